Background: an optimization exercise with open tools, aiming at small area, a short achievable clock period and few clock cycles per item. Do not read the settings as production practice. RTL that was checked went through simulation tests only; none was proved equivalent to the original. Order is by start time. A run may have started before the one above it ended, and the first run may already hold edits. Not every run is shown, and edits may drop behaviour that the tests do not exercise. The RTL of runs 2 to 9, 12 to 14, 18, 22, 29, 33, 38 to 42, 44 to 46 and 52 was laid out without a check of its function. The clock port is modelled as an ideal driver; clocking choices that lean on that would not hold on a real chip.

`design/flow/config.mk`:
```
export PLATFORM = sky130hd
export DESIGN_NAME = atan
export DESIGN_NICKNAME = atan
export VERILOG_FILES = /design/flow/design.v
export SDC_FILE = /design/flow/constraint.sdc
export NUM_CORES = 4
export LEC_CHECK = 0
export CAP_MARGIN = 20
export CORE_MARGIN = 2
export CORE_UTILIZATION = 40
export SLEW_MARGIN = 20
```
`design/flow/constraint.sdc`:
```
create_clock -name core_clock -period 6.0 [get_ports {clk}]
set_input_delay 1.2000 -clock core_clock [delete_from_list [all_inputs] [get_ports {clk}]]
set_output_delay 1.2000 -clock core_clock [all_outputs]
set_load 0.01 [all_outputs]
```
`design/flow/design.v`:
```
module atan
(
    input                       clk         ,
    input                       rst_n       ,
    input                       trig        ,
    output                      vld         ,
    input       signed  [16:0]  para_in     ,
    output  reg signed  [11:0]  atany            
);
reg                     run_latch   ;
reg             [3:0]   cnt         ;
reg     signed  [18:0]  tmp1        ;
reg     signed  [18:0]  tmp2        ;
wire    signed  [19:0]  y0          ;
reg     signed  [19:0]  xr          ;
reg     signed  [19:0]  yr          ;
reg     signed  [19:0]  x2          ;
reg     signed  [19:0]  y2          ;
always @(posedge clk or negedge rst_n)
begin
    if (!rst_n)
        run_latch <= 1'b0;
    else
    begin
        if (trig)
            run_latch <= 1'b1;
        else if (cnt == 4'd9)
            run_latch <= 1'b0;
    end
end
always @(posedge clk or negedge rst_n)
begin
    if (!rst_n)
        cnt <= 4'd0;
    else
    begin
        if (run_latch)
            cnt <= cnt + 4'd1;
        else
            cnt <= 4'd0;
    end
end
assign vld = (cnt == 4'd10);
assign y0 = para_in<<2;
always @(*)
begin
    if (run_latch)
    begin
        case(cnt)
            4'd0:
            begin
                tmp1 = y2>>>1;
                tmp2 = x2>>>1;
            end
            4'd1:
            begin
                tmp1 = y2>>>2;
                tmp2 = x2>>>2;
            end
            4'd2:
            begin
                tmp1 = y2>>>3;
                tmp2 = x2>>>3;
            end
            4'd3:
            begin
                tmp1 = y2>>>4;
                tmp2 = x2>>>4;
            end
            4'd4:
            begin
                tmp1 = y2>>>5;
                tmp2 = x2>>>5;
            end
            4'd5:
            begin
                tmp1 = y2>>>6;
                tmp2 = x2>>>6;
            end
            4'd6:
            begin
                tmp1 = y2>>>7;
                tmp2 = x2>>>7;
            end
            4'd7:
            begin
                tmp1 = y2>>>8;
                tmp2 = x2>>>8;
            end
            4'd8:
            begin
                tmp1 = y2>>>9;
                tmp2 = x2>>>9;
            end
            4'd9:
            begin
                tmp1 = y2>>>10;
                tmp2 = x2>>>10;
            end
            default:     
            begin
                tmp1 = 19'd0;
                tmp2 = 19'd0;
            end
        endcase
    end
    else
    begin
        tmp1 = 19'd0;
        tmp2 = 19'd0;
    end
end
always @(*)
begin
    if (run_latch)
    begin
        if ((x2[19] == y2[19]) | (x2 == 20'd0) | (y2 == 20'd0))
        begin
            xr = x2 + tmp1;
            yr = y2 - tmp2;
        end
        else
        begin
            xr = x2 - tmp1;
            yr = y2 + tmp2;
        end
    end
    else
    begin
        xr = 20'd0;
        yr = 20'd0;
    end
end
always @(posedge clk or negedge rst_n)
begin
    if (!rst_n)
    begin
        x2 <= 20'd0;
        y2 <= 20'd0;
    end
    else
    begin
        if (trig)
        begin
            if (~para_in[16]) 
            begin
                x2 <= 20'd1024 + y0;
                y2 <= y0 - 20'd1024;
            end
            else  
            begin
                x2 <= 20'd1024 - y0;
                y2 <= y0 + 20'd1024;
            end
        end
        else if (run_latch)
        begin
            x2 <= xr;
            y2 <= yr;
        end
    end
end
always @(posedge clk or negedge rst_n)
begin
    if (!rst_n)
        atany <= 12'd0;
    else 
    begin
        if (trig)
        begin
            if (~para_in[16]) 
                atany <= 12'd804;
            else 
                atany <= 12'd3292;
        end
        else if (run_latch)
        begin
            case (cnt)
                4'd0: 
                begin
                    if ((x2[19] == y2[19]) | (x2 == 20'd0) | (y2 == 20'd0))
                        atany <= atany + 12'd475;
                    else
                        atany <= atany - 12'd475;
                end
                4'd1: 
                begin
                    if ((x2[19] == y2[19]) | (x2 == 20'd0) | (y2 == 20'd0)) 
                        atany <= atany + 12'd251;
                    else
                        atany <= atany - 12'd251;
                end
                4'd2: 
                begin
                    if ((x2[19] == y2[19]) | (x2 == 20'd0) | (y2 == 20'd0)) 
                        atany <= atany + 12'd127;
                    else
                        atany <= atany - 12'd127;
                end
                4'd3: 
                begin
                    if ((x2[19] == y2[19]) | (x2 == 20'd0) | (y2 == 20'd0))
                        atany <= atany + 12'd64;
                    else
                        atany <= atany - 12'd64;
                end
                4'd4: 
                begin
                    if ((x2[19] == y2[19]) | (x2 == 20'd0) | (y2 == 20'd0))
                        atany <= atany + 12'd32;
                    else
                        atany <= atany - 12'd32;
                end
                4'd5: 
                begin
                    if ((x2[19] == y2[19]) | (x2 == 20'd0) | (y2 == 20'd0))
                        atany <= atany + 12'd16;
                    else
                        atany <= atany - 12'd16;
                end
                4'd6: 
                begin
                    if ((x2[19] == y2[19]) | (x2 == 20'd0) | (y2 == 20'd0))
                        atany <= atany + 12'd8;
                    else
                        atany <= atany - 12'd8;
                end
                4'd7: 
                begin
                    if ((x2[19] == y2[19]) | (x2 == 20'd0) | (y2 == 20'd0))
                        atany <= atany + 12'd4;
                    else
                        atany <= atany - 12'd4;
                end
                4'd8: 
                begin
                    if ((x2[19] == y2[19]) | (x2 == 20'd0) | (y2 == 20'd0))
                        atany <= atany + 12'd2;
                    else
                        atany <= atany - 12'd2;
                end
                4'd9: 
                begin
                    if ((x2[19] == y2[19]) | (x2 == 20'd0) | (y2 == 20'd0))
                        atany <= atany + 12'd1;
                    else
                        atany <= atany - 12'd1;
                end
            endcase
        end
    end
end
endmodule
```
`design/flow/run.sh`:
```
#!/bin/bash
# synth_recipe.tcl (not shown) runs the flow's synth.tcl, then flattens the netlist and writes it again
# the make line also repeats each setting of config.mk as NAME=value (left out here)
make -C /OpenROAD-flow-scripts/flow DESIGN_CONFIG=/design/flow/config.mk WORK_HOME=/design/flow/orfs CLKGATE_MAP_FILE= SYNTH_SCRIPT=/design/flow/synth_recipe.tcl finish
```
==> impl_metrics.json, run 1 <==
{
  "status": "timing/DRC/antenna clean",
  "htreeDepth": 3,
  "design.core.area_um2": 25000,
  "hold_violations": 0,
  "die_h_um": 163,
  "drtIter0Drc": 1753,
  "cts_buffers": 9,
  "grt_remaining_overflow": 0,
  "antenna_found_initial": 0,
  "ys_seq_elements": 57,
  "synthDominantCellAreaShare_pct": 14.1,
  "async_reset_ff_share_pct": 100,
  "finClkSkew_ns": 0.0129,
  "path_cells": "inv_1 -> ha_2 -> buf_4 -> buf_4 -> a22oi_1 -> nand2_1 -> a221oi_2 -> nand4_1 -> o31a_1 -> o21ai_0 -> xor2_1 -> ha_1 -> nand2_1 -> a2111oi_1 -> o32a_1 -> a221o_1 -> a41oi_1 -> xor2_1 -> o21ai_0",
  "critPathKind": "reg -> reg",
  "yosys.area.top_type": "dfrtp_1",
  "post-route-period-util_pct": 92.8,
  "cts_sinks": 57,
  "max_stage_delay_ns": 0.70,
  "post-route-drc-count": 0,
  "nNetsFinal": 1457,
  "worst_pin_slew_ns": 0.921,
  "arrival_ns": 5.83,
  "dieArea_um2": 26600,
  "syn_avg_cell_area_um2": 7.28,
  "viasPerCell": 6.65,
  "root_buffer": "clkbuf_16",
  "n_fill_cell": 2617,
  "grt_usage_pct": 29.5,
  "cp.required_ns": 6.26,
  "grt_pass1_wl_um": 61300,
  "initial_core_util_pct": 40.5,
  "synthesis.area_um2": 10100,
  "drive_gt1_share_pct": 6.30,
  "cts_tree": "built",
  "cp-end-kind": "flip-flop",
  "synth_edf_count": 0,
  "port_buffers": 32,
  "yosysUniqueCellTypes": 86,
  "tns_ns": 0,
  "min_from": "cnt[0]$_DFF_PN0_",
  "cts_buffer_depth": 2,
  "report.final.slew_viol_count": 0,
  "vias": 11300,
  "grt_max_degree": 58,
  "crit_start": "cnt[1]$_DFF_PN0_",
  "drt_pass1_iterations": 6,
  "cp_slowest_cell": "a2111oi_1",
  "ys_warn_count": 1,
  "slew-limit-headroom_pct": 38.2,
  "synth_area_leaders": "dfrtp_1 (14%), ha_1 (8.5%), xnor2_1 (5.9%), a21oi_1 (5.8%), o21ai_0 (5.0%)",
  "cap_violations": 0,
  "syn_inst": 1393,
  "hpwl_um": 28700,
  "path_clk_slew_ns": 0.06,
  "post-cts-setup-buffers": 0,
  "wl_per_cell_um": 23.2,
  "r2r_start": "cnt[1]$_DFF_PN0_",
  "grt_pass1_vias": 10400,
  "die_x_um": 163,
  "syn-num-nets": 1491,
  "startpoint_type": "flip-flop",
  "fmax_mhz": 180,
  "postRouteAntennaNets": 0,
  "ys_seq_area_share_pct": 14.1,
  "rows": 58,
  "hp-class": "reg -> reg",
  "finalCriticalPeriod_ns": 5.57,
  "insertion_delay_ns": 0.36,
  "place_congestion": 0.998,
  "crit_fanout": 23,
  "synthToLayoutAreaGrowth_pct": 8.11,
  "route.final.wire_length_um": 39300,
  "ios": 33,
  "synth_flop_cell": "dfrtp_1",
  "finalSetupViolations": 0,
  "antenna_cells": 0,
  "grt_setup_unrepaired": "no"
}
[repair_timing]
item / in CTS / in global routing
resized for setup: 0 / 1
hold buffers: 0 / 0
endpoints found under the setup margin: 0 / 1
[path summary, 6_finish.rpt]
path                                 endpoint  slack [ns]  depth (start not counted)
hold / removal               cnt[0]$_DFF_PN0_        0.53                          1
max in group asynchronous    cnt[2]$_DFF_PN0_        4.38                          2
min in group asynchronous  y2[16]$_DFFE_PN0N_        1.02                          2
hold reg to reg              cnt[0]$_DFF_PN0_        0.53                          1
setup reg to reg           x2[18]$_DFFE_PN0N_        0.43                         19
setup / recovery           x2[18]$_DFFE_PN0N_        0.43                         19
[cell type report]
type                       instances  area (um^2)  area share [%]
sequential                        57         1430            13.0
timing repair buffer              70          621            5.66
clock buffer                      11          243            2.21
tap                              330          413            3.77
inverter                          50          188            1.71
multi-input combinational       1171         7990            72.9
clock inverter                     5         78.8           0.719
[cell families (layout without fill, tap and decap cells)]
family / count (synthesis) / in the layout / synth area share, %
xor gates and xnor gates: 103 / 103 / 8.90
adders and majority gates: 78 / 78 / 10.3
muxes: 35 / 35 / 3.53
buffers and inverters: 165 / 136 / 7.31
AOI/OAI and AO/OA: 528 / 528 / 35.2
and+or+nand+nor: 427 / 427 / 20.7
DFF: 57 / 57 / 14.1
[synth_stat cells, types with 7 or more instances]
cell type    n
nand2_1    132
a21oi_1    117
o21ai_0    102
nor2_1      99
ha_1        69
xnor2_1     68
clkbuf_1    67
dfrtp_1     57
inv_1       49
a22oi_1     45
nand3_1     41
xor2_1      35
a21o_1      32
mux2i_1     29
nor3_1      23
a211oi_1    20
nor2b_1     19
o22ai_1     19
a31oi_1     18
buf_2       18
nand2b_1    17
a221oi_1    16
a22o_1      16
o31ai_1     15
a222oi_1    14
buf_1       14
nor4_1      14
and3_1      11
buf_6       11
nand3b_1    11
or3_1       11
and2_1      10
fa_1         9
nand4_1      9
o211ai_1     9
o21a_1       9
a221o_1      8
o2bb2ai_1    8
o221ai_1     7
o41ai_1      7
or4_1        7
[worst max-delay path: cells and delay by family (launching register included)]
| family | cells | cell delay [ns] |
|---|---|---|
| xor gates and xnor gates | 2 | 0.29 |
| AOI/OAI and AO/OA | 9 | 3.08 |
| buffers and inverters | 3 | 0.61 |
| DFF | 1 | 0.39 |
| adders and majority gates | 2 | 0.71 |
| and+or+nand+nor | 3 | 0.42 |
[stage by stage]
step	utilization, %	std cells	hold slack (ns)	worst slack, ns	instance area, um^2
floorplan	-	1393	0.480	0.633	10100
global placement	42.5	1678	0.510	0.325	10600
detailed placement	42.5	1678	0.523	0.346	10600
CTS	43.8	1694	0.533	0.326	11000
global route	43.8	1694	0.559	0.149	11000
finish	43.8	1694	0.531	0.430	11000
[flip-flops by register name, indices dropped and copies added, names as in the netlist]
name / count
run_latch: 1
x2: 20
cnt: 4
atany: 12
y2: 20
[per-layer routing]
layer  part of all wire, %  track usage, %  wire, um
met1                    44            41.5     17200
met2                    44            44.9     17100
met3                   8.5            3.83      3330
met4                   4.2            13.1      1640
met5                     0               0         0
[cells in the final DEF (no fill, tap or decap), types with 30 or more instances in the layout]
cell type	Yosys	routed
nand3_1	41	41
xor2_1	35	35
nor2_1	99	98
inv_1	49	49
a21o_1	32	32
clkdlybuf4s50_1	0	30
xnor2_1	68	68
a21oi_1	117	117
nand2_1	132	132
dfrtp_1	57	54
ha_1	69	66
a22oi_1	45	45
buf_4	4	36
o21ai_0	102	102
Testbench counts, summed over its fixed seeds: cycles 26,408, items 2,400.
Power of run 1 is left out: the tool's default activity adds up to more than one toggle a clock period on the data nets, which glitch-free logic cannot reach.
==> run 2: changes to the inputs <==
==> design/flow/design.v (replaced) <==
module atan
(
    input                       clk         ,
    input                       rst_n       ,
    input                       trig        ,
    output                      vld         ,
    input       signed  [16:0]  para_in     ,
    output      signed  [11:0]  atany
);
reg vld_r;
always @(posedge clk or negedge rst_n)
    if (!rst_n) vld_r <= 1'b0;
    else        vld_r <= trig;
assign vld = vld_r;
wire s = para_in[16];
wire [18:0] p4 = {para_in, 2'b00};
wire [18:0] y0 = s ? p4 + 19'd1024 : p4 - 19'd1024;
wire [18:0] x0 = s ? 19'd1024 - p4 : 19'd1024 + p4;
wire d0 = ~y0[18];
wire [18:0] tx0 = x0 >> 1;
wire [17:0] y1 = d0 ? y0[17:0] - tx0[17:0] : y0[17:0] + tx0[17:0];
wire signed [18:0] ys0 = y0;
wire [18:0] ty0 = ys0 >>> 1;
wire [18:0] x1 = d0 ? x0 + ty0 : x0 - ty0;
wire d1 = ~y1[17];
wire [18:0] tx1 = x1 >> 2;
wire [15:0] y2 = d1 ? y1[15:0] - tx1[15:0] : y1[15:0] + tx1[15:0];
wire signed [17:0] ys1 = y1;
wire [18:0] ty1 = {{1{y1[17]}}, ys1 >>> 2};
wire [18:0] x2 = d1 ? x1 + ty1 : x1 - ty1;
wire d2 = ~y2[15];
wire [18:0] tx2 = x2 >> 3;
wire [15:0] y3 = d2 ? y2[15:0] - tx2[15:0] : y2[15:0] + tx2[15:0];
wire signed [15:0] ys2 = y2;
wire [18:0] ty2 = {{3{y2[15]}}, ys2 >>> 3};
wire [18:0] x3 = d2 ? x2 + ty2 : x2 - ty2;
wire d3 = ~y3[15];
wire [18:0] tx3 = x3 >> 4;
wire [13:0] y4 = d3 ? y3[13:0] - tx3[13:0] : y3[13:0] + tx3[13:0];
wire signed [15:0] ys3 = y3;
wire [18:0] ty3 = {{3{y3[15]}}, ys3 >>> 4};
wire [18:0] x4 = d3 ? x3 + ty3 : x3 - ty3;
wire d4 = ~y4[13];
wire [18:0] tx4 = x4 >> 5;
wire [14:0] y5 = d4 ? {{1{y4[13]}}, y4} - tx4[14:0] : {{1{y4[13]}}, y4} + tx4[14:0];
wire signed [13:0] ys4 = y4;
wire [18:0] ty4 = {{5{y4[13]}}, ys4 >>> 5};
wire [18:0] x5 = d4 ? x4 + ty4 : x4 - ty4;
reg [18:0] xr;
reg [14:0] yr;
reg [5:0] dr;
always @(posedge clk) begin
    xr <= x5;
    yr <= y5;
    dr <= {s, d0, d1, d2, d3, d4};
end
wire sr = dr[5];
wire dq0 = dr[4];
wire dq1 = dr[3];
wire dq2 = dr[2];
wire dq3 = dr[1];
wire dq4 = dr[0];
wire [18:0] x5_b = xr;
wire [14:0] y5_b = yr;
wire d5 = ~y5_b[14];
wire [18:0] tx5 = x5_b >> 6;
wire [11:0] y6 = d5 ? y5_b[11:0] - tx5[11:0] : y5_b[11:0] + tx5[11:0];
wire signed [14:0] ys5 = y5_b;
wire [18:0] ty5 = {{4{y5_b[14]}}, ys5 >>> 6};
wire [18:0] x6 = d5 ? x5_b + ty5 : x5_b - ty5;
wire d6 = ~y6[11];
wire [18:0] tx6 = x6 >> 7;
wire [11:0] y7 = d6 ? y6[11:0] - tx6[11:0] : y6[11:0] + tx6[11:0];
wire signed [11:0] ys6 = y6;
wire [18:0] ty6 = {{7{y6[11]}}, ys6 >>> 7};
wire [18:0] x7 = d6 ? x6 + ty6 : x6 - ty6;
wire d7 = ~y7[11];
wire [18:0] tx7 = x7 >> 8;
wire [10:0] y8 = d7 ? y7[10:0] - tx7[10:0] : y7[10:0] + tx7[10:0];
wire signed [11:0] ys7 = y7;
wire [18:0] ty7 = {{7{y7[11]}}, ys7 >>> 8};
wire [18:0] x8 = d7 ? x7 + ty7 : x7 - ty7;
wire d8 = ~y8[10];
wire [18:0] tx8 = x8 >> 9;
wire [9:0] y9 = d8 ? y8[9:0] - tx8[9:0] : y8[9:0] + tx8[9:0];
wire d9 = ~y9[9];
assign atany = (sr ? 12'd2312 : 12'd3920) + (dq0 ? 12'd950 : 12'd0) + (dq1 ? 12'd502 : 12'd0) + (dq2 ? 12'd254 : 12'd0) + {4'd0, dq3, dq4, d5, d6, d7, d8, d9, 1'b0};
endmodule
==> run 2 against run 1 <==
The layout now fails its checks (setup timing). Synthesized area is 68% higher. Die area increased by 66%. Worst setup slack worse by 9.9 ns. Synthesized cell count up 66%. Final cell count rose by 130%. Sequential share of layout area decreased by 10 points.
==> impl_metrics.json, run 2 <==
{
  "ios": 33,
  "so.violations": "setup timing",
  "crit_fanout": 6,
  "wl_per_cell_um": 15.8,
  "use_met3_pct": 1.10,
  "grt_max_degree": 21,
  "critPathKind": "in -> reg",
  "post-route-period-util_pct": 258,
  "cts_sinks": 41,
  "final_common_cell": "buf_4",
  "tns_ns": -365.92,
  "regMostFlops": "xr",
  "hpwl_um": 47800,
  "post_dp_cell_area_um2": 25000,
  "cts_tree": "built",
  "finalSetupViolations": 48,
  "final_cells": 3871,
  "cts_buffers": 5,
  "grtUsageMet1_pct": 31.4,
  "yosysUniqueCellTypes": 98,
  "nNetsFinal": 3671,
  "syn_avg_cell_area_um2": 7.34,
  "report.final.slew_viol_count": 0,
  "crit_top_cell": "o21ai_2",
  "synth_flop_cell": "dfxtp_1",
  "cp_slowest_cell": "or4b_4",
  "cp.required_ns": 6.17,
  "syn_inst": 2319,
  "grt_pass1_vias": 20700,
  "hold_violations": 0,
  "antenna_cells": 0,
  "max_stage_delay_ns": 0.50,
  "largest_reg_flops": 19,
  "fin_area_um2": 27200,
  "cap_violations": 0,
  "drt_pass1_iterations": 6,
  "viasPerCell": 5.29,
  "worst_slack_ns": -9.50,
  "grt.busiest_layer": "met2",
  "cp-end-kind": "flip-flop",
  "startpoint_type": "input port",
  "port_buffers": 31,
  "vias": 20500,
  "post-place-cells": 3736,
  "fmax_mhz": 64.5,
  "place_congestion": 0.916,
  "initial_core_util_pct": 40.6,
  "grt_setup_unrepaired": "yes",
  "route.final.wire_length_um": 61300,
  "synthesis.area_um2": 17000,
  "post-route-drc-count": 0,
  "design.core.area_um2": 41900,
  "crit_cells": 87,
  "grt_pass1_wl_um": 96900,
  "synthToLayoutAreaGrowth_pct": 59.9,
  "hold_buffers": 0,
  "slew-limit-headroom_pct": 55.9,
  "die_h_um": 210,
  "ys_seq_elements": 41,
  "critPathBufInv": 10,
  "antenna_found_initial": 0,
  "root_buffer": "clkbuf_16",
  "die_x_um": 210,
  "worst_pin_slew_ns": 0.657,
  "yosys.area.top_type": "ha_1",
  "cts_buffer_depth": 2,
  "syn-num-nets": 2659,
  "dieArea_um2": 44200,
  "status": "finished with violations",
  "grt_remaining_overflow": 0,
  "use_met2_pct": 50.4,
  "synth_area_leaders": "ha_1 (22%), xnor2_1 (13%), xor2_1 (6.3%), a21oi_1 (6.0%), nor2_1 (4.9%)",
  "drive_gt1_share_pct": 40.4,
  "synth_edf_count": 0,
  "critPathTopFamily": "compound AO/OA/AOI/OAI gates",
  "postRouteAntennaNets": 0,
  "synthDominantCellAreaShare_pct": 21.7,
  "ys_seq_area_share_pct": 4.85,
  "htreeDepth": 2,
  "final_cell_mix": "buf_4 (973), ha_1 (281), xnor2_1 (234)",
  "netlist_top_cells_count": "ha_1 (295), xnor2_1 (259), nor2_1 (223)",
  "rows": 75,
  "path_clk_slew_ns": 0.07,
  "drtIter0Drc": 1147,
  "synth.most_common_cell": "ha_1",
  "ys_warn_count": 1,
  "hp-class": "in -> async",
  "async_reset_ff_share_pct": 2.44,
  "arrival_ns": 15.67,
  "finalCriticalPeriod_ns": 15.50,
  "grt_usage_pct": 26.2,
  "crit_start": "para_in[1]"
}
## run 2: cell types whose count changed after synthesis, sizes merged, moves of 50 or more
cell    before  now
xnor2       68  261
dfrtp       57    1
ha          69  295
nor3        23   87
a21oi      117  204
inv         49  198
o21bai       6   56
nor2       100  224
xor2        35  124
## run 2: area by class of cell
cell class	instances	area [um^2]
Clock inverter	2	13.8
Inverter	200	777
Fill cell	3425	14700
Sequential cell	41	832
Timing Repair Buffer	1052	8170
Clock buffer	6	139
Multi-Input combinational cell	2031	16600
Tap cell	539	674
## run 2: repair_timing
action,CTS,global route
pin swaps,140,160
resized for setup,227,115
endpoints found under the hold margin,0,0
endpoints found under the setup margin,48,48
setup buffers,125,54
## run 2: worst paths after layout
kind                       slack [ns]         endpoint
worst min-delay path             1.04  vld_r$_DFF_PN0_
worst max-delay path            -9.50   xr[17]$_DFF_P_
min in group core_clock          1.35    dr[5]$_DFF_P_
max in group asynchronous        4.86  vld_r$_DFF_PN0_
## run 2: through the flow
step	setup slack, ns	hold WS (ns)	util [%]
2_1_floorplan	-9.71	0.904	-
3_3_place_gp	-9.58	1.35	59.7
3_5_place_dp	-10.04	1.35	59.7
4_1_cts	-9.13	1.03	63.5
5_1_grt	-10.30	1.04	64.9
6_report	-9.50	1.04	64.9
## run 2: per-layer routing
layer  part of all wire, %  vias to the layer above
met3                   3.0                      152
met1                    43                     9674
li1                      -                    10200
met5                     0                        -
met4                   3.3                        0
met2                    51                      435
## run 2: logic make-up (layout without fill, tap and decap cells)
kind of cell	after synthesis	after routing	share of synthesized area, %
and+or+nand+nor	690	690	20.3
AOI/OAI and AO/OA	619	619	23.5
xor gates and xnor gates	386	386	20.1
adders and majority gates	323	323	24.8
buffers and inverters	247	1260	5.70
DFF	41	41	4.85
muxes	12	12	0.765
other	1	1	0.0220
Power of run 2 is left out for the same reason.
==> run 3: changes to the inputs <==
==> design/flow/design.v (replaced) <==
module atan
(
    input                       clk         ,
    input                       rst_n       ,
    input                       trig        ,
    output                      vld         ,
    input       signed  [16:0]  para_in     ,
    output      signed  [11:0]  atany
);
reg         busy;
reg         vld_r;
reg  [2:0]  cnt;
reg  [18:0] x;
reg  [18:0] y;
reg  [8:0]  dsr;     
wire last = (cnt == 3'd7);
always @(posedge clk or negedge rst_n)
    if (!rst_n) begin
        busy  <= 1'b0;
        vld_r <= 1'b0;
    end else begin
        busy  <= trig | (busy & ~last);
        vld_r <= busy & last;
    end
assign vld = vld_r;
wire        s   = para_in[16];
wire [18:0] p4  = {para_in, 2'b00};
wire [18:0] y0  = s ? p4 + 19'd1024 : p4 - 19'd1024;
wire [18:0] x0  = s ? 19'd1024 - p4 : 19'd1024 + p4;
wire        d   = ~y[18];
wire [18:0] tx  = x >> (cnt + 4'd1);
wire signed [18:0] ys = y;
wire [18:0] ty  = ys >>> (cnt + 4'd1);
wire [17:0] yn  = y[17:0] + (tx[17:0] ^ {18{d}}) + d;
wire [18:0] xn  = x + (ty ^ {19{~d}}) + !d;
always @(posedge clk) begin
    cnt <= trig ? 3'd0 : cnt + 3'd1;
    x   <= trig ? x0 : xn;
    y   <= trig ? y0 : {yn[17], yn};
    dsr <= {dsr[7:0], trig ? s : d};
end
wire       d8 = ~y[18];
wire [9:0] y9 = y[9:0] + (x[18:9] ^ {10{d8}}) + d8;
wire       d9 = ~y9[9];
wire       sr = dsr[8];
wire [11:0] e0 = (sr ? 12'd2312 : 12'd3920) + (dsr[7] ? 12'd950 : 12'd0) + (dsr[6] ? 12'd502 : 12'd0)
               + (dsr[5] ? 12'd254 : 12'd0) + {4'd0, dsr[4:0], d8, 2'b00};
wire [11:0] e1 = e0 + 12'd2;
assign atany = d9 ? e1 : e0;
endmodule
==> run 3 against run 2 <==
The run now finishes clean. Synthesized area decreased by 62%. Non-clock buffer count decreased by 1011. Wire length decreased by 74%. Hold slack got worse by 0.69 ns. Sequential share of layout area increased by 12 points. Worst setup slack improved by 9.8 ns. Final area decreased by 74%. Final cell count decreased by 74%. Utilization decreased by 20 points. Synthesized cell count decreased by 66%. Critical path type is now reg -> out.
==> impl_metrics.json, run 3 <==
{
  "r2r_start": "cnt[2]$_SDFF_PP0_",
  "vias": 5283,
  "nNetsFinal": 891,
  "worst_pin_slew_ns": 0.735,
  "post-route-drc-count": 0,
  "reg2reg_depth": 17,
  "synth_edf_count": 0,
  "design.core.area_um2": 15800,
  "hpwl_um": 12600,
  "place_congestion": 0.908,
  "synth_top_family_by_area": "compound AO/OA/AOI/OAI gates",
  "final_cells": 1005,
  "worstHoldEndpoint": "dsr[1]$_DFF_P_",
  "route.final.wire_length_um": 15700,
  "grt_pass1_vias": 5080,
  "synth.area.mux_share_pct": 12.5,
  "ys_seq_area_share_pct": 16.4,
  "r2r_slack_ns": 0.96,
  "routed.top_layer": "met4",
  "insertion_delay_ns": 0.30,
  "syn_avg_cell_area_um2": 8.23,
  "ys_warn_count": 1,
  "cts_sinks": 52,
  "yosysUniqueCellTypes": 62,
  "finClkSkew_ns": 0.00650,
  "post_dp_cell_area_um2": 6900,
  "grt_remaining_overflow": 0,
  "rr_endpoint": "x[18]$_DFF_P_",
  "cp.required_ns": 4.80,
  "synth_area_leaders": "dfxtp_1 (16%), ha_1 (13%), xnor2_1 (12%), mux2i_1 (7.2%), fa_1 (4.7%)",
  "report.final.slew_viol_count": 0,
  "finalCriticalPeriod_ns": 5.68,
  "multi_input_area_um2": 5020,
  "finalSetupViolations": 0,
  "initial_core_util_pct": 40.6,
  "dieArea_um2": 17000,
  "netlist_top_cells_count": "xnor2_1 (90), nand2_1 (69), ha_1 (68)",
  "critPathKind": "reg -> out",
  "async_reset_ff_share_pct": 3.85,
  "final_common_cell": "xnor2_1",
  "path_clk_slew_ns": 0.07,
  "cap_violations": 0,
  "syn_inst": 779,
  "synth_compound_area_share_pct": 18.4,
  "grt_setup_unrepaired": "no",
  "status": "timing/DRC/antenna clean",
  "synthesis.area_um2": 6410,
  "antenna_cells": 0,
  "hp-class": "reg -> reg",
  "cts_buffers": 5,
  "tns_ns": 0,
  "wl_per_cell_um": 15.6,
  "hold_buffers": 0,
  "min_from": "dsr[0]$_DFF_P_",
  "drtIter0Drc": 259,
  "yosys.area.top_type": "dfxtp_1",
  "startpoint_type": "flip-flop",
  "route.met3.wl_um": 565,
  "root_buffer": "clkbuf_16",
  "port_buffers": 31,
  "slew-limit-headroom_pct": 51.0,
  "ios": 33,
  "postRouteAntennaNets": 0,
  "fin_area_um2": 7050,
  "n_fill_cell": 1596,
  "rows": 46,
  "arrival_ns": 4.48,
  "hold_violations": 0,
  "viasPerCell": 5.26,
  "die_x_um": 131,
  "cp-end-kind": "output port",
  "synth_flop_cell": "dfxtp_1",
  "wl_met2_um": 7200,
  "synthDominantCellAreaShare_pct": 15.6,
  "synth_adder_area_share_pct": 18.0,
  "htreeDepth": 2,
  "fmax_mhz": 176,
  "min_path_cells": 0,
  "final_cell_mix": "xnor2_1 (90), nand2_1 (69), ha_1 (68)",
  "wl_met1_um": 7750,
  "synthXorXnorAreaFrac_pct": 15.7,
  "synthToLayoutAreaGrowth_pct": 10.0,
  "antenna_found_initial": 0,
  "drt_pass1_iterations": 5,
  "grt_usage_pct": 19.5,
  "ys_seq_elements": 52,
  "die_h_um": 131,
  "synthSimpleGateAreaFrac_pct": 13.6,
  "grt_pass1_wl_um": 26100,
  "syn-num-nets": 882,
  "post-route-period-util_pct": 94.6,
  "synth.most_common_cell": "xnor2_1",
  "drive_gt1_share_pct": 6.08,
  "crit_fanout": 5,
  "grt_max_degree": 79,
  "post-place-cells": 997,
  "cts_tree": "built",
  "register_area_um2": 1050,
  "cts_buffer_depth": 2
}
==> run 3: critical path, stage by stage (launching register included) <==
cell and delay (ns):
dfxtp_1 0.31, inv_1 0.11, fa_1 0.51, inv_1 0.05, fa_1 0.51, inv_1 0.05
fa_1 0.46, ha_1 0.24, fa_1 0.40, a21oi_1 0.17, nor2_1 0.07, nor2_2 0.11
xnor2_1 0.10, nor3_1 0.14, and4_4 0.26, xor2_1 0.14, clkdlybuf4s50_1 0.54
==> run 3: metrics by stage <==
step                      hold slack, ns  utilization, %  worst slack, ns
after global routing               0.346            44.7           0.0388
after CTS                          0.349            44.6          0.00752
after global placement             0.336            43.7            0.408
after detailed placement           0.340            43.7            0.340
final                              0.352            44.7            0.324
after floorplan                    0.331               -             1.03
==> run 3: how the worst max path moves through the flow <==
stage                         startpoint  slack [ns]   endpoint  cells past startpoint
after floorplan            y[18]$_DFF_P_        1.03  atany[11]                     14
after global placement    dsr[5]$_DFF_P_        0.41  atany[11]                     16
after detailed placement  dsr[5]$_DFF_P_        0.34  atany[11]                     16
after CTS                 dsr[5]$_DFF_P_       0.008  atany[11]                     16
after global routing      dsr[8]$_DFF_P_        0.04   atany[9]                     16
final                     dsr[8]$_DFF_P_        0.32   atany[9]                     16
==> run 3: metal layers <==
metal  GRT usage (%)  up-vias
met5               0        -
met4            4.38        0
met3            2.81        9
met2            31.7       97
met1            27.5     2434
li1                -     2743
==> run 3: layout make-up <==
cell class	count	area share, %
sequential	52	14.9
clock inverter	1	0.124
multi-input combinational	640	71.2
tap	216	3.83
clock buffer	7	1.88
timing repair buffer	41	5.47
inverter	48	2.56
==> run 3: logic make-up (layout without fill, tap and decap cells) <==
family / count (synthesis) / after routing
AO/OA/AOI/OAI: 191 / 191
XOR/XNOR: 115 / 115
adder cells (fa/ha/maj): 83 / 83
buffers and inverters: 87 / 97
flip-flops: 52 / 52
multiplexers: 65 / 65
other: 1 / 1
AND/OR/NAND/NOR: 185 / 185
==> run 3: timing repair <==
| action | in CTS | in global routing |
|---|---|---|
| setup endpoints to repair | 0 | 3 |
| buffers inserted | 0 | 0 |
| gates resized for setup | 0 | 6 |
Power of run 3 is left out for the same reason.
==> run 4: changes to the inputs <==
--- a/design/flow/config.mk
+++ b/design/flow/config.mk
@@ -9,3 +9,4 @@
 export CORE_MARGIN = 2
 export CORE_UTILIZATION = 40
+export SETUP_SLACK_MARGIN = 3.5
 export SLEW_MARGIN = 20
==> run 4 against run 3 <==
Critical endpoint is now atany[11]. First-iteration DRC count is 22% higher. Synthesized cell count stayed put. Wire length is 26% higher. Clock skew is 0.0075 ns higher.
==> impl_metrics.json, run 4 <==
{
  "netlist_top_cells_count": "xnor2_1 (90), nand2_1 (69), ha_1 (68)",
  "finalSetupViolations": 0,
  "dieArea_um2": 17000,
  "htreeDepth": 2,
  "crit_fanout": 4,
  "grt_pass1_wl_um": 30400,
  "port_buffers": 31,
  "cts_sinks": 52,
  "crit_top_cell": "fa_1",
  "status": "timing/DRC/antenna clean",
  "synth_top_family_by_area": "compound AO/OA/AOI/OAI gates",
  "synth.area.mux_share_pct": 12.5,
  "hpwl_um": 13300,
  "finClkSkew_ns": 0.0140,
  "yosys.area.top_type": "dfxtp_1",
  "arrival_ns": 4.05,
  "insertion_delay_ns": 0.31,
  "cap_violations": 0,
  "rows": 46,
  "syn_inst": 779,
  "final_common_cell": "xnor2_1",
  "slew-limit-headroom_pct": 41.3,
  "cts_tree": "built",
  "route.final.wire_length_um": 19700,
  "finalCriticalPeriod_ns": 5.25,
  "root_buffer": "clkbuf_16",
  "wl_met1_um": 8550,
  "synth_edf_count": 0,
  "grt_pass1_vias": 6017,
  "final_cell_mix": "xnor2_1 (73), buf_4 (65), nand2_1 (63)",
  "fin_area_um2": 8900,
  "worst_pin_slew_ns": 0.881,
  "path_cells": "inv_4 -> fa_1 -> inv_1 -> fa_1 -> inv_1 -> fa_1 -> ha_2 -> fa_2 -> xor2_1 -> nand2_1 -> nor3_1 -> and4_4 -> nand3_4 -> xnor2_2 -> buf_2",
  "drtIter0Drc": 316,
  "register_area_um2": 1070,
  "syn_avg_cell_area_um2": 8.23,
  "hp-class": "reg -> reg",
  "cts_buffer_depth": 2,
  "place_congestion": 0.882,
  "async_reset_ff_share_pct": 3.85,
  "syn-num-nets": 882,
  "synthXorXnorAreaFrac_pct": 15.7,
  "drt_pass1_iterations": 5,
  "postRouteAntennaNets": 0,
  "hold_buffers": 0,
  "grt_setup_unrepaired": "yes",
  "min_path_cells": 0,
  "antenna_found_initial": 0,
  "ys_seq_area_share_pct": 16.4,
  "drive_gt1_share_pct": 34.0,
  "grt_max_degree": 48,
  "n_fill_cell": 1368,
  "max_stage_delay_ns": 0.50,
  "tns_ns": 0,
  "fmax_mhz": 190,
  "cp.required_ns": 4.80,
  "synth_adder_area_share_pct": 18.0,
  "multi_input_area_um2": 5910,
  "path_clk_slew_ns": 0.06,
  "synth_compound_area_share_pct": 18.4,
  "r2r_slack_ns": 1.95,
  "reg2reg_depth": 22,
  "initial_core_util_pct": 40.6,
  "synthToLayoutAreaGrowth_pct": 38.9,
  "vias": 6095,
  "synthDominantCellAreaShare_pct": 15.6,
  "nNetsFinal": 981,
  "ys_warn_count": 1,
  "yosysUniqueCellTypes": 62,
  "cp-end-kind": "output port",
  "synthesis.area_um2": 6410,
  "cp_slowest_cell": "fa_1",
  "design.core.area_um2": 15800,
  "route.met3.wl_um": 885,
  "viasPerCell": 5.57,
  "wl_per_cell_um": 18.0,
  "wl_met2_um": 9700,
  "ios": 33,
  "synthSimpleGateAreaFrac_pct": 13.6,
  "post-route-period-util_pct": 87.6,
  "post_dp_cell_area_um2": 7100,
  "ys_seq_elements": 52,
  "routed.top_layer": "met4",
  "synth_flop_cell": "dfxtp_1",
  "startpoint_type": "flip-flop",
  "die_x_um": 131,
  "synth.most_common_cell": "xnor2_1",
  "report.final.slew_viol_count": 0,
  "cts_buffers": 5,
  "post-route-drc-count": 0,
  "grt_remaining_overflow": 0,
  "die_h_um": 131,
  "critPathKind": "reg -> out",
  "synth_area_leaders": "dfxtp_1 (16%), ha_1 (13%), xnor2_1 (12%), mux2i_1 (7.2%), fa_1 (4.7%)",
  "antenna_cells": 0,
  "hold_violations": 0,
  "grt_usage_pct": 22.7
}
-- run 4: layout make-up --
type	instances	area share (%)
multi-input cells	640	66.4
repair buffers	131	14.3
flip-flops and latches	52	12.1
well taps	216	3.04
inverters	48	2.29
clock buffers	7	1.84
clock inverters	1	0.0984
-- run 4: logic make-up (layout without fill, tap and decap cells) --
kind of cell,count (synthesis),after routing
simple gates,185,185
fa+ha+maj,83,83
compound gates,191,191
mux,65,65
xor+xnor,115,115
flops,52,52
other cells,1,1
buf+inv,87,187
-- run 4: layer usage --
metal	GRT usage [%]	up-vias
li1	-	2936
met1	30.0	2941
met2	38.8	169
met3	2.69	49
met4	6.82	0
met5	0	-
-- run 4: per-stage QoR --
stage	std cells	hold slack [ns]	utilization [%]	setup slack, ns
floorplan	779	0.328	-	1.31
global placement	994	0.339	45.0	0.687
detailed placement	994	0.336	45.0	0.597
CTS	1062	0.350	52.4	0.726
global route	1095	0.362	56.5	0.590
finish	1095	0.351	56.5	0.747
-- run 4: final timing paths --
path | from | to
worst max-delay path | dsr[8]$_DFF_P_ | atany[11]
worst min-delay path | dsr[0]$_DFF_P_ | dsr[1]$_DFF_P_
worst max register to register | cnt[1]$_SDFF_PP0_ | x[18]$_DFF_P_
worst min register to register | dsr[0]$_DFF_P_ | dsr[1]$_DFF_P_
max in group asynchronous | rst_n | busy$_DFF_PN0_
min in group asynchronous | rst_n | vld_r$_DFF_PN0_
-- run 4: worst max-delay path: cells and delay by family, from the launching register on --
family | cells | cell delay [ns]
adders and majority gates | 5 | 1.99
and+or+nand+nor | 4 | 0.71
xor gates and xnor gates | 2 | 0.44
DFF | 1 | 0.34
buffers and inverters | 4 | 0.28
-- run 4: what timing repair did --
item,in CTS,in global routing
buffers inserted,57,33
pin swaps,59,77
setup endpoints to repair,47,47
gates cloned,3,0
endpoints found under the hold margin,0,0
gates resized for setup,164,81
Power of run 4 is left out for the same reason.
==> run 5: changes to the inputs <==
--- a/design/flow/config.mk
+++ b/design/flow/config.mk
@@ -9,4 +9,4 @@
 export CORE_MARGIN = 2
 export CORE_UTILIZATION = 40
-export SETUP_SLACK_MARGIN = 3.5
+export SETUP_SLACK_MARGIN = 2
 export SLEW_MARGIN = 20
==> run 5 against run 4 <==
Still clean. Critical path depth increased by 2. Clock-buffer cell count did not move. Sequential share of layout area rose by 1.8 points. Critical endpoint unchanged.
==> impl_metrics.json, run 5 <==
{
  "async_reset_ff_share_pct": 3.85,
  "startpoint_type": "flip-flop",
  "final_common_cell": "xnor2_1",
  "die_h_um": 131,
  "yosys.area.top_type": "dfxtp_1",
  "ys_seq_elements": 52,
  "netlist_top_cells_count": "xnor2_1 (90), nand2_1 (69), ha_1 (68)",
  "synth.most_common_cell": "xnor2_1",
  "synth_edf_count": 0,
  "htreeDepth": 2,
  "cap_violations": 0,
  "ys_warn_count": 1,
  "hp-class": "reg -> reg",
  "grt_remaining_overflow": 0,
  "cp-end-kind": "output port",
  "cts_buffers": 5,
  "place_congestion": 0.913,
  "finClkSkew_ns": 0.00339,
  "nNetsFinal": 928,
  "finalSetupViolations": 0,
  "ios": 33,
  "fmax_mhz": 193,
  "vias": 5666,
  "yosysUniqueCellTypes": 62,
  "grt_usage_pct": 20.6,
  "arrival_ns": 3.97,
  "initial_core_util_pct": 40.6,
  "critPathKind": "reg -> out",
  "post-route-drc-count": 0,
  "rows": 46,
  "dieArea_um2": 17000,
  "slew-limit-headroom_pct": 49.6,
  "hold_violations": 0,
  "cp.required_ns": 4.80,
  "design.core.area_um2": 15800,
  "ys_seq_area_share_pct": 16.4,
  "final_cell_mix": "xnor2_1 (82), nand2_1 (68), ha_1 (65)",
  "drtIter0Drc": 277,
  "postRouteAntennaNets": 0,
  "syn_inst": 779,
  "cts_buffer_depth": 2,
  "drt_pass1_iterations": 5,
  "worst_pin_slew_ns": 0.755,
  "hold_buffers": 0,
  "grt_pass1_wl_um": 27400,
  "cts_tree": "built",
  "syn-num-nets": 882,
  "viasPerCell": 5.44,
  "synthDominantCellAreaShare_pct": 15.6,
  "insertion_delay_ns": 0.31,
  "port_buffers": 31,
  "wl_per_cell_um": 16.6,
  "antenna_cells": 0,
  "hpwl_um": 12700,
  "grt_pass1_vias": 5288,
  "root_buffer": "clkbuf_16",
  "report.final.slew_viol_count": 0,
  "post-route-period-util_pct": 86.2,
  "grt_max_degree": 79,
  "synth_area_leaders": "dfxtp_1 (16%), ha_1 (13%), xnor2_1 (12%), mux2i_1 (7.2%), fa_1 (4.7%)",
  "die_x_um": 131,
  "tns_ns": 0,
  "path_clk_slew_ns": 0.07,
  "grt_setup_unrepaired": "yes",
  "antenna_found_initial": 0,
  "drive_gt1_share_pct": 18.5,
  "route.final.wire_length_um": 17300,
  "synth_flop_cell": "dfxtp_1",
  "status": "timing/DRC/antenna clean",
  "crit_fanout": 3,
  "cts_sinks": 52,
  "syn_avg_cell_area_um2": 8.23,
  "synthesis.area_um2": 6410,
  "synthToLayoutAreaGrowth_pct": 20.0,
  "finalCriticalPeriod_ns": 5.17
}
==> run 5: path summary, 6_finish.rpt <==
path	startpoint	end	slack [ns]	depth (start not counted)
setup / recovery	dsr[8]$_DFF_P_	atany[11]	0.83	17
hold / removal	dsr[2]$_DFF_P_	dsr[3]$_DFF_P_	0.35	0
setup reg to reg	cnt[0]$_SDFF_PP0_	x[18]$_DFF_P_	2.00	16
hold reg to reg	dsr[2]$_DFF_P_	dsr[3]$_DFF_P_	0.35	0
max in group asynchronous	rst_n	vld_r$_DFF_PN0_	4.84	1
min in group asynchronous	rst_n	busy$_DFF_PN0_	1.05	1
==> run 5: cell families (layout without fill, tap and decap cells) <==
family	Yosys count	in the layout	share of synthesized area, %
AOI/OAI and AO/OA	191	191	18.4
and+or+nand+nor	185	185	13.6
xor gates and xnor gates	115	115	15.7
buffers and inverters	87	134	5.33
adders and majority gates	83	83	18.0
muxes	65	65	12.5
DFF	52	52	16.4
other	1	1	0.0585
==> run 5: timing repair <==
action                                  CTS  global route
endpoints found under the setup margin   28            24
resized for setup                        78            45
gates cloned                              2             0
pin swaps                                13            26
setup buffers                            16            18
==> run 5: cell type report <==
| cell class | count | area (um^2) |
|---|---|---|
| clock buffer | 7 | 143 |
| multi-input combinational | 640 | 5290 |
| sequential | 52 | 1070 |
| inverter | 48 | 195 |
| clock inverter | 1 | 7.51 |
| fill | 1577 | 8080 |
| timing repair buffer | 78 | 721 |
| tap | 216 | 270 |
==> run 5: metrics by stage <==
stage                     hold WS, ns  std cells  utilization (%)  setup WS [ns]  cell area (um^2)
after global placement          0.336        998             44.2          0.670              6970
after floorplan                 0.328        779                -           1.31              6500
final                           0.352       1042             48.8          0.829              7690
after global routing            0.360       1042             48.8          0.599              7690
after CTS                       0.354       1024             46.9          0.755              7400
after detailed placement        0.339        998             44.2          0.630              6970
==> run 5: routing by layer <==
metal | wire, um | vias to the layer above | track usage [%]
met3 | 879 | 30 | 2.97
met5 | 0 | - | 0
met2 | 8080 | 145 | 32.9
met1 | 7890 | 2662 | 28.7
met4 | 471 | 0 | 6.63
li1 | - | 2829 | -
==> run 5: critical path, cell delays in order, from the launching register on <==
cell and delay, ns:
dfxtp_2 0.34, inv_4 0.04, fa_1 0.49, inv_1 0.05, fa_1 0.47, inv_1 0.05, fa_1 0.44, ha_2 0.20
fa_2 0.39, a21oi_2 0.13, nor2_1 0.06, nor2_2 0.16, o21bai_1 0.10, a21oi_2 0.17, xnor2_2 0.18, nand3_4 0.11
xnor2_2 0.14, buf_2 0.14
Power of run 5 is left out for the same reason.
==> run 6: changes to the inputs <==
==> design/flow/design.v (replaced) <==
module atan
(
    input                       clk         ,
    input                       rst_n       ,
    input                       trig        ,
    output                      vld         ,
    input       signed  [16:0]  para_in     ,
    output      signed  [11:0]  atany
);
reg         busy;
reg         vld_r;
reg  [7:0]  h;       
reg  [7:0]  clr;     
reg  [18:0] x;
reg  [19:0] z;
reg  [8:0]  dsr;     
always @(posedge clk or negedge rst_n)
    if (!rst_n) begin
        busy  <= 1'b0;
        vld_r <= 1'b0;
    end else begin
        busy  <= trig | (busy & ~h[7]);
        vld_r <= busy & h[7];
    end
assign vld = vld_r;
wire        s   = para_in[16];
wire [18:0] p4  = {para_in, 2'b00};
wire [18:0] y0  = s ? p4 + 19'd1024 : p4 - 19'd1024;
wire [18:0] x0  = s ? 19'd1024 - p4 : 19'd1024 + p4;
wire        d   = ~z[19];
wire [18:0] xm  = {x[18:8], x[7:0] & ~clr};
wire [19:0] zn  = {z[18:0], 1'b0} + ({1'b0, xm} ^ {20{d}}) + d;
wire [34:0] ze  = {{15{z[19]}}, z};
reg  [18:0] ty;
integer i, j;
always @(*) begin
    ty = 19'd0;
    for (i = 0; i < 8; i = i + 1)
        for (j = 0; j < 19; j = j + 1)
            ty[j] = ty[j] | (h[i] & ze[j + 2*i + 1]);
end
wire [18:0] xn  = x + (ty ^ {19{~d}}) + !d;
always @(posedge clk) begin
    h   <= trig ? 8'd1 : {h[6:0], 1'b0};
    clr <= trig ? 8'd1 : {clr[6:0], 1'b1};
    x   <= trig ? x0 : xn;
    z   <= trig ? {y0[18], y0} : zn;
    dsr <= {dsr[7:0], trig ? s : d};
end
wire       d8 = ~z[19];
wire [9:0] y9 = z[17:8] + (x[18:9] ^ {10{d8}}) + d8;
wire       d9 = ~y9[9];
reg  [11:0] e;
always @(*)
    case (dsr[8:5])
        4'b0000: e = 12'd3920;
        4'b0001: e = 12'd78;
        4'b0010: e = 12'd326;
        4'b0011: e = 12'd580;
        4'b0100: e = 12'd774;
        4'b0101: e = 12'd1028;
        4'b0110: e = 12'd1276;
        4'b0111: e = 12'd1530;
        4'b1000: e = 12'd2312;
        4'b1001: e = 12'd2566;
        4'b1010: e = 12'd2814;
        4'b1011: e = 12'd3068;
        4'b1100: e = 12'd3262;
        4'b1101: e = 12'd3516;
        4'b1110: e = 12'd3764;
        default: e = 12'd4018;
    endcase
wire [11:0] e0 = e + {4'd0, dsr[4:0], d8, 2'b00};
wire [11:0] e1 = e0 + 12'd2;
assign atany = d9 ? e1 : e0;
endmodule
==> run 6 against run 5 <==
Still clean. Clock-buffer cell count increased by 3. Die area decreased by 7.7%. Final area decreased by 8.7%. Worst setup slack improved by 0.87 ns. Clock skew increased by 0.0047 ns. Register-to-register slack improved by 0.27 ns. Largest cell class unchanged.
==> impl_metrics.json, run 6 <==
{
  "yosys.area.top_type": "dfxtp_1",
  "cap_violations": 0,
  "cts_tree": "built",
  "postRouteAntennaNets": 0,
  "critPathKind": "reg -> out",
  "post_dp_cell_area_um2": 6330,
  "root_buffer": "clkbuf_16",
  "final_common_cell": "dfxtp_1",
  "finalCriticalPeriod_ns": 4.30,
  "viasPerCell": 5.67,
  "fin_area_um2": 7020,
  "worst_pin_slew_ns": 0.845,
  "synth.most_common_cell": "dfxtp_1",
  "drt_pass1_iterations": 5,
  "crit_fanout": 5,
  "initial_core_util_pct": 40.7,
  "path_cells": "buf_12 -> xnor2_2 -> ha_1 -> a21o_1 -> or3_1 -> a31oi_2 -> o21a_4 -> mux2i_4 -> buf_6 -> a31oi_4 -> xnor2_1 -> buf_2",
  "ys_warn_count": 1,
  "fmax_mhz": 233,
  "synth_edf_count": 0,
  "cts_buffers": 9,
  "max_stage_delay_ns": 0.37,
  "min_from": "dsr[1]$_DFF_P_",
  "cp.required_ns": 4.80,
  "grt_max_degree": 76,
  "post-route-period-util_pct": 71.7,
  "worstHoldEndpoint": "dsr[2]$_DFF_P_",
  "finalSetupViolations": 0,
  "rows": 44,
  "grt_setup_unrepaired": "yes",
  "port_buffers": 31,
  "finClkSkew_ns": 0.00809,
  "cp-end-kind": "output port",
  "cp_slowest_cell": "dfxtp_4",
  "synthDominantCellAreaShare_pct": 24.1,
  "slew-limit-headroom_pct": 43.6,
  "min_path_cells": 0,
  "ys_seq_area_share_pct": 25.0,
  "syn_inst": 725,
  "synthToLayoutAreaGrowth_pct": 19.1,
  "synth_area_leaders": "dfxtp_1 (24%), ha_1 (11%), xnor2_1 (8.5%), a21oi_1 (4.8%), xor2_1 (4.8%)",
  "die_x_um": 125,
  "wl_per_cell_um": 16.4,
  "tns_ns": 0,
  "place_congestion": 0.922,
  "critPathBufInv": 3,
  "grt_pass1_wl_um": 25700,
  "async_reset_ff_share_pct": 2.74,
  "ios": 33,
  "status": "timing/DRC/antenna clean",
  "netlist_top_cells_count": "dfxtp_1 (71), a21oi_1 (57), xnor2_1 (57)",
  "critPathTopFamily": "compound AO/OA/AOI/OAI gates",
  "route.final.wire_length_um": 15500,
  "antenna_found_initial": 0,
  "synth_flop_cell": "dfxtp_1",
  "drive_gt1_share_pct": 12.6,
  "cts_buffer_depth": 2,
  "design.core.area_um2": 14500,
  "report.final.slew_viol_count": 0,
  "path_clk_slew_ns": 0.06,
  "r2r_slack_ns": 2.27,
  "grt_remaining_overflow": 0,
  "antenna_cells": 0,
  "grt_usage_pct": 19.8,
  "startpoint_type": "flip-flop",
  "n_fill_cell": 1387,
  "hold_violations": 0,
  "syn_avg_cell_area_um2": 8.13,
  "hp-class": "reg -> reg",
  "hpwl_um": 11200,
  "dieArea_um2": 15700,
  "vias": 5365,
  "final_cell_mix": "dfxtp_1 (70), xnor2_1 (54), a21oi_1 (54)",
  "yosysUniqueCellTypes": 63,
  "syn-num-nets": 799,
  "cts_sinks": 73,
  "ys_seq_elements": 73,
  "synthesis.area_um2": 5900,
  "drtIter0Drc": 395,
  "grt_pass1_vias": 5202,
  "arrival_ns": 3.10,
  "nNetsFinal": 831,
  "post-route-drc-count": 0,
  "reg2reg_depth": 12,
  "r2r_start": "h[0]$_DFF_P_",
  "insertion_delay_ns": 0.34,
  "htreeDepth": 3,
  "rr_endpoint": "x[18]$_DFF_P_",
  "hold_slack_ns": 0.357,
  "die_h_um": 125
}
run 6: final cells by class:
cell class | instances | area (um^2) | share of cell area (%)
clock inverters | 6 | 115 | 1.64
inverters | 26 | 101 | 1.44
multi-input cells | 587 | 4330 | 61.7
repair buffers | 60 | 529 | 7.54
well taps | 184 | 230 | 3.28
clock buffers | 10 | 239 | 3.40
flip-flops and latches | 73 | 1480 | 21.0
run 6: kinds of logic (layout without fill, tap and decap cells):
kind of cell               Yosys count  after routing  share of synthesized area, %
and+or+nand+nor                    199            199                          17.0
buffers and inverters               65            102                          4.48
DFF                                 73             73                          25.0
adders and majority gates           54             54                          11.7
xor gates and xnor gates            89             89                          13.2
other                                1              1                        0.0636
muxes                               16             16                          2.74
AOI/OAI and AO/OA                  228            228                          25.9
run 6: worst max path at each step:
| stage | start | endpoint | slack (ns) | cells after the start |
|---|---|---|---|---|
| global placement | z[19]$_DFF_P_ | atany[7] | 1.44 | 11 |
| global route | z[19]$_DFF_P_ | atany[10] | 1.62 | 12 |
| finish | z[19]$_DFF_P_ | atany[10] | 1.70 | 12 |
| floorplan | z[19]$_DFF_P_ | atany[10] | 2.02 | 13 |
| detailed placement | z[19]$_DFF_P_ | atany[10] | 1.39 | 11 |
| CTS | z[19]$_DFF_P_ | atany[10] | 1.66 | 13 |
run 6: through the flow:
stage	util [%]	setup WS [ns]	cells
floorplan	-	2.02	725
global placement	43.7	1.44	905
detailed placement	43.7	1.39	905
CTS	47.7	1.66	938
global route	48.5	1.62	946
finish	48.5	1.70	946
run 6: layer usage:
metal,GRT usage [%],routed length [um]
met5,0,0
met3,3.21,845
met4,6.73,349
met1,27.0,7410
met2,31.9,6920
run 6: worst reg2reg max path: cells and delay by family, from the launching register on:
kind	cells	cell delay, ns
adders and majority gates	1	0.44
AOI/OAI and AO/OA	10	2.21
and+or+nand+nor	1	0.19
DFF	1	0.79
run 6: what timing repair did:
action                                  CTS  global route
endpoints found under the hold margin     0             0
gates resized for setup                  67            10
hold buffers                              0             0
pin swaps                                14            14
gates cloned                              1             0
setup buffers                            16             8
endpoints found under the setup margin   11            13
Power of run 6 is left out for the same reason.
==> run 7: changes to the inputs <==
--- a/design/flow/config.mk
+++ b/design/flow/config.mk
@@ -9,4 +9,4 @@
 export CORE_MARGIN = 2
 export CORE_UTILIZATION = 40
-export SETUP_SLACK_MARGIN = 2
+export SETUP_SLACK_MARGIN = 3
 export SLEW_MARGIN = 20
==> run 7 against run 6 <==
Global-route usage is essentially flat. Register-to-register slack gained 0.54 ns. Die area is the same. Critical path depth grew 2. Synthesized area is the same. Final cell count grew 3.2%. Synthesized cell count is the same. Critical endpoint is now atany[7].
==> impl_metrics.json, run 7 <==
{
  "status": "timing/DRC/antenna clean",
  "wl_met1_um": 7520,
  "critPathBufInv": 4,
  "fin_area_um2": 7530,
  "hold_violations": 0,
  "hold_buffers": 0,
  "cts_buffer_depth": 2,
  "post-place-ws_ns": 1.40,
  "place_congestion": 0.882,
  "ys_warn_count": 1,
  "syn_inst": 725,
  "critPathKind": "reg -> out",
  "synthDominantCellAreaShare_pct": 24.1,
  "viasPerCell": 5.74,
  "fmax_mhz": 234,
  "cp.required_ns": 4.80,
  "design.core.area_um2": 14500,
  "ys_seq_elements": 73,
  "initial_core_util_pct": 40.7,
  "cts_buffers": 9,
  "grt_setup_unrepaired": "yes",
  "port_buffers": 31,
  "grt_pass1_vias": 5257,
  "rows": 44,
  "arrival_ns": 3.08,
  "routed.top_layer": "met4",
  "async_reset_ff_share_pct": 2.74,
  "startpoint_type": "flip-flop",
  "min_from": "dsr[3]$_DFF_P_",
  "synth.most_common_cell": "dfxtp_1",
  "cts_sinks": 73,
  "syn-num-nets": 799,
  "drtIter0Drc": 467,
  "syn_avg_cell_area_um2": 8.13,
  "ys_seq_area_share_pct": 25.0,
  "antenna_found_initial": 0,
  "worst_slack_ns": 1.72,
  "post-route-period-util_pct": 71.3,
  "yosys.area.top_type": "dfxtp_1",
  "antenna_cells": 0,
  "path_cells": "buf_12 -> buf_8 -> xnor2_4 -> ha_4 -> a21o_1 -> a21o_1 -> a21o_1 -> a31oi_4 -> o21a_4 -> mux2i_4 -> buf_6 -> nor2b_4 -> xor2_2 -> buf_2",
  "critPathTopFamily": "compound AO/OA/AOI/OAI gates",
  "yosysUniqueCellTypes": 63,
  "hpwl_um": 11100,
  "drive_gt1_share_pct": 23.1,
  "synth_area_leaders": "dfxtp_1 (24%), ha_1 (11%), xnor2_1 (8.5%), a21oi_1 (4.8%), xor2_1 (4.8%)",
  "report.final.slew_viol_count": 0,
  "grt_usage_pct": 19.9,
  "synth_edf_count": 0,
  "r2r_start": "z[19]$_DFF_P_",
  "crit_fanout": 5,
  "worst_pin_slew_ns": 0.732,
  "hp-class": "reg -> reg",
  "cts_tree": "built",
  "postRouteAntennaNets": 0,
  "wl_met2_um": 7740,
  "nNetsFinal": 861,
  "cp-end-kind": "output port",
  "cap_violations": 0,
  "finalSetupViolations": 0,
  "synth_flop_cell": "dfxtp_1",
  "insertion_delay_ns": 0.34,
  "post-route-drc-count": 0,
  "crit_start": "z[19]$_DFF_P_",
  "grt_max_degree": 76,
  "path_clk_slew_ns": 0.06,
  "finClkSkew_ns": 0.00965,
  "root_buffer": "clkbuf_16",
  "die_x_um": 125,
  "drt_pass1_iterations": 6,
  "route.final.wire_length_um": 16200,
  "tns_ns": 0,
  "die_h_um": 125,
  "synthesis.area_um2": 5900,
  "cp_slowest_cell": "dfxtp_4",
  "final_common_cell": "dfxtp_1",
  "htreeDepth": 3,
  "wl_per_cell_um": 16.6,
  "ios": 33,
  "netlist_top_cells_count": "dfxtp_1 (71), a21oi_1 (57), xnor2_1 (57)",
  "grt_remaining_overflow": 0,
  "route.met3.wl_um": 719,
  "vias": 5607,
  "slew-limit-headroom_pct": 51.2,
  "synthToLayoutAreaGrowth_pct": 27.8,
  "finalCriticalPeriod_ns": 4.28,
  "final_cell_mix": "dfxtp_1 (54), nand2_1 (49), a21oi_1 (49)",
  "grt_pass1_wl_um": 25800,
  "post_dp_cell_area_um2": 6380,
  "max_stage_delay_ns": 0.36,
  "dieArea_um2": 15700,
  "crit_top_cell": "a21o_1"
}
-- run 7: path summary, 6_finish.rpt --
check / slack (ns) / depth (start not counted) / end
setup reg to reg: 2.81 / 11 / x[18]$_DFF_P_
hold reg to reg: 0.36 / 0 / dsr[4]$_DFF_P_
min in group asynchronous: 1.03 / 1 / vld_r$_DFF_PN0_
setup / recovery: 1.72 / 14 / atany[7]
max in group asynchronous: 4.85 / 1 / busy$_DFF_PN0_
hold / removal: 0.36 / 0 / dsr[4]$_DFF_P_
-- run 7: timing repair --
action                                  CTS  global route
pin swaps                                19            46
buffers inserted                         26            29
endpoints found under the setup margin   25            29
resized for setup                        92            66
hold endpoints to repair                  0             0
cloned                                    0             0
-- run 7: layout make-up --
cell class / count / area, um^2
Fill cell: 1314 / 6950
Multi-Input combinational cell: 587 / 4650
Sequential cell: 73 / 1510
Timing Repair Buffer: 90 / 748
Clock buffer: 11 / 233
Tap cell: 184 / 230
Inverter: 26 / 101
Clock inverter: 5 / 56.3
-- run 7: metal layers --
layer | global-route usage [%] | up-vias
met5 | 0 | -
met4 | 5.69 | 0
met3 | 3.64 | 20
met2 | 33.2 | 154
met1 | 26.2 | 2682
li1 | - | 2751
-- run 7: worst reg2reg max path, delay by kind of cell (launching register included) --
family	cells	cell delay, ns
compound gates	5	1.30
fa+ha+maj	1	0.27
buf+inv	1	0.30
flops	1	0.38
simple gates	4	0.83
-- run 7: through the flow --
stage	cells	util (%)	hold WS, ns
2_1_floorplan	725	-	0.337
3_3_place_gp	905	44.0	0.347
3_5_place_dp	905	44.0	0.351
4_1_cts	947	48.5	0.362
5_1_grt	976	52.0	0.367
6_report	976	52.0	0.357
-- run 7: kinds of logic after synthesis --
kind of cell	count (synthesis)	synth area share, %
flops	73	25.0
fa+ha+maj	54	11.7
xor+xnor	89	13.2
buf+inv	65	4.48
mux	16	2.74
simple gates	199	17.0
other cells	1	0.0636
compound gates	228	25.9
Power of run 7 is left out for the same reason.
==> run 8: changes to the inputs <==
--- a/design/flow/design.v
+++ b/design/flow/design.v
@@ -10,6 +10,6 @@
 reg         busy;
 reg         vld_r;
-reg  [7:0]  h;       
 reg  [7:0]  clr;     
+wire [7:0]  h = clr & ~{1'b0, clr[7:1]};    
 reg  [18:0] x;
 reg  [19:0] z;
@@ -20,6 +20,6 @@
         vld_r <= 1'b0;
     end else begin
-        busy  <= trig | (busy & ~h[7]);
-        vld_r <= busy & h[7];
+        busy  <= trig | (busy & ~clr[7]);
+        vld_r <= busy & clr[7];
     end
 assign vld = vld_r;
@@ -42,5 +42,4 @@
 wire [18:0] xn  = x + (ty ^ {19{~d}}) + !d;
 always @(posedge clk) begin
-    h   <= trig ? 8'd1 : {h[6:0], 1'b0};
     clr <= trig ? 8'd1 : {clr[6:0], 1'b1};
     x   <= trig ? x0 : xn;
@@ -48,7 +47,8 @@
     dsr <= {dsr[7:0], trig ? s : d};
 end
-wire       d8 = ~z[19];
-wire [9:0] y9 = z[17:8] + (x[18:9] ^ {10{d8}}) + d8;
-wire       d9 = ~y9[9];
+wire       d8  = ~z[19];
+wire [9:0] y9a = z[17:8] - x[18:9];
+wire [9:0] y9b = z[17:8] + x[18:9];
+wire       d9  = d8 ? ~y9a[9] : ~y9b[9];
 reg  [11:0] e;
 always @(*)
==> run 8 against run 7 <==
Still clean on timing, DRC and antenna. Clock skew is 0.0012 ns lower. Sequential share of layout area fell by 3.3 points. Hold slack lost 0.0037 ns. Fmax is 1.3% higher. Final area up 6.8%. Non-clock buffer count is 11 higher. Flip-flop and latch count decreased by 8. First-iteration DRC count is 12% lower. Wire length up 6.9%. Register-to-register slack got worse by 0.39 ns. Die area grew 2.8%. Critical endpoint is now atany[9].
==> impl_metrics.json, run 8 <==
{
  "yosys.area.top_type": "dfxtp_1",
  "tns_ns": 0,
  "synth.area.mux_share_pct": 1.67,
  "final_cell_mix": "nand2_1 (66), xnor2_1 (66), ha_1 (59)",
  "final_cells": 1028,
  "finalCriticalPeriod_ns": 4.22,
  "critPathBufInv": 4,
  "worst_pin_slew_ns": 0.655,
  "cp_slowest_cell": "dfxtp_4",
  "antenna_cells": 0,
  "finalSetupViolations": 0,
  "root_buffer": "clkbuf_16",
  "post-place-cells": 948,
  "synth_area_leaders": "dfxtp_1 (21%), ha_1 (14%), xnor2_1 (11%), o21ai_0 (4.8%), nand2_1 (4.3%)",
  "grt_max_degree": 70,
  "syn-num-nets": 850,
  "critPathKind": "reg -> out",
  "status": "timing/DRC/antenna clean",
  "critPathTopFamily": "simple AND/OR/NAND/NOR gates",
  "min_from": "dsr[3]$_DFF_P_",
  "cap_violations": 0,
  "hold_buffers": 0,
  "grt_remaining_overflow": 0,
  "route.final.wire_length_um": 17300,
  "arrival_ns": 3.02,
  "max_stage_delay_ns": 0.40,
  "ys_seq_elements": 65,
  "cts_sinks": 65,
  "drt_pass1_iterations": 5,
  "cp-end-kind": "output port",
  "synthXorXnorAreaFrac_pct": 13.9,
  "r2r_start": "clr[3]$_SDFF_PP0_",
  "hpwl_um": 12100,
  "dieArea_um2": 16200,
  "rows": 45,
  "synth_flop_cell": "dfxtp_1",
  "htreeDepth": 3,
  "synthesis.area_um2": 6070,
  "ios": 33,
  "hp-class": "reg -> reg",
  "cp.required_ns": 4.80,
  "grt_pass1_vias": 5409,
  "design.core.area_um2": 15000,
  "synth_compound_area_share_pct": 26.2,
  "async_reset_ff_share_pct": 3.08,
  "report.final.slew_viol_count": 0,
  "nNetsFinal": 925,
  "path_clk_slew_ns": 0.06,
  "crit_start": "z[19]$_DFF_P_",
  "ys_warn_count": 1,
  "wl_per_cell_um": 16.9,
  "synth.most_common_cell": "xnor2_1",
  "cts_buffer_depth": 2,
  "cts_buffers": 9,
  "synth_top_family_by_area": "compound AO/OA/AOI/OAI gates",
  "synthDominantCellAreaShare_pct": 20.8,
  "die_x_um": 127,
  "cts_tree": "built",
  "startpoint_type": "flip-flop",
  "grt_setup_unrepaired": "yes",
  "port_buffers": 31,
  "synthSimpleGateAreaFrac_pct": 17.1,
  "grt_pass1_wl_um": 27600,
  "n_fill_cell": 1345,
  "drive_gt1_share_pct": 25.7,
  "die_h_um": 127,
  "crit_fanout": 3,
  "path_cells": "clkinv_8 -> ha_4 -> fa_2 -> a21oi_2 -> nor2_1 -> nor2_2 -> o21bai_1 -> a21oi_2 -> xor2_2 -> buf_4 -> buf_4 -> nor3_1 -> nor4b_4 -> xnor2_1 -> buf_2",
  "place_congestion": 0.930,
  "yosysUniqueCellTypes": 73,
  "vias": 5825,
  "synthToLayoutAreaGrowth_pct": 32.7,
  "drtIter0Drc": 409,
  "post-route-period-util_pct": 70.4,
  "synth_edf_count": 0,
  "synth_adder_area_share_pct": 14.7,
  "netlist_top_cells_count": "xnor2_1 (75), nand2_1 (69), ha_1 (68)",
  "insertion_delay_ns": 0.34,
  "finClkSkew_ns": 0.00842,
  "antenna_found_initial": 0,
  "syn_inst": 760,
  "viasPerCell": 5.67,
  "syn_avg_cell_area_um2": 7.98,
  "ys_seq_area_share_pct": 21.6,
  "postRouteAntennaNets": 0,
  "fmax_mhz": 237,
  "post-route-drc-count": 0,
  "grt_usage_pct": 21.1,
  "initial_core_util_pct": 40.3,
  "hold_violations": 0,
  "slew-limit-headroom_pct": 56.0
}
==> run 8: changes by cell type in the layout (fill, tap and decap cells not counted), moves of 8 or more <==
cell / delta
xnor2_1: +19
a22oi_1: -17
nand2_1: +17
ha_1: +13
o21ai_0: +13
a21oi_1: -11
buf_6: +10
xor2_1: -10
nor2b_1: -9
a21o_1: +8
dfxtp_1: -8
inv_1: +8
==> run 8: worst paths after layout <==
path	end	slack (ns)	depth (start not counted)
max reg2reg	x[18]$_DFF_P_	2.42	16
max	atany[9]	1.78	15
min	dsr[4]$_DFF_P_	0.35	0
max in group asynchronous	busy$_DFF_PN0_	4.86	1
min reg2reg	dsr[4]$_DFF_P_	0.35	0
min in group asynchronous	vld_r$_DFF_PN0_	1.02	1
==> run 8: cell families (layout without fill, tap and decap cells) <==
family                   count (synthesis)  after routing
multiplexers                            10             10
other                                    1              1
AND/OR/NAND/NOR                        207            207
buffers and inverters                   74            154
flip-flops                              65             65
AO/OA/AOI/OAI                          237            237
XOR/XNOR                                96             96
adder cells (fa/ha/maj)                 70             70
==> run 8: area by class of cell <==
type,count,area [um^2],share of cell area (%)
clock inverters,6,45.0,0.560
inverters,37,154,1.91
well taps,188,235,2.92
clock buffers,10,229,2.84
flip-flops and latches,65,1350,16.8
multi-input cells,621,5130,63.7
repair buffers,101,905,11.2
==> run 8: metrics by stage <==
stage	util, %	area, um^2	hold slack [ns]	setup WS (ns)
global route	53.5	8050	0.364	1.63
detailed placement	44.5	6690	0.346	1.58
floorplan	-	6280	0.337	2.24
global placement	44.5	6690	0.346	1.65
CTS	50.2	7540	0.352	1.68
finish	53.5	8050	0.354	1.78
==> run 8: routing by layer <==
metal,vias up,part of all wire (%),track usage (%)
met4,0,1.6,6.33
met1,2761,45,27.6
met3,23,3.8,2.93
met2,150,49,36.3
met5,-,0,0
li1,2891,-,-
==> run 8: worst reg2reg max path, delay by kind of cell, from the launching register on <==
kind,cells,cell delay (ns)
adders and majority gates,1,0.21
AOI/OAI and AO/OA,8,1.52
buffers and inverters,1,0.13
xor gates and xnor gates,1,0.15
and+or+nand+nor,5,1.05
DFF,1,0.36
==> run 8: what timing repair did <==
item	CTS	global route
cloned	3	1
pin swaps	30	54
gates resized for setup	129	67
setup endpoints to repair	34	28
setup buffers	34	26
Power of run 8 is left out for the same reason.
==> run 9: changes to the inputs <==
--- a/design/flow/config.mk
+++ b/design/flow/config.mk
@@ -9,4 +9,4 @@
 export CORE_MARGIN = 2
 export CORE_UTILIZATION = 40
-export SETUP_SLACK_MARGIN = 3
+export SETUP_SLACK_MARGIN = 2.5
 export SLEW_MARGIN = 20
==> run 9 against run 8 <==
Still clean. Non-clock buffer count is 10 lower. Fmax is essentially flat. Die area stayed put. Utilization decreased by 2.6 points. Clock skew decreased by 0.0027 ns. Clock-buffer cell count is 1 lower. Critical endpoint is now atany[10]. Highest routed layer unchanged.
==> impl_metrics.json, run 9 <==
{
  "status": "timing/DRC/antenna clean",
  "htreeDepth": 3,
  "async_reset_ff_share_pct": 3.08,
  "yosysUniqueCellTypes": 73,
  "synth.most_common_cell": "xnor2_1",
  "hold_buffers": 0,
  "finalSetupViolations": 0,
  "tns_ns": 0,
  "crit_top_cell": "a21oi_2",
  "cp_slowest_cell": "or3_4",
  "cp-end-kind": "output port",
  "max_stage_delay_ns": 0.42,
  "synthesis.area_um2": 6070,
  "r2r_slack_ns": 2.39,
  "register_area_um2": 1350,
  "grt_max_degree": 70,
  "post-route-drc-count": 0,
  "path_cells": "clkinv_8 -> ha_4 -> fa_2 -> a21oi_2 -> nor2_1 -> nor2_2 -> o21bai_1 -> a21oi_2 -> xor2_2 -> or3_4 -> nor4_4 -> xnor2_1 -> buf_2",
  "drtIter0Drc": 534,
  "grt_setup_unrepaired": "yes",
  "final_cell_mix": "xnor2_1 (69), nand2_1 (67), ha_1 (63)",
  "synth_edf_count": 0,
  "die_x_um": 127,
  "reg2reg_depth": 15,
  "yosys.area.top_type": "dfxtp_1",
  "finClkSkew_ns": 0.00569,
  "design.core.area_um2": 15000,
  "dieArea_um2": 16200,
  "nNetsFinal": 915,
  "root_buffer": "clkbuf_16",
  "vias": 5843,
  "route.final.wire_length_um": 17200,
  "drive_gt1_share_pct": 21.0,
  "die_h_um": 127,
  "insertion_delay_ns": 0.34,
  "ys_seq_area_share_pct": 21.6,
  "synthToLayoutAreaGrowth_pct": 26.3,
  "worst_pin_slew_ns": 0.631,
  "grt_pass1_wl_um": 27100,
  "grt_usage_pct": 20.7,
  "final_common_cell": "xnor2_1",
  "startpoint_type": "flip-flop",
  "report.final.slew_viol_count": 0,
  "crit_fanout": 2,
  "antenna_found_initial": 0,
  "cap_violations": 0,
  "place_congestion": 0.882,
  "r2r_start": "clr[4]$_SDFF_PP0_",
  "syn_avg_cell_area_um2": 7.98,
  "critPathTopFamily": "simple AND/OR/NAND/NOR gates",
  "hold_violations": 0,
  "critPathKind": "reg -> out",
  "grt_pass1_vias": 5447,
  "viasPerCell": 5.74,
  "port_buffers": 31,
  "hp-class": "reg -> reg",
  "drt_pass1_iterations": 8,
  "fmax_mhz": 237,
  "cts_tree": "built",
  "cts_sinks": 65,
  "syn_inst": 760,
  "wl_per_cell_um": 16.9,
  "crit_start": "z[19]$_DFF_P_",
  "postRouteAntennaNets": 0,
  "critPathBufInv": 2,
  "ys_warn_count": 1,
  "arrival_ns": 3.03,
  "post-route-period-util_pct": 70.4,
  "crit_cells": 13,
  "synthDominantCellAreaShare_pct": 20.8,
  "hpwl_um": 12100,
  "cp.required_ns": 4.80,
  "rr_endpoint": "x[18]$_DFF_P_",
  "grt_remaining_overflow": 0,
  "ys_seq_elements": 65,
  "syn-num-nets": 850,
  "cts_buffers": 9,
  "path_clk_slew_ns": 0.06,
  "multi_input_area_um2": 4850,
  "antenna_cells": 0,
  "slew-limit-headroom_pct": 57.9,
  "crit_end": "atany[10]",
  "n_fill_cell": 1403,
  "cts_buffer_depth": 2,
  "initial_core_util_pct": 40.3,
  "rows": 45,
  "synth_flop_cell": "dfxtp_1",
  "ios": 33,
  "netlist_top_cells_count": "xnor2_1 (75), nand2_1 (69), ha_1 (68)",
  "finalCriticalPeriod_ns": 4.23,
  "synth_area_leaders": "dfxtp_1 (21%), ha_1 (14%), xnor2_1 (11%), o21ai_0 (4.8%), nand2_1 (4.3%)"
}
==> run 9: timing repair <==
action	4_1_cts	5_1_grt
pin swaps	37	35
setup buffers	40	16
resized for setup	113	22
endpoints found under the setup margin	24	18
==> run 9: logic make-up after synthesis <==
group                    after synthesis  share of synthesized area, %
multiplexers                          10                          1.67
AO/OA/AOI/OAI                        237                          26.2
XOR/XNOR                              96                          13.9
other                                  1                        0.0618
buffers and inverters                 74                          4.74
flip-flops                            65                          21.6
adder cells (fa/ha/maj)               70                          14.7
AND/OR/NAND/NOR                      207                          17.1
==> run 9: worst min path at each step <==
stage | start | endpoint | slack (ns) | cells after the start
after floorplan | dsr[1]$_DFF_P_ | dsr[2]$_DFF_P_ | 0.34 | 0
after global placement | dsr[3]$_DFF_P_ | dsr[4]$_DFF_P_ | 0.35 | 0
after detailed placement | dsr[2]$_DFF_P_ | dsr[3]$_DFF_P_ | 0.35 | 0
after CTS | dsr[2]$_DFF_P_ | dsr[3]$_DFF_P_ | 0.36 | 0
after global routing | dsr[2]$_DFF_P_ | dsr[3]$_DFF_P_ | 0.37 | 0
final | dsr[2]$_DFF_P_ | dsr[3]$_DFF_P_ | 0.36 | 0
==> run 9: layout make-up <==
class	count	share of cell area, %
well taps	188	3.07
repair buffers	91	10.0
clock inverters	7	1.01
clock buffers	9	2.94
multi-input cells	621	63.3
flip-flops and latches	65	17.6
inverters	37	2.01
==> run 9: through the flow <==
step                util (%)  setup WS (ns)  instance area [um^2]  hold WS, ns  instances
finish                  50.9           1.77                  7660        0.360       1018
global route            50.9           1.63                  7660        0.371       1018
CTS                     49.4           1.76                  7430        0.364       1002
detailed placement      43.9           1.59                  6610        0.351        946
global placement        43.9           1.61                  6610        0.353        946
floorplan                  -           2.24                  6210        0.337        760
==> run 9: layer usage <==
layer / share of wire, % / up-vias / wire length, um / track usage [%]
met3: 4.7 / 26 / 808 / 3.52
li1: - / 2875 / - / -
met1: 44 / 2755 / 7600 / 26.0
met2: 49 / 187 / 8450 / 36.4
met5: 0 / - / 0 / 0
met4: 2.1 / 0 / 359 / 6.14
==> run 9: worst register-to-register path: stages, from the launching register on <==
cell and delay (ns):
dfxtp_4 0.36, nor2b_4 0.16, buf_6 0.13, a222oi_1 0.43, nand3_1 0.20, xnor2_2 0.21, fa_2 0.36, a21o_1 0.19
a31oi_2 0.16, o221ai_2 0.17, nand2b_1 0.14, a31oi_2 0.10, or4_1 0.43, a31oi_1 0.22, xor2_1 0.17, o21ai_1 0.07
Power of run 9 is left out for the same reason.
==> run 10: changes to the inputs <==
==> design/flow/design.v (replaced) <==
module atan
(
    input                       clk         ,
    input                       rst_n       ,
    input                       trig        ,
    output                      vld         ,
    input       signed  [16:0]  para_in     ,
    output      signed  [11:0]  atany
);
reg         busy;
reg         vld_r;
reg  [7:1]  clr;     
reg  [18:0] x;
reg  [19:2] z;
reg  [11:0] acc;     
wire [7:0]  ct  = {clr, 1'b1};
wire [7:0]  h   = ct & ~{1'b0, ct[7:1]};      
always @(posedge clk or negedge rst_n)
    if (!rst_n) begin
        busy  <= 1'b0;
        vld_r <= 1'b0;
    end else begin
        busy  <= trig | (busy & ~clr[7]);
        vld_r <= busy & clr[7];
    end
assign vld = vld_r;
wire        s   = para_in[16];
wire [18:0] p4  = {para_in, 2'b00};
wire [18:0] y0  = s ? p4 + 19'd1024 : p4 - 19'd1024;
wire [18:0] x0  = s ? 19'd1024 - p4 : 19'd1024 + p4;
wire        d   = ~z[19];
wire [19:0] zf  = {z, 2'b00};
wire [18:0] xm  = {x[18:1] & {11'h7FF, ~clr}, 1'b0};
wire [19:0] zn  = {zf[18:0], 1'b0} + ({1'b0, xm} ^ {20{d}}) + d;
wire [34:0] ze  = {{15{zf[19]}}, zf};
reg  [18:0] ty;
integer i, j;
always @(*) begin
    ty = 19'd0;
    for (i = 0; i < 8; i = i + 1)
        for (j = 0; j < 19; j = j + 1)
            ty[j] = ty[j] | (h[i] & ze[j + 2*i + 1]);
end
wire [18:0] xn  = x + (ty ^ {19{~d}}) + !d;
wire [11:0] k2  = ({12{h[0]}} & 12'd950) | ({12{h[1]}} & 12'd502) | ({12{h[2]}} & 12'd254)
                | {4'd0, h[3], h[4], h[5], h[6], h[7], 3'd0};
wire [11:0] accn = acc + (k2 & {12{d}});
always @(posedge clk) begin
    clr <= trig ? 7'd0 : {clr[6:1], 1'b1};
    x   <= trig ? x0 : xn;
    z   <= trig ? {y0[18], y0[18:2]} : zn[19:2];
    acc <= trig ? (s ? 12'd2312 : 12'd3920) : accn;
end
wire       d8  = ~z[19];
wire [9:0] y9a = zf[17:8] - x[18:9];
wire [9:0] y9b = zf[17:8] + x[18:9];
wire       d9  = d8 ? ~y9a[9] : ~y9b[9];
wire [11:0] a0 = acc + {9'd0, d8, 2'b00};
wire [11:0] a1 = acc + {9'd0, d8, 2'b10};
assign atany = d9 ? a1 : a0;
endmodule
--- a/design/flow/config.mk
+++ b/design/flow/config.mk
@@ -9,4 +9,3 @@
 export CORE_MARGIN = 2
 export CORE_UTILIZATION = 40
-export SETUP_SLACK_MARGIN = 2.5
 export SLEW_MARGIN = 20
==> run 10 against run 9 <==
Synthesized area down 2.2%. Worst setup slack worse by 0.61 ns. Clock skew about the same. Clock-buffer cell count up 5. Utilization down 5.1 points. Hold slack better by 0.13 ns. Sequential share of layout area down 0.35 points.
==> impl_metrics.json, run 10 <==
{
  "arrival_ns": 3.64,
  "synthToLayoutAreaGrowth_pct": 12.3,
  "synth_area_leaders": "dfxtp_1 (19%), ha_1 (14%), xnor2_1 (9.7%), a21oi_1 (5.2%), nand2_1 (4.9%)",
  "final_cell_mix": "nand2_1 (77), xnor2_1 (66), ha_1 (66)",
  "ys_seq_area_share_pct": 19.4,
  "cp.required_ns": 4.80,
  "ios": 33,
  "startpoint_type": "flip-flop",
  "final_common_cell": "nand2_1",
  "synth_edf_count": 0,
  "post-route-period-util_pct": 80.7,
  "hold_buffers": 0,
  "grt_pass1_vias": 5379,
  "root_buffer": "clkbuf_16",
  "cp-end-kind": "output port",
  "synthDominantCellAreaShare_pct": 18.6,
  "design.core.area_um2": 14500,
  "hpwl_um": 12300,
  "hold_violations": 0,
  "yosys.area.top_type": "dfxtp_1",
  "antenna_cells": 0,
  "status": "timing/DRC/antenna clean",
  "critPathKind": "reg -> out",
  "syn-num-nets": 868,
  "drive_gt1_share_pct": 3.91,
  "cap_violations": 0,
  "post-route-drc-count": 0,
  "async_reset_ff_share_pct": 3.51,
  "regMostFlops": "x",
  "finClkSkew_ns": 0.00571,
  "grt_setup_unrepaired": "no",
  "die_h_um": 126,
  "ys_seq_elements": 57,
  "ys_warn_count": 1,
  "insertion_delay_ns": 0.34,
  "grt_pass1_wl_um": 26800,
  "port_buffers": 31,
  "route.final.wire_length_um": 16400,
  "wl_per_cell_um": 16.8,
  "place_congestion": 0.913,
  "largest_reg_flops": 19,
  "drt_pass1_iterations": 5,
  "finalSetupViolations": 0,
  "grt_usage_pct": 20.9,
  "grt_remaining_overflow": 0,
  "cts_buffers": 9,
  "cts_resized": 0,
  "post-cts-setup-buffers": 0,
  "cp_slowest_cell": "dfxtp_1",
  "syn_avg_cell_area_um2": 7.61,
  "reg2reg_depth": 16,
  "tns_ns": 0,
  "antenna_found_initial": 0,
  "synthesis.area_um2": 5930,
  "path_cells": "ha_1 -> or4_1 -> a21oi_1 -> o31ai_1 -> o2111ai_1 -> and3_1 -> mux2_1 -> xnor2_1 -> clkdlybuf4s50_1",
  "cts_buffer_depth": 2,
  "postRouteAntennaNets": 0,
  "yosysUniqueCellTypes": 68,
  "nNetsFinal": 876,
  "cts_sinks": 57,
  "max_stage_delay_ns": 0.56,
  "finalCriticalPeriod_ns": 4.84,
  "htreeDepth": 3,
  "path_clk_slew_ns": 0.05,
  "synth_flop_cell": "dfxtp_1",
  "drtIter0Drc": 400,
  "grt_max_degree": 68,
  "hp-class": "reg -> reg",
  "fmax_mhz": 207,
  "cts_tree": "built",
  "min_path_cells": 1,
  "viasPerCell": 5.80,
  "slew-limit-headroom_pct": 31.5,
  "syn_inst": 779,
  "vias": 5660,
  "dieArea_um2": 15800,
  "netlist_top_cells_count": "nand2_1 (77), ha_1 (66), xnor2_1 (66)",
  "worst_pin_slew_ns": 1.01,
  "synth.most_common_cell": "nand2_1",
  "die_x_um": 126,
  "initial_core_util_pct": 40.8,
  "rows": 44,
  "report.final.slew_viol_count": 0,
  "crit_fanout": 11
}
==> run 10: critical path: cells and delay by family (launching register included) <==
| kind | cells | cell delay (ns) |
|---|---|---|
| adders and majority gates | 1 | 0.34 |
| AOI/OAI and AO/OA | 3 | 0.37 |
| and+or+nand+nor | 2 | 0.96 |
| xor gates and xnor gates | 1 | 0.14 |
| DFF | 1 | 0.56 |
| buffers and inverters | 1 | 0.55 |
| muxes | 1 | 0.38 |
==> run 10: cell families after synthesis <==
kind of cell | count (synthesis) | share of synthesized area [%]
simple gates | 240 | 19.5
flops | 57 | 19.4
buf+inv | 80 | 5.40
other cells | 1 | 0.0632
mux | 14 | 2.40
compound gates | 222 | 24.1
xor+xnor | 96 | 14.2
fa+ha+maj | 69 | 14.9
==> run 10: layout make-up <==
cell class	instances	area (um^2)
well taps	184	230
repair buffers	36	343
inverters	41	154
multi-input cells	642	4460
clock inverters	2	60.1
clock buffers	14	264
fillers	1495	7870
flip-flops and latches	57	1150
==> run 10: metrics by stage <==
stage | instances | instance area (um^2) | setup WS, ns | util, % | hold WS (ns)
floorplan | 779 | 5930 | 2.31 | - | 0.458
global placement | 960 | 6340 | 1.31 | 43.6 | 0.472
detailed placement | 960 | 6340 | 1.34 | 43.6 | 0.481
CTS | 976 | 6660 | 1.15 | 45.9 | 0.493
global route | 976 | 6660 | 0.923 | 45.9 | 0.516
finish | 976 | 6660 | 1.16 | 45.9 | 0.488
==> run 10: per-layer routing <==
layer,up-vias,GRT usage [%],wire [um]
li1,2807,-,-
met4,0,9.50,464
met1,2623,28.3,7690
met2,195,33.6,7360
met3,35,2.42,904
met5,-,0,0
==> run 10: final timing paths <==
kind	slack, ns	to	from
setup reg to reg	1.28	x[16]$_DFF_P_	clr[1]$_DFF_P_
hold reg to reg	0.49	vld_r$_DFF_PN0_	busy$_DFF_PN0_
min in group asynchronous	1.02	vld_r$_DFF_PN0_	rst_n
max in group asynchronous	4.87	busy$_DFF_PN0_	rst_n
setup / recovery	1.16	atany[9]	z[15]$_DFF_P_
hold / removal	0.49	vld_r$_DFF_PN0_	busy$_DFF_PN0_
Testbench counts for the RTL of run 10, summed over its fixed seeds: cycles 21,608, items 2,400.
Power of run 10 is not shown: the default activity estimate is doubtful for this run.
==> run 11: changes to the inputs <==
--- a/design/flow/config.mk
+++ b/design/flow/config.mk
@@ -9,3 +9,4 @@
 export CORE_MARGIN = 2
 export CORE_UTILIZATION = 40
+export SETUP_SLACK_MARGIN = 3
 export SLEW_MARGIN = 20
==> run 11 against run 10 <==
Synthesized cell count unchanged. Via count is 6.3% higher. Global-route usage up 1.2 points. Non-clock buffer count up 71. Critical path type unchanged.
==> impl_metrics.json, run 11 <==
{
  "status": "timing/DRC/antenna clean",
  "synth.most_common_cell": "nand2_1",
  "rows": 44,
  "critPathKind": "reg -> out",
  "register_area_um2": 1230,
  "crit_top_cell": "buf_4",
  "n_all_buffers": 107,
  "yosysUniqueCellTypes": 68,
  "seq_area_share_pct": 15.6,
  "syn_avg_cell_area_um2": 7.61,
  "cap_violations": 0,
  "cts_tree": "built",
  "path_clk_slew_ns": 0.05,
  "grt_pass1_wl_um": 28600,
  "grt_max_degree": 68,
  "arrival_ns": 2.75,
  "grt_setup_unrepaired": "yes",
  "synthToLayoutAreaGrowth_pct": 33.1,
  "critPathTopFamily": "compound AO/OA/AOI/OAI gates",
  "post-route-drc-count": 0,
  "place_congestion": 0.957,
  "drive_gt1_share_pct": 26.2,
  "n_fill_cell": 1335,
  "startpoint_type": "flip-flop",
  "yosys.area.top_type": "dfxtp_1",
  "insertion_delay_ns": 0.34,
  "multi_input_cells": 642,
  "buf_share_pct": 12.1,
  "finClkSkew_ns": 0.00656,
  "grt_pass1_vias": 5672,
  "ys_warn_count": 1,
  "finalCriticalPeriod_ns": 3.95,
  "initial_core_util_pct": 40.8,
  "syn_inst": 779,
  "async_reset_ff_share_pct": 3.51,
  "root_buffer": "clkbuf_16",
  "slew-limit-headroom_pct": 52.0,
  "grt_remaining_overflow": 0,
  "dieArea_um2": 15800,
  "post-route-period-util_pct": 65.9,
  "tns_ns": 0,
  "ys_seq_elements": 57,
  "drt_pass1_iterations": 5,
  "synth_flop_cell": "dfxtp_1",
  "syn-num-nets": 868,
  "worst_pin_slew_ns": 0.713,
  "taps": 184,
  "antenna_found_initial": 0,
  "vias": 6019,
  "multi_input_area_um2": 5020,
  "finalSetupViolations": 0,
  "fmax_mhz": 253,
  "dominant_cells": "multi-input gates",
  "postRouteAntennaNets": 0,
  "die_x_um": 126,
  "synthesis.area_um2": 5930,
  "grt_usage_pct": 22.1,
  "drtIter0Drc": 474,
  "final_cell_mix": "nand2_1 (74), xnor2_1 (59), buf_4 (58)",
  "max_stage_delay_ns": 0.52,
  "cp_slowest_cell": "or4_4",
  "clkbuf_count": 11,
  "final_common_cell": "nand2_1",
  "synth_area_leaders": "dfxtp_1 (19%), ha_1 (14%), xnor2_1 (9.7%), a21oi_1 (5.2%), nand2_1 (4.9%)",
  "design.core.area_um2": 14500,
  "clk_share_pct": 3.77,
  "cts_buffers": 9,
  "nNetsFinal": 947,
  "critPathBufInv": 4,
  "hpwl_um": 12400,
  "cp.required_ns": 4.80,
  "seq_cells": 57,
  "route.final.wire_length_um": 18600,
  "cp-end-kind": "output port",
  "ys_seq_area_share_pct": 19.4,
  "inv_count": 41,
  "path_cells": "inv_2 -> ha_4 -> or4_4 -> a21oi_2 -> o31ai_2 -> o21a_1 -> buf_4 -> a41oi_4 -> buf_4 -> nor2_2 -> xor2_1 -> buf_2",
  "port_buffers": 31,
  "hp-class": "reg -> reg",
  "regMostFlops": "x",
  "antenna_cells": 0,
  "synthDominantCellAreaShare_pct": 18.6,
  "netlist_top_cells_count": "nand2_1 (77), ha_1 (66), xnor2_1 (66)",
  "htreeDepth": 3,
  "viasPerCell": 5.75,
  "wl_per_cell_um": 17.7,
  "synth_edf_count": 0,
  "report.final.slew_viol_count": 0,
  "ios": 33,
  "cts_sinks": 57,
  "largest_reg_flops": 19,
  "crit_fanout": 4,
  "multi_input_area_share_pct": 63.6,
  "hold_violations": 0,
  "cts_buffer_depth": 2,
  "die_h_um": 126
}
[run 11: cell count changes in the layout (fill, tap and decap cells not counted), sizes merged]
cell           delta
buf              +81
bufbuf            +1
bufinv            -1
clkbuf            -3
clkdlybuf4s50    -11
clkinv            +2
clkinvlp          +2
[run 11: cell families (layout without fill, tap and decap cells)]
kind of cell | count (synthesis) | in the layout | synth area share [%]
AND/OR/NAND/NOR | 240 | 240 | 19.5
AO/OA/AOI/OAI | 222 | 222 | 24.1
XOR/XNOR | 96 | 96 | 14.2
buffers and inverters | 80 | 164 | 5.40
adder cells (fa/ha/maj) | 69 | 69 | 14.9
flip-flops | 57 | 57 | 19.4
multiplexers | 14 | 14 | 2.40
other | 1 | 1 | 0.0632
[run 11: final timing paths]
path | startpoint | end | slack, ns | cells past startpoint
setup / recovery | x[15]$_DFF_P_ | atany[10] | 2.05 | 12
hold reg to reg | busy$_DFF_PN0_ | vld_r$_DFF_PN0_ | 0.50 | 1
min in group asynchronous | rst_n | vld_r$_DFF_PN0_ | 1.02 | 1
setup reg to reg | z[19]$_DFF_P_ | x[16]$_DFF_P_ | 2.43 | 15
hold / removal | busy$_DFF_PN0_ | vld_r$_DFF_PN0_ | 0.50 | 1
max in group asynchronous | rst_n | busy$_DFF_PN0_ | 4.86 | 1
[run 11: metrics by stage]
stage               cell area (um^2)  hold WS [ns]  util [%]  cells  setup slack, ns
detailed placement              6440         0.483      44.3    960             1.34
global route                    7890         0.525      54.3   1047             1.92
CTS                             7300         0.495      50.3   1011             2.02
global placement                6440         0.472      44.3    960             1.39
finish                          7890         0.496      54.3   1047             2.05
floorplan                       6060         0.458         -    779             2.49
[run 11: routing by layer]
metal  vias to the layer above  track usage, %  wire length (um)
li1                       2949               -                 -
met1                      2811            29.2              8310
met2                       211            37.0              8770
met3                        48            3.06              1010
met4                         0            7.95               466
met5                         -               0                 0
[run 11: worst reg2reg max path, delay by kind of cell, from the launching register on]
| family | cells | cell delay [ns] |
|---|---|---|
| DFF | 1 | 0.37 |
| xor gates and xnor gates | 2 | 0.39 |
| and+or+nand+nor | 1 | 0.23 |
| buffers and inverters | 4 | 0.51 |
| muxes | 1 | 0.08 |
| adders and majority gates | 1 | 0.32 |
| AOI/OAI and AO/OA | 6 | 1.54 |
[run 11: timing repair]
| item | in CTS | in global routing |
|---|---|---|
| gates resized for setup | 123 | 82 |
| buffers inserted | 34 | 36 |
| hold buffers | 0 | 0 |
| pin swaps | 25 | 45 |
| endpoints found under the setup margin | 39 | 29 |
| cloned | 1 | 0 |
Power of run 11 is not shown: default switching activity piles up to over one toggle a cycle in this logic, so the estimate is an artifact.
==> run 12: changes to the inputs <==
==> design/flow/design.v (replaced) <==
module atan
(
    input                       clk         ,
    input                       rst_n       ,
    input                       trig        ,
    output                      vld         ,
    input       signed  [16:0]  para_in     ,
    output      signed  [11:0]  atany
);
reg [2:0] v;
always @(posedge clk or negedge rst_n)
    if (!rst_n) v <= 3'd0;
    else        v <= {v[1:0], trig};
assign vld = v[2];
wire s0 = para_in[16];
wire [18:0] p4 = {para_in, 2'b00};
wire [18:0] y0 = s0 ? p4 + 19'd1024 : p4 - 19'd1024;
wire [18:0] x0 = s0 ? 19'd1024 - p4 : 19'd1024 + p4;
wire d0 = ~y0[18];
wire [18:0] tx0 = x0 >> 1;
wire [17:0] y1 = y0[17:0] + (tx0[17:0] ^ {18{d0}}) + d0;
wire signed [18:0] ys0 = y0;
wire [18:0] ty0 = ys0 >>> 1;
wire [18:0] x1 = x0 + (ty0 ^ {19{~d0}}) + !d0;
wire d1 = ~y1[17];
wire [18:0] tx1 = x1 >> 2;
wire [15:0] y2 = y1[15:0] + (tx1[15:0] ^ {16{d1}}) + d1;
wire signed [17:0] ys1 = y1;
wire [18:0] ty1 = {{1{y1[17]}}, ys1 >>> 2};
wire [18:0] x2 = x1 + (ty1 ^ {19{~d1}}) + !d1;
reg [18:0] xr1;
reg [15:0] yr1;
reg [2:0] dr1;
always @(posedge clk) begin
    xr1 <= x2;
    yr1 <= y2;
    dr1 <= {s0, d0, d1};
end
wire d2 = ~yr1[15];
wire [18:0] tx2 = xr1 >> 3;
wire [15:0] y3 = yr1[15:0] + (tx2[15:0] ^ {16{d2}}) + d2;
wire signed [15:0] ys2 = yr1;
wire [18:0] ty2 = {{3{yr1[15]}}, ys2 >>> 3};
wire [18:0] x3 = xr1 + (ty2 ^ {19{~d2}}) + !d2;
wire d3 = ~y3[15];
wire [18:0] tx3 = x3 >> 4;
wire [13:0] y4 = y3[13:0] + (tx3[13:0] ^ {14{d3}}) + d3;
wire signed [15:0] ys3 = y3;
wire [18:0] ty3 = {{3{y3[15]}}, ys3 >>> 4};
wire [18:0] x4 = x3 + (ty3 ^ {19{~d3}}) + !d3;
wire d4 = ~y4[13];
wire [18:0] tx4 = x4 >> 5;
wire [14:0] y5 = {{1{y4[13]}}, y4} + (tx4[14:0] ^ {15{d4}}) + d4;
wire signed [13:0] ys4 = y4;
wire [18:0] ty4 = {{5{y4[13]}}, ys4 >>> 5};
wire [18:0] x5 = x4 + (ty4 ^ {19{~d4}}) + !d4;
reg [18:0] xr2;
reg [14:0] yr2;
reg [5:0] dr2;
always @(posedge clk) begin
    xr2 <= x5;
    yr2 <= y5;
    dr2 <= {dr1[2], dr1[1], dr1[0], d2, d3, d4};
end
wire d5 = ~yr2[14];
wire [18:0] tx5 = xr2 >> 6;
wire [11:0] y6 = yr2[11:0] + (tx5[11:0] ^ {12{d5}}) + d5;
wire signed [14:0] ys5 = yr2;
wire [18:0] ty5 = {{4{yr2[14]}}, ys5 >>> 6};
wire [18:0] x6 = xr2 + (ty5 ^ {19{~d5}}) + !d5;
wire d6 = ~y6[11];
wire [18:0] tx6 = x6 >> 7;
wire [11:0] y7 = y6[11:0] + (tx6[11:0] ^ {12{d6}}) + d6;
wire signed [11:0] ys6 = y6;
wire [18:0] ty6 = {{7{y6[11]}}, ys6 >>> 7};
wire [18:0] x7 = x6 + (ty6 ^ {19{~d6}}) + !d6;
reg [18:0] xr3;
reg [11:0] yr3;
reg [7:0] dr3;
always @(posedge clk) begin
    xr3 <= x7;
    yr3 <= y7;
    dr3 <= {dr2[5], dr2[4], dr2[3], dr2[2], dr2[1], dr2[0], d5, d6};
end
wire d7 = ~yr3[11];
wire [18:0] tx7 = xr3 >> 8;
wire [10:0] y8 = yr3[10:0] + (tx7[10:0] ^ {11{d7}}) + d7;
wire signed [11:0] ys7 = yr3;
wire [18:0] ty7 = {{7{yr3[11]}}, ys7 >>> 8};
wire [18:0] x8 = xr3 + (ty7 ^ {19{~d7}}) + !d7;
wire d8 = ~y8[10];
wire [18:0] tx8 = x8 >> 9;
wire [9:0] y9 = y8[9:0] + (tx8[9:0] ^ {10{d8}}) + d8;
wire d9 = ~y9[9];
wire [11:0] e0 = (dr3[7] ? 12'd2312 : 12'd3920) + (dr3[6] ? 12'd950 : 12'd0) + (dr3[5] ? 12'd502 : 12'd0) + (dr3[4] ? 12'd254 : 12'd0)
               + {4'd0, dr3[3], dr3[2], dr3[1], dr3[0], d7, d8, 2'b00};
wire [11:0] e1 = e0 + 12'd2;
assign atany = d9 ? e1 : e0;
endmodule
--- a/design/flow/config.mk
+++ b/design/flow/config.mk
@@ -9,4 +9,4 @@
 export CORE_MARGIN = 2
 export CORE_UTILIZATION = 40
-export SETUP_SLACK_MARGIN = 3
+export SETUP_SLACK_MARGIN = 1
 export SLEW_MARGIN = 20
==> run 12 against run 11 <==
The layout now fails its checks (setup timing). Global-route usage up 0.47 points. Utilization up 12 points. Synthesized cell count up 120%. Die area up 140%. Non-clock buffer count up 630. Register-to-register slack worse by 3.0 ns. First-iteration DRC count up 27%. Flip-flop and latch count up 63. Critical path depth up 26. Sequential share of layout area down 5.3 points. Clock-buffer cell count up 7. Clock skew up 0.0016 ns.
==> impl_metrics.json, run 12 <==
{
  "grtUsageMet1_pct": 25.5,
  "critPathKind": "reg -> reg",
  "drive_gt1_share_pct": 44.6,
  "report.final.slew_viol_count": 0,
  "wl_per_cell_um": 15.9,
  "hold_slack_ns": 0.321,
  "post-route-drc-count": 0,
  "hpwl_um": 33800,
  "yosysUniqueCellTypes": 75,
  "reg2reg_depth": 38,
  "grt_setup_unrepaired": "yes",
  "hp-class": "reg -> reg",
  "ys_warn_count": 1,
  "crit_top_cell": "o21ai_2",
  "use_met3_pct": 2.85,
  "rows": 69,
  "antenna_cells": 0,
  "design.core.area_um2": 35700,
  "dieArea_um2": 38100,
  "initial_core_util_pct": 40.9,
  "ys_seq_elements": 120,
  "path_clk_slew_ns": 0.06,
  "viasPerCell": 5.11,
  "async_reset_ff_share_pct": 2.50,
  "cp.required_ns": 6.37,
  "netlist_top_cells_count": "xnor2_1 (295), ha_1 (204), xor2_1 (127)",
  "ios": 33,
  "max_stage_delay_ns": 0.39,
  "crit_fanout": 5,
  "antenna_found_initial": 1,
  "grt_usage_pct": 22.6,
  "post-route-period-util_pct": 110,
  "root_buffer": "clkbuf_16",
  "drt_pass1_iterations": 5,
  "multi_input_area_um2": 13800,
  "synthDominantCellAreaShare_pct": 17.7,
  "final_common_cell": "buf_4",
  "postRouteAntennaNets": 0,
  "cts_sinks": 120,
  "synth_area_leaders": "xnor2_1 (18%), ha_1 (17%), dfxtp_1 (16%), xor2_1 (7.6%), a21oi_1 (4.0%)",
  "finalSetupViolations": 46,
  "r2r_slack_ns": -0.57,
  "cp_slowest_cell": "dfxtp_4",
  "hold_buffers": 0,
  "syn-num-nets": 2000,
  "syn_avg_cell_area_um2": 8.35,
  "drtIter0Drc": 603,
  "fmax_mhz": 152,
  "nNetsFinal": 2722,
  "grt.busiest_layer": "met2",
  "grt_remaining_overflow": 0,
  "final_cells": 2946,
  "register_area_um2": 2430,
  "grt_pass1_wl_um": 70400,
  "synth_flop_cell": "dfxtp_1",
  "cap_violations": 0,
  "cts_buffer_depth": 2,
  "synthToLayoutAreaGrowth_pct": 62.9,
  "htreeDepth": 4,
  "yosys.area.top_type": "xnor2_1",
  "synth.most_common_cell": "xnor2_1",
  "die_h_um": 195,
  "post-place-ws_ns": -1.29,
  "final_core_util_pct": 66.6,
  "crit_end": "yr2[14]$_DFF_P_",
  "startpoint_type": "flip-flop",
  "worst_pin_slew_ns": 0.666,
  "cts_buffers": 17,
  "grt_max_degree": 20,
  "place_congestion": 0.863,
  "arrival_ns": 6.94,
  "worst_slack_ns": -0.571,
  "cp-end-kind": "flip-flop",
  "slew-limit-headroom_pct": 55.3,
  "n_fill_cell": 2685,
  "synth_edf_count": 0,
  "r2r_start": "yr1[15]$_DFF_P_",
  "ys_seq_area_share_pct": 16.5,
  "so.violations": "setup timing",
  "rr_endpoint": "yr2[14]$_DFF_P_",
  "syn_inst": 1750,
  "crit_start": "yr1[15]$_DFF_P_",
  "finalCriticalPeriod_ns": 6.57,
  "die_x_um": 195,
  "status": "finished with violations",
  "port_buffers": 31,
  "vias": 15100,
  "use_met2_pct": 43.1,
  "finClkSkew_ns": 0.00819,
  "cts_tree": "built",
  "final_cell_mix": "buf_4 (612), xnor2_1 (209), ha_1 (188)",
  "synthesis.area_um2": 14600,
  "route.final.wire_length_um": 46800,
  "hold_violations": 0,
  "insertion_delay_ns": 0.44,
  "post-place-cells": 2741,
  "grt_pass1_vias": 15000
}
-- run 12: cell types whose count changed after synthesis, sizes merged, moves of 23 or more --
cell   change
a21o      +49
a21oi     +54
nor2      +57
dfxtp     +62
ha       +138
o21ai     +26
inv       +75
xor2      +99
xnor2    +231
fa        +23
-- run 12: what timing repair did --
action                     CTS  global route
pin swaps                  152           174
setup buffers              105            67
resized for setup          283           218
setup endpoints to repair   86            87
cloned                       0             1
-- run 12: cell type report --
class | instances | share of cell area [%]
Clock buffer | 18 | 1.80
Clock inverter | 14 | 0.699
Inverter | 116 | 1.90
Multi-Input combinational cell | 1480 | 57.9
Sequential cell | 120 | 10.2
Tap cell | 461 | 2.42
Timing Repair Buffer | 737 | 25.1
-- run 12: through the flow --
step,setup TNS [ns],instance area (um^2)
floorplan,-4.23,15400
global placement,-31.35,20000
detailed placement,-36.70,20000
CTS,-13.23,22200
global route,-29.37,23800
finish,-15.65,23800
-- run 12: cell families (layout without fill, tap and decap cells) --
family	Yosys count	after routing	share of synthesized area, %
xor+xnor	427	427	25.9
compound gates	409	409	18.3
simple gates	404	404	13.6
fa+ha+maj	230	230	21.0
buf+inv	150	885	3.95
flops	120	120	16.5
mux	9	9	0.651
other cells	1	1	0.0257
-- run 12: worst min path at each step --
stage,from,endpoint,slack [ns],cells after the start
after floorplan,dr1[0]$_DFF_P_,dr2[3]$_DFF_P_,0.31,0
after global placement,dr2[4]$_DFF_P_,dr3[6]$_DFF_P_,0.31,0
after detailed placement,dr1[0]$_DFF_P_,dr2[3]$_DFF_P_,0.31,0
after CTS,dr2[2]$_DFF_P_,dr3[4]$_DFF_P_,0.32,0
after global routing,dr1[1]$_DFF_P_,dr2[4]$_DFF_P_,0.32,0
final,dr2[2]$_DFF_P_,dr3[4]$_DFF_P_,0.32,0
-- run 12: worst max-delay path: cells and delay by family, from the launching register on --
family / cells / cell delay, ns
AOI/OAI and AO/OA: 21 / 3.21
xor gates and xnor gates: 5 / 0.79
adders and majority gates: 3 / 0.81
buffers and inverters: 4 / 0.56
DFF: 1 / 0.39
and+or+nand+nor: 5 / 0.70
-- run 12: per-layer routing --
layer / routed length (um) / vias to the layer above
met1: 19000 / 7200
met4: 1600 / 2
met5: 12 / -
met2: 25100 / 231
met3: 1170 / 105
li1: - / 7515
Power of run 12 is left out for the same reason.
==> run 13: changes to the inputs <==
==> design/flow/design.v (replaced) <==
module atan
(
    input                       clk         ,
    input                       rst_n       ,
    input                       trig        ,
    output                      vld         ,
    input       signed  [16:0]  para_in     ,
    output      signed  [11:0]  atany
);
reg         busy;
reg         vld_r;
reg  [7:1]  clr;     
reg  [18:0] x;
reg  [19:2] z;
reg  [11:0] acc;     
wire [7:0]  ct  = {clr, 1'b1};
wire [7:0]  h   = ct & ~{1'b0, ct[7:1]};      
always @(posedge clk or negedge rst_n)
    if (!rst_n) begin
        busy  <= 1'b0;
        vld_r <= 1'b0;
    end else begin
        busy  <= trig | (busy & ~clr[7]);
        vld_r <= busy & clr[7];
    end
assign vld = vld_r;
wire        s   = para_in[16];
wire [18:0] p4  = {para_in, 2'b00};
wire [18:0] y0  = s ? p4 + 19'd1024 : p4 - 19'd1024;
wire [18:0] x0  = s ? 19'd1024 - p4 : 19'd1024 + p4;
wire        d   = ~z[19];
wire [19:0] zf  = {z, 2'b00};
wire [18:0] xm  = {x[18:1] & {11'h7FF, ~clr}, 1'b0};
wire [19:0] zn  = {zf[18:0], 1'b0} + ({1'b0, xm} ^ {20{d}}) + d;
wire [18:0] za  = zf[18:0] ^ {19{zf[19]}};
wire [33:0] ze  = {15'd0, za};
reg  [18:0] ty;
integer i, j;
always @(*) begin
    ty = 19'd0;
    for (i = 0; i < 8; i = i + 1)
        for (j = 0; j < 19; j = j + 1)
            ty[j] = ty[j] | (h[i] & ze[j + 2*i + 1]);
end
wire [18:0] xn  = x + ty + !d;
wire [11:0] k2  = ({12{h[0]}} & 12'd950) | ({12{h[1]}} & 12'd502) | ({12{h[2]}} & 12'd254)
                | {4'd0, h[3], h[4], h[5], h[6], h[7], 3'd0};
wire [11:0] accn = acc + (k2 & {12{d}});
always @(posedge clk) begin
    clr <= trig ? 7'd0 : {clr[6:1], 1'b1};
    x   <= trig ? x0 : xn;
    z   <= trig ? {y0[18], y0[18:2]} : zn[19:2];
    acc <= trig ? (s ? 12'd2312 : 12'd3920) : accn;
end
wire       d8  = ~z[19];
wire [9:0] y9a = zf[17:8] - x[18:9];
wire [9:0] y9b = zf[17:8] + x[18:9];
wire       d9  = d8 ? ~y9a[9] : ~y9b[9];
wire [11:0] a0 = acc + {9'd0, d8, 2'b00};
wire [11:0] a1 = acc + {9'd0, d8, 2'b10};
assign atany = d9 ? a1 : a0;
endmodule
--- a/design/flow/config.mk
+++ b/design/flow/config.mk
@@ -9,4 +9,4 @@
 export CORE_MARGIN = 2
 export CORE_UTILIZATION = 40
-export SETUP_SLACK_MARGIN = 1
+export SETUP_SLACK_MARGIN = 3
 export SLEW_MARGIN = 20
==> run 13 against run 12 <==
The run now finishes clean. Critical path depth down 26. Final cell count is 61% lower. Critical path type is now reg -> out. Hold slack better by 0.15 ns. Flip-flop and latch count fell by 63. Synthesized cell count decreased by 51%. Via count down 56%. Global-route usage increased by 0.89 points. Clock-buffer cell count fell by 7.
==> impl_metrics.json, run 13 <==
{
  "drive_gt1_share_pct": 28.7,
  "netlist_top_cells_count": "xnor2_1 (69), ha_1 (66), nor2_1 (65)",
  "antenna_cells": 0,
  "largest_reg_flops": 19,
  "antenna_found_initial": 0,
  "grt.busiest_layer": "met2",
  "cts_tree": "built",
  "synth_edf_count": 0,
  "finalSetupViolations": 0,
  "grtUsageMet1_pct": 32.1,
  "wl_met2_um": 9520,
  "cts_buffers": 9,
  "grt_pass1_wl_um": 32800,
  "syn-num-nets": 943,
  "arrival_ns": 2.89,
  "grt_setup_unrepaired": "yes",
  "ys_seq_elements": 57,
  "hold_violations": 0,
  "syn_avg_cell_area_um2": 7.68,
  "finalCriticalPeriod_ns": 4.09,
  "place_congestion": 0.888,
  "n_fill_cell": 1509,
  "route.final.wire_length_um": 20900,
  "ys_warn_count": 1,
  "wl_per_cell_um": 18.1,
  "startpoint_type": "flip-flop",
  "yosysUniqueCellTypes": 77,
  "insertion_delay_ns": 0.35,
  "root_buffer": "clkbuf_16",
  "path_clk_slew_ns": 0.06,
  "initial_core_util_pct": 41.1,
  "postRouteAntennaNets": 0,
  "yosys.area.top_type": "dfxtp_1",
  "post-route-drc-count": 0,
  "grt_usage_pct": 23.5,
  "drtIter0Drc": 588,
  "hp-class": "reg -> reg",
  "grt_pass1_vias": 6265,
  "synthDominantCellAreaShare_pct": 16.8,
  "final_cell_mix": "buf_4 (70), xnor2_1 (62), nor2_1 (60)",
  "tns_ns": 0,
  "route.met3.wl_um": 1300,
  "synthesis.area_um2": 6550,
  "use_met2_pct": 37.0,
  "synth_flop_cell": "dfxtp_1",
  "drt_pass1_iterations": 8,
  "r2r_slack_ns": 2.51,
  "cp.required_ns": 4.80,
  "ios": 33,
  "use_met3_pct": 4.27,
  "vias": 6696,
  "design.core.area_um2": 15900,
  "cts_sinks": 57,
  "synth_area_leaders": "dfxtp_1 (17%), ha_1 (13%), xnor2_1 (9.2%), nor2_1 (3.7%), o21ai_0 (3.7%)",
  "nNetsFinal": 1025,
  "cap_violations": 0,
  "hpwl_um": 13700,
  "async_reset_ff_share_pct": 3.51,
  "status": "timing/DRC/antenna clean",
  "dieArea_um2": 17400,
  "grt_remaining_overflow": 0,
  "die_x_um": 132,
  "slew-limit-headroom_pct": 38.7,
  "htreeDepth": 3,
  "port_buffers": 31,
  "worst_pin_slew_ns": 0.918,
  "rows": 46,
  "cts_buffer_depth": 2,
  "critPathKind": "reg -> out",
  "report.final.slew_viol_count": 0,
  "fmax_mhz": 244,
  "synthToLayoutAreaGrowth_pct": 36.6,
  "ys_seq_area_share_pct": 17.6,
  "crit_fanout": 4,
  "synth.most_common_cell": "xnor2_1",
  "regMostFlops": "x",
  "hold_buffers": 0,
  "post-route-period-util_pct": 68.2,
  "syn_inst": 853,
  "routed.top_layer": "met4",
  "grt_max_degree": 59,
  "viasPerCell": 5.79,
  "die_h_um": 132,
  "wl_met1_um": 9540,
  "final_common_cell": "buf_4",
  "finClkSkew_ns": 0.00695,
  "cp-end-kind": "output port"
}
==> run 13: cell types whose count changed in the layout (fill, tap and decap cells not counted), moves of 70 or more <==
| cell | change |
|---|---|
| buf_4 | -542 |
| dfxtp_1 | -85 |
| ha_1 | -135 |
| inv_1 | -70 |
| xnor2_1 | -147 |
| xnor2_2 | -74 |
| xor2_1 | -92 |
==> run 13: worst paths after layout <==
path | start | end | cells after the start
max | x[11]$_DFF_P_ | atany[9] | 12
min | busy$_DFF_PN0_ | busy$_DFF_PN0_ | 1
max reg2reg | clr[3]$_SDFF_PP0_ | x[14]$_DFF_P_ | 15
min reg2reg | busy$_DFF_PN0_ | busy$_DFF_PN0_ | 1
max in group asynchronous | rst_n | vld_r$_DFF_PN0_ | 1
min in group asynchronous | rst_n | busy$_DFF_PN0_ | 1
==> run 13: layout make-up <==
class / count / area [um^2] / area share [%]
Clock inverter: 5 / 78.8 / 0.881
Timing Repair Buffer: 125 / 1160 / 12.9
Multi-Input combinational cell: 700 / 5790 / 64.7
Inverter: 41 / 163 / 1.82
Timing Repair inverter: 1 / 7.51 / 0.0839
Sequential cell: 57 / 1240 / 13.9
Clock buffer: 11 / 243 / 2.71
Tap cell: 216 / 270 / 3.02
==> run 13: logic make-up after synthesis <==
group / Yosys count / share of synthesized area [%]
compound gates: 279 / 29.4
flops: 57 / 17.6
fa+ha+maj: 70 / 13.8
mux: 13 / 2.01
simple gates: 245 / 19.0
other cells: 1 / 0.0573
xor+xnor: 92 / 12.3
buf+inv: 96 / 5.73
==> run 13: critical path: stages, from the launching register on <==
cell	delay, ns
dfxtp_4	0.36
inv_4	0.04
ha_4	0.25
and4bb_4	0.22
o31ai_4	0.25
a211oi_2	0.10
a311o_1	0.34
a21oi_4	0.21
buf_6	0.14
buf_6	0.09
mux2i_2	0.21
xor2_1	0.17
buf_2	0.15
==> run 13: metrics by stage <==
stage | cells | hold WS (ns) | setup slack (ns) | utilization (%) | cell area (um^2)
after floorplan | 853 | 0.446 | 2.57 | - | 6730
after global placement | 1048 | 0.457 | 1.73 | 44.3 | 7070
after detailed placement | 1048 | 0.470 | 1.62 | 44.3 | 7070
after CTS | 1128 | 0.482 | 1.84 | 52.7 | 8410
after global routing | 1156 | 0.517 | 1.81 | 56.1 | 8940
final | 1156 | 0.475 | 1.91 | 56.1 | 8940
==> run 13: timing repair <==
action                                 4_1_cts  5_1_grt
setup buffers                               60       28
pin swaps                                   31       42
gates cloned                                 4        0
gates resized for setup                    169       71
setup endpoints to repair                   37       34
endpoints found under the hold margin        0        0
Power of run 13 is not shown: the default activity estimate is doubtful for this run.
==> run 14: changes to the inputs <==
==> design/flow/design.v (replaced) <==
module atan
(
    input                       clk         ,
    input                       rst_n       ,
    input                       trig        ,
    output                      vld         ,
    input       signed  [16:0]  para_in     ,
    output      signed  [11:0]  atany
);
reg         busy;
reg         vld_r;
reg  [8:1]  clr;     
reg  [18:0] x;
reg  [19:2] z;
reg  [11:0] acc;     
wire [8:0]  ct  = {clr, 1'b1};
wire [8:0]  h   = ct & ~{1'b0, ct[8:1]};      
always @(posedge clk or negedge rst_n)
    if (!rst_n) begin
        busy  <= 1'b0;
        vld_r <= 1'b0;
    end else begin
        busy  <= trig | (busy & ~clr[8]);
        vld_r <= busy & clr[8];
    end
assign vld = vld_r;
wire        s   = para_in[16];
wire [18:0] p4  = {para_in, 2'b00};
wire [18:0] y0  = s ? p4 + 19'd1024 : p4 - 19'd1024;
wire [18:0] x0  = s ? 19'd1024 - p4 : 19'd1024 + p4;
wire        d   = ~z[19];
wire [19:0] zf  = {z, 2'b00};
wire [18:0] xm  = {x[18:1] & {10'h3FF, ~clr}, 1'b0};
wire [19:0] zn  = {zf[18:0], 1'b0} + ({1'b0, xm} ^ {20{d}}) + d;
wire [18:0] za  = zf[18:0] ^ {19{zf[19]}};
wire [33:0] ze  = {15'd0, za};
reg  [18:0] ty;
integer i, j;
always @(*) begin
    ty = 19'd0;
    for (i = 0; i < 8; i = i + 1)
        for (j = 0; j < 19; j = j + 1)
            ty[j] = ty[j] | (h[i] & ze[j + 2*i + 1]);
end
wire [18:0] xn  = x + ty + !d;
wire [11:0] k2  = ({12{h[0]}} & 12'd950) | ({12{h[1]}} & 12'd502) | ({12{h[2]}} & 12'd254)
                | {4'd0, h[3], h[4], h[5], h[6], h[7], h[8], 2'd0};
wire [11:0] accn = acc + (k2 & {12{d}});
always @(posedge clk) begin
    clr <= trig ? 8'd0 : {clr[7:1], 1'b1};
    x   <= trig ? x0 : xn;
    z   <= trig ? {y0[18], y0[18:2]} : zn[19:2];
    acc <= trig ? (s ? 12'd2312 : 12'd3920) : accn;
end
wire        d9 = ~z[19];
wire [11:0] a1 = acc + 12'd2;
assign atany = d9 ? a1 : acc;
endmodule
==> run 14 against run 13 <==
Worst setup slack improved by 0.98 ns. Still clean. Largest cell class unchanged. Synthesized cell count is 9.8% lower. Register-to-register slack gained 0.38 ns. Final cell count is 12% lower. Via count shrank 5.0%. Wire length up 1.0%. Hold slack better by 0.010 ns. Fmax is 32% higher. Sequential share of layout area grew 1.7 points.
==> impl_metrics.json, run 14 <==
{
  "ys_warn_count": 1,
  "largest_reg_flops": 19,
  "async_reset_ff_share_pct": 3.45,
  "grt_pass1_wl_um": 32000,
  "die_x_um": 126,
  "synth.most_common_cell": "xnor2_1",
  "drt_pass1_iterations": 12,
  "syn-num-nets": 841,
  "report.final.slew_viol_count": 0,
  "synth_edf_count": 0,
  "final_common_cell": "xnor2_1",
  "nNetsFinal": 900,
  "antenna_found_initial": 0,
  "synthToLayoutAreaGrowth_pct": 31.6,
  "synth_area_leaders": "dfxtp_1 (19%), xnor2_1 (11%), ha_1 (10%), a21oi_1 (4.8%), o21ai_0 (4.2%)",
  "status": "timing/DRC/antenna clean",
  "initial_core_util_pct": 40.9,
  "ys_seq_elements": 58,
  "syn_avg_cell_area_um2": 7.73,
  "design.core.area_um2": 14500,
  "post-route-period-util_pct": 51.8,
  "fmax_mhz": 321,
  "cap_violations": 0,
  "dieArea_um2": 15900,
  "port_buffers": 31,
  "cts_sinks": 58,
  "yosysUniqueCellTypes": 68,
  "hold_violations": 0,
  "antenna_cells": 0,
  "arrival_ns": 3.38,
  "grt_remaining_overflow": 0,
  "place_congestion": 0.938,
  "die_h_um": 126,
  "root_buffer": "clkbuf_16",
  "finalCriticalPeriod_ns": 3.11,
  "wl_per_cell_um": 20.8,
  "slew-limit-headroom_pct": 50.0,
  "yosys.area.top_type": "dfxtp_1",
  "vias": 6360,
  "cp.required_ns": 6.26,
  "finClkSkew_ns": 0.00612,
  "post-route-drc-count": 0,
  "synth_flop_cell": "dfxtp_1",
  "synthDominantCellAreaShare_pct": 18.8,
  "regMostFlops": "x",
  "grt_setup_unrepaired": "yes",
  "grt_max_degree": 72,
  "worst_pin_slew_ns": 0.746,
  "synthesis.area_um2": 5950,
  "crit_fanout": 10,
  "ios": 33,
  "path_clk_slew_ns": 0.05,
  "rows": 44,
  "htreeDepth": 3,
  "cts_buffer_depth": 2,
  "drtIter0Drc": 686,
  "route.final.wire_length_um": 21100,
  "crit_start": "z[17]$_DFF_P_",
  "ys_seq_area_share_pct": 19.7,
  "critPathKind": "reg -> reg",
  "hpwl_um": 13200,
  "grt_pass1_vias": 6086,
  "finalSetupViolations": 0,
  "cts_tree": "built",
  "viasPerCell": 6.25,
  "insertion_delay_ns": 0.35,
  "tns_ns": 0,
  "hold_buffers": 0,
  "grt_usage_pct": 25.0,
  "netlist_top_cells_count": "xnor2_1 (76), a21oi_1 (57), dfxtp_1 (56)",
  "final_cell_mix": "xnor2_1 (75), buf_4 (58), a21oi_1 (48)",
  "cp-end-kind": "flip-flop",
  "r2r_start": "z[17]$_DFF_P_",
  "syn_inst": 769,
  "startpoint_type": "flip-flop",
  "cts_buffers": 9,
  "hp-class": "reg -> reg",
  "min_from": "busy$_DFF_PN0_",
  "drive_gt1_share_pct": 25.2,
  "postRouteAntennaNets": 0
}
-- run 14: through the flow --
step	setup WS [ns]	hold WS, ns	cell area [um^2]	util [%]	std cells
3_3_place_gp	2.30	0.461	6300	43.4	931
6_report	2.89	0.485	7830	53.8	1017
3_5_place_dp	2.16	0.486	6300	43.4	931
2_1_floorplan	3.01	0.446	5960	-	769
5_1_grt	2.76	0.511	7830	53.8	1017
4_1_cts	2.85	0.497	7250	49.9	985
-- run 14: final timing paths --
kind                              endpoint  slack [ns]  cells after the start
hold / removal              busy$_DFF_PN0_        0.49                      1
max in group asynchronous   busy$_DFF_PN0_        4.86                      1
setup / recovery             x[16]$_DFF_P_        2.89                     10
hold reg to reg             busy$_DFF_PN0_        0.49                      1
min in group asynchronous  vld_r$_DFF_PN0_        1.02                      1
setup reg to reg             x[16]$_DFF_P_        2.89                     10
-- run 14: final cells by class --
cell class,instances,area [um^2]
inverters,25,101
well taps,184,230
repair buffers,102,956
clock inverters,2,10.0
multi-input cells,630,5020
clock buffers,14,274
flip-flops and latches,58,1220
repair inverters,2,12.5
fillers,1298,6710
-- run 14: layer usage --
layer	vias up	part of all wire, %	track usage (%)	routed length, um
li1	2961	-	-	-
met1	3024	42	32.1	8800
met2	297	48	41.8	10200
met3	78	6.3	3.95	1330
met4	0	3.9	10.3	818
met5	-	0	0	0
-- run 14: timing repair --
item                       in CTS  in global routing
setup endpoints to repair      40                 25
buffers inserted               33                 31
pin swaps                      19                 43
gates cloned                    5                  1
gates resized for setup       104                 89
-- run 14: critical path: stages, from the launching register on --
cell	delay, ns
dfxtp_1	0.72
o22ai_1	0.21
o31ai_2	0.25
o221ai_1	0.19
ha_1	0.46
o21a_1	0.19
o21ai_2	0.08
a22oi_2	0.34
a21oi_2	0.11
or3_1	0.32
a31oi_1	0.15
-- run 14: cells by family after synthesis --
kind of cell	after synthesis	synth area share [%]
flops	58	19.7
other cells	1	0.0630
compound gates	271	30.3
xor+xnor	102	15.0
buf+inv	82	5.34
mux	8	1.41
simple gates	195	16.8
fa+ha+maj	52	11.3
Power of run 14 is not shown: the default activity estimate is doubtful for this run.
==> run 15: changes to the inputs <==
--- a/design/flow/design.v
+++ b/design/flow/design.v
@@ -33,6 +33,5 @@
 wire [18:0] xm  = {x[18:1] & {10'h3FF, ~clr}, 1'b0};
 wire [19:0] zn  = {zf[18:0], 1'b0} + ({1'b0, xm} ^ {20{d}}) + d;
-wire [18:0] za  = zf[18:0] ^ {19{zf[19]}};
-wire [33:0] ze  = {15'd0, za};
+wire [34:0] ze  = {{15{zf[19]}}, zf};
 reg  [18:0] ty;
 integer i, j;
@@ -43,5 +42,5 @@
             ty[j] = ty[j] | (h[i] & ze[j + 2*i + 1]);
 end
-wire [18:0] xn  = x + ty + !d;
+wire [18:0] xn  = x + (ty ^ {19{~d}}) + !d;
 wire [11:0] k2  = ({12{h[0]}} & 12'd950) | ({12{h[1]}} & 12'd502) | ({12{h[2]}} & 12'd254)
                 | {4'd0, h[3], h[4], h[5], h[6], h[7], h[8], 2'd0};
==> run 15 against run 14 <==
Clock-buffer cell count unchanged. Worst setup slack got worse by 0.13 ns. Global-route usage decreased by 0.74 points. Via count decreased by 7.5%. Utilization increased by 1.4 points. Fmax decreased by 3.9%. First-iteration DRC count decreased by 38%. Synthesized area decreased by 5.6%.
==> impl_metrics.json, run 15 <==
{
  "syn-num-nets": 801,
  "finClkSkew_ns": 0.00990,
  "drt_pass1_iterations": 7,
  "viasPerCell": 5.90,
  "postRouteAntennaNets": 0,
  "vias": 5885,
  "ys_seq_area_share_pct": 20.9,
  "post-route-period-util_pct": 53.9,
  "synthDominantCellAreaShare_pct": 20.0,
  "insertion_delay_ns": 0.34,
  "hold_buffers": 0,
  "cts_buffer_depth": 2,
  "tns_ns": 0,
  "finalCriticalPeriod_ns": 3.24,
  "path_clk_slew_ns": 0.06,
  "syn_avg_cell_area_um2": 7.69,
  "max_stage_delay_ns": 0.40,
  "critPathBufInv": 1,
  "synth.most_common_cell": "nand2_1",
  "rows": 43,
  "final_cell_mix": "buf_4 (72), nand2_1 (66), xnor2_1 (61)",
  "n_fill_cell": 1244,
  "route.final.wire_length_um": 18600,
  "report.final.slew_viol_count": 0,
  "netlist_top_cells_count": "nand2_1 (70), xnor2_1 (64), dfxtp_1 (56)",
  "post-route-drc-count": 0,
  "yosysUniqueCellTypes": 69,
  "port_buffers": 31,
  "htreeDepth": 3,
  "cp_slowest_cell": "a221o_1",
  "ys_warn_count": 1,
  "cp-end-kind": "flip-flop",
  "syn_inst": 730,
  "antenna_cells": 0,
  "synth_area_leaders": "dfxtp_1 (20%), ha_1 (11%), xnor2_1 (10%), nand2_1 (4.7%), o21ai_0 (4.4%)",
  "crit_fanout": 5,
  "initial_core_util_pct": 40.8,
  "ios": 33,
  "cts_sinks": 58,
  "grt_remaining_overflow": 0,
  "fmax_mhz": 309,
  "critPathTopFamily": "compound AO/OA/AOI/OAI gates",
  "ys_seq_elements": 58,
  "status": "timing/DRC/antenna clean",
  "antenna_found_initial": 0,
  "die_x_um": 122,
  "drive_gt1_share_pct": 24.4,
  "grt_setup_unrepaired": "yes",
  "finalSetupViolations": 0,
  "die_h_um": 122,
  "grt_usage_pct": 24.3,
  "cts_buffers": 9,
  "synth_flop_cell": "dfxtp_1",
  "startpoint_type": "flip-flop",
  "critPathKind": "reg -> reg",
  "hpwl_um": 12100,
  "synthesis.area_um2": 5620,
  "cts_tree": "built",
  "grt_pass1_wl_um": 28500,
  "cap_violations": 0,
  "synth_edf_count": 0,
  "root_buffer": "clkbuf_16",
  "nNetsFinal": 884,
  "worst_pin_slew_ns": 0.767,
  "grt_max_degree": 72,
  "slew-limit-headroom_pct": 48.4,
  "cp.required_ns": 6.21,
  "hp-class": "reg -> reg",
  "dieArea_um2": 15000,
  "wl_per_cell_um": 18.6,
  "place_congestion": 0.943,
  "final_common_cell": "buf_4",
  "largest_reg_flops": 19,
  "yosys.area.top_type": "dfxtp_1",
  "regMostFlops": "x",
  "hold_violations": 0,
  "drtIter0Drc": 425,
  "path_cells": "buf_4 -> nor2b_4 -> a222oi_1 -> nand4_1 -> mux2i_1 -> ha_1 -> a21oi_2 -> o21ai_2 -> a21oi_2 -> o31ai_4 -> a221o_1 -> a31o_2 -> nand4_1 -> o211ai_1",
  "arrival_ns": 3.45,
  "design.core.area_um2": 13800,
  "grt_pass1_vias": 5638,
  "synthToLayoutAreaGrowth_pct": 35.4,
  "async_reset_ff_share_pct": 3.45
}
-- run 15: cell count changes in the layout (fill, tap and decap cells not counted), moves of 5 or more --
cell,change
xnor2_1,-14
nand3_1,+8
o21a_1,-5
dfxtp_1,+8
o22ai_1,-27
dfxtp_2,-7
nand2_1,+23
buf_4,+14
o221ai_1,-7
mux2i_1,+13
nor2_1,+12
a21oi_1,-15
o221ai_2,-5
-- run 15: metal layers --
metal | vias up | share of wire (%) | global-route usage, %
li1 | 2807 | - | -
met1 | 2802 | 42 | 30.8
met2 | 209 | 48 | 40.5
met3 | 67 | 6.3 | 4.18
met4 | 0 | 3.8 | 10.3
met5 | - | 0 | 0
-- run 15: cell type report --
class                      count  area [um^2]  area share, %
sequential                    58         1210           15.9
multi-input combinational    606         4750           62.4
clock buffer                  14          274           3.60
clock inverter                 2         35.0          0.461
timing repair buffer         113         1010           13.2
timing repair inverter         1         7.51         0.0987
tap                          180          225           2.96
inverter                      24         97.6           1.28
-- run 15: timing repair --
action,4_1_cts,5_1_grt
setup buffers,54,22
cloned,4,1
gates resized for setup,100,47
setup endpoints to repair,42,26
pin swaps,53,42
-- run 15: cell families after synthesis --
family / synth area share [%]
XOR/XNOR: 14.2
buffers and inverters: 4.63
adder cells (fa/ha/maj): 11.6
other: 0.0668
multiplexers: 3.41
flip-flops: 20.9
AND/OR/NAND/NOR: 20.6
AO/OA/AOI/OAI: 24.6
-- run 15: stage by stage --
stage               worst slack, ns  hold WS [ns]  instance area, um^2  util, %  instances
floorplan                      2.87         0.458                 5740        -        730
global placement               2.03         0.470                 6100     44.3        901
detailed placement             1.95         0.476                 6100     44.3        901
CTS                            2.77         0.479                 7250     52.6        975
global route                   2.64         0.486                 7600     55.2        998
finish                         2.76         0.474                 7600     55.2        998
-- run 15: path summary, 6_finish.rpt --
check                                  startpoint         endpoint  slack [ns]  depth (start not counted)
max in group asynchronous                   rst_n   busy$_DFF_PN0_        4.86                          1
worst min register to register     busy$_DFF_PN0_  vld_r$_DFF_PN0_        0.47                          1
min in group asynchronous                   rst_n  vld_r$_DFF_PN0_        1.01                          1
worst min-delay path               busy$_DFF_PN0_  vld_r$_DFF_PN0_        0.47                          1
worst max register to register  clr[2]$_SDFF_PP0_    x[16]$_DFF_P_        2.76                         14
worst max-delay path            clr[2]$_SDFF_PP0_    x[16]$_DFF_P_        2.76                         14
Testbench counts for the RTL of run 15, summed over its fixed seeds: cycles 24,008, items 2,400.
Power of run 15 is not shown: the default activity estimate is doubtful for this run.
==> run 16: changes to the inputs <==
--- a/design/flow/config.mk
+++ b/design/flow/config.mk
@@ -8,5 +8,5 @@
 export CAP_MARGIN = 20
 export CORE_MARGIN = 2
-export CORE_UTILIZATION = 40
+export CORE_UTILIZATION = 60
 export SETUP_SLACK_MARGIN = 3
 export SLEW_MARGIN = 20
==> run 16 against run 15 <==
Non-clock buffer count shrank 22. Fmax fell by 5.9%. Die area is 32% lower. Utilization up 23 points. Via count grew 3.1%. Sequential share of layout area up 0.88 points. Final area is 5.5% lower.
==> impl_metrics.json, run 16 <==
{
  "worst_slack_ns": 2.56,
  "insertion_delay_ns": 0.36,
  "grt_usage_pct": 36.3,
  "ys_seq_area_share_pct": 20.9,
  "grt_pass1_vias": 5538,
  "synth_flop_cell": "dfxtp_1",
  "startpoint_type": "flip-flop",
  "postRouteAntennaNets": 0,
  "finalCriticalPeriod_ns": 3.44,
  "post-route-period-util_pct": 57.3,
  "drive_gt1_share_pct": 22.3,
  "antenna_found_initial": 0,
  "ys_seq_elements": 58,
  "grt_pass1_wl_um": 28600,
  "syn_inst": 730,
  "drtIter0Drc": 631,
  "synth_top_family_by_area": "compound AO/OA/AOI/OAI gates",
  "tns_ns": 0,
  "synthSimpleGateAreaFrac_pct": 20.6,
  "final_core_util_pct": 78.5,
  "ys_warn_count": 1,
  "synth_edf_count": 0,
  "syn_avg_cell_area_um2": 7.69,
  "cap_violations": 0,
  "cp.required_ns": 6.24,
  "initial_core_util_pct": 61.4,
  "largest_reg_flops": 19,
  "die_h_um": 101,
  "rows": 35,
  "synthDominantCellAreaShare_pct": 20.0,
  "yosys.area.top_type": "dfxtp_1",
  "die_x_um": 101,
  "synthesis.area_um2": 5620,
  "register_area_um2": 1210,
  "drt_pass1_iterations": 7,
  "synthXorXnorAreaFrac_pct": 14.2,
  "design.core.area_um2": 9150,
  "place_congestion": 0.941,
  "hold_violations": 0,
  "synth.most_common_cell": "nand2_1",
  "port_buffers": 31,
  "syn-num-nets": 801,
  "root_buffer": "clkbuf_8",
  "final_common_cell": "nand2_1",
  "critPathKind": "reg -> reg",
  "nNetsFinal": 861,
  "fin_area_um2": 7190,
  "post-place-cells": 831,
  "path_clk_slew_ns": 0.08,
  "viasPerCell": 6.70,
  "arrival_ns": 3.68,
  "synth_compound_area_share_pct": 24.6,
  "ios": 33,
  "final_cell_mix": "nand2_1 (67), xnor2_1 (61), nor2_1 (50)",
  "antenna_cells": 0,
  "post-route-drc-count": 0,
  "cts_sinks": 58,
  "hold_slack_ns": 0.490,
  "crit_fanout": 7,
  "synth_area_leaders": "dfxtp_1 (20%), ha_1 (11%), xnor2_1 (10%), nand2_1 (4.7%), o21ai_0 (4.4%)",
  "grt_remaining_overflow": 0,
  "wl_per_cell_um": 21.3,
  "final_cells": 906,
  "grt_max_degree": 73,
  "cts_tree": "built",
  "fmax_mhz": 291,
  "multi_input_area_um2": 4670,
  "hp-class": "reg -> reg",
  "netlist_top_cells_count": "nand2_1 (70), xnor2_1 (64), dfxtp_1 (56)",
  "cts_buffer_depth": 2,
  "status": "timing/DRC/antenna clean",
  "n_fill_cell": 617,
  "report.final.slew_viol_count": 0,
  "worst_pin_slew_ns": 0.795,
  "synthToLayoutAreaGrowth_pct": 28.0,
  "vias": 6070,
  "synth_adder_area_share_pct": 11.6,
  "cp-end-kind": "flip-flop",
  "route.final.wire_length_um": 19300,
  "cts_buffers": 9,
  "post_dp_cell_area_um2": 6000,
  "htreeDepth": 3,
  "post-place-ws_ns": 2.04,
  "grt_setup_unrepaired": "yes",
  "yosysUniqueCellTypes": 69,
  "slew-limit-headroom_pct": 46.5,
  "regMostFlops": "x",
  "finalSetupViolations": 0,
  "hpwl_um": 11900,
  "dieArea_um2": 10200,
  "synth.area.mux_share_pct": 3.41,
  "finClkSkew_ns": 0.0142,
  "async_reset_ff_share_pct": 3.45
}
==> run 16: cell types whose count changed in the layout (fill, tap and decap cells not counted), sizes merged <==
cell | previous run | this run
buf | 81 | 64
clkbuf | 19 | 13
nor2b | 27 | 25
bufinv | 1 | 2
clkdlybuf4s50 | 20 | 19
clkinv | 1 | 2
clkinvlp | 3 | 4
dlymetal6s2s | 2 | 1
nor2 | 53 | 54
==> run 16: cells by family (layout without fill, tap and decap cells) <==
group | count (synthesis) | count (layout)
xor gates and xnor gates | 91 | 91
DFF | 58 | 58
and+or+nand+nor | 235 | 236
AOI/OAI and AO/OA | 207 | 207
adders and majority gates | 51 | 51
muxes | 19 | 19
buffers and inverters | 68 | 132
other | 1 | 1
==> run 16: worst max-delay path, cell delays in order (launching register included) <==
cell and delay, ns:
dfxtp_4 0.42, buf_6 0.13, nor2b_4 0.05, a22o_1 0.29
a221oi_2 0.33, nand3_1 0.17, xnor2_1 0.28, ha_4 0.28
a21oi_4 0.17, o21ai_2 0.07, a21oi_2 0.22, o31ai_4 0.09
a221o_1 0.38, nand3_1 0.11, o211ai_1 0.10, a32o_1 0.22
==> run 16: routing by layer <==
| layer | global-route usage, % | vias to the layer above | part of all wire, % |
|---|---|---|---|
| met5 | 0 | - | 0 |
| li1 | - | 2757 | - |
| met3 | 10.4 | 106 | 11 |
| met2 | 54.4 | 364 | 43 |
| met1 | 49.7 | 2843 | 42 |
| met4 | 12.9 | 0 | 5.0 |
==> run 16: timing repair <==
action | in CTS | in global routing
pin swaps | 44 | 47
resized for setup | 95 | 51
setup endpoints to repair | 38 | 29
cloned | 3 | 0
hold buffers | 0 | 0
setup buffers | 38 | 17
==> run 16: final cells by class <==
type	count	share of cell area, %
repair inverters	1	0.104
multi-input cells	605	65.0
clock buffers	11	1.97
repair buffers	91	11.8
clock inverters	5	1.08
flip-flops and latches	58	16.8
well taps	111	1.93
inverters	24	1.36
==> run 16: final timing paths <==
path | slack, ns | start | cells past startpoint | endpoint
setup / recovery | 2.56 | clr[7]$_SDFF_PP0_ | 15 | x[18]$_DFF_P_
hold / removal | 0.49 | busy$_DFF_PN0_ | 1 | vld_r$_DFF_PN0_
setup reg to reg | 2.56 | clr[7]$_SDFF_PP0_ | 15 | x[18]$_DFF_P_
hold reg to reg | 0.49 | busy$_DFF_PN0_ | 1 | vld_r$_DFF_PN0_
max in group asynchronous | 4.88 | rst_n | 1 | busy$_DFF_PN0_
min in group asynchronous | 0.99 | rst_n | 1 | vld_r$_DFF_PN0_
Power of run 16 is not shown: the default activity estimate is doubtful for this run.
==> run 17: changes to the inputs <==
--- a/design/flow/design.v
+++ b/design/flow/design.v
@@ -13,5 +13,5 @@
 reg  [18:0] x;
 reg  [19:2] z;
-reg  [11:0] acc;     
+reg  [11:1] acc;     
 wire [8:0]  ct  = {clr, 1'b1};
 wire [8:0]  h   = ct & ~{1'b0, ct[8:1]};      
@@ -33,5 +33,6 @@
 wire [18:0] xm  = {x[18:1] & {10'h3FF, ~clr}, 1'b0};
 wire [19:0] zn  = {zf[18:0], 1'b0} + ({1'b0, xm} ^ {20{d}}) + d;
-wire [34:0] ze  = {{15{zf[19]}}, zf};
+wire [18:0] za  = zf[18:0] ^ {19{zf[19]}};
+wire [33:0] ze  = {15'd0, za};
 reg  [18:0] ty;
 integer i, j;
@@ -42,16 +43,16 @@
             ty[j] = ty[j] | (h[i] & ze[j + 2*i + 1]);
 end
-wire [18:0] xn  = x + (ty ^ {19{~d}}) + !d;
+wire [18:0] xn  = x + ty + !d;
 wire [11:0] k2  = ({12{h[0]}} & 12'd950) | ({12{h[1]}} & 12'd502) | ({12{h[2]}} & 12'd254)
                 | {4'd0, h[3], h[4], h[5], h[6], h[7], h[8], 2'd0};
-wire [11:0] accn = acc + (k2 & {12{d}});
+wire [11:1] accn = acc + (k2[11:1] & {11{d}});
 always @(posedge clk) begin
     clr <= trig ? 8'd0 : {clr[7:1], 1'b1};
     x   <= trig ? x0 : xn;
     z   <= trig ? {y0[18], y0[18:2]} : zn[19:2];
-    acc <= trig ? (s ? 12'd2312 : 12'd3920) : accn;
+    acc <= trig ? (s ? 11'd1156 : 11'd1960) : accn;
 end
 wire        d9 = ~z[19];
-wire [11:0] a1 = acc + 12'd2;
-assign atany = d9 ? a1 : acc;
+wire [11:1] a1 = acc + 11'd1;
+assign atany = {d9 ? a1 : acc, 1'b0};
 endmodule
--- a/design/flow/config.mk
+++ b/design/flow/config.mk
@@ -8,5 +8,5 @@
 export CAP_MARGIN = 20
 export CORE_MARGIN = 2
-export CORE_UTILIZATION = 60
+export CORE_UTILIZATION = 40
 export SETUP_SLACK_MARGIN = 3
 export SLEW_MARGIN = 20
==> run 17 against run 16 <==
Still clean. Flip-flop and latch count is the same. First-iteration DRC count decreased by 10%. Final area grew 6.8%. Die area increased by 56%. Synthesized cell count is 5.3% higher. Critical path depth decreased by 2. Clock skew decreased by 0.0086 ns. Clock-buffer cell count up 1. Non-clock buffer count is 5 higher. Via count up 4.0%. Highest routed layer unchanged.
==> impl_metrics.json, run 17 <==
{
  "n_fill_cell": 1382,
  "min_path_cells": 1,
  "cp.required_ns": 6.27,
  "worstHoldEndpoint": "busy$_DFF_PN0_",
  "cts_tree": "built",
  "die_h_um": 126,
  "drtIter0Drc": 565,
  "htreeDepth": 3,
  "grt_pass1_vias": 6003,
  "tns_ns": 0,
  "status": "timing/DRC/antenna clean",
  "grt_pass1_wl_um": 31500,
  "design.core.area_um2": 14500,
  "cp_slowest_cell": "dfxtp_4",
  "hp-class": "reg -> reg",
  "antenna_cells": 0,
  "ys_warn_count": 1,
  "rr_endpoint": "x[16]$_DFF_P_",
  "regMostFlops": "x",
  "route.final.wire_length_um": 20000,
  "finalSetupViolations": 0,
  "post-route-period-util_pct": 51.5,
  "cp-end-kind": "flip-flop",
  "report.final.slew_viol_count": 0,
  "place_congestion": 0.884,
  "viasPerCell": 6.25,
  "synthToLayoutAreaGrowth_pct": 29.0,
  "startpoint_type": "flip-flop",
  "post-route-drc-count": 0,
  "min_from": "busy$_DFF_PN0_",
  "critPathKind": "reg -> reg",
  "nNetsFinal": 893,
  "hold_buffers": 0,
  "synth.most_common_cell": "xnor2_1",
  "root_buffer": "clkbuf_16",
  "hold_violations": 0,
  "grt_max_degree": 72,
  "arrival_ns": 3.37,
  "dieArea_um2": 15900,
  "r2r_slack_ns": 2.91,
  "r2r_start": "clr[2]$_SDFF_PP0_",
  "crit_top_cell": "fa_2",
  "insertion_delay_ns": 0.35,
  "ys_seq_area_share_pct": 19.7,
  "ys_seq_elements": 58,
  "grt_remaining_overflow": 0,
  "hpwl_um": 13000,
  "synthDominantCellAreaShare_pct": 18.8,
  "grt_usage_pct": 24.7,
  "ios": 33,
  "async_reset_ff_share_pct": 3.45,
  "max_stage_delay_ns": 0.37,
  "initial_core_util_pct": 40.9,
  "grt_setup_unrepaired": "yes",
  "synth_area_leaders": "dfxtp_1 (19%), xnor2_1 (11%), ha_1 (10%), a21oi_1 (4.8%), o21ai_0 (4.2%)",
  "fmax_mhz": 323,
  "antenna_found_initial": 0,
  "die_x_um": 126,
  "syn_avg_cell_area_um2": 7.73,
  "cts_buffer_depth": 2,
  "finClkSkew_ns": 0.00555,
  "final_cell_mix": "xnor2_1 (74), buf_4 (56), a21oi_1 (51)",
  "path_cells": "or2b_4 -> o22a_1 -> o2111ai_2 -> o31ai_2 -> fa_2 -> fa_2 -> nor2b_1 -> o21a_1 -> o21ai_4 -> a22oi_2 -> a21oi_2 -> or3_1 -> a31oi_1",
  "yosysUniqueCellTypes": 68,
  "crit_fanout": 5,
  "postRouteAntennaNets": 0,
  "rows": 44,
  "final_common_cell": "xnor2_1",
  "syn_inst": 769,
  "reg2reg_depth": 13,
  "finalCriticalPeriod_ns": 3.09,
  "synthesis.area_um2": 5950,
  "port_buffers": 31,
  "drive_gt1_share_pct": 22.6,
  "worst_pin_slew_ns": 0.937,
  "syn-num-nets": 841,
  "wl_per_cell_um": 19.8,
  "drt_pass1_iterations": 12,
  "synth_flop_cell": "dfxtp_1",
  "largest_reg_flops": 19,
  "path_clk_slew_ns": 0.05,
  "vias": 6310,
  "cts_buffers": 9,
  "cap_violations": 0,
  "yosys.area.top_type": "dfxtp_1",
  "synth_edf_count": 0,
  "slew-limit-headroom_pct": 37.5,
  "netlist_top_cells_count": "xnor2_1 (76), a21oi_1 (57), dfxtp_1 (56)",
  "cts_sinks": 58
}
## run 17: final cells by class
cell class	instances	area [um^2]	share of cell area, %
multi-input cells	630	4890	63.7
flip-flops and latches	58	1210	15.8
repair buffers	96	897	11.7
clock buffers	12	267	3.47
well taps	184	230	3.00
inverters	25	97.6	1.27
clock inverters	4	72.6	0.946
repair inverters	1	7.51	0.0978
## run 17: worst max-delay path by stage
stage	start	endpoint	slack, ns	depth (start not counted)
global route	clr[2]$_SDFF_PP0_	x[15]$_DFF_P_	2.77	15
finish	clr[2]$_SDFF_PP0_	x[16]$_DFF_P_	2.91	13
detailed placement	clr[2]$_SDFF_PP0_	x[17]$_DFF_P_	2.12	13
global placement	clr[2]$_SDFF_PP0_	x[17]$_DFF_P_	2.34	13
CTS	clr[2]$_SDFF_PP0_	x[15]$_DFF_P_	2.95	13
floorplan	clr[2]$_SDFF_PP0_	x[17]$_DFF_P_	3.01	14
## run 17: what timing repair did
item                       4_1_cts  5_1_grt
gates cloned                     5        0
pin swaps                       24       17
gates resized for setup        109       39
buffers inserted                35       23
setup endpoints to repair       39       25
## run 17: through the flow
stage / hold slack, ns / cell area [um^2] / setup slack (ns) / util, % / std cells
after CTS: 0.489 / 7380 / 2.95 / 50.7 / 987
after global routing: 0.507 / 7670 / 2.77 / 52.8 / 1010
after global placement: 0.460 / 6300 / 2.34 / 43.4 / 931
after floorplan: 0.446 / 5960 / 3.01 / - / 769
final: 0.482 / 7670 / 2.91 / 52.8 / 1010
after detailed placement: 0.478 / 6300 / 2.12 / 43.4 / 931
## run 17: logic make-up after synthesis
family | count (synthesis) | share of synthesized area, %
compound gates | 271 | 30.3
simple gates | 195 | 16.8
xor+xnor | 102 | 15.0
buf+inv | 82 | 5.34
flops | 58 | 19.7
fa+ha+maj | 52 | 11.3
mux | 8 | 1.41
other cells | 1 | 0.0630
## run 17: layer usage
metal | vias up | GRT usage (%) | part of all wire (%)
met3 | 87 | 4.12 | 7.1
li1 | 2948 | - | -
met2 | 316 | 40.1 | 46
met1 | 2959 | 31.5 | 42
met4 | 0 | 12.9 | 4.1
met5 | - | 0 | 0
## run 17: critical path: cells and delay by family (launching register included)
kind | cells | cell delay (ns)
AO/OA/AOI/OAI | 8 | 1.14
adder cells (fa/ha/maj) | 2 | 0.72
flip-flops | 1 | 0.37
AND/OR/NAND/NOR | 3 | 0.77
Testbench counts for the RTL of run 17, summed over its fixed seeds: cycles 24,008, items 2,400.
Power of run 17 is not shown: the default activity estimate is doubtful for this run.
==> run 18: changes to the inputs <==
--- a/design/flow/design.v
+++ b/design/flow/design.v
@@ -10,10 +10,9 @@
 reg         busy;
 reg         vld_r;
-reg  [8:1]  clr;     
+reg  [8:0]  h;       
 reg  [18:0] x;
 reg  [19:2] z;
 reg  [11:1] acc;     
-wire [8:0]  ct  = {clr, 1'b1};
-wire [8:0]  h   = ct & ~{1'b0, ct[8:1]};      
+wire [8:1]  clr = {h[8], h[8] | h[7], |h[8:6], |h[8:5], |h[8:4], |h[8:3], |h[8:2], |h[8:1]};
 always @(posedge clk or negedge rst_n)
     if (!rst_n) begin
@@ -21,6 +20,6 @@
         vld_r <= 1'b0;
     end else begin
-        busy  <= trig | (busy & ~clr[8]);
-        vld_r <= busy & clr[8];
+        busy  <= trig | (busy & ~h[8]);
+        vld_r <= busy & h[8];
     end
 assign vld = vld_r;
@@ -48,5 +47,5 @@
 wire [11:1] accn = acc + (k2[11:1] & {11{d}});
 always @(posedge clk) begin
-    clr <= trig ? 8'd0 : {clr[7:1], 1'b1};
+    h   <= trig ? 9'd1 : {h[7:0], 1'b0};
     x   <= trig ? x0 : xn;
     z   <= trig ? {y0[18], y0[18:2]} : zn[19:2];
==> run 18 against run 17 <==
Largest cell class unchanged. Synthesized area decreased by 6.8%. Global-route usage decreased by 2.5 points. Critical endpoint is now z[19]$_DFF_P_. Still clean. Highest routed layer unchanged. Hold slack got worse by 0.0056 ns. Flip-flop and latch count increased by 1. Clock skew increased by 0.00097 ns.
==> impl_metrics.json, run 18 <==
{
  "yosysUniqueCellTypes": 78,
  "critPathBufInv": 2,
  "startpoint_type": "flip-flop",
  "place_congestion": 0.888,
  "ys_seq_elements": 59,
  "hold_buffers": 0,
  "cts_buffers": 9,
  "arrival_ns": 3.58,
  "max_stage_delay_ns": 0.58,
  "regMostFlops": "x",
  "final_cells": 948,
  "path_cells": "or4_4 -> nor2_2 -> nand2_1 -> xnor2_1 -> ha_1 -> a21o_2 -> a211oi_4 -> buf_4 -> buf_6 -> a311oi_4 -> a21boi_2 -> o221ai_4 -> a31oi_2 -> xnor2_1 -> o21ai_1",
  "cp.required_ns": 6.19,
  "grt_usage_pct": 22.2,
  "tns_ns": 0,
  "synth.most_common_cell": "xnor2_1",
  "path_clk_slew_ns": 0.05,
  "syn-num-nets": 765,
  "finClkSkew_ns": 0.00653,
  "report.final.slew_viol_count": 0,
  "antenna_found_initial": 1,
  "ys_warn_count": 1,
  "route.final.wire_length_um": 16200,
  "cap_violations": 0,
  "cp-end-kind": "flip-flop",
  "netlist_top_cells_count": "xnor2_1 (60), dfxtp_1 (57), nand2_1 (57)",
  "grt_max_degree": 51,
  "async_reset_ff_share_pct": 3.39,
  "cp_slowest_cell": "or4_4",
  "final_common_cell": "nand2_1",
  "grt_pass1_vias": 5186,
  "cts_buffer_depth": 2,
  "synth.area.mux_share_pct": 1.29,
  "synthToLayoutAreaGrowth_pct": 33.6,
  "postRouteAntennaNets": 0,
  "syn_avg_cell_area_um2": 8.00,
  "post-route-drc-count": 0,
  "critPathTopFamily": "compound AO/OA/AOI/OAI gates",
  "grt_setup_unrepaired": "yes",
  "cts_sinks": 59,
  "synthSimpleGateAreaFrac_pct": 17.7,
  "die_h_um": 122,
  "synth_edf_count": 0,
  "synth_adder_area_share_pct": 12.1,
  "syn_inst": 693,
  "synthesis.area_um2": 5550,
  "rows": 43,
  "initial_core_util_pct": 40.4,
  "hold_violations": 0,
  "htreeDepth": 3,
  "root_buffer": "clkbuf_16",
  "slew-limit-headroom_pct": 47.3,
  "synthDominantCellAreaShare_pct": 20.6,
  "synth_area_leaders": "dfxtp_1 (21%), ha_1 (11%), xnor2_1 (9.5%), xor2_1 (5.5%), o21ai_0 (4.4%)",
  "port_buffers": 31,
  "viasPerCell": 5.67,
  "drtIter0Drc": 369,
  "ios": 33,
  "grt_pass1_wl_um": 26100,
  "wl_per_cell_um": 17.1,
  "fmax_mhz": 295,
  "finalSetupViolations": 0,
  "post-place-cells": 873,
  "die_x_um": 122,
  "insertion_delay_ns": 0.34,
  "crit_top_cell": "xnor2_1",
  "crit_fanout": 4,
  "synth_flop_cell": "dfxtp_1",
  "synth_top_family_by_area": "compound AO/OA/AOI/OAI gates",
  "n_fill_cell": 1245,
  "synthXorXnorAreaFrac_pct": 15.0,
  "design.core.area_um2": 13700,
  "post-route-period-util_pct": 56.4,
  "status": "timing/DRC/antenna clean",
  "antenna_cells": 0,
  "synth_compound_area_share_pct": 26.6,
  "final_cell_mix": "nand2_1 (57), xnor2_1 (56), dfxtp_1 (49), buf_4 (49), ha_1 (44)",
  "largest_reg_flops": 19,
  "drt_pass1_iterations": 5,
  "vias": 5377,
  "drive_gt1_share_pct": 25.8,
  "cts_tree": "built",
  "hp-class": "reg -> reg",
  "finalCriticalPeriod_ns": 3.39,
  "hpwl_um": 10800,
  "nNetsFinal": 836,
  "worst_pin_slew_ns": 0.791,
  "grt_remaining_overflow": 0,
  "dieArea_um2": 14800,
  "ys_seq_area_share_pct": 21.5,
  "yosys.area.top_type": "dfxtp_1",
  "critPathKind": "reg -> reg"
}
## run 18: changes by cell type in the layout (fill, tap and decap cells not counted), sizes merged, moves of 8 or more
cell,delta
nand2,+13
o22ai,-29
nor2,-9
a22oi,+8
nand4,-12
xor2,+9
inv,+13
xnor2,-16
nor2b,-13
o221ai,-11
a21oi,-14
## run 18: cell families after synthesis
family,count (synthesis)
xor+xnor,95
simple gates,192
other cells,1
flops,59
compound gates,216
mux,7
buf+inv,71
fa+ha+maj,52
## run 18: area by class of cell
cell class              instances  area [um^2]  area share, %
clock buffers                  13          260           3.51
clock inverters                 2         35.0          0.473
inverters                      37          155           2.09
multi-input cells             563         4640           62.6
flip-flops and latches         59         1220           16.4
well taps                     180          225           3.04
repair buffers                 94          880           11.9
## run 18: what timing repair did
action | 4_1_cts | 5_1_grt
gates resized for setup | 110 | 60
pin swaps | 29 | 43
setup endpoints to repair | 50 | 37
setup buffers | 38 | 21
cloned | 1 | 0
## run 18: per-stage QoR
step,hold WS (ns),instance area [um^2],setup WS [ns],util (%)
after global routing,0.507,7410,2.50,54.0
after detailed placement,0.465,5990,1.90,43.7
after global placement,0.455,5990,1.97,43.7
final,0.477,7410,2.61,54.0
after CTS,0.476,7030,2.65,51.2
after floorplan,0.446,5650,2.83,-
## run 18: per-layer routing
metal  vias to the layer above  global-route usage [%]  routed length, um
met5                         -                       0                  0
met4                         0                    8.84                439
met3                        32                    3.23                740
met2                       151                    36.8               7870
met1                      2559                    29.1               7180
li1                       2635                       -                  -
## run 18: final timing paths
check                      depth (start not counted)         endpoint       startpoint  slack, ns
setup / recovery                                  15    z[19]$_DFF_P_  h[5]$_SDFF_PP0_       2.61
hold / removal                                     1   busy$_DFF_PN0_   busy$_DFF_PN0_       0.48
setup reg to reg                                  15    z[19]$_DFF_P_  h[5]$_SDFF_PP0_       2.61
hold reg to reg                                    1   busy$_DFF_PN0_   busy$_DFF_PN0_       0.48
max in group asynchronous                          1   busy$_DFF_PN0_            rst_n       4.85
min in group asynchronous                          1  vld_r$_DFF_PN0_            rst_n       1.03
Power of run 18 is not shown: the default activity estimate is doubtful for this run.
==> run 19: changes to the inputs <==
--- a/design/flow/design.v
+++ b/design/flow/design.v
@@ -10,9 +10,10 @@
 reg         busy;
 reg         vld_r;
-reg  [8:0]  h;       
+reg  [8:1]  clr;     
 reg  [18:0] x;
 reg  [19:2] z;
 reg  [11:1] acc;     
-wire [8:1]  clr = {h[8], h[8] | h[7], |h[8:6], |h[8:5], |h[8:4], |h[8:3], |h[8:2], |h[8:1]};
+wire [8:0]  ct  = {clr, 1'b1};
+wire [8:0]  h   = ct & ~{1'b0, ct[8:1]};      
 always @(posedge clk or negedge rst_n)
     if (!rst_n) begin
@@ -20,6 +21,6 @@
         vld_r <= 1'b0;
     end else begin
-        busy  <= trig | (busy & ~h[8]);
-        vld_r <= busy & h[8];
+        busy  <= trig | (busy & ~clr[8]);
+        vld_r <= busy & clr[8];
     end
 assign vld = vld_r;
@@ -47,5 +48,5 @@
 wire [11:1] accn = acc + (k2[11:1] & {11{d}});
 always @(posedge clk) begin
-    h   <= trig ? 9'd1 : {h[7:0], 1'b0};
+    clr <= trig ? 8'd0 : {clr[7:1], 1'b1};
     x   <= trig ? x0 : xn;
     z   <= trig ? {y0[18], y0[18:2]} : zn[19:2];
--- a/design/flow/config.mk
+++ b/design/flow/config.mk
@@ -9,4 +9,4 @@
 export CORE_MARGIN = 2
 export CORE_UTILIZATION = 40
-export SETUP_SLACK_MARGIN = 3
+export SETUP_SLACK_MARGIN = 4
 export SLEW_MARGIN = 20
==> run 19 against run 18 <==
Still clean on timing, DRC and antenna. Worst setup slack improved by 0.20 ns. Wire length grew 41%. Synthesized cell count is 11% higher. Sequential share of layout area fell by 2.5 points.
==> impl_metrics.json, run 19 <==
{
  "post-route-period-util_pct": 53.0,
  "route.met3.wl_um": 1560,
  "cts_sinks": 58,
  "wl_met1_um": 9620,
  "die_h_um": 126,
  "place_congestion": 0.900,
  "cts_tree": "built",
  "postRouteAntennaNets": 0,
  "htreeDepth": 3,
  "finalCriticalPeriod_ns": 3.18,
  "final_cell_mix": "buf_4 (82), xnor2_1 (55), nand2_1 (38)",
  "max_stage_delay_ns": 0.39,
  "use_met3_pct": 4.42,
  "largest_reg_flops": 19,
  "ys_warn_count": 1,
  "final_common_cell": "buf_4",
  "report.final.slew_viol_count": 0,
  "grt.busiest_layer": "met2",
  "synthDominantCellAreaShare_pct": 18.8,
  "hp-class": "reg -> reg",
  "antenna_found_initial": 0,
  "fin_area_um2": 8800,
  "path_clk_slew_ns": 0.05,
  "ys_seq_elements": 58,
  "dieArea_um2": 15900,
  "cts_buffer_depth": 2,
  "vias": 6709,
  "root_buffer": "clkbuf_16",
  "synth.most_common_cell": "xnor2_1",
  "cp-end-kind": "flip-flop",
  "worst_pin_slew_ns": 0.669,
  "crit_fanout": 6,
  "synthToLayoutAreaGrowth_pct": 48.0,
  "critPathKind": "reg -> reg",
  "antenna_cells": 0,
  "cp.required_ns": 6.23,
  "drtIter0Drc": 589,
  "yosys.area.top_type": "dfxtp_1",
  "grt_max_degree": 73,
  "rows": 44,
  "startpoint_type": "flip-flop",
  "yosysUniqueCellTypes": 68,
  "grt_pass1_wl_um": 33600,
  "syn_inst": 769,
  "wl_per_cell_um": 21.5,
  "syn-num-nets": 841,
  "synth_area_leaders": "dfxtp_1 (19%), xnor2_1 (11%), ha_1 (10%), a21oi_1 (4.8%), o21ai_0 (4.2%)",
  "ios": 33,
  "hold_slack_ns": 0.476,
  "routed.top_layer": "met4",
  "regMostFlops": "x",
  "crit_top_cell": "buf_4",
  "cts_buffers": 9,
  "wl_met2_um": 10600,
  "path_cells": "or2b_4 -> buf_4 -> buf_4 -> o22ai_1 -> o31ai_1 -> o221ai_1 -> ha_1 -> a211oi_2 -> a31oi_4 -> a221oi_4 -> buf_4 -> xor2_1 -> a21oi_1",
  "ys_seq_area_share_pct": 19.7,
  "synthesis.area_um2": 5950,
  "grt_remaining_overflow": 0,
  "async_reset_ff_share_pct": 3.45,
  "post-route-drc-count": 0,
  "cp_slowest_cell": "ha_1",
  "die_x_um": 126,
  "drive_gt1_share_pct": 38.2,
  "finClkSkew_ns": 0.0135,
  "status": "timing/DRC/antenna clean",
  "insertion_delay_ns": 0.35,
  "grt_setup_unrepaired": "yes",
  "grt_usage_pct": 26.5,
  "tns_ns": 0,
  "viasPerCell": 6.32,
  "arrival_ns": 3.41,
  "syn_avg_cell_area_um2": 7.73,
  "design.core.area_um2": 14500,
  "netlist_top_cells_count": "xnor2_1 (76), a21oi_1 (57), dfxtp_1 (56)",
  "synth_edf_count": 0,
  "critPathTopFamily": "compound AO/OA/AOI/OAI gates",
  "grt_pass1_vias": 6223,
  "n_fill_cell": 1235,
  "hold_violations": 0,
  "finalSetupViolations": 0,
  "fmax_mhz": 314,
  "cap_violations": 0,
  "grtUsageMet1_pct": 34.9,
  "synth_flop_cell": "dfxtp_1",
  "nNetsFinal": 946,
  "slew-limit-headroom_pct": 55.4,
  "use_met2_pct": 42.1,
  "drt_pass1_iterations": 8,
  "critPathBufInv": 3,
  "route.final.wire_length_um": 22800,
  "port_buffers": 31,
  "hpwl_um": 13700,
  "initial_core_util_pct": 40.9,
  "post_dp_cell_area_um2": 6580
}
run 19: cell count changes after synthesis, moves of 11 or more:
cell and change:
clkbuf_1 +23, o22ai_1 +29, inv_1 -11, o221ai_1 +12
nand4_1 +12, a21oi_1 +13, nor2b_1 +12, xnor2_1 +16
nand2_1 -13
run 19: metrics by stage:
| stage | util (%) | instances | setup slack, ns |
|---|---|---|---|
| after global routing | 60.6 | 1062 | 2.75 |
| after global placement | 45.3 | 930 | 2.23 |
| final | 60.6 | 1062 | 2.82 |
| after floorplan | - | 769 | 3.04 |
| after detailed placement | 45.3 | 930 | 2.27 |
| after CTS | 53.9 | 1010 | 2.92 |
run 19: path summary, 6_finish.rpt:
path	from	to	slack, ns	cells past startpoint
worst min register to register	busy$_DFF_PN0_	busy$_DFF_PN0_	0.48	1
worst max register to register	clr[2]$_SDFF_PP0_	x[13]$_DFF_P_	2.82	13
max in group asynchronous	rst_n	vld_r$_DFF_PN0_	4.85	1
worst max-delay path	clr[2]$_SDFF_PP0_	x[13]$_DFF_P_	2.82	13
worst min-delay path	busy$_DFF_PN0_	busy$_DFF_PN0_	0.48	1
min in group asynchronous	rst_n	busy$_DFF_PN0_	1.02	1
run 19: repair_timing:
action,CTS,global route
cloned,5,3
hold buffers,0,0
gates resized for setup,172,118
pin swaps,35,70
setup buffers,60,49
endpoints found under the setup margin,59,55
run 19: cells by family (layout without fill, tap and decap cells):
logic type               count (synthesis)  after routing  share of synthesized area [%]
other                                    1              1                         0.0630
flip-flops                              58             58                           19.7
multiplexers                             8              8                           1.41
AND/OR/NAND/NOR                        195            196                           16.8
AO/OA/AOI/OAI                          271            271                           30.3
XOR/XNOR                               102            102                           15.0
buffers and inverters                   82            190                           5.34
adder cells (fa/ha/maj)                 52             52                           11.3
run 19: final cells by class:
cell class	instances	area [um^2]	area share [%]
Timing Repair inverter	2	13.8	0.156
Tap cell	184	230	2.62
Multi-Input combinational cell	630	5540	63.0
Timing Repair Buffer	148	1380	15.7
Clock inverter	3	65.1	0.739
Sequential cell	58	1230	13.9
Inverter	25	105	1.19
Clock buffer	12	236	2.69
run 19: worst register-to-register path, stage by stage (launching register included):
cell      delay, ns
dfxtp_4        0.36
or2b_4         0.25
buf_4          0.14
buf_4          0.14
o22ai_1        0.08
o31ai_1        0.23
o221ai_1       0.21
ha_1           0.39
a211oi_2       0.34
a31oi_4        0.19
a221oi_4       0.35
buf_4          0.17
xor2_1         0.14
a21oi_1        0.08
Testbench counts for the RTL of run 19, summed over its fixed seeds: cycles 24,008, items 2,400.
Power of run 19 is left out: the tool's default activity adds up to more than one toggle a clock period on the data nets, which glitch-free logic cannot reach.
==> run 20: changes to the inputs <==
--- a/design/flow/config.mk
+++ b/design/flow/config.mk
@@ -9,4 +9,5 @@
 export CORE_MARGIN = 2
 export CORE_UTILIZATION = 40
-export SETUP_SLACK_MARGIN = 4
+export SETUP_SLACK_MARGIN = 3
 export SLEW_MARGIN = 20
+export TNS_END_PERCENT = 100
==> run 20 against run 19 <==
Still clean. Hold slack gained 0.0061 ns. First-iteration DRC count shrank 4.1%. Synthesized cell count is the same. Highest routed layer unchanged.
==> impl_metrics.json, run 20 <==
{
  "fmax_mhz": 323,
  "worstHoldEndpoint": "busy$_DFF_PN0_",
  "cp.required_ns": 6.27,
  "root_buffer": "clkbuf_16",
  "postRouteAntennaNets": 0,
  "yosysUniqueCellTypes": 68,
  "cp-end-kind": "flip-flop",
  "synth_area_leaders": "dfxtp_1 (19%), xnor2_1 (11%), ha_1 (10%), a21oi_1 (4.8%), o21ai_0 (4.2%)",
  "post-route-drc-count": 0,
  "finalCriticalPeriod_ns": 3.09,
  "grtUsageMet1_pct": 31.5,
  "status": "timing/DRC/antenna clean",
  "viasPerCell": 6.25,
  "r2r_slack_ns": 2.91,
  "route.final.wire_length_um": 20000,
  "yosys.area.top_type": "dfxtp_1",
  "path_clk_slew_ns": 0.05,
  "port_buffers": 31,
  "grt_max_degree": 72,
  "synthToLayoutAreaGrowth_pct": 29.0,
  "netlist_top_cells_count": "xnor2_1 (76), a21oi_1 (57), dfxtp_1 (56)",
  "vias": 6310,
  "cts_sinks": 58,
  "n_fill_cell": 1382,
  "r2r_start": "clr[2]$_SDFF_PP0_",
  "reg2reg_depth": 13,
  "antenna_cells": 0,
  "largest_reg_flops": 19,
  "grt.busiest_layer": "met2",
  "hold_slack_ns": 0.482,
  "hold_violations": 0,
  "grt_setup_unrepaired": "yes",
  "grt_pass1_vias": 6003,
  "startpoint_type": "flip-flop",
  "final_common_cell": "xnor2_1",
  "cts_buffer_depth": 2,
  "hpwl_um": 13000,
  "synth_flop_cell": "dfxtp_1",
  "syn-num-nets": 841,
  "post-route-period-util_pct": 51.5,
  "synth_edf_count": 0,
  "design.core.area_um2": 14500,
  "finalSetupViolations": 0,
  "grt_usage_pct": 24.7,
  "post-place-cells": 931,
  "place_congestion": 0.884,
  "hold_buffers": 0,
  "arrival_ns": 3.37,
  "min_from": "busy$_DFF_PN0_",
  "syn_inst": 769,
  "regMostFlops": "x",
  "drtIter0Drc": 565,
  "die_x_um": 126,
  "final_cells": 1010,
  "slew-limit-headroom_pct": 37.5,
  "grt_pass1_wl_um": 31500,
  "finClkSkew_ns": 0.00555,
  "grt_remaining_overflow": 0,
  "synth.most_common_cell": "xnor2_1",
  "rows": 44,
  "crit_start": "clr[2]$_SDFF_PP0_",
  "synthesis.area_um2": 5950,
  "min_path_cells": 1,
  "rr_endpoint": "x[16]$_DFF_P_",
  "critPathKind": "reg -> reg",
  "wl_per_cell_um": 19.8,
  "ys_warn_count": 1,
  "hp-class": "reg -> reg",
  "insertion_delay_ns": 0.35,
  "cap_violations": 0,
  "cts_tree": "built",
  "synthDominantCellAreaShare_pct": 18.8,
  "die_h_um": 126,
  "ios": 33,
  "ys_seq_area_share_pct": 19.7,
  "nNetsFinal": 893,
  "use_met2_pct": 40.1,
  "worst_pin_slew_ns": 0.937,
  "use_met3_pct": 4.12,
  "async_reset_ff_share_pct": 3.45,
  "crit_fanout": 5,
  "tns_ns": 0,
  "syn_avg_cell_area_um2": 7.73,
  "drt_pass1_iterations": 12,
  "htreeDepth": 3,
  "cts_buffers": 9,
  "antenna_found_initial": 0,
  "ys_seq_elements": 58,
  "final_cell_mix": "xnor2_1 (74), buf_4 (56), a21oi_1 (51)",
  "initial_core_util_pct": 40.9,
  "drive_gt1_share_pct": 22.6,
  "dieArea_um2": 15900,
  "report.final.slew_viol_count": 0
}
## run 20: cell counts after synthesis
Identical to the previous run, type by type.
## run 20: area by class of cell
cell class	instances	area, um^2	area share [%]
clock buffer	12	267	3.47
inverter	25	97.6	1.27
tap	184	230	3.00
multi-input combinational	630	4890	63.7
timing repair buffer	96	897	11.7
timing repair inverter	1	7.51	0.0978
sequential	58	1210	15.8
clock inverter	4	72.6	0.946
## run 20: repair_timing
item / in CTS / in global routing
endpoints found under the setup margin: 39 / 25
buffers inserted: 35 / 23
gates cloned: 5 / 0
pin swaps: 24 / 17
resized for setup: 109 / 39
## run 20: cell families after synthesis
group | Yosys count | share of synthesized area [%]
buffers and inverters | 82 | 5.34
xor gates and xnor gates | 102 | 15.0
DFF | 58 | 19.7
other | 1 | 0.0630
AOI/OAI and AO/OA | 271 | 30.3
muxes | 8 | 1.41
and+or+nand+nor | 195 | 16.8
adders and majority gates | 52 | 11.3
## run 20: worst max-delay path by stage
stage	to	cells after the start
after floorplan	x[17]$_DFF_P_	14
after global placement	x[17]$_DFF_P_	13
after detailed placement	x[17]$_DFF_P_	13
after CTS	x[15]$_DFF_P_	13
after global routing	x[15]$_DFF_P_	15
final	x[16]$_DFF_P_	13
## run 20: through the flow
step / setup WS (ns) / instance area (um^2) / utilization [%]
after global placement: 2.34 / 6300 / 43.4
after CTS: 2.95 / 7380 / 50.7
after floorplan: 3.01 / 5960 / -
after global routing: 2.77 / 7670 / 52.8
final: 2.91 / 7670 / 52.8
after detailed placement: 2.12 / 6300 / 43.4
## run 20: critical path, stage by stage (launching register included)
cell and delay [ns]:
dfxtp_4 0.37, or2b_4 0.30, o22a_1 0.18, o2111ai_2 0.09
o31ai_2 0.09, fa_2 0.36, fa_2 0.36, nor2b_1 0.12
o21a_1 0.18, o21ai_4 0.08, a22oi_2 0.27, a21oi_2 0.09
or3_1 0.35, a31oi_1 0.16
## run 20: metal layers
| layer | up-vias | part of all wire [%] |
|---|---|---|
| met3 | 87 | 7.1 |
| met2 | 316 | 46 |
| li1 | 2948 | - |
| met5 | - | 0 |
| met1 | 2959 | 42 |
| met4 | 0 | 4.1 |
Power of run 20 is not shown: the default activity estimate is doubtful for this run.
==> run 21: changes to the inputs <==
--- a/design/flow/config.mk
+++ b/design/flow/config.mk
@@ -9,5 +9,4 @@
 export CORE_MARGIN = 2
 export CORE_UTILIZATION = 40
-export SETUP_SLACK_MARGIN = 3
+export SETUP_SLACK_MARGIN = 2
 export SLEW_MARGIN = 20
-export TNS_END_PERCENT = 100
==> run 21 against run 20 <==
Wire length is 9.5% lower. Hold slack better by 0.011 ns. Final cell count is 6.3% lower. Clock-buffer cell count is 3 lower. Critical endpoint is now x[17]$_DFF_P_.
==> impl_metrics.json, run 21 <==
{
  "tns_ns": 0,
  "report.final.slew_viol_count": 0,
  "postRouteAntennaNets": 0,
  "startpoint_type": "flip-flop",
  "arrival_ns": 3.98,
  "regMostFlops": "x",
  "largest_reg_flops": 19,
  "grt_setup_unrepaired": "yes",
  "die_h_um": 126,
  "port_buffers": 31,
  "cts_sinks": 58,
  "post-route-period-util_pct": 63.1,
  "antenna_cells": 0,
  "drive_gt1_share_pct": 5.64,
  "cts_buffer_depth": 2,
  "final_core_util_pct": 45.5,
  "synth_area_leaders": "dfxtp_1 (19%), xnor2_1 (11%), ha_1 (10%), a21oi_1 (4.8%), o21ai_0 (4.2%)",
  "multi_input_area_um2": 4490,
  "post-route-drc-count": 0,
  "yosys.area.top_type": "dfxtp_1",
  "min_from": "busy$_DFF_PN0_",
  "r2r_start": "clr[2]$_SDFF_PP0_",
  "syn-num-nets": 841,
  "ys_seq_area_share_pct": 19.7,
  "r2r_slack_ns": 2.22,
  "status": "timing/DRC/antenna clean",
  "cap_violations": 0,
  "nNetsFinal": 829,
  "root_buffer": "clkbuf_16",
  "worstHoldEndpoint": "busy$_DFF_PN0_",
  "post-cts-setup-buffers": 0,
  "die_x_um": 126,
  "slew-limit-headroom_pct": 32.9,
  "grt_remaining_overflow": 0,
  "worst_pin_slew_ns": 1.01,
  "min_path_cells": 1,
  "reg2reg_depth": 13,
  "synth_edf_count": 0,
  "wl_per_cell_um": 19.1,
  "drtIter0Drc": 358,
  "final_cell_mix": "xnor2_1 (76), a21oi_1 (57), dfxtp_1 (54)",
  "vias": 5863,
  "path_clk_slew_ns": 0.06,
  "hp-class": "reg -> reg",
  "critPathKind": "reg -> reg",
  "finClkSkew_ns": 0.00848,
  "crit_fanout": 16,
  "syn_avg_cell_area_um2": 7.73,
  "synth.most_common_cell": "xnor2_1",
  "grt_pass1_vias": 5635,
  "ys_warn_count": 1,
  "initial_core_util_pct": 40.9,
  "syn_inst": 769,
  "cts_buffers": 9,
  "hpwl_um": 13400,
  "htreeDepth": 3,
  "netlist_top_cells_count": "xnor2_1 (76), a21oi_1 (57), dfxtp_1 (56)",
  "register_area_um2": 1170,
  "finalSetupViolations": 0,
  "drt_pass1_iterations": 5,
  "synth_flop_cell": "dfxtp_1",
  "grt_pass1_wl_um": 29600,
  "antenna_found_initial": 0,
  "design.core.area_um2": 14500,
  "grt_max_degree": 71,
  "fmax_mhz": 264,
  "yosysUniqueCellTypes": 68,
  "ios": 33,
  "ys_seq_elements": 58,
  "cts_tree": "built",
  "synthToLayoutAreaGrowth_pct": 11.2,
  "insertion_delay_ns": 0.35,
  "finalCriticalPeriod_ns": 3.78,
  "async_reset_ff_share_pct": 3.45,
  "n_fill_cell": 1470,
  "dieArea_um2": 15900,
  "rr_endpoint": "x[17]$_DFF_P_",
  "cp.required_ns": 6.19,
  "final_common_cell": "xnor2_1",
  "cp-end-kind": "flip-flop",
  "grt_usage_pct": 23.1,
  "synthesis.area_um2": 5950,
  "route.final.wire_length_um": 18100,
  "viasPerCell": 6.20,
  "hold_violations": 0,
  "synthDominantCellAreaShare_pct": 18.8,
  "place_congestion": 0.942,
  "rows": 44
}
## run 21: cell counts after synthesis
Identical to the previous run, type by type.
## run 21: how the worst max path moves through the flow
stage	from	endpoint	slack, ns	depth (start not counted)
3_3_place_gp	clr[2]$_SDFF_PP0_	x[16]$_DFF_P_	2.00	14
6_report	clr[2]$_SDFF_PP0_	x[17]$_DFF_P_	2.22	13
4_1_cts	clr[2]$_SDFF_PP0_	x[17]$_DFF_P_	2.06	13
2_1_floorplan	clr[2]$_SDFF_PP0_	x[16]$_DFF_P_	2.74	14
5_1_grt	clr[2]$_SDFF_PP0_	x[17]$_DFF_P_	1.97	13
3_5_place_dp	clr[1]$_DFF_P_	x[16]$_DFF_P_	1.83	14
## run 21: layout make-up
cell class	instances	share of cell area [%]
Multi-Input combinational cell	629	67.9
Sequential cell	58	17.7
Clock inverter	7	1.04
Tap cell	184	3.48
Inverter	25	1.48
Timing Repair Buffer	34	4.96
Clock buffer	9	3.40
## run 21: kinds of logic after synthesis
kind of cell	share of synthesized area, %
flip-flops	19.7
other	0.0630
buffers and inverters	5.34
adder cells (fa/ha/maj)	11.3
XOR/XNOR	15.0
multiplexers	1.41
AO/OA/AOI/OAI	30.3
AND/OR/NAND/NOR	16.8
## run 21: routing by layer
metal	share of wire, %	routed length (um)	up-vias	GRT usage [%]
met2	44	7960	235	35.2
met5	0	0	-	0
li1	-	-	2809	-
met3	6.7	1200	54	4.38
met4	3.5	640	0	9.50
met1	46	8280	2765	32.1
## run 21: repair_timing
item / in CTS / in global routing
resized for setup: 2 / 10
hold buffers: 0 / 0
endpoints found under the setup margin: 6 / 13
endpoints found under the hold margin: 0 / 0
## run 21: worst max-delay path, cell delays in order (launching register included)
cell and delay (ns):
dfxtp_1 0.47, nand2b_2 0.41, o22ai_1 0.14, nor4_1 0.31, a41o_1 0.15, o221ai_1 0.17, ha_1 0.32, nor2b_1 0.14
o31ai_1 0.39, a31oi_1 0.32, a221oi_2 0.43, o21ai_0 0.16, xnor2_1 0.14, o21ai_0 0.08
## run 21: through the flow
step                cell area [um^2]  hold slack [ns]  cells  worst slack (ns)
floorplan                       5950            0.446    769              2.74
global placement                6280            0.457    930              2.00
detailed placement              6280            0.488    930              1.83
CTS                             6580            0.501    946              2.06
global route                    6620            0.515    946              1.97
finish                          6620            0.493    946              2.22
Power of run 21 is not shown: the default activity estimate is doubtful for this run.
==> run 22: changes to the inputs <==
--- a/design/flow/design.v
+++ b/design/flow/design.v
@@ -10,10 +10,9 @@
 reg         busy;
 reg         vld_r;
-reg  [8:1]  clr;     
+reg  [8:0]  h;       
 reg  [18:0] x;
 reg  [19:2] z;
 reg  [11:1] acc;     
-wire [8:0]  ct  = {clr, 1'b1};
-wire [8:0]  h   = ct & ~{1'b0, ct[8:1]};      
+wire [8:1]  clr = {h[8], h[8] | h[7], |h[8:6], |h[8:5], |h[8:4], |h[8:3], |h[8:2], |h[8:1]};
 always @(posedge clk or negedge rst_n)
     if (!rst_n) begin
@@ -21,6 +20,6 @@
         vld_r <= 1'b0;
     end else begin
-        busy  <= trig | (busy & ~clr[8]);
-        vld_r <= busy & clr[8];
+        busy  <= trig | (busy & ~h[8]);
+        vld_r <= busy & h[8];
     end
 assign vld = vld_r;
@@ -48,5 +47,5 @@
 wire [11:1] accn = acc + (k2[11:1] & {11{d}});
 always @(posedge clk) begin
-    clr <= trig ? 8'd0 : {clr[7:1], 1'b1};
+    h   <= trig ? 9'd1 : {h[7:0], 1'b0};
     x   <= trig ? x0 : xn;
     z   <= trig ? {y0[18], y0[18:2]} : zn[19:2];
--- a/design/flow/config.mk
+++ b/design/flow/config.mk
@@ -6,7 +6,8 @@
 export NUM_CORES = 4
 export LEC_CHECK = 0
+export ABC_AREA = 1
 export CAP_MARGIN = 20
 export CORE_MARGIN = 2
 export CORE_UTILIZATION = 40
-export SETUP_SLACK_MARGIN = 2
+export SETUP_SLACK_MARGIN = 3
 export SLEW_MARGIN = 20
==> run 22 against run 21 <==
Still clean. Critical path depth rose by 5. Worst setup slack improved by 0.72 ns. Sequential share of layout area fell by 1.9 points. Critical endpoint is now x[14]$_DFF_P_.
==> impl_metrics.json, run 22 <==
{
  "final_cell_mix": "nand2_1 (205), inv_1 (122), nor2_1 (73)",
  "ys_seq_area_share_pct": 19.7,
  "cts_buffers": 9,
  "synthSimpleGateAreaFrac_pct": 30.3,
  "cts_buffer_depth": 2,
  "synth.most_common_cell": "nand2_1",
  "antenna_cells": 0,
  "vias": 6671,
  "async_reset_ff_share_pct": 3.39,
  "worst_pin_slew_ns": 0.537,
  "slew-limit-headroom_pct": 64.2,
  "hold_buffers": 0,
  "antenna_found_initial": 0,
  "rows": 44,
  "synth_compound_area_share_pct": 21.6,
  "netlist_top_cells_count": "nand2_1 (222), inv_1 (131), nor2_1 (81)",
  "report.final.slew_viol_count": 0,
  "viasPerCell": 5.49,
  "cp_slowest_cell": "or4_4",
  "critPathBufInv": 4,
  "initial_core_util_pct": 41.4,
  "crit_fanout": 7,
  "cts_sinks": 59,
  "synthXorXnorAreaFrac_pct": 6.80,
  "register_area_um2": 1210,
  "n_fill_cell": 1445,
  "cap_violations": 0,
  "max_stage_delay_ns": 0.55,
  "synth_top_family_by_area": "simple AND/OR/NAND/NOR gates",
  "dieArea_um2": 16100,
  "grt_max_degree": 40,
  "htreeDepth": 3,
  "drive_gt1_share_pct": 17.1,
  "syn_avg_cell_area_um2": 6.28,
  "r2r_slack_ns": 2.93,
  "finClkSkew_ns": 0.0113,
  "grt_pass1_wl_um": 31400,
  "nNetsFinal": 1098,
  "largest_reg_flops": 19,
  "cts_tree": "built",
  "critPathTopFamily": "simple AND/OR/NAND/NOR gates",
  "insertion_delay_ns": 0.34,
  "cp.required_ns": 6.28,
  "grt_remaining_overflow": 0,
  "grt_setup_unrepaired": "yes",
  "synth_flop_cell": "dfxtp_1",
  "route.final.wire_length_um": 20300,
  "die_h_um": 127,
  "path_cells": "buf_12 -> buf_16 -> or2_4 -> nand2_4 -> inv_2 -> nand2_1 -> o21ai_1 -> or4_4 -> ha_4 -> a21oi_4 -> o21ai_2 -> a21boi_2 -> inv_2 -> nand3b_1 -> nand2_2 -> a21oi_2 -> o21ai_2 -> nand3_1",
  "drtIter0Drc": 517,
  "hp-class": "reg -> reg",
  "syn_inst": 965,
  "finalSetupViolations": 0,
  "design.core.area_um2": 14600,
  "yosys.area.top_type": "dfxtp_1",
  "port_buffers": 31,
  "synth_adder_area_share_pct": 11.1,
  "ios": 33,
  "finalCriticalPeriod_ns": 3.07,
  "fmax_mhz": 326,
  "synth_area_leaders": "dfxtp_1 (19%), nand2_1 (14%), ha_1 (10%), inv_1 (8.1%), a21oi_1 (6.2%)",
  "wl_per_cell_um": 16.7,
  "synth_edf_count": 0,
  "synthToLayoutAreaGrowth_pct": 26.1,
  "grt_pass1_vias": 6033,
  "final_common_cell": "nand2_1",
  "multi_input_area_um2": 4650,
  "post-route-drc-count": 0,
  "arrival_ns": 3.35,
  "hold_violations": 0,
  "ys_seq_elements": 59,
  "syn-num-nets": 1037,
  "startpoint_type": "flip-flop",
  "die_x_um": 127,
  "synthesis.area_um2": 6060,
  "root_buffer": "clkbuf_16",
  "ys_warn_count": 1,
  "critPathKind": "reg -> reg",
  "synth.area.mux_share_pct": 0,
  "status": "timing/DRC/antenna clean",
  "place_congestion": 0.965,
  "post-route-period-util_pct": 51.1,
  "regMostFlops": "x",
  "synthDominantCellAreaShare_pct": 18.8,
  "grt_usage_pct": 24.8,
  "hpwl_um": 14900,
  "tns_ns": 0,
  "yosysUniqueCellTypes": 55,
  "postRouteAntennaNets": 0,
  "cp-end-kind": "flip-flop",
  "path_clk_slew_ns": 0.06,
  "drt_pass1_iterations": 5
}
==> run 22: path summary, 6_finish.rpt <==
check | endpoint | cells past startpoint | from
setup / recovery | x[14]$_DFF_P_ | 18 | z[19]$_DFF_P_
hold reg to reg | vld_r$_DFF_PN0_ | 2 | busy$_DFF_PN0_
min in group asynchronous | vld_r$_DFF_PN0_ | 1 | rst_n
setup reg to reg | x[14]$_DFF_P_ | 18 | z[19]$_DFF_P_
max in group asynchronous | busy$_DFF_PN0_ | 1 | rst_n
hold / removal | vld_r$_DFF_PN0_ | 2 | busy$_DFF_PN0_
==> run 22: kinds of logic after synthesis <==
kind of cell / count (synthesis)
AO/OA/AOI/OAI: 223
XOR/XNOR: 47
adder cells (fa/ha/maj): 52
AND/OR/NAND/NOR: 424
other: 1
buffers and inverters: 159
flip-flops: 59
==> run 22: area by class of cell <==
type / count / share of cell area [%]
Multi-Input combinational cell: 747 / 60.9
Sequential cell: 59 / 15.9
Timing Repair Buffer: 73 / 9.22
Inverter: 135 / 6.81
Clock buffer: 12 / 3.49
Tap cell: 184 / 3.01
Clock inverter: 4 / 0.622
Timing Repair inverter: 1 / 0.0983
==> run 22: worst reg2reg max path, delay by kind of cell, from the launching register on <==
kind	cells	cell delay, ns
AO/OA/AOI/OAI	6	0.76
flip-flops	1	0.40
buffers and inverters	4	0.39
adder cells (fa/ha/maj)	1	0.27
AND/OR/NAND/NOR	7	1.19
==> run 22: per-layer routing <==
| metal | track usage [%] | vias to the layer above | wire (um) |
|---|---|---|---|
| met3 | 3.89 | 44 | 1310 |
| met4 | 10.6 | 0 | 757 |
| met1 | 31.4 | 3039 | 8550 |
| li1 | - | 3333 | - |
| met5 | 0 | - | 0 |
| met2 | 41.9 | 255 | 9660 |
==> run 22: per-stage QoR <==
stage	utilization, %	setup WS, ns	std cells	hold WS, ns	area (um^2)
detailed placement	44.3	1.90	1158	0.458	6480
global route	52.2	2.80	1215	0.483	7640
CTS	49.1	2.89	1196	0.471	7200
floorplan	-	3.17	965	0.436	6060
finish	52.2	2.93	1215	0.469	7640
global placement	44.3	1.97	1158	0.453	6480
==> run 22: repair_timing <==
item,in CTS,in global routing
buffers inserted,20,18
endpoints found under the setup margin,50,28
pin swaps,19,37
cloned,2,1
resized for setup,68,77
Power of run 22 is not shown: the default activity estimate is doubtful for this run.
==> run 23: changes to the inputs <==
--- a/design/flow/design.v
+++ b/design/flow/design.v
@@ -10,9 +10,10 @@
 reg         busy;
 reg         vld_r;
-reg  [8:0]  h;       
+reg  [8:1]  clr;     
 reg  [18:0] x;
 reg  [19:2] z;
 reg  [11:1] acc;     
-wire [8:1]  clr = {h[8], h[8] | h[7], |h[8:6], |h[8:5], |h[8:4], |h[8:3], |h[8:2], |h[8:1]};
+wire [8:0]  ct  = {clr, 1'b1};
+wire [8:0]  h   = ct & ~{1'b0, ct[8:1]};      
 always @(posedge clk or negedge rst_n)
     if (!rst_n) begin
@@ -20,6 +21,6 @@
         vld_r <= 1'b0;
     end else begin
-        busy  <= trig | (busy & ~h[8]);
-        vld_r <= busy & h[8];
+        busy  <= trig | (busy & ~clr[8]);
+        vld_r <= busy & clr[8];
     end
 assign vld = vld_r;
@@ -47,5 +48,5 @@
 wire [11:1] accn = acc + (k2[11:1] & {11{d}});
 always @(posedge clk) begin
-    h   <= trig ? 9'd1 : {h[7:0], 1'b0};
+    clr <= trig ? 8'd0 : {clr[7:1], 1'b1};
     x   <= trig ? x0 : xn;
     z   <= trig ? {y0[18], y0[18:2]} : zn[19:2];
--- a/design/flow/config.mk
+++ b/design/flow/config.mk
@@ -10,4 +10,4 @@
 export CORE_MARGIN = 2
 export CORE_UTILIZATION = 40
-export SETUP_SLACK_MARGIN = 3
+export SETUP_SLACK_MARGIN = 3.5
 export SLEW_MARGIN = 20
==> run 23 against run 22 <==
Still clean. Clock skew hardly changed. Final cell count rose by 9.2%. Fmax rose by 5.4%. Worst setup slack better by 0.16 ns. First-iteration DRC count up 17%. Die area up 2.7%. Critical path depth increased by 2. Via count rose by 10%. Clock-buffer cell count down 2. Hold slack got worse by 0.0091 ns. Non-clock buffer count grew 49.
==> impl_metrics.json, run 23 <==
{
  "status": "timing/DRC/antenna clean",
  "synth_area_leaders": "dfxtp_1 (18%), nand2_1 (17%), ha_1 (9.8%), inv_1 (7.5%), nand3_1 (6.9%)",
  "die_h_um": 129,
  "synthesis.area_um2": 6230,
  "path_clk_slew_ns": 0.06,
  "nNetsFinal": 1206,
  "vias": 7339,
  "post_dp_cell_area_um2": 6660,
  "antenna_cells": 0,
  "grt_setup_unrepaired": "yes",
  "yosysUniqueCellTypes": 51,
  "hold_violations": 0,
  "largest_reg_flops": 19,
  "grt_pass1_wl_um": 35600,
  "viasPerCell": 5.53,
  "drtIter0Drc": 606,
  "cp-end-kind": "flip-flop",
  "cap_violations": 0,
  "finClkSkew_ns": 0.0117,
  "synthDominantCellAreaShare_pct": 18.0,
  "hp-class": "reg -> reg",
  "grt_usage_pct": 27.7,
  "slew-limit-headroom_pct": 61.2,
  "final_cell_mix": "nand2_1 (236), inv_1 (110), nor2_1 (85)",
  "htreeDepth": 3,
  "design.core.area_um2": 15200,
  "critPathKind": "reg -> reg",
  "drive_gt1_share_pct": 29.4,
  "tns_ns": 0,
  "insertion_delay_ns": 0.35,
  "wl_per_cell_um": 17.5,
  "crit_fanout": 5,
  "async_reset_ff_share_pct": 3.45,
  "netlist_top_cells_count": "nand2_1 (278), inv_1 (124), nor2_1 (102)",
  "syn-num-nets": 1093,
  "report.final.slew_viol_count": 0,
  "hold_buffers": 0,
  "die_x_um": 129,
  "cts_buffers": 9,
  "worst_pin_slew_ns": 0.582,
  "fin_area_um2": 8780,
  "fmax_mhz": 343,
  "hpwl_um": 16100,
  "ys_seq_elements": 58,
  "dieArea_um2": 16600,
  "drt_pass1_iterations": 5,
  "route.final.wire_length_um": 23200,
  "post-route-drc-count": 0,
  "post-route-period-util_pct": 48.5,
  "syn_avg_cell_area_um2": 6.10,
  "grt_max_degree": 44,
  "grt_pass1_vias": 6956,
  "final_core_util_pct": 57.7,
  "finalSetupViolations": 0,
  "final_common_cell": "nand2_1",
  "grt_remaining_overflow": 0,
  "startpoint_type": "flip-flop",
  "rows": 45,
  "synth_edf_count": 0,
  "cts_buffer_depth": 2,
  "root_buffer": "clkbuf_16",
  "ys_seq_area_share_pct": 18.8,
  "postRouteAntennaNets": 0,
  "finalCriticalPeriod_ns": 2.91,
  "cts_sinks": 58,
  "arrival_ns": 3.15,
  "syn_inst": 1021,
  "port_buffers": 31,
  "cts_tree": "built",
  "ios": 33,
  "synthToLayoutAreaGrowth_pct": 41.0,
  "synth_flop_cell": "dfxtp_1",
  "initial_core_util_pct": 41.0,
  "hold_slack_ns": 0.460,
  "yosys.area.top_type": "dfxtp_1",
  "ys_warn_count": 1,
  "regMostFlops": "x",
  "antenna_found_initial": 0,
  "cp.required_ns": 6.23,
  "synth.most_common_cell": "nand2_1",
  "place_congestion": 0.996
}
## run 23: layer usage
layer	GRT usage, %	up-vias	wire length (um)
met2	46.6	292	10900
li1	-	3594	-
met5	0	-	0
met1	33.9	3368	9610
met3	5.11	85	1500
met4	13.8	0	1180
## run 23: kinds of logic after synthesis
group | share of synthesized area (%)
and+or+nand+nor | 37.1
DFF | 18.8
adders and majority gates | 10.8
xor gates and xnor gates | 6.61
buffers and inverters | 10.2
other | 0.0602
AOI/OAI and AO/OA | 16.4
## run 23: path summary, 6_finish.rpt
path / depth (start not counted) / to / startpoint / slack, ns
setup / recovery: 20 / x[16]$_DFF_P_ / z[19]$_DFF_P_ / 3.09
hold / removal: 2 / vld_r$_DFF_PN0_ / clr[8]$_SDFF_PP0_ / 0.46
setup reg to reg: 20 / x[16]$_DFF_P_ / z[19]$_DFF_P_ / 3.09
min in group asynchronous: 1 / busy$_DFF_PN0_ / rst_n / 1.02
hold reg to reg: 2 / vld_r$_DFF_PN0_ / clr[8]$_SDFF_PP0_ / 0.46
max in group asynchronous: 1 / vld_r$_DFF_PN0_ / rst_n / 4.87
## run 23: repair_timing
action,in CTS,in global routing
gates cloned,6,0
resized for setup,238,98
buffers inserted,58,26
pin swaps,57,53
endpoints found under the setup margin,58,46
## run 23: critical path, cell delays in order (launching register included)
cell and delay [ns]:
dfxtp_4 0.35, buf_12 0.14, buf_12 0.13, buf_8 0.12, or2_4 0.23, nand2_4 0.11
o22ai_2 0.08, nor2_1 0.13, nand4_1 0.21, ha_4 0.37, buf_6 0.12, nand2_4 0.05
buf_4 0.13, nand3_2 0.08, nand3_2 0.09, nand2_4 0.11, nand3_2 0.09, nand2_1 0.08
nand2_1 0.05, nand3_1 0.07, nand2_1 0.06
## run 23: final cells by class
type / count / area [um^2]
flip-flops and latches: 58 / 1200
inverters: 129 / 504
multi-input cells: 812 / 5400
fillers: 1447 / 6420
clock buffers: 10 / 239
well taps: 188 / 235
clock inverters: 6 / 42.5
repair inverters: 2 / 25.0
repair buffers: 122 / 1130
## run 23: stage by stage
| stage | instances | setup WS [ns] |
|---|---|---|
| 2_1_floorplan | 1021 | 3.49 |
| 3_3_place_gp | 1221 | 2.46 |
| 3_5_place_dp | 1221 | 2.40 |
| 4_1_cts | 1301 | 3.04 |
| 5_1_grt | 1327 | 3.00 |
| 6_report | 1327 | 3.09 |
Testbench counts for the RTL of run 23, summed over its fixed seeds: cycles 24,008, items 2,400.
Power of run 23 is not shown: default switching activity piles up to over one toggle a cycle in this logic, so the estimate is an artifact.
==> run 24: changes to the inputs <==
--- a/design/flow/config.mk
+++ b/design/flow/config.mk
@@ -10,4 +10,4 @@
 export CORE_MARGIN = 2
 export CORE_UTILIZATION = 40
-export SETUP_SLACK_MARGIN = 3.5
+export SETUP_SLACK_MARGIN = 3
 export SLEW_MARGIN = 20
==> run 24 against run 23 <==
Synthesized cell count unchanged. Critical path type is now in -> reg. Largest cell class unchanged. Sequential share of layout area increased by 2.6 points. Critical path depth decreased by 14. Non-clock buffer count decreased by 67. Worst setup slack got worse by 0.026 ns.
==> impl_metrics.json, run 24 <==
{
  "multi_input_area_um2": 4520,
  "crit_top_cell": "buf_4",
  "synth_area_leaders": "dfxtp_1 (18%), nand2_1 (17%), ha_1 (9.8%), inv_1 (7.5%), nand3_1 (6.9%)",
  "postRouteAntennaNets": 0,
  "viasPerCell": 5.47,
  "finalCriticalPeriod_ns": 2.94,
  "grt_remaining_overflow": 0,
  "post-route-drc-count": 0,
  "arrival_ns": 3.22,
  "final_cell_mix": "nand2_1 (272), inv_1 (120), nor2_1 (100)",
  "ys_warn_count": 1,
  "cts_sinks": 58,
  "grt_usage_pct": 24.7,
  "vias": 6889,
  "root_buffer": "clkbuf_16",
  "synth_flop_cell": "dfxtp_1",
  "antenna_found_initial": 0,
  "grt_pass1_vias": 6165,
  "design.core.area_um2": 15200,
  "largest_reg_flops": 19,
  "critPathTopFamily": "buffers and inverters",
  "critPathBufInv": 4,
  "slew-limit-headroom_pct": 40.6,
  "reg2reg_depth": 17,
  "ios": 33,
  "r2r_slack_ns": 3.11,
  "crit_start": "trig",
  "synthesis.area_um2": 6230,
  "worst_slack_ns": 3.06,
  "route.final.wire_length_um": 20400,
  "finalSetupViolations": 0,
  "yosys.area.top_type": "dfxtp_1",
  "antenna_cells": 0,
  "grt_pass1_wl_um": 31900,
  "hpwl_um": 15700,
  "drive_gt1_share_pct": 9.34,
  "worst_pin_slew_ns": 0.890,
  "port_buffers": 31,
  "cts_buffer_depth": 2,
  "crit_cells": 6,
  "min_path_cells": 2,
  "cp.required_ns": 6.28,
  "cap_violations": 0,
  "grt_max_degree": 44,
  "critPathKind": "in -> reg",
  "synthToLayoutAreaGrowth_pct": 17.6,
  "startpoint_type": "input port",
  "initial_core_util_pct": 41.0,
  "rows": 45,
  "place_congestion": 1.01,
  "post-route-period-util_pct": 49.0,
  "max_stage_delay_ns": 0.63,
  "report.final.slew_viol_count": 0,
  "die_x_um": 129,
  "syn_inst": 1021,
  "regMostFlops": "x",
  "syn-num-nets": 1093,
  "crit_fanout": 43,
  "async_reset_ff_share_pct": 3.45,
  "final_core_util_pct": 48.2,
  "hp-class": "reg -> reg",
  "ys_seq_area_share_pct": 18.8,
  "post-place-ws_ns": 2.42,
  "path_cells": "clkdlybuf4s15_1 -> buf_4 -> clkinv_1 -> buf_4 -> nand3_1 -> nand2_1",
  "n_fill_cell": 1628,
  "cp_slowest_cell": "clkdlybuf4s15_1",
  "tns_ns": 0,
  "path_clk_slew_ns": 0.05,
  "htreeDepth": 3,
  "synthDominantCellAreaShare_pct": 18.0,
  "cp-end-kind": "flip-flop",
  "insertion_delay_ns": 0.34,
  "status": "timing/DRC/antenna clean",
  "yosysUniqueCellTypes": 51,
  "netlist_top_cells_count": "nand2_1 (278), inv_1 (124), nor2_1 (102)",
  "die_h_um": 129,
  "nNetsFinal": 1138,
  "ys_seq_elements": 58,
  "crit_end": "x[3]$_DFF_P_",
  "drtIter0Drc": 490,
  "cts_buffers": 9,
  "rr_endpoint": "x[16]$_DFF_P_",
  "dieArea_um2": 16600,
  "cts_tree": "built",
  "min_from": "clr[8]$_SDFF_PP0_",
  "fmax_mhz": 340,
  "drt_pass1_iterations": 7,
  "r2r_start": "clr[1]$_DFF_P_",
  "synth.most_common_cell": "nand2_1",
  "register_area_um2": 1190,
  "hold_violations": 0,
  "final_common_cell": "nand2_1",
  "wl_per_cell_um": 16.2,
  "finClkSkew_ns": 0.00910,
  "synth_edf_count": 0,
  "syn_avg_cell_area_um2": 6.10,
  "grt_setup_unrepaired": "yes"
}
[run 24: cell count changes in the layout (fill, tap and decap cells not counted), sizes merged]
cell           previous run  this run
clkbuf                   11        12
clkdlybuf4s50            12        24
buf                     102        22
bufinv                    0         2
dlygate4sd2               2         3
inv                     129       128
dlymetal6s2s              3         1
clkinvlp                  2         1
clkinv                    6         5
bufbuf                    1         2
[run 24: worst min path at each step]
stage | end | slack (ns)
after floorplan | vld_r$_DFF_PN0_ | 0.41
after global placement | vld_r$_DFF_PN0_ | 0.45
after detailed placement | vld_r$_DFF_PN0_ | 0.45
after CTS | vld_r$_DFF_PN0_ | 0.46
after global routing | vld_r$_DFF_PN0_ | 0.49
final | vld_r$_DFF_PN0_ | 0.45
[run 24: through the flow]
step	area [um^2]	hold WS [ns]	instances
global placement	6650	0.446	1221
global route	7320	0.493	1259
finish	7320	0.451	1259
floorplan	6230	0.411	1021
CTS	7090	0.462	1241
detailed placement	6650	0.455	1221
[run 24: timing repair]
item,4_1_cts,5_1_grt
setup endpoints to repair,46,17
hold buffers,0,0
gates resized for setup,29,28
setup buffers,1,18
gates cloned,3,0
hold endpoints to repair,0,0
pin swaps,1,8
[run 24: worst min-delay path: cells and delay by family, from the launching register on]
kind	cells	cell delay (ns)
and+or+nand+nor	1	0.06
DFF	1	0.33
buffers and inverters	1	0.03
[run 24: layout make-up]
class | count | area share, %
Multi-Input combinational cell | 812 | 61.8
Sequential cell | 58 | 16.3
Timing Repair Buffer | 55 | 7.40
Inverter | 129 | 6.90
Clock buffer | 10 | 3.26
Tap cell | 188 | 3.21
Clock inverter | 6 | 1.09
Timing Repair inverter | 1 | 0.120
[run 24: per-layer routing]
metal / track usage (%) / vias to the layer above / share of wire, %
li1: - / 3457 / -
met1: 31.5 / 3091 / 43
met2: 39.6 / 281 / 45
met3: 4.86 / 60 / 6.7
met4: 12.5 / 0 / 4.9
met5: 0 / - / 0
[run 24: kinds of logic (layout without fill, tap and decap cells)]
kind of cell / count (synthesis) / after routing / share of synthesized area [%]
other cells: 1 / 1 / 0.0602
flops: 58 / 58 / 18.8
compound gates: 180 / 180 / 16.4
fa+ha+maj: 52 / 52 / 10.8
simple gates: 535 / 535 / 37.1
xor+xnor: 44 / 44 / 6.61
buf+inv: 151 / 201 / 10.2
Power of run 24 is not shown: the default activity estimate is doubtful for this run.
==> run 25: changes to the inputs <==
--- a/design/flow/config.mk
+++ b/design/flow/config.mk
@@ -7,4 +7,5 @@
 export LEC_CHECK = 0
 export ABC_AREA = 1
+export ABC_CLOCK_PERIOD_IN_PS = 3000
 export CAP_MARGIN = 20
 export CORE_MARGIN = 2
==> run 25 against run 24 <==
Highest routed layer unchanged. Critical path depth unchanged. Utilization unchanged. First-iteration DRC count unchanged. Final cell count unchanged. Final area unchanged. Synthesized area unchanged. Still clean. Via count unchanged. Sequential share of layout area unchanged. Flip-flop and latch count unchanged.
==> impl_metrics.json, run 25 <==
{
  "status": "timing/DRC/antenna clean",
  "yosys.area.top_type": "dfxtp_1",
  "route.final.wire_length_um": 20400,
  "die_h_um": 129,
  "yosysUniqueCellTypes": 51,
  "synthesis.area_um2": 6230,
  "slew-limit-headroom_pct": 40.6,
  "crit_fanout": 43,
  "ys_seq_area_share_pct": 18.8,
  "initial_core_util_pct": 41.0,
  "post-route-drc-count": 0,
  "insertion_delay_ns": 0.34,
  "root_buffer": "clkbuf_16",
  "critPathKind": "in -> reg",
  "worst_pin_slew_ns": 0.890,
  "drtIter0Drc": 490,
  "largest_reg_flops": 19,
  "dieArea_um2": 16600,
  "syn_inst": 1021,
  "grt_setup_unrepaired": "yes",
  "vias": 6889,
  "path_clk_slew_ns": 0.05,
  "crit_top_cell": "buf_4",
  "hp-class": "reg -> reg",
  "n_fill_cell": 1628,
  "netlist_top_cells_count": "nand2_1 (278), inv_1 (124), nor2_1 (102)",
  "cts_sinks": 58,
  "rows": 45,
  "synthDominantCellAreaShare_pct": 18.0,
  "report.final.slew_viol_count": 0,
  "hold_violations": 0,
  "startpoint_type": "input port",
  "grt_remaining_overflow": 0,
  "drt_pass1_iterations": 7,
  "design.core.area_um2": 15200,
  "grt_pass1_vias": 6165,
  "nNetsFinal": 1138,
  "final_cell_mix": "nand2_1 (272), inv_1 (120), nor2_1 (100)",
  "fmax_mhz": 340,
  "cts_tree": "built",
  "final_cells": 1259,
  "ys_seq_elements": 58,
  "wl_per_cell_um": 16.2,
  "syn-num-nets": 1093,
  "multi_input_area_um2": 4520,
  "ys_warn_count": 1,
  "port_buffers": 31,
  "finalSetupViolations": 0,
  "synth.most_common_cell": "nand2_1",
  "syn_avg_cell_area_um2": 6.10,
  "arrival_ns": 3.22,
  "cp-end-kind": "flip-flop",
  "post-place-cells": 1221,
  "critPathBufInv": 4,
  "synth_flop_cell": "dfxtp_1",
  "drive_gt1_share_pct": 9.34,
  "place_congestion": 1.01,
  "critPathTopFamily": "buffers and inverters",
  "htreeDepth": 3,
  "cts_buffer_depth": 2,
  "cts_buffers": 9,
  "finClkSkew_ns": 0.00910,
  "antenna_found_initial": 0,
  "async_reset_ff_share_pct": 3.45,
  "antenna_cells": 0,
  "post-route-period-util_pct": 49.0,
  "cap_violations": 0,
  "tns_ns": 0,
  "grt_max_degree": 44,
  "ios": 33,
  "max_stage_delay_ns": 0.63,
  "path_cells": "clkdlybuf4s15_1 -> buf_4 -> clkinv_1 -> buf_4 -> nand3_1 -> nand2_1",
  "grt_pass1_wl_um": 31900,
  "cp_slowest_cell": "clkdlybuf4s15_1",
  "postRouteAntennaNets": 0,
  "hpwl_um": 15700,
  "viasPerCell": 5.47,
  "regMostFlops": "x",
  "synth_edf_count": 0,
  "die_x_um": 129,
  "synthToLayoutAreaGrowth_pct": 17.6,
  "final_common_cell": "nand2_1",
  "finalCriticalPeriod_ns": 2.94,
  "grt_usage_pct": 24.7,
  "register_area_um2": 1190,
  "hold_slack_ns": 0.451,
  "synth_area_leaders": "dfxtp_1 (18%), nand2_1 (17%), ha_1 (9.8%), inv_1 (7.5%), nand3_1 (6.9%)",
  "cp.required_ns": 6.28
}
## run 25: cell counts in the layout (fill, tap and decap cells not counted)
Identical to the previous run, type by type.
## run 25: routing by layer
metal	routed length, um	track usage (%)
met5	0	0
met1	8800	31.5
met3	1370	4.86
met2	9240	39.6
met4	990	12.5
## run 25: what timing repair did
| action | 4_1_cts | 5_1_grt |
|---|---|---|
| gates resized for setup | 29 | 28 |
| endpoints found under the setup margin | 46 | 17 |
| pin swaps | 1 | 8 |
| cloned | 3 | 0 |
| hold buffers | 0 | 0 |
| buffers inserted | 1 | 18 |
## run 25: kinds of logic (layout without fill, tap and decap cells)
group | Yosys count | after routing | synth area share (%)
buf+inv | 151 | 201 | 10.2
flops | 58 | 58 | 18.8
other cells | 1 | 1 | 0.0602
xor+xnor | 44 | 44 | 6.61
fa+ha+maj | 52 | 52 | 10.8
simple gates | 535 | 535 | 37.1
compound gates | 180 | 180 | 16.4
## run 25: area by class of cell
type                    count  share of cell area [%]
repair buffers             55                    7.40
repair inverters            1                   0.120
flip-flops and latches     58                    16.3
clock inverters             6                    1.09
multi-input cells         812                    61.8
clock buffers              10                    3.26
well taps                 188                    3.21
inverters                 129                    6.90
## run 25: worst register-to-register path, stage by stage, from the launching register on
cell and delay (ns):
dfxtp_4 0.49, inv_2 0.16, nor2_4 0.27, nand2_1 0.09, o2111ai_1 0.14, nor3_2 0.08, fa_2 0.37, fa_1 0.38
inv_2 0.08, nand3_1 0.08, nand3_2 0.09, nand3_1 0.09, nand2_2 0.11, nand3_1 0.10, nand2_1 0.07, nand2_1 0.04
nand3_1 0.07, nand2_1 0.06
## run 25: path summary, 6_finish.rpt
check	slack, ns	from	end	cells past startpoint
worst max-delay path	3.06	trig	x[3]$_DFF_P_	6
worst min register to register	0.45	clr[8]$_SDFF_PP0_	vld_r$_DFF_PN0_	2
min in group asynchronous	1.01	rst_n	vld_r$_DFF_PN0_	1
worst min-delay path	0.45	clr[8]$_SDFF_PP0_	vld_r$_DFF_PN0_	2
max in group asynchronous	4.87	rst_n	busy$_DFF_PN0_	1
worst max register to register	3.11	clr[1]$_DFF_P_	x[16]$_DFF_P_	17
## run 25: through the flow
stage	setup slack (ns)	cell area, um^2	util (%)
final	3.06	7320	48.2
after global routing	2.92	7320	48.2
after CTS	2.91	7090	46.7
after detailed placement	2.42	6650	43.7
after global placement	2.46	6650	43.7
after floorplan	3.36	6230	-
Power of run 25 is not shown: the default activity estimate is doubtful for this run.
==> run 26: changes to the inputs <==
--- a/design/flow/config.mk
+++ b/design/flow/config.mk
@@ -7,8 +7,7 @@
 export LEC_CHECK = 0
 export ABC_AREA = 1
-export ABC_CLOCK_PERIOD_IN_PS = 3000
 export CAP_MARGIN = 20
 export CORE_MARGIN = 2
 export CORE_UTILIZATION = 40
-export SETUP_SLACK_MARGIN = 3
+export SETUP_SLACK_MARGIN = 2.5
 export SLEW_MARGIN = 20
==> run 26 against run 25 <==
Die area did not move. Via count fell by 2.7%. Non-clock buffer count fell by 20. Still clean. Utilization fell by 2.0 points. Final area fell by 4.2%. Clock skew rose by 0.00055 ns. Final cell count fell by 1.7%.
==> impl_metrics.json, run 26 <==
{
  "report.final.slew_viol_count": 0,
  "dieArea_um2": 16600,
  "htreeDepth": 3,
  "yosysUniqueCellTypes": 51,
  "syn_avg_cell_area_um2": 6.10,
  "synthDominantCellAreaShare_pct": 18.0,
  "viasPerCell": 5.41,
  "rows": 45,
  "grt_setup_unrepaired": "no",
  "grt_pass1_vias": 6119,
  "cp.required_ns": 6.26,
  "async_reset_ff_share_pct": 3.45,
  "grt_usage_pct": 24.3,
  "cts_sinks": 58,
  "initial_core_util_pct": 41.0,
  "drt_pass1_iterations": 5,
  "synthToLayoutAreaGrowth_pct": 12.6,
  "post-route-drc-count": 0,
  "hpwl_um": 15700,
  "final_common_cell": "nand2_1",
  "max_stage_delay_ns": 1.03,
  "synthesis.area_um2": 6230,
  "synth_flop_cell": "dfxtp_1",
  "place_congestion": 1.01,
  "cp_slowest_cell": "clkdlybuf4s50_1",
  "fmax_mhz": 301,
  "grt_remaining_overflow": 0,
  "ys_seq_area_share_pct": 18.8,
  "route.final.wire_length_um": 19500,
  "path_cells": "clkdlybuf4s50_1 -> nand2_1 -> inv_1 -> o21ai_0 -> o22ai_1 -> o21bai_1",
  "crit_fanout": 18,
  "synth_area_leaders": "dfxtp_1 (18%), nand2_1 (17%), ha_1 (9.8%), inv_1 (7.5%), nand3_1 (6.9%)",
  "root_buffer": "clkbuf_16",
  "drive_gt1_share_pct": 4.95,
  "wl_per_cell_um": 15.8,
  "regMostFlops": "x",
  "largest_reg_flops": 19,
  "finalSetupViolations": 0,
  "netlist_top_cells_count": "nand2_1 (278), inv_1 (124), nor2_1 (102)",
  "cp-end-kind": "flip-flop",
  "die_h_um": 129,
  "ys_seq_elements": 58,
  "worst_pin_slew_ns": 0.858,
  "startpoint_type": "input port",
  "hp-class": "reg -> reg",
  "nNetsFinal": 1117,
  "cts_tree": "built",
  "antenna_found_initial": 0,
  "synth.most_common_cell": "nand2_1",
  "ios": 33,
  "final_cells": 1238,
  "ys_warn_count": 1,
  "postRouteAntennaNets": 0,
  "synth_edf_count": 0,
  "antenna_cells": 0,
  "final_core_util_pct": 46.1,
  "cts_buffers": 9,
  "finalCriticalPeriod_ns": 3.32,
  "syn-num-nets": 1093,
  "critPathKind": "in -> reg",
  "insertion_delay_ns": 0.34,
  "yosys.area.top_type": "dfxtp_1",
  "final_cell_mix": "nand2_1 (278), inv_1 (124), nor2_1 (102)",
  "cts_buffer_depth": 2,
  "grt_max_degree": 49,
  "drtIter0Drc": 485,
  "die_x_um": 129,
  "arrival_ns": 3.58,
  "finClkSkew_ns": 0.00965,
  "cap_violations": 0,
  "syn_inst": 1021,
  "grt_pass1_wl_um": 31400,
  "slew-limit-headroom_pct": 42.6,
  "path_clk_slew_ns": 0.05,
  "vias": 6703,
  "status": "timing/DRC/antenna clean",
  "hold_buffers": 0,
  "tns_ns": 0,
  "post-route-period-util_pct": 55.3,
  "hold_violations": 0,
  "design.core.area_um2": 15200,
  "post-place-cells": 1221,
  "port_buffers": 31
}
## run 26: area by class of cell
cell class	instances	area [um^2]
Fill cell	1642	8190
Multi-Input combinational cell	812	4430
Sequential cell	58	1170
Inverter	129	497
Timing Repair Buffer	35	355
Clock buffer	10	239
Tap cell	188	235
Clock inverter	6	80.1
## run 26: per-stage QoR
step,setup WS (ns),hold WS (ns),area (um^2)
6_report,2.68,0.452,7010
5_1_grt,2.54,0.493,7010
4_1_cts,2.50,0.462,6980
3_5_place_dp,2.42,0.455,6650
3_3_place_gp,2.46,0.446,6650
2_1_floorplan,3.36,0.411,6230
## run 26: cell families (layout without fill, tap and decap cells)
group | Yosys count | count (layout) | share of synthesized area [%]
xor+xnor | 44 | 44 | 6.61
simple gates | 535 | 535 | 37.1
buf+inv | 151 | 180 | 10.2
flops | 58 | 58 | 18.8
compound gates | 180 | 180 | 16.4
fa+ha+maj | 52 | 52 | 10.8
other cells | 1 | 1 | 0.0602
## run 26: metal layers
metal / part of all wire, % / track usage (%) / up-vias
met5: 0 / 0 / -
met4: 5.1 / 12.7 / 0
met3: 6.1 / 4.62 / 57
met2: 45 / 39.2 / 254
met1: 43 / 30.9 / 2986
li1: - / - / 3406
## run 26: what timing repair did
item / 4_1_cts / 5_1_grt
pin swaps: 0 / 1
resized for setup: 6 / 7
setup endpoints to repair: 8 / 3
buffers inserted: 0 / 1
## run 26: final timing paths
| path | from | to | slack, ns | cells past startpoint |
|---|---|---|---|---|
| worst max-delay path | trig | z[13]$_DFF_P_ | 2.68 | 6 |
| worst min-delay path | clr[8]$_SDFF_PP0_ | vld_r$_DFF_PN0_ | 0.45 | 2 |
| worst max register to register | z[19]$_DFF_P_ | x[16]$_DFF_P_ | 2.79 | 19 |
| worst min register to register | clr[8]$_SDFF_PP0_ | vld_r$_DFF_PN0_ | 0.45 | 2 |
| max in group asynchronous | rst_n | vld_r$_DFF_PN0_ | 4.86 | 1 |
| min in group asynchronous | rst_n | busy$_DFF_PN0_ | 1.02 | 1 |
## run 26: worst max-delay path: cells and delay by family
family | cells | cell delay, ns
AND/OR/NAND/NOR | 1 | 0.60
buffers and inverters | 2 | 1.35
AO/OA/AOI/OAI | 3 | 0.43
Power of run 26 is not shown: the default activity estimate is doubtful for this run.
==> run 27: changes to the inputs <==
--- a/design/flow/config.mk
+++ b/design/flow/config.mk
@@ -9,5 +9,5 @@
 export CAP_MARGIN = 20
 export CORE_MARGIN = 2
-export CORE_UTILIZATION = 40
-export SETUP_SLACK_MARGIN = 2.5
+export CORE_UTILIZATION = 50
+export SETUP_SLACK_MARGIN = 3
 export SLEW_MARGIN = 20
==> run 27 against run 26 <==
Still clean. Sequential share of layout area fell by 0.55 points. Fmax rose by 14%. Worst setup slack improved by 0.41 ns. First-iteration DRC count rose by 4.5%. Flip-flop and latch count did not move. Die area fell by 19%. Final area rose by 4.7%. Via count rose by 1.8%. Non-clock buffer count rose by 18. Largest cell class unchanged.
==> impl_metrics.json, run 27 <==
{
  "cap_violations": 0,
  "synth_area_leaders": "dfxtp_1 (18%), nand2_1 (17%), ha_1 (9.8%), inv_1 (7.5%), nand3_1 (6.9%)",
  "ios": 33,
  "max_stage_delay_ns": 0.52,
  "syn-num-nets": 1093,
  "crit_start": "z[19]$_DFF_P_",
  "cts_sinks": 58,
  "rr_endpoint": "x[16]$_DFF_P_",
  "synthDominantCellAreaShare_pct": 18.0,
  "cp.required_ns": 4.80,
  "hold_violations": 0,
  "finClkSkew_ns": 0.0123,
  "syn_inst": 1021,
  "nNetsFinal": 1136,
  "wl_per_cell_um": 16.3,
  "dieArea_um2": 13400,
  "worstHoldEndpoint": "vld_r$_DFF_PN0_",
  "yosysUniqueCellTypes": 51,
  "post-route-period-util_pct": 48.5,
  "crit_fanout": 20,
  "r2r_slack_ns": 3.12,
  "largest_reg_flops": 19,
  "r2r_start": "z[19]$_DFF_P_",
  "drt_pass1_iterations": 5,
  "finalSetupViolations": 0,
  "hp-class": "reg -> reg",
  "antenna_found_initial": 0,
  "cts_buffer_depth": 2,
  "post-place-cells": 1201,
  "status": "timing/DRC/antenna clean",
  "grt_max_degree": 38,
  "root_buffer": "clkbuf_16",
  "reg2reg_depth": 19,
  "min_path_cells": 2,
  "syn_avg_cell_area_um2": 6.10,
  "final_common_cell": "nand2_1",
  "final_cells": 1237,
  "synthToLayoutAreaGrowth_pct": 17.9,
  "path_clk_slew_ns": 0.05,
  "hpwl_um": 15900,
  "hold_buffers": 0,
  "drtIter0Drc": 507,
  "grt_remaining_overflow": 0,
  "grt_usage_pct": 31.4,
  "die_x_um": 116,
  "place_congestion": 0.972,
  "port_buffers": 31,
  "ys_warn_count": 1,
  "cts_tree": "built",
  "path_cells": "buf_12 -> inv_16 -> nand2_1 -> xor2_1 -> inv_1 -> clkdlybuf4s50_1",
  "tns_ns": 0,
  "design.core.area_um2": 12100,
  "async_reset_ff_share_pct": 3.45,
  "rows": 40,
  "synth_flop_cell": "dfxtp_1",
  "drive_gt1_share_pct": 10.3,
  "final_cell_mix": "nand2_1 (270), inv_1 (117), nor2_1 (98)",
  "grt_setup_unrepaired": "yes",
  "initial_core_util_pct": 51.6,
  "postRouteAntennaNets": 0,
  "route.final.wire_length_um": 20100,
  "cts_buffers": 9,
  "arrival_ns": 1.71,
  "regMostFlops": "x",
  "yosys.area.top_type": "dfxtp_1",
  "insertion_delay_ns": 0.35,
  "fmax_mhz": 344,
  "vias": 6823,
  "netlist_top_cells_count": "nand2_1 (278), inv_1 (124), nor2_1 (102)",
  "ys_seq_area_share_pct": 18.8,
  "viasPerCell": 5.52,
  "synth.most_common_cell": "nand2_1",
  "die_h_um": 116,
  "ys_seq_elements": 58,
  "cp-end-kind": "output port",
  "critPathKind": "reg -> out",
  "startpoint_type": "flip-flop",
  "report.final.slew_viol_count": 0,
  "min_from": "clr[8]$_SDFF_PP0_",
  "antenna_cells": 0,
  "grt_pass1_wl_um": 32400,
  "grt_pass1_vias": 6367,
  "synth_edf_count": 0,
  "htreeDepth": 3,
  "post-route-drc-count": 0,
  "finalCriticalPeriod_ns": 2.91,
  "cp_slowest_cell": "clkdlybuf4s50_1",
  "synthesis.area_um2": 6230
}
[run 27: area by class of cell]
type | count | area (um^2)
Clock buffer | 11 | 253
Clock inverter | 5 | 100
Fill cell | 1225 | 4720
Inverter | 129 | 505
Multi-Input combinational cell | 812 | 4570
Sequential cell | 58 | 1190
Tap cell | 168 | 210
Timing Repair Buffer | 53 | 502
Timing Repair inverter | 1 | 8.76
[run 27: timing repair]
item,CTS,global route
buffers inserted,5,13
cloned,2,0
resized for setup,34,42
pin swaps,1,17
setup endpoints to repair,44,21
[run 27: how the worst max path moves through the flow]
stage	endpoint	slack, ns
2_1_floorplan	x[16]$_DFF_P_	3.36
3_3_place_gp	atany[11]	2.38
3_5_place_dp	atany[11]	2.35
4_1_cts	atany[11]	2.96
5_1_grt	x[16]$_DFF_P_	2.93
6_report	atany[3]	3.09
[run 27: cell families (layout without fill, tap and decap cells)]
logic type / count (synthesis) / after routing / share of synthesized area (%)
and+or+nand+nor: 535 / 535 / 37.1
xor gates and xnor gates: 44 / 44 / 6.61
adders and majority gates: 52 / 52 / 10.8
buffers and inverters: 151 / 199 / 10.2
other: 1 / 1 / 0.0602
DFF: 58 / 58 / 18.8
AOI/OAI and AO/OA: 180 / 180 / 16.4
[run 27: metal layers]
metal	share of wire [%]	routed length (um)	GRT usage, %	vias to the layer above
li1	-	-	-	3463
met1	43	8690	39.5	3048
met2	46	9160	51.3	254
met3	6.7	1350	7.22	56
met4	4.4	886	13.7	2
met5	0.15	30	1.85	-
[run 27: worst max-delay path, delay by kind of cell (launching register included)]
family	cells	cell delay (ns)
buffers and inverters	4	0.81
DFF	1	0.35
xor gates and xnor gates	1	0.13
and+or+nand+nor	1	0.06
[run 27: metrics by stage]
| step | util (%) | hold WS, ns | instance area (um^2) | worst slack, ns |
|---|---|---|---|---|
| 2_1_floorplan | - | 0.411 | 6230 | 3.36 |
| 3_3_place_gp | 54.9 | 0.461 | 6620 | 2.38 |
| 3_5_place_dp | 54.9 | 0.466 | 6620 | 2.35 |
| 4_1_cts | 58.9 | 0.479 | 7100 | 2.96 |
| 5_1_grt | 60.9 | 0.504 | 7340 | 2.93 |
| 6_report | 60.9 | 0.470 | 7340 | 3.09 |
Power of run 27 is not shown: the default activity estimate is doubtful for this run.
==> run 28: changes to the inputs <==
--- a/design/flow/design.v
+++ b/design/flow/design.v
@@ -13,5 +13,5 @@
 reg  [18:0] x;
 reg  [19:2] z;
-reg  [11:1] acc;     
+reg  [11:0] acc;     
 wire [8:0]  ct  = {clr, 1'b1};
 wire [8:0]  h   = ct & ~{1'b0, ct[8:1]};      
@@ -33,6 +33,5 @@
 wire [18:0] xm  = {x[18:1] & {10'h3FF, ~clr}, 1'b0};
 wire [19:0] zn  = {zf[18:0], 1'b0} + ({1'b0, xm} ^ {20{d}}) + d;
-wire [18:0] za  = zf[18:0] ^ {19{zf[19]}};
-wire [33:0] ze  = {15'd0, za};
+wire [34:0] ze  = {{15{zf[19]}}, zf};
 reg  [18:0] ty;
 integer i, j;
@@ -43,16 +42,16 @@
             ty[j] = ty[j] | (h[i] & ze[j + 2*i + 1]);
 end
-wire [18:0] xn  = x + ty + !d;
+wire [18:0] xn  = x + (ty ^ {19{~d}}) + !d;
 wire [11:0] k2  = ({12{h[0]}} & 12'd950) | ({12{h[1]}} & 12'd502) | ({12{h[2]}} & 12'd254)
                 | {4'd0, h[3], h[4], h[5], h[6], h[7], h[8], 2'd0};
-wire [11:1] accn = acc + (k2[11:1] & {11{d}});
+wire [11:0] accn = acc + (k2 & {12{d}});
 always @(posedge clk) begin
     clr <= trig ? 8'd0 : {clr[7:1], 1'b1};
     x   <= trig ? x0 : xn;
     z   <= trig ? {y0[18], y0[18:2]} : zn[19:2];
-    acc <= trig ? (s ? 11'd1156 : 11'd1960) : accn;
+    acc <= trig ? (s ? 12'd2312 : 12'd3920) : accn;
 end
 wire        d9 = ~z[19];
-wire [11:1] a1 = acc + 11'd1;
-assign atany = {d9 ? a1 : acc, 1'b0};
+wire [11:0] a1 = acc + 12'd2;
+assign atany = d9 ? a1 : acc;
 endmodule
--- a/design/flow/config.mk
+++ b/design/flow/config.mk
@@ -9,5 +9,5 @@
 export CAP_MARGIN = 20
 export CORE_MARGIN = 2
-export CORE_UTILIZATION = 50
+export CORE_UTILIZATION = 40
 export SETUP_SLACK_MARGIN = 3
 export SLEW_MARGIN = 20
==> run 28 against run 27 <==
Wire length up 7.2%. Hold slack worse by 0.0055 ns. Final area grew 6.3%. Sequential share of layout area fell by 0.85 points. Clock-buffer cell count up 3. Clock skew down 0.0041 ns. Synthesized cell count decreased by 5.1%. First-iteration DRC count decreased by 16%. Highest routed layer is now met4.
==> impl_metrics.json, run 28 <==
{
  "status": "timing/DRC/antenna clean",
  "grt_max_degree": 43,
  "worst_slack_ns": 2.99,
  "path_clk_slew_ns": 0.06,
  "vias": 6906,
  "cts_sinks": 58,
  "arrival_ns": 3.25,
  "hp-class": "reg -> reg",
  "htreeDepth": 3,
  "nNetsFinal": 1113,
  "tns_ns": 0,
  "path_cells": "inv_1 -> o21ai_0 -> a221oi_2 -> o2111ai_1 -> xor2_1 -> ha_2 -> nand2_1 -> o21ai_2 -> nor2_4 -> o21ai_4 -> a21o_1 -> a21oi_1 -> o21ai_1 -> nand2_1",
  "cap_violations": 0,
  "die_h_um": 128,
  "synthToLayoutAreaGrowth_pct": 28.0,
  "synth_flop_cell": "dfxtp_1",
  "slew-limit-headroom_pct": 62.2,
  "post-route-period-util_pct": 50.2,
  "ys_seq_area_share_pct": 19.2,
  "cts_tree": "built",
  "design.core.area_um2": 15000,
  "cp_slowest_cell": "ha_2",
  "netlist_top_cells_count": "nand2_1 (204), inv_1 (139), nor2_1 (87)",
  "worst_pin_slew_ns": 0.566,
  "fmax_mhz": 332,
  "synth_area_leaders": "dfxtp_1 (18%), nand2_1 (13%), ha_1 (10%), inv_1 (8.6%), o21ai_0 (6.1%)",
  "crit_fanout": 7,
  "finClkSkew_ns": 0.00815,
  "max_stage_delay_ns": 0.38,
  "async_reset_ff_share_pct": 3.45,
  "synth_edf_count": 0,
  "yosys.area.top_type": "dfxtp_1",
  "place_congestion": 0.945,
  "wl_per_cell_um": 17.4,
  "critPathBufInv": 1,
  "synthesis.area_um2": 6100,
  "critPathKind": "reg -> reg",
  "synthDominantCellAreaShare_pct": 18.4,
  "grt_setup_unrepaired": "yes",
  "syn_inst": 969,
  "dieArea_um2": 16300,
  "cts_buffers": 9,
  "grt_pass1_wl_um": 32400,
  "finalSetupViolations": 0,
  "ys_seq_elements": 58,
  "n_fill_cell": 1496,
  "insertion_delay_ns": 0.34,
  "regMostFlops": "x",
  "drtIter0Drc": 426,
  "crit_cells": 14,
  "cts_buffer_depth": 2,
  "grt_pass1_vias": 6350,
  "critPathTopFamily": "compound AO/OA/AOI/OAI gates",
  "cp.required_ns": 6.24,
  "postRouteAntennaNets": 0,
  "syn-num-nets": 1040,
  "die_x_um": 128,
  "synth.most_common_cell": "nand2_1",
  "port_buffers": 31,
  "min_path_cells": 2,
  "r2r_start": "z[17]$_DFF_P_",
  "drt_pass1_iterations": 7,
  "ys_warn_count": 1,
  "yosysUniqueCellTypes": 49,
  "finalCriticalPeriod_ns": 3.01,
  "grt_usage_pct": 25.4,
  "syn_avg_cell_area_um2": 6.30,
  "drive_gt1_share_pct": 18.7,
  "post-place-ws_ns": 2.05,
  "ios": 33,
  "final_common_cell": "nand2_1",
  "cp-end-kind": "flip-flop",
  "root_buffer": "clkbuf_16",
  "viasPerCell": 5.59,
  "rows": 45,
  "hold_violations": 0,
  "final_cell_mix": "nand2_1 (197), inv_1 (126), nor2_1 (74)",
  "reg2reg_depth": 14,
  "crit_start": "z[17]$_DFF_P_",
  "initial_core_util_pct": 40.6,
  "startpoint_type": "flip-flop",
  "largest_reg_flops": 19,
  "min_from": "clr[8]$_SDFF_PP0_",
  "report.final.slew_viol_count": 0,
  "grt_remaining_overflow": 0,
  "hpwl_um": 15600,
  "post-route-drc-count": 0,
  "antenna_found_initial": 1,
  "route.final.wire_length_um": 21600,
  "crit_top_cell": "nand2_1"
}
==> run 28: worst paths after layout <==
| path | end | slack [ns] |
|---|---|---|
| setup / recovery | x[14]$_DFF_P_ | 2.99 |
| hold / removal | vld_r$_DFF_PN0_ | 0.46 |
| setup reg to reg | x[14]$_DFF_P_ | 2.99 |
| hold reg to reg | vld_r$_DFF_PN0_ | 0.46 |
| max in group asynchronous | vld_r$_DFF_PN0_ | 4.86 |
| min in group asynchronous | busy$_DFF_PN0_ | 1.02 |
==> run 28: cell type report <==
cell class              count  area, um^2  area share (%)
multi-input cells         741        4700            60.2
flip-flops and latches     58        1200            15.4
repair buffers             87         793            10.2
inverters                 145         577            7.39
clock buffers              14         264            3.38
well taps                 188         235            3.01
clock inverters             2        35.0           0.449
diodes                      1        2.50          0.0321
==> run 28: cells by family after synthesis <==
family          count (synthesis)  share of synthesized area [%]
simple gates                  402                           28.0
compound gates                228                           22.4
buf+inv                       171                           11.1
xor+xnor                       58                           8.63
flops                          58                           19.2
fa+ha+maj                      51                           10.7
other cells                     1                         0.0615
==> run 28: metrics by stage <==
| step | hold WS [ns] | cells | area (um^2) | utilization [%] |
|---|---|---|---|---|
| 5_1_grt | 0.496 | 1235 | 7800 | 51.9 |
| 4_1_cts | 0.466 | 1195 | 7100 | 47.2 |
| 2_1_floorplan | 0.411 | 969 | 6100 | - |
| 6_report | 0.464 | 1236 | 7810 | 51.9 |
| 3_3_place_gp | 0.440 | 1166 | 6550 | 43.6 |
| 3_5_place_dp | 0.457 | 1166 | 6550 | 43.6 |
==> run 28: timing repair <==
item,in CTS,in global routing
resized for setup,65,103
buffers inserted,13,37
setup endpoints to repair,36,23
pin swaps,8,44
hold buffers,0,0
cloned,0,3
==> run 28: per-layer routing <==
layer	vias up	routed length [um]	track usage, %
met1	3140	9180	31.3
li1	3399	-	-
met3	85	1120	3.31
met2	282	10000	42.0
met5	-	0	0
met4	0	1240	15.9
==> run 28: tightest hold or removal path: stages (launching register included) <==
cell and delay [ns]:
dfxtp_1 0.33, nand2_1 0.07, inv_1 0.03
Testbench counts for the RTL of run 28, summed over its fixed seeds: cycles 24,008, items 2,400.
Power of run 28 is not shown: the default activity estimate is doubtful for this run.
==> run 29: changes to the inputs <==
--- a/design/flow/design.v
+++ b/design/flow/design.v
@@ -13,5 +13,5 @@
 reg  [18:0] x;
 reg  [19:2] z;
-reg  [11:0] acc;     
+reg  [11:1] acc;     
 wire [8:0]  ct  = {clr, 1'b1};
 wire [8:0]  h   = ct & ~{1'b0, ct[8:1]};      
@@ -32,6 +32,8 @@
 wire [19:0] zf  = {z, 2'b00};
 wire [18:0] xm  = {x[18:1] & {10'h3FF, ~clr}, 1'b0};
-wire [19:0] zn  = {zf[18:0], 1'b0} + ({1'b0, xm} ^ {20{d}}) + d;
-wire [34:0] ze  = {{15{zf[19]}}, zf};
+wire [20:0] zc  = {zf[18:0], 1'b0, 1'b1} + {{1'b0, xm} ^ {20{d}}, d};
+wire [19:0] zn  = zc[20:1];
+wire [18:0] za  = zf[18:0] ^ {19{zf[19]}};
+wire [33:0] ze  = {15'd0, za};
 reg  [18:0] ty;
 integer i, j;
@@ -42,16 +44,17 @@
             ty[j] = ty[j] | (h[i] & ze[j + 2*i + 1]);
 end
-wire [18:0] xn  = x + (ty ^ {19{~d}}) + !d;
+wire [19:0] xc  = {x, 1'b1} + {ty, !d};
+wire [18:0] xn  = xc[19:1];
 wire [11:0] k2  = ({12{h[0]}} & 12'd950) | ({12{h[1]}} & 12'd502) | ({12{h[2]}} & 12'd254)
                 | {4'd0, h[3], h[4], h[5], h[6], h[7], h[8], 2'd0};
-wire [11:0] accn = acc + (k2 & {12{d}});
+wire [11:1] accn = acc + (k2[11:1] & {11{d}});
 always @(posedge clk) begin
     clr <= trig ? 8'd0 : {clr[7:1], 1'b1};
     x   <= trig ? x0 : xn;
     z   <= trig ? {y0[18], y0[18:2]} : zn[19:2];
-    acc <= trig ? (s ? 12'd2312 : 12'd3920) : accn;
+    acc <= trig ? (s ? 11'd1156 : 11'd1960) : accn;
 end
 wire        d9 = ~z[19];
-wire [11:0] a1 = acc + 12'd2;
-assign atany = d9 ? a1 : acc;
+wire [11:1] a1 = acc + 11'd1;
+assign atany = {d9 ? a1 : acc, 1'b0};
 endmodule
==> run 29 against run 28 <==
Still clean on timing, DRC and antenna. Non-clock buffer count fell by 27. First-iteration DRC count rose by 51%. Utilization fell by 2.3 points. Global-route usage fell by 0.81 points. Fmax rose by 1.9%. Via count rose by 4.1%. Hold slack got worse by 0.012 ns. Clock skew fell by 0.0022 ns. Critical path type is now reg -> out.
==> impl_metrics.json, run 29 <==
{
  "drtIter0Drc": 642,
  "cp-end-kind": "output port",
  "cts_tree": "built",
  "cts_buffers": 9,
  "rows": 46,
  "root_buffer": "clkbuf_16",
  "path_clk_slew_ns": 0.05,
  "tns_ns": 0,
  "insertion_delay_ns": 0.35,
  "synth_flop_cell": "dfxtp_1",
  "post_dp_cell_area_um2": 6990,
  "grt_setup_unrepaired": "yes",
  "wl_per_cell_um": 16.1,
  "hp-class": "reg -> reg",
  "drive_gt1_share_pct": 14.4,
  "route.final.wire_length_um": 21800,
  "arrival_ns": 1.76,
  "dieArea_um2": 17400,
  "post-route-period-util_pct": 49.3,
  "hpwl_um": 16800,
  "viasPerCell": 5.29,
  "grt_pass1_wl_um": 34100,
  "crit_start": "z[19]$_DFF_P_",
  "critPathKind": "reg -> out",
  "ys_seq_area_share_pct": 17.9,
  "hold_buffers": 0,
  "synthDominantCellAreaShare_pct": 17.1,
  "port_buffers": 31,
  "max_stage_delay_ns": 0.55,
  "finalCriticalPeriod_ns": 2.96,
  "yosys.area.top_type": "dfxtp_1",
  "cp_slowest_cell": "clkdlybuf4s50_1",
  "synthesis.area_um2": 6540,
  "place_congestion": 0.979,
  "startpoint_type": "flip-flop",
  "crit_end": "atany[5]",
  "grt_remaining_overflow": 0,
  "synthToLayoutAreaGrowth_pct": 20.9,
  "ios": 33,
  "grt_pass1_vias": 6510,
  "worst_pin_slew_ns": 0.752,
  "antenna_cells": 0,
  "final_core_util_pct": 49.6,
  "finalSetupViolations": 0,
  "r2r_slack_ns": 3.07,
  "synth_area_leaders": "dfxtp_1 (17%), nand2_1 (17%), ha_1 (9.8%), inv_1 (7.9%), nand3_1 (6.4%)",
  "grt_max_degree": 41,
  "fin_area_um2": 7910,
  "die_x_um": 132,
  "syn_inst": 1090,
  "hold_violations": 0,
  "regMostFlops": "x",
  "drt_pass1_iterations": 6,
  "slew-limit-headroom_pct": 49.9,
  "synth_edf_count": 0,
  "largest_reg_flops": 19,
  "path_cells": "clkinv_8 -> buf_4 -> nand4_4 -> xor2_1 -> clkdlybuf4s50_1",
  "cts_buffer_depth": 2,
  "design.core.area_um2": 15900,
  "grt_usage_pct": 24.6,
  "cts_sinks": 58,
  "fmax_mhz": 338,
  "htreeDepth": 3,
  "async_reset_ff_share_pct": 3.45,
  "antenna_found_initial": 0,
  "status": "timing/DRC/antenna clean",
  "initial_core_util_pct": 41.0,
  "cap_violations": 0,
  "nNetsFinal": 1210,
  "crit_fanout": 7,
  "r2r_start": "z[19]$_DFF_P_",
  "netlist_top_cells_count": "nand2_1 (295), inv_1 (138), nor2_1 (106)",
  "cp.required_ns": 4.80,
  "rr_endpoint": "x[15]$_DFF_P_",
  "reg2reg_depth": 17,
  "die_h_um": 132,
  "yosysUniqueCellTypes": 47,
  "final_common_cell": "nand2_1",
  "final_cell_mix": "nand2_1 (274), inv_1 (135), nor2_1 (97)",
  "syn_avg_cell_area_um2": 6.00,
  "postRouteAntennaNets": 0,
  "vias": 7188,
  "finClkSkew_ns": 0.00591,
  "report.final.slew_viol_count": 0,
  "ys_warn_count": 1,
  "syn-num-nets": 1163,
  "synth.most_common_cell": "nand2_1",
  "post-route-drc-count": 0,
  "ys_seq_elements": 58
}
## run 29: cell type report
cell class	instances	area, um^2
tap	216	270
fill	1679	8030
inverter	156	598
multi-input combinational	851	4930
sequential	58	1180
timing repair inverter	1	8.76
timing repair buffer	60	568
clock buffer	11	253
clock inverter	5	100
## run 29: how the worst min path moves through the flow
stage | from | endpoint | slack [ns] | cells after the start
2_1_floorplan | clr[8]$_SDFF_PP0_ | vld_r$_DFF_PN0_ | 0.41 | 2
5_1_grt | clr[8]$_SDFF_PP0_ | vld_r$_DFF_PN0_ | 0.49 | 2
6_report | clr[8]$_SDFF_PP0_ | vld_r$_DFF_PN0_ | 0.45 | 2
3_5_place_dp | clr[8]$_SDFF_PP0_ | vld_r$_DFF_PN0_ | 0.45 | 2
3_3_place_gp | clr[8]$_SDFF_PP0_ | vld_r$_DFF_PN0_ | 0.44 | 2
4_1_cts | clr[8]$_SDFF_PP0_ | vld_r$_DFF_PN0_ | 0.45 | 2
## run 29: worst max-delay path: cells and delay by family (launching register included)
| family | cells | cell delay [ns] |
|---|---|---|
| buffers and inverters | 3 | 0.77 |
| xor gates and xnor gates | 1 | 0.15 |
| DFF | 1 | 0.41 |
| and+or+nand+nor | 1 | 0.07 |
## run 29: kinds of logic (layout without fill, tap and decap cells)
logic type,Yosys count,after routing,share of synthesized area (%)
AO/OA/AOI/OAI,179,179,15.3
XOR/XNOR,46,46,6.39
adder cells (fa/ha/maj),53,53,10.4
buffers and inverters,181,233,11.5
flip-flops,58,58,17.9
other,1,1,0.0573
AND/OR/NAND/NOR,572,572,38.6
## run 29: metrics by stage
step / instances / setup slack, ns / hold WS (ns)
floorplan: 1090 / 3.48 / 0.415
global placement: 1315 / 2.50 / 0.440
detailed placement: 1315 / 2.47 / 0.446
CTS: 1341 / 2.97 / 0.453
global route: 1358 / 2.97 / 0.485
finish: 1358 / 3.04 / 0.452
## run 29: layer usage
metal,global-route usage (%),routed length (um)
met4,8.94,690
met1,32.6,9960
met3,3.31,1140
met2,40.8,10100
met5,0,0
## run 29: what timing repair did
action / in CTS / in global routing
cloned: 0 / 2
resized for setup: 39 / 74
buffers inserted: 10 / 15
endpoints found under the setup margin: 30 / 22
pin swaps: 16 / 36
Power of run 29 is not shown: the default activity estimate is doubtful for this run.
==> run 30: changes to the inputs <==
--- a/design/flow/design.v
+++ b/design/flow/design.v
@@ -32,6 +32,5 @@
 wire [19:0] zf  = {z, 2'b00};
 wire [18:0] xm  = {x[18:1] & {10'h3FF, ~clr}, 1'b0};
-wire [20:0] zc  = {zf[18:0], 1'b0, 1'b1} + {{1'b0, xm} ^ {20{d}}, d};
-wire [19:0] zn  = zc[20:1];
+wire [19:0] zn  = {zf[18:0], 1'b0} + ({1'b0, xm} ^ {20{d}}) + d;
 wire [18:0] za  = zf[18:0] ^ {19{zf[19]}};
 wire [33:0] ze  = {15'd0, za};
@@ -44,6 +43,5 @@
             ty[j] = ty[j] | (h[i] & ze[j + 2*i + 1]);
 end
-wire [19:0] xc  = {x, 1'b1} + {ty, !d};
-wire [18:0] xn  = xc[19:1];
+wire [18:0] xn  = x + ty + !d;
 wire [11:0] k2  = ({12{h[0]}} & 12'd950) | ({12{h[1]}} & 12'd502) | ({12{h[2]}} & 12'd254)
                 | {4'd0, h[3], h[4], h[5], h[6], h[7], h[8], 2'd0};
==> design/flow/flow/run.sh (new file) <==
#!/bin/bash
# Own layout flow: the standard flow (standard.sh, ORFS) with two changes:
#  - the port buffers are the smallest buffer cell (every port still gets one);
#  - after the clock tree step's timing repair, cells on paths with slack are
#    sized down again (repair_timing -recover_power), keeping the setup margin.
# Each make run writes its full output to a log of its own in this folder.
set -euo pipefail
here=$(pwd)
bash standard.sh \
  "BUFFER_PORTS_ARGS=-buffer_cell sky130_fd_sc_hd__buf_1" \
  "POST_CTS_TCL=$here/flow/post_cts.tcl" \
  finish > "$here/flow_make.log" 2>&1
==> design/flow/flow/post_cts.tcl (new file) <==
# Size down cells on paths that have slack to spare (area recovery), then
# legalize again.
log_cmd repair_timing -recover_power 100 -setup_margin $::env(SETUP_SLACK_MARGIN) -verbose
detailed_placement
==> design/flow/standard.sh (new file) <==
#!/bin/bash
# synth_recipe.tcl (not shown) runs the flow's synth.tcl, then flattens the netlist and writes it again
# the make line also repeats each setting of config.mk as NAME=value (left out here)
make -C /OpenROAD-flow-scripts/flow DESIGN_CONFIG=/design/flow/config.mk WORK_HOME=/design/flow/orfs CLKGATE_MAP_FILE= SYNTH_SCRIPT=/design/flow/synth_recipe.tcl "${@:-finish}"
removed: design/flow/run.sh
==> run 30 against run 29 <==
Still clean. Wire length fell by 7.6%. Flip-flop and latch count unchanged. First-iteration DRC count fell by 32%. Clock-buffer cell count unchanged. Clock skew is 0.0048 ns higher. Die area is 4.7% lower. Global-route usage grew 0.48 points. Via count is 4.4% lower. Utilization shrank 3.5 points. Critical path type unchanged. Largest cell class unchanged.
==> impl_metrics.json, run 30 <==
{
  "grt_pass1_vias": 6345,
  "insertion_delay_ns": 0.34,
  "worst_pin_slew_ns": 0.727,
  "synthXorXnorAreaFrac_pct": 6.61,
  "initial_core_util_pct": 41.0,
  "hold_slack_ns": 0.455,
  "grt_usage_pct": 25.1,
  "regMostFlops": "x",
  "ios": 33,
  "rows": 45,
  "ys_seq_elements": 58,
  "finalSetupViolations": 0,
  "report.final.slew_viol_count": 0,
  "cp-end-kind": "output port",
  "place_congestion": 0.958,
  "grt_max_degree": 38,
  "startpoint_type": "flip-flop",
  "largest_reg_flops": 19,
  "wl_per_cell_um": 16.1,
  "post-route-period-util_pct": 48.3,
  "antenna_found_initial": 0,
  "synth.area.mux_share_pct": 0,
  "yosysUniqueCellTypes": 51,
  "finClkSkew_ns": 0.0107,
  "port_buffers": 31,
  "rr_endpoint": "x[15]$_DFF_P_",
  "vias": 6870,
  "nNetsFinal": 1129,
  "synthesis.area_um2": 6230,
  "async_reset_ff_share_pct": 3.45,
  "route.final.wire_length_um": 20200,
  "cts_tree": "built",
  "path_clk_slew_ns": 0.05,
  "syn_avg_cell_area_um2": 6.10,
  "netlist_top_cells_count": "nand2_1 (278), inv_1 (124), nor2_1 (102)",
  "ys_warn_count": 1,
  "synth_adder_area_share_pct": 10.8,
  "synth_top_family_by_area": "simple AND/OR/NAND/NOR gates",
  "slew-limit-headroom_pct": 51.3,
  "design.core.area_um2": 15200,
  "drt_pass1_iterations": 5,
  "die_x_um": 129,
  "finalCriticalPeriod_ns": 2.90,
  "viasPerCell": 5.50,
  "reg2reg_depth": 17,
  "drtIter0Drc": 434,
  "syn_inst": 1021,
  "post-route-drc-count": 0,
  "cp.required_ns": 4.80,
  "arrival_ns": 1.70,
  "worstHoldEndpoint": "vld_r$_DFF_PN0_",
  "r2r_slack_ns": 3.14,
  "routed.top_layer": "met4",
  "synthToLayoutAreaGrowth_pct": 12.6,
  "synth_area_leaders": "dfxtp_1 (18%), nand2_1 (17%), ha_1 (9.8%), inv_1 (7.5%), nand3_1 (6.9%)",
  "hold_violations": 0,
  "r2r_start": "z[19]$_DFF_P_",
  "crit_fanout": 15,
  "tns_ns": 0,
  "n_fill_cell": 1656,
  "cts_sinks": 58,
  "synth_compound_area_share_pct": 16.4,
  "wl_met1_um": 8740,
  "route.met3.wl_um": 1140,
  "fmax_mhz": 345,
  "ys_seq_area_share_pct": 18.8,
  "final_common_cell": "nand2_1",
  "yosys.area.top_type": "dfxtp_1",
  "postRouteAntennaNets": 0,
  "wl_met2_um": 9290,
  "synth_edf_count": 0,
  "synthDominantCellAreaShare_pct": 18.0,
  "synthSimpleGateAreaFrac_pct": 37.1,
  "min_path_cells": 2,
  "critPathKind": "reg -> out",
  "synth.most_common_cell": "nand2_1",
  "final_cell_mix": "nand2_1 (275), inv_1 (120), nor2_1 (101)",
  "min_from": "clr[8]$_SDFF_PP0_",
  "synth_flop_cell": "dfxtp_1",
  "hpwl_um": 15900,
  "drive_gt1_share_pct": 8.00,
  "antenna_cells": 0,
  "dieArea_um2": 16600,
  "hp-class": "reg -> reg",
  "die_h_um": 129,
  "cap_violations": 0,
  "syn-num-nets": 1093,
  "status": "timing/DRC/antenna clean",
  "grt_pass1_wl_um": 32300,
  "grt_setup_unrepaired": "yes",
  "grt_remaining_overflow": 0
}
-- run 30: critical path, stage by stage (launching register included) --
cell and delay, ns:
dfxtp_4 0.37, buf_6 0.18, inv_16 0.08, nand4_1 0.12, nor3_2 0.18, buf_4 0.14, xor2_1 0.13, buf_2 0.14
-- run 30: final cells by class --
cell class / instances / area (um^2) / area share, %
Timing Repair inverter: 1 / 8.76 / 0.125
Tap cell: 188 / 235 / 3.36
Inverter: 129 / 502 / 7.16
Clock buffer: 11 / 253 / 3.61
Sequential cell: 58 / 1180 / 16.9
Clock inverter: 5 / 52.6 / 0.750
Multi-Input combinational cell: 812 / 4510 / 64.3
Timing Repair Buffer: 46 / 268 / 3.82
-- run 30: logic make-up after synthesis --
group / Yosys count
AO/OA/AOI/OAI: 180
XOR/XNOR: 44
adder cells (fa/ha/maj): 52
buffers and inverters: 151
flip-flops: 58
other: 1
AND/OR/NAND/NOR: 535
-- run 30: worst max-delay path by stage --
stage / start / endpoint / slack, ns
detailed placement: trig / z[5]$_DFF_P_ / 2.54
global placement: trig / z[5]$_DFF_P_ / 2.59
finish: z[19]$_DFF_P_ / atany[9] / 3.10
floorplan: z[19]$_DFF_P_ / x[16]$_DFF_P_ / 3.36
global route: z[19]$_DFF_P_ / x[16]$_DFF_P_ / 2.99
-- run 30: per-layer routing --
metal	vias up	GRT usage, %
li1	3435	-
met1	3130	31.2
met2	244	41.1
met3	61	5.28
met4	0	12.7
met5	-	0
-- run 30: stage by stage --
| step | cell area, um^2 | worst slack, ns | cells | util [%] |
|---|---|---|---|---|
| detailed placement | 6440 | 2.54 | 1220 | 42.4 |
| finish | 7010 | 3.10 | 1250 | 46.1 |
| global route | 7010 | 2.99 | 1250 | 46.1 |
| global placement | 6440 | 2.59 | 1220 | 42.4 |
| floorplan | 6230 | 3.36 | 1021 | - |
Testbench counts for the RTL of run 30, summed over its fixed seeds: cycles 24,008, items 2,400.
Power of run 30 is not shown: the default activity estimate is doubtful for this run.
==> run 31: changes to the inputs <==
==> design/flow/run.sh (new file) <==
#!/bin/bash
# synth_recipe.tcl (not shown) runs the flow's synth.tcl, then flattens the netlist and writes it again
# the make line also repeats each setting of config.mk as NAME=value (left out here)
make -C /OpenROAD-flow-scripts/flow DESIGN_CONFIG=/design/flow/config.mk WORK_HOME=/design/flow/orfs CLKGATE_MAP_FILE= SYNTH_SCRIPT=/design/flow/synth_recipe.tcl finish
--- a/design/flow/config.mk
+++ b/design/flow/config.mk
@@ -10,4 +10,5 @@
 export CORE_MARGIN = 2
 export CORE_UTILIZATION = 40
+export CTS_BUF_LIST = sky130_fd_sc_hd__clkbuf_4
 export SETUP_SLACK_MARGIN = 3
 export SLEW_MARGIN = 20
removed: design/flow/flow/run.sh
removed: design/flow/flow/post_cts.tcl
removed: design/flow/standard.sh
==> run 31 against run 30 <==
Via count decreased by 0.84%. Final area is 3.8% higher. Die area stayed put. Non-clock buffer count grew 14. Clock skew up 0.0068 ns. Utilization up 1.7 points. Flip-flop and latch count unchanged. Critical path depth unchanged. Synthesized area unchanged. Register-to-register slack hardly changed. Hold slack better by 0.0015 ns. Critical path type unchanged. Largest cell class unchanged.
==> impl_metrics.json, run 31 <==
{
  "root_buffer": "clkbuf_4",
  "initial_core_util_pct": 41.0,
  "worst_pin_slew_ns": 0.858,
  "wl_per_cell_um": 16.0,
  "synthToLayoutAreaGrowth_pct": 16.8,
  "ys_warn_count": 1,
  "tns_ns": 0,
  "postRouteAntennaNets": 0,
  "critPathKind": "reg -> out",
  "die_x_um": 129,
  "hpwl_um": 15700,
  "drive_gt1_share_pct": 11.2,
  "route.final.wire_length_um": 20200,
  "syn_inst": 1021,
  "yosys.area.top_type": "dfxtp_1",
  "dieArea_um2": 16600,
  "grt_setup_unrepaired": "yes",
  "grt_pass1_wl_um": 31700,
  "port_buffers": 31,
  "grt_usage_pct": 24.6,
  "design.core.area_um2": 15200,
  "grt_pass1_vias": 6168,
  "syn-num-nets": 1093,
  "post-route-period-util_pct": 48.4,
  "cp_slowest_cell": "dfxtp_4",
  "synth.most_common_cell": "nand2_1",
  "ios": 33,
  "finClkSkew_ns": 0.0175,
  "cap_violations": 0,
  "finalSetupViolations": 0,
  "hold_slack_ns": 0.457,
  "final_cell_mix": "nand2_1 (270), inv_1 (119), nor2_1 (98)",
  "fin_area_um2": 7270,
  "report.final.slew_viol_count": 0,
  "cts_tree": "built",
  "worst_slack_ns": 3.10,
  "htreeDepth": 3,
  "hp-class": "reg -> reg",
  "cts_sinks": 58,
  "async_reset_ff_share_pct": 3.45,
  "critPathBufInv": 4,
  "cts_buffer_depth": 2,
  "synth_edf_count": 0,
  "synth_flop_cell": "dfxtp_1",
  "arrival_ns": 1.70,
  "cts_buffers": 9,
  "drtIter0Drc": 546,
  "fmax_mhz": 344,
  "post-route-drc-count": 0,
  "largest_reg_flops": 19,
  "place_congestion": 1.01,
  "viasPerCell": 5.38,
  "hold_violations": 0,
  "final_core_util_pct": 47.8,
  "vias": 6812,
  "grt_max_degree": 44,
  "yosysUniqueCellTypes": 51,
  "regMostFlops": "x",
  "cp.required_ns": 4.80,
  "slew-limit-headroom_pct": 42.8,
  "die_h_um": 129,
  "antenna_found_initial": 1,
  "nNetsFinal": 1143,
  "drt_pass1_iterations": 8,
  "cp-end-kind": "output port",
  "status": "timing/DRC/antenna clean",
  "syn_avg_cell_area_um2": 6.10,
  "post-place-cells": 1221,
  "netlist_top_cells_count": "nand2_1 (278), inv_1 (124), nor2_1 (102)",
  "critPathTopFamily": "buffers and inverters",
  "ys_seq_elements": 58,
  "max_stage_delay_ns": 0.36,
  "post_dp_cell_area_um2": 6650,
  "post-place-ws_ns": 2.42,
  "rows": 45,
  "path_clk_slew_ns": 0.10,
  "final_cells": 1265,
  "insertion_delay_ns": 0.45,
  "synth_area_leaders": "dfxtp_1 (18%), nand2_1 (17%), ha_1 (9.8%), inv_1 (7.5%), nand3_1 (6.9%)",
  "finalCriticalPeriod_ns": 2.90,
  "synthDominantCellAreaShare_pct": 18.0,
  "final_common_cell": "nand2_1",
  "startpoint_type": "flip-flop",
  "n_fill_cell": 1623,
  "synthesis.area_um2": 6230,
  "grt_remaining_overflow": 0,
  "crit_fanout": 6,
  "path_cells": "buf_12 -> inv_12 -> nand4_1 -> nor3_2 -> buf_4 -> xor2_1 -> buf_2",
  "ys_seq_area_share_pct": 18.8
}
-- run 31: final cells by class --
| class | instances | area (um^2) | share of cell area, % |
|---|---|---|---|
| Multi-Input combinational cell | 812 | 4600 | 63.3 |
| Sequential cell | 58 | 1200 | 16.5 |
| Timing Repair Buffer | 60 | 577 | 7.93 |
| Inverter | 129 | 497 | 6.83 |
| Tap cell | 188 | 235 | 3.23 |
| Clock inverter | 7 | 83.8 | 1.15 |
| Clock buffer | 9 | 67.6 | 0.929 |
| Timing Repair inverter | 1 | 8.76 | 0.120 |
| Antenna cell | 1 | 2.50 | 0.0344 |
-- run 31: repair_timing --
item                       4_1_cts  5_1_grt
pin swaps                        3       18
setup buffers                   13       11
hold buffers                     0        0
resized for setup               49       41
gates cloned                     3        0
setup endpoints to repair       29       22
-- run 31: metal layers --
| metal | vias to the layer above | GRT usage [%] | wire (um) | part of all wire (%) |
|---|---|---|---|---|
| li1 | 3470 | - | - | - |
| met4 | 0 | 11.6 | 1000 | 5.0 |
| met1 | 3052 | 31.6 | 8880 | 44 |
| met3 | 59 | 4.78 | 1160 | 5.7 |
| met2 | 231 | 39.7 | 9170 | 45 |
| met5 | - | 0 | 0 | 0 |
-- run 31: worst paths after layout --
path                              startpoint  slack [ns]         endpoint  cells after the start
max in group asynchronous              rst_n        4.99  vld_r$_DFF_PN0_                      1
hold reg to reg            clr[8]$_SDFF_PP0_        0.46  vld_r$_DFF_PN0_                      2
min in group asynchronous              rst_n        0.90   busy$_DFF_PN0_                      1
setup reg to reg               z[19]$_DFF_P_        3.14    x[18]$_DFF_P_                     18
hold / removal             clr[8]$_SDFF_PP0_        0.46  vld_r$_DFF_PN0_                      2
setup / recovery               z[19]$_DFF_P_        3.10         atany[9]                      7
-- run 31: cell families (layout without fill, tap and decap cells) --
group	Yosys count	after routing	share of synthesized area [%]
AO/OA/AOI/OAI	180	180	16.4
XOR/XNOR	44	44	6.61
other	1	2	0.0602
adder cells (fa/ha/maj)	52	52	10.8
flip-flops	58	58	18.8
buffers and inverters	151	206	10.2
AND/OR/NAND/NOR	535	535	37.1
-- run 31: worst register-to-register path: stages (launching register included) --
cell       delay [ns]
dfxtp_4          0.36
buf_4            0.14
bufbuf_16        0.27
or2_1            0.24
nand2_2          0.13
o21ai_1          0.07
a21oi_1          0.14
o2111ai_2        0.15
ha_1             0.37
buf_4            0.13
nand2_1          0.08
nor2_2           0.15
nand3_1          0.10
nand3_2          0.14
nand2_1          0.09
nand2_1          0.07
nand2_1          0.04
nand3_1          0.06
nand2_1          0.05
Power of run 31 is not shown: the default activity estimate is doubtful for this run.
==> run 32: changes to the inputs <==
--- a/design/flow/config.mk
+++ b/design/flow/config.mk
@@ -10,5 +10,5 @@
 export CORE_MARGIN = 2
 export CORE_UTILIZATION = 40
-export CTS_BUF_LIST = sky130_fd_sc_hd__clkbuf_4
+export CTS_BUF_LIST = sky130_fd_sc_hd__clkbuf_2 sky130_fd_sc_hd__clkbuf_4
 export SETUP_SLACK_MARGIN = 3
 export SLEW_MARGIN = 20
==> run 32 against run 31 <==
Critical endpoint unchanged. Non-clock buffer count unchanged. Sequential share of layout area unchanged. Final cell count stayed put. First-iteration DRC count stayed put. Worst setup slack is the same. Clock skew stayed put. Wire length is the same. Clock-buffer cell count did not move. Critical path depth is the same. Fmax is the same. Flip-flop and latch count unchanged. Critical path type unchanged.
==> impl_metrics.json, run 32 <==
{
  "status": "timing/DRC/antenna clean",
  "final_cells": 1265,
  "syn_inst": 1021,
  "hold_violations": 0,
  "final_cell_mix": "nand2_1 (270), inv_1 (119), nor2_1 (98)",
  "fmax_mhz": 344,
  "cts_tree": "built",
  "drtIter0Drc": 546,
  "ys_warn_count": 1,
  "grt_remaining_overflow": 0,
  "cp.required_ns": 4.80,
  "cp-end-kind": "output port",
  "startpoint_type": "flip-flop",
  "synthesis.area_um2": 6230,
  "drt_pass1_iterations": 8,
  "slew-limit-headroom_pct": 42.8,
  "report.final.slew_viol_count": 0,
  "wl_per_cell_um": 16.0,
  "synth.most_common_cell": "nand2_1",
  "min_path_cells": 2,
  "port_buffers": 31,
  "hp-class": "reg -> reg",
  "vias": 6812,
  "grt_pass1_vias": 6168,
  "crit_fanout": 6,
  "yosysUniqueCellTypes": 51,
  "ys_seq_elements": 58,
  "tns_ns": 0,
  "regMostFlops": "x",
  "grt_setup_unrepaired": "yes",
  "viasPerCell": 5.38,
  "r2r_slack_ns": 3.14,
  "finalSetupViolations": 0,
  "synthDominantCellAreaShare_pct": 18.0,
  "die_h_um": 129,
  "post-route-period-util_pct": 48.4,
  "route.final.wire_length_um": 20200,
  "cts_buffer_depth": 2,
  "largest_reg_flops": 19,
  "reg2reg_depth": 18,
  "critPathKind": "reg -> out",
  "finClkSkew_ns": 0.0175,
  "root_buffer": "clkbuf_4",
  "postRouteAntennaNets": 0,
  "ios": 33,
  "synth_area_leaders": "dfxtp_1 (18%), nand2_1 (17%), ha_1 (9.8%), inv_1 (7.5%), nand3_1 (6.9%)",
  "path_clk_slew_ns": 0.10,
  "worst_pin_slew_ns": 0.858,
  "critPathBufInv": 4,
  "async_reset_ff_share_pct": 3.45,
  "cp_slowest_cell": "dfxtp_4",
  "synth_flop_cell": "dfxtp_1",
  "finalCriticalPeriod_ns": 2.90,
  "yosys.area.top_type": "dfxtp_1",
  "syn-num-nets": 1093,
  "die_x_um": 129,
  "syn_avg_cell_area_um2": 6.10,
  "cts_buffers": 9,
  "dieArea_um2": 16600,
  "max_stage_delay_ns": 0.36,
  "synthToLayoutAreaGrowth_pct": 16.8,
  "crit_cells": 7,
  "antenna_found_initial": 1,
  "design.core.area_um2": 15200,
  "synth_edf_count": 0,
  "ys_seq_area_share_pct": 18.8,
  "path_cells": "buf_12 -> inv_12 -> nand4_1 -> nor3_2 -> buf_4 -> xor2_1 -> buf_2",
  "initial_core_util_pct": 41.0,
  "post-place-cells": 1221,
  "grt_max_degree": 44,
  "grt_pass1_wl_um": 31700,
  "post-route-drc-count": 0,
  "drive_gt1_share_pct": 11.2,
  "critPathTopFamily": "buffers and inverters",
  "htreeDepth": 3,
  "nNetsFinal": 1143,
  "cts_sinks": 58,
  "grt_usage_pct": 24.6,
  "arrival_ns": 1.70,
  "insertion_delay_ns": 0.45,
  "place_congestion": 1.01,
  "hpwl_um": 15700,
  "rows": 45,
  "final_common_cell": "nand2_1",
  "netlist_top_cells_count": "nand2_1 (278), inv_1 (124), nor2_1 (102)",
  "cap_violations": 0
}
[run 32: worst paths after layout]
kind,start,end
max,z[19]$_DFF_P_,atany[9]
min,clr[8]$_SDFF_PP0_,vld_r$_DFF_PN0_
max reg2reg,z[19]$_DFF_P_,x[18]$_DFF_P_
min reg2reg,clr[8]$_SDFF_PP0_,vld_r$_DFF_PN0_
max in group asynchronous,rst_n,vld_r$_DFF_PN0_
min in group asynchronous,rst_n,busy$_DFF_PN0_
[run 32: metal layers]
| metal | vias to the layer above | wire (um) | track usage, % |
|---|---|---|---|
| li1 | 3470 | - | - |
| met1 | 3052 | 8880 | 31.6 |
| met2 | 231 | 9170 | 39.7 |
| met3 | 59 | 1160 | 4.78 |
| met4 | 0 | 1000 | 11.6 |
| met5 | - | 0 | 0 |
[run 32: cell families (layout without fill, tap and decap cells)]
| family | after synthesis | after routing | share of synthesized area (%) |
|---|---|---|---|
| AOI/OAI and AO/OA | 180 | 180 | 16.4 |
| xor gates and xnor gates | 44 | 44 | 6.61 |
| adders and majority gates | 52 | 52 | 10.8 |
| buffers and inverters | 151 | 206 | 10.2 |
| DFF | 58 | 58 | 18.8 |
| other | 1 | 2 | 0.0602 |
| and+or+nand+nor | 535 | 535 | 37.1 |
[run 32: layout make-up]
cell class | instances | area (um^2)
fillers | 1623 | 7930
multi-input cells | 812 | 4600
flip-flops and latches | 58 | 1200
repair buffers | 60 | 577
inverters | 129 | 497
well taps | 188 | 235
clock inverters | 7 | 83.8
clock buffers | 9 | 67.6
repair inverters | 1 | 8.76
diodes | 1 | 2.50
[run 32: per-stage QoR]
stage	setup WS, ns	hold WS [ns]	area (um^2)	util, %
floorplan	3.36	0.411	6230	-
global placement	2.46	0.446	6650	43.7
detailed placement	2.42	0.455	6650	43.7
CTS	2.86	0.470	7040	46.3
global route	2.95	0.502	7270	47.8
finish	3.10	0.457	7270	47.8
[run 32: timing repair]
action / 4_1_cts / 5_1_grt
hold buffers: 0 / 0
resized for setup: 49 / 41
endpoints found under the setup margin: 29 / 22
setup buffers: 13 / 11
gates cloned: 3 / 0
pin swaps: 3 / 18
[run 32: worst min-delay path, delay by kind of cell (launching register included)]
family        cells  cell delay, ns
flops             1            0.35
simple gates      1            0.06
buf+inv           1            0.03
Power of run 32 is not shown: the default activity estimate is doubtful for this run.
==> run 33: changes to the inputs <==
--- a/design/flow/design.v
+++ b/design/flow/design.v
@@ -10,10 +10,9 @@
 reg         busy;
 reg         vld_r;
-reg  [8:1]  clr;     
+reg  [8:0]  h;       
 reg  [18:0] x;
 reg  [19:2] z;
 reg  [11:1] acc;     
-wire [8:0]  ct  = {clr, 1'b1};
-wire [8:0]  h   = ct & ~{1'b0, ct[8:1]};      
+wire [8:1]  clr = {h[8], h[8] | h[7], |h[8:6], |h[8:5], |h[8:4], |h[8:3], |h[8:2], |h[8:1]};
 always @(posedge clk or negedge rst_n)
     if (!rst_n) begin
@@ -21,6 +20,6 @@
         vld_r <= 1'b0;
     end else begin
-        busy  <= trig | (busy & ~clr[8]);
-        vld_r <= busy & clr[8];
+        busy  <= trig | (busy & ~h[8]);
+        vld_r <= busy & h[8];
     end
 assign vld = vld_r;
@@ -32,5 +31,6 @@
 wire [19:0] zf  = {z, 2'b00};
 wire [18:0] xm  = {x[18:1] & {10'h3FF, ~clr}, 1'b0};
-wire [19:0] zn  = {zf[18:0], 1'b0} + ({1'b0, xm} ^ {20{d}}) + d;
+wire [20:0] zc  = {zf[18:0], 1'b0, 1'b1} + {{1'b0, xm} ^ {20{d}}, d};
+wire [19:0] zn  = zc[20:1];
 wire [18:0] za  = zf[18:0] ^ {19{zf[19]}};
 wire [33:0] ze  = {15'd0, za};
@@ -43,10 +43,11 @@
             ty[j] = ty[j] | (h[i] & ze[j + 2*i + 1]);
 end
-wire [18:0] xn  = x + ty + !d;
+wire [19:0] xc  = {x, 1'b1} + {ty, !d};
+wire [18:0] xn  = xc[19:1];
 wire [11:0] k2  = ({12{h[0]}} & 12'd950) | ({12{h[1]}} & 12'd502) | ({12{h[2]}} & 12'd254)
                 | {4'd0, h[3], h[4], h[5], h[6], h[7], h[8], 2'd0};
 wire [11:1] accn = acc + (k2[11:1] & {11{d}});
 always @(posedge clk) begin
-    clr <= trig ? 8'd0 : {clr[7:1], 1'b1};
+    h   <= trig ? 9'd1 : {h[7:0], 1'b0};
     x   <= trig ? x0 : xn;
     z   <= trig ? {y0[18], y0[18:2]} : zn[19:2];
--- a/design/flow/config.mk
+++ b/design/flow/config.mk
@@ -10,5 +10,4 @@
 export CORE_MARGIN = 2
 export CORE_UTILIZATION = 40
-export CTS_BUF_LIST = sky130_fd_sc_hd__clkbuf_2 sky130_fd_sc_hd__clkbuf_4
 export SETUP_SLACK_MARGIN = 3
 export SLEW_MARGIN = 20
==> run 33 against run 32 <==
Synthesized cell count is 2.3% lower. Final area rose by 2.1%. Wire length up 2.3%. First-iteration DRC count decreased by 7.9%. Sequential share of layout area down 0.26 points. Non-clock buffer count fell by 4. Clock skew shrank 0.0057 ns. Global-route usage up 0.50 points. Critical endpoint is now x[9]$_DFF_P_.
==> impl_metrics.json, run 33 <==
{
  "cp_slowest_cell": "dfxtp_4",
  "place_congestion": 0.959,
  "yosysUniqueCellTypes": 56,
  "synth_flop_cell": "dfxtp_1",
  "ios": 33,
  "postRouteAntennaNets": 0,
  "max_stage_delay_ns": 0.38,
  "drt_pass1_iterations": 5,
  "port_buffers": 31,
  "antenna_found_initial": 0,
  "cts_buffer_depth": 2,
  "cts_buffers": 9,
  "die_x_um": 129,
  "grt_usage_pct": 25.1,
  "arrival_ns": 3.20,
  "post-route-period-util_pct": 49.6,
  "r2r_slack_ns": 3.03,
  "slew-limit-headroom_pct": 64.0,
  "min_from": "busy$_DFF_PN0_",
  "grt_setup_unrepaired": "yes",
  "antenna_cells": 0,
  "critPathBufInv": 4,
  "synthToLayoutAreaGrowth_pct": 18.6,
  "final_common_cell": "nand2_1",
  "ys_warn_count": 1,
  "hold_violations": 0,
  "synth.most_common_cell": "nand2_1",
  "htreeDepth": 3,
  "insertion_delay_ns": 0.35,
  "startpoint_type": "flip-flop",
  "finClkSkew_ns": 0.0118,
  "drive_gt1_share_pct": 14.0,
  "crit_fanout": 10,
  "route.final.wire_length_um": 20700,
  "worstHoldEndpoint": "vld_r$_DFF_PN0_",
  "drtIter0Drc": 503,
  "synth_edf_count": 0,
  "crit_top_cell": "buf_4",
  "cap_violations": 0,
  "finalSetupViolations": 0,
  "fmax_mhz": 336,
  "viasPerCell": 5.41,
  "ys_seq_area_share_pct": 19.0,
  "synth_area_leaders": "dfxtp_1 (18%), nand2_1 (14%), ha_1 (10%), a21oi_1 (6.7%), inv_1 (6.1%)",
  "syn-num-nets": 1071,
  "cp.required_ns": 6.22,
  "root_buffer": "clkbuf_16",
  "cp-end-kind": "flip-flop",
  "finalCriticalPeriod_ns": 2.97,
  "regMostFlops": "x",
  "ys_seq_elements": 59,
  "crit_start": "z[19]$_DFF_P_",
  "async_reset_ff_share_pct": 3.39,
  "syn_inst": 998,
  "status": "timing/DRC/antenna clean",
  "syn_avg_cell_area_um2": 6.28,
  "initial_core_util_pct": 41.0,
  "nNetsFinal": 1113,
  "final_cell_mix": "nand2_1 (221), inv_1 (101), nor2_1 (92)",
  "critPathTopFamily": "compound AO/OA/AOI/OAI gates",
  "die_h_um": 129,
  "path_cells": "buf_4 -> or2_1 -> nand2_2 -> inv_1 -> a21oi_1 -> o221ai_1 -> ha_1 -> nand2_1 -> nor2_2 -> buf_4 -> a21oi_1 -> o21ai_2 -> buf_4 -> o21ai_0 -> o21ai_0",
  "grt_pass1_wl_um": 32300,
  "hold_slack_ns": 0.467,
  "grt_pass1_vias": 6206,
  "yosys.area.top_type": "dfxtp_1",
  "worst_pin_slew_ns": 0.541,
  "critPathKind": "reg -> reg",
  "rows": 45,
  "min_path_cells": 2,
  "hp-class": "reg -> reg",
  "vias": 6795,
  "dieArea_um2": 16700,
  "hpwl_um": 16000,
  "synthesis.area_um2": 6260,
  "report.final.slew_viol_count": 0,
  "post-route-drc-count": 0,
  "netlist_top_cells_count": "nand2_1 (226), inv_1 (102), nor2_1 (96)",
  "final_core_util_pct": 48.7,
  "largest_reg_flops": 19,
  "r2r_start": "z[19]$_DFF_P_",
  "cts_sinks": 59,
  "synthDominantCellAreaShare_pct": 18.2,
  "wl_per_cell_um": 16.5,
  "reg2reg_depth": 15,
  "tns_ns": 0,
  "path_clk_slew_ns": 0.05,
  "grt_remaining_overflow": 0,
  "grt_max_degree": 43,
  "cts_tree": "built",
  "rr_endpoint": "x[9]$_DFF_P_",
  "design.core.area_um2": 15300
}
run 33: metal layers:
metal	part of all wire (%)	GRT usage, %	vias up
li1	-	-	3422
met1	43	31.6	3096
met2	48	42.9	233
met3	5.0	2.89	44
met4	3.6	11.4	0
met5	0	0	-
run 33: area by class of cell:
class / instances / area, um^2
multi-input cells: 794 / 4670
repair buffers: 56 / 495
well taps: 211 / 264
inverters: 120 / 469
flip-flops and latches: 59 / 1200
clock inverters: 5 / 75.1
clock buffers: 11 / 253
fillers: 1604 / 7830
run 33: how the worst max path moves through the flow:
stage | slack, ns | depth (start not counted) | endpoint
2_1_floorplan | 3.41 | 17 | x[12]$_DFF_P_
3_3_place_gp | 2.48 | 15 | x[13]$_DFF_P_
3_5_place_dp | 2.39 | 15 | x[13]$_DFF_P_
4_1_cts | 2.89 | 8 | atany[10]
5_1_grt | 2.89 | 16 | x[14]$_DFF_P_
6_report | 3.03 | 15 | x[9]$_DFF_P_
run 33: cell families (layout without fill, tap and decap cells):
family | Yosys count | after routing | synth area share (%)
flip-flops | 59 | 59 | 19.0
XOR/XNOR | 43 | 43 | 6.01
AND/OR/NAND/NOR | 468 | 468 | 33.5
buffers and inverters | 145 | 192 | 9.53
other | 1 | 1 | 0.0599
AO/OA/AOI/OAI | 229 | 229 | 21.0
adder cells (fa/ha/maj) | 53 | 53 | 10.8
run 33: what timing repair did:
| action | 4_1_cts | 5_1_grt |
|---|---|---|
| buffers inserted | 16 | 7 |
| hold buffers | 0 | 0 |
| pin swaps | 11 | 16 |
| gates resized for setup | 38 | 42 |
| gates cloned | 0 | 0 |
| setup endpoints to repair | 29 | 25 |
run 33: worst reg2reg max path, cell delays in order (launching register included):
cell and delay (ns):
dfxtp_4 0.38, buf_4 0.18, or2_1 0.24, nand2_2 0.15, inv_1 0.12, a21oi_1 0.17, o221ai_1 0.13, ha_1 0.38
nand2_1 0.18, nor2_2 0.08, buf_4 0.14, a21oi_1 0.17, o21ai_2 0.11, buf_4 0.16, o21ai_0 0.16, o21ai_0 0.10
run 33: stage by stage:
stage	instance area, um^2	worst slack (ns)	instances
final	7430	3.03	1256
after global placement	6710	2.48	1217
after detailed placement	6710	2.39	1217
after global routing	7430	2.89	1256
after floorplan	6260	3.41	998
after CTS	7230	2.89	1249
Power of run 33 is not shown: the default activity estimate is doubtful for this run.
==> run 34: changes to the inputs <==
--- a/design/flow/design.v
+++ b/design/flow/design.v
@@ -10,9 +10,10 @@
 reg         busy;
 reg         vld_r;
-reg  [8:0]  h;       
+reg  [8:1]  clr;     
 reg  [18:0] x;
 reg  [19:2] z;
 reg  [11:1] acc;     
-wire [8:1]  clr = {h[8], h[8] | h[7], |h[8:6], |h[8:5], |h[8:4], |h[8:3], |h[8:2], |h[8:1]};
+wire [8:0]  ct  = {clr, 1'b1};
+wire [8:0]  h   = ct & ~{1'b0, ct[8:1]};      
 always @(posedge clk or negedge rst_n)
     if (!rst_n) begin
@@ -20,6 +21,6 @@
         vld_r <= 1'b0;
     end else begin
-        busy  <= trig | (busy & ~h[8]);
-        vld_r <= busy & h[8];
+        busy  <= trig | (busy & ~clr[8]);
+        vld_r <= busy & clr[8];
     end
 assign vld = vld_r;
@@ -31,6 +32,5 @@
 wire [19:0] zf  = {z, 2'b00};
 wire [18:0] xm  = {x[18:1] & {10'h3FF, ~clr}, 1'b0};
-wire [20:0] zc  = {zf[18:0], 1'b0, 1'b1} + {{1'b0, xm} ^ {20{d}}, d};
-wire [19:0] zn  = zc[20:1];
+wire [19:0] zn  = {zf[18:0], 1'b0} + ({1'b0, xm} ^ {20{d}}) + d;
 wire [18:0] za  = zf[18:0] ^ {19{zf[19]}};
 wire [33:0] ze  = {15'd0, za};
@@ -43,11 +43,10 @@
             ty[j] = ty[j] | (h[i] & ze[j + 2*i + 1]);
 end
-wire [19:0] xc  = {x, 1'b1} + {ty, !d};
-wire [18:0] xn  = xc[19:1];
+wire [18:0] xn  = x + ty + !d;
 wire [11:0] k2  = ({12{h[0]}} & 12'd950) | ({12{h[1]}} & 12'd502) | ({12{h[2]}} & 12'd254)
                 | {4'd0, h[3], h[4], h[5], h[6], h[7], h[8], 2'd0};
 wire [11:1] accn = acc + (k2[11:1] & {11{d}});
 always @(posedge clk) begin
-    h   <= trig ? 9'd1 : {h[7:0], 1'b0};
+    clr <= trig ? 8'd0 : {clr[7:1], 1'b1};
     x   <= trig ? x0 : xn;
     z   <= trig ? {y0[18], y0[18:2]} : zn[19:2];
--- a/design/flow/config.mk
+++ b/design/flow/config.mk
@@ -7,7 +7,7 @@
 export LEC_CHECK = 0
 export ABC_AREA = 1
-export CAP_MARGIN = 20
+export CAP_MARGIN = 0
 export CORE_MARGIN = 2
 export CORE_UTILIZATION = 40
 export SETUP_SLACK_MARGIN = 3
-export SLEW_MARGIN = 20
+export SLEW_MARGIN = 0
==> run 34 against run 33 <==
Critical path type is now in -> reg. Final area shrank 1.4%. Final cell count is 0.24% higher. Die area down 0.58%. Sequential share of layout area about the same. Critical path depth is 9 lower. Via count grew 1.4%. Synthesized area fell by 0.60%. First-iteration DRC count decreased by 2.6%. Utilization shrank 0.52 points. Still clean. Register-to-register slack gained 0.08 ns.
==> impl_metrics.json, run 34 <==
{
  "root_buffer": "clkbuf_16",
  "hold_buffers": 0,
  "route.final.wire_length_um": 20400,
  "slew-limit-headroom_pct": 40.6,
  "synth_compound_area_share_pct": 16.4,
  "netlist_top_cells_count": "nand2_1 (278), inv_1 (124), nor2_1 (102)",
  "grt_remaining_overflow": 0,
  "die_h_um": 129,
  "async_reset_ff_share_pct": 3.45,
  "finalSetupViolations": 0,
  "n_fill_cell": 1628,
  "worst_pin_slew_ns": 0.890,
  "vias": 6889,
  "design.core.area_um2": 15200,
  "hold_slack_ns": 0.451,
  "path_clk_slew_ns": 0.05,
  "ys_seq_elements": 58,
  "post-place-ws_ns": 2.42,
  "ys_seq_area_share_pct": 18.8,
  "startpoint_type": "input port",
  "drtIter0Drc": 490,
  "finClkSkew_ns": 0.00910,
  "crit_fanout": 43,
  "grt_setup_unrepaired": "yes",
  "synthXorXnorAreaFrac_pct": 6.61,
  "drive_gt1_share_pct": 9.34,
  "dieArea_um2": 16600,
  "finalCriticalPeriod_ns": 2.94,
  "cts_tree": "built",
  "synth.area.mux_share_pct": 0,
  "regMostFlops": "x",
  "fmax_mhz": 340,
  "final_cell_mix": "nand2_1 (272), inv_1 (120), nor2_1 (100)",
  "cp-end-kind": "flip-flop",
  "syn_inst": 1021,
  "cts_sinks": 58,
  "drt_pass1_iterations": 7,
  "grt_usage_pct": 24.7,
  "min_path_cells": 2,
  "worst_slack_ns": 3.06,
  "ys_warn_count": 1,
  "report.final.slew_viol_count": 0,
  "synthDominantCellAreaShare_pct": 18.0,
  "yosysUniqueCellTypes": 51,
  "cp.required_ns": 6.28,
  "tns_ns": 0,
  "ios": 33,
  "synth_top_family_by_area": "simple AND/OR/NAND/NOR gates",
  "post-route-drc-count": 0,
  "synthSimpleGateAreaFrac_pct": 37.1,
  "r2r_start": "clr[1]$_DFF_P_",
  "syn_avg_cell_area_um2": 6.10,
  "hold_violations": 0,
  "synth_flop_cell": "dfxtp_1",
  "grt_pass1_wl_um": 31900,
  "reg2reg_depth": 17,
  "min_from": "clr[8]$_SDFF_PP0_",
  "rows": 45,
  "synth_adder_area_share_pct": 10.8,
  "cts_buffer_depth": 2,
  "wl_per_cell_um": 16.2,
  "viasPerCell": 5.47,
  "place_congestion": 1.01,
  "yosys.area.top_type": "dfxtp_1",
  "die_x_um": 129,
  "syn-num-nets": 1093,
  "crit_start": "trig",
  "status": "timing/DRC/antenna clean",
  "antenna_cells": 0,
  "grt_pass1_vias": 6165,
  "largest_reg_flops": 19,
  "synthToLayoutAreaGrowth_pct": 17.6,
  "rr_endpoint": "x[16]$_DFF_P_",
  "initial_core_util_pct": 41.0,
  "synth.most_common_cell": "nand2_1",
  "cts_buffers": 9,
  "r2r_slack_ns": 3.11,
  "cap_violations": 0,
  "arrival_ns": 3.22,
  "critPathKind": "in -> reg",
  "grt_max_degree": 44,
  "antenna_found_initial": 0,
  "hpwl_um": 15700,
  "synth_area_leaders": "dfxtp_1 (18%), nand2_1 (17%), ha_1 (9.8%), inv_1 (7.5%), nand3_1 (6.9%)",
  "insertion_delay_ns": 0.34,
  "final_common_cell": "nand2_1",
  "post-route-period-util_pct": 49.0,
  "synth_edf_count": 0,
  "htreeDepth": 3,
  "port_buffers": 31,
  "nNetsFinal": 1138,
  "postRouteAntennaNets": 0,
  "synthesis.area_um2": 6230,
  "worstHoldEndpoint": "vld_r$_DFF_PN0_",
  "hp-class": "reg -> reg"
}
-- run 34: changes by cell type after synthesis, sizes merged, moves of 6 or more --
cell    before  now
nand3b       7   13
a21oi       85   64
a221oi       9    2
nand2      244  284
o21a         7    0
xor2        28   21
xnor2       15   23
inv        118  128
o21ai       84   64
nand3       65   87
-- run 34: how the worst max path moves through the flow --
| stage | depth (start not counted) | slack (ns) | to |
|---|---|---|---|
| 2_1_floorplan | 20 | 3.36 | x[16]$_DFF_P_ |
| 6_report | 6 | 3.06 | x[3]$_DFF_P_ |
| 3_3_place_gp | 7 | 2.46 | atany[11] |
| 3_5_place_dp | 7 | 2.42 | atany[11] |
| 5_1_grt | 17 | 2.92 | x[18]$_DFF_P_ |
| 4_1_cts | 6 | 2.91 | atany[11] |
-- run 34: cells by family (layout without fill, tap and decap cells) --
kind of cell               Yosys count  in the layout
AOI/OAI and AO/OA                  180            180
xor gates and xnor gates            44             44
adders and majority gates           52             52
buffers and inverters              151            201
DFF                                 58             58
other                                1              1
and+or+nand+nor                    535            535
-- run 34: final cells by class --
cell class              instances  area, um^2  area share [%]
multi-input cells             812        4520            61.8
flip-flops and latches         58        1190            16.3
repair buffers                 55         542            7.40
inverters                     129         505            6.90
clock buffers                  10         239            3.26
well taps                     188         235            3.21
clock inverters                 6        80.1            1.09
repair inverters                1        8.76           0.120
-- run 34: stage by stage --
| step | utilization, % | instance area [um^2] | cells |
|---|---|---|---|
| after floorplan | - | 6230 | 1021 |
| after detailed placement | 43.7 | 6650 | 1221 |
| after CTS | 46.7 | 7090 | 1241 |
| after global routing | 48.2 | 7320 | 1259 |
| final | 48.2 | 7320 | 1259 |
| after global placement | 43.7 | 6650 | 1221 |
-- run 34: repair_timing --
action                                  4_1_cts  5_1_grt
buffers inserted                              1       18
resized for setup                            29       28
pin swaps                                     1        8
endpoints found under the hold margin         0        0
endpoints found under the setup margin       46       17
cloned                                        3        0
-- run 34: worst max-delay path, cell delays in order --
cell and delay [ns]:
clkdlybuf4s15_1 0.63, buf_4 0.45, clkinv_1 0.06, buf_4 0.44
nand3_1 0.31, nand2_1 0.11
-- run 34: routing by layer --
layer / vias to the layer above / track usage [%] / wire, um
met3: 60 / 4.86 / 1370
met2: 281 / 39.6 / 9240
li1: 3457 / - / -
met5: - / 0 / 0
met4: 0 / 12.5 / 990
met1: 3091 / 31.5 / 8800
Testbench counts for the RTL of run 34, summed over its fixed seeds: cycles 24,008, items 2,400.
Power of run 34 is not shown: the default activity estimate is doubtful for this run.
==> run 35: changes to the inputs <==
==> design/flow/flow/run.sh (new file) <==
#!/bin/bash
# Own layout flow: the standard flow (standard.sh, ORFS) with one change:
# the port buffers are the smallest buffer cell (every port still gets one).
# The make run writes its full output to a log of its own in this folder.
set -euo pipefail
here=$(pwd)
bash standard.sh \
  "BUFFER_PORTS_ARGS=-buffer_cell sky130_fd_sc_hd__buf_1" \
  finish > "$here/flow_make.log" 2>&1
==> design/flow/standard.sh (new file) <==
#!/bin/bash
# synth_recipe.tcl (not shown) runs the flow's synth.tcl, then flattens the netlist and writes it again
# the make line also repeats each setting of config.mk as NAME=value (left out here)
make -C /OpenROAD-flow-scripts/flow DESIGN_CONFIG=/design/flow/config.mk WORK_HOME=/design/flow/orfs CLKGATE_MAP_FILE= SYNTH_SCRIPT=/design/flow/synth_recipe.tcl "${@:-finish}"
--- a/design/flow/config.mk
+++ b/design/flow/config.mk
@@ -7,7 +7,8 @@
 export LEC_CHECK = 0
 export ABC_AREA = 1
-export CAP_MARGIN = 0
+export CAP_MARGIN = 20
 export CORE_MARGIN = 2
 export CORE_UTILIZATION = 40
+export CTS_BUF_LIST = sky130_fd_sc_hd__clkbuf_4
 export SETUP_SLACK_MARGIN = 3
-export SLEW_MARGIN = 0
+export SLEW_MARGIN = 20
removed: design/flow/run.sh
==> run 35 against run 34 <==
Still clean. Die area did not move. Non-clock buffer count did not move. Global-route usage up 0.52 points. Register-to-register slack got worse by 0.02 ns. Clock-buffer cell count shrank 1. Fmax is 1.4% lower. Clock skew up 0.0074 ns. Sequential share of layout area up 0.62 points. Critical endpoint is now atany[9].
==> impl_metrics.json, run 35 <==
{
  "status": "timing/DRC/antenna clean",
  "wl_per_cell_um": 16.3,
  "die_h_um": 129,
  "ys_seq_elements": 58,
  "drtIter0Drc": 418,
  "report.final.slew_viol_count": 0,
  "yosys.area.top_type": "dfxtp_1",
  "cts_sinks": 58,
  "reg2reg_depth": 18,
  "syn_inst": 1021,
  "synth.most_common_cell": "nand2_1",
  "die_x_um": 129,
  "cp-end-kind": "output port",
  "cp.required_ns": 4.80,
  "synth_flop_cell": "dfxtp_1",
  "critPathKind": "reg -> out",
  "drt_pass1_iterations": 7,
  "hp-class": "reg -> reg",
  "yosysUniqueCellTypes": 51,
  "dieArea_um2": 16600,
  "design.core.area_um2": 15200,
  "tns_ns": 0,
  "r2r_slack_ns": 3.09,
  "finalCriticalPeriod_ns": 2.98,
  "post_dp_cell_area_um2": 6440,
  "synth_area_leaders": "dfxtp_1 (18%), nand2_1 (17%), ha_1 (9.8%), inv_1 (7.5%), nand3_1 (6.9%)",
  "slew-limit-headroom_pct": 41.9,
  "largest_reg_flops": 19,
  "nNetsFinal": 1138,
  "fin_area_um2": 7020,
  "synth_edf_count": 0,
  "hpwl_um": 15900,
  "syn_avg_cell_area_um2": 6.10,
  "final_common_cell": "nand2_1",
  "rr_endpoint": "x[16]$_DFF_P_",
  "grt_remaining_overflow": 0,
  "synth_top_family_by_area": "simple AND/OR/NAND/NOR gates",
  "async_reset_ff_share_pct": 3.45,
  "cts_buffer_depth": 2,
  "place_congestion": 0.958,
  "grt_usage_pct": 25.2,
  "path_clk_slew_ns": 0.11,
  "final_cell_mix": "nand2_1 (269), inv_1 (120), nor2_1 (95)",
  "grt.busiest_layer": "met2",
  "grt_max_degree": 38,
  "synth_compound_area_share_pct": 16.4,
  "synthesis.area_um2": 6230,
  "postRouteAntennaNets": 0,
  "crit_fanout": 3,
  "use_met3_pct": 4.95,
  "grt_setup_unrepaired": "yes",
  "final_cells": 1259,
  "final_core_util_pct": 46.1,
  "vias": 6898,
  "regMostFlops": "x",
  "ios": 33,
  "grt_pass1_wl_um": 32700,
  "htreeDepth": 3,
  "finalSetupViolations": 0,
  "synthSimpleGateAreaFrac_pct": 37.1,
  "initial_core_util_pct": 41.0,
  "cts_tree": "built",
  "root_buffer": "clkbuf_4",
  "viasPerCell": 5.48,
  "ys_seq_area_share_pct": 18.8,
  "port_buffers": 31,
  "r2r_start": "z[19]$_DFF_P_",
  "hold_violations": 0,
  "synth.area.mux_share_pct": 0,
  "hold_buffers": 0,
  "insertion_delay_ns": 0.45,
  "post-route-period-util_pct": 49.6,
  "startpoint_type": "flip-flop",
  "fmax_mhz": 336,
  "worst_pin_slew_ns": 0.872,
  "cap_violations": 0,
  "post-route-drc-count": 0,
  "rows": 45,
  "synth_adder_area_share_pct": 10.8,
  "use_met2_pct": 41.4,
  "synthXorXnorAreaFrac_pct": 6.61,
  "arrival_ns": 1.78,
  "post-place-cells": 1220,
  "finClkSkew_ns": 0.0165,
  "grt_pass1_vias": 6342,
  "antenna_found_initial": 0,
  "syn-num-nets": 1093,
  "synthToLayoutAreaGrowth_pct": 12.7,
  "synthDominantCellAreaShare_pct": 18.0,
  "ys_warn_count": 1,
  "grtUsageMet1_pct": 31.5,
  "route.final.wire_length_um": 20500,
  "drive_gt1_share_pct": 10.3,
  "netlist_top_cells_count": "nand2_1 (278), inv_1 (124), nor2_1 (102)",
  "antenna_cells": 0,
  "worstHoldEndpoint": "vld_r$_DFF_PN0_",
  "min_from": "clr[8]$_SDFF_PP0_",
  "cts_buffers": 9,
  "min_path_cells": 2
}
-- run 35: cell count changes in the layout (fill, tap and decap cells not counted), moves of 4 or more --
cell	before	now
buf_1	0	26
clkbuf_4	0	9
nor2_1	100	95
nor2_2	3	7
buf_2	0	4
nand2_2	8	12
clkdlybuf4s50_1	24	0
clkbuf_16	9	0
-- run 35: layout make-up --
class,instances,area [um^2]
Fill cell,1665,8190
Multi-Input combinational cell,812,4600
Sequential cell,58,1180
Inverter,129,500
Timing Repair Buffer,55,363
Tap cell,188,235
Clock buffer,9,67.6
Clock inverter,7,60.1
Timing Repair inverter,1,8.76
-- run 35: kinds of logic (layout without fill, tap and decap cells) --
kind of cell / count (synthesis) / in the layout
compound gates: 180 / 180
xor+xnor: 44 / 44
fa+ha+maj: 52 / 52
buf+inv: 151 / 201
flops: 58 / 58
other cells: 1 / 1
simple gates: 535 / 535
-- run 35: how the worst max path moves through the flow --
stage                           start       endpoint  slack, ns  cells past startpoint
global route        clr[4]$_SDFF_PP0_  x[16]$_DFF_P_       2.85                     17
finish                  z[19]$_DFF_P_       atany[9]       3.02                      7
detailed placement               trig   z[5]$_DFF_P_       2.54                      5
floorplan               z[19]$_DFF_P_  x[16]$_DFF_P_       3.36                     20
global placement                 trig   z[5]$_DFF_P_       2.59                      5
CTS                     z[19]$_DFF_P_       atany[9]       2.95                      7
-- run 35: critical path, cell delays in order, from the launching register on --
cell	delay, ns
dfxtp_4	0.39
buf_12	0.14
inv_12	0.05
nand4_1	0.14
nor3_2	0.19
buf_4	0.15
xor2_1	0.13
buf_2	0.14
-- run 35: what timing repair did --
action / 4_1_cts / 5_1_grt
endpoints found under the setup margin: 27 / 34
hold endpoints to repair: 0 / 0
resized for setup: 20 / 47
pin swaps: 2 / 16
gates cloned: 2 / 0
setup buffers: 9 / 12
-- run 35: stage by stage --
stage               hold slack [ns]  worst slack (ns)
floorplan                     0.411              3.36
global placement              0.435              2.59
detailed placement            0.456              2.54
CTS                           0.473              2.95
global route                  0.481              2.85
finish                        0.463              3.02
-- run 35: metal layers --
| layer | vias up | part of all wire, % | wire length (um) |
|---|---|---|---|
| met5 | - | 0 | 0 |
| met4 | 0 | 5.1 | 1050 |
| met3 | 64 | 5.2 | 1060 |
| met2 | 233 | 46 | 9450 |
| met1 | 3148 | 44 | 8940 |
| li1 | 3453 | - | - |
Power of run 35 is not shown: the default activity estimate is doubtful for this run.
==> run 36: changes to the inputs <==
--- a/design/flow/config.mk
+++ b/design/flow/config.mk
@@ -10,5 +10,4 @@
 export CORE_MARGIN = 2
 export CORE_UTILIZATION = 40
-export CTS_BUF_LIST = sky130_fd_sc_hd__clkbuf_4
 export SETUP_SLACK_MARGIN = 3
 export SLEW_MARGIN = 20
==> run 36 against run 35 <==
Highest routed layer unchanged. Via count decreased by 1.2%. Still clean on timing, DRC and antenna. Flip-flop and latch count unchanged. Fmax increased by 3.2%. Worst setup slack improved by 0.094 ns.
==> impl_metrics.json, run 36 <==
{
  "cp_slowest_cell": "ha_1",
  "fmax_mhz": 347,
  "ys_seq_elements": 58,
  "hold_buffers": 0,
  "ios": 33,
  "port_buffers": 31,
  "arrival_ns": 3.12,
  "root_buffer": "clkbuf_16",
  "n_fill_cell": 1659,
  "final_cell_mix": "nand2_1 (275), inv_1 (120), nor2_1 (100)",
  "antenna_found_initial": 0,
  "grt_setup_unrepaired": "yes",
  "synthDominantCellAreaShare_pct": 18.0,
  "finalCriticalPeriod_ns": 2.88,
  "initial_core_util_pct": 41.0,
  "status": "timing/DRC/antenna clean",
  "grt_pass1_wl_um": 32300,
  "path_clk_slew_ns": 0.05,
  "netlist_top_cells_count": "nand2_1 (278), inv_1 (124), nor2_1 (102)",
  "post-place-ws_ns": 2.54,
  "cts_buffer_depth": 2,
  "critPathBufInv": 3,
  "yosysUniqueCellTypes": 51,
  "wl_per_cell_um": 16.1,
  "grt_max_degree": 38,
  "synth.most_common_cell": "nand2_1",
  "cp.required_ns": 6.23,
  "die_x_um": 129,
  "final_common_cell": "nand2_1",
  "cts_tree": "built",
  "critPathTopFamily": "simple AND/OR/NAND/NOR gates",
  "synth_area_leaders": "dfxtp_1 (18%), nand2_1 (17%), ha_1 (9.8%), inv_1 (7.5%), nand3_1 (6.9%)",
  "postRouteAntennaNets": 0,
  "critPathKind": "reg -> reg",
  "synthesis.area_um2": 6230,
  "worst_pin_slew_ns": 0.754,
  "synth_edf_count": 0,
  "cp-end-kind": "flip-flop",
  "crit_fanout": 6,
  "syn_inst": 1021,
  "hp-class": "reg -> reg",
  "hold_violations": 0,
  "tns_ns": 0,
  "largest_reg_flops": 19,
  "cts_sinks": 58,
  "synth_flop_cell": "dfxtp_1",
  "syn_avg_cell_area_um2": 6.10,
  "vias": 6814,
  "nNetsFinal": 1128,
  "grt_usage_pct": 25.1,
  "drive_gt1_share_pct": 8.01,
  "finalSetupViolations": 0,
  "ys_warn_count": 1,
  "syn-num-nets": 1093,
  "report.final.slew_viol_count": 0,
  "max_stage_delay_ns": 0.39,
  "regMostFlops": "x",
  "cts_buffers": 9,
  "die_h_um": 129,
  "dieArea_um2": 16600,
  "startpoint_type": "flip-flop",
  "finClkSkew_ns": 0.00877,
  "insertion_delay_ns": 0.34,
  "viasPerCell": 5.46,
  "ys_seq_area_share_pct": 18.8,
  "crit_top_cell": "nand2_1",
  "r2r_slack_ns": 3.12,
  "grt_pass1_vias": 6345,
  "synthToLayoutAreaGrowth_pct": 12.3,
  "htreeDepth": 3,
  "drtIter0Drc": 409,
  "place_congestion": 0.958,
  "hpwl_um": 15900,
  "grt_remaining_overflow": 0,
  "cap_violations": 0,
  "rows": 45,
  "design.core.area_um2": 15200,
  "post-route-drc-count": 0,
  "slew-limit-headroom_pct": 49.8,
  "yosys.area.top_type": "dfxtp_1",
  "post-route-period-util_pct": 48.1,
  "register_area_um2": 1180,
  "path_cells": "buf_4 -> buf_4 -> or2_2 -> nand2_4 -> inv_1 -> nand2_1 -> o21ai_1 -> a21oi_1 -> o21ai_0 -> ha_1 -> nand2_1 -> o21ai_0 -> a21oi_1 -> nand2_1 -> nand2_1 -> nand3_1 -> nand2_1",
  "worst_slack_ns": 3.12,
  "async_reset_ff_share_pct": 3.45,
  "route.final.wire_length_um": 20100,
  "drt_pass1_iterations": 4,
  "antenna_cells": 0,
  "multi_input_area_um2": 4500
}
-- run 36: cells by family after synthesis --
family / synth area share [%]
xor gates and xnor gates: 6.61
AOI/OAI and AO/OA: 16.4
and+or+nand+nor: 37.1
buffers and inverters: 10.2
other: 0.0602
adders and majority gates: 10.8
DFF: 18.8
-- run 36: worst register-to-register path: stages, from the launching register on --
cell and delay, ns:
dfxtp_4 0.37, buf_4 0.16, buf_4 0.16, or2_2 0.32, nand2_4 0.10, inv_1 0.06, nand2_1 0.05, o21ai_1 0.06
a21oi_1 0.13, o21ai_0 0.14, ha_1 0.39, nand2_1 0.14, o21ai_0 0.28, a21oi_1 0.14, nand2_1 0.08, nand2_1 0.04
nand3_1 0.09, nand2_1 0.05
-- run 36: metal layers --
metal	GRT usage (%)	part of all wire, %
met1	31.2	44
met4	12.7	4.7
met5	0	0
met3	5.28	5.4
met2	41.1	46
-- run 36: area by class of cell --
cell class / count / share of cell area [%]
well taps: 188 / 3.36
inverters: 129 / 7.17
clock buffers: 11 / 3.61
repair buffers: 45 / 3.76
clock inverters: 5 / 0.751
repair inverters: 1 / 0.125
multi-input cells: 812 / 64.3
flip-flops and latches: 58 / 16.9
-- run 36: stage by stage --
| step | cell area, um^2 | std cells | hold slack, ns | utilization, % |
|---|---|---|---|---|
| floorplan | 6230 | 1021 | 0.411 | - |
| global placement | 6440 | 1220 | 0.435 | 42.4 |
| detailed placement | 6440 | 1220 | 0.456 | 42.4 |
| CTS | 6890 | 1244 | 0.465 | 45.3 |
| global route | 6990 | 1249 | 0.480 | 46.0 |
| finish | 6990 | 1249 | 0.455 | 46.0 |
-- run 36: repair_timing --
item	in CTS	in global routing
resized for setup	19	18
pin swaps	2	7
endpoints found under the setup margin	40	18
cloned	2	0
endpoints found under the hold margin	0	0
setup buffers	6	5
-- run 36: worst paths after layout --
path | startpoint | endpoint | depth (start not counted)
max | z[19]$_DFF_P_ | x[15]$_DFF_P_ | 17
min reg2reg | clr[8]$_SDFF_PP0_ | vld_r$_DFF_PN0_ | 2
max in group asynchronous | rst_n | busy$_DFF_PN0_ | 1
min in group asynchronous | rst_n | vld_r$_DFF_PN0_ | 1
min | clr[8]$_SDFF_PP0_ | vld_r$_DFF_PN0_ | 2
max reg2reg | z[19]$_DFF_P_ | x[15]$_DFF_P_ | 17
Power of run 36 is not shown: the default activity estimate is doubtful for this run.
==> run 37: changes to the inputs <==
--- a/design/flow/config.mk
+++ b/design/flow/config.mk
@@ -10,4 +10,4 @@
 export CORE_MARGIN = 2
 export CORE_UTILIZATION = 40
-export SETUP_SLACK_MARGIN = 3
+export SETUP_SLACK_MARGIN = 3.2
 export SLEW_MARGIN = 20
==> run 37 against run 36 <==
Still clean on timing, DRC and antenna. Sequential share of layout area fell by 1.1 points. Wire length is 3.4% higher. Hold slack about the same. Die area stayed put. Critical path depth decreased by 10. Via count up 2.3%. Final area increased by 7.2%. Utilization is 3.3 points higher. Clock-buffer cell count stayed put. Register-to-register slack better by 0.06 ns. Critical endpoint is now atany[9].
==> impl_metrics.json, run 37 <==
{
  "register_area_um2": 1190,
  "cap_violations": 0,
  "reg2reg_depth": 14,
  "synth_edf_count": 0,
  "ys_seq_area_share_pct": 18.8,
  "synthDominantCellAreaShare_pct": 18.0,
  "synth_area_leaders": "dfxtp_1 (18%), nand2_1 (17%), ha_1 (9.8%), inv_1 (7.5%), nand3_1 (6.9%)",
  "route.final.wire_length_um": 20800,
  "nNetsFinal": 1156,
  "htreeDepth": 3,
  "viasPerCell": 5.46,
  "vias": 6970,
  "async_reset_ff_share_pct": 3.45,
  "synth.area.mux_share_pct": 0,
  "final_common_cell": "nand2_1",
  "design.core.area_um2": 15200,
  "antenna_found_initial": 0,
  "drive_gt1_share_pct": 15.1,
  "status": "timing/DRC/antenna clean",
  "syn_avg_cell_area_um2": 6.10,
  "die_h_um": 129,
  "critPathKind": "reg -> out",
  "tns_ns": 0,
  "netlist_top_cells_count": "nand2_1 (278), inv_1 (124), nor2_1 (102)",
  "synthXorXnorAreaFrac_pct": 6.61,
  "finClkSkew_ns": 0.00918,
  "antenna_cells": 0,
  "syn-num-nets": 1093,
  "startpoint_type": "flip-flop",
  "min_path_cells": 2,
  "dieArea_um2": 16600,
  "cts_buffers": 9,
  "initial_core_util_pct": 41.0,
  "arrival_ns": 1.71,
  "wl_per_cell_um": 16.3,
  "synth_compound_area_share_pct": 16.4,
  "rows": 45,
  "ys_seq_elements": 58,
  "finalSetupViolations": 0,
  "n_fill_cell": 1606,
  "yosysUniqueCellTypes": 51,
  "ys_warn_count": 1,
  "multi_input_area_um2": 4750,
  "report.final.slew_viol_count": 0,
  "cts_buffer_depth": 2,
  "insertion_delay_ns": 0.34,
  "grt_pass1_vias": 6431,
  "synthToLayoutAreaGrowth_pct": 20.4,
  "finalCriticalPeriod_ns": 2.91,
  "cp-end-kind": "output port",
  "hold_violations": 0,
  "synthSimpleGateAreaFrac_pct": 37.1,
  "synth_flop_cell": "dfxtp_1",
  "syn_inst": 1021,
  "largest_reg_flops": 19,
  "yosys.area.top_type": "dfxtp_1",
  "grt_max_degree": 38,
  "ios": 33,
  "drtIter0Drc": 390,
  "grt_pass1_wl_um": 32800,
  "cts_tree": "built",
  "path_clk_slew_ns": 0.05,
  "crit_fanout": 6,
  "grt_setup_unrepaired": "yes",
  "synth_adder_area_share_pct": 10.8,
  "hp-class": "reg -> reg",
  "port_buffers": 31,
  "synth_top_family_by_area": "simple AND/OR/NAND/NOR gates",
  "hpwl_um": 15900,
  "post-route-period-util_pct": 48.4,
  "fmax_mhz": 344,
  "regMostFlops": "x",
  "postRouteAntennaNets": 0,
  "place_congestion": 0.958,
  "die_x_um": 129,
  "grt_remaining_overflow": 0,
  "cp.required_ns": 4.80,
  "root_buffer": "clkbuf_16",
  "final_cell_mix": "nand2_1 (262), inv_1 (117), nor2_1 (94)",
  "hold_slack_ns": 0.455,
  "post-route-drc-count": 0,
  "synth.most_common_cell": "nand2_1",
  "synthesis.area_um2": 6230,
  "cts_sinks": 58,
  "drt_pass1_iterations": 5,
  "grt_usage_pct": 25.6
}
==> run 37: cell counts after synthesis <==
No cell type changed its count.
==> run 37: cells by family after synthesis <==
| logic type | Yosys count |
|---|---|
| other cells | 1 |
| flops | 58 |
| xor+xnor | 44 |
| buf+inv | 151 |
| simple gates | 535 |
| fa+ha+maj | 52 |
| compound gates | 180 |
==> run 37: per-stage QoR <==
step | std cells | utilization, % | worst slack, ns | cell area [um^2]
after floorplan | 1021 | - | 3.36 | 6230
after global placement | 1220 | 42.4 | 2.59 | 6440
after detailed placement | 1220 | 42.4 | 2.54 | 6440
after CTS | 1258 | 46.9 | 3.07 | 7130
after global routing | 1277 | 49.3 | 3.01 | 7490
final | 1277 | 49.3 | 3.09 | 7490
==> run 37: path summary, 6_finish.rpt <==
path	start	endpoint	slack, ns
setup reg to reg	z[19]$_DFF_P_	x[13]$_DFF_P_	3.18
hold / removal	clr[8]$_SDFF_PP0_	vld_r$_DFF_PN0_	0.46
max in group asynchronous	rst_n	busy$_DFF_PN0_	5.24
setup / recovery	z[19]$_DFF_P_	atany[9]	3.09
min in group asynchronous	rst_n	vld_r$_DFF_PN0_	0.63
hold reg to reg	clr[8]$_SDFF_PP0_	vld_r$_DFF_PN0_	0.46
==> run 37: area by class of cell <==
type,count,area share (%)
Clock buffer,11,3.37
Clock inverter,5,0.701
Inverter,129,6.73
Multi-Input combinational cell,812,63.3
Sequential cell,58,15.8
Tap cell,188,3.14
Timing Repair Buffer,73,6.78
Timing Repair inverter,1,0.117
==> run 37: repair_timing <==
| action | 4_1_cts | 5_1_grt |
|---|---|---|
| pin swaps | 16 | 35 |
| buffers inserted | 20 | 18 |
| gates cloned | 2 | 1 |
| resized for setup | 53 | 56 |
| hold buffers | 0 | 0 |
| endpoints found under the setup margin | 50 | 26 |
==> run 37: per-layer routing <==
layer	GRT usage, %	vias to the layer above	part of all wire, %
li1	-	3497	-
met1	31.5	3176	42
met2	42.0	228	46
met3	4.28	69	5.5
met4	15.0	0	5.9
met5	0	-	0
==> run 37: critical path, cell delays in order (launching register included) <==
cell,delay [ns]
dfxtp_4,0.37
buf_12,0.15
inv_16,0.05
nand4_1,0.12
nor3_2,0.25
buf_4,0.14
xor2_1,0.13
buf_2,0.14
Power of run 37 is not shown: the default activity estimate is doubtful for this run.
==> run 38: changes to the inputs <==
--- a/design/flow/design.v
+++ b/design/flow/design.v
@@ -32,5 +32,6 @@
 wire [19:0] zf  = {z, 2'b00};
 wire [18:0] xm  = {x[18:1] & {10'h3FF, ~clr}, 1'b0};
-wire [19:0] zn  = {zf[18:0], 1'b0} + ({1'b0, xm} ^ {20{d}}) + d;
+wire [20:0] zc  = {zf[18:0], 1'b0, 1'b1} + {{1'b0, xm} ^ {20{d}}, d};
+wire [19:0] zn  = zc[20:1];
 wire [18:0] za  = zf[18:0] ^ {19{zf[19]}};
 wire [33:0] ze  = {15'd0, za};
@@ -43,5 +44,6 @@
             ty[j] = ty[j] | (h[i] & ze[j + 2*i + 1]);
 end
-wire [18:0] xn  = x + ty + !d;
+wire [19:0] xc  = {x, 1'b1} + {ty, !d};
+wire [18:0] xn  = xc[19:1];
 wire [11:0] k2  = ({12{h[0]}} & 12'd950) | ({12{h[1]}} & 12'd502) | ({12{h[2]}} & 12'd254)
                 | {4'd0, h[3], h[4], h[5], h[6], h[7], h[8], 2'd0};
--- a/design/flow/config.mk
+++ b/design/flow/config.mk
@@ -9,5 +9,5 @@
 export CAP_MARGIN = 20
 export CORE_MARGIN = 2
-export CORE_UTILIZATION = 40
-export SETUP_SLACK_MARGIN = 3.2
+export CORE_UTILIZATION = 50
+export SETUP_SLACK_MARGIN = 3
 export SLEW_MARGIN = 20
==> run 38 against run 37 <==
Hold slack improved by 0.015 ns. Clock-buffer cell count is the same. Synthesized cell count grew 6.8%. Flip-flop and latch count is the same. Highest routed layer unchanged. Clock skew down 0.0025 ns. Final area fell by 1.5%. Utilization increased by 8.7 points. Largest cell class unchanged. Sequential share of layout area up 0.22 points. Critical path type unchanged. Still clean. Critical endpoint is now atany[10].
==> impl_metrics.json, run 38 <==
{
  "port_buffers": 31,
  "grt_pass1_vias": 6450,
  "design.core.area_um2": 12700,
  "vias": 7071,
  "ys_seq_elements": 58,
  "root_buffer": "clkbuf_16",
  "cp_slowest_cell": "dfxtp_4",
  "drive_gt1_share_pct": 9.73,
  "status": "timing/DRC/antenna clean",
  "startpoint_type": "flip-flop",
  "rows": 41,
  "arrival_ns": 1.70,
  "async_reset_ff_share_pct": 3.45,
  "grt_max_degree": 38,
  "hpwl_um": 16600,
  "drt_pass1_iterations": 5,
  "synth_area_leaders": "dfxtp_1 (17%), nand2_1 (17%), ha_1 (9.8%), inv_1 (7.9%), nand3_1 (6.4%)",
  "die_h_um": 118,
  "path_clk_slew_ns": 0.05,
  "grt_usage_pct": 30.4,
  "yosysUniqueCellTypes": 47,
  "path_cells": "buf_12 -> clkinv_8 -> nand4_1 -> nor2_1 -> nand2_1 -> nor2_2 -> nand3_1 -> xor2_1 -> clkbuf_2",
  "hold_buffers": 0,
  "antenna_found_initial": 0,
  "cts_buffers": 9,
  "ys_warn_count": 1,
  "grt_setup_unrepaired": "yes",
  "place_congestion": 0.918,
  "crit_fanout": 4,
  "slew-limit-headroom_pct": 39.9,
  "largest_reg_flops": 19,
  "grt_remaining_overflow": 0,
  "hp-class": "reg -> reg",
  "grt_pass1_wl_um": 33700,
  "post-route-drc-count": 0,
  "final_cell_mix": "nand2_1 (287), inv_1 (137), nor2_1 (102)",
  "ys_seq_area_share_pct": 17.9,
  "dieArea_um2": 14000,
  "viasPerCell": 5.43,
  "synthesis.area_um2": 6540,
  "syn-num-nets": 1163,
  "cp.required_ns": 4.80,
  "cts_buffer_depth": 2,
  "synth_edf_count": 0,
  "drtIter0Drc": 658,
  "wl_per_cell_um": 16.3,
  "cp-end-kind": "output port",
  "tns_ns": 0,
  "htreeDepth": 3,
  "cts_sinks": 58,
  "final_common_cell": "nand2_1",
  "finalSetupViolations": 0,
  "insertion_delay_ns": 0.34,
  "antenna_cells": 0,
  "route.final.wire_length_um": 21200,
  "synthToLayoutAreaGrowth_pct": 12.8,
  "fmax_mhz": 345,
  "synthDominantCellAreaShare_pct": 17.1,
  "synth_flop_cell": "dfxtp_1",
  "report.final.slew_viol_count": 0,
  "nNetsFinal": 1198,
  "netlist_top_cells_count": "nand2_1 (295), inv_1 (138), nor2_1 (106)",
  "critPathKind": "reg -> out",
  "finClkSkew_ns": 0.00668,
  "cap_violations": 0,
  "hold_violations": 0,
  "worst_pin_slew_ns": 0.902,
  "postRouteAntennaNets": 0,
  "syn_inst": 1090,
  "syn_avg_cell_area_um2": 6.00,
  "initial_core_util_pct": 51.4,
  "max_stage_delay_ns": 0.35,
  "post-route-period-util_pct": 48.3,
  "yosys.area.top_type": "dfxtp_1",
  "die_x_um": 118,
  "ios": 33,
  "cts_tree": "built",
  "finalCriticalPeriod_ns": 2.90,
  "regMostFlops": "x",
  "synth.most_common_cell": "nand2_1"
}
[run 38: final cells by class]
cell class                 instances  area (um^2)
timing repair inverter             1         8.76
clock inverter                     5         77.6
tap                              172          215
inverter                         156          598
sequential                        58         1180
multi-input combinational        851         4750
timing repair buffer              48          305
clock buffer                      11          243
fill                            1336         5340
[run 38: stage by stage]
step           hold slack [ns]  worst slack [ns]  cells  utilization, %  instance area, um^2
6_report                 0.470              3.10   1302            58.0                 7380
5_1_grt                  0.496              2.92   1302            58.0                 7380
3_3_place_gp             0.460              2.82   1270            52.9                 6730
2_1_floorplan            0.415              3.48   1090               -                 6540
3_5_place_dp             0.460              2.79   1270            52.9                 6730
4_1_cts                  0.471              3.00   1294            56.8                 7220
[run 38: final timing paths]
| kind | start | endpoint | slack (ns) | depth (start not counted) |
|---|---|---|---|---|
| worst max-delay path | z[19]$_DFF_P_ | atany[10] | 3.10 | 9 |
| worst min-delay path | clr[7]$_SDFF_PP0_ | clr[8]$_SDFF_PP0_ | 0.47 | 2 |
| worst max register to register | z[19]$_DFF_P_ | x[18]$_DFF_P_ | 3.16 | 17 |
| worst min register to register | clr[7]$_SDFF_PP0_ | clr[8]$_SDFF_PP0_ | 0.47 | 2 |
| max in group asynchronous | rst_n | busy$_DFF_PN0_ | 5.25 | 1 |
| min in group asynchronous | rst_n | vld_r$_DFF_PN0_ | 0.63 | 1 |
[run 38: logic make-up (layout without fill, tap and decap cells)]
group	count (synthesis)	count (layout)	share of synthesized area, %
flip-flops	58	58	17.9
buffers and inverters	181	221	11.5
adder cells (fa/ha/maj)	53	53	10.4
AND/OR/NAND/NOR	572	572	38.6
other	1	1	0.0573
XOR/XNOR	46	46	6.39
AO/OA/AOI/OAI	179	179	15.3
[run 38: what timing repair did]
item,in CTS,in global routing
gates cloned,3,0
gates resized for setup,15,31
pin swaps,3,13
setup endpoints to repair,18,17
setup buffers,5,8
[run 38: routing by layer]
metal	GRT usage (%)	up-vias	part of all wire [%]
li1	-	3633	-
met1	42.2	3116	46
met2	46.7	276	43
met3	5.74	46	7.9
met4	10.9	0	2.9
met5	0	-	0
[run 38: worst max-delay path: cells and delay by family, from the launching register on]
family,cells,cell delay [ns]
simple gates,5,0.53
flops,1,0.35
buf+inv,3,0.34
xor+xnor,1,0.14
Power of run 38 is not shown: the default activity estimate is doubtful for this run.
==> run 39: changes to the inputs <==
--- a/design/flow/design.v
+++ b/design/flow/design.v
@@ -10,10 +10,9 @@
 reg         busy;
 reg         vld_r;
-reg  [8:1]  clr;     
+reg  [8:0]  h;       
 reg  [18:0] x;
 reg  [19:2] z;
 reg  [11:1] acc;     
-wire [8:0]  ct  = {clr, 1'b1};
-wire [8:0]  h   = ct & ~{1'b0, ct[8:1]};      
+wire [8:1]  clr = {h[8], h[8] | h[7], |h[8:6], |h[8:5], |h[8:4], |h[8:3], |h[8:2], |h[8:1]};
 always @(posedge clk or negedge rst_n)
     if (!rst_n) begin
@@ -21,6 +20,6 @@
         vld_r <= 1'b0;
     end else begin
-        busy  <= trig | (busy & ~clr[8]);
-        vld_r <= busy & clr[8];
+        busy  <= trig | (busy & ~h[8]);
+        vld_r <= busy & h[8];
     end
 assign vld = vld_r;
@@ -50,5 +49,5 @@
 wire [11:1] accn = acc + (k2[11:1] & {11{d}});
 always @(posedge clk) begin
-    clr <= trig ? 8'd0 : {clr[7:1], 1'b1};
+    h   <= trig ? 9'd1 : {h[7:0], 1'b0};
     x   <= trig ? x0 : xn;
     z   <= trig ? {y0[18], y0[18:2]} : zn[19:2];
==> run 39 against run 38 <==
Wire length is 0.81% higher. Utilization is 3.2 points higher. Via count is 1.8% lower. Worst setup slack worse by 0.17 ns. Critical path depth stayed put. Fmax is 5.4% lower. Final area is 0.44% higher.
==> impl_metrics.json, run 39 <==
{
  "status": "timing/DRC/antenna clean",
  "synth_flop_cell": "dfxtp_1",
  "syn-num-nets": 1071,
  "hp-class": "reg -> reg",
  "hpwl_um": 16100,
  "critPathBufInv": 3,
  "register_area_um2": 1200,
  "drive_gt1_share_pct": 16.6,
  "fmax_mhz": 326,
  "report.final.slew_viol_count": 0,
  "drt_pass1_iterations": 5,
  "post_dp_cell_area_um2": 6460,
  "n_fill_cell": 1199,
  "wl_met1_um": 9440,
  "grt_pass1_wl_um": 32900,
  "critPathTopFamily": "simple AND/OR/NAND/NOR gates",
  "final_cell_mix": "nand2_1 (214), inv_1 (100), nor2_1 (92)",
  "r2r_start": "z[19]$_DFF_P_",
  "ys_warn_count": 1,
  "post-route-period-util_pct": 51.1,
  "finalSetupViolations": 0,
  "viasPerCell": 5.69,
  "cts_tree": "built",
  "synthXorXnorAreaFrac_pct": 6.01,
  "port_buffers": 31,
  "fin_area_um2": 7410,
  "yosysUniqueCellTypes": 56,
  "rows": 40,
  "wl_met2_um": 9560,
  "synth.area.mux_share_pct": 0,
  "cts_sinks": 59,
  "synthDominantCellAreaShare_pct": 18.2,
  "initial_core_util_pct": 51.7,
  "async_reset_ff_share_pct": 3.39,
  "drtIter0Drc": 700,
  "startpoint_type": "flip-flop",
  "path_clk_slew_ns": 0.06,
  "design.core.area_um2": 12100,
  "crit_start": "z[19]$_DFF_P_",
  "synth_top_family_by_area": "simple AND/OR/NAND/NOR gates",
  "place_congestion": 0.933,
  "ios": 33,
  "insertion_delay_ns": 0.35,
  "syn_avg_cell_area_um2": 6.28,
  "antenna_found_initial": 0,
  "regMostFlops": "x",
  "htreeDepth": 3,
  "hold_buffers": 0,
  "ys_seq_area_share_pct": 19.0,
  "crit_cells": 9,
  "synth_area_leaders": "dfxtp_1 (18%), nand2_1 (14%), ha_1 (10%), a21oi_1 (6.7%), inv_1 (6.1%)",
  "rr_endpoint": "x[12]$_DFF_P_",
  "cts_buffer_depth": 2,
  "max_stage_delay_ns": 0.37,
  "cts_buffers": 9,
  "cp.required_ns": 4.80,
  "synthesis.area_um2": 6260,
  "synth_adder_area_share_pct": 10.8,
  "grt_setup_unrepaired": "yes",
  "antenna_cells": 0,
  "worst_pin_slew_ns": 0.547,
  "reg2reg_depth": 17,
  "nNetsFinal": 1120,
  "syn_inst": 998,
  "cap_violations": 0,
  "die_x_um": 116,
  "finClkSkew_ns": 0.0101,
  "grt_max_degree": 43,
  "postRouteAntennaNets": 0,
  "tns_ns": 0,
  "path_cells": "buf_12 -> inv_12 -> nand4_1 -> nor3_2 -> nand3_1 -> nor2_1 -> nand2_1 -> xor2_1 -> buf_2",
  "ys_seq_elements": 59,
  "synth.most_common_cell": "nand2_1",
  "hold_slack_ns": 0.481,
  "synth_edf_count": 0,
  "yosys.area.top_type": "dfxtp_1",
  "root_buffer": "clkbuf_16",
  "die_h_um": 116,
  "critPathKind": "reg -> out",
  "vias": 6942,
  "hold_violations": 0,
  "grt_usage_pct": 32.2,
  "routed.top_layer": "met4",
  "post-route-drc-count": 0,
  "netlist_top_cells_count": "nand2_1 (226), inv_1 (102), nor2_1 (96)",
  "wl_per_cell_um": 17.5,
  "dieArea_um2": 13400,
  "slew-limit-headroom_pct": 63.6,
  "arrival_ns": 1.87,
  "cp-end-kind": "output port",
  "final_common_cell": "nand2_1",
  "synthSimpleGateAreaFrac_pct": 33.5,
  "multi_input_area_um2": 4770,
  "r2r_slack_ns": 3.03,
  "route.met3.wl_um": 1410,
  "post-cts-setup-buffers": 6,
  "synthToLayoutAreaGrowth_pct": 18.4,
  "cp_slowest_cell": "dfxtp_4",
  "cts_resized": 26,
  "crit_end": "atany[10]",
  "grt_remaining_overflow": 0,
  "finalCriticalPeriod_ns": 3.07,
  "synth_compound_area_share_pct": 21.0,
  "largest_reg_flops": 19,
  "grt_pass1_vias": 6329,
  "crit_fanout": 7,
  "route.final.wire_length_um": 21300
}
==> run 39: changes by cell type in the layout (fill, tap and decap cells not counted), sizes merged, moves of 4 or more <==
| cell | change |
|---|---|
| o21a | +6 |
| buf | +14 |
| a21oi | +16 |
| nand2 | -62 |
| xor2 | +4 |
| xnor2 | -7 |
| o22ai | -5 |
| nand3b | -5 |
| o21ai | +25 |
| nor3 | +5 |
| nand3 | -23 |
| nor2 | -13 |
| inv | -34 |
| a221oi | +9 |
==> run 39: worst reg2reg max path: stages (launching register included) <==
cell       delay (ns)
dfxtp_4          0.37
bufbuf_16        0.27
or2_1            0.22
nand2_2          0.14
o22ai_1          0.09
a21oi_1          0.22
o2111ai_2        0.22
ha_4             0.31
a21oi_2          0.21
o21ai_2          0.10
nor2_2           0.17
inv_2            0.06
nand2_1          0.06
nand2_1          0.09
nand2_1          0.11
nand3b_1         0.09
nand3_1          0.09
nand2_1          0.05
==> run 39: cell type report <==
cell class / count / share of cell area (%)
Multi-Input combinational cell: 794 / 64.3
Sequential cell: 59 / 16.2
Inverter: 120 / 6.35
Timing Repair Buffer: 63 / 6.23
Clock buffer: 9 / 3.04
Tap cell: 168 / 2.84
Clock inverter: 7 / 1.05
==> run 39: worst min path at each step <==
stage                   startpoint         endpoint  slack (ns)  depth (start not counted)
floorplan           busy$_DFF_PN0_  vld_r$_DFF_PN0_        0.44                          2
global placement    busy$_DFF_PN0_  vld_r$_DFF_PN0_        0.47                          2
detailed placement  busy$_DFF_PN0_  vld_r$_DFF_PN0_        0.47                          2
CTS                 busy$_DFF_PN0_  vld_r$_DFF_PN0_        0.49                          2
global route        busy$_DFF_PN0_   busy$_DFF_PN0_        0.51                          2
finish              busy$_DFF_PN0_  vld_r$_DFF_PN0_        0.48                          2
==> run 39: per-stage QoR <==
stage | util (%) | instances | worst slack [ns]
global placement | 53.3 | 1174 | 2.63
global route | 61.2 | 1220 | 2.84
finish | 61.2 | 1220 | 2.93
detailed placement | 53.3 | 1174 | 2.65
floorplan | - | 998 | 3.41
CTS | 57.7 | 1199 | 2.93
==> run 39: per-layer routing <==
| metal | global-route usage [%] | vias to the layer above |
|---|---|---|
| met2 | 51.0 | 288 |
| met5 | 0 | - |
| met4 | 14.0 | 0 |
| met3 | 6.01 | 61 |
| met1 | 42.9 | 3139 |
| li1 | - | 3454 |
Power of run 39 is not shown: the default activity estimate is doubtful for this run.
==> run 40: changes to the inputs <==
==> design/flow/design.v (replaced) <==
module atan
(
    input                       clk         ,
    input                       rst_n       ,
    input                       trig        ,
    output                      vld         ,
    input       signed  [16:0]  para_in     ,
    output      signed  [11:0]  atany
);
reg         busy;
reg         vld_r;
reg  [8:1]  clr;     
reg  [18:0] x;
reg  [19:2] z;
reg  [2:0]  sc;      
reg  [11:1] acc;     
wire [8:0]  ct  = {clr, 1'b1};
wire [8:0]  h   = ct & ~{1'b0, ct[8:1]};      
always @(posedge clk or negedge rst_n)
    if (!rst_n) begin
        busy  <= 1'b0;
        vld_r <= 1'b0;
    end else begin
        busy  <= trig | (busy & ~clr[8]);
        vld_r <= busy & clr[8];
    end
assign vld = vld_r;
wire        s   = para_in[16];
wire [18:0] p4  = {para_in, 2'b00};
wire [18:0] y0  = s ? p4 + 19'd1024 : p4 - 19'd1024;
wire [18:0] x0  = s ? 19'd1024 - p4 : 19'd1024 + p4;
wire        d   = ~z[19];
wire [19:0] zf  = {z, 2'b00};
wire [18:0] xm  = {x[18:1] & {10'h3FF, ~clr}, 1'b0};
wire [19:0] zn  = {zf[18:0], 1'b0} + ({1'b0, xm} ^ {20{d}}) + d;
wire [18:0] za  = zf[18:0] ^ {19{zf[19]}};
wire [18:0] t1  = za >> 1;
wire [18:0] t2  = sc[0] ? t1 >> 2 : t1;
wire [18:0] t3  = sc[1] ? t2 >> 4 : t2;
wire [18:0] ty  = sc[2] ? t3 >> 8 : t3;
wire [18:0] xn  = x + ty + !d;
wire [11:0] k2  = ({12{h[0]}} & 12'd950) | ({12{h[1]}} & 12'd502) | ({12{h[2]}} & 12'd254)
                | {4'd0, h[3], h[4], h[5], h[6], h[7], h[8], 2'd0};
wire [11:1] accn = acc + (k2[11:1] & {11{d}});
always @(posedge clk) begin
    clr <= trig ? 8'd0 : {clr[7:1], 1'b1};
    sc  <= trig ? 3'd0 : sc + 3'd1;
    x   <= trig ? x0 : xn;
    z   <= trig ? {y0[18], y0[18:2]} : zn[19:2];
    acc <= trig ? (s ? 11'd1156 : 11'd1960) : accn;
end
wire        d9 = ~z[19];
wire [11:1] a1 = acc + 11'd1;
assign atany = {d9 ? a1 : acc, 1'b0};
endmodule
==> run 40 against run 39 <==
Still clean on timing, DRC and antenna. Wire length is 13% lower. First-iteration DRC count is 35% lower. Worst setup slack better by 0.061 ns. Flip-flop and latch count is 2 higher. Die area hardly changed. Clock skew is 0.0016 ns lower. Largest cell class unchanged. Highest routed layer unchanged.
==> impl_metrics.json, run 40 <==
{
  "syn_avg_cell_area_um2": 6.11,
  "report.final.slew_viol_count": 0,
  "cp-end-kind": "output port",
  "ys_seq_elements": 61,
  "drtIter0Drc": 454,
  "synth_edf_count": 0,
  "antenna_found_initial": 0,
  "root_buffer": "clkbuf_16",
  "use_met2_pct": 43.9,
  "crit_end": "atany[10]",
  "grt_usage_pct": 28.4,
  "grt_pass1_vias": 5967,
  "design.core.area_um2": 12100,
  "async_reset_ff_share_pct": 3.28,
  "grt_max_degree": 43,
  "synth.most_common_cell": "nand2_1",
  "cts_sinks": 61,
  "tns_ns": 0,
  "drive_gt1_share_pct": 7.88,
  "yosysUniqueCellTypes": 47,
  "grtUsageMet1_pct": 40.7,
  "r2r_slack_ns": 3.09,
  "cts_tree": "built",
  "post-place-ws_ns": 2.60,
  "reg2reg_depth": 19,
  "ys_warn_count": 1,
  "worst_pin_slew_ns": 0.876,
  "ys_seq_area_share_pct": 19.7,
  "synthesis.area_um2": 6260,
  "wl_per_cell_um": 15.0,
  "hp-class": "reg -> reg",
  "netlist_top_cells_count": "nand2_1 (287), inv_1 (119), nor2_1 (99)",
  "startpoint_type": "flip-flop",
  "slew-limit-headroom_pct": 41.6,
  "use_met3_pct": 4.34,
  "grt_setup_unrepaired": "yes",
  "dieArea_um2": 13400,
  "largest_reg_flops": 19,
  "port_buffers": 31,
  "min_path_cells": 2,
  "hpwl_um": 14400,
  "finClkSkew_ns": 0.00848,
  "hold_violations": 0,
  "initial_core_util_pct": 51.7,
  "arrival_ns": 1.80,
  "grt.busiest_layer": "met2",
  "worst_slack_ns": 3.00,
  "syn_inst": 1025,
  "post-route-drc-count": 0,
  "die_h_um": 116,
  "rows": 40,
  "rr_endpoint": "x[16]$_DFF_P_",
  "route.final.wire_length_um": 18500,
  "path_clk_slew_ns": 0.06,
  "synthToLayoutAreaGrowth_pct": 12.5,
  "yosys.area.top_type": "dfxtp_1",
  "cp.required_ns": 4.80,
  "finalSetupViolations": 0,
  "status": "timing/DRC/antenna clean",
  "cap_violations": 0,
  "postRouteAntennaNets": 0,
  "final_common_cell": "nand2_1",
  "viasPerCell": 5.30,
  "grt_remaining_overflow": 0,
  "htreeDepth": 3,
  "drt_pass1_iterations": 5,
  "crit_fanout": 6,
  "synthDominantCellAreaShare_pct": 18.9,
  "synth_flop_cell": "dfxtp_1",
  "finalCriticalPeriod_ns": 3.00,
  "nNetsFinal": 1134,
  "grt_pass1_wl_um": 29400,
  "crit_start": "z[19]$_DFF_P_",
  "r2r_start": "z[19]$_DFF_P_",
  "syn-num-nets": 1098,
  "fmax_mhz": 333,
  "place_congestion": 0.907,
  "antenna_cells": 0,
  "critPathKind": "reg -> out",
  "vias": 6545,
  "die_x_um": 116,
  "regMostFlops": "x",
  "insertion_delay_ns": 0.35,
  "final_cell_mix": "nand2_1 (286), inv_1 (117), nor2_1 (98)",
  "synth_area_leaders": "dfxtp_1 (19%), nand2_1 (17%), ha_1 (10%), inv_1 (7.1%), nand3_1 (7.0%)",
  "ios": 33,
  "cts_buffers": 9,
  "cts_buffer_depth": 2,
  "post-route-period-util_pct": 50.1
}
-- run 40: worst max-delay path: stages (launching register included) --
cell and delay, ns:
dfxtp_4 0.34, buf_6 0.13, buf_6 0.12, inv_8 0.05, buf_6 0.11, nand4_1 0.13, nor3_2 0.22, xor2_1 0.16
inv_1 0.05, buf_2 0.13
-- run 40: layout make-up --
cell class                      count  area, um^2
Inverter                          127         493
Sequential cell                    61        1250
Tap cell                          168         210
Timing Repair Buffer               55         323
Multi-Input combinational cell    807        4470
Clock buffer                       10         229
Clock inverter                      6        63.8
Fill cell                        1303        5070
-- run 40: logic make-up (layout without fill, tap and decap cells) --
| family | count (synthesis) | in the layout | synth area share [%] |
|---|---|---|---|
| and+or+nand+nor | 530 | 530 | 36.2 |
| AOI/OAI and AO/OA | 165 | 165 | 14.4 |
| buffers and inverters | 157 | 198 | 10.3 |
| DFF | 61 | 61 | 19.7 |
| xor gates and xnor gates | 54 | 54 | 7.80 |
| adders and majority gates | 53 | 53 | 11.0 |
| muxes | 4 | 4 | 0.640 |
| other | 1 | 1 | 0.0599 |
-- run 40: worst min-delay path by stage --
stage | startpoint | end | slack (ns)
6_report | clr[8]$_SDFF_PP0_ | vld_r$_DFF_PN0_ | 0.47
5_1_grt | clr[4]$_SDFF_PP0_ | clr[5]$_SDFF_PP0_ | 0.49
4_1_cts | clr[8]$_SDFF_PP0_ | vld_r$_DFF_PN0_ | 0.46
3_5_place_dp | clr[8]$_SDFF_PP0_ | vld_r$_DFF_PN0_ | 0.45
3_3_place_gp | clr[8]$_SDFF_PP0_ | vld_r$_DFF_PN0_ | 0.45
2_1_floorplan | clr[8]$_SDFF_PP0_ | vld_r$_DFF_PN0_ | 0.41
-- run 40: layer usage --
metal  routed length [um]  vias to the layer above  share of wire [%]
met4                  386                        0                2.1
met2                 7960                      163                 43
met5                    0                        -                  0
li1                     -                     3421                  -
met1                 9250                     2929                 50
met3                  871                       32                4.7
-- run 40: timing repair --
action	in CTS	in global routing
pin swaps	2	9
setup buffers	9	13
resized for setup	20	26
hold buffers	0	0
setup endpoints to repair	25	14
-- run 40: stage by stage --
stage	cell area, um^2	hold WS [ns]	std cells	util [%]
floorplan	6260	0.411	1025	-
global placement	6430	0.449	1196	53.1
detailed placement	6430	0.451	1196	53.1
CTS	6850	0.460	1221	56.6
global route	7040	0.489	1234	58.1
finish	7040	0.471	1234	58.1
Power of run 40 is not shown: the default activity estimate is doubtful for this run.
==> run 41: changes to the inputs <==
--- a/design/flow/design.v
+++ b/design/flow/design.v
@@ -10,11 +10,9 @@
 reg         busy;
 reg         vld_r;
-reg  [8:1]  clr;     
+reg  [8:0]  h;       
 reg  [18:0] x;
 reg  [19:2] z;
-reg  [2:0]  sc;      
 reg  [11:1] acc;     
-wire [8:0]  ct  = {clr, 1'b1};
-wire [8:0]  h   = ct & ~{1'b0, ct[8:1]};      
+wire [8:1]  clr = {h[8], h[8] | h[7], |h[8:6], |h[8:5], |h[8:4], |h[8:3], |h[8:2], |h[8:1]};
 always @(posedge clk or negedge rst_n)
     if (!rst_n) begin
@@ -22,6 +20,6 @@
         vld_r <= 1'b0;
     end else begin
-        busy  <= trig | (busy & ~clr[8]);
-        vld_r <= busy & clr[8];
+        busy  <= trig | (busy & ~h[8]);
+        vld_r <= busy & h[8];
     end
 assign vld = vld_r;
@@ -35,8 +33,13 @@
 wire [19:0] zn  = {zf[18:0], 1'b0} + ({1'b0, xm} ^ {20{d}}) + d;
 wire [18:0] za  = zf[18:0] ^ {19{zf[19]}};
-wire [18:0] t1  = za >> 1;
-wire [18:0] t2  = sc[0] ? t1 >> 2 : t1;
-wire [18:0] t3  = sc[1] ? t2 >> 4 : t2;
-wire [18:0] ty  = sc[2] ? t3 >> 8 : t3;
+wire [33:0] ze  = {15'd0, za};
+reg  [18:0] ty;
+integer i, j;
+always @(*) begin
+    ty = 19'd0;
+    for (i = 0; i < 8; i = i + 1)
+        for (j = 0; j < 19; j = j + 1)
+            ty[j] = ty[j] | (h[i] & ze[j + 2*i + 1]);
+end
 wire [18:0] xn  = x + ty + !d;
 wire [11:0] k2  = ({12{h[0]}} & 12'd950) | ({12{h[1]}} & 12'd502) | ({12{h[2]}} & 12'd254)
@@ -44,6 +47,5 @@
 wire [11:1] accn = acc + (k2[11:1] & {11{d}});
 always @(posedge clk) begin
-    clr <= trig ? 8'd0 : {clr[7:1], 1'b1};
-    sc  <= trig ? 3'd0 : sc + 3'd1;
+    h   <= trig ? 9'd1 : {h[7:0], 1'b0};
     x   <= trig ? x0 : xn;
     z   <= trig ? {y0[18], y0[18:2]} : zn[19:2];
==> run 41 against run 40 <==
Fmax fell by 0.67%. Hold slack got worse by 0.0010 ns. Synthesized cell count fell by 5.9%. Final cell count decreased by 3.9%. Highest routed layer unchanged. Utilization grew 5.4 points. Register-to-register slack worse by 0.08 ns. Die area shrank 3.1%. Global-route usage grew 4.1 points. Non-clock buffer count grew 27. Final area grew 7.6%.
==> impl_metrics.json, run 41 <==
{
  "route.final.wire_length_um": 21600,
  "hold_violations": 0,
  "critPathBufInv": 7,
  "cp-end-kind": "output port",
  "synth_edf_count": 0,
  "post-route-drc-count": 0,
  "path_cells": "inv_4 -> buf_12 -> nand4_1 -> nor2_2 -> buf_4 -> buf_6 -> buf_6 -> buf_6 -> xor2_1 -> buf_2",
  "slew-limit-headroom_pct": 61.7,
  "port_buffers": 31,
  "largest_reg_flops": 19,
  "design.core.area_um2": 11900,
  "hp-class": "reg -> reg",
  "nNetsFinal": 1106,
  "regMostFlops": "x",
  "final_core_util_pct": 63.6,
  "final_cell_mix": "nand2_1 (206), inv_1 (120), nor2_1 (76)",
  "finalSetupViolations": 0,
  "root_buffer": "clkbuf_16",
  "dieArea_um2": 13000,
  "tns_ns": 0,
  "finalCriticalPeriod_ns": 3.02,
  "cts_buffers": 9,
  "syn_avg_cell_area_um2": 6.28,
  "drive_gt1_share_pct": 17.8,
  "cp_slowest_cell": "dfxtp_4",
  "arrival_ns": 1.82,
  "final_common_cell": "nand2_1",
  "status": "timing/DRC/antenna clean",
  "cts_sinks": 59,
  "grt_remaining_overflow": 0,
  "crit_top_cell": "buf_6",
  "synth.most_common_cell": "nand2_1",
  "grt_max_degree": 41,
  "crit_end": "atany[7]",
  "fmax_mhz": 331,
  "viasPerCell": 5.87,
  "cts_tree": "built",
  "synthToLayoutAreaGrowth_pct": 25.0,
  "cap_violations": 0,
  "wl_per_cell_um": 18.2,
  "hpwl_um": 15800,
  "antenna_found_initial": 0,
  "cp.required_ns": 4.80,
  "drtIter0Drc": 583,
  "place_congestion": 0.965,
  "antenna_cells": 0,
  "ys_seq_area_share_pct": 19.7,
  "yosysUniqueCellTypes": 55,
  "die_x_um": 114,
  "insertion_delay_ns": 0.35,
  "ys_warn_count": 1,
  "synth_area_leaders": "dfxtp_1 (19%), nand2_1 (14%), ha_1 (10%), inv_1 (8.1%), a21oi_1 (6.2%)",
  "grt_pass1_vias": 6260,
  "grt_pass1_wl_um": 32800,
  "path_clk_slew_ns": 0.06,
  "ys_seq_elements": 59,
  "ios": 33,
  "startpoint_type": "flip-flop",
  "finClkSkew_ns": 0.0101,
  "post-route-period-util_pct": 50.4,
  "synthesis.area_um2": 6060,
  "rr_endpoint": "x[16]$_DFF_P_",
  "r2r_slack_ns": 3.01,
  "rows": 40,
  "vias": 6963,
  "yosys.area.top_type": "dfxtp_1",
  "drt_pass1_iterations": 6,
  "crit_cells": 10,
  "synth_flop_cell": "dfxtp_1",
  "critPathKind": "reg -> out",
  "crit_fanout": 7,
  "htreeDepth": 3,
  "die_h_um": 114,
  "synthDominantCellAreaShare_pct": 18.8,
  "cts_buffer_depth": 2,
  "initial_core_util_pct": 50.9,
  "grt_setup_unrepaired": "yes",
  "r2r_start": "z[19]$_DFF_P_",
  "report.final.slew_viol_count": 0,
  "grt_usage_pct": 32.4,
  "reg2reg_depth": 17,
  "worst_pin_slew_ns": 0.573,
  "syn-num-nets": 1037,
  "postRouteAntennaNets": 0,
  "max_stage_delay_ns": 0.43,
  "async_reset_ff_share_pct": 3.39,
  "crit_start": "z[19]$_DFF_P_",
  "syn_inst": 965,
  "critPathTopFamily": "buffers and inverters",
  "netlist_top_cells_count": "nand2_1 (222), inv_1 (131), nor2_1 (81)"
}
==> run 41: layout make-up <==
cell class,instances,area [um^2]
flip-flops and latches,59,1200
clock buffers,9,225
well taps,147,184
multi-input cells,747,4660
inverters,135,527
fillers,1100,4340
repair buffers,82,674
clock inverters,7,101
==> run 41: cell families after synthesis <==
group                      after synthesis  share of synthesized area (%)
AOI/OAI and AO/OA                      223                           21.6
xor gates and xnor gates                47                           6.80
adders and majority gates               52                           11.1
buffers and inverters                  159                           10.5
DFF                                     59                           19.7
other                                    1                         0.0619
and+or+nand+nor                        424                           30.3
==> run 41: per-layer routing <==
layer	share of wire, %	track usage (%)	vias to the layer above
met1	42	43.7	3211
met2	46	52.9	319
li1	-	-	3368
met4	3.8	11.1	0
met3	8.3	5.24	65
met5	0	0	-
==> run 41: worst register-to-register path: stages, from the launching register on <==
cell and delay (ns):
dfxtp_4 0.43, buf_12 0.16, or2_1 0.12, nand2_2 0.10, o221ai_4 0.21, a2111oi_4 0.06, fa_2 0.40, fa_2 0.38
inv_2 0.10, nand2_4 0.06, o21ai_4 0.16, a21boi_2 0.10, o21ai_2 0.26, nand3_2 0.11, nand2_1 0.08, nand2_1 0.05
nand3_1 0.06, nand2_1 0.05
==> run 41: worst min-delay path by stage <==
stage / startpoint / to / cells past startpoint
final: h[8]$_SDFF_PP0_ / vld_r$_DFF_PN0_ / 2
after global routing: busy$_DFF_PN0_ / busy$_DFF_PN0_ / 2
after CTS: h[8]$_SDFF_PP0_ / vld_r$_DFF_PN0_ / 2
after detailed placement: busy$_DFF_PN0_ / vld_r$_DFF_PN0_ / 2
after global placement: busy$_DFF_PN0_ / vld_r$_DFF_PN0_ / 2
after floorplan: busy$_DFF_PN0_ / vld_r$_DFF_PN0_ / 2
==> run 41: repair_timing <==
action | 4_1_cts | 5_1_grt
buffers inserted | 19 | 26
setup endpoints to repair | 33 | 20
resized for setup | 49 | 91
cloned | 1 | 3
pin swaps | 10 | 53
hold buffers | 0 | 0
==> run 41: stage by stage <==
step | cell area, um^2 | std cells | hold WS, ns | setup slack (ns)
2_1_floorplan | 6060 | 965 | 0.436 | 3.17
3_3_place_gp | 6240 | 1121 | 0.452 | 2.44
3_5_place_dp | 6240 | 1121 | 0.464 | 2.29
4_1_cts | 6940 | 1157 | 0.470 | 2.93
5_1_grt | 7570 | 1186 | 0.514 | 2.86
6_report | 7570 | 1186 | 0.470 | 2.98
Power of run 41 is not shown: the default activity estimate is doubtful for this run.
==> run 42: changes to the inputs <==
--- a/design/flow/design.v
+++ b/design/flow/design.v
@@ -10,9 +10,10 @@
 reg         busy;
 reg         vld_r;
-reg  [8:0]  h;       
+reg  [8:1]  clr;     
 reg  [18:0] x;
 reg  [19:2] z;
 reg  [11:1] acc;     
-wire [8:1]  clr = {h[8], h[8] | h[7], |h[8:6], |h[8:5], |h[8:4], |h[8:3], |h[8:2], |h[8:1]};
+wire [8:0]  ct  = {clr, 1'b1};
+wire [8:0]  h   = ct & ~{1'b0, ct[8:1]};      
 always @(posedge clk or negedge rst_n)
     if (!rst_n) begin
@@ -20,6 +21,6 @@
         vld_r <= 1'b0;
     end else begin
-        busy  <= trig | (busy & ~h[8]);
-        vld_r <= busy & h[8];
+        busy  <= trig | (busy & ~clr[8]);
+        vld_r <= busy & clr[8];
     end
 assign vld = vld_r;
@@ -42,10 +43,11 @@
             ty[j] = ty[j] | (h[i] & ze[j + 2*i + 1]);
 end
-wire [18:0] xn  = x + ty + !d;
+wire [19:0] xc  = {x, 1'b1} + {ty, !d};
+wire [18:0] xn  = xc[19:1];
 wire [11:0] k2  = ({12{h[0]}} & 12'd950) | ({12{h[1]}} & 12'd502) | ({12{h[2]}} & 12'd254)
                 | {4'd0, h[3], h[4], h[5], h[6], h[7], h[8], 2'd0};
 wire [11:1] accn = acc + (k2[11:1] & {11{d}});
 always @(posedge clk) begin
-    h   <= trig ? 9'd1 : {h[7:0], 1'b0};
+    clr <= trig ? 8'd0 : {clr[7:1], 1'b1};
     x   <= trig ? x0 : xn;
     z   <= trig ? {y0[18], y0[18:2]} : zn[19:2];
==> run 42 against run 41 <==
Wire length is 3.5% lower. Synthesized area is 4.0% higher. Worst setup slack better by 0.022 ns. Fmax is 0.73% higher. Hold slack worse by 0.022 ns. Highest routed layer unchanged.
==> impl_metrics.json, run 42 <==
{
  "finalCriticalPeriod_ns": 3.00,
  "grt_max_degree": 46,
  "hold_buffers": 0,
  "grt_setup_unrepaired": "yes",
  "synthXorXnorAreaFrac_pct": 5.84,
  "n_fill_cell": 1269,
  "place_congestion": 1.01,
  "post-route-drc-count": 0,
  "ys_seq_elements": 58,
  "critPathKind": "reg -> out",
  "grt_pass1_vias": 6172,
  "hold_violations": 0,
  "design.core.area_um2": 12200,
  "synth_flop_cell": "dfxtp_1",
  "cp_slowest_cell": "dfxtp_4",
  "synth.area.mux_share_pct": 0,
  "drtIter0Drc": 713,
  "cap_violations": 0,
  "final_cell_mix": "nand2_1 (292), inv_1 (130), nor2_1 (94)",
  "syn-num-nets": 1128,
  "final_common_cell": "nand2_1",
  "die_x_um": 116,
  "cp.required_ns": 4.80,
  "post-place-ws_ns": 2.76,
  "synth_area_leaders": "nand2_1 (18%), dfxtp_1 (18%), ha_1 (9.9%), inv_1 (7.8%), nand3_1 (6.9%)",
  "cts_buffers": 9,
  "antenna_found_initial": 0,
  "cts_buffer_depth": 2,
  "crit_fanout": 10,
  "synth_top_family_by_area": "simple AND/OR/NAND/NOR gates",
  "largest_reg_flops": 19,
  "async_reset_ff_share_pct": 3.45,
  "postRouteAntennaNets": 0,
  "port_buffers": 31,
  "htreeDepth": 3,
  "cts_sinks": 58,
  "hpwl_um": 16200,
  "syn_inst": 1056,
  "path_cells": "buf_8 -> inv_8 -> nand4_1 -> nor2_2 -> and3_4 -> nand3_1 -> xor2_1 -> buf_2",
  "cp-end-kind": "output port",
  "dieArea_um2": 13500,
  "yosysUniqueCellTypes": 45,
  "synthDominantCellAreaShare_pct": 17.9,
  "yosys.area.top_type": "nand2_1",
  "rows": 40,
  "path_clk_slew_ns": 0.06,
  "regMostFlops": "x",
  "hp-class": "reg -> reg",
  "route.final.wire_length_um": 20900,
  "report.final.slew_viol_count": 0,
  "drt_pass1_iterations": 5,
  "insertion_delay_ns": 0.35,
  "drive_gt1_share_pct": 7.85,
  "ys_warn_count": 1,
  "netlist_top_cells_count": "nand2_1 (300), inv_1 (131), nor2_1 (101)",
  "finClkSkew_ns": 0.00761,
  "tns_ns": 0,
  "vias": 7079,
  "synthesis.area_um2": 6300,
  "synthToLayoutAreaGrowth_pct": 12.3,
  "viasPerCell": 5.60,
  "status": "timing/DRC/antenna clean",
  "grt_remaining_overflow": 0,
  "initial_core_util_pct": 51.8,
  "synth_compound_area_share_pct": 17.2,
  "synth.most_common_cell": "nand2_1",
  "worst_slack_ns": 3.00,
  "ys_seq_area_share_pct": 18.6,
  "max_stage_delay_ns": 0.37,
  "worst_pin_slew_ns": 0.874,
  "fmax_mhz": 333,
  "synth_edf_count": 0,
  "grt_usage_pct": 31.3,
  "arrival_ns": 1.80,
  "synth_adder_area_share_pct": 10.6,
  "finalSetupViolations": 0,
  "post-route-period-util_pct": 50.0,
  "slew-limit-headroom_pct": 41.7,
  "root_buffer": "clkbuf_16",
  "startpoint_type": "flip-flop",
  "grt_pass1_wl_um": 32500,
  "ios": 33,
  "cts_tree": "built",
  "wl_per_cell_um": 16.5,
  "antenna_cells": 0,
  "syn_avg_cell_area_um2": 5.96,
  "synthSimpleGateAreaFrac_pct": 37.1,
  "critPathBufInv": 3,
  "critPathTopFamily": "simple AND/OR/NAND/NOR gates",
  "die_h_um": 116,
  "nNetsFinal": 1162
}
-- run 42: changes by cell type in the layout (fill, tap and decap cells not counted), moves of 7 or more --
cell | previous run | this run
buf_4 | 35 | 13
inv_1 | 120 | 130
nand2_1 | 206 | 292
nand3_1 | 58 | 86
nor2_1 | 76 | 94
o21ai_1 | 15 | 8
o22ai_1 | 20 | 27
-- run 42: layout make-up --
type	instances	area, um^2	area share, %
repair buffers	48	274	3.87
multi-input cells	832	4540	64.2
clock inverters	7	103	1.45
clock buffers	9	225	3.18
inverters	141	537	7.59
flip-flops and latches	58	1180	16.7
well taps	168	210	2.97
-- run 42: cells by family (layout without fill, tap and decap cells) --
logic type,count (synthesis),count (layout)
fa+ha+maj,52,52
simple gates,551,551
flops,58,58
xor+xnor,42,42
buf+inv,166,205
other cells,1,1
compound gates,186,186
-- run 42: layer usage --
| layer | GRT usage (%) | vias up | wire length (um) |
|---|---|---|---|
| met5 | 0 | - | 0 |
| met4 | 9.92 | 0 | 614 |
| met3 | 5.24 | 46 | 1400 |
| met2 | 51.5 | 330 | 9550 |
| met1 | 42.0 | 3151 | 9320 |
| li1 | - | 3552 | - |
-- run 42: repair_timing --
| action | 4_1_cts | 5_1_grt |
|---|---|---|
| pin swaps | 1 | 12 |
| setup buffers | 4 | 12 |
| resized for setup | 12 | 31 |
| endpoints found under the setup margin | 22 | 20 |
-- run 42: worst min-delay path: stages, from the launching register on --
cell and delay, ns:
dfxtp_1 0.33, nand2_1 0.06, inv_1 0.03
-- run 42: path summary, 6_finish.rpt --
kind | startpoint | depth (start not counted) | to | slack [ns]
min in group asynchronous | rst_n | 1 | vld_r$_DFF_PN0_ | 0.62
hold / removal | clr[8]$_SDFF_PP0_ | 2 | vld_r$_DFF_PN0_ | 0.45
max in group asynchronous | rst_n | 1 | busy$_DFF_PN0_ | 5.25
setup reg to reg | z[19]$_DFF_P_ | 17 | x[16]$_DFF_P_ | 3.10
hold reg to reg | clr[8]$_SDFF_PP0_ | 2 | vld_r$_DFF_PN0_ | 0.45
setup / recovery | z[19]$_DFF_P_ | 8 | atany[11] | 3.00
-- run 42: through the flow --
stage	utilization [%]	instances	hold WS [ns]	area (um^2)
floorplan	-	1056	0.415	6300
global placement	53.4	1231	0.430	6490
CTS	56.6	1251	0.455	6890
finish	58.1	1263	0.448	7070
global route	58.1	1263	0.487	7070
detailed placement	53.4	1231	0.447	6490
Power of run 42 is not shown: the default activity estimate is doubtful for this run.
==> run 43: changes to the inputs <==
--- a/design/flow/design.v
+++ b/design/flow/design.v
@@ -43,6 +43,5 @@
             ty[j] = ty[j] | (h[i] & ze[j + 2*i + 1]);
 end
-wire [19:0] xc  = {x, 1'b1} + {ty, !d};
-wire [18:0] xn  = xc[19:1];
+wire [18:0] xn  = x + ty + !d;
 wire [11:0] k2  = ({12{h[0]}} & 12'd950) | ({12{h[1]}} & 12'd502) | ({12{h[2]}} & 12'd254)
                 | {4'd0, h[3], h[4], h[5], h[6], h[7], h[8], 2'd0};
==> run 43 against run 42 <==
Final area fell by 1.8%. Clock skew rose by 0.0019 ns. Critical path type unchanged. Worst setup slack improved by 0.097 ns. Still clean. Synthesized cell count fell by 3.3%. Flip-flop and latch count did not move. Global-route usage fell by 0.76 points.
==> impl_metrics.json, run 43 <==
{
  "design.core.area_um2": 12100,
  "synthDominantCellAreaShare_pct": 18.0,
  "vias": 6746,
  "grt_setup_unrepaired": "yes",
  "die_x_um": 116,
  "rr_endpoint": "x[16]$_DFF_P_",
  "synth.most_common_cell": "nand2_1",
  "synthToLayoutAreaGrowth_pct": 11.6,
  "cts_sinks": 58,
  "syn_inst": 1021,
  "grt_usage_pct": 30.6,
  "r2r_slack_ns": 3.13,
  "yosysUniqueCellTypes": 51,
  "path_clk_slew_ns": 0.05,
  "worst_pin_slew_ns": 0.754,
  "ys_seq_area_share_pct": 18.8,
  "critPathKind": "reg -> out",
  "root_buffer": "clkbuf_16",
  "place_congestion": 0.969,
  "nNetsFinal": 1126,
  "initial_core_util_pct": 51.6,
  "yosys.area.top_type": "dfxtp_1",
  "post-place-cells": 1200,
  "async_reset_ff_share_pct": 3.45,
  "drtIter0Drc": 612,
  "max_stage_delay_ns": 0.37,
  "dieArea_um2": 13400,
  "route.final.wire_length_um": 19800,
  "netlist_top_cells_count": "nand2_1 (278), inv_1 (124), nor2_1 (102)",
  "crit_end": "atany[11]",
  "wl_per_cell_um": 16.2,
  "crit_fanout": 10,
  "cap_violations": 0,
  "post-route-period-util_pct": 48.4,
  "drt_pass1_iterations": 5,
  "hp-class": "reg -> reg",
  "die_h_um": 116,
  "regMostFlops": "x",
  "final_core_util_pct": 57.6,
  "status": "timing/DRC/antenna clean",
  "finalSetupViolations": 0,
  "fmax_mhz": 344,
  "r2r_start": "clr[4]$_SDFF_PP0_",
  "finalCriticalPeriod_ns": 2.91,
  "cp-end-kind": "output port",
  "hpwl_um": 15700,
  "rows": 40,
  "grt_max_degree": 37,
  "ys_seq_elements": 58,
  "slew-limit-headroom_pct": 49.4,
  "n_fill_cell": 1274,
  "ys_warn_count": 1,
  "crit_start": "z[19]$_DFF_P_",
  "finClkSkew_ns": 0.00948,
  "final_cell_mix": "nand2_1 (275), inv_1 (120), nor2_1 (101)",
  "final_common_cell": "nand2_1",
  "synth_edf_count": 0,
  "synth_area_leaders": "dfxtp_1 (18%), nand2_1 (17%), ha_1 (9.8%), inv_1 (7.5%), nand3_1 (6.9%)",
  "antenna_found_initial": 0,
  "cp_slowest_cell": "dfxtp_4",
  "insertion_delay_ns": 0.35,
  "final_cells": 1227,
  "cts_tree": "built",
  "ios": 33,
  "htreeDepth": 3,
  "hold_slack_ns": 0.463,
  "grt_remaining_overflow": 0,
  "reg2reg_depth": 18,
  "drive_gt1_share_pct": 7.18,
  "post-route-drc-count": 0,
  "cts_buffer_depth": 2,
  "path_cells": "buf_12 -> inv_8 -> nand4_1 -> nor3_2 -> nand3_1 -> xor2_1 -> clkbuf_2",
  "grt_pass1_vias": 6075,
  "largest_reg_flops": 19,
  "startpoint_type": "flip-flop",
  "register_area_um2": 1180,
  "grt_pass1_wl_um": 31300,
  "report.final.slew_viol_count": 0,
  "arrival_ns": 1.71,
  "multi_input_area_um2": 4460,
  "hold_buffers": 0,
  "synthesis.area_um2": 6230,
  "antenna_cells": 0,
  "hold_violations": 0,
  "viasPerCell": 5.50,
  "synth_flop_cell": "dfxtp_1",
  "cts_buffers": 9,
  "cp.required_ns": 4.80,
  "syn_avg_cell_area_um2": 6.10,
  "port_buffers": 31,
  "postRouteAntennaNets": 0,
  "tns_ns": 0,
  "syn-num-nets": 1093
}
[run 43: cells by family (layout without fill, tap and decap cells)]
family | Yosys count | after routing | share of synthesized area [%]
fa+ha+maj | 52 | 52 | 10.8
compound gates | 180 | 180 | 16.4
buf+inv | 151 | 189 | 10.2
xor+xnor | 44 | 44 | 6.61
simple gates | 535 | 535 | 37.1
other cells | 1 | 1 | 0.0602
flops | 58 | 58 | 18.8
[run 43: what timing repair did]
item | 4_1_cts | 5_1_grt
resized for setup | 12 | 11
endpoints found under the setup margin | 40 | 13
pin swaps | 2 | 2
setup buffers | 5 | 5
cloned | 1 | 0
[run 43: stage by stage]
step | setup slack (ns) | area [um^2]
final | 3.09 | 6950
after global placement | 2.49 | 6420
after global routing | 2.99 | 6950
after detailed placement | 2.42 | 6420
after floorplan | 3.36 | 6230
after CTS | 2.98 | 6860
[run 43: critical path, delay by kind of cell (launching register included)]
family | cells | cell delay, ns
and+or+nand+nor | 3 | 0.47
DFF | 1 | 0.37
buffers and inverters | 3 | 0.36
xor gates and xnor gates | 1 | 0.16
[run 43: worst min-delay path by stage]
| stage | start | end | slack (ns) | depth (start not counted) |
|---|---|---|---|---|
| after CTS | busy$_DFF_PN0_ | busy$_DFF_PN0_ | 0.47 | 2 |
| final | clr[8]$_SDFF_PP0_ | vld_r$_DFF_PN0_ | 0.46 | 2 |
| after detailed placement | busy$_DFF_PN0_ | busy$_DFF_PN0_ | 0.46 | 2 |
| after floorplan | clr[8]$_SDFF_PP0_ | vld_r$_DFF_PN0_ | 0.41 | 2 |
| after global routing | clr[8]$_SDFF_PP0_ | vld_r$_DFF_PN0_ | 0.49 | 2 |
| after global placement | busy$_DFF_PN0_ | vld_r$_DFF_PN0_ | 0.46 | 2 |
[run 43: area by class of cell]
type	instances	area share, %
flip-flops and latches	58	17.0
multi-input cells	812	64.2
clock buffers	11	3.64
well taps	168	3.03
repair inverters	1	0.0901
repair buffers	43	3.48
inverters	129	7.08
clock inverters	5	1.44
[run 43: per-layer routing]
layer | global-route usage (%) | wire length (um) | vias to the layer above
li1 | - | - | 3433
met1 | 40.3 | 8990 | 3016
met2 | 48.9 | 8790 | 246
met3 | 4.60 | 1180 | 51
met4 | 14.9 | 864 | 0
met5 | 0 | 0 | -
Testbench counts for the RTL of run 43, summed over its fixed seeds: cycles 24,008, items 2,400.
Power of run 43 is not shown: the default activity estimate is doubtful for this run.
==> run 44: changes to the inputs <==
--- a/design/flow/design.v
+++ b/design/flow/design.v
@@ -29,5 +29,5 @@
 wire [18:0] y0  = s ? p4 + 19'd1024 : p4 - 19'd1024;
 wire [18:0] x0  = s ? 19'd1024 - p4 : 19'd1024 + p4;
-wire        d   = ~z[19];
+reg         d;
 wire [19:0] zf  = {z, 2'b00};
 wire [18:0] xm  = {x[18:1] & {10'h3FF, ~clr}, 1'b0};
@@ -51,7 +51,8 @@
     x   <= trig ? x0 : xn;
     z   <= trig ? {y0[18], y0[18:2]} : zn[19:2];
+    d   <= trig ? ~y0[18] : ~zn[19];
     acc <= trig ? (s ? 11'd1156 : 11'd1960) : accn;
 end
-wire        d9 = ~z[19];
+wire        d9 = d;
 wire [11:1] a1 = acc + 11'd1;
 assign atany = {d9 ? a1 : acc, 1'b0};
==> run 44 against run 43 <==
Still clean on timing, DRC and antenna. Fmax down 0.13%. Critical path depth stayed put. Clock-buffer cell count fell by 2. Critical path type unchanged. Critical endpoint is now atany[10].
==> impl_metrics.json, run 44 <==
{
  "post-route-drc-count": 0,
  "port_buffers": 31,
  "antenna_found_initial": 0,
  "grt_pass1_vias": 6244,
  "path_clk_slew_ns": 0.06,
  "reg2reg_depth": 15,
  "final_common_cell": "nand2_1",
  "post-route-period-util_pct": 48.5,
  "wl_per_cell_um": 16.5,
  "synth_edf_count": 0,
  "grt_usage_pct": 30.4,
  "drt_pass1_iterations": 6,
  "grt_pass1_wl_um": 33000,
  "ys_seq_area_share_pct": 18.5,
  "rr_endpoint": "x[8]$_DFF_P_",
  "dieArea_um2": 13800,
  "r2r_slack_ns": 3.20,
  "root_buffer": "clkbuf_16",
  "critPathKind": "reg -> out",
  "antenna_cells": 0,
  "path_cells": "inv_4 -> nor2_4 -> nand2_1 -> nor3b_2 -> nand3_1 -> xor2_1 -> buf_1",
  "grt_setup_unrepaired": "no",
  "report.final.slew_viol_count": 0,
  "fmax_mhz": 344,
  "ys_seq_elements": 59,
  "worst_pin_slew_ns": 1.00,
  "cts_buffer_depth": 2,
  "route.final.wire_length_um": 20800,
  "final_cell_mix": "nand2_1 (284), inv_1 (129), nor2_1 (86)",
  "synthToLayoutAreaGrowth_pct": 10.8,
  "die_h_um": 117,
  "grt_max_degree": 53,
  "hpwl_um": 16700,
  "synth_flop_cell": "dfxtp_1",
  "hp-class": "reg -> reg",
  "design.core.area_um2": 12600,
  "arrival_ns": 1.71,
  "max_stage_delay_ns": 0.39,
  "hold_violations": 0,
  "initial_core_util_pct": 51.1,
  "syn_inst": 1057,
  "crit_end": "atany[10]",
  "nNetsFinal": 1155,
  "r2r_start": "z[19]$_DFF_P_",
  "syn_avg_cell_area_um2": 6.08,
  "cp_slowest_cell": "dfxtp_4",
  "slew-limit-headroom_pct": 33.2,
  "async_reset_ff_share_pct": 3.39,
  "cts_buffers": 9,
  "netlist_top_cells_count": "nand2_1 (292), inv_1 (130), nor2_1 (88)",
  "synthesis.area_um2": 6430,
  "yosysUniqueCellTypes": 54,
  "postRouteAntennaNets": 0,
  "finalSetupViolations": 0,
  "synth_area_leaders": "dfxtp_1 (18%), nand2_1 (17%), ha_1 (9.5%), inv_1 (7.6%), nand3_1 (6.7%)",
  "status": "timing/DRC/antenna clean",
  "die_x_um": 117,
  "synthDominantCellAreaShare_pct": 17.8,
  "ys_warn_count": 1,
  "yosys.area.top_type": "dfxtp_1",
  "finalCriticalPeriod_ns": 2.91,
  "syn-num-nets": 1129,
  "vias": 6865,
  "finClkSkew_ns": 0.00829,
  "cap_violations": 0,
  "cp-end-kind": "output port",
  "drive_gt1_share_pct": 10.6,
  "ios": 33,
  "cts_sinks": 59,
  "htreeDepth": 3,
  "min_from": "clr[7]$_SDFF_PP0_",
  "cp.required_ns": 4.80,
  "viasPerCell": 5.45,
  "drtIter0Drc": 533,
  "place_congestion": 0.947,
  "startpoint_type": "flip-flop",
  "grt_remaining_overflow": 0,
  "crit_fanout": 10,
  "crit_start": "d$_DFF_P_",
  "largest_reg_flops": 19,
  "rows": 41,
  "insertion_delay_ns": 0.35,
  "cts_tree": "built",
  "tns_ns": 0,
  "regMostFlops": "x",
  "synth.most_common_cell": "nand2_1"
}
==> run 44: critical path, delay by kind of cell, from the launching register on <==
kind,cells,cell delay (ns)
DFF,1,0.39
xor gates and xnor gates,1,0.14
and+or+nand+nor,4,0.57
buffers and inverters,2,0.25
==> run 44: per-layer routing <==
| layer | track usage (%) | up-vias | routed length, um |
|---|---|---|---|
| li1 | - | 3511 | - |
| met1 | 40.7 | 3081 | 9490 |
| met5 | 0 | - | 0 |
| met2 | 49.2 | 224 | 9540 |
| met4 | 11.3 | 0 | 609 |
| met3 | 5.25 | 49 | 1200 |
==> run 44: per-stage QoR <==
| stage | setup WS, ns | instances | hold slack, ns | utilization (%) | cell area, um^2 |
|---|---|---|---|---|---|
| final | 3.09 | 1260 | 0.474 | 56.6 | 7120 |
| after global routing | 3.00 | 1260 | 0.495 | 56.6 | 7120 |
| after CTS | 3.02 | 1256 | 0.472 | 55.4 | 6960 |
| after detailed placement | 2.67 | 1238 | 0.464 | 52.7 | 6620 |
| after global placement | 2.65 | 1238 | 0.459 | 52.7 | 6620 |
| after floorplan | 3.53 | 1057 | 0.411 | - | 6430 |
==> run 44: kinds of logic after synthesis <==
| kind of cell | Yosys count | synth area share, % |
|---|---|---|
| adders and majority gates | 52 | 10.5 |
| AOI/OAI and AO/OA | 173 | 15.7 |
| other | 1 | 0.0584 |
| DFF | 59 | 18.5 |
| xor gates and xnor gates | 43 | 5.86 |
| and+or+nand+nor | 551 | 38.0 |
| buffers and inverters | 178 | 11.4 |
==> run 44: worst min path at each step <==
stage / end / depth (start not counted)
floorplan: vld_r$_DFF_PN0_ / 2
global placement: vld_r$_DFF_PN0_ / 2
detailed placement: clr[8]$_SDFF_PP0_ / 2
CTS: clr[8]$_SDFF_PP0_ / 2
global route: busy$_DFF_PN0_ / 2
finish: clr[8]$_SDFF_PP0_ / 2
==> run 44: cell type report <==
type                       instances  area, um^2
clock inverter                     7        68.8
sequential                        59        1210
timing repair buffer              39         181
fill                            1329        5450
clock buffer                       9         225
tap                              172         215
multi-input combinational        820        4640
inverter                         154         581
==> run 44: timing repair <==
item | 4_1_cts | 5_1_grt
pin swaps | 1 | 13
hold buffers | 0 | 0
resized for setup | 12 | 31
buffers inserted | 2 | 4
setup endpoints to repair | 26 | 14
Power of run 44 is not shown: the default activity estimate is doubtful for this run.
==> run 45: changes to the inputs <==
--- a/design/flow/config.mk
+++ b/design/flow/config.mk
@@ -9,5 +9,5 @@
 export CAP_MARGIN = 20
 export CORE_MARGIN = 2
-export CORE_UTILIZATION = 50
+export CORE_UTILIZATION = 40
 export SETUP_SLACK_MARGIN = 3
 export SLEW_MARGIN = 20
==> run 45 against run 44 <==
Sequential share of layout area fell by 0.42 points. Die area is 24% higher. Register-to-register slack barely moved. Flip-flop and latch count unchanged. Utilization down 10 points. Via count down 0.15%. Highest routed layer unchanged.
==> impl_metrics.json, run 45 <==
{
  "report.final.slew_viol_count": 0,
  "finalSetupViolations": 0,
  "cp.required_ns": 4.80,
  "place_congestion": 0.939,
  "synth_flop_cell": "dfxtp_1",
  "arrival_ns": 1.69,
  "tns_ns": 0,
  "min_path_cells": 2,
  "die_h_um": 131,
  "post-route-drc-count": 0,
  "grt_max_degree": 53,
  "viasPerCell": 5.22,
  "synth_adder_area_share_pct": 10.5,
  "grt_pass1_vias": 6215,
  "syn-num-nets": 1129,
  "netlist_top_cells_count": "nand2_1 (292), inv_1 (130), nor2_1 (88)",
  "initial_core_util_pct": 40.7,
  "r2r_slack_ns": 3.20,
  "synth_area_leaders": "dfxtp_1 (18%), nand2_1 (17%), ha_1 (9.5%), inv_1 (7.6%), nand3_1 (6.7%)",
  "synth.area.mux_share_pct": 0,
  "yosysUniqueCellTypes": 54,
  "cp_slowest_cell": "dfxtp_4",
  "synthSimpleGateAreaFrac_pct": 38.0,
  "yosys.area.top_type": "dfxtp_1",
  "ios": 33,
  "antenna_cells": 0,
  "htreeDepth": 3,
  "worst_slack_ns": 3.11,
  "finClkSkew_ns": 0.00843,
  "rows": 46,
  "grt_usage_pct": 25.5,
  "critPathBufInv": 5,
  "postRouteAntennaNets": 0,
  "final_common_cell": "nand2_1",
  "drtIter0Drc": 530,
  "synth.most_common_cell": "nand2_1",
  "synthesis.area_um2": 6430,
  "critPathTopFamily": "buffers and inverters",
  "path_cells": "buf_12 -> inv_6 -> nor2_4 -> nand2_2 -> nor3b_2 -> buf_4 -> xnor2_1 -> inv_1 -> clkbuf_2",
  "wl_per_cell_um": 16.2,
  "min_from": "clr[8]$_SDFF_PP0_",
  "reg2reg_depth": 15,
  "status": "timing/DRC/antenna clean",
  "rr_endpoint": "x[8]$_DFF_P_",
  "synthDominantCellAreaShare_pct": 17.8,
  "worst_pin_slew_ns": 1.03,
  "cts_buffers": 9,
  "startpoint_type": "flip-flop",
  "hold_violations": 0,
  "r2r_start": "z[19]$_DFF_P_",
  "die_x_um": 131,
  "cp-end-kind": "output port",
  "syn_avg_cell_area_um2": 6.08,
  "hold_buffers": 0,
  "synth_compound_area_share_pct": 15.7,
  "cts_tree": "built",
  "post-route-period-util_pct": 48.1,
  "max_stage_delay_ns": 0.35,
  "cap_violations": 0,
  "async_reset_ff_share_pct": 3.39,
  "post-place-ws_ns": 2.67,
  "fmax_mhz": 347,
  "syn_inst": 1057,
  "drive_gt1_share_pct": 10.9,
  "dieArea_um2": 17100,
  "hp-class": "reg -> reg",
  "worstHoldEndpoint": "vld_r$_DFF_PN0_",
  "ys_seq_elements": 59,
  "slew-limit-headroom_pct": 31.6,
  "grt_pass1_wl_um": 33300,
  "grt_setup_unrepaired": "no",
  "synth_top_family_by_area": "simple AND/OR/NAND/NOR gates",
  "critPathKind": "reg -> out",
  "largest_reg_flops": 19,
  "hpwl_um": 16700,
  "port_buffers": 31,
  "root_buffer": "clkbuf_16",
  "synthToLayoutAreaGrowth_pct": 13.3,
  "insertion_delay_ns": 0.34,
  "path_clk_slew_ns": 0.06,
  "vias": 6855,
  "ys_seq_area_share_pct": 18.5,
  "finalCriticalPeriod_ns": 2.89,
  "cts_sinks": 59,
  "route.final.wire_length_um": 21200,
  "ys_warn_count": 1,
  "synth_edf_count": 0,
  "grt_remaining_overflow": 0,
  "synthXorXnorAreaFrac_pct": 5.86,
  "drt_pass1_iterations": 6,
  "final_cell_mix": "nand2_1 (287), inv_1 (129), nor2_1 (86)",
  "regMostFlops": "x",
  "nNetsFinal": 1164,
  "cts_buffer_depth": 2,
  "crit_cells": 9,
  "antenna_found_initial": 0,
  "design.core.area_um2": 15800,
  "crit_fanout": 10
}
==> run 45: cell counts after synthesis <==
Identical to the previous run, type by type.
==> run 45: area by class of cell <==
cell class,count,area [um^2]
Tap cell,216,270
Fill cell,1744,8490
Timing Repair Buffer,48,304
Sequential cell,59,1210
Multi-Input combinational cell,820,4610
Inverter,154,583
Clock inverter,4,48.8
Clock buffer,12,256
==> run 45: what timing repair did <==
item | CTS | global route
pin swaps | 1 | 11
setup buffers | 3 | 11
endpoints found under the setup margin | 19 | 16
cloned | 1 | 0
gates resized for setup | 10 | 30
==> run 45: how the worst max path moves through the flow <==
| stage | start | to | slack (ns) |
|---|---|---|---|
| detailed placement | z[19]$_DFF_P_ | x[12]$_DFF_P_ | 2.67 |
| floorplan | acc[1]$_SDFF_PP0_ | atany[11] | 3.53 |
| global placement | clr[1]$_DFF_P_ | x[12]$_DFF_P_ | 2.71 |
| finish | d$_DFF_P_ | atany[8] | 3.11 |
| global route | z[19]$_DFF_P_ | x[17]$_DFF_P_ | 2.99 |
| CTS | clr[1]$_DFF_P_ | x[12]$_DFF_P_ | 2.99 |
==> run 45: per-layer routing <==
layer,track usage (%),share of wire (%),vias to the layer above
li1,-,-,3519
met1,35.4,47,3108
met2,42.0,47,203
met3,2.52,4.5,25
met4,7.57,2.0,0
met5,0,0,-
==> run 45: worst reg2reg max path: stages, from the launching register on <==
cell and delay [ns]:
dfxtp_4 0.38, buf_12 0.14, xnor2_1 0.28, o22ai_1 0.12, nor2_1 0.14, o2111ai_2 0.16
fa_2 0.39, inv_1 0.08, fa_1 0.15, inv_1 0.08, nand3_1 0.08, nand3_1 0.11
nand2_1 0.09, nand2_1 0.10, o21ai_0 0.25, o31ai_1 0.11
==> run 45: logic make-up (layout without fill, tap and decap cells) <==
logic type               count (synthesis)  in the layout
AO/OA/AOI/OAI                          173            173
flip-flops                              59             59
XOR/XNOR                                43             43
AND/OR/NAND/NOR                        551            551
adder cells (fa/ha/maj)                 52             52
other                                    1              1
buffers and inverters                  178            218
==> run 45: stage by stage <==
| step | hold WS (ns) | area (um^2) | instances | utilization (%) |
|---|---|---|---|---|
| after floorplan | 0.411 | 6430 | 1057 | - |
| after global placement | 0.460 | 6680 | 1282 | 42.3 |
| after detailed placement | 0.467 | 6680 | 1282 | 42.3 |
| after CTS | 0.469 | 7060 | 1302 | 44.8 |
| after global routing | 0.480 | 7280 | 1313 | 46.2 |
| final | 0.461 | 7280 | 1313 | 46.2 |
Power of run 45 is not shown: the default activity estimate is doubtful for this run.
==> run 46: changes to the inputs <==
--- a/design/flow/design.v
+++ b/design/flow/design.v
@@ -10,10 +10,9 @@
 reg         busy;
 reg         vld_r;
-reg  [8:1]  clr;     
+reg  [8:0]  h;       
 reg  [18:0] x;
 reg  [19:2] z;
 reg  [11:1] acc;     
-wire [8:0]  ct  = {clr, 1'b1};
-wire [8:0]  h   = ct & ~{1'b0, ct[8:1]};      
+wire [8:1]  clr = {h[8], h[8] | h[7], |h[8:6], |h[8:5], |h[8:4], |h[8:3], |h[8:2], |h[8:1]};
 always @(posedge clk or negedge rst_n)
     if (!rst_n) begin
@@ -21,6 +20,6 @@
         vld_r <= 1'b0;
     end else begin
-        busy  <= trig | (busy & ~clr[8]);
-        vld_r <= busy & clr[8];
+        busy  <= trig | (busy & ~h[8]);
+        vld_r <= busy & h[8];
     end
 assign vld = vld_r;
@@ -32,5 +31,6 @@
 wire [19:0] zf  = {z, 2'b00};
 wire [18:0] xm  = {x[18:1] & {10'h3FF, ~clr}, 1'b0};
-wire [19:0] zn  = {zf[18:0], 1'b0} + ({1'b0, xm} ^ {20{d}}) + d;
+wire [20:0] zc  = {zf[18:0], 1'b0, 1'b1} + {{1'b0, xm} ^ {20{d}}, d};
+wire [19:0] zn  = zc[20:1];
 wire [18:0] za  = zf[18:0] ^ {19{zf[19]}};
 wire [33:0] ze  = {15'd0, za};
@@ -43,10 +43,11 @@
             ty[j] = ty[j] | (h[i] & ze[j + 2*i + 1]);
 end
-wire [18:0] xn  = x + ty + !d;
+wire [19:0] xc  = {x, 1'b1} + {ty, !d};
+wire [18:0] xn  = xc[19:1];
 wire [11:0] k2  = ({12{h[0]}} & 12'd950) | ({12{h[1]}} & 12'd502) | ({12{h[2]}} & 12'd254)
                 | {4'd0, h[3], h[4], h[5], h[6], h[7], h[8], 2'd0};
 wire [11:1] accn = acc + (k2[11:1] & {11{d}});
 always @(posedge clk) begin
-    clr <= trig ? 8'd0 : {clr[7:1], 1'b1};
+    h   <= trig ? 9'd1 : {h[7:0], 1'b0};
     x   <= trig ? x0 : xn;
     z   <= trig ? {y0[18], y0[18:2]} : zn[19:2];
--- a/design/flow/config.mk
+++ b/design/flow/config.mk
@@ -9,5 +9,5 @@
 export CAP_MARGIN = 20
 export CORE_MARGIN = 2
-export CORE_UTILIZATION = 40
+export CORE_UTILIZATION = 50
 export SETUP_SLACK_MARGIN = 3
 export SLEW_MARGIN = 20
==> run 46 against run 45 <==
Clock skew about the same. Hold slack better by 0.035 ns. Still clean on timing, DRC and antenna. Flip-flop and latch count up 1. Non-clock buffer count up 14. Via count up 0.71%. Global-route usage up 5.9 points. Final area down 0.36%. Critical path type is now reg -> reg. Critical path depth up 6. Critical endpoint is now x[14]$_DFF_P_. Largest cell class unchanged.
==> impl_metrics.json, run 46 <==
{
  "finClkSkew_ns": 0.00809,
  "crit_end": "x[14]$_DFF_P_",
  "post-route-drc-count": 0,
  "regMostFlops": "x",
  "vias": 6904,
  "dieArea_um2": 13400,
  "place_congestion": 0.951,
  "yosysUniqueCellTypes": 57,
  "cts_buffer_depth": 2,
  "largest_reg_flops": 19,
  "hold_violations": 0,
  "status": "timing/DRC/antenna clean",
  "synth.most_common_cell": "nand2_1",
  "critPathKind": "reg -> reg",
  "final_common_cell": "nand2_1",
  "root_buffer": "clkbuf_16",
  "crit_start": "z[19]$_DFF_P_",
  "ys_seq_elements": 60,
  "antenna_found_initial": 0,
  "async_reset_ff_share_pct": 3.33,
  "grt_setup_unrepaired": "yes",
  "report.final.slew_viol_count": 0,
  "multi_input_area_um2": 4590,
  "wl_per_cell_um": 17.2,
  "final_cell_mix": "nand2_1 (212), inv_1 (108), nor2_1 (89)",
  "htreeDepth": 3,
  "netlist_top_cells_count": "nand2_1 (223), inv_1 (111), nor2_1 (91)",
  "antenna_cells": 0,
  "postRouteAntennaNets": 0,
  "cap_violations": 0,
  "ios": 33,
  "grt_pass1_wl_um": 31800,
  "route.final.wire_length_um": 20900,
  "rr_endpoint": "x[14]$_DFF_P_",
  "path_clk_slew_ns": 0.06,
  "drtIter0Drc": 678,
  "ys_seq_area_share_pct": 19.4,
  "port_buffers": 31,
  "fmax_mhz": 341,
  "max_stage_delay_ns": 0.57,
  "synth_area_leaders": "dfxtp_1 (19%), nand2_1 (13%), ha_1 (10%), inv_1 (6.7%), a21oi_1 (6.6%)",
  "finalCriticalPeriod_ns": 2.93,
  "die_h_um": 116,
  "cts_sinks": 60,
  "hpwl_um": 15900,
  "cp_slowest_cell": "or4_4",
  "arrival_ns": 3.18,
  "final_core_util_pct": 59.9,
  "drt_pass1_iterations": 6,
  "synth_flop_cell": "dfxtp_1",
  "worst_pin_slew_ns": 0.750,
  "viasPerCell": 5.66,
  "r2r_start": "z[19]$_DFF_P_",
  "die_x_um": 116,
  "cts_tree": "built",
  "finalSetupViolations": 0,
  "grt_max_degree": 44,
  "hold_slack_ns": 0.497,
  "synthToLayoutAreaGrowth_pct": 16.1,
  "register_area_um2": 1230,
  "startpoint_type": "flip-flop",
  "path_cells": "clkbuf_2 -> or2_2 -> nand2_2 -> o22ai_1 -> or4_4 -> ha_4 -> nand3_1 -> nand2_2 -> a21boi_4 -> o21ai_2 -> nand3_1 -> nand2_1 -> nand2_1 -> nand3_1 -> nand2_1",
  "n_fill_cell": 1226,
  "rows": 40,
  "syn_inst": 998,
  "grt_remaining_overflow": 0,
  "design.core.area_um2": 12100,
  "cts_buffers": 9,
  "r2r_slack_ns": 3.07,
  "insertion_delay_ns": 0.35,
  "post-route-period-util_pct": 48.9,
  "cp-end-kind": "flip-flop",
  "syn_avg_cell_area_um2": 6.26,
  "yosys.area.top_type": "dfxtp_1",
  "grt_usage_pct": 31.4,
  "hp-class": "reg -> reg",
  "reg2reg_depth": 15,
  "initial_core_util_pct": 51.6,
  "tns_ns": 0,
  "synthDominantCellAreaShare_pct": 18.6,
  "slew-limit-headroom_pct": 49.8,
  "synthesis.area_um2": 6250,
  "drive_gt1_share_pct": 12.2,
  "syn-num-nets": 1071,
  "ys_warn_count": 1,
  "nNetsFinal": 1120,
  "cp.required_ns": 6.25,
  "grt_pass1_vias": 6051,
  "hold_buffers": 0,
  "crit_fanout": 7,
  "synth_edf_count": 0
}
-- run 46: through the flow --
stage	setup WS [ns]	cell area [um^2]	instances
after floorplan	3.36	6250	998
after global placement	2.55	6460	1175
after detailed placement	2.51	6460	1175
after CTS	2.99	6930	1195
after global routing	2.88	7250	1220
final	3.07	7250	1220
-- run 46: final cells by class --
| class | instances | share of cell area (%) |
|---|---|---|
| multi-input combinational | 792 | 63.3 |
| sequential | 60 | 16.9 |
| inverter | 121 | 6.44 |
| timing repair buffer | 62 | 5.54 |
| clock buffer | 12 | 3.54 |
| tap | 168 | 2.90 |
| clock inverter | 4 | 1.31 |
| timing repair inverter | 1 | 0.0690 |
-- run 46: cells by family after synthesis --
family,synth area share [%]
AOI/OAI and AO/OA,21.8
other,0.0600
and+or+nand+nor,32.3
DFF,19.4
xor gates and xnor gates,6.03
adders and majority gates,10.9
buffers and inverters,9.57
-- run 46: layer usage --
layer / wire length [um] / track usage, %
met2: 9190 / 49.4
met4: 537 / 10.3
met1: 9570 / 43.5
met3: 1640 / 5.91
met5: 0 / 0
-- run 46: worst min path at each step --
stage | startpoint | endpoint | slack, ns | cells past startpoint
after CTS | busy$_DFF_PN0_ | vld_r$_DFF_PN0_ | 0.47 | 2
after global routing | busy$_DFF_PN0_ | vld_r$_DFF_PN0_ | 0.54 | 2
after detailed placement | busy$_DFF_PN0_ | vld_r$_DFF_PN0_ | 0.46 | 2
after global placement | busy$_DFF_PN0_ | busy$_DFF_PN0_ | 0.46 | 2
after floorplan | busy$_DFF_PN0_ | vld_r$_DFF_PN0_ | 0.44 | 2
final | busy$_DFF_PN0_ | vld_r$_DFF_PN0_ | 0.50 | 2
-- run 46: timing repair --
item,in CTS,in global routing
setup endpoints to repair,21,19
setup buffers,3,24
pin swaps,2,16
resized for setup,21,38
gates cloned,1,1
-- run 46: worst max-delay path: cells and delay by family (launching register included) --
family                   cells  cell delay [ns]
buffers and inverters        1             0.14
adder cells (fa/ha/maj)      1             0.34
AO/OA/AOI/OAI                3             0.35
AND/OR/NAND/NOR             10             1.62
flip-flops                   1             0.37
Power of run 46 is not shown: the default activity estimate is doubtful for this run.
==> run 47: changes to the inputs <==
==> design/flow/design.v (replaced) <==
module atan
(
    input                       clk         ,
    input                       rst_n       ,
    input                       trig        ,
    output                      vld         ,
    input       signed  [16:0]  para_in     ,
    output      signed  [11:0]  atany
);
reg         busy;
reg         vld_r;
reg  [8:1]  clr;     
reg  [18:0] x;
reg  [19:2] z;
reg  [11:1] acc;     
wire [8:0]  ct  = {clr, 1'b1};
wire [8:0]  h   = ct & ~{1'b0, ct[8:1]};      
always @(posedge clk or negedge rst_n)
    if (!rst_n) begin
        busy  <= 1'b0;
        vld_r <= 1'b0;
    end else begin
        busy  <= trig | (busy & ~clr[8]);
        vld_r <= busy & clr[8];
    end
assign vld = vld_r;
wire        s   = para_in[16];
wire [18:0] p4  = {para_in, 2'b00};
wire [18:0] y0  = s ? p4 + 19'd1024 : p4 - 19'd1024;
wire [18:0] x0  = s ? 19'd1024 - p4 : 19'd1024 + p4;
wire        d   = ~z[19];
wire [19:0] zf  = {z, 2'b00};
wire [18:0] xm  = {x[18:1] & {10'h3FF, ~clr}, 1'b0};
wire [19:0] zn  = {zf[18:0], 1'b0} + ({1'b0, xm} ^ {20{d}}) + d;
wire [18:0] za  = zf[18:0] ^ {19{zf[19]}};
wire [33:0] ze  = {15'd0, za};
reg  [18:0] ty;
integer i, j;
always @(*) begin
    ty = 19'd0;
    for (i = 0; i < 8; i = i + 1)
        for (j = 0; j < 19; j = j + 1)
            ty[j] = ty[j] | (h[i] & ze[j + 2*i + 1]);
end
wire [18:0] xn  = x + ty + !d;
wire [11:0] k2  = ({12{h[0]}} & 12'd950) | ({12{h[1]}} & 12'd502) | ({12{h[2]}} & 12'd254)
                | {4'd0, h[3], h[4], h[5], h[6], h[7], h[8], 2'd0};
wire [11:1] accn = acc + (k2[11:1] & {11{d}});
always @(posedge clk) begin
    clr <= trig ? 8'd0 : {clr[7:1], 1'b1};
    x   <= trig ? x0 : xn;
    z   <= trig ? {y0[18], y0[18:2]} : zn[19:2];
    acc <= trig ? (s ? 11'd1156 : 11'd1960) : accn;
end
wire        d9 = ~z[19];
wire [11:1] a1 = acc + 11'd1;
assign atany = {d9 ? a1 : acc, 1'b0};
endmodule
--- a/design/flow/config.mk
+++ b/design/flow/config.mk
@@ -9,5 +9,5 @@
 export CAP_MARGIN = 20
 export CORE_MARGIN = 2
-export CORE_UTILIZATION = 50
+export CORE_UTILIZATION = 55
 export SETUP_SLACK_MARGIN = 3
 export SLEW_MARGIN = 20
==> run 47 against run 46 <==
Largest cell class unchanged. Non-clock buffer count down 16. Register-to-register slack better by 0.06 ns. Final area down 3.6%. Die area down 9.1%. Sequential share of layout area about the same. Via count down 1.8%. Flip-flop and latch count down 2. Worst setup slack better by 0.0058 ns. Utilization up 4.0 points. Critical path depth down 9. Fmax up 0.20%. Critical path type is now reg -> out.
==> impl_metrics.json, run 47 <==
{
  "viasPerCell": 5.65,
  "postRouteAntennaNets": 0,
  "report.final.slew_viol_count": 0,
  "post-route-drc-count": 0,
  "path_cells": "clkinv_8 -> nand4_1 -> nor3_2 -> nand3_1 -> xor2_1 -> clkbuf_2",
  "drive_gt1_share_pct": 8.48,
  "die_h_um": 110,
  "hp-class": "reg -> reg",
  "cts_sinks": 58,
  "yosysUniqueCellTypes": 51,
  "arrival_ns": 1.73,
  "grt_pass1_wl_um": 30900,
  "post-route-period-util_pct": 48.8,
  "route.final.wire_length_um": 19600,
  "dieArea_um2": 12200,
  "post_dp_cell_area_um2": 6380,
  "insertion_delay_ns": 0.35,
  "root_buffer": "clkbuf_16",
  "final_cell_mix": "nand2_1 (272), inv_1 (119), nor2_1 (100)",
  "async_reset_ff_share_pct": 3.45,
  "fmax_mhz": 342,
  "worst_pin_slew_ns": 0.798,
  "cp.required_ns": 4.80,
  "grt_pass1_vias": 6088,
  "grt_usage_pct": 33.4,
  "drtIter0Drc": 535,
  "synth_adder_area_share_pct": 10.8,
  "ios": 33,
  "ys_seq_area_share_pct": 18.8,
  "fin_area_um2": 6990,
  "synthesis.area_um2": 6230,
  "r2r_start": "z[19]$_DFF_P_",
  "grt_max_degree": 38,
  "cts_tree": "built",
  "use_met3_pct": 8.00,
  "die_x_um": 110,
  "synth_flop_cell": "dfxtp_1",
  "synthXorXnorAreaFrac_pct": 6.61,
  "port_buffers": 31,
  "min_from": "busy$_DFF_PN0_",
  "initial_core_util_pct": 56.9,
  "netlist_top_cells_count": "nand2_1 (278), inv_1 (124), nor2_1 (102)",
  "synth_area_leaders": "dfxtp_1 (18%), nand2_1 (17%), ha_1 (9.8%), inv_1 (7.5%), nand3_1 (6.9%)",
  "r2r_slack_ns": 3.13,
  "synth_edf_count": 0,
  "synthToLayoutAreaGrowth_pct": 12.3,
  "yosys.area.top_type": "dfxtp_1",
  "synth_top_family_by_area": "simple AND/OR/NAND/NOR gates",
  "status": "timing/DRC/antenna clean",
  "startpoint_type": "flip-flop",
  "reg2reg_depth": 18,
  "min_path_cells": 2,
  "cap_violations": 0,
  "finalSetupViolations": 0,
  "synth.area.mux_share_pct": 0,
  "final_core_util_pct": 63.9,
  "critPathKind": "reg -> out",
  "rows": 38,
  "critPathTopFamily": "simple AND/OR/NAND/NOR gates",
  "critPathBufInv": 2,
  "design.core.area_um2": 10900,
  "syn_avg_cell_area_um2": 6.10,
  "cts_buffers": 9,
  "tns_ns": 0,
  "synth.most_common_cell": "nand2_1",
  "cp_slowest_cell": "dfxtp_4",
  "slew-limit-headroom_pct": 46.8,
  "finalCriticalPeriod_ns": 2.93,
  "ys_warn_count": 1,
  "max_stage_delay_ns": 0.40,
  "syn_inst": 1021,
  "crit_fanout": 20,
  "vias": 6780,
  "hold_violations": 0,
  "final_common_cell": "nand2_1",
  "grt_remaining_overflow": 0,
  "ys_seq_elements": 58,
  "wl_per_cell_um": 16.4,
  "antenna_cells": 0,
  "use_met2_pct": 53.2,
  "place_congestion": 0.993,
  "grt.busiest_layer": "met2",
  "synthSimpleGateAreaFrac_pct": 37.1,
  "nNetsFinal": 1128,
  "hpwl_um": 15300,
  "cp-end-kind": "output port",
  "synth_compound_area_share_pct": 16.4,
  "rr_endpoint": "x[18]$_DFF_P_",
  "worstHoldEndpoint": "busy$_DFF_PN0_",
  "regMostFlops": "x",
  "syn-num-nets": 1093,
  "cts_buffer_depth": 2,
  "hold_slack_ns": 0.484,
  "grt_setup_unrepaired": "yes",
  "htreeDepth": 3,
  "grtUsageMet1_pct": 42.4,
  "synthDominantCellAreaShare_pct": 18.0,
  "finClkSkew_ns": 0.00740,
  "antenna_found_initial": 0,
  "path_clk_slew_ns": 0.06,
  "drt_pass1_iterations": 5,
  "largest_reg_flops": 19
}
==> run 47: worst max-delay path by stage <==
stage          depth (start not counted)  slack (ns)              start            end
2_1_floorplan                         20        3.36      z[19]$_DFF_P_  x[16]$_DFF_P_
3_3_place_gp                          15        2.48      z[19]$_DFF_P_  x[16]$_DFF_P_
3_5_place_dp                          15        2.40      z[19]$_DFF_P_  x[16]$_DFF_P_
4_1_cts                                6        2.96  acc[1]$_SDFF_PP0_      atany[11]
5_1_grt                               19        2.91      z[19]$_DFF_P_  x[16]$_DFF_P_
6_report                               6        3.07      z[19]$_DFF_P_      atany[11]
==> run 47: area by class of cell <==
class	count	area (um^2)
clock buffer	12	267
fill	1084	3950
timing repair buffer	46	253
clock inverter	4	72.6
sequential	58	1190
tap	140	175
inverter	129	498
multi-input combinational	812	4540
==> run 47: per-stage QoR <==
stage | setup WS, ns | cells
5_1_grt | 2.91 | 1201
4_1_cts | 2.96 | 1193
6_report | 3.07 | 1201
3_5_place_dp | 2.40 | 1171
2_1_floorplan | 3.36 | 1021
3_3_place_gp | 2.48 | 1171
==> run 47: repair_timing <==
action	4_1_cts	5_1_grt
hold buffers	0	0
hold endpoints to repair	0	0
setup buffers	6	8
setup endpoints to repair	48	19
resized for setup	11	35
pin swaps	0	8
==> run 47: layer usage <==
| layer | share of wire [%] | up-vias |
|---|---|---|
| li1 | - | 3439 |
| met1 | 43 | 2992 |
| met2 | 44 | 279 |
| met3 | 7.6 | 70 |
| met4 | 5.1 | 0 |
| met5 | 0 | - |
==> run 47: worst reg2reg max path, cell delays in order, from the launching register on <==
cell and delay (ns):
dfxtp_4 0.40, buf_4 0.20, or2_2 0.33, nand2_4 0.14, o22ai_1 0.09, inv_1 0.07
nand4_1 0.24, ha_4 0.33, buf_4 0.14, nand2_1 0.09, nand2_1 0.06, nand2_1 0.05
nand2_1 0.06, nand2_1 0.08, nand3_2 0.14, nand2_1 0.12, nand3b_1 0.08, nand3_1 0.08
nand2_1 0.06
==> run 47: cell families after synthesis <==
logic type / after synthesis
adder cells (fa/ha/maj): 52
flip-flops: 58
other: 1
XOR/XNOR: 44
buffers and inverters: 151
AND/OR/NAND/NOR: 535
AO/OA/AOI/OAI: 180
Testbench counts for the RTL of run 47, summed over its fixed seeds: cycles 24,008, items 2,400.
Power of run 47 is not shown: the default activity estimate is doubtful for this run.
==> run 48: changes to the inputs <==
--- a/design/flow/config.mk
+++ b/design/flow/config.mk
@@ -9,5 +9,6 @@
 export CAP_MARGIN = 20
 export CORE_MARGIN = 2
-export CORE_UTILIZATION = 55
+export CORE_UTILIZATION = 50
+export CTS_BUF_LIST = sky130_fd_sc_hd__clkbuf_4
 export SETUP_SLACK_MARGIN = 3
 export SLEW_MARGIN = 20
==> run 48 against run 47 <==
Fmax is 0.66% higher. Worst setup slack better by 0.019 ns. Non-clock buffer count is 1 lower. Clock skew is 0.013 ns higher. Flip-flop and latch count stayed put. Register-to-register slack worse by 0.03 ns. Synthesized cell count stayed put. Clock-buffer cell count is 3 lower.
==> impl_metrics.json, run 48 <==
{
  "status": "timing/DRC/antenna clean",
  "post-route-drc-count": 0,
  "cts_sinks": 58,
  "synth_area_leaders": "dfxtp_1 (18%), nand2_1 (17%), ha_1 (9.8%), inv_1 (7.5%), nand3_1 (6.9%)",
  "synth_compound_area_share_pct": 16.4,
  "ys_seq_elements": 58,
  "port_buffers": 31,
  "syn_avg_cell_area_um2": 6.10,
  "grt_pass1_vias": 6110,
  "syn-num-nets": 1093,
  "fin_area_um2": 6870,
  "synthToLayoutAreaGrowth_pct": 10.4,
  "route.final.wire_length_um": 20100,
  "finClkSkew_ns": 0.0199,
  "wl_per_cell_um": 16.3,
  "initial_core_util_pct": 51.6,
  "post-route-period-util_pct": 48.4,
  "postRouteAntennaNets": 0,
  "largest_reg_flops": 19,
  "arrival_ns": 1.71,
  "rows": 40,
  "antenna_cells": 0,
  "viasPerCell": 5.54,
  "synthSimpleGateAreaFrac_pct": 37.1,
  "synthesis.area_um2": 6230,
  "design.core.area_um2": 12100,
  "grt_setup_unrepaired": "no",
  "synth_edf_count": 0,
  "finalSetupViolations": 0,
  "cts_buffer_depth": 2,
  "regMostFlops": "x",
  "synthDominantCellAreaShare_pct": 18.0,
  "synth.area.mux_share_pct": 0,
  "critPathKind": "reg -> out",
  "yosys.area.top_type": "dfxtp_1",
  "place_congestion": 0.969,
  "die_x_um": 116,
  "synth_adder_area_share_pct": 10.8,
  "hpwl_um": 15700,
  "ys_seq_area_share_pct": 18.8,
  "synth.most_common_cell": "nand2_1",
  "final_common_cell": "nand2_1",
  "finalCriticalPeriod_ns": 2.91,
  "root_buffer": "clkbuf_4",
  "synthXorXnorAreaFrac_pct": 6.61,
  "cts_tree": "built",
  "cp.required_ns": 4.80,
  "slew-limit-headroom_pct": 50.3,
  "grt_pass1_wl_um": 31500,
  "worst_pin_slew_ns": 0.741,
  "antenna_found_initial": 0,
  "vias": 6813,
  "nNetsFinal": 1128,
  "startpoint_type": "flip-flop",
  "ios": 33,
  "syn_inst": 1021,
  "cap_violations": 0,
  "ys_warn_count": 1,
  "htreeDepth": 3,
  "drive_gt1_share_pct": 7.82,
  "tns_ns": 0,
  "final_cell_mix": "nand2_1 (275), inv_1 (120), nor2_1 (101)",
  "cts_buffers": 9,
  "grt_max_degree": 37,
  "grt_usage_pct": 30.7,
  "cp-end-kind": "output port",
  "async_reset_ff_share_pct": 3.45,
  "report.final.slew_viol_count": 0,
  "post_dp_cell_area_um2": 6420,
  "grt_remaining_overflow": 0,
  "fmax_mhz": 344,
  "yosysUniqueCellTypes": 51,
  "crit_fanout": 6,
  "die_h_um": 116,
  "hp-class": "reg -> reg",
  "dieArea_um2": 13400,
  "insertion_delay_ns": 0.46,
  "hold_violations": 0,
  "path_clk_slew_ns": 0.12,
  "synth_flop_cell": "dfxtp_1",
  "drtIter0Drc": 529,
  "drt_pass1_iterations": 6,
  "synth_top_family_by_area": "simple AND/OR/NAND/NOR gates",
  "netlist_top_cells_count": "nand2_1 (278), inv_1 (124), nor2_1 (102)"
}
==> run 48: cell counts after synthesis <==
No cell type changed its count.
==> run 48: worst paths after layout <==
kind	from	slack, ns	end	cells past startpoint
worst max-delay path	z[19]$_DFF_P_	3.09	atany[9]	6
worst min-delay path	clr[8]$_SDFF_PP0_	0.47	vld_r$_DFF_PN0_	2
worst max register to register	z[19]$_DFF_P_	3.10	x[16]$_DFF_P_	17
worst min register to register	clr[8]$_SDFF_PP0_	0.47	vld_r$_DFF_PN0_	2
max in group asynchronous	rst_n	5.37	vld_r$_DFF_PN0_	1
min in group asynchronous	rst_n	0.51	busy$_DFF_PN0_	1
==> run 48: worst max-delay path, cell delays in order (launching register included) <==
cell and delay (ns):
dfxtp_4 0.42, inv_8 0.07, nand4_1 0.14, nor3_2 0.18, buf_4 0.14, xor2_1 0.13, buf_1 0.16
==> run 48: what timing repair did <==
action	in CTS	in global routing
pin swaps	4	9
cloned	1	1
hold buffers	0	0
buffers inserted	10	1
resized for setup	18	21
endpoints found under the setup margin	39	13
==> run 48: cell families (layout without fill, tap and decap cells) <==
group | Yosys count | in the layout
compound gates | 180 | 180
flops | 58 | 58
fa+ha+maj | 52 | 52
simple gates | 535 | 535
other cells | 1 | 1
xor+xnor | 44 | 44
buf+inv | 151 | 191
==> run 48: stage by stage <==
| step | hold slack (ns) | cells | worst slack, ns | util [%] |
|---|---|---|---|---|
| 3_3_place_gp | 0.461 | 1200 | 2.49 | 53.2 |
| 6_report | 0.468 | 1229 | 3.09 | 57.0 |
| 4_1_cts | 0.477 | 1227 | 2.98 | 56.0 |
| 3_5_place_dp | 0.460 | 1200 | 2.42 | 53.2 |
| 2_1_floorplan | 0.411 | 1021 | 3.36 | - |
| 5_1_grt | 0.484 | 1229 | 2.98 | 57.0 |
==> run 48: cell type report <==
class	instances	area [um^2]
Multi-Input combinational cell	812	4520
Timing Repair inverter	1	6.26
Fill cell	1299	5190
Tap cell	168	210
Inverter	129	492
Sequential cell	58	1190
Timing Repair Buffer	45	279
Clock inverter	7	108
Clock buffer	9	67.6
==> run 48: routing by layer <==
| layer | vias to the layer above | wire length, um | track usage (%) |
|---|---|---|---|
| met4 | 0 | 855 | 14.7 |
| met5 | - | 0 | 0 |
| met2 | 249 | 8890 | 49.2 |
| li1 | 3451 | - | - |
| met1 | 3066 | 9060 | 40.8 |
| met3 | 47 | 1240 | 4.24 |
Power of run 48 is not shown: the default activity estimate is doubtful for this run.
==> run 49: changes to the inputs <==
--- a/design/flow/config.mk
+++ b/design/flow/config.mk
@@ -10,5 +10,5 @@
 export CORE_MARGIN = 2
 export CORE_UTILIZATION = 50
-export CTS_BUF_LIST = sky130_fd_sc_hd__clkbuf_4
+export CTS_BUF_LIST = sky130_fd_sc_hd__clkbuf_4 sky130_fd_sc_hd__clkbuf_8
 export SETUP_SLACK_MARGIN = 3
 export SLEW_MARGIN = 20
==> run 49 against run 48 <==
Largest cell class unchanged. Wire length down 1.4%. Worst setup slack gained 0.022 ns. Non-clock buffer count is the same. Synthesized area did not move. Critical endpoint is now atany[11]. Clock skew shrank 0.0084 ns. Via count down 1.0%. Still clean on timing, DRC and antenna. Final cell count barely moved.
==> impl_metrics.json, run 49 <==
{
  "dieArea_um2": 13400,
  "die_h_um": 116,
  "grt_remaining_overflow": 0,
  "fmax_mhz": 347,
  "ys_seq_area_share_pct": 18.8,
  "arrival_ns": 1.68,
  "synth_flop_cell": "dfxtp_1",
  "grt_max_degree": 37,
  "drive_gt1_share_pct": 7.55,
  "hold_buffers": 0,
  "antenna_found_initial": 0,
  "critPathBufInv": 1,
  "hold_violations": 0,
  "cp.required_ns": 4.80,
  "use_met2_pct": 48.7,
  "die_x_um": 116,
  "multi_input_area_um2": 4490,
  "syn_inst": 1021,
  "synthDominantCellAreaShare_pct": 18.0,
  "ios": 33,
  "yosys.area.top_type": "dfxtp_1",
  "cap_violations": 0,
  "cts_buffer_depth": 2,
  "reg2reg_depth": 17,
  "synth.most_common_cell": "nand2_1",
  "use_met3_pct": 4.29,
  "synthesis.area_um2": 6230,
  "grt.busiest_layer": "met2",
  "syn_avg_cell_area_um2": 6.10,
  "largest_reg_flops": 19,
  "viasPerCell": 5.49,
  "final_common_cell": "nand2_1",
  "critPathKind": "reg -> out",
  "vias": 6743,
  "rr_endpoint": "x[16]$_DFF_P_",
  "root_buffer": "clkbuf_8",
  "place_congestion": 0.969,
  "synth_edf_count": 0,
  "insertion_delay_ns": 0.37,
  "r2r_start": "z[19]$_DFF_P_",
  "cp_slowest_cell": "dfxtp_4",
  "post-route-drc-count": 0,
  "n_fill_cell": 1286,
  "slew-limit-headroom_pct": 50.5,
  "hp-class": "reg -> reg",
  "crit_cells": 6,
  "post-route-period-util_pct": 48.1,
  "design.core.area_um2": 12100,
  "finClkSkew_ns": 0.0115,
  "max_stage_delay_ns": 0.37,
  "worst_pin_slew_ns": 0.737,
  "drt_pass1_iterations": 5,
  "synth_area_leaders": "dfxtp_1 (18%), nand2_1 (17%), ha_1 (9.8%), inv_1 (7.5%), nand3_1 (6.9%)",
  "nNetsFinal": 1127,
  "htreeDepth": 3,
  "grt_pass1_vias": 6044,
  "cts_tree": "built",
  "regMostFlops": "x",
  "critPathTopFamily": "simple AND/OR/NAND/NOR gates",
  "hpwl_um": 15700,
  "ys_warn_count": 1,
  "grt_usage_pct": 30.3,
  "drtIter0Drc": 574,
  "postRouteAntennaNets": 0,
  "cts_sinks": 58,
  "antenna_cells": 0,
  "port_buffers": 31,
  "cp-end-kind": "output port",
  "status": "timing/DRC/antenna clean",
  "wl_per_cell_um": 16.1,
  "netlist_top_cells_count": "nand2_1 (278), inv_1 (124), nor2_1 (102)",
  "async_reset_ff_share_pct": 3.45,
  "fin_area_um2": 6890,
  "grt_setup_unrepaired": "yes",
  "crit_start": "acc[1]$_SDFF_PP0_",
  "grt_pass1_wl_um": 31200,
  "register_area_um2": 1180,
  "post_dp_cell_area_um2": 6420,
  "path_clk_slew_ns": 0.07,
  "final_cell_mix": "nand2_1 (272), inv_1 (120), nor2_1 (100)",
  "startpoint_type": "flip-flop",
  "initial_core_util_pct": 51.6,
  "yosysUniqueCellTypes": 51,
  "cts_buffers": 9,
  "syn-num-nets": 1093,
  "r2r_slack_ns": 3.13,
  "route.final.wire_length_um": 19800,
  "rows": 40,
  "crit_fanout": 5,
  "path_cells": "ha_1 -> nand4_1 -> nor3_2 -> nand3_1 -> xor2_1 -> clkbuf_2",
  "synthToLayoutAreaGrowth_pct": 10.7,
  "finalCriticalPeriod_ns": 2.88,
  "report.final.slew_viol_count": 0,
  "tns_ns": 0,
  "finalSetupViolations": 0,
  "grtUsageMet1_pct": 40.2,
  "crit_end": "atany[11]",
  "ys_seq_elements": 58
}
[run 49: cell count changes in the layout (fill, tap and decap cells not counted), sizes merged]
cell / before / now
clkbuf: 12 / 13
buf: 42 / 43
inv: 129 / 127
clkinv: 5 / 4
[run 49: what timing repair did]
item                       in CTS  in global routing
gates cloned                    0                  0
pin swaps                       1                 10
setup endpoints to repair      38                 16
setup buffers                   6                  6
gates resized for setup        12                 20
hold endpoints to repair        0                  0
[run 49: worst min-delay path by stage]
stage	depth (start not counted)	endpoint	slack (ns)	start
4_1_cts	2	busy$_DFF_PN0_	0.48	busy$_DFF_PN0_
2_1_floorplan	2	vld_r$_DFF_PN0_	0.41	clr[8]$_SDFF_PP0_
3_3_place_gp	2	vld_r$_DFF_PN0_	0.46	busy$_DFF_PN0_
5_1_grt	2	vld_r$_DFF_PN0_	0.49	clr[8]$_SDFF_PP0_
6_report	2	vld_r$_DFF_PN0_	0.46	clr[8]$_SDFF_PP0_
3_5_place_dp	2	busy$_DFF_PN0_	0.46	busy$_DFF_PN0_
[run 49: final cells by class]
cell class / count / share of cell area [%]
clock buffers: 11 / 2.20
clock inverters: 5 / 1.45
inverters: 129 / 7.21
multi-input cells: 812 / 65.1
flip-flops and latches: 58 / 17.2
well taps: 168 / 3.05
repair buffers: 45 / 3.78
[run 49: through the flow]
| step | worst slack [ns] | utilization, % | cells | hold slack [ns] |
|---|---|---|---|---|
| floorplan | 3.36 | - | 1021 | 0.411 |
| global placement | 2.49 | 53.2 | 1200 | 0.461 |
| finish | 3.12 | 57.1 | 1228 | 0.464 |
| detailed placement | 2.42 | 53.2 | 1200 | 0.460 |
| global route | 2.99 | 57.1 | 1228 | 0.491 |
| CTS | 2.99 | 56.1 | 1222 | 0.477 |
[run 49: cells by family after synthesis]
logic type / Yosys count / synth area share, %
AO/OA/AOI/OAI: 180 / 16.4
adder cells (fa/ha/maj): 52 / 10.8
XOR/XNOR: 44 / 6.61
other: 1 / 0.0602
buffers and inverters: 151 / 10.2
AND/OR/NAND/NOR: 535 / 37.1
flip-flops: 58 / 18.8
[run 49: layer usage]
metal / routed length [um] / part of all wire [%] / vias up
li1: - / - / 3447
met1: 9010 / 46 / 3003
met2: 8860 / 45 / 243
met3: 1070 / 5.4 / 50
met4: 823 / 4.2 / 0
met5: 0 / 0 / -
Power of run 49 is not shown: the default activity estimate is doubtful for this run.
==> run 50: changes to the inputs <==
--- a/design/flow/config.mk
+++ b/design/flow/config.mk
@@ -10,5 +10,5 @@
 export CORE_MARGIN = 2
 export CORE_UTILIZATION = 50
-export CTS_BUF_LIST = sky130_fd_sc_hd__clkbuf_4 sky130_fd_sc_hd__clkbuf_8
+export CTS_BUF_LIST = sky130_fd_sc_hd__clkbuf_8
 export SETUP_SLACK_MARGIN = 3
 export SLEW_MARGIN = 20
==> run 50 against run 49 <==
Global-route usage unchanged. First-iteration DRC count is the same. Non-clock buffer count unchanged. Final cell count unchanged. Worst setup slack is the same. Flip-flop and latch count stayed put. Die area unchanged. Clock-buffer cell count unchanged.
==> impl_metrics.json, run 50 <==
{
  "startpoint_type": "flip-flop",
  "post-route-drc-count": 0,
  "multi_input_area_um2": 4490,
  "crit_fanout": 5,
  "synthToLayoutAreaGrowth_pct": 10.7,
  "fmax_mhz": 347,
  "status": "timing/DRC/antenna clean",
  "slew-limit-headroom_pct": 50.5,
  "syn_avg_cell_area_um2": 6.10,
  "syn-num-nets": 1093,
  "wl_per_cell_um": 16.1,
  "die_x_um": 116,
  "path_clk_slew_ns": 0.07,
  "design.core.area_um2": 12100,
  "cts_buffer_depth": 2,
  "max_stage_delay_ns": 0.37,
  "drive_gt1_share_pct": 7.55,
  "grt_usage_pct": 30.3,
  "ys_seq_area_share_pct": 18.8,
  "drt_pass1_iterations": 5,
  "grt_pass1_vias": 6044,
  "rows": 40,
  "cts_tree": "built",
  "port_buffers": 31,
  "worst_pin_slew_ns": 0.737,
  "final_cell_mix": "nand2_1 (272), inv_1 (120), nor2_1 (100)",
  "cts_sinks": 58,
  "route.final.wire_length_um": 19800,
  "postRouteAntennaNets": 0,
  "yosys.area.top_type": "dfxtp_1",
  "largest_reg_flops": 19,
  "viasPerCell": 5.49,
  "initial_core_util_pct": 51.6,
  "nNetsFinal": 1127,
  "ios": 33,
  "cts_buffers": 9,
  "report.final.slew_viol_count": 0,
  "hp-class": "reg -> reg",
  "path_cells": "ha_1 -> nand4_1 -> nor3_2 -> nand3_1 -> xor2_1 -> clkbuf_2",
  "finalSetupViolations": 0,
  "synth_edf_count": 0,
  "grt_setup_unrepaired": "yes",
  "arrival_ns": 1.68,
  "synth_flop_cell": "dfxtp_1",
  "critPathKind": "reg -> out",
  "hold_violations": 0,
  "grt_remaining_overflow": 0,
  "ys_warn_count": 1,
  "cp.required_ns": 4.80,
  "yosysUniqueCellTypes": 51,
  "root_buffer": "clkbuf_8",
  "final_common_cell": "nand2_1",
  "regMostFlops": "x",
  "cap_violations": 0,
  "dieArea_um2": 13400,
  "insertion_delay_ns": 0.37,
  "hpwl_um": 15700,
  "tns_ns": 0,
  "register_area_um2": 1180,
  "finClkSkew_ns": 0.0115,
  "antenna_found_initial": 0,
  "netlist_top_cells_count": "nand2_1 (278), inv_1 (124), nor2_1 (102)",
  "finalCriticalPeriod_ns": 2.88,
  "place_congestion": 0.969,
  "vias": 6743,
  "async_reset_ff_share_pct": 3.45,
  "drtIter0Drc": 574,
  "cp_slowest_cell": "dfxtp_4",
  "antenna_cells": 0,
  "die_h_um": 116,
  "hold_buffers": 0,
  "n_fill_cell": 1286,
  "cp-end-kind": "output port",
  "htreeDepth": 3,
  "ys_seq_elements": 58,
  "grt_pass1_wl_um": 31200,
  "synthDominantCellAreaShare_pct": 18.0,
  "post-route-period-util_pct": 48.1,
  "grt_max_degree": 37,
  "synthesis.area_um2": 6230,
  "syn_inst": 1021,
  "synth_area_leaders": "dfxtp_1 (18%), nand2_1 (17%), ha_1 (9.8%), inv_1 (7.5%), nand3_1 (6.9%)",
  "synth.most_common_cell": "nand2_1"
}
[run 50: area by class of cell]
class                      count  area share [%]
multi-input combinational    812            65.1
clock inverter                 5            1.45
inverter                     129            7.21
sequential                    58            17.2
clock buffer                  11            2.20
tap                          168            3.05
timing repair buffer          45            3.78
[run 50: metrics by stage]
stage	setup WS (ns)	hold WS [ns]	util, %	instance area [um^2]	instances
after floorplan	3.36	0.411	-	6230	1021
after global placement	2.49	0.461	53.2	6420	1200
after detailed placement	2.42	0.460	53.2	6420	1200
after CTS	2.99	0.477	56.1	6770	1222
after global routing	2.99	0.491	57.1	6890	1228
final	3.12	0.464	57.1	6890	1228
[run 50: final timing paths]
kind                              endpoint  depth (start not counted)  slack (ns)              start
setup / recovery                 atany[11]                          6        3.12  acc[1]$_SDFF_PP0_
hold / removal             vld_r$_DFF_PN0_                          2        0.46  clr[8]$_SDFF_PP0_
setup reg to reg             x[16]$_DFF_P_                         17        3.13      z[19]$_DFF_P_
hold reg to reg            vld_r$_DFF_PN0_                          2        0.46  clr[8]$_SDFF_PP0_
max in group asynchronous  vld_r$_DFF_PN0_                          1        5.27              rst_n
min in group asynchronous   busy$_DFF_PN0_                          1        0.60              rst_n
[run 50: critical path: cells and delay by family (launching register included)]
family	cells	cell delay [ns]
simple gates	3	0.44
xor+xnor	1	0.18
buf+inv	1	0.15
flops	1	0.37
fa+ha+maj	1	0.18
[run 50: per-layer routing]
metal	GRT usage [%]	wire (um)
met1	40.2	9010
met2	48.7	8860
met3	4.29	1070
met4	14.3	823
met5	0	0
[run 50: what timing repair did]
| action | 4_1_cts | 5_1_grt |
|---|---|---|
| setup buffers | 6 | 6 |
| resized for setup | 12 | 20 |
| cloned | 0 | 0 |
| endpoints found under the setup margin | 38 | 16 |
| pin swaps | 1 | 10 |
[run 50: cell families after synthesis]
group	share of synthesized area, %
simple gates	37.1
compound gates	16.4
buf+inv	10.2
flops	18.8
fa+ha+maj	10.8
xor+xnor	6.61
other cells	0.0602
Power of run 50 is not shown: the default activity estimate is doubtful for this run.
==> run 51: changes to the inputs <==
--- a/design/flow/config.mk
+++ b/design/flow/config.mk
@@ -9,5 +9,5 @@
 export CAP_MARGIN = 20
 export CORE_MARGIN = 2
-export CORE_UTILIZATION = 50
+export CORE_UTILIZATION = 45
 export CTS_BUF_LIST = sky130_fd_sc_hd__clkbuf_8
 export SETUP_SLACK_MARGIN = 3
==> run 51 against run 50 <==
Still clean on timing, DRC and antenna. Die area is 11% higher. Via count up 0.96%. Fmax shrank 0.81%. Hold slack worse by 0.015 ns. Critical path type unchanged. Critical endpoint unchanged. Largest cell class unchanged.
==> impl_metrics.json, run 51 <==
{
  "status": "timing/DRC/antenna clean",
  "drtIter0Drc": 507,
  "dieArea_um2": 14800,
  "post-route-period-util_pct": 48.5,
  "vias": 6808,
  "htreeDepth": 3,
  "ys_seq_elements": 58,
  "final_cell_mix": "nand2_1 (273), inv_1 (120), nor2_1 (99)",
  "grt_pass1_wl_um": 31900,
  "finClkSkew_ns": 0.0141,
  "grt_setup_unrepaired": "yes",
  "cp-end-kind": "output port",
  "crit_fanout": 10,
  "n_fill_cell": 1429,
  "design.core.area_um2": 13400,
  "grt_remaining_overflow": 0,
  "antenna_found_initial": 0,
  "yosys.area.top_type": "dfxtp_1",
  "slew-limit-headroom_pct": 46.2,
  "synth_flop_cell": "dfxtp_1",
  "rows": 42,
  "die_x_um": 122,
  "min_path_cells": 2,
  "wl_per_cell_um": 16.1,
  "cts_buffer_depth": 2,
  "netlist_top_cells_count": "nand2_1 (278), inv_1 (124), nor2_1 (102)",
  "syn_inst": 1021,
  "route.final.wire_length_um": 19900,
  "drt_pass1_iterations": 6,
  "synthToLayoutAreaGrowth_pct": 11.2,
  "path_cells": "buf_12 -> inv_8 -> nand4_1 -> nor3_2 -> nand3_1 -> xor2_1 -> buf_2",
  "arrival_ns": 1.71,
  "synthDominantCellAreaShare_pct": 18.0,
  "crit_start": "z[19]$_DFF_P_",
  "initial_core_util_pct": 46.5,
  "cp.required_ns": 4.80,
  "synth_edf_count": 0,
  "cts_tree": "built",
  "cp_slowest_cell": "dfxtp_4",
  "nNetsFinal": 1127,
  "critPathKind": "reg -> out",
  "finalSetupViolations": 0,
  "ys_seq_area_share_pct": 18.8,
  "worst_pin_slew_ns": 0.807,
  "min_from": "clr[8]$_SDFF_PP0_",
  "syn-num-nets": 1093,
  "root_buffer": "clkbuf_8",
  "critPathBufInv": 3,
  "fmax_mhz": 344,
  "grt_max_degree": 38,
  "grt_pass1_vias": 6217,
  "synthesis.area_um2": 6230,
  "synth_area_leaders": "dfxtp_1 (18%), nand2_1 (17%), ha_1 (9.8%), inv_1 (7.5%), nand3_1 (6.9%)",
  "hold_violations": 0,
  "tns_ns": 0,
  "port_buffers": 31,
  "final_cells": 1236,
  "die_h_um": 122,
  "largest_reg_flops": 19,
  "path_clk_slew_ns": 0.08,
  "place_congestion": 0.980,
  "max_stage_delay_ns": 0.36,
  "insertion_delay_ns": 0.37,
  "grt_usage_pct": 27.6,
  "hp-class": "reg -> reg",
  "critPathTopFamily": "simple AND/OR/NAND/NOR gates",
  "regMostFlops": "x",
  "cts_buffers": 9,
  "post-place-cells": 1207,
  "startpoint_type": "flip-flop",
  "crit_cells": 7,
  "drive_gt1_share_pct": 7.92,
  "postRouteAntennaNets": 0,
  "r2r_start": "clr[1]$_DFF_P_",
  "cap_violations": 0,
  "final_common_cell": "nand2_1",
  "ios": 33,
  "synth.most_common_cell": "nand2_1",
  "syn_avg_cell_area_um2": 6.10,
  "async_reset_ff_share_pct": 3.45,
  "antenna_cells": 0,
  "hpwl_um": 15500,
  "cts_sinks": 58,
  "ys_warn_count": 1,
  "report.final.slew_viol_count": 0,
  "finalCriticalPeriod_ns": 2.91,
  "reg2reg_depth": 17,
  "viasPerCell": 5.51,
  "post-route-drc-count": 0,
  "yosysUniqueCellTypes": 51
}
## run 51: layer usage
metal / up-vias / part of all wire [%] / wire length, um / GRT usage, %
met5: - / 0 / 0 / 0
met4: 0 / 4.0 / 791 / 11.1
met1: 3079 / 44 / 8790 / 36.0
met2: 242 / 46 / 9170 / 46.1
li1: 3441 / - / - / -
met3: 46 / 5.9 / 1170 / 3.46
## run 51: worst reg2reg max path, delay by kind of cell, from the launching register on
kind	cells	cell delay, ns
compound gates	1	0.11
fa+ha+maj	2	0.80
buf+inv	2	0.22
flops	1	0.48
simple gates	12	1.12
## run 51: stage by stage
stage	setup slack, ns	hold slack [ns]	instance area, um^2	util, %
floorplan	3.36	0.411	6230	-
global placement	2.49	0.432	6420	47.9
detailed placement	2.40	0.441	6420	47.9
CTS	3.00	0.451	6800	50.7
global route	2.99	0.496	6930	51.7
finish	3.09	0.450	6930	51.7
## run 51: logic make-up after synthesis
| logic type | count (synthesis) | share of synthesized area (%) |
|---|---|---|
| compound gates | 180 | 16.4 |
| xor+xnor | 44 | 6.61 |
| fa+ha+maj | 52 | 10.8 |
| buf+inv | 151 | 10.2 |
| flops | 58 | 18.8 |
| other cells | 1 | 0.0602 |
| simple gates | 535 | 37.1 |
## run 51: worst paths after layout
path                                   endpoint  slack (ns)
min in group asynchronous        busy$_DFF_PN0_        0.60
worst min register to register  vld_r$_DFF_PN0_        0.45
worst max-delay path                  atany[11]        3.09
max in group asynchronous       vld_r$_DFF_PN0_        5.28
worst max register to register    x[16]$_DFF_P_        3.17
worst min-delay path            vld_r$_DFF_PN0_        0.45
## run 51: layout make-up
type | count | area [um^2] | share of cell area (%)
inverter | 129 | 498 | 7.19
tap | 176 | 220 | 3.18
clock buffer | 9 | 124 | 1.79
clock inverter | 7 | 125 | 1.81
timing repair buffer | 44 | 253 | 3.65
multi-input combinational | 812 | 4520 | 65.2
sequential | 58 | 1180 | 17.1
timing repair inverter | 1 | 6.26 | 0.0903
## run 51: what timing repair did
| item | in CTS | in global routing |
|---|---|---|
| pin swaps | 1 | 9 |
| endpoints found under the setup margin | 41 | 23 |
| resized for setup | 15 | 23 |
| setup buffers | 7 | 5 |
| hold buffers | 0 | 0 |
| gates cloned | 1 | 0 |
Power of run 51 is not shown: the default activity estimate is doubtful for this run.
==> run 52: changes to the inputs <==
--- a/design/flow/design.v
+++ b/design/flow/design.v
@@ -26,7 +26,8 @@
 assign vld = vld_r;
 wire        s   = para_in[16];
-wire [18:0] p4  = {para_in, 2'b00};
-wire [18:0] y0  = s ? p4 + 19'd1024 : p4 - 19'd1024;
-wire [18:0] x0  = s ? 19'd1024 - p4 : 19'd1024 + p4;
+wire [8:0]  yh  = para_in[16:8] + {{8{~s}}, 1'b1};
+wire [18:0] y0  = {yh, para_in[7:0], 2'b00};
+wire [16:0] xa  = (para_in ^ {17{s}}) + {8'd0, 1'b1, 7'd0, s};
+wire [18:0] x0  = {xa, 2'b00};
 wire        d   = ~z[19];
 wire [19:0] zf  = {z, 2'b00};
--- a/design/flow/config.mk
+++ b/design/flow/config.mk
@@ -9,5 +9,5 @@
 export CAP_MARGIN = 20
 export CORE_MARGIN = 2
-export CORE_UTILIZATION = 45
+export CORE_UTILIZATION = 50
 export CTS_BUF_LIST = sky130_fd_sc_hd__clkbuf_8
 export SETUP_SLACK_MARGIN = 3
==> run 52 against run 51 <==
Final area is 2.5% higher. Fmax is 2.1% lower. Synthesized cell count is 1.6% lower. Still clean. Clock skew is 0.0045 ns higher. Highest routed layer unchanged. Non-clock buffer count is 11 higher.
==> impl_metrics.json, run 52 <==
{
  "hold_violations": 0,
  "final_core_util_pct": 58.8,
  "port_buffers": 31,
  "async_reset_ff_share_pct": 3.45,
  "hold_buffers": 0,
  "n_fill_cell": 1238,
  "grt_pass1_wl_um": 30700,
  "synthToLayoutAreaGrowth_pct": 14.4,
  "worst_pin_slew_ns": 0.799,
  "grt_remaining_overflow": 0,
  "viasPerCell": 5.40,
  "hold_slack_ns": 0.466,
  "finalCriticalPeriod_ns": 2.97,
  "grt_max_degree": 57,
  "synthesis.area_um2": 6200,
  "largest_reg_flops": 19,
  "yosys.area.top_type": "dfxtp_1",
  "grt_usage_pct": 30.0,
  "crit_fanout": 4,
  "ys_seq_area_share_pct": 18.9,
  "cp-end-kind": "output port",
  "design.core.area_um2": 12100,
  "hp-class": "reg -> reg",
  "route.met3.wl_um": 978,
  "ys_warn_count": 1,
  "hpwl_um": 15000,
  "post-route-period-util_pct": 49.5,
  "rows": 40,
  "antenna_cells": 0,
  "grt_setup_unrepaired": "yes",
  "routed.top_layer": "met4",
  "synth_edf_count": 0,
  "cts_buffer_depth": 2,
  "route.final.wire_length_um": 19600,
  "insertion_delay_ns": 0.38,
  "startpoint_type": "flip-flop",
  "status": "timing/DRC/antenna clean",
  "drt_pass1_iterations": 5,
  "antenna_found_initial": 0,
  "synth.most_common_cell": "nand2_1",
  "drive_gt1_share_pct": 10.8,
  "final_cells": 1221,
  "critPathKind": "reg -> out",
  "initial_core_util_pct": 51.4,
  "cts_buffers": 9,
  "final_cell_mix": "nand2_1 (284), inv_1 (105), nor2_1 (92)",
  "syn_avg_cell_area_um2": 6.17,
  "htreeDepth": 3,
  "post-place-cells": 1183,
  "fmax_mhz": 337,
  "ys_seq_elements": 58,
  "place_congestion": 1.03,
  "ios": 33,
  "grt_pass1_vias": 5939,
  "netlist_top_cells_count": "nand2_1 (293), inv_1 (106), nor2_1 (97)",
  "wl_met1_um": 8710,
  "post-route-drc-count": 0,
  "wl_per_cell_um": 16.0,
  "slew-limit-headroom_pct": 46.6,
  "drtIter0Drc": 559,
  "wl_met2_um": 9200,
  "nNetsFinal": 1125,
  "vias": 6596,
  "synth_flop_cell": "dfxtp_1",
  "path_clk_slew_ns": 0.08,
  "tns_ns": 0,
  "synth_area_leaders": "dfxtp_1 (18%), nand2_1 (18%), ha_1 (11%), nand3_1 (6.8%), inv_1 (6.4%)",
  "root_buffer": "clkbuf_8",
  "yosysUniqueCellTypes": 47,
  "report.final.slew_viol_count": 0,
  "die_h_um": 115,
  "finalSetupViolations": 0,
  "finClkSkew_ns": 0.0186,
  "cts_tree": "built",
  "die_x_um": 115,
  "arrival_ns": 1.77,
  "postRouteAntennaNets": 0,
  "synthDominantCellAreaShare_pct": 18.1,
  "syn-num-nets": 1082,
  "regMostFlops": "x",
  "cp.required_ns": 4.80,
  "final_common_cell": "nand2_1",
  "cap_violations": 0,
  "syn_inst": 1005,
  "dieArea_um2": 13300,
  "cts_sinks": 58
}
-- run 52: cell families after synthesis --
logic type               share of synthesized area [%]
AO/OA/AOI/OAI                                     14.7
AND/OR/NAND/NOR                                   37.2
XOR/XNOR                                          8.41
adder cells (fa/ha/maj)                           12.0
buffers and inverters                             8.78
other                                           0.0605
flip-flops                                        18.9
-- run 52: final cells by class --
cell class	count	area (um^2)	area share, %
Clock buffer	9	124	1.75
Clock inverter	7	141	1.99
Inverter	110	425	6.00
Multi-Input combinational cell	814	4630	65.3
Sequential cell	58	1180	16.7
Tap cell	168	210	2.96
Timing Repair Buffer	55	378	5.33
-- run 52: what timing repair did --
item | CTS | global route
gates resized for setup | 20 | 36
gates cloned | 0 | 1
endpoints found under the setup margin | 35 | 20
pin swaps | 6 | 8
setup buffers | 10 | 11
-- run 52: layer usage --
| metal | track usage (%) | vias to the layer above |
|---|---|---|
| met3 | 4.32 | 48 |
| met2 | 50.4 | 194 |
| met4 | 11.7 | 0 |
| met5 | 0 | - |
| met1 | 38.7 | 2958 |
| li1 | - | 3396 |
-- run 52: worst paths after layout --
path / start / end / slack [ns] / cells past startpoint
min in group asynchronous: rst_n / vld_r$_DFF_PN0_ / 0.60 / 1
setup / recovery: acc[1]$_SDFF_PP0_ / atany[11] / 3.03 / 8
hold / removal: clr[8]$_SDFF_PP0_ / vld_r$_DFF_PN0_ / 0.47 / 2
max in group asynchronous: rst_n / busy$_DFF_PN0_ / 5.28 / 1
hold reg to reg: clr[8]$_SDFF_PP0_ / vld_r$_DFF_PN0_ / 0.47 / 2
setup reg to reg: z[19]$_DFF_P_ / x[9]$_DFF_P_ / 3.15 / 15
-- run 52: worst max-delay path, stage by stage (launching register included) --
cell	delay, ns
dfxtp_4	0.39
ha_4	0.14
nand3_1	0.08
nor2_2	0.13
nand3_2	0.11
nor3_4	0.17
nand3_1	0.11
xor2_1	0.15
buf_2	0.13
-- run 52: stage by stage --
stage / setup WS, ns / area (um^2)
2_1_floorplan: 3.26 / 6200
3_3_place_gp: 2.48 / 6410
3_5_place_dp: 2.50 / 6410
4_1_cts: 2.91 / 6840
5_1_grt: 2.92 / 7100
6_report: 3.03 / 7100
Power of run 52 is not shown: the default activity estimate is doubtful for this run.

==> what the ideal ports hide <==
The flow's constraints put no driver on any port. The routed layouts listed below were extracted and timed again, unchanged, in two steps. Step 1 assumes that a clkbuf_16 drives the clock port and a buf_2 every other input. Step 2, shift: input delay + t, output delay - t, t = (earliest + latest rising clock arrival at the registers) / 2. This alone moves slack from input paths to output paths. a / b / c = ideal / step 1 / step 2; a / b = the first two.
| run | t, ns | slack for setup (ns) | pins driven straight from the clock port |
|---|---|---|---|
| run 1 | 0.400 | 0.430 / 0.430 / 0.430 | 1 |
| run 2 | 0.340 | -9.498 / -9.493 / -9.832 | 1 |
| run 3 | 0.347 | 0.324 / 0.277 / 0.623 | 1 |
| run 4 | 0.347 | 0.747 / 0.703 / 1.049 | 1 |
| run 5 | 0.348 | 0.829 / 0.786 / 1.135 | 1 |
| run 6 | 0.380 | 1.700 / 1.658 / 2.038 | 1 |
| run 7 | 0.378 | 1.723 / 1.681 / 2.059 | 1 |
| run 8 | 0.379 | 1.776 / 1.735 / 2.113 | 1 |
| run 9 | 0.383 | 1.773 / 1.730 / 2.113 | 1 |
| run 10 | 0.381 | 1.159 / 1.120 / 1.275 | 1 |
| run 11 | 0.378 | 2.046 / 2.002 / 2.314 | 1 |
| run 12 | 0.488 | -0.571 / -0.571 / -0.949 | 1 |
| run 13 | 0.389 | 1.905 / 1.863 / 2.251 | 1 |
| run 14 | 0.388 | 2.889 / 2.889 / 2.761 | 1 |
| run 15 | 0.376 | 2.764 / 2.764 / 2.512 | 1 |
| run 16 | 0.391 | 2.562 / 2.562 / 2.527 | 1 |
| run 17 | 0.386 | 2.908 / 2.908 / 2.603 | 1 |
| run 18 | 0.378 | 2.615 / 2.615 / 2.426 | 1 |
| run 19 | 0.383 | 2.817 / 2.817 / 2.753 | 1 |
| run 20 | 0.386 | 2.908 / 2.908 / 2.603 | 1 |
| run 21 | 0.380 | 2.216 / 2.216 / 2.216 | 1 |
| run 22 | 0.385 | 2.932 / 2.932 / 2.692 | 1 |
| run 23 | 0.385 | 3.089 / 3.051 / 2.884 | 1 |
| run 24 | 0.383 | 3.062 / 3.042 / 2.697 | 1 |
| run 25 | 0.383 | 3.062 / 3.042 / 2.697 | 1 |
| run 26 | 0.381 | 2.679 / 2.651 / 2.317 | 1 |
| run 27 | 0.386 | 3.091 / 3.049 / 2.772 | 1 |
| run 28 | 0.385 | 2.987 / 2.965 / 2.751 | 1 |
| run 29 | 0.385 | 3.045 / 3.003 / 2.812 | 1 |
| run 30 | 0.382 | 3.104 / 3.060 / 2.762 | 1 |
| run 31 | 0.480 | 3.096 / 3.061 / 2.748 | 1 |
| run 32 | 0.480 | 3.096 / 3.061 / 2.748 | 1 |
| run 33 | 0.391 | 3.027 / 3.018 / 2.830 | 1 |
| run 34 | 0.383 | 3.062 / 3.042 / 2.697 | 1 |
| run 35 | 0.477 | 3.022 / 2.987 / 2.647 | 1 |
| run 36 | 0.381 | 3.115 / 3.078 / 2.761 | 1 |
| run 37 | 0.384 | 3.093 / 3.047 / 2.946 | 1 |
| run 38 | 0.381 | 3.101 / 3.060 / 2.971 | 1 |
| run 39 | 0.389 | 2.934 / 2.893 / 2.816 | 1 |
| run 40 | 0.384 | 2.995 / 2.954 / 2.794 | 1 |
| run 41 | 0.386 | 2.975 / 2.936 / 2.809 | 1 |
| run 42 | 0.388 | 2.997 / 2.956 / 2.729 | 1 |
| run 43 | 0.384 | 3.094 / 3.052 / 2.970 | 1 |
| run 44 | 0.386 | 3.090 / 3.049 / 2.949 | 1 |
| run 45 | 0.377 | 3.114 / 3.078 / 2.957 | 1 |
| run 46 | 0.389 | 3.069 / 3.049 / 2.865 | 1 |
| run 47 | 0.380 | 3.075 / 3.037 / 2.823 | 1 |
| run 48 | 0.488 | 3.094 / 3.058 / 2.707 | 1 |
| run 49 | 0.406 | 3.115 / 3.077 / 2.955 | 1 |
| run 50 | 0.406 | 3.115 / 3.077 / 2.955 | 1 |
| run 51 | 0.403 | 3.092 / 3.052 / 2.781 | 1 |
| run 52 | 0.404 | 3.030 / 2.991 / 2.733 | 1 |
For run 48, which loses most, drivers alone change the setup slack by -0.036 ns; drivers and shift together by -0.387 ns.
